This design comes from an exercise in tuning for small area and a short achievable clock period on the open sky130 flow, not from production work. RTL that was checked went through simulation tests only; none was proved equivalent to the original. The runs stand in the order in which they began. Some may have run side by side, so a run need not build on the results above it, and the first need not be the original design. Some runs may be left out. An edit can pass the tests and still lose a function that they never use. For runs 2 to 6, 10 to 12, 14, 15, 17, 18, 32, 38 and 40, only the layout was checked, not whether the RTL still works. Power figures rest on the tool's default switching activity, not on a simulated workload.

## flow/run.sh

```bash
#!/bin/bash
# synth_recipe.tcl (not shown) runs the flow's synth.tcl, then flattens the netlist and writes it again
# the make line also repeats each setting of config.mk as NAME=value (left out here)
make -C /OpenROAD-flow-scripts/flow DESIGN_CONFIG=/design/flow/config.mk WORK_HOME=/design/flow/orfs CLKGATE_MAP_FILE= SYNTH_SCRIPT=/design/flow/synth_recipe.tcl finish
```

## flow/config.mk

```make
export PLATFORM = sky130hd
export DESIGN_NAME = datapath
export DESIGN_NICKNAME = datapath
export VERILOG_FILES = /design/flow/design.v
export SDC_FILE = /design/flow/constraint.sdc
export NUM_CORES = 4
export LEC_CHECK = 0
export CAP_MARGIN = 20
export CORE_MARGIN = 2
export CORE_UTILIZATION = 40
export SLEW_MARGIN = 20
```

## flow/constraint.sdc

```tcl
create_clock -name core_clock -period 5.5 [get_ports {clk}]
set_input_delay 1.1000 -clock core_clock [delete_from_list [all_inputs] [get_ports {clk}]]
set_output_delay 1.1000 -clock core_clock [all_outputs]
set_load 0.01 [all_outputs]
```

## flow/design.v

```verilog
module ALU(Ain,Bin,ALUop,out,Z);
input [15:0] Ain, Bin;
input [1:0] ALUop;
output [15:0] out;
output Z;
assign out = (ALUop == 2'b00) ? (Ain + Bin) : (ALUop == 2'b01) ? (Ain - Bin) : (ALUop == 2'b10) ? (Ain & Bin) : (~Bin) ;
assign Z =  (out == 16'b0000000000000000) ?  1'b1 : 1'b0;
endmodule
module regfile(data_in,writenum,write,readnum,clk,data_out);
input [15:0] data_in;
input [2:0] writenum, readnum;
input write, clk;
output [15:0] data_out;
reg [15:0] R[7:0];  
reg [15:0] data_out;
always_ff @ (posedge clk)
begin 
if (write)  
    R[writenum] <= data_in;   
end  
assign data_out = R[readnum];  
endmodule
module shifter(in,shift,sout);
input [15:0] in;
input [1:0] shift;
output [15:0] sout;
reg [15:0] sout;
always_comb 
begin 
    if (shift == 2'b00)
        sout = in;
    else if (shift == 2'b01)
        sout = in << 1;
    else if (shift == 2'b10)
        sout = in >> 1;
    else if (shift == 2'b11)
    begin
      sout = in >> 1;
      sout[15] = in[15];
    end 
    else 
    sout = 16'bxxxxxxxxxxxxxxxx;
end 
endmodule
module datapath (clk, writenum, readnum, write, datapath_in, vsel, loada, loadb, loadc, shift, asel, bsel, ALUop, loads, Z_out, datapath_out);
input write, clk, loada, loadb, loadc, asel, bsel, loads, vsel;
input [1:0] ALUop, shift;
input [2:0] writenum, readnum;
input [15:0] datapath_in;
output Z_out;
output [15:0] datapath_out;
wire [15:0] data_in;
reg[15:0] aloaded, in;
wire [15:0] Bin, Ain;
reg Z_out;
reg [15:0] datapath_out;
wire [15:0] data_out, sout, out;
wire Z;
assign data_in = vsel ? datapath_in : datapath_out;  
regfile REGFILE(data_in, writenum, write, readnum, clk, data_out);  
always_ff @(posedge clk)  
begin
if (loada == 1) 
begin
 aloaded <= data_out ;
end
end 
always_ff @(posedge clk)  
begin
if (loadb == 1) 
begin
 in <= data_out ;
end
end 
shifter SHIFTER(in,shift,sout);
assign Bin = bsel ? ({11'b0, datapath_in[4:0]}) : sout ;  
assign Ain = asel ? (16'b0000000000000000) : aloaded ;
ALU alu(Ain,Bin,ALUop,out,Z);  
always_ff @(posedge clk)  
begin
if (loads == 1) 
begin
 Z_out <= Z ;
end
end 
always_ff @(posedge clk)  
begin
if (loadc == 1) 
begin
 datapath_out <= out ;
end
end 
endmodule 
```

==> reports/results.tsv, run 1 <==
metric	value	unit
status	finished clean	
wirelength	22300	um
clockBufferDepth	2	
cts_hold_buf	0	
hold_path.class	register to register	
first_pass_iters	5	
synth_area_per_cell	13.8	sq um
path_class	input port to register	
path_cells	clkdlybuf4s50_1, inv_1, buf_4, mux2i_1, ha_1, a21o_1, buf_4, o211ai_1, o22ai_2, o41ai_4, o31ai_2, mux2_4, a211o_1, or4_1, or4_4, nor4_2	
drtAntennaViolNets	0	
vias	6095	
tritoncts	built	
p_per_area	310	mW/mm^2
die_h	156	um
tns	0	ps
synth.largest_area_cell	edfxtp_1	
cp.required	5750	ps
grt_use_met2	32.0	%
synth_area	0.00919	sq mm
synth_edf_count	177	
seq_area	0.00532	sq mm
relSlewSlack	32.5	%
die_w	156	um
fp.dieArea	0.0242	sq mm
cts_sinks	177	
multi_input_area	0.00368	sq mm
drt_iter0_markers	518	
fillCellCount	1965	
cp_common_cell	buf_4	
setup_viol	0	
seq_area_frac_synth	57.8	%
top_usage_layer	met2	
gp_congestion	0.895	
skew	7.99	ps
hold_violations	0	
arrival	5490	ps
cp_max_fo	3	
max_stage_delay	550	ps
coreArea	0.0226	sq mm
async_reset_ff_share	0	%
avgViaCountPerCell	5.63	
antennaDiodeCount	0	
max-cap-violations	0	
drc	0	
wl_per_cell	20.6	um
post_dp_cell_area	0.0106	sq mm
fmaxAchievable	0.191	GHz
tightest_slew	1010	ps
num_rows	55	
min_period	5240	ps
design_area	0.0112	sq mm
syn_inst	664	
netlist.area_leader.share	57.8	%
synthTopCellsByArea	edfxtp_1 (58%), mux4_2 (8.6%), mux2_2 (4.5%)	
maxSlewViolCount	0	
critPathTopFamily	compound AO/OA/AOI/OAI gates	
start_util	40.7	%
final_common_cell	edfxtp_1	
numCtsBuffers	17	
portBuffers	51	
vdd_drop_max	0.000255	V
critPathBufInv	4	
grt_usage	19.0	%
nNetsFinal	851	
critPathSlowestCell	or4_1	
cp-end-kind	register	
yosysUniqueCellTypes	68	
startpoint_type	input port	
post-route-period-util	95.3	%
ys_warn_count	4	
cts-root-buf	clkbuf_16	
clk_latency	420	ps
grt_pass1_vias	6242	
layout_common_cells	edfxtp_1 (177), buf_4 (84), nor2_1 (50), clkdlybuf4s50_1 (48), mux2_2 (37)	
use_met3	2.47	%
ys.flop_type	edfxtp_1	
h-tree-depth	4	
ios	52	
layout-drive-gt1-share	26.2	%
antenna_found_initial	0	
synth_seq_cells	177	
hpwl	15800	um
syn2layout_area_growth	22.1	%
rsz0062_at_grt	no	
power	3.47	mW
p_leak	4.08	nW
grt_pass1_wl	34800	um
grt_util_met1	25.3	%
path_clk_slew	70	ps
grt_max_degree	38	
grt_overflow_total	0	
-- timing repair --
action	in CTS	in global routing
resized for setup	0	10
setup endpoints to repair	0	1
buffers inserted	0	1
-- kinds of logic (layout without fill, tap and decap cells) --
kind of cell | Yosys count | count (layout) | share of synthesized area, %
compound gates | 122 | 122 | 9.57
mux | 92 | 92 | 15.3
xor+xnor | 9 | 9 | 0.858
fa+ha+maj | 32 | 32 | 4.49
flops | 177 | 177 | 57.8
simple gates | 170 | 170 | 9.22
buf+inv | 62 | 196 | 2.70
-- through the flow --
stage                     hold WS [ps]  utilization (%)  setup slack, ps  instances
after floorplan                    706                -              223        664
after global placement             681             46.7             -275       1050
after detailed placement           703             46.7             -347       1050
after CTS                          719             49.4             69.1       1082
after global routing               759             49.7              140       1083
final                              712             49.7              260       1083
-- layout make-up --
type	count	area share [%]
sequential	177	47.4
multi-input combinational	425	32.8
timing repair buffer	136	10.3
clock buffer	18	3.82
tap	285	3.18
clock inverter	14	1.59
inverter	28	0.937
-- synth_stat cells, types with 10 or more instances --
cell and count:
nor2_1 50, nor2b_1 21, edfxtp_1 177, mux4_2 35, o21ai_0 23, a21oi_1 30
mux2i_1 19, mux2_2 37, clkbuf_1 21, nor3_1 14, inv_1 27, ha_1 29
nand3_1 15, nand2b_1 10, nand2_1 33
-- state kept, by name, summed over array words and instances, names as in the netlist --
| register | cells |
|---|---|
| REGFILE.R | 128 |
| aloaded | 16 |
| datapath_out | 16 |
| in | 16 |
| Z_out | 1 |
-- where the power goes --
group          internal, mW  switching [mW]
Sequential             1.58          0.0269
Combinational         0.307           0.344
Clock                 0.723           0.497
Total                  2.61           0.868
-- path summary, 6_finish.rpt --
check / startpoint / end / slack [ps] / cells past startpoint
worst max-delay path: bsel / Z_out / 260 / 16
worst min-delay path: datapath_out[3] / REGFILE.R[7][3] / 710 / 1
worst max register to register: in[0] / Z_out / 830 / 16
worst min register to register: datapath_out[3] / REGFILE.R[7][3] / 710 / 1
-- routing by layer --
metal / vias to the layer above / wire [um]
li1: 2832 / -
met1: 3057 / 9760
met2: 164 / 11200
met3: 42 / 830
met4: 0 / 539
met5: - / 0
==> run 2: changes to the inputs <==
==> flow/design.v (replaced) <==
module ALU(Ain, Bin, ALUop, out, Z);
  input [15:0] Ain, Bin;
  input [1:0] ALUop;
  output [15:0] out;
  output Z;
  wire        cin = ALUop[0];
  wire [15:0] bx  = Bin ^ {16{ALUop[0]}};
  wire [15:0] g   = Ain & bx;
  wire [15:0] p   = Ain ^ bx;
  wire [15:0] t   = Ain | bx;
  wire [15:0] gl [0:4];
  wire [15:0] pl [0:4];
  assign gl[0] = {g[15:1], g[0] | (p[0] & cin)};
  assign pl[0] = p;
  genvar k, i;
  generate
    for (k = 0; k < 4; k = k + 1) begin : lvl
      for (i = 0; i < 16; i = i + 1) begin : bit_
        if ((i >> k) & 1) begin : comb
          localparam integer J = ((i >> k) << k) - 1;
          assign gl[k+1][i] = gl[k][i] | (pl[k][i] & gl[k][J]);
          assign pl[k+1][i] = pl[k][i] & pl[k][J];
        end else begin : pass
          assign gl[k+1][i] = gl[k][i];
          assign pl[k+1][i] = pl[k][i];
        end
      end
    end
  endgenerate
  wire [15:0] c   = {gl[4][14:0], cin};
  wire [15:0] sum = p ^ c;
  assign out = ALUop[1] ? (ALUop[0] ? bx : g) : sum;
  wire zas  = &(p ~^ {t[14:0], cin});
  wire zand = ~|g;
  wire znot = ~|bx;
  assign Z = ALUop[1] ? (ALUop[0] ? znot : zand) : zas;
endmodule
module regfile(data_in, writenum, write, readnum, clk, data_out);
  input [15:0] data_in;
  input [2:0] writenum, readnum;
  input write, clk;
  output [15:0] data_out;
  reg [15:0] R [7:0];
  always_ff @(posedge clk)
    if (write)
      R[writenum] <= data_in;
  assign data_out = R[readnum];
endmodule
module shifter(in, shift, sout);
  input [15:0] in;
  input [1:0] shift;
  output [15:0] sout;
  assign sout = (shift == 2'b00) ? in :
                (shift == 2'b01) ? {in[14:0], 1'b0} :
                (shift == 2'b10) ? {1'b0, in[15:1]} :
                                   {in[15], in[15:1]};
endmodule
module datapath (clk, writenum, readnum, write, datapath_in, vsel, loada, loadb, loadc, shift, asel, bsel, ALUop, loads, Z_out, datapath_out);
  input write, clk, loada, loadb, loadc, asel, bsel, loads, vsel;
  input [1:0] ALUop, shift;
  input [2:0] writenum, readnum;
  input [15:0] datapath_in;
  output reg Z_out;
  output reg [15:0] datapath_out;
  reg  [15:0] aloaded, in;
  wire [15:0] data_in, data_out, sout, Ain, Bin, out;
  wire Z;
  assign data_in = vsel ? datapath_in : datapath_out;
  regfile REGFILE(data_in, writenum, write, readnum, clk, data_out);
  always_ff @(posedge clk) if (loada) aloaded <= data_out;
  always_ff @(posedge clk) if (loadb) in <= data_out;
  shifter SHIFTER(in, shift, sout);
  assign Bin = bsel ? {11'b0, datapath_in[4:0]} : sout;
  assign Ain = asel ? 16'b0 : aloaded;
  ALU alu(Ain, Bin, ALUop, out, Z);
  always_ff @(posedge clk) if (loads) Z_out <= Z;
  always_ff @(posedge clk) if (loadc) datapath_out <= out;
endmodule
==> run 2 against run 1 <==
Fmax up 15%. Area after synthesis decreased by 1.9%. Register-to-register slack improved by 1200 ps. Die area down 1.9%. Cell area is 7.4% lower. Clock power shrank 6%. Combinational power down 14%. Sequential share of layout area increased by 3.8 points. Clock skew increased by 8.3 ps. Non-clock buffer count is 69 lower.
==> reports/results.tsv, run 2 <==
metric	value	unit
vdd_drop_max	0.000198	V
reg2reg_from	in[2]	
min_period	4560	ps
drtAntennaViolNets	0	
portBuffers	51	
hold_depth	1	
largest_reg_flops	128	
synth.largest_area_cell	edfxtp_1	
hold_violations	0	
synth_compound_area_share	6.59	%
final_core_util	47.3	%
synth-xor-area-share	3.68	%
cts_resized	0	
fp.dieArea	0.0237	sq mm
critPathTopFamily	compound AO/OA/AOI/OAI gates	
largest-register	REGFILE.R	
muxShareOfSynthArea	15.0	%
netlist.area_leader.share	59.0	%
cp_common_cell	a21oi_1	
relSlewSlack	32.5	%
wl_per_cell	21.3	um
max_stage_delay	640	ps
critPathBufInv	3	
wirelength	20400	um
start_util	41.0	%
ios	52	
clk_latency	430	ps
gp_congestion	0.890	
tritoncts	built	
grt_pass1_vias	5445	
clockBufferDepth	2	
synth_area	0.00901	sq mm
avgViaCountPerCell	5.58	
first_pass_iters	5	
hold_path.class	register to register	
final_common_cell	edfxtp_1	
worstHoldStart	datapath_out[1]	
tightest_slew	1010	ps
synth_most_common_cell	edfxtp_1	
drc	0	
layout_common_cells	edfxtp_1 (177), clkdlybuf4s50_1 (48), mux2_2 (38), nand2_1 (35), inv_1 (33)	
setup_viol	0	
post-route-period-util	82.9	%
h-tree-depth	4	
die_h	154	um
rr_worst_depth	11	
grt_max_degree	35	
grt_pass1_wl	31700	um
tns	0	ps
rsz0062_at_grt	no	
die_w	154	um
fmaxAchievable	0.219	GHz
syn2layout_area_growth	15.2	%
antennaDiodeCount	0	
ys.flop_type	edfxtp_1	
drt_iter0_markers	403	
reg2reg_setup_slack	2050	ps
cp-end-kind	register	
synth_area_per_cell	14.6	sq um
path_depth	13	
cp_max_fo	16	
maxSlewViolCount	0	
cts_hold_buf	0	
fin_cells	960	
critPathSlowestCell	clkdlybuf4s50_1	
max-cap-violations	0	
place_inst	928	
vias	5355	
antenna_found_initial	0	
path_clk_slew	70	ps
nNetsFinal	736	
synth_edf_count	177	
synth-simple-area-share	7.39	%
cp.required	5770	ps
p_per_area	320	mW/mm^2
cts_sinks	177	
coreArea	0.0220	sq mm
num_rows	54	
startpoint_type	input port	
layout-drive-gt1-share	20.1	%
status	finished clean	
yosys.area_share.adder	4.97	%
synthTopCellsByArea	edfxtp_1 (59%), mux4_2 (8.0%), mux2_2 (4.7%)	
synth_common_cells	edfxtp_1 (177), mux2_2 (38), nand2_1 (35)	
post_cts_buffers	0	
ys_warn_count	3	
path_cells	clkdlybuf4s50_1, buf_4, inv_2, a211oi_1, a21oi_1, xnor2_1, ha_1, a21oi_1, a21oi_1, a211oi_2, and2_1, fa_1, o21ai_0	
rr_endpoint	datapath_out[8]	
arrival	4830	ps
syn_inst	617	
worst_hold_path.endpoint	REGFILE.R[0][1]	
seq_area_frac_synth	59.0	%
skew	16.2	ps
numCtsBuffers	17	
grt_usage	18.0	%
cts-root-buf	clkbuf_16	
synth_seq_cells	177	
synth_top_family_by_area	multiplexers	
path_class	input port to register	
grt_overflow_total	0	
power	3.32	mW
p_leak	3.65	nW
async_reset_ff_share	0	%
yosysUniqueCellTypes	57	
hpwl	14300	um
run 2: through the flow:
| step | cell area (sq um) | worst slack, ps | hold WS (ps) |
|---|---|---|---|
| after floorplan | 9010 | 1330 | 706 |
| after global placement | 9820 | 631 | 701 |
| after detailed placement | 9820 | 561 | 733 |
| after CTS | 10400 | 979 | 759 |
| after global routing | 10400 | 741 | 798 |
| final | 10400 | 941 | 743 |
run 2: cell families (layout without fill, tap and decap cells):
family	count (synthesis)	in the layout
flip-flops	177	177
AND/OR/NAND/NOR	130	130
multiplexers	88	88
AO/OA/AOI/OAI	81	81
buffers and inverters	70	133
XOR/XNOR	37	37
adder cells (fa/ha/maj)	34	34
run 2: area by class of cell:
| class | count | area (sq um) |
|---|---|---|
| fill | 1881 | 11600 |
| sequential | 177 | 5320 |
| multi-input combinational | 370 | 3410 |
| timing repair buffer | 67 | 616 |
| clock buffer | 17 | 425 |
| tap | 280 | 350 |
| clock inverter | 15 | 146 |
| inverter | 34 | 128 |
run 2: worst reg2reg max path, cell delays in order, from the launching register on:
cell and delay [ps]:
edfxtp_1 490, mux2i_1 130, a211oi_1 310, a21oi_1 150
xnor2_1 200, ha_1 420, a21oi_1 220, a21oi_1 110
a211oi_2 350, and2_1 320, fa_1 430, o21ai_0 170
run 2: worst max path at each step:
| stage | slack, ps | end | startpoint |
|---|---|---|---|
| 2_1_floorplan | 1330 | datapath_out[9] | shift[0] |
| 3_3_place_gp | 630 | datapath_out[14] | shift[0] |
| 3_5_place_dp | 560 | datapath_out[9] | shift[1] |
| 4_1_cts | 980 | datapath_out[9] | shift[1] |
| 5_1_grt | 740 | datapath_out[8] | shift[1] |
| 6_report | 940 | datapath_out[8] | shift[1] |
run 2: power breakdown:
group / internal [mW] / leakage (nW) / switching (mW)
combinational: 0.243 / 1.73 / 0.318
clock: 0.600 / 0.274 / 0.551
sequential: 1.58 / 1.64 / 0.0314
run 2: layer usage:
metal	global-route usage, %	part of all wire (%)	up-vias
li1	-	-	2440
met1	23.4	43	2747
met2	30.3	51	139
met3	3.30	3.6	29
met4	6.19	2.2	0
met5	0	0	-
==> run 3: changes to the inputs <==
--- a/flow/config.mk
+++ b/flow/config.mk
@@ -7,5 +7,6 @@
 export LEC_CHECK = 0
 export CAP_MARGIN = 20
 export CORE_MARGIN = 2
-export CORE_UTILIZATION = 40
+export CORE_UTILIZATION = 60
+export SETUP_SLACK_MARGIN = 2.0
 export SLEW_MARGIN = 20
==> run 3 against run 2 <==
Critical path depth is 1 lower. Global-route usage is 8.0 points higher. Count of clock-buffer cells in the layout is 1 higher. Die area down 33%. Total power increased by 2.6%. Still clean. Combinational power increased by 13%. Register-to-register slack improved by 430 ps. Setup slack improved by 1200 ps. Cell count fell by 8.2%.
==> reports/results.tsv, run 3 <==
metric	value	unit
grt_overflow_total	0	
cp_max_fo	7	
clockBufferDepth	2	
path_cells	buf_8, buf_12, mux2_1, nand2_1, a21oi_4, xor2_1, ha_2, a21o_1, a221oi_4, nor2_1, o311a_1, a211oi_1	
grt_usage	26.0	%
die_w	127	um
critPathSlowestCell	ha_2	
critPathTopFamily	compound AO/OA/AOI/OAI gates	
ys.flop_type	edfxtp_1	
synth_edf_count	177	
syn_inst	617	
ios	52	
cts-root-buf	clkbuf_16	
path_class	input port to register	
yosysUniqueCellTypes	57	
status	finished clean	
hold_path.class	register to register	
clk_latency	440	ps
numCtsBuffers	17	
synth_area	0.00901	sq mm
vdd_drop_max	0.000299	V
drc	0	
fin_ws	2110	ps
tightest_slew	976	ps
grt_pass1_wl	30900	um
relSlewSlack	34.8	%
cp.required	5770	ps
antennaDiodeCount	0	
num_rows	44	
p_per_area	317	mW/mm^2
async_reset_ff_share	0	%
die_h	127	um
fillCellCount	909	
switching_power	0.935	mW
vias	5454	
arrival	3660	ps
netSwitchingFraction	27.4	%
cts_sinks	177	
p_seq_share	47.2	%
skew	13.1	ps
path_clk_slew	70	ps
holdWs	763	ps
startpoint_type	input port	
h-tree-depth	4	
setup_viol	0	
wirelength	19800	um
min_period	3390	ps
synth_seq_cells	177	
layout_common_cells	edfxtp_1 (177), clkdlybuf4s50_1 (43), mux2_2 (37), nand2_1 (34), mux4_2 (32)	
final_common_cell	edfxtp_1	
hold_violations	0	
largest-register	REGFILE.R	
combPwrFrac	18.6	%
pwr-share-clk	34.1	%
first_pass_iters	5	
start_util	61.8	%
largest_reg_flops	128	
seq_area_frac_synth	59.0	%
ys_warn_count	3	
critPathBufInv	2	
synthTopCellsByArea	edfxtp_1 (59%), mux4_2 (8.0%), mux2_2 (4.7%)	
cp-end-kind	register	
maxSlewViolCount	0	
grt_max_degree	36	
syn2layout_area_growth	19.4	%
grt_pass1_vias	5632	
antenna_found_initial	0	
layout-drive-gt1-share	28.1	%
portBuffers	51	
avgViaCountPerCell	6.19	
wl_per_cell	22.5	um
max_stage_delay	360	ps
rsz0062_at_grt	no	
fp.dieArea	0.0160	sq mm
max-cap-violations	0	
fmaxAchievable	0.295	GHz
post_dp_cell_area	0.00974	sq mm
synth_most_common_cell	edfxtp_1	
nNetsFinal	753	
synth_common_cells	edfxtp_1 (177), mux2_2 (38), nand2_1 (35)	
design_area	0.0108	sq mm
p_leak	3.79	nW
synth.largest_area_cell	edfxtp_1	
drt_iter0_markers	482	
netlist.area_leader.share	59.0	%
tns	0	ps
gp_congestion	0.875	
place_ws	781	ps
synth_area_per_cell	14.6	sq um
coreArea	0.0146	sq mm
tritoncts	built	
hpwl	13600	um
p_int	2.48	mW
drtAntennaViolNets	0	
post-route-period-util	61.6	%
## run 3: power by group through the flow
stage	Clock (mW)	Combinational, mW	Sequential, mW
finish	1.16	0.635	1.61
global placement	0	0.551	1.64
CTS	1.17	0.611	1.61
floorplan	0	0.387	1.63
global route	1.23	0.687	1.62
detailed placement	0	0.561	1.64
## run 3: area by class of cell
type	count	area, sq um	share of cell area [%]
Sequential cell	177	5320	49.4
Tap cell	184	230	2.14
Timing Repair Buffer	84	795	7.38
Clock buffer	18	429	3.99
Inverter	34	133	1.23
Clock inverter	14	151	1.41
Multi-Input combinational cell	370	3710	34.4
## run 3: path summary, 6_finish.rpt
kind,start,endpoint,slack (ps),cells after the start
setup / recovery,shift[0],datapath_out[14],2110,12
hold / removal,datapath_out[11],REGFILE.R[2][11],760,1
setup reg to reg,in[2],datapath_out[9],2480,14
hold reg to reg,datapath_out[11],REGFILE.R[2][11],760,1
## run 3: layer usage
layer | routed length (um) | global-route usage, % | vias up
met5 | 0 | 0 | -
met2 | 10100 | 44.0 | 206
met1 | 8050 | 33.5 | 2733
met4 | 691 | 9.83 | 0
met3 | 1000 | 5.06 | 49
li1 | - | - | 2466
## run 3: logic make-up after synthesis
kind of cell,count (synthesis),share of synthesized area (%)
AOI/OAI and AO/OA,81,6.59
xor gates and xnor gates,37,3.68
adders and majority gates,34,4.97
buffers and inverters,70,3.35
DFF,177,59.0
muxes,88,15.0
and+or+nand+nor,130,7.39
## run 3: what timing repair did
item	CTS	global route
hold buffers	0	0
hold endpoints to repair	0	0
pin swaps	15	10
buffers inserted	10	5
gates cloned	2	1
resized for setup	55	27
setup endpoints to repair	15	10
## run 3: stage by stage
stage	std cells	util (%)	total power, mW
global route	881	73.7	3.53
floorplan	617	-	2.02
CTS	875	72.8	3.40
detailed placement	831	66.7	2.20
finish	881	73.7	3.41
global placement	831	66.7	2.19
==> run 4: changes to the inputs <==
--- a/flow/config.mk
+++ b/flow/config.mk
@@ -8,5 +8,5 @@
 export CAP_MARGIN = 20
 export CORE_MARGIN = 2
 export CORE_UTILIZATION = 60
-export SETUP_SLACK_MARGIN = 2.0
+export SETUP_SLACK_MARGIN = 3.0
 export SLEW_MARGIN = 20
==> run 4 against run 3 <==
Still clean. Global-route usage is 1.9 points higher. Clock skew shrank 0.73 ps. Sequential power hardly changed. First-iteration DRC count shrank 2.9%. Critical path depth stayed put. Combinational power increased by 22%. Cell area increased by 7.2%. Routed wire length increased by 10%. Register-to-register slack about the same. Non-clock buffer count grew 37. Highest routed layer unchanged.
==> reports/results.tsv, run 4 <==
metric	value	unit
status	finished clean	
vdd_drop_max	0.000310	V
numCtsBuffers	17	
startpoint_type	input port	
combPwrFrac	21.3	%
fp.dieArea	0.0160	sq mm
antenna_found_initial	0	
post-route-period-util	61.1	%
netlist.area_leader.share	59.0	%
coreArea	0.0146	sq mm
relSlewSlack	35.4	%
vias	5696	
synth_area	0.00901	sq mm
ys.flop_type	edfxtp_1	
antennaDiodeCount	0	
start_util	61.8	%
layout_common_cells	edfxtp_1 (177), buf_4 (55), mux2_2 (37), inv_1 (32), mux4_2 (32)	
hpwl	13700	um
tritoncts	built	
gp_congestion	0.883	
die_w	127	um
fin_cells	918	
multi_input_area	0.00409	sq mm
nNetsFinal	790	
synth_edf_count	177	
cp-end-kind	register	
wl_per_cell	23.9	um
avgViaCountPerCell	6.20	
min_period	3360	ps
seq_area_frac_synth	59.0	%
cts-root-buf	clkbuf_16	
rsz0062_at_grt	yes	
cp_max_fo	8	
max_stage_delay	430	ps
setup_viol	0	
synth_area_per_cell	14.6	sq um
synth_common_cells	edfxtp_1 (177), mux2_2 (38), nand2_1 (35)	
clk_latency	440	ps
hold_path.class	register to register	
h-tree-depth	4	
maxSlewViolCount	0	
ios	52	
fmaxAchievable	0.297	GHz
switching_power	0.984	mW
tightest_slew	967	ps
first_pass_iters	5	
async_reset_ff_share	0	%
power	3.62	mW
p_seq_share	44.6	%
largest-register	REGFILE.R	
seq_area	0.00532	sq mm
final_common_cell	edfxtp_1	
cts_hold_buf	0	
routed.top_layer	met4	
drt_iter0_markers	468	
skew	12.4	ps
tns	0	ps
syn2layout_area_growth	28.0	%
grt_overflow_total	0	
clockBufferDepth	2	
critPathSlowestCell	fa_2	
ys_warn_count	3	
hold_violations	0	
path_class	input port to register	
drtAntennaViolNets	0	
largest_reg_flops	128	
pwr-share-clk	34.1	%
syn_inst	617	
num_rows	44	
yosysUniqueCellTypes	57	
synth.largest_area_cell	edfxtp_1	
p_leak	4.14	nW
wl_met2	11800	um
grt_pass1_vias	5854	
synthTopCellsByArea	edfxtp_1 (59%), mux4_2 (8.0%), mux2_2 (4.7%)	
synth_seq_cells	177	
grt_usage	27.8	%
max-cap-violations	0	
p_per_area	314	mW/mm^2
netSwitchingFraction	27.2	%
p_int	2.63	mW
path_clk_slew	70	ps
wirelength	21900	um
synth_most_common_cell	edfxtp_1	
layout-drive-gt1-share	37.9	%
met1_length	8520	um
critPathBufInv	2	
path_cells	buf_12, buf_8, nor2b_4, a211oi_4, xor2_2, ha_4, a21o_1, a21o_1, a211oi_4, and2_4, fa_2, o21ai_1	
die_h	127	um
cp.required	5780	ps
reg2reg_setup_slack	2480	ps
drc	0	
place_inst	831	
portBuffers	51	
critPathTopFamily	compound AO/OA/AOI/OAI gates	
arrival	3650	ps
grt_max_degree	33	
wl_met3	856	um
grt_pass1_wl	32900	um
fillCellCount	799	
cts_sinks	177	
[run 4: path summary, 6_finish.rpt]
path | from | endpoint | depth (start not counted)
setup / recovery | shift[1] | datapath_out[8] | 12
hold / removal | datapath_out[1] | REGFILE.R[0][1] | 1
setup reg to reg | in[2] | datapath_out[8] | 12
hold reg to reg | datapath_out[1] | REGFILE.R[0][1] | 1
[run 4: cells by family (layout without fill, tap and decap cells)]
logic type               after synthesis  count (layout)  share of synthesized area (%)
AO/OA/AOI/OAI                         81              81                           6.59
buffers and inverters                 70             187                           3.35
adder cells (fa/ha/maj)               34              34                           4.97
flip-flops                           177             177                           59.0
XOR/XNOR                              37              37                           3.68
AND/OR/NAND/NOR                      130             130                           7.39
multiplexers                          88              88                           15.0
[run 4: metrics by stage]
step / utilization (%) / cell area, sq um / hold WS, ps / setup WS, ps
floorplan: - / 9190 / 706 / 1640
detailed placement: 67.0 / 9780 / 730 / 642
global placement: 67.0 / 9780 / 705 / 783
global route: 79.1 / 11500 / 805 / 2120
finish: 79.1 / 11500 / 752 / 2140
CTS: 76.1 / 11100 / 758 / 2230
[run 4: timing repair]
item | in CTS | in global routing
cloned | 1 | 0
pin swaps | 40 | 44
gates resized for setup | 118 | 57
endpoints found under the setup margin | 54 | 21
setup buffers | 36 | 18
[run 4: layer usage]
layer  track usage [%]  vias up
met2              49.3      184
met1              34.9     2915
li1                  -     2544
met4              9.05        0
met5                 0        -
met3              5.02       53
[run 4: power by group through the flow]
stage                     Clock [mW]  Combinational (mW)  Sequential [mW]
final                           1.23               0.772             1.61
after global routing            1.29               0.823             1.62
after CTS                       1.24               0.685             1.61
after detailed placement           0               0.568             1.64
after global placement             0               0.559             1.64
after floorplan                    0               0.400             1.63
[run 4: area by class of cell]
cell class / instances / share of cell area, %
Clock inverter: 14 / 1.54
Timing Repair Buffer: 121 / 10.1
Clock buffer: 18 / 3.72
Multi-Input combinational cell: 370 / 35.5
Tap cell: 184 / 2.00
Sequential cell: 177 / 46.1
Inverter: 34 / 1.15
[run 4: worst reg2reg max path, delay by kind of cell, from the launching register on]
kind | cells | cell delay [ps]
multiplexers | 2 | 490
adder cells (fa/ha/maj) | 2 | 800
AO/OA/AOI/OAI | 2 | 120
AND/OR/NAND/NOR | 4 | 590
XOR/XNOR | 1 | 190
buffers and inverters | 1 | 60
flip-flops | 1 | 510
==> run 5: changes to the inputs <==
--- a/flow/config.mk
+++ b/flow/config.mk
@@ -8,5 +8,5 @@
 export CAP_MARGIN = 20
 export CORE_MARGIN = 2
 export CORE_UTILIZATION = 60
-export SETUP_SLACK_MARGIN = 3.0
+export SETUP_SLACK_MARGIN = 2.5
 export SLEW_MARGIN = 20
==> run 5 against run 4 <==
Critical path type unchanged. Clock skew up 3.4 ps. Still clean. Combinational power down 2%. Hold slack worse by 0.62 ps. Area after synthesis unchanged. Via count up 0.33%. Cell area down 1.3%. Flip-flop and latch count unchanged. Clock power up 4%. Sequential power about the same. Cell count down 0.33%.
==> reports/results.tsv, run 5 <==
metric	value	unit
final_core_util	78.0	%
synth_seq_cells	177	
synthTopCellsByArea	edfxtp_1 (59%), mux4_2 (8.0%), mux2_2 (4.7%)	
grt_max_degree	43	
cp_max_fo	5	
post-route-period-util	61.0	%
arrival	3530	ps
synth.largest_area_cell	edfxtp_1	
max-cap-violations	0	
seq_area_frac_synth	59.0	%
cp.required	5680	ps
layout-drive-gt1-share	35.8	%
maxSlewViolCount	0	
layout_common_cells	edfxtp_1 (177), buf_4 (55), clkdlybuf4s50_1 (41), mux2_2 (36), mux4_2 (32)	
drt_iter0_markers	503	
synth_common_cells	edfxtp_1 (177), mux2_2 (38), nand2_1 (35)	
antenna_found_initial	0	
hpwl	13700	um
grt_usage	28.2	%
nNetsFinal	787	
place_inst	831	
grt_pass1_vias	6014	
fmaxAchievable	0.298	GHz
largest_reg_flops	128	
start_util	61.8	%
rsz0062_at_grt	yes	
async_reset_ff_share	0	%
tightest_slew	979	ps
p_leak	4.08	nW
wl_per_cell	23.3	um
relSlewSlack	34.5	%
cts-root-buf	clkbuf_16	
netlist.area_leader.share	59.0	%
clk_latency	430	ps
critPathBufInv	1	
hold_path.class	register to register	
grt_overflow_total	0	
tns	0	ps
path_cells	buf_12, mux2i_4, mux2i_4, nand2_2, ha_4, ha_4, nand3_1, a21oi_2, a211oi_4, and2_4, fa_2, o21ai_2	
wirelength	21300	um
path_class	input port to register	
die_h	127	um
num_rows	44	
skew	15.8	ps
grt_pass1_wl	33400	um
drtAntennaViolNets	0	
syn_inst	617	
routed.top_layer	met4	
critPathSlowestCell	fa_2	
cp-end-kind	register	
syn2layout_area_growth	26.3	%
clockBufferDepth	2	
hold_violations	0	
synth_edf_count	177	
ys.flop_type	edfxtp_1	
synth_most_common_cell	edfxtp_1	
ios	52	
fin_ws	2140	ps
fin_cells	915	
numCtsBuffers	17	
gp_congestion	0.926	
setup_viol	0	
vdd_drop_max	0.000346	V
place_ws	692	ps
critPathTopFamily	adder cells	
synth_area	0.00901	sq mm
coreArea	0.0146	sq mm
largest-register	REGFILE.R	
max_stage_delay	570	ps
cts_hold_buf	0	
wl_met3	1150	um
met1_length	8510	um
portBuffers	51	
yosysUniqueCellTypes	57	
h-tree-depth	4	
tritoncts	built	
fp.dieArea	0.0160	sq mm
vias	5715	
p_per_area	321	mW/mm^2
first_pass_iters	5	
synth_area_per_cell	14.6	sq um
antennaDiodeCount	0	
drc	0	
status	finished clean	
path_clk_slew	70	ps
startpoint_type	input port	
wl_met2	10900	um
min_period	3360	ps
cts_sinks	177	
final_common_cell	edfxtp_1	
die_w	127	um
ys_warn_count	3	
avgViaCountPerCell	6.25	
run 5: cell counts after synthesis:
No cell type changed its count.
run 5: where the power goes:
| part | switching [mW] | internal [mW] |
|---|---|---|
| Clock | 0.580 | 0.703 |
| Combinational | 0.390 | 0.368 |
| Sequential | 0.0330 | 1.58 |
run 5: logic make-up (layout without fill, tap and decap cells):
logic type      count (synthesis)  count (layout)  share of synthesized area, %
flops                         177             177                          59.0
simple gates                  130             130                          7.39
mux                            88              88                          15.0
compound gates                 81              81                          6.59
buf+inv                        70             184                          3.35
xor+xnor                       37              37                          3.68
fa+ha+maj                      34              34                          4.97
run 5: worst paths after layout:
check	start	endpoint	slack, ps	cells past startpoint
worst max-delay path	shift[0]	datapath_out[8]	2140	12
worst min-delay path	datapath_out[6]	REGFILE.R[0][6]	750	1
worst max register to register	in[2]	datapath_out[8]	2420	12
worst min register to register	datapath_out[6]	REGFILE.R[0][6]	750	1
run 5: routing by layer:
metal / vias up / global-route usage, %
li1: 2546 / -
met1: 2883 / 36.1
met2: 224 / 48.1
met3: 62 / 4.56
met4: 0 / 12.0
met5: - / 0
run 5: per-stage QoR:
step                total power, mW  instance area, sq um  hold slack, ps
global placement               2.19                  9780             729
floorplan                      2.03                  9160             706
finish                         3.65                 11400             752
global route                   3.79                 11400             792
CTS                            3.63                 11200             761
detailed placement             2.21                  9780             749
run 5: repair_timing:
item	4_1_cts	5_1_grt
setup buffers	44	7
setup endpoints to repair	17	14
gates cloned	1	0
resized for setup	126	14
endpoints found under the hold margin	0	0
pin swaps	62	15
run 5: worst reg2reg max path: cells and delay by family, from the launching register on:
kind	cells	cell delay [ps]
AO/OA/AOI/OAI	2	140
XOR/XNOR	1	150
adder cells (fa/ha/maj)	2	860
buffers and inverters	1	70
flip-flops	1	510
multiplexers	2	490
AND/OR/NAND/NOR	4	610
run 5: layout make-up:
class,instances,area [sq um]
clock buffer,17,425
tap,184,230
timing repair buffer,118,1120
multi-input combinational,370,3950
clock inverter,15,211
sequential,177,5320
fill,826,3200
inverter,34,135
==> run 6: changes to the inputs <==
==> flow/design.v (replaced) <==
module ALU(Aq, Bq, imm, shift, asel, bsel, ALUop, Cq, loadc, Sq, loads, Cnext, Snext);
  input  [15:0] Aq, Bq, Cq;
  input  [4:0]  imm;
  input  [1:0]  shift, ALUop;
  input         asel, bsel, loadc, Sq, loads;
  output [15:0] Cnext;
  output        Snext;
  wire [15:0] sh  = (shift == 2'b00) ? Bq :
                    (shift == 2'b01) ? {Bq[14:0], 1'b0} :
                    (shift == 2'b10) ? {1'b0, Bq[15:1]} :
                                       {Bq[15], Bq[15:1]};
  wire [15:0] Bin = bsel ? {11'b0, imm} : sh;
  wire [15:0] Ain = asel ? 16'b0 : Aq;
  wire        cin = ALUop[0];
  wire [15:0] bx  = Bin ^ {16{ALUop[0]}};
  wire [15:0] g0  = Ain & bx;
  wire [15:0] t   = Ain | bx;
  wire [15:0] p   = Ain ^ bx;
  wire [15:0] g   = {g0[15:1], g0[0] | (t[0] & cin)};
  wire [15:0] x   = ALUop[0] ? bx : g0;
  wire [15:0] y0  = loadc ? (ALUop[1] ? x : p) : Cq;
  wire [15:0] y1  = loadc ? (ALUop[1] ? x : ~p) : Cq;
  wire [15:0] c;
  wire g1_1;
  wire g1_3;
  wire t1_3;
  wire g1_5;
  wire t1_5;
  wire g1_7;
  wire t1_7;
  wire g1_9;
  wire t1_9;
  wire g1_11;
  wire t1_11;
  wire g1_13;
  wire t1_13;
  wire g1_1_i;
  wire g2_2;
  wire g2_3;
  wire g1_5_i;
  wire t1_5_i;
  wire g2_6;
  wire t2_6;
  wire g2_7;
  wire t2_7;
  wire g1_9_i;
  wire t1_9_i;
  wire g2_10;
  wire t2_10;
  wire g2_11;
  wire t2_11;
  wire g1_13_i;
  wire t1_13_i;
  wire g2_14;
  wire t2_14;
  wire g3_4;
  wire g2_3_i;
  wire g3_5;
  wire g3_6;
  wire g3_7;
  wire g3_12;
  wire t3_12;
  wire g2_11_i;
  wire t2_11_i;
  wire g3_13;
  wire t3_13;
  wire g3_14;
  wire t3_14;
  wire g3_7_i;
  wire g4_8;
  wire g4_9;
  wire g4_10;
  wire g4_11;
  wire g4_12;
  wire g4_13;
  wire g4_14;
  g_aoi u1 (.gh(g[1]), .th(t[1]), .gl(g[0]), .go(g1_1));
  pg_aoi u2 (.gh(g[3]), .th(t[3]), .gl(g[2]), .tl(t[2]), .go(g1_3), .to(t1_3));
  pg_aoi u3 (.gh(g[5]), .th(t[5]), .gl(g[4]), .tl(t[4]), .go(g1_5), .to(t1_5));
  pg_aoi u4 (.gh(g[7]), .th(t[7]), .gl(g[6]), .tl(t[6]), .go(g1_7), .to(t1_7));
  pg_aoi u5 (.gh(g[9]), .th(t[9]), .gl(g[8]), .tl(t[8]), .go(g1_9), .to(t1_9));
  pg_aoi u6 (.gh(g[11]), .th(t[11]), .gl(g[10]), .tl(t[10]), .go(g1_11), .to(t1_11));
  pg_aoi u7 (.gh(g[13]), .th(t[13]), .gl(g[12]), .tl(t[12]), .go(g1_13), .to(t1_13));
  pfx_inv u8 (.a(g1_1), .y(g1_1_i));
  g_aoi u9 (.gh(g[2]), .th(t[2]), .gl(g1_1_i), .go(g2_2));
  g_oai u10 (.gh(g1_3), .th(t1_3), .gl(g1_1), .go(g2_3));
  pfx_inv u11 (.a(g1_5), .y(g1_5_i));
  pfx_inv u12 (.a(t1_5), .y(t1_5_i));
  pg_aoi u13 (.gh(g[6]), .th(t[6]), .gl(g1_5_i), .tl(t1_5_i), .go(g2_6), .to(t2_6));
  pg_oai u14 (.gh(g1_7), .th(t1_7), .gl(g1_5), .tl(t1_5), .go(g2_7), .to(t2_7));
  pfx_inv u15 (.a(g1_9), .y(g1_9_i));
  pfx_inv u16 (.a(t1_9), .y(t1_9_i));
  pg_aoi u17 (.gh(g[10]), .th(t[10]), .gl(g1_9_i), .tl(t1_9_i), .go(g2_10), .to(t2_10));
  pg_oai u18 (.gh(g1_11), .th(t1_11), .gl(g1_9), .tl(t1_9), .go(g2_11), .to(t2_11));
  pfx_inv u19 (.a(g1_13), .y(g1_13_i));
  pfx_inv u20 (.a(t1_13), .y(t1_13_i));
  pg_aoi u21 (.gh(g[14]), .th(t[14]), .gl(g1_13_i), .tl(t1_13_i), .go(g2_14), .to(t2_14));
  g_aoi u22 (.gh(g[4]), .th(t[4]), .gl(g2_3), .go(g3_4));
  pfx_inv u23 (.a(g2_3), .y(g2_3_i));
  g_oai u24 (.gh(g1_5), .th(t1_5), .gl(g2_3_i), .go(g3_5));
  g_oai u25 (.gh(g2_6), .th(t2_6), .gl(g2_3_i), .go(g3_6));
  g_aoi u26 (.gh(g2_7), .th(t2_7), .gl(g2_3), .go(g3_7));
  pg_aoi u27 (.gh(g[12]), .th(t[12]), .gl(g2_11), .tl(t2_11), .go(g3_12), .to(t3_12));
  pfx_inv u28 (.a(g2_11), .y(g2_11_i));
  pfx_inv u29 (.a(t2_11), .y(t2_11_i));
  pg_oai u30 (.gh(g1_13), .th(t1_13), .gl(g2_11_i), .tl(t2_11_i), .go(g3_13), .to(t3_13));
  pg_oai u31 (.gh(g2_14), .th(t2_14), .gl(g2_11_i), .tl(t2_11_i), .go(g3_14), .to(t3_14));
  pfx_inv u32 (.a(g3_7), .y(g3_7_i));
  g_aoi u33 (.gh(g[8]), .th(t[8]), .gl(g3_7_i), .go(g4_8));
  g_oai u34 (.gh(g1_9), .th(t1_9), .gl(g3_7), .go(g4_9));
  g_oai u35 (.gh(g2_10), .th(t2_10), .gl(g3_7), .go(g4_10));
  g_aoi u36 (.gh(g2_11), .th(t2_11), .gl(g3_7_i), .go(g4_11));
  g_oai u37 (.gh(g3_12), .th(t3_12), .gl(g3_7), .go(g4_12));
  g_aoi u38 (.gh(g3_13), .th(t3_13), .gl(g3_7_i), .go(g4_13));
  g_aoi u39 (.gh(g3_14), .th(t3_14), .gl(g3_7_i), .go(g4_14));
  assign c = {~g4_14, ~g4_13, g4_12, ~g4_11, g4_10, g4_9, ~g4_8, ~g3_7, g3_6, g3_5, ~g3_4, g2_3, ~g2_2, ~g1_1, g[0], cin};
  genvar i;
  generate
    for (i = 0; i < 16; i = i + 1) begin : sel
      csel u (.c(c[i]), .y0(y0[i]), .y1(y1[i]), .o(Cnext[i]));
    end
  endgenerate
  wire [15:0] zb = ALUop[1] ? ~x : (p ~^ {t[14:0], cin});
  assign Snext = loads ? &zb : Sq;
endmodule
module csel(c, y0, y1, o);
  input c, y0, y1;
  output o;
  assign o = c ? y1 : y0;
endmodule
module pg_aoi(gh, th, gl, tl, go, to);
  input gh, th, gl, tl;
  output go, to;
  assign go = ~(gh | (th & gl));
  assign to = ~(th & tl);
endmodule
module g_aoi(gh, th, gl, go);
  input gh, th, gl;
  output go;
  assign go = ~(gh | (th & gl));
endmodule
module pg_oai(gh, th, gl, tl, go, to);
  input gh, th, gl, tl;
  output go, to;
  assign go = ~(gh & (th | gl));
  assign to = ~(th | tl);
endmodule
module g_oai(gh, th, gl, go);
  input gh, th, gl;
  output go;
  assign go = ~(gh & (th | gl));
endmodule
module pfx_inv(a, y);
  input a;
  output y;
  assign y = ~a;
endmodule
module regfile(data_in, writenum, write, readnum, clk, data_out);
  input [15:0] data_in;
  input [2:0] writenum, readnum;
  input write, clk;
  output [15:0] data_out;
  reg  [15:0] R [7:0];
  wire [15:0] Rn [7:0];
  genvar k, b;
  generate
    for (k = 0; k < 8; k = k + 1) begin : r
      wire we = write & (writenum == k);
      for (b = 0; b < 16; b = b + 1) begin : bit_
        hold_ao h (.e(we), .en(~we), .d(data_in[b]), .q(R[k][b]), .o(Rn[k][b]));
      end
      always_ff @(posedge clk) R[k] <= Rn[k];
    end
  endgenerate
  assign data_out = R[readnum];
endmodule
module hold_ao(e, en, d, q, o);
  input e, en, d, q;
  output o;
  assign o = (e & d) | (en & q);
endmodule
module datapath (clk, writenum, readnum, write, datapath_in, vsel, loada, loadb, loadc, shift, asel, bsel, ALUop, loads, Z_out, datapath_out);
  input write, clk, loada, loadb, loadc, asel, bsel, loads, vsel;
  input [1:0] ALUop, shift;
  input [2:0] writenum, readnum;
  input [15:0] datapath_in;
  output reg Z_out;
  output reg [15:0] datapath_out;
  reg  [15:0] aloaded, in;
  wire [15:0] data_in, data_out, an, bn, cn;
  wire sn;
  assign data_in = vsel ? datapath_in : datapath_out;
  regfile REGFILE(data_in, writenum, write, readnum, clk, data_out);
  genvar b;
  generate
    for (b = 0; b < 16; b = b + 1) begin : ab
      hold_ao ha (.e(loada), .en(~loada), .d(data_out[b]), .q(aloaded[b]), .o(an[b]));
      hold_ao hb (.e(loadb), .en(~loadb), .d(data_out[b]), .q(in[b]), .o(bn[b]));
    end
  endgenerate
  always_ff @(posedge clk) aloaded <= an;
  always_ff @(posedge clk) in <= bn;
  ALU alu(aloaded, in, datapath_in[4:0], shift, asel, bsel, ALUop,
          datapath_out, loadc, Z_out, loads, cn, sn);
  always_ff @(posedge clk) Z_out <= sn;
  always_ff @(posedge clk) datapath_out <= cn;
endmodule
--- a/flow/config.mk
+++ b/flow/config.mk
@@ -10,3 +10,5 @@
 export CORE_UTILIZATION = 60
 export SETUP_SLACK_MARGIN = 2.5
 export SLEW_MARGIN = 20
+export SYNTH_HIERARCHICAL = 1
+export SYNTH_MINIMUM_KEEP_SIZE = 0
==> run 6 against run 5 <==
Total power rose by 22%. Count of clock-buffer cells in the layout rose by 2. Sequential power rose by 16%. Register-to-register slack improved by 430 ps. Clock skew fell by 5.4 ps. Clock power fell by 4%. Routed wire length rose by 28%. Fmax rose by 7.3%. Cell area fell by 3.5%. Via count rose by 40%. Combinational power rose by 81%. Die area rose by 2.1%.
==> reports/results.tsv, run 6 <==
metric	value	unit
syn_inst	947	
power	4.45	mW
seq_area_frac_synth	38.5	%
synth_area	0.00921	sq mm
synth_top_family_by_area	compound AO/OA/AOI/OAI gates	
post-route-period-util	56.9	%
vdd_drop_max	0.000251	V
ios	52	
num_rows	45	
die_h	128	um
coreArea	0.0151	sq mm
maxSlewViolCount	0	
synth.largest_area_cell	dfxtp_1	
layout-drive-gt1-share	20.9	%
fin_cells	1217	
gp_congestion	0.881	
drc	0	
fp.dieArea	0.0164	sq mm
hold_violations	0	
first_pass_iters	5	
path_class	input port to register	
tightest_slew	1100	ps
synth_compound_area_share	28.5	%
async_reset_ff_share	0	%
yosys.area_share.adder	2.45	%
numCtsBuffers	17	
portBuffers	51	
min_period	3130	ps
critPathSlowestCell	nand2_1	
syn2layout_area_growth	19.4	%
fmaxAchievable	0.320	GHz
drtAntennaViolNets	0	
final_common_cell	dfxtp_1	
hold_depth	1	
skew	10.4	ps
grt_usage	33.3	%
grt_overflow_total	0	
cts_hold_buf	0	
startpoint_type	input port	
ys.flop_type	dfxtp_1	
grt_pass1_wl	42200	um
cts_sinks	177	
path_clk_slew	70	ps
max_stage_delay	620	ps
drt_iter0_markers	694	
antenna_found_initial	0	
tritoncts	built	
netlist.area_leader.share	38.5	%
relSlewSlack	26.2	%
nNetsFinal	1070	
synthTopCellsByArea	dfxtp_1 (38%), a22o_1 (15%), mux2i_1 (6.2%)	
hold_path.class	register to register	
rsz0062_at_grt	yes	
p_per_area	405	mW/mm^2
clk_latency	440	ps
critPathBufInv	2	
rr_worst_depth	9	
synth_most_common_cell	dfxtp_1	
tns	0	ps
avgViaCountPerCell	6.56	
grt_max_degree	34	
largest_reg_flops	128	
grt_pass1_vias	7824	
fillCellCount	1053	
cp.required	5830	ps
cts-root-buf	clkbuf_16	
synth_seq_cells	177	
cp-end-kind	register	
cp_max_fo	17	
p_leak	4.87	nW
status	finished clean	
layout_common_cells	dfxtp_1 (177), a22o_1 (160), nor2_1 (77), mux2i_1 (56), nand2_1 (41)	
synth_edf_count	0	
clockBufferDepth	2	
largest-register	REGFILE.R	
vias	7987	
muxShareOfSynthArea	12.0	%
critPathTopFamily	buffers and inverters	
antennaDiodeCount	0	
yosysUniqueCellTypes	67	
path_cells	clkdlybuf4s50_1, nor2b_1, nand2_1, clkinvlp_4, a22o_1	
setup_viol	0	
synth_area_per_cell	9.72	sq um
arrival	3460	ps
ys_warn_count	9	
die_w	128	um
start_util	61.0	%
wl_per_cell	22.5	um
place_inst	1157	
max-cap-violations	0	
path_depth	5	
synth-xor-area-share	2.28	%
synth_common_cells	dfxtp_1 (177), a22o_1 (160), nor2_1 (77)	
synth-simple-area-share	11.3	%
h-tree-depth	4	
wirelength	27400	um
hpwl	17900	um
-- run 6: metrics by stage --
step	cell area, sq um	setup WS, ps	hold WS (ps)	utilization (%)
after floorplan	9290	1980	431	-
after global placement	9850	1070	447	65.3
after detailed placement	9850	974	451	65.3
after CTS	10700	2190	467	70.9
after global routing	11000	2230	482	72.8
final	11000	2370	470	72.8
-- run 6: final timing paths --
check,slack [ps],from,end
setup reg to reg,2850,in[11],Z_out
hold / removal,470,REGFILE.R[2][9],REGFILE.R[2][9]
setup / recovery,2370,write,REGFILE.R[0][9]
hold reg to reg,470,REGFILE.R[2][9],REGFILE.R[2][9]
-- run 6: timing repair --
item                       in CTS  in global routing
setup endpoints to repair     105                 60
cloned                          1                  0
setup buffers                  18                 10
pin swaps                      15                 19
gates resized for setup        58                 43
-- run 6: area by class of cell --
cell class / instances / area (sq um) / area share, %
Multi-Input combinational cell: 679 / 5560 / 50.6
Sequential cell: 177 / 3540 / 32.2
Timing Repair Buffer: 92 / 850 / 7.73
Clock buffer: 19 / 433 / 3.94
Tap cell: 188 / 235 / 2.14
Inverter: 49 / 220 / 2.00
Clock inverter: 12 / 148 / 1.34
Timing Repair inverter: 1 / 5.00 / 0.0455
-- run 6: where the power goes --
part           leakage [nW]  internal (mW)  switching (mW)
clock                 0.283          0.680           0.546
sequential             1.48           1.62           0.232
combinational          3.10          0.702           0.666
total                  4.87           3.01            1.44
-- run 6: worst reg2reg max path, cell delays in order (launching register included) --
cell,delay [ps]
dfxtp_1,420
mux2i_1,150
a211oi_4,360
xnor2_1,120
ha_1,220
or4_1,520
nor2_1,100
a41oi_1,60
o32a_1,370
o32ai_2,240
-- run 6: per-layer routing --
metal | wire length, um | global-route usage (%) | up-vias
met4 | 882 | 13.4 | 0
met3 | 1780 | 6.09 | 83
met1 | 11800 | 43.3 | 3887
li1 | - | - | 3664
met2 | 13000 | 54.8 | 353
met5 | 0 | 0 | -
-- run 6: cells by family (layout without fill, tap and decap cells) --
logic type | Yosys count | after routing
fa+ha+maj | 18 | 18
xor+xnor | 24 | 24
flops | 177 | 177
compound gates | 328 | 328
simple gates | 214 | 214
mux | 95 | 95
buf+inv | 91 | 173
-- run 6: Yosys stat by module (local to each module, per instance) --
| module | copies in the design | flip-flops and latches |
|---|---|---|
| hold_ao | 160 | 0 |
| datapath | 1 | 49 |
| g_aoi | 8 | 0 |
| ALU | 1 | 0 |
| pfx_inv | 11 | 0 |
| g_oai | 6 | 0 |
| pg_aoi | 10 | 0 |
| pg_oai | 4 | 0 |
| regfile | 1 | 128 |
| csel | 16 | 0 |
==> run 7: changes to the inputs <==
--- a/flow/design.v
+++ b/flow/design.v
@@ -1,10 +1,10 @@
-module ALU(Aq, Bq, imm, shift, asel, bsel, ALUop, Cq, loadc, Sq, loads, Cnext, Snext);
-  input  [15:0] Aq, Bq, Cq;
+module ALU(Aq, Bq, imm, shift, asel, bsel, ALUop, out, Z);
+  input  [15:0] Aq, Bq;
   input  [4:0]  imm;
   input  [1:0]  shift, ALUop;
-  input         asel, bsel, loadc, Sq, loads;
-  output [15:0] Cnext;
-  output        Snext;
+  input         asel, bsel;
+  output [15:0] out;
+  output        Z;
   wire [15:0] sh  = (shift == 2'b00) ? Bq :
                     (shift == 2'b01) ? {Bq[14:0], 1'b0} :
                     (shift == 2'b10) ? {1'b0, Bq[15:1]} :
@@ -18,8 +18,8 @@
   wire [15:0] p   = Ain ^ bx;
   wire [15:0] g   = {g0[15:1], g0[0] | (t[0] & cin)};
   wire [15:0] x   = ALUop[0] ? bx : g0;
-  wire [15:0] y0  = loadc ? (ALUop[1] ? x : p) : Cq;
-  wire [15:0] y1  = loadc ? (ALUop[1] ? x : ~p) : Cq;
+  wire [15:0] y0  = ALUop[1] ? x : p;
+  wire [15:0] y1  = ALUop[1] ? x : ~p;
   wire [15:0] c;
   wire g1_1;
   wire g1_3;
@@ -114,19 +114,9 @@
   g_aoi u38 (.gh(g3_13), .th(t3_13), .gl(g3_7_i), .go(g4_13));
   g_aoi u39 (.gh(g3_14), .th(t3_14), .gl(g3_7_i), .go(g4_14));
   assign c = {~g4_14, ~g4_13, g4_12, ~g4_11, g4_10, g4_9, ~g4_8, ~g3_7, g3_6, g3_5, ~g3_4, g2_3, ~g2_2, ~g1_1, g[0], cin};
-  genvar i;
-  generate
-    for (i = 0; i < 16; i = i + 1) begin : sel
-      csel u (.c(c[i]), .y0(y0[i]), .y1(y1[i]), .o(Cnext[i]));
-    end
-  endgenerate
+  assign out = (c & y1) | (~c & y0);
   wire [15:0] zb = ALUop[1] ? ~x : (p ~^ {t[14:0], cin});
-  assign Snext = loads ? &zb : Sq;
-endmodule
-module csel(c, y0, y1, o);
-  input c, y0, y1;
-  output o;
-  assign o = c ? y1 : y0;
+  assign Z = &zb;
 endmodule
 module pg_aoi(gh, th, gl, tl, go, to);
   input gh, th, gl, tl;
@@ -160,24 +150,11 @@
   input [2:0] writenum, readnum;
   input write, clk;
   output [15:0] data_out;
-  reg  [15:0] R [7:0];
-  wire [15:0] Rn [7:0];
-  genvar k, b;
-  generate
-    for (k = 0; k < 8; k = k + 1) begin : r
-      wire we = write & (writenum == k);
-      for (b = 0; b < 16; b = b + 1) begin : bit_
-        hold_ao h (.e(we), .en(~we), .d(data_in[b]), .q(R[k][b]), .o(Rn[k][b]));
-      end
-      always_ff @(posedge clk) R[k] <= Rn[k];
-    end
-  endgenerate
+  reg [15:0] R [7:0];
+  always_ff @(posedge clk)
+    if (write)
+      R[writenum] <= data_in;
   assign data_out = R[readnum];
-endmodule
-module hold_ao(e, en, d, q, o);
-  input e, en, d, q;
-  output o;
-  assign o = (e & d) | (en & q);
 endmodule
 module datapath (clk, writenum, readnum, write, datapath_in, vsel, loada, loadb, loadc, shift, asel, bsel, ALUop, loads, Z_out, datapath_out);
   input write, clk, loada, loadb, loadc, asel, bsel, loads, vsel;
@@ -187,21 +164,13 @@
   output reg Z_out;
   output reg [15:0] datapath_out;
   reg  [15:0] aloaded, in;
-  wire [15:0] data_in, data_out, an, bn, cn;
-  wire sn;
+  wire [15:0] data_in, data_out, out;
+  wire Z;
   assign data_in = vsel ? datapath_in : datapath_out;
   regfile REGFILE(data_in, writenum, write, readnum, clk, data_out);
-  genvar b;
-  generate
-    for (b = 0; b < 16; b = b + 1) begin : ab
-      hold_ao ha (.e(loada), .en(~loada), .d(data_out[b]), .q(aloaded[b]), .o(an[b]));
-      hold_ao hb (.e(loadb), .en(~loadb), .d(data_out[b]), .q(in[b]), .o(bn[b]));
-    end
-  endgenerate
-  always_ff @(posedge clk) aloaded <= an;
-  always_ff @(posedge clk) in <= bn;
-  ALU alu(aloaded, in, datapath_in[4:0], shift, asel, bsel, ALUop,
-          datapath_out, loadc, Z_out, loads, cn, sn);
-  always_ff @(posedge clk) Z_out <= sn;
-  always_ff @(posedge clk) datapath_out <= cn;
+  always_ff @(posedge clk) if (loada) aloaded <= data_out;
+  always_ff @(posedge clk) if (loadb) in <= data_out;
+  ALU alu(aloaded, in, datapath_in[4:0], shift, asel, bsel, ALUop, out, Z);
+  always_ff @(posedge clk) if (loads) Z_out <= Z;
+  always_ff @(posedge clk) if (loadc) datapath_out <= out;
 endmodule
==> run 7 against run 6 <==
Still clean on timing, DRC and antenna. Via count shrank 34%. Critical path depth grew 6. First-iteration DRC count shrank 29%. Flip-flop and latch count is the same. Non-clock buffer count grew 5. Critical path type unchanged. Count of clock-buffer cells in the layout shrank 1. Sequential power shrank 13%. Highest routed layer unchanged. Largest cell class is now registers.
==> reports/results.tsv, run 7 <==
metric	value	unit
synth_top_family_by_area	multiplexers	
syn2layout_area_growth	21.4	%
yosysUniqueCellTypes	54	
p_seq_share	46.6	%
tightest_slew	1080	ps
synth-simple-area-share	6.99	%
cts_sinks	177	
synth.largest_area_cell	edfxtp_1	
muxShareOfSynthArea	16.0	%
hold_depth	1	
post-route-period-util	57.5	%
coreArea	0.0145	sq mm
drt_iter0_markers	491	
async_reset_ff_share	0	%
grt_usage	26.1	%
switching_power	0.955	mW
grt_pass1_vias	5408	
reg2reg_setup_slack	2770	ps
vias	5283	
antenna_found_initial	0	
die_h	126	um
p_per_area	319	mW/mm^2
fin_cells	859	
post_dp_cell_area	0.00960	sq mm
clockBufferDepth	2	
cp-end-kind	register	
design_area	0.0108	sq mm
portBuffers	51	
netlist.area_leader.share	59.5	%
pwr-share-clk	34.1	%
met1_length	8310	um
multi_input_area	0.00366	sq mm
synth_seq_cells	177	
maxSlewViolCount	0	
drc	0	
synth_area	0.00893	sq mm
wl_met2	10100	um
p_int	2.51	mW
rr_worst_depth	9	
relSlewSlack	28.1	%
largest_reg_flops	128	
grt_max_degree	46	
final_core_util	74.6	%
wl_per_cell	23.1	um
wirelength	19800	um
ios	52	
max-cap-violations	0	
layout-drive-gt1-share	33.3	%
cp_max_fo	8	
cp.required	5750	ps
setup_viol	0	
final_common_cell	edfxtp_1	
die_w	126	um
cts_hold_buf	0	
antennaDiodeCount	0	
skew	7.55	ps
path_clk_slew	70	ps
start_util	61.5	%
num_rows	44	
yosys.area_share.adder	2.52	%
place_inst	794	
synth_area_per_cell	15.6	sq um
avgViaCountPerCell	6.15	
seq_area	0.00532	sq mm
status	finished clean	
seq_area_frac_synth	59.5	%
holdWs	723	ps
synthTopCellsByArea	edfxtp_1 (59%), mux4_1 (8.2%), mux2_2 (3.2%)	
synth_compound_area_share	7.34	%
synth-xor-area-share	4.02	%
clk_latency	430	ps
vdd_drop_max	0.000494	V
tns	0	ps
cts-root-buf	clkbuf_16	
synth_most_common_cell	edfxtp_1	
synth_common_cells	edfxtp_1 (177), nand2_1 (29), mux4_1 (28)	
layout_common_cells	edfxtp_1 (177), clkdlybuf4s50_1 (41), buf_4 (39), mux4_1 (28), nand2_1 (26)	
nNetsFinal	715	
combPwrFrac	19.3	%
p_leak	3.86	nW
netSwitchingFraction	27.6	%
largest-register	REGFILE.R	
hold_path.class	register to register	
tritoncts	built	
wl_met3	817	um
gp_congestion	0.935	
numCtsBuffers	17	
ys.flop_type	edfxtp_1	
drtAntennaViolNets	0	
hold_violations	0	
ys_warn_count	8	
min_period	3160	ps
syn_inst	573	
fp.dieArea	0.0159	sq mm
hpwl	12800	um
h-tree-depth	4	
first_pass_iters	5	
arrival	3410	ps
fillCellCount	889	
startpoint_type	input port	
synth_edf_count	177	
grt_overflow_total	0	
grt_pass1_wl	30600	um
path_class	input port to register	
fmaxAchievable	0.316	GHz
rsz0062_at_grt	yes	
routed.top_layer	met4	
run 7: path summary, 6_finish.rpt:
check	start	end
setup / recovery	shift[0]	Z_out
hold / removal	datapath_out[5]	REGFILE.R[3][5]
setup reg to reg	in[8]	Z_out
hold reg to reg	datapath_out[5]	REGFILE.R[3][5]
run 7: what timing repair did:
item,4_1_cts,5_1_grt
pin swaps,32,17
setup buffers,25,6
resized for setup,88,21
gates cloned,2,0
endpoints found under the setup margin,17,13
run 7: kinds of logic after synthesis:
family,after synthesis
AOI/OAI and AO/OA,88
xor gates and xnor gates,41
adders and majority gates,18
buffers and inverters,49
DFF,177
muxes,84
and+or+nand+nor,116
run 7: cell type report:
| cell class | count | share of cell area [%] |
|---|---|---|
| Sequential cell | 177 | 49.0 |
| Inverter | 22 | 0.831 |
| Clock buffer | 18 | 3.96 |
| Tap cell | 184 | 2.12 |
| Multi-Input combinational cell | 347 | 33.8 |
| Clock inverter | 14 | 1.52 |
| Timing Repair Buffer | 97 | 8.79 |
run 7: power by group through the flow:
stage                     Combinational [mW]  Sequential (mW)  Clock, mW
after detailed placement               0.559             1.64          0
after global placement                 0.547             1.64          0
final                                  0.667             1.61       1.18
after CTS                              0.640             1.61       1.20
after global routing                   0.712             1.62       1.26
after floorplan                        0.389             1.63          0
run 7: worst max-delay path, stage by stage:
cell and delay [ps]:
buf_16 130, buf_8 130, mux2i_2 150, a211oi_2 270, xor2_1 140, ha_2 240
nor3_2 150, a31oi_2 90, or4b_4 560, or3_4 400, o41ai_2 50
run 7: Yosys stat by module, one instance, submodules excluded:
| module | flops+latches | times used |
|---|---|---|
| ALU | 0 | 1 |
| g_oai | 0 | 6 |
| pfx_inv | 0 | 11 |
| datapath | 49 | 1 |
| pg_oai | 0 | 4 |
| regfile | 128 | 1 |
| g_aoi | 0 | 8 |
| pg_aoi | 0 | 10 |
run 7: metrics by stage:
stage               power, mW  setup WS, ps
CTS                      3.45          2380
global placement         2.19           883
detailed placement       2.20           823
floorplan                2.02          2090
finish                   3.46          2340
global route             3.59          2260
run 7: layer usage:
metal,up-vias,global-route usage [%]
met5,-,0
met4,0,9.44
met3,46,4.72
met2,163,43.8
met1,2677,34.5
li1,2397,-
==> run 8: changes to the inputs <==
==> flow/design.v (replaced) <==
module ALU(Aq, Bq, imm, shift, asel, bsel, ALUop, out, Z);
  input  [15:0] Aq, Bq;
  input  [4:0]  imm;
  input  [1:0]  shift, ALUop;
  input         asel, bsel;
  output [15:0] out;
  output        Z;
  wire [15:0] sh  = (shift == 2'b00) ? Bq :
                    (shift == 2'b01) ? {Bq[14:0], 1'b0} :
                    (shift == 2'b10) ? {1'b0, Bq[15:1]} :
                                       {Bq[15], Bq[15:1]};
  wire [15:0] Bin = bsel ? {11'b0, imm} : sh;
  wire [15:0] Ain = asel ? 16'b0 : Aq;
  wire        sub = ALUop[0];
  wire [15:0] ai  = Ain ^ {16{sub}};
  wire [15:0] g   = ai & Bin & {16{~ALUop[1]}};
  wire [15:0] t   = ai | Bin;
  wire [15:0] sr  = Ain ^ Bin;
  wire [15:0] x   = ALUop[0] ? ~Bin : (Ain & Bin);
  wire [15:0] y   = ALUop[1] ? x : sr;
  wire [15:0] zas = sub ? ~sr : (sr ~^ {t[14:0], 1'b0});
  wire [15:0] zb  = ALUop[1] ? ~x : zas;
  wire g1_1;
  wire g1_3;
  wire t1_3;
  wire g1_5;
  wire t1_5;
  wire g1_7;
  wire t1_7;
  wire g1_9;
  wire t1_9;
  wire g1_11;
  wire t1_11;
  wire g1_13;
  wire t1_13;
  wire g1_1_n;
  wire g2_2;
  wire g2_3;
  wire g1_5_n;
  wire t1_5_n;
  wire g2_6;
  wire t2_6;
  wire g2_7;
  wire t2_7;
  wire g1_9_n;
  wire t1_9_n;
  wire g2_10;
  wire t2_10;
  wire g2_11;
  wire t2_11;
  wire g1_13_n;
  wire t1_13_n;
  wire g2_14;
  wire t2_14;
  wire g3_4;
  wire g2_3_n;
  wire g3_5;
  wire g3_6;
  wire g3_7;
  wire g3_12;
  wire t3_12;
  wire g2_11_n;
  wire t2_11_n;
  wire g3_13;
  wire t3_13;
  wire g3_14;
  wire t3_14;
  wire g3_7_n;
  wire g4_8;
  wire g4_9;
  wire g4_10;
  wire g4_11;
  wire g4_12;
  wire g4_13;
  wire g4_14;
  g_aoi u1 (.gh(g[1]), .th(t[1]), .gl(g[0]), .go(g1_1));
  pg_aoi u2 (.gh(g[3]), .th(t[3]), .gl(g[2]), .tl(t[2]), .go(g1_3), .to(t1_3));
  pg_aoi u3 (.gh(g[5]), .th(t[5]), .gl(g[4]), .tl(t[4]), .go(g1_5), .to(t1_5));
  pg_aoi u4 (.gh(g[7]), .th(t[7]), .gl(g[6]), .tl(t[6]), .go(g1_7), .to(t1_7));
  pg_aoi u5 (.gh(g[9]), .th(t[9]), .gl(g[8]), .tl(t[8]), .go(g1_9), .to(t1_9));
  pg_aoi u6 (.gh(g[11]), .th(t[11]), .gl(g[10]), .tl(t[10]), .go(g1_11), .to(t1_11));
  pg_aoi u7 (.gh(g[13]), .th(t[13]), .gl(g[12]), .tl(t[12]), .go(g1_13), .to(t1_13));
  pfx_inv u8 (.a(g1_1), .y(g1_1_n));
  g_aoi u9 (.gh(g[2]), .th(t[2]), .gl(g1_1_n), .go(g2_2));
  g_oai u10 (.gh(g1_3), .th(t1_3), .gl(g1_1), .go(g2_3));
  pfx_inv u11 (.a(g1_5), .y(g1_5_n));
  pfx_inv u12 (.a(t1_5), .y(t1_5_n));
  pg_aoi u13 (.gh(g[6]), .th(t[6]), .gl(g1_5_n), .tl(t1_5_n), .go(g2_6), .to(t2_6));
  pg_oai u14 (.gh(g1_7), .th(t1_7), .gl(g1_5), .tl(t1_5), .go(g2_7), .to(t2_7));
  pfx_inv u15 (.a(g1_9), .y(g1_9_n));
  pfx_inv u16 (.a(t1_9), .y(t1_9_n));
  pg_aoi u17 (.gh(g[10]), .th(t[10]), .gl(g1_9_n), .tl(t1_9_n), .go(g2_10), .to(t2_10));
  pg_oai u18 (.gh(g1_11), .th(t1_11), .gl(g1_9), .tl(t1_9), .go(g2_11), .to(t2_11));
  pfx_inv u19 (.a(g1_13), .y(g1_13_n));
  pfx_inv u20 (.a(t1_13), .y(t1_13_n));
  pg_aoi u21 (.gh(g[14]), .th(t[14]), .gl(g1_13_n), .tl(t1_13_n), .go(g2_14), .to(t2_14));
  g_aoi u22 (.gh(g[4]), .th(t[4]), .gl(g2_3), .go(g3_4));
  pfx_inv u23 (.a(g2_3), .y(g2_3_n));
  g_oai u24 (.gh(g1_5), .th(t1_5), .gl(g2_3_n), .go(g3_5));
  g_oai u25 (.gh(g2_6), .th(t2_6), .gl(g2_3_n), .go(g3_6));
  g_aoi u26 (.gh(g2_7), .th(t2_7), .gl(g2_3), .go(g3_7));
  pg_aoi u27 (.gh(g[12]), .th(t[12]), .gl(g2_11), .tl(t2_11), .go(g3_12), .to(t3_12));
  pfx_inv u28 (.a(g2_11), .y(g2_11_n));
  pfx_inv u29 (.a(t2_11), .y(t2_11_n));
  pg_oai u30 (.gh(g1_13), .th(t1_13), .gl(g2_11_n), .tl(t2_11_n), .go(g3_13), .to(t3_13));
  pg_oai u31 (.gh(g2_14), .th(t2_14), .gl(g2_11_n), .tl(t2_11_n), .go(g3_14), .to(t3_14));
  pfx_inv u32 (.a(g3_7), .y(g3_7_n));
  g_aoi u33 (.gh(g[8]), .th(t[8]), .gl(g3_7_n), .go(g4_8));
  g_oai u34 (.gh(g1_9), .th(t1_9), .gl(g3_7), .go(g4_9));
  g_oai u35 (.gh(g2_10), .th(t2_10), .gl(g3_7), .go(g4_10));
  g_aoi u36 (.gh(g2_11), .th(t2_11), .gl(g3_7_n), .go(g4_11));
  g_oai u37 (.gh(g3_12), .th(t3_12), .gl(g3_7), .go(g4_12));
  g_aoi u38 (.gh(g3_13), .th(t3_13), .gl(g3_7_n), .go(g4_13));
  g_aoi u39 (.gh(g3_14), .th(t3_14), .gl(g3_7_n), .go(g4_14));
  assign out[0] = y[0];
  cxor cx1 (.c(g[0]), .y(y[1]), .o(out[1]));
  cxnor cx2 (.c(g1_1), .y(y[2]), .o(out[2]));
  cxnor cx3 (.c(g2_2), .y(y[3]), .o(out[3]));
  cxor cx4 (.c(g2_3), .y(y[4]), .o(out[4]));
  cxnor cx5 (.c(g3_4), .y(y[5]), .o(out[5]));
  cxor cx6 (.c(g3_5), .y(y[6]), .o(out[6]));
  cxor cx7 (.c(g3_6), .y(y[7]), .o(out[7]));
  cxnor cx8 (.c(g3_7), .y(y[8]), .o(out[8]));
  cxnor cx9 (.c(g4_8), .y(y[9]), .o(out[9]));
  cxor cx10 (.c(g4_9), .y(y[10]), .o(out[10]));
  cxor cx11 (.c(g4_10), .y(y[11]), .o(out[11]));
  cxnor cx12 (.c(g4_11), .y(y[12]), .o(out[12]));
  cxor cx13 (.c(g4_12), .y(y[13]), .o(out[13]));
  cxnor cx14 (.c(g4_13), .y(y[14]), .o(out[14]));
  cxnor cx15 (.c(g4_14), .y(y[15]), .o(out[15]));
  wire [7:0] zn1;
  wire [3:0] z2;
  wire [1:0] zn3;
  z_nand zt1_0 (.a(zb[0]), .b(zb[1]), .y(zn1[0]));
  z_nand zt1_1 (.a(zb[2]), .b(zb[3]), .y(zn1[1]));
  z_nand zt1_2 (.a(zb[4]), .b(zb[5]), .y(zn1[2]));
  z_nand zt1_3 (.a(zb[6]), .b(zb[7]), .y(zn1[3]));
  z_nand zt1_4 (.a(zb[8]), .b(zb[9]), .y(zn1[4]));
  z_nand zt1_5 (.a(zb[10]), .b(zb[11]), .y(zn1[5]));
  z_nand zt1_6 (.a(zb[12]), .b(zb[13]), .y(zn1[6]));
  z_nand zt1_7 (.a(zb[14]), .b(zb[15]), .y(zn1[7]));
  z_nor zt2_0 (.a(zn1[0]), .b(zn1[1]), .y(z2[0]));
  z_nor zt2_1 (.a(zn1[2]), .b(zn1[3]), .y(z2[1]));
  z_nor zt2_2 (.a(zn1[4]), .b(zn1[5]), .y(z2[2]));
  z_nor zt2_3 (.a(zn1[6]), .b(zn1[7]), .y(z2[3]));
  z_nand zt3_0 (.a(z2[0]), .b(z2[1]), .y(zn3[0]));
  z_nand zt3_1 (.a(z2[2]), .b(z2[3]), .y(zn3[1]));
  z_nor zt4 (.a(zn3[0]), .b(zn3[1]), .y(Z));
endmodule
module pg_aoi(gh, th, gl, tl, go, to);
  input gh, th, gl, tl;
  output go, to;
  assign go = ~(gh | (th & gl));
  assign to = ~(th & tl);
endmodule
module g_aoi(gh, th, gl, go);
  input gh, th, gl;
  output go;
  assign go = ~(gh | (th & gl));
endmodule
module pg_oai(gh, th, gl, tl, go, to);
  input gh, th, gl, tl;
  output go, to;
  assign go = ~(gh & (th | gl));
  assign to = ~(th | tl);
endmodule
module g_oai(gh, th, gl, go);
  input gh, th, gl;
  output go;
  assign go = ~(gh & (th | gl));
endmodule
module pfx_inv(a, y);
  input a;
  output y;
  assign y = ~a;
endmodule
module cxor(c, y, o);
  input c, y;
  output o;
  assign o = c ^ y;
endmodule
module cxnor(c, y, o);
  input c, y;
  output o;
  assign o = ~(c ^ y);
endmodule
module z_nand(a, b, y);
  input a, b;
  output y;
  assign y = ~(a & b);
endmodule
module z_nor(a, b, y);
  input a, b;
  output y;
  assign y = ~(a | b);
endmodule
module regfile(data_in, writenum, write, readnum, clk, data_out);
  input [15:0] data_in;
  input [2:0] writenum, readnum;
  input write, clk;
  output [15:0] data_out;
  reg [15:0] R [7:0];
  always_ff @(posedge clk)
    if (write)
      R[writenum] <= data_in;
  assign data_out = R[readnum];
endmodule
module datapath (clk, writenum, readnum, write, datapath_in, vsel, loada, loadb, loadc, shift, asel, bsel, ALUop, loads, Z_out, datapath_out);
  input write, clk, loada, loadb, loadc, asel, bsel, loads, vsel;
  input [1:0] ALUop, shift;
  input [2:0] writenum, readnum;
  input [15:0] datapath_in;
  output reg Z_out;
  output reg [15:0] datapath_out;
  reg  [15:0] aloaded, in;
  wire [15:0] data_in, data_out, out;
  wire Z;
  assign data_in = vsel ? datapath_in : datapath_out;
  regfile REGFILE(data_in, writenum, write, readnum, clk, data_out);
  always_ff @(posedge clk) if (loada) aloaded <= data_out;
  always_ff @(posedge clk) if (loadb) in <= data_out;
  ALU alu(aloaded, in, datapath_in[4:0], shift, asel, bsel, ALUop, out, Z);
  always_ff @(posedge clk) if (loads) Z_out <= Z;
  always_ff @(posedge clk) if (loadc) datapath_out <= out;
endmodule
==> run 8 against run 7 <==
Clock skew increased by 2.4 ps. Routed wire length is 3.7% higher. Total power is 1.1% lower.
==> reports/results.tsv, run 8 <==
metric	value	unit
antennaDiodeCount	0	
max-cap-violations	0	
synth_most_common_cell	edfxtp_1	
vias	5779	
power	3.42	mW
grt_overflow_total	0	
tns	0	ps
gp_congestion	0.877	
status	finished clean	
synthTopCellsByArea	edfxtp_1 (57%), mux4_1 (7.8%), mux2_2 (5.2%)	
synth_area_per_cell	14.3	sq um
worst_hold_path.endpoint	REGFILE.R[2][10]	
min_period	2930	ps
reg2reg_setup_slack	3020	ps
synth_common_cells	edfxtp_1 (177), nand2_1 (44), mux2_2 (43)	
first_pass_iters	5	
ys_warn_count	8	
hpwl	13500	um
wl_per_cell	21.6	um
fmaxAchievable	0.341	GHz
num_rows	45	
tritoncts	built	
cp.required	5790	ps
synth.largest_area_cell	edfxtp_1	
cp_max_fo	3	
p_leak	4.00	nW
cts_sinks	177	
vdd_drop_max	0.000235	V
start_util	61.5	%
rr_worst_depth	11	
fin_cells	953	
fp.dieArea	0.0167	sq mm
final_common_cell	edfxtp_1	
antenna_found_initial	0	
skew	9.91	ps
max_stage_delay	480	ps
synth_seq_cells	177	
tightest_slew	1080	ps
grt_pass1_wl	31400	um
drt_iter0_markers	446	
cp-end-kind	register	
holdWs	678	ps
clk_latency	430	ps
path_cells	clkdlybuf4s50_1, nor2b_1, a211o_1, inv_2, ha_4, nor2b_1, a22oi_1, o21ai_1, nor3_1, nand2_1, nor2_1, nand2_1, nor2_1	
clockBufferDepth	2	
worstHoldStart	datapath_out[10]	
coreArea	0.0153	sq mm
async_reset_ff_share	0	%
ys.flop_type	edfxtp_1	
hold_violations	0	
syn2layout_area_growth	17.8	%
critPathTopFamily	simple AND/OR/NAND/NOR gates	
drc	0	
die_w	129	um
wirelength	20600	um
startpoint_type	input port	
place_inst	899	
critPathBufInv	2	
largest-register	REGFILE.R	
synth_area	0.00938	sq mm
largest_reg_flops	128	
seq_area_frac_synth	56.6	%
layout-drive-gt1-share	27.2	%
layout_common_cells	edfxtp_1 (177), clkdlybuf4s50_1 (44), nand2_1 (43), mux2_2 (41), nor2_1 (35)	
reg2reg_from	in[11]	
syn_inst	657	
avgViaCountPerCell	6.06	
cts-root-buf	clkbuf_16	
numCtsBuffers	17	
relSlewSlack	27.5	%
setup_viol	0	
rr_endpoint	Z_out	
maxSlewViolCount	0	
path_depth	13	
final_core_util	72.5	%
path_class	input port to register	
portBuffers	51	
drtAntennaViolNets	0	
post-route-period-util	53.3	%
grt_max_degree	37	
die_h	129	um
path_clk_slew	70	ps
arrival	3220	ps
critPathSlowestCell	clkdlybuf4s50_1	
yosysUniqueCellTypes	55	
netlist.area_leader.share	56.6	%
h-tree-depth	4	
ios	52	
grt_pass1_vias	5618	
nNetsFinal	780	
grt_usage	25.8	%
rsz0062_at_grt	yes	
p_per_area	309	mW/mm^2
hold_depth	1	
hold_path.class	register to register	
synth_edf_count	177	
[run 8: cell types whose count changed in the layout (fill, tap and decap cells not counted), moves of 9 or more]
cell | previous run | this run
nand2_1 | 26 | 43
nor2_1 | 13 | 35
nor3_1 | 4 | 16
ha_2 | 9 | 0
mux2_2 | 25 | 41
ha_4 | 0 | 9
inv_1 | 17 | 29
nand2b_1 | 6 | 15
[run 8: repair_timing]
item	4_1_cts	5_1_grt
gates resized for setup	44	25
buffers inserted	11	10
setup endpoints to repair	17	11
pin swaps	7	15
hold buffers	0	0
cloned	1	0
[run 8: layout make-up]
class / instances / area (sq um)
Fill cell: 986 / 4200
Tap cell: 211 / 264
Timing Repair Buffer: 85 / 792
Multi-Input combinational cell: 414 / 3960
Clock buffer: 17 / 425
Sequential cell: 177 / 5320
Inverter: 34 / 131
Clock inverter: 15 / 169
[run 8: power by group]
| part | internal, mW | leakage, nW | total [mW] | switching [mW] |
|---|---|---|---|---|
| combinational | 0.286 | 2.06 | 0.623 | 0.338 |
| clock | 0.609 | 0.286 | 1.17 | 0.558 |
| sequential | 1.60 | 1.65 | 1.63 | 0.0358 |
| total | 2.49 | 4.00 | 3.42 | 0.931 |
[run 8: worst max path at each step]
stage	startpoint	endpoint	slack [ps]
2_1_floorplan	shift[0]	Z_out	2270
4_1_cts	shift[0]	Z_out	2510
3_3_place_gp	shift[0]	Z_out	1020
3_5_place_dp	shift[0]	Z_out	1010
5_1_grt	datapath_in[4]	Z_out	2450
6_report	datapath_in[4]	Z_out	2570
[run 8: through the flow]
stage	setup slack (ps)	area [sq um]
2_1_floorplan	2270	9430
3_3_place_gp	1020	10000
3_5_place_dp	1010	10000
4_1_cts	2510	10900
5_1_grt	2450	11100
6_report	2570	11100
[run 8: layer usage]
metal  global-route usage, %  vias up  wire length, um
met5                       0        -                0
met4                    8.63        0              325
met3                    4.46       24              697
met2                    42.0      148            10400
met1                    36.0     2931             9170
li1                        -     2676                -
[run 8: Yosys stat by module, one instance, submodules excluded, a selection]
module / flip-flops and latches / cell area (sq um)
regfile: 128 / 4970
ALU: 0 / 2190
datapath: 49 / 1720
pg_oai: 0 / 12.5
cxor: 0 / 8.76
g_oai: 0 / 5.00
pfx_inv: 0 / 3.75
z_nor: 0 / 3.75
[run 8: kinds of logic after synthesis]
logic type	synth area share [%]
AOI/OAI and AO/OA	8.27
xor gates and xnor gates	2.80
adders and majority gates	2.13
buffers and inverters	4.08
DFF	56.6
muxes	17.3
and+or+nand+nor	8.79
==> run 9: changes to the inputs <==
--- a/flow/config.mk
+++ b/flow/config.mk
@@ -7,8 +7,10 @@
 export LEC_CHECK = 0
 export CAP_MARGIN = 20
 export CORE_MARGIN = 2
-export CORE_UTILIZATION = 60
-export SETUP_SLACK_MARGIN = 2.5
+export CORE_UTILIZATION = 70
+export CTS_BUF_LIST = sky130_fd_sc_hd__clkbuf_4 sky130_fd_sc_hd__clkbuf_8
+export CTS_CLUSTER_SIZE = 30
+export SETUP_SLACK_MARGIN = 2.8
 export SLEW_MARGIN = 20
 export SYNTH_HIERARCHICAL = 1
 export SYNTH_MINIMUM_KEEP_SIZE = 0
==> run 9 against run 8 <==
Largest cell class unchanged. First-iteration DRC count rose by 100%. Non-clock buffer count is 27 higher. Critical path depth increased by 1. Still clean. Clock power down 22%. Global-route usage rose by 7.2 points. Routed wire length grew 12%. Area after synthesis unchanged. Die area shrank 14%. Highest routed layer unchanged.
==> reports/results.tsv, run 9 <==
metric	value	unit
status	finished clean	
startpoint_type	input port	
netlist.area_leader.share	56.6	%
layout-drive-gt1-share	34.1	%
wl_per_cell	24.4	um
synth_most_common_cell	edfxtp_1	
fp.dieArea	0.0143	sq mm
cts_sinks	177	
nNetsFinal	807	
grt_max_degree	37	
grt_pass1_wl	34700	um
num_rows	42	
largest_reg_flops	128	
cp_max_fo	7	
ios	52	
fmaxAchievable	0.348	GHz
avgViaCountPerCell	6.62	
p_int	2.34	mW
cp-end-kind	register	
synth_seq_cells	177	
switching_power	0.913	mW
hold_violations	0	
ys.flop_type	edfxtp_1	
arrival	3190	ps
place_inst	864	
vdd_drop_max	0.000284	V
grt_pass1_vias	6286	
max_stage_delay	320	ps
portBuffers	51	
post-route-period-util	52.3	%
numCtsBuffers	17	
drtAntennaViolNets	0	
coreArea	0.0132	sq mm
largest-register	REGFILE.R	
die_w	120	um
hpwl	13900	um
cp.required	5820	ps
path_class	input port to register	
drt_iter0_markers	898	
clockBufferDepth	2	
p_per_area	287	mW/mm^2
synth_edf_count	177	
p_seq_share	50.1	%
async_reset_ff_share	0	%
p_leak	4.19	nW
rsz0062_at_grt	yes	
first_pass_iters	5	
netSwitchingFraction	28.0	%
skew	25.6	ps
tns	0	ps
antennaDiodeCount	0	
grt_usage	33.0	%
hold_path.class	register to register	
drc	0	
grt_overflow_total	0	
setup_viol	0	
relSlewSlack	25.7	%
path_clk_slew	110	ps
synth_common_cells	edfxtp_1 (177), nand2_1 (44), mux2_2 (43)	
pwr-share-clk	28.1	%
combPwrFrac	21.7	%
h-tree-depth	4	
seq_area_frac_synth	56.6	%
cts_hold_buf	0	
critPathSlowestCell	a211o_1	
fin_cells	944	
path_cells	buf_4, buf_12, nor3b_2, a211o_1, inv_2, ha_4, nor2b_2, a22oi_1, o21ai_1, nor3_1, nand2_1, nor2_1, nand2_1, nor2_1	
synth_area_per_cell	14.3	sq um
min_period	2880	ps
gp_congestion	0.876	
wirelength	23000	um
clk_latency	460	ps
tritoncts	built	
tightest_slew	1110	ps
syn_inst	657	
maxSlewViolCount	0	
yosysUniqueCellTypes	55	
die_h	120	um
synth.largest_area_cell	edfxtp_1	
antenna_found_initial	0	
ys_warn_count	8	
vias	6251	
start_util	71.1	%
final_common_cell	edfxtp_1	
synth_area	0.00938	sq mm
layout_common_cells	edfxtp_1 (177), buf_4 (47), mux2_2 (39), clkdlybuf4s50_1 (39), nand2_1 (38)	
syn2layout_area_growth	20.9	%
cts-root-buf	clkbuf_8	
synthTopCellsByArea	edfxtp_1 (57%), mux4_1 (7.8%), mux2_2 (5.2%)	
max-cap-violations	0	
-- run 9: cell types whose count changed in the layout (fill, tap and decap cells not counted), sizes merged --
cell           before  now
bufinv              0    2
dlymetal6s2s        0    2
dlygate4sd2         0    3
inv                39   40
clkinv              8    5
clkdlybuf4s50      44   39
buf                39   66
clkinvlp            2    1
-- run 9: what timing repair did --
action,4_1_cts,5_1_grt
pin swaps,30,33
setup buffers,31,15
endpoints found under the hold margin,0,0
cloned,2,1
setup endpoints to repair,34,21
gates resized for setup,85,47
-- run 9: logic make-up (layout without fill, tap and decap cells) --
kind of cell	Yosys count	in the layout	share of synthesized area, %
AND/OR/NAND/NOR	167	167	8.79
adder cells (fa/ha/maj)	16	16	2.13
AO/OA/AOI/OAI	102	102	8.27
XOR/XNOR	30	30	2.80
multiplexers	99	99	17.3
buffers and inverters	66	177	4.08
flip-flops	177	177	56.6
-- run 9: worst max-delay path, delay by kind of cell --
kind            cells  cell delay [ps]
compound gates      3              570
fa+ha+maj           1              210
buf+inv             3              390
simple gates        7              910
-- run 9: power groups by stage --
stage          Combinational, mW  Clock [mW]  Sequential (mW)
2_1_floorplan              0.392           0             1.65
3_3_place_gp               0.550           0             1.65
3_5_place_dp               0.569           0             1.66
4_1_cts                    0.640       0.922             1.63
5_1_grt                    0.753       0.973             1.64
6_report                   0.707       0.916             1.63
-- run 9: final timing paths --
path	from	to	slack, ps	cells past startpoint
max	shift[1]	Z_out	2620	14
min	datapath_out[7]	REGFILE.R[2][7]	730	1
max reg2reg	in[2]	datapath_out[15]	3020	12
min reg2reg	datapath_out[7]	REGFILE.R[2][7]	730	1
-- run 9: through the flow --
step                      total power [mW]  hold WS, ps  utilization [%]  instance area, sq um  setup WS [ps]
after global routing                  3.36          740             86.0                 11300           2590
after global placement                2.20          661             76.3                 10100           1150
after floorplan                       2.04          678                -                  9540           2270
final                                 3.26          726             86.0                 11300           2620
after CTS                             3.19          711             83.3                 11000           2670
after detailed placement              2.23          675             76.3                 10100           1010
-- run 9: routing by layer --
| metal | vias to the layer above | global-route usage [%] | part of all wire, % |
|---|---|---|---|
| met2 | 370 | 54.2 | 50 |
| li1 | 2730 | - | - |
| met3 | 84 | 5.42 | 7.4 |
| met4 | 0 | 13.5 | 4.0 |
| met1 | 3067 | 44.6 | 39 |
| met5 | - | 0 | 0 |
-- run 9: layout make-up --
type                       count  area (sq um)
sequential                   177          5320
multi-input combinational    414          4170
fill                         599          1850
timing repair buffer         112          1100
clock buffer                  17           234
tap                          176           220
clock inverter                14           171
inverter                      34           136
-- run 9: modules after synthesis, one instance, submodules excluded, excerpt --
| module | copies in the design | cells inside |
|---|---|---|
| g_aoi | 8 | 1 |
| datapath | 1 | 67 |
| cxor | 7 | 1 |
| pg_aoi | 10 | 2 |
| z_nand | 10 | 1 |
| z_nor | 5 | 1 |
| pg_oai | 4 | 2 |
| ALU | 1 | 309 |
==> run 10: changes to the inputs <==
--- a/flow/design.v
+++ b/flow/design.v
@@ -1,25 +1,28 @@
-module ALU(Aq, Bq, imm, shift, asel, bsel, ALUop, out, Z);
-  input  [15:0] Aq, Bq;
+module ALU(Aq, Bq, Cq, Sq, imm, shift, asel, bsel, ALUop, loadc, loads, Cn, Sn);
+  input  [15:0] Aq, Bq, Cq;
   input  [4:0]  imm;
   input  [1:0]  shift, ALUop;
-  input         asel, bsel;
-  output [15:0] out;
-  output        Z;
-  wire [15:0] sh  = (shift == 2'b00) ? Bq :
-                    (shift == 2'b01) ? {Bq[14:0], 1'b0} :
-                    (shift == 2'b10) ? {1'b0, Bq[15:1]} :
-                                       {Bq[15], Bq[15:1]};
-  wire [15:0] Bin = bsel ? {11'b0, imm} : sh;
-  wire [15:0] Ain = asel ? 16'b0 : Aq;
-  wire        sub = ALUop[0];
-  wire [15:0] ai  = Ain ^ {16{sub}};
-  wire [15:0] g   = ai & Bin & {16{~ALUop[1]}};
-  wire [15:0] t   = ai | Bin;
-  wire [15:0] sr  = Ain ^ Bin;
-  wire [15:0] x   = ALUop[0] ? ~Bin : (Ain & Bin);
-  wire [15:0] y   = ALUop[1] ? x : sr;
-  wire [15:0] zas = sub ? ~sr : (sr ~^ {t[14:0], 1'b0});
-  wire [15:0] zb  = ALUop[1] ? ~x : zas;
+  input         Sq, asel, bsel, loadc, loads;
+  output [15:0] Cn;
+  output        Sn;
+  wire s0  = ~bsel & (shift == 2'b00);
+  wire sl  = ~bsel & (shift == 2'b01);
+  wire sr  = ~bsel & shift[1];
+  wire s15 = ~bsel & (shift[1] == shift[0]);
+  wire kill = ALUop[1] | ~loadc;
+  wire [15:0] g, t, yc, zb;
+  wire [16:0] bx = {1'b0, Bq, 1'b0};
+  wire [15:0] im = {11'b0, imm};
+  genvar i;
+  generate
+    for (i = 0; i < 16; i = i + 1) begin : b
+      opbit u (.s0(i == 15 ? s15 : s0), .sl(sl), .sr(i == 15 ? 1'b0 : sr), .si(bsel),
+               .b0(bx[i+1]), .bl(bx[i]), .br(bx[i+2]), .imm(im[i]),
+               .a(Aq[i]), .asel(asel), .op(ALUop), .kill(kill), .loadc(loadc), .cq(Cq[i]),
+               .tprev(i == 0 ? 1'b0 : t[i == 0 ? 0 : i-1]),
+               .g(g[i]), .t(t[i]), .yc(yc[i]), .zb(zb[i]));
+    end
+  endgenerate
   wire g1_1;
   wire g1_3;
   wire t1_3;
@@ -112,22 +115,22 @@
   g_oai u37 (.gh(g3_12), .th(t3_12), .gl(g3_7), .go(g4_12));
   g_aoi u38 (.gh(g3_13), .th(t3_13), .gl(g3_7_n), .go(g4_13));
   g_aoi u39 (.gh(g3_14), .th(t3_14), .gl(g3_7_n), .go(g4_14));
-  assign out[0] = y[0];
-  cxor cx1 (.c(g[0]), .y(y[1]), .o(out[1]));
-  cxnor cx2 (.c(g1_1), .y(y[2]), .o(out[2]));
-  cxnor cx3 (.c(g2_2), .y(y[3]), .o(out[3]));
-  cxor cx4 (.c(g2_3), .y(y[4]), .o(out[4]));
-  cxnor cx5 (.c(g3_4), .y(y[5]), .o(out[5]));
-  cxor cx6 (.c(g3_5), .y(y[6]), .o(out[6]));
-  cxor cx7 (.c(g3_6), .y(y[7]), .o(out[7]));
-  cxnor cx8 (.c(g3_7), .y(y[8]), .o(out[8]));
-  cxnor cx9 (.c(g4_8), .y(y[9]), .o(out[9]));
-  cxor cx10 (.c(g4_9), .y(y[10]), .o(out[10]));
-  cxor cx11 (.c(g4_10), .y(y[11]), .o(out[11]));
-  cxnor cx12 (.c(g4_11), .y(y[12]), .o(out[12]));
-  cxor cx13 (.c(g4_12), .y(y[13]), .o(out[13]));
-  cxnor cx14 (.c(g4_13), .y(y[14]), .o(out[14]));
-  cxnor cx15 (.c(g4_14), .y(y[15]), .o(out[15]));
+  assign Cn[0] = yc[0];
+  cxor cx1 (.c(g[0]), .y(yc[1]), .o(Cn[1]));
+  cxnor cx2 (.c(g1_1), .y(yc[2]), .o(Cn[2]));
+  cxnor cx3 (.c(g2_2), .y(yc[3]), .o(Cn[3]));
+  cxor cx4 (.c(g2_3), .y(yc[4]), .o(Cn[4]));
+  cxnor cx5 (.c(g3_4), .y(yc[5]), .o(Cn[5]));
+  cxor cx6 (.c(g3_5), .y(yc[6]), .o(Cn[6]));
+  cxor cx7 (.c(g3_6), .y(yc[7]), .o(Cn[7]));
+  cxnor cx8 (.c(g3_7), .y(yc[8]), .o(Cn[8]));
+  cxnor cx9 (.c(g4_8), .y(yc[9]), .o(Cn[9]));
+  cxor cx10 (.c(g4_9), .y(yc[10]), .o(Cn[10]));
+  cxor cx11 (.c(g4_10), .y(yc[11]), .o(Cn[11]));
+  cxnor cx12 (.c(g4_11), .y(yc[12]), .o(Cn[12]));
+  cxor cx13 (.c(g4_12), .y(yc[13]), .o(Cn[13]));
+  cxnor cx14 (.c(g4_13), .y(yc[14]), .o(Cn[14]));
+  cxnor cx15 (.c(g4_14), .y(yc[15]), .o(Cn[15]));
   wire [7:0] zn1;
   wire [3:0] z2;
   wire [1:0] zn3;
@@ -145,7 +148,7 @@
   z_nor zt2_3 (.a(zn1[6]), .b(zn1[7]), .y(z2[3]));
   z_nand zt3_0 (.a(z2[0]), .b(z2[1]), .y(zn3[0]));
   z_nand zt3_1 (.a(z2[2]), .b(z2[3]), .y(zn3[1]));
-  z_nor zt4 (.a(zn3[0]), .b(zn3[1]), .y(Z));
+  z_fin zt4 (.a(zn3[0]), .b(zn3[1]), .ld(loads), .s(Sq), .y(Sn));
 endmodule
 module pg_aoi(gh, th, gl, tl, go, to);
   input gh, th, gl, tl;
@@ -173,6 +176,26 @@
   input a;
   output y;
   assign y = ~a;
+endmodule
+module opbit(s0, sl, sr, si, b0, bl, br, imm, a, asel, op, kill, loadc, cq, tprev, g, t, yc, zb);
+  input s0, sl, sr, si, b0, bl, br, imm, a, asel, kill, loadc, cq, tprev;
+  input [1:0] op;
+  output g, t, yc, zb;
+  wire bin = (s0 & b0) | (sl & bl) | (sr & br) | (si & imm);
+  wire ain = a & ~asel;
+  wire ai  = ain ^ op[0];
+  assign g = ai & bin & ~kill;
+  assign t = ai | bin;
+  wire s   = ain ^ bin;
+  wire x   = op[0] ? ~bin : (ain & bin);
+  wire y   = op[1] ? x : s;
+  assign yc = loadc ? y : cq;
+  assign zb = op[1] ? ~x : ~(s ^ (tprev & ~op[0]));
+endmodule
+module z_fin(a, b, ld, s, y);
+  input a, b, ld, s;
+  output y;
+  assign y = ld ? ~(a | b) : s;
 endmodule
 module cxor(c, y, o);
   input c, y;
@@ -213,13 +236,14 @@
   output reg Z_out;
   output reg [15:0] datapath_out;
   reg  [15:0] aloaded, in;
-  wire [15:0] data_in, data_out, out;
-  wire Z;
+  wire [15:0] data_in, data_out, cn;
+  wire sn;
   assign data_in = vsel ? datapath_in : datapath_out;
   regfile REGFILE(data_in, writenum, write, readnum, clk, data_out);
   always_ff @(posedge clk) if (loada) aloaded <= data_out;
   always_ff @(posedge clk) if (loadb) in <= data_out;
-  ALU alu(aloaded, in, datapath_in[4:0], shift, asel, bsel, ALUop, out, Z);
-  always_ff @(posedge clk) if (loads) Z_out <= Z;
-  always_ff @(posedge clk) if (loadc) datapath_out <= out;
-endmodule
+  ALU alu(aloaded, in, datapath_out, Z_out, datapath_in[4:0], shift, asel, bsel, ALUop,
+          loadc, loads, cn, sn);
+  always_ff @(posedge clk) Z_out <= sn;
+  always_ff @(posedge clk) datapath_out <= cn;
+endmodule
==> flow/flow/run.sh (new file) <==
#!/bin/bash
# The standard layout (standard.sh), with every input and output port
# buffered by a buf_4 cell instead of the buffer the resizer picks by default.
set -euo pipefail
bash standard.sh 'BUFFER_PORTS_ARGS=-buffer_cell sky130_fd_sc_hd__buf_4' finish > make.log 2>&1
==> flow/standard.sh (new file) <==
#!/bin/bash
# synth_recipe.tcl (not shown) runs the flow's synth.tcl, then flattens the netlist and writes it again
# the make line also repeats each setting of config.mk as NAME=value (left out here)
make -C /OpenROAD-flow-scripts/flow DESIGN_CONFIG=/design/flow/config.mk WORK_HOME=/design/flow/orfs CLKGATE_MAP_FILE= SYNTH_SCRIPT=/design/flow/synth_recipe.tcl "${@:-finish}"
--- a/flow/config.mk
+++ b/flow/config.mk
@@ -7,9 +7,7 @@
 export LEC_CHECK = 0
 export CAP_MARGIN = 20
 export CORE_MARGIN = 2
-export CORE_UTILIZATION = 70
-export CTS_BUF_LIST = sky130_fd_sc_hd__clkbuf_4 sky130_fd_sc_hd__clkbuf_8
-export CTS_CLUSTER_SIZE = 30
+export CORE_UTILIZATION = 60
 export SETUP_SLACK_MARGIN = 2.8
 export SLEW_MARGIN = 20
 export SYNTH_HIERARCHICAL = 1
removed: flow/run.sh
==> run 10 against run 9 <==
Cell area down 0.62%. Largest power group unchanged. Highest routed layer unchanged. Setup slack worse by 250 ps. Fmax is 8.1% lower. Clock skew is 13 ps lower. Hold slack worse by 220 ps. Largest cell class unchanged.
==> reports/results.tsv, run 10 <==
metric	value	unit
cp-endpoint	Z_out	
p_leak	4.15	nW
portBuffers	51	
coreArea	0.0152	sq mm
grt_usage	25.5	%
clockBufferDepth	2	
wirelength	20700	um
cp-end-kind	register	
grt_pass1_vias	5674	
ios	52	
fmaxAchievable	0.319	GHz
crit_start	shift[0]	
cp_max_fo	7	
holdWs	507	ps
synth_area_per_cell	14.5	sq um
largest_reg_flops	128	
die_w	129	um
layout_common_cells	edfxtp_1 (160), buf_4 (87), nor2b_1 (46), nand2_1 (31)	
h-tree-depth	4	
largest-register	REGFILE.R	
startpoint_type	input port	
grt_overflow_total	0	
status	finished clean	
hold_violations	0	
final_common_cell	edfxtp_1	
path_clk_slew	70	ps
tns	0	ps
die_h	129	um
avgViaCountPerCell	6.18	
syn2layout_area_growth	20.4	%
num_rows	45	
layout-drive-gt1-share	34.7	%
rr_endpoint	Z_out	
hold_depth	1	
clk_latency	430	ps
multi_input_area	0.00439	sq mm
rsz0062_at_grt	yes	
min_period	3130	ps
hpwl	13400	um
use_met3	3.87	%
seq_area	0.00514	sq mm
reg2reg_from	in[14]	
arrival	3510	ps
vdd_drop_max	0.000268	V
fillCellCount	1004	
synth_area	0.00936	sq mm
rr_worst_depth	12	
tightest_slew	851	ps
path_class	input port to register	
drt_iter0_markers	481	
max-cap-violations	0	
skew	12.4	ps
grt_max_degree	80	
relSlewSlack	43.3	%
grt_use_met2	42.2	%
ys_warn_count	9	
cts_sinks	177	
wl_per_cell	21.4	um
top_usage_layer	met2	
start_util	61.6	%
grt_util_met1	34.5	%
hold_path.class	register to register	
final_core_util	74.1	%
gp_congestion	0.836	
first_pass_iters	5	
syn_inst	645	
cp.required	5880	ps
fp.dieArea	0.0166	sq mm
cts_hold_buf	0	
nNetsFinal	818	
reg2reg_setup_slack	2990	ps
antenna_found_initial	0	
maxSlewViolCount	0	
tritoncts	built	
p_per_area	318	mW/mm^2
drc	0	
setup_viol	0	
drtAntennaViolNets	0	
cts-root-buf	clkbuf_16	
numCtsBuffers	17	
post-route-period-util	56.9	%
antennaDiodeCount	0	
vias	5969	
grt_pass1_wl	31200	um
==> run 10: cell types whose count changed in the layout (fill, tap and decap cells not counted), moves of 17 or more <==
cell / delta
buf_4: +40
nor2b_1: +34
clkdlybuf4s50_1: -39
edfxtp_1: -17
dfxtp_1: +17
mux2_2: -17
clkbuf_8: -17
==> run 10: timing repair <==
item / in CTS / in global routing
pin swaps: 26 / 38
endpoints found under the setup margin: 17 / 16
setup buffers: 17 / 21
resized for setup: 20 / 43
cloned: 2 / 0
==> run 10: stage by stage <==
stage | cells | power [mW] | setup slack [ps] | instance area [sq um]
2_1_floorplan | 659 | 2.12 | 2320 | 9530
3_5_place_dp | 894 | 2.37 | 1500 | 10100
5_1_grt | 966 | 3.72 | 2200 | 11300
4_1_cts | 945 | 3.54 | 2400 | 10900
6_report | 966 | 3.58 | 2370 | 11300
3_3_place_gp | 894 | 2.35 | 1560 | 10100
==> run 10: worst min-delay path by stage <==
stage,start,to,slack (ps)
after floorplan,Z_out,Z_out,530
after global placement,Z_out,Z_out,490
after detailed placement,Z_out,Z_out,500
after CTS,Z_out,Z_out,520
after global routing,Z_out,Z_out,540
final,Z_out,Z_out,510
==> run 10: routing by layer <==
layer	share of wire [%]	up-vias
li1	-	2785
met1	43	3000
met2	51	154
met3	3.7	30
met4	2.2	0
met5	0	-
==> run 10: layout make-up <==
type	instances	share of cell area [%]
flip-flops and latches	177	45.6
multi-input cells	443	39.0
repair buffers	97	7.13
clock buffers	18	3.81
well taps	188	2.09
clock inverters	14	1.20
inverters	29	1.14
==> run 10: power breakdown <==
part	total, mW	internal, mW	switching [mW]
sequential	1.69	1.61	0.0817
clock	1.14	0.601	0.540
combinational	0.749	0.355	0.394
==> run 10: worst max-delay path, cell delays in order <==
cell and delay, ps:
buf_8 90, inv_6 30, ha_4 150, nor2b_2 190
a22o_1 270, a221oi_4 280, nand2_1 170, nor2b_1 170
nor2b_1 170, a311oi_1 310, nand2_1 130, nor2_1 140
nand2_1 70, nor2_2 100, mux2_4 140
==> run 11: changes to the inputs <==
--- a/flow/config.mk
+++ b/flow/config.mk
@@ -8,7 +8,7 @@
 export CAP_MARGIN = 20
 export CORE_MARGIN = 2
 export CORE_UTILIZATION = 60
-export SETUP_SLACK_MARGIN = 2.8
+export SETUP_SLACK_MARGIN = 3.1
 export SLEW_MARGIN = 20
 export SYNTH_HIERARCHICAL = 1
 export SYNTH_MINIMUM_KEEP_SIZE = 0
==> run 11 against run 10 <==
Area after synthesis unchanged. Core utilization is 1.8 points higher. Routed wire length increased by 2.7%. Critical endpoint unchanged. Highest routed layer unchanged.
==> reports/results.tsv, run 11 <==
metric	value	unit
die_w	129	um
largest_reg_flops	128	
p_leak	4.19	nW
tritoncts	built	
cts_sinks	177	
critPathTopFamily	simple AND/OR/NAND/NOR gates	
cp-endpoint	Z_out	
ys_warn_count	9	
vdd_drop_max	0.000292	V
largest-register	REGFILE.R	
clk_latency	430	ps
rsz0062_at_grt	yes	
max-cap-violations	0	
grt_pass1_vias	6156	
coreArea	0.0152	sq mm
grt_pass1_wl	33000	um
cp_max_fo	8	
skew	13.2	ps
cp-end-kind	register	
tightest_slew	953	ps
path_depth	16	
critPathBufInv	3	
wl_per_cell	21.9	um
place_inst	893	
fillCellCount	912	
syn2layout_area_growth	23.3	%
fmaxAchievable	0.327	GHz
path_cells	buf_12, inv_12, ha_4, nor2b_4, a22o_1, a221oi_4, inv_2, ha_4, or2_4, nor2b_2, a311oi_2, nand2_1, nor2_2, nand2_1, nor2_1, mux2_4	
numCtsBuffers	17	
path_class	input port to register	
antenna_found_initial	0	
portBuffers	51	
layout_common_cells	edfxtp_1 (160), buf_4 (82), nor2b_1 (45), nand2_1 (32), nor2_1 (29)	
path_clk_slew	80	ps
start_util	61.6	%
cts-root-buf	clkbuf_16	
min_period	3060	ps
post-route-period-util	55.6	%
hold_violations	0	
synth_area_per_cell	14.5	sq um
syn_inst	645	
max_stage_delay	340	ps
rr_worst_depth	12	
setup_viol	0	
crit_start	shift[1]	
synth_area	0.00936	sq mm
tns	0	ps
nNetsFinal	824	
reg2reg_from	in[10]	
clockBufferDepth	2	
layout-drive-gt1-share	39.9	%
avgViaCountPerCell	6.26	
cp.required	5820	ps
num_rows	45	
vias	6083	
drtAntennaViolNets	0	
fin_ws	2440	ps
hpwl	13700	um
antennaDiodeCount	0	
fin_cells	972	
fp.dieArea	0.0166	sq mm
place_ws	1640	ps
reg2reg_setup_slack	3020	ps
startpoint_type	input port	
final_common_cell	edfxtp_1	
drc	0	
critPathSlowestCell	a221oi_4	
gp_congestion	0.900	
maxSlewViolCount	0	
status	finished clean	
rr_endpoint	Z_out	
relSlewSlack	36.3	%
grt_usage	26.7	%
grt_overflow_total	0	
seq_area	0.00514	sq mm
grt_max_degree	80	
hold_path.class	register to register	
wirelength	21300	um
ios	52	
p_per_area	323	mW/mm^2
worstHoldStart	Z_out	
h-tree-depth	4	
drt_iter0_markers	394	
arrival	3380	ps
multi_input_area	0.00452	sq mm
first_pass_iters	4	
die_h	129	um
run 11: routing by layer:
metal  vias up  global-route usage [%]  routed length, um
li1       2769                       -                  -
met2       174                    45.6              10700
met4         0                    8.38                567
met1      3097                    35.3               9210
met3        43                    4.41                815
met5         -                       0                  0
run 11: final cells by class:
| cell class | instances | share of cell area [%] |
|---|---|---|
| flip-flops and latches | 177 | 44.6 |
| well taps | 188 | 2.04 |
| inverters | 29 | 1.14 |
| clock buffers | 17 | 3.69 |
| clock inverters | 15 | 1.65 |
| multi-input cells | 443 | 39.2 |
| repair buffers | 103 | 7.72 |
run 11: worst min path at each step:
stage            end  slack [ps]  cells past startpoint
3_3_place_gp   Z_out         470                      1
5_1_grt        Z_out         530                      1
3_5_place_dp   Z_out         490                      1
2_1_floorplan  Z_out         530                      1
6_report       Z_out         500                      1
4_1_cts        Z_out         510                      1
run 11: repair_timing:
item | 4_1_cts | 5_1_grt
hold buffers | 0 | 0
buffers inserted | 30 | 15
setup endpoints to repair | 21 | 17
resized for setup | 53 | 51
pin swaps | 45 | 43
gates cloned | 2 | 0
run 11: through the flow:
step / power, mW / instance area (sq um) / hold slack, ps / util (%)
global route: 3.86 / 11500 / 533 / 75.9
detailed placement: 2.38 / 10000 / 488 / 66.0
finish: 3.72 / 11500 / 502 / 75.9
floorplan: 2.13 / 9470 / 533 / -
global placement: 2.36 / 10000 / 474 / 66.0
CTS: 3.67 / 11200 / 506 / 73.7
run 11: report_power, final:
| part | internal, mW | switching (mW) | total [mW] |
|---|---|---|---|
| Sequential | 1.61 | 0.0780 | 1.69 |
| Clock | 0.658 | 0.571 | 1.23 |
| Combinational | 0.385 | 0.421 | 0.806 |
| Total | 2.65 | 1.07 | 3.72 |
==> run 12: changes to the inputs <==
--- a/flow/design.v
+++ b/flow/design.v
@@ -9,20 +9,45 @@
   wire sl  = ~bsel & (shift == 2'b01);
   wire sr  = ~bsel & shift[1];
   wire s15 = ~bsel & (shift[1] == shift[0]);
+  wire ka  = ~asel & ~ALUop[0];
+  wire kn  = ~asel & ALUop[0];
+  wire k1  = asel & ALUop[0];
   wire kill = ALUop[1] | ~loadc;
-  wire [15:0] g, t, yc, zb;
-  wire [16:0] bx = {1'b0, Bq, 1'b0};
-  wire [15:0] im = {11'b0, imm};
+  wire kz  = ~ALUop[1] & ~ALUop[0];
+  wire [15:0] An  = ~Aq;
+  wire [15:0] Ain = Aq & {16{~asel}};
+  wire [16:0] bx  = {1'b0, Bq, 1'b0};
+  wire [15:0] Bin, nai, g, t, q, zb;
   genvar i;
   generate
     for (i = 0; i < 16; i = i + 1) begin : b
-      opbit u (.s0(i == 15 ? s15 : s0), .sl(sl), .sr(i == 15 ? 1'b0 : sr), .si(bsel),
-               .b0(bx[i+1]), .bl(bx[i]), .br(bx[i+2]), .imm(im[i]),
-               .a(Aq[i]), .asel(asel), .op(ALUop), .kill(kill), .loadc(loadc), .cq(Cq[i]),
-               .tprev(i == 0 ? 1'b0 : t[i == 0 ? 0 : i-1]),
-               .g(g[i]), .t(t[i]), .yc(yc[i]), .zb(zb[i]));
+      gm_a221oi ua (.a1(ka), .a2(Aq[i]), .b1(kn), .b2(An[i]), .c1(k1), .y(nai[i]));
+      if (i < 5) begin : lo
+        wire u, v;
+        gm_a22oi uu (.a1(s0), .a2(bx[i+1]), .b1(sl), .b2(bx[i]), .y(u));
+        gm_a22oi uv (.a1(sr), .a2(bx[i+2]), .b1(bsel), .b2(imm[i]), .y(v));
+        gm_nand2 ub (.a(u), .b(v), .y(Bin[i]));
+        gm_a211oi ug (.a1(u), .a2(v), .b1(nai[i]), .c1(kill), .y(g[i]));
+        gm_nand3 ut (.a(u), .b(v), .c(nai[i]), .y(t[i]));
+      end else begin : hi
+        wire nb;
+        gm_a222oi un (.a1(i == 15 ? s15 : s0), .a2(bx[i+1]), .b1(sl), .b2(bx[i]),
+                      .c1(i == 15 ? 1'b0 : sr), .c2(bx[i+2]), .y(nb));
+        gm_inv ub (.a(nb), .y(Bin[i]));
+        gm_nor3 ug (.a(nb), .b(nai[i]), .c(kill), .y(g[i]));
+        gm_nand2 ut (.a(nb), .b(nai[i]), .y(t[i]));
+      end
+      zq uq (.ain(Ain[i]), .bin(Bin[i]), .op(ALUop), .q(q[i]));
+      if (i == 0) begin : z0
+        assign zb[0] = q[0];
+      end else begin : zi
+        zx uz (.q(q[i]), .tp(t[i-1]), .k(kz), .y(zb[i]));
+      end
     end
   endgenerate
+  wire [15:0] x   = ALUop[0] ? ~Bin : (Ain & Bin);
+  wire [15:0] y   = ALUop[1] ? x : (Ain ^ Bin);
+  wire [15:0] yc  = loadc ? y : Cq;
   wire g1_1;
   wire g1_3;
   wire t1_3;
@@ -177,25 +202,62 @@
   output y;
   assign y = ~a;
 endmodule
-module opbit(s0, sl, sr, si, b0, bl, br, imm, a, asel, op, kill, loadc, cq, tprev, g, t, yc, zb);
-  input s0, sl, sr, si, b0, bl, br, imm, a, asel, kill, loadc, cq, tprev;
+module zq(ain, bin, op, q);
+  input ain, bin;
   input [1:0] op;
-  output g, t, yc, zb;
-  wire bin = (s0 & b0) | (sl & bl) | (sr & br) | (si & imm);
-  wire ain = a & ~asel;
-  wire ai  = ain ^ op[0];
-  assign g = ai & bin & ~kill;
-  assign t = ai | bin;
-  wire s   = ain ^ bin;
-  wire x   = op[0] ? ~bin : (ain & bin);
-  wire y   = op[1] ? x : s;
-  assign yc = loadc ? y : cq;
-  assign zb = op[1] ? ~x : ~(s ^ (tprev & ~op[0]));
+  output q;
+  wire x = op[0] ? ~bin : (ain & bin);
+  assign q = op[1] ? ~x : ~(ain ^ bin);
+endmodule
+module zx(q, tp, k, y);
+  input q, tp, k;
+  output y;
+  assign y = q ^ (tp & k);
 endmodule
 module z_fin(a, b, ld, s, y);
   input a, b, ld, s;
   output y;
   assign y = ld ? ~(a | b) : s;
+endmodule
+module gm_a221oi(a1, a2, b1, b2, c1, y);
+  input a1, a2, b1, b2, c1;
+  output y;
+  assign y = ~((a1 & a2) | (b1 & b2) | c1);
+endmodule
+module gm_a22oi(a1, a2, b1, b2, y);
+  input a1, a2, b1, b2;
+  output y;
+  assign y = ~((a1 & a2) | (b1 & b2));
+endmodule
+module gm_a222oi(a1, a2, b1, b2, c1, c2, y);
+  input a1, a2, b1, b2, c1, c2;
+  output y;
+  assign y = ~((a1 & a2) | (b1 & b2) | (c1 & c2));
+endmodule
+module gm_a211oi(a1, a2, b1, c1, y);
+  input a1, a2, b1, c1;
+  output y;
+  assign y = ~((a1 & a2) | b1 | c1);
+endmodule
+module gm_nand2(a, b, y);
+  input a, b;
+  output y;
+  assign y = ~(a & b);
+endmodule
+module gm_nand3(a, b, c, y);
+  input a, b, c;
+  output y;
+  assign y = ~(a & b & c);
+endmodule
+module gm_nor3(a, b, c, y);
+  input a, b, c;
+  output y;
+  assign y = ~(a | b | c);
+endmodule
+module gm_inv(a, y);
+  input a;
+  output y;
+  assign y = ~a;
 endmodule
 module cxor(c, y, o);
   input c, y;
--- a/flow/config.mk
+++ b/flow/config.mk
@@ -8,7 +8,7 @@
 export CAP_MARGIN = 20
 export CORE_MARGIN = 2
 export CORE_UTILIZATION = 60
-export SETUP_SLACK_MARGIN = 3.1
+export SETUP_SLACK_MARGIN = 2.9
 export SLEW_MARGIN = 20
 export SYNTH_HIERARCHICAL = 1
 export SYNTH_MINIMUM_KEEP_SIZE = 0
==> run 12 against run 11 <==
Flip-flop and latch count is the same. Fmax shrank 1.3%. Combinational power shrank 21%. Total power shrank 6.2%. Clock skew shrank 0.82 ps. Cell count grew 4.3%. Global-route usage shrank 0.13 points. Largest power group unchanged. Synthesized cell count grew 5.7%. Setup slack lost 39 ps. Area after synthesis grew 1.6%. Hold slack is essentially flat. Clock power is essentially flat.
==> reports/results.tsv, run 12 <==
metric	value	unit
path_class	input port to register	
gp_congestion	0.892	
cts_sinks	177	
nNetsFinal	854	
synth.largest_area_cell	edfxtp_1	
start_util	60.5	%
tns	0	ps
drtAntennaViolNets	0	
wirelength	21500	um
largest_reg_flops	128	
tightest_slew	1030	ps
path_clk_slew	70	ps
vias	6051	
antenna_found_initial	0	
async_reset_ff_share	0	%
grt_usage	26.5	%
syn2layout_area_growth	18.4	%
pwr-share-clk	34.3	%
wl_per_cell	21.2	um
cp_max_fo	6	
startpoint_type	input port	
synth_seq_cells	177	
synth_area_per_cell	13.9	sq um
die_w	130	um
combPwrFrac	18.3	%
grt_overflow_total	0	
switching_power	0.994	mW
die_h	130	um
seq_area	0.00514	sq mm
hpwl	14400	um
synthTopCellsByArea	edfxtp_1 (51%), mux4_1 (7.7%), ha_1 (4.5%)	
p_int	2.50	mW
p_seq_share	47.4	%
syn_inst	682	
ys.flop_type	edfxtp_1	
status	finished clean	
fillCellCount	1077	
yosysUniqueCellTypes	43	
grt_pass1_vias	5862	
numCtsBuffers	17	
cp-end-kind	register	
largest-register	REGFILE.R	
drt_iter0_markers	494	
hold_violations	0	
multi_input_area	0.00422	sq mm
rsz0062_at_grt	yes	
p_per_area	310	mW/mm^2
power	3.49	mW
seq_area_frac_synth	54.1	%
clockBufferDepth	2	
p_leak	4.34	nW
hold_path.class	register to register	
skew	12.3	ps
final_common_cell	edfxtp_1	
grt_max_degree	69	
synth_most_common_cell	edfxtp_1	
vdd_drop_max	0.000241	V
avgViaCountPerCell	5.97	
max-cap-violations	0	
place_ws	1730	ps
portBuffers	51	
maxSlewViolCount	0	
drc	0	
synth_common_cells	edfxtp_1 (160), nor2_1 (64), nand2_1 (55)	
antennaDiodeCount	0	
fp.dieArea	0.0169	sq mm
tritoncts	built	
num_rows	46	
synth_edf_count	160	
ys_warn_count	9	
fmaxAchievable	0.323	GHz
cp.required	5830	ps
netSwitchingFraction	28.4	%
first_pass_iters	5	
post-route-period-util	56.3	%
grt_pass1_wl	32800	um
synth_area	0.00951	sq mm
setup_viol	0	
coreArea	0.0157	sq mm
ios	52	
layout-drive-gt1-share	34.8	%
netlist.area_leader.share	50.5	%
layout_common_cells	edfxtp_1 (160), buf_4 (94), nor2_1 (58), nand2_1 (47), nand2b_1 (36)	
clk_latency	430	ps
relSlewSlack	30.9	%
h-tree-depth	4	
min_period	3100	ps
fin_ws	2400	ps
arrival	3420	ps
cts-root-buf	clkbuf_16	
==> run 12: timing repair <==
item                                    in CTS  in global routing
hold buffers                                 0                  0
endpoints found under the setup margin      16                 16
buffers inserted                            31                 14
gates resized for setup                     22                 22
gates cloned                                 1                  0
endpoints found under the hold margin        0                  0
pin swaps                                   28                 17
==> run 12: metal layers <==
| layer | vias up | wire length, um | global-route usage, % |
|---|---|---|---|
| met1 | 3012 | 9380 | 36.5 |
| met4 | 0 | 480 | 8.92 |
| met2 | 173 | 10900 | 44.3 |
| met5 | - | 0 | 0 |
| met3 | 38 | 785 | 3.53 |
| li1 | 2828 | - | - |
==> run 12: cells by family (layout without fill, tap and decap cells) <==
| logic type | Yosys count | in the layout | share of synthesized area [%] |
|---|---|---|---|
| multiplexers | 65 | 65 | 13.0 |
| adder cells (fa/ha/maj) | 34 | 34 | 4.47 |
| AND/OR/NAND/NOR | 196 | 197 | 10.4 |
| XOR/XNOR | 30 | 30 | 2.76 |
| other | 1 | 3 | 0.0394 |
| buffers and inverters | 63 | 176 | 3.49 |
| AO/OA/AOI/OAI | 116 | 116 | 11.7 |
| flip-flops | 177 | 177 | 54.1 |
==> run 12: power by group through the flow <==
stage                     logic, mW  clock network [mW]  registers, mW
after detailed placement      0.579                   0           1.68
after floorplan               0.390                   0           1.67
final                         0.639                1.20           1.66
after global routing          0.695                1.26           1.66
after CTS                     0.617                1.22           1.65
after global placement        0.566                   0           1.68
==> run 12: path summary, 6_finish.rpt <==
kind,startpoint,end,slack [ps],depth (start not counted)
setup / recovery,shift[1],Z_out,2400,15
setup reg to reg,in[8],Z_out,3020,11
hold reg to reg,Z_out,Z_out,500,1
hold / removal,Z_out,Z_out,500,1
==> run 12: layout make-up <==
| type | count | share of cell area (%) |
|---|---|---|
| repair buffers | 104 | 7.48 |
| multi-input cells | 445 | 37.5 |
| clock buffers | 17 | 3.78 |
| clock inverters | 15 | 1.61 |
| well taps | 216 | 2.40 |
| inverters | 40 | 1.58 |
| flip-flops and latches | 177 | 45.7 |
==> run 12: per-module statistics from Yosys (local to each module, per instance), excerpt <==
module / copies in the design / cells / flip-flops and latches / area [sq um]
regfile: 1 / 198 / 128 / 4970
datapath: 1 / 67 / 49 / 1550
ALU: 1 / 141 / 0 / 936
zq: 16 / 5 / 0 / 37.5
zx: 15 / 2 / 0 / 12.5
pg_oai: 4 / 2 / 0 / 12.5
gm_a211oi: 5 / 1 / 0 / 12.5
pg_aoi: 10 / 2 / 0 / 12.5
gm_a222oi: 11 / 1 / 0 / 10.0
gm_nor3: 10 / 1 / 0 / 10.0
cxnor: 8 / 1 / 0 / 8.76
cxor: 7 / 1 / 0 / 8.76
g_oai: 6 / 1 / 0 / 5.00
pfx_inv: 11 / 1 / 0 / 3.75
z_nand: 10 / 1 / 0 / 3.75
gm_nand2: 15 / 1 / 0 / 3.75
==> run 12: critical path, stage by stage <==
cell and delay [ps]:
buf_8 90, inv_12 30, ha_4 150, nor2b_4 150, a222oi_1 620, inv_1 170, ha_1 330, nor2_1 40
a31o_1 200, xnor2_1 120, nand2_1 50, nor2_1 40, nand2_1 50, nor2_1 30, mux2_4 240
==> run 12: metrics by stage <==
stage                     instance area, sq um  hold WS [ps]  utilization [%]  instances
after floorplan                           9620           533                -        684
after global placement                   10100           498             64.5        936
after detailed placement                 10100           485             64.5        936
after CTS                                11100           505             70.5       1000
after global routing                     11300           531             71.7       1014
final                                    11300           501             71.7       1014
==> run 13: changes to the inputs <==
==> flow/design.v: back to that of run 8 <==
--- a/flow/config.mk
+++ b/flow/config.mk
@@ -8,7 +8,7 @@
 export CAP_MARGIN = 20
 export CORE_MARGIN = 2
 export CORE_UTILIZATION = 60
-export SETUP_SLACK_MARGIN = 2.9
+export SETUP_SLACK_MARGIN = 2.5
 export SLEW_MARGIN = 20
 export SYNTH_HIERARCHICAL = 1
 export SYNTH_MINIMUM_KEEP_SIZE = 0
==> run 13 against run 12 <==
Sequential share of layout area is 3.5 points higher. Area after synthesis is 1.4% lower. Total power is 0.32% lower. Cell area is 4.1% lower. Still clean on timing, DRC and antenna. Die area is 1.3% lower. Highest routed layer unchanged. Non-clock buffer count is 28 lower. Routed wire length is 6.8% lower. Sequential power hardly changed.
==> reports/results.tsv, run 13 <==
metric	value	unit
hpwl	13300	um
synth_most_common_cell	edfxtp_1	
min_period	2950	ps
die_h	129	um
start_util	61.5	%
synth_seq_cells	177	
num_rows	45	
vdd_drop_max	0.000333	V
layout_common_cells	edfxtp_1 (177), buf_4 (71), nand2_1 (44), mux2_2 (41), nor2_1 (34)	
arrival	3140	ps
nNetsFinal	771	
syn_inst	657	
grt_pass1_wl	30500	um
first_pass_iters	5	
yosys.area_share.adder	2.13	%
antenna_found_initial	0	
netlist.area_leader.share	56.6	%
critPathSlowestCell	mux2_2	
p_leak	4.00	nW
cp-end-kind	register	
synth-simple-area-share	8.79	%
maxSlewViolCount	0	
numCtsBuffers	17	
relSlewSlack	44.4	%
worst_hold_path.endpoint	REGFILE.R[3][6]	
muxShareOfSynthArea	17.3	%
post-route-period-util	53.6	%
clockBufferDepth	2	
vias	5686	
portBuffers	51	
tritoncts	built	
fp.dieArea	0.0167	sq mm
cts-root-buf	clkbuf_16	
largest_reg_flops	128	
syn2layout_area_growth	15.2	%
power	3.48	mW
final_common_cell	edfxtp_1	
grt_usage	25.3	%
grt_overflow_total	0	
layout-drive-gt1-share	30.2	%
status	finished clean	
setup_viol	0	
async_reset_ff_share	0	%
ys.flop_type	edfxtp_1	
hold_depth	1	
rsz0062_at_grt	no	
reg2reg_setup_slack	3010	ps
ios	52	
die_w	129	um
max_stage_delay	370	ps
max-cap-violations	0	
startpoint_type	input port	
synth-xor-area-share	2.80	%
wl_per_cell	21.2	um
path_clk_slew	80	ps
h-tree-depth	4	
hold_violations	0	
p_per_area	322	mW/mm^2
yosysUniqueCellTypes	55	
cp_max_fo	17	
synth_common_cells	edfxtp_1 (177), nand2_1 (44), mux2_2 (43)	
hold_path.class	register to register	
synth.largest_area_cell	edfxtp_1	
skew	15.6	ps
drtAntennaViolNets	0	
avgViaCountPerCell	6.02	
synth_area	0.00938	sq mm
synth_compound_area_share	8.27	%
drc	0	
reg2reg_from	in[10]	
path_class	input port to register	
rr_endpoint	Z_out	
drt_iter0_markers	461	
antennaDiodeCount	0	
cts_sinks	177	
largest-register	REGFILE.R	
grt_pass1_vias	5353	
cp_common_cell	nor2_1	
grt_max_degree	62	
path_cells	buf_12, mux2_2, o211ai_4, inv_1, ha_4, nor2_1, a31o_2, or3_1, nand2_1, nor2_1, nand2_1, nor2_1	
worstHoldStart	datapath_out[6]	
cp.required	5690	ps
tns	0	ps
gp_congestion	0.865	
tightest_slew	831	ps
wirelength	20100	um
seq_area_frac_synth	56.6	%
synth_edf_count	177	
coreArea	0.0153	sq mm
holdWs	710	ps
clk_latency	440	ps
rr_worst_depth	11	
synthTopCellsByArea	edfxtp_1 (57%), mux4_1 (7.8%), mux2_2 (5.2%)	
ys_warn_count	8	
synth_area_per_cell	14.3	sq um
fmaxAchievable	0.339	GHz
synth_top_family_by_area	multiplexers	
[run 13: report_power, final]
part           internal (mW)  switching, mW
clock network          0.700          0.570
logic                  0.256          0.327
registers               1.59         0.0345
[run 13: logic make-up (layout without fill, tap and decap cells)]
| group | Yosys count | after routing |
|---|---|---|
| AOI/OAI and AO/OA | 102 | 102 |
| xor gates and xnor gates | 30 | 30 |
| adders and majority gates | 16 | 16 |
| buffers and inverters | 66 | 142 |
| DFF | 177 | 177 |
| muxes | 99 | 99 |
| and+or+nand+nor | 167 | 167 |
[run 13: how the worst max path moves through the flow]
| stage | from | slack, ps | endpoint | cells after the start |
|---|---|---|---|---|
| after global placement | shift[0] | 1870 | Z_out | 12 |
| after CTS | shift[0] | 2470 | Z_out | 12 |
| after global routing | shift[1] | 2490 | Z_out | 13 |
| final | shift[0] | 2550 | Z_out | 12 |
| after detailed placement | shift[0] | 1840 | Z_out | 12 |
| after floorplan | shift[0] | 2270 | Z_out | 12 |
[run 13: layout make-up]
class	count	area, sq um
Clock buffer	17	425
Clock inverter	15	216
Fill cell	1016	4450
Inverter	34	131
Multi-Input combinational cell	414	3850
Sequential cell	177	5320
Tap cell	211	264
Timing Repair Buffer	76	611
[run 13: metrics by stage]
stage          std cells  utilization (%)  instance area [sq um]  setup slack [ps]
2_1_floorplan        657                -                   9430              2270
3_3_place_gp         895             64.7                   9880              1870
3_5_place_dp         895             64.7                   9880              1840
4_1_cts              929             69.3                  10600              2470
5_1_grt              944             70.8                  10800              2490
6_report             944             70.8                  10800              2550
[run 13: what timing repair did]
action                     CTS  global route
gates resized for setup      7            17
setup buffers                2            15
cloned                       0             0
hold buffers                 0             0
setup endpoints to repair    1             8
pin swaps                    2             8
[run 13: worst max-delay path, delay by kind of cell]
family,cells,cell delay [ps]
compound gates,2,500
fa+ha+maj,1,290
mux,1,370
simple gates,6,620
buf+inv,2,240
[run 13: modules after synthesis (local to each module, per instance), excerpt]
module | cell area [sq um] | cells inside | times used | flip-flops and latches
pfx_inv | 3.75 | 1 | 11 | 0
cxnor | 8.76 | 1 | 8 | 0
datapath | 1720 | 67 | 1 | 49
g_aoi | 8.76 | 1 | 8 | 0
z_nand | 3.75 | 1 | 10 | 0
pg_oai | 12.5 | 2 | 4 | 0
pg_aoi | 12.5 | 2 | 10 | 0
regfile | 4970 | 198 | 1 | 128
[run 13: metal layers]
| layer | part of all wire, % | global-route usage (%) | vias up |
|---|---|---|---|
| li1 | - | - | 2663 |
| met1 | 44 | 35.4 | 2845 |
| met2 | 50 | 41.1 | 149 |
| met3 | 3.8 | 4.79 | 29 |
| met4 | 1.8 | 7.42 | 0 |
| met5 | 0 | 0 | - |
==> run 14: too many edits to list; what changed since run 13 <==
flow/design.v: 225 -> 334 lines; modules unchanged: 10
  ALU: edited, 149 -> 192 lines, shown in part
  zsel: new, 6 lines
  zx: new, 5 lines
  bdec: new, 8 lines
  bdec15: new, 6 lines
  z_fin: new, 5 lines
  gm_buf: new, 5 lines
  gm_nand4: new, 5 lines
  gm_nor2: new, 5 lines
  gm_xnor2: new, 5 lines
  gm_nand2: new, 5 lines
  gm_nand3: new, 5 lines
  gm_inv: new, 5 lines
  datapath: edited, 18 -> 19 lines, not shown
==> module ALU, changes in run 14, first 47 of 202 lines <==
@@ -1,25 +1,68 @@
-module ALU(Aq, Bq, imm, shift, asel, bsel, ALUop, out, Z);
-  input  [15:0] Aq, Bq;
+module ALU(Aq, Bq, Cq, Sq, imm, shift, asel, bsel, ALUop, loadc, loads, Cn, Sn);
+  input  [15:0] Aq, Bq, Cq;
   input  [4:0]  imm;
   input  [1:0]  shift, ALUop;
-  input         asel, bsel;
-  output [15:0] out;
-  output        Z;
-  wire [15:0] sh  = (shift == 2'b00) ? Bq :
-                    (shift == 2'b01) ? {Bq[14:0], 1'b0} :
-                    (shift == 2'b10) ? {1'b0, Bq[15:1]} :
-                                       {Bq[15], Bq[15:1]};
-  wire [15:0] Bin = bsel ? {11'b0, imm} : sh;
-  wire [15:0] Ain = asel ? 16'b0 : Aq;
-  wire        sub = ALUop[0];
-  wire [15:0] ai  = Ain ^ {16{sub}};
-  wire [15:0] g   = ai & Bin & {16{~ALUop[1]}};
-  wire [15:0] t   = ai | Bin;
-  wire [15:0] sr  = Ain ^ Bin;
-  wire [15:0] x   = ALUop[0] ? ~Bin : (Ain & Bin);
-  wire [15:0] y   = ALUop[1] ? x : sr;
-  wire [15:0] zas = sub ? ~sr : (sr ~^ {t[14:0], 1'b0});
-  wire [15:0] zb  = ALUop[1] ? ~x : zas;
+  input         Sq, asel, bsel, loadc, loads;
+  output [15:0] Cn;
+  output        Sn;
+  wire s0, sl, sr, s15;
+  bdec ud (.bsel(bsel), .sh(shift), .s0(s0), .sl(sl), .sr(sr));
+  bdec15 ud15 (.bsel(bsel), .sh(shift), .s15(s15));
+  wire pa, subb;
+  gm_xnor2 upa (.a(asel), .b(ALUop[0]), .y(pa));
+  gm_buf usb (.a(ALUop[0]), .y(subb));
+  wire op0b, op1b, ldcb;
+  gm_buf ub0 (.a(ALUop[0]), .y(op0b));
+  gm_buf ub1 (.a(ALUop[1]), .y(op1b));
+  gm_buf ubc (.a(loadc), .y(ldcb));
+  wire [1:0] opb = {op1b, op0b};
+  wire nokill = ~ALUop[1] & loadc;
+  wire kz  = ~ALUop[1] & ~ALUop[0];
+  wire [15:0] An  = ~Aq;
+  wire [15:0] Ain = Aq & {16{~asel}};
+  wire [16:0] bx  = {1'b0, Bq, 1'b0};
+  wire [15:0] Bin, ai, g, t, xn, nd, q, zb;
+  genvar i;
+  generate
==> module zsel as of run 14 <==
module zsel(xn, nd, bin, op, q);
  input xn, nd, bin;
  input [1:0] op;
  output q;
  assign q = op[1] ? (op[0] ? bin : nd) : xn;
endmodule
==> module zx as of run 14 <==
module zx(q, tn, k, y);
  input q, tn, k;
  output y;
  assign y = q ^ (~tn & k);
endmodule
==> module bdec as of run 14 <==
module bdec(bsel, sh, s0, sl, sr);
  input bsel;
  input [1:0] sh;
  output s0, sl, sr;
  assign s0 = ~bsel & ~sh[1] & ~sh[0];
  assign sl = ~bsel & ~sh[1] & sh[0];
  assign sr = ~bsel & sh[1];
endmodule
==> module bdec15 as of run 14 <==
module bdec15(bsel, sh, s15);
  input bsel;
  input [1:0] sh;
  output s15;
  assign s15 = ~bsel & (sh[1] == sh[0]);
endmodule
==> module z_fin as of run 14 <==
module z_fin(a, b, ldn, q, y);
  input a, b, ldn, q;
  output y;
  assign y = ~((a | b | ldn) & q);
endmodule
==> module gm_buf as of run 14 <==
module gm_buf(a, y);
  input a;
  output y;
  assign y = a;
endmodule
==> module gm_nand4 as of run 14 <==
module gm_nand4(a, b, c, d, y);
  input a, b, c, d;
  output y;
  assign y = ~(a & b & c & d);
endmodule
==> module gm_nor2 as of run 14 <==
module gm_nor2(a, b, y);
  input a, b;
  output y;
  assign y = ~(a | b);
endmodule
==> module gm_xnor2 as of run 14 <==
module gm_xnor2(a, b, y);
  input a, b;
  output y;
  assign y = ~(a ^ b);
endmodule
==> module gm_nand2 as of run 14 <==
module gm_nand2(a, b, y);
  input a, b;
  output y;
  assign y = ~(a & b);
endmodule
==> module gm_nand3 as of run 14 <==
module gm_nand3(a, b, c, y);
  input a, b, c;
  output y;
  assign y = ~(a & b & c);
endmodule
==> module gm_inv as of run 14 <==
module gm_inv(a, y);
  input a;
  output y;
  assign y = ~a;
endmodule
--- a/flow/config.mk
+++ b/flow/config.mk
@@ -8,7 +8,7 @@
 export CAP_MARGIN = 20
 export CORE_MARGIN = 2
 export CORE_UTILIZATION = 60
-export SETUP_SLACK_MARGIN = 2.5
+export SETUP_SLACK_MARGIN = 2.9
 export SLEW_MARGIN = 20
 export SYNTH_HIERARCHICAL = 1
 export SYNTH_MINIMUM_KEEP_SIZE = 0
==> run 14 against run 13 <==
Still clean on timing, DRC and antenna. Synthesized cell count rose by 10%. Count of clock-buffer cells in the layout rose by 1. Hold slack got worse by 230 ps. Via count rose by 4.4%. Total power rose by 3.2%. Critical endpoint is now Z_out. Highest routed layer unchanged.
==> reports/results.tsv, run 14 <==
metric	value	unit
p_leak	4.51	nW
cts_hold_buf	0	
clk_latency	440	ps
path_depth	15	
largest-register	REGFILE.R	
p_int	2.58	mW
cp_common_cell	buf_6	
cp.required	5860	ps
grt_overflow_total	0	
synth_area	0.00939	sq mm
cp_max_fo	5	
layout-drive-gt1-share	35.2	%
numCtsBuffers	17	
path_clk_slew	80	ps
rr_endpoint	datapath_out[10]	
wirelength	21000	um
coreArea	0.0153	sq mm
syn2layout_area_growth	21.1	%
startpoint_type	input port	
nNetsFinal	849	
vias	5937	
p_per_area	316	mW/mm^2
synthTopCellsByArea	edfxtp_1 (51%), mux4_1 (7.8%), nand2_1 (5.2%)	
arrival	3020	ps
seq_area_frac_synth	54.8	%
tritoncts	built	
synth_seq_cells	177	
reg2reg_from	in[2]	
portBuffers	51	
pwr-share-clk	34.0	%
tns	0	ps
ys_warn_count	8	
fp.dieArea	0.0167	sq mm
critPathSlowestCell	nor3b_4	
setup_viol	0	
antennaDiodeCount	0	
syn_inst	723	
critPathBufInv	5	
cp-end-kind	register	
synth.largest_area_cell	edfxtp_1	
cts_sinks	177	
yosysUniqueCellTypes	37	
switching_power	1.01	mW
rr_worst_depth	9	
antenna_found_initial	0	
combPwrFrac	19.8	%
drc	0	
synth_area_per_cell	13.0	sq um
synth_common_cells	edfxtp_1 (160), nand2_1 (131), nor2_1 (68)	
drt_iter0_markers	388	
hold_path.class	register to register	
ios	52	
maxSlewViolCount	0	
grt_pass1_wl	32300	um
path_class	input port to register	
cts-root-buf	clkbuf_16	
post-route-period-util	48.4	%
final_common_cell	edfxtp_1	
grt_max_degree	52	
status	finished clean	
hpwl	13500	um
ys.flop_type	edfxtp_1	
rsz0062_at_grt	yes	
synth_edf_count	160	
first_pass_iters	6	
hold_depth	2	
fillCellCount	945	
start_util	61.5	%
netSwitchingFraction	28.1	%
drtAntennaViolNets	0	
hold_violations	0	
vdd_drop_max	0.000423	V
synth_most_common_cell	edfxtp_1	
max_stage_delay	270	ps
grt_pass1_vias	5824	
async_reset_ff_share	0	%
worst_hold_path.endpoint	Z_out	
max-cap-violations	0	
reg2reg_setup_slack	3420	ps
wl_per_cell	20.2	um
p_seq_share	46.2	%
tightest_slew	1070	ps
critPathTopFamily	simple AND/OR/NAND/NOR gates	
layout_common_cells	edfxtp_1 (160), nand2_1 (128), buf_4 (84), nor2_1 (51), mux2i_1 (32)	
die_h	129	um
relSlewSlack	28.7	%
grt_usage	26.8	%
worstHoldStart	Z_out	
netlist.area_leader.share	51.2	%
place_ws	1790	ps
path_cells	buf_12, nor3b_4, buf_6, clkbuf_16, nand2_4, nand4_1, buf_6, buf_6, mux2i_1, a21oi_2, xnor2_2, nand2_1, nor2_2, nand2_1, o31ai_2	
min_period	2660	ps
clockBufferDepth	2	
h-tree-depth	4	
avgViaCountPerCell	5.72	
num_rows	45	
die_w	129	um
fin_ws	2840	ps
fmaxAchievable	0.376	GHz
gp_congestion	0.870	
skew	15.7	ps
largest_reg_flops	128	
## run 14: cell types whose count changed after synthesis, moves of 19 or more
cell	change
mux2_2	-21
mux2i_1	+21
nand2_1	+87
nand3_1	+22
nor2_1	+32
nor3_1	-19
## run 14: final cells by class
cell class	instances	area, sq um	share of cell area [%]
flip-flops and latches	177	5140	45.3
multi-input cells	493	4400	38.7
repair buffers	97	860	7.56
clock buffers	18	429	3.77
well taps	211	264	2.32
clock inverters	14	163	1.43
inverters	28	105	0.924
## run 14: power groups by stage
stage,clock network (mW),registers [mW],logic (mW)
after floorplan,0,1.67,0.449
after global placement,0,1.68,0.618
after detailed placement,0,1.69,0.633
after CTS,1.24,1.66,0.673
after global routing,1.29,1.67,0.770
final,1.22,1.66,0.710
## run 14: worst max-delay path by stage
stage,start,to
global route,shift[1],Z_out
floorplan,shift[0],datapath_out[12]
CTS,bsel,datapath_out[10]
finish,shift[1],Z_out
global placement,loadc,datapath_out[12]
detailed placement,loadc,datapath_out[14]
## run 14: repair_timing
item,in CTS,in global routing
resized for setup,17,40
pin swaps,12,16
hold endpoints to repair,0,0
endpoints found under the setup margin,15,12
buffers inserted,25,14
gates cloned,1,1
## run 14: logic make-up (layout without fill, tap and decap cells)
family | Yosys count | in the layout | synth area share (%)
AND/OR/NAND/NOR | 286 | 287 | 14.9
flip-flops | 177 | 177 | 54.8
multiplexers | 96 | 96 | 16.4
AO/OA/AOI/OAI | 61 | 61 | 4.79
buffers and inverters | 54 | 157 | 3.37
XOR/XNOR | 48 | 48 | 5.68
other | 1 | 1 | 0.0400
## run 14: Yosys stat by module, one instance, submodules excluded, a selection
module,flip-flops and latches,cells inside,times used
bdec,0,3,1
z_nor,0,1,4
zsel,0,3,16
gm_nor2,0,1,15
cxor,0,1,8
z_fin,0,1,1
pg_aoi,0,2,4
gm_nand2,0,1,114
bdec15,0,2,1
datapath,49,67,1
regfile,128,198,1
gm_xnor2,0,1,17
pfx_inv,0,1,11
gm_buf,0,1,4
g_aoi,0,1,6
g_oai,0,1,8
## run 14: routing by layer
metal | wire length (um) | GRT usage, % | part of all wire (%)
met1 | 9220 | 36.6 | 44
met2 | 10500 | 44.1 | 50
met3 | 916 | 5.45 | 4.4
met4 | 343 | 7.86 | 1.6
met5 | 0 | 0 | 0
## run 14: worst min-delay path, cell delays in order, from the launching register on
cell and delay [ps]:
dfxtp_1 340, nand2_1 60, o31ai_2 50
## run 14: through the flow
step | std cells | power (mW) | hold slack, ps | utilization [%] | cell area, sq um
finish | 1038 | 3.59 | 477 | 74.5 | 11400
global route | 1038 | 3.73 | 520 | 74.5 | 11400
CTS | 1023 | 3.57 | 474 | 72.4 | 11000
detailed placement | 965 | 2.32 | 455 | 66.4 | 10100
global placement | 965 | 2.30 | 450 | 66.4 | 10100
floorplan | 723 | 2.12 | 498 | - | 9630
==> run 15: changes to the inputs <==
--- a/flow/config.mk
+++ b/flow/config.mk
@@ -8,7 +8,7 @@
 export CAP_MARGIN = 20
 export CORE_MARGIN = 2
 export CORE_UTILIZATION = 60
-export SETUP_SLACK_MARGIN = 2.9
+export SETUP_SLACK_MARGIN = 2.5
 export SLEW_MARGIN = 20
 export SYNTH_HIERARCHICAL = 1
 export SYNTH_MINIMUM_KEEP_SIZE = 0
==> run 15 against run 14 <==
Clock power hardly changed. Global-route usage down 1.2 points. Flip-flop and latch count is the same. Cell area down 5.5%. Area after synthesis did not move. Fmax is 8.3% lower. Combinational power shrank 11%. Sequential share of layout area grew 2.6 points. Sequential power about the same. Non-clock buffer count down 28. Core utilization down 4.1 points. Hold slack worse by 6.6 ps. Critical path type unchanged. Critical endpoint unchanged. Largest power group unchanged. Highest routed layer unchanged.
==> reports/results.tsv, run 15 <==
metric	value	unit
post-route-period-util	52.7	%
p_seq_share	47.1	%
cts_hold_buf	0	
wl_per_cell	19.7	um
start_util	61.5	%
ys_warn_count	8	
status	finished clean	
largest_reg_flops	128	
clockBufferDepth	2	
setup_viol	0	
h-tree-depth	4	
switching_power	0.970	mW
cts_sinks	177	
drt_iter0_markers	407	
async_reset_ff_share	0	%
avgViaCountPerCell	5.72	
synth_area_per_cell	13.0	sq um
fmaxAchievable	0.345	GHz
tightest_slew	975	ps
grt_pass1_wl	31100	um
vdd_drop_max	0.000290	V
grt_max_degree	52	
syn2layout_area_growth	14.5	%
yosysUniqueCellTypes	37	
grt_pass1_vias	5823	
place_ws	1640	ps
nNetsFinal	821	
ios	52	
synth.largest_area_cell	edfxtp_1	
skew	9.71	ps
combPwrFrac	18.0	%
synth_most_common_cell	edfxtp_1	
critPathBufInv	3	
antenna_found_initial	0	
netSwitchingFraction	27.6	%
seq_area_frac_synth	54.8	%
synth_edf_count	160	
synthTopCellsByArea	edfxtp_1 (51%), mux4_1 (7.8%), nand2_1 (5.2%)	
startpoint_type	input port	
top_usage_layer	met2	
coreArea	0.0153	sq mm
grt_overflow_total	0	
grt_util_met1	33.0	%
max-cap-violations	0	
synth_seq_cells	177	
drtAntennaViolNets	0	
largest-register	REGFILE.R	
tns	0	ps
path_clk_slew	70	ps
path_class	input port to register	
first_pass_iters	4	
cp_max_fo	11	
critPathTopFamily	simple AND/OR/NAND/NOR gates	
grt_use_met2	44.5	%
relSlewSlack	34.8	%
numCtsBuffers	17	
clk_latency	430	ps
use_met3	4.21	%
rsz0062_at_grt	no	
maxSlewViolCount	0	
portBuffers	51	
gp_congestion	0.838	
layout_common_cells	edfxtp_1 (160), nand2_1 (131), buf_4 (67), nor2_1 (66), mux2i_1 (32)	
netlist.area_leader.share	51.2	%
antennaDiodeCount	0	
synth_area	0.00939	sq mm
drc	0	
p_per_area	327	mW/mm^2
path_cells	buf_4, nor3_4, buf_4, buf_4, nand2_1, nand3_1, xnor2_1, nor2_1, a21oi_2, xnor2_2, nand2_1, nor2_1, nand2_1, o31ai_2	
synth_common_cells	edfxtp_1 (160), nand2_1 (131), nor2_1 (68)	
fin_ws	2600	ps
arrival	3250	ps
hold_path.class	register to register	
p_int	2.54	mW
tritoncts	built	
critPathSlowestCell	a21oi_2	
fp.dieArea	0.0167	sq mm
cts-root-buf	clkbuf_16	
p_leak	4.22	nW
hold_violations	0	
ys.flop_type	edfxtp_1	
num_rows	45	
vias	5781	
die_w	129	um
syn_inst	723	
hpwl	13500	um
cp.required	5850	ps
layout-drive-gt1-share	25.9	%
pwr-share-clk	34.9	%
grt_usage	25.5	%
die_h	129	um
wirelength	19900	um
holdWs	470	ps
cp-end-kind	register	
fillCellCount	1085	
min_period	2900	ps
max_stage_delay	220	ps
final_common_cell	edfxtp_1	
run 15: cell counts after synthesis:
Identical to the previous run, type by type.
run 15: Yosys stat by module, one instance, submodules excluded, a selection:
module | flops+latches | cells inside | times used
cxor | 0 | 1 | 8
pg_aoi | 0 | 2 | 4
z_nand | 0 | 1 | 10
gm_nor2 | 0 | 1 | 15
regfile | 128 | 198 | 1
zsel | 0 | 3 | 16
gm_buf | 0 | 1 | 4
gm_xnor2 | 0 | 1 | 17
pg_oai | 0 | 2 | 10
run 15: metal layers:
metal | part of all wire [%] | routed length (um)
met1 | 42 | 8410
met2 | 52 | 10500
met3 | 3.7 | 731
met4 | 1.6 | 321
met5 | 0 | 0
run 15: layout make-up:
| cell class | count | area [sq um] | share of cell area, % |
|---|---|---|---|
| flip-flops and latches | 177 | 5140 | 47.9 |
| multi-input cells | 493 | 4070 | 37.9 |
| repair buffers | 69 | 543 | 5.05 |
| clock buffers | 17 | 425 | 3.96 |
| well taps | 211 | 264 | 2.46 |
| clock inverters | 15 | 195 | 1.82 |
| inverters | 28 | 105 | 0.978 |
run 15: kinds of logic after synthesis:
| group | share of synthesized area [%] |
|---|---|
| AND/OR/NAND/NOR | 14.9 |
| buffers and inverters | 3.37 |
| flip-flops | 54.8 |
| multiplexers | 16.4 |
| XOR/XNOR | 5.68 |
| AO/OA/AOI/OAI | 4.79 |
| other | 0.0400 |
run 15: worst paths after layout:
kind,from,endpoint,slack [ps],cells past startpoint
worst min register to register,Z_out,Z_out,470,2
worst max-delay path,shift[1],Z_out,2600,14
worst min-delay path,Z_out,Z_out,470,2
worst max register to register,in[3],Z_out,3390,10
run 15: tightest hold or removal path, delay by kind of cell, from the launching register on:
family	cells	cell delay, ps
AO/OA/AOI/OAI	1	50
flip-flops	1	330
AND/OR/NAND/NOR	1	60
run 15: per-stage QoR:
stage          instances  power (mW)  utilization, %  cell area [sq um]
6_report            1010        3.51            70.4              10700
5_1_grt             1010        3.65            70.4              10700
4_1_cts             1005        3.52            69.8              10700
3_5_place_dp         966        2.30            65.2               9940
3_3_place_gp         966        2.28            65.2               9940
2_1_floorplan        723        2.10               -               9430
run 15: repair_timing:
action                                  4_1_cts  5_1_grt
endpoints found under the setup margin       11        8
buffers inserted                              7        4
hold endpoints to repair                      0        0
pin swaps                                     3        4
cloned                                        0        1
gates resized for setup                       3       13
run 15: power by group through the flow:
stage                     sequential, mW  clock [mW]  combinational (mW)
after global routing                1.67        1.29               0.693
after global placement              1.68           0               0.597
final                               1.65        1.22               0.634
after floorplan                     1.67           0               0.427
after detailed placement            1.69           0               0.612
after CTS                           1.66        1.24               0.624
==> run 16: changes to the inputs <==
--- a/flow/design.v
+++ b/flow/design.v
@@ -8,14 +8,8 @@
   wire s0, sl, sr, s15;
   bdec ud (.bsel(bsel), .sh(shift), .s0(s0), .sl(sl), .sr(sr));
   bdec15 ud15 (.bsel(bsel), .sh(shift), .s15(s15));
-  wire pa, subb;
-  gm_xnor2 upa (.a(asel), .b(ALUop[0]), .y(pa));
-  gm_buf usb (.a(ALUop[0]), .y(subb));
-  wire op0b, op1b, ldcb;
-  gm_buf ub0 (.a(ALUop[0]), .y(op0b));
-  gm_buf ub1 (.a(ALUop[1]), .y(op1b));
-  gm_buf ubc (.a(loadc), .y(ldcb));
-  wire [1:0] opb = {op1b, op0b};
+  wire ka, kn, k1;
+  adec ua (.asel(asel), .sub(ALUop[0]), .ka(ka), .kn(kn), .k1(k1));
   wire nokill = ~ALUop[1] & loadc;
   wire kz  = ~ALUop[1] & ~ALUop[0];
   wire [15:0] An  = ~Aq;
@@ -25,10 +19,7 @@
   genvar i;
   generate
     for (i = 0; i < 16; i = i + 1) begin : b
-      wire na0, na1;
-      gm_nand2 ua0 (.a(Aq[i]), .b(pa), .y(na0));
-      gm_nand2 ua1 (.a(An[i]), .b(subb), .y(na1));
-      gm_nand2 ua (.a(na0), .b(na1), .y(ai[i]));
+      gm_a221o ua (.a1(ka), .a2(Aq[i]), .b1(kn), .b2(An[i]), .c1(k1), .x(ai[i]));
       if (i < 5) begin : lo
         wire n0, n1, n2, n3;
         gm_nand2 u0 (.a(s0), .b(bx[i+1]), .y(n0));
@@ -52,7 +43,7 @@
       gm_nor2 ut (.a(Bin[i]), .b(ai[i]), .y(t[i]));
       gm_xnor2 ux (.a(Ain[i]), .b(Bin[i]), .y(xn[i]));
       gm_nand2 un (.a(Ain[i]), .b(Bin[i]), .y(nd[i]));
-      zsel uq (.xn(xn[i]), .nd(nd[i]), .bin(Bin[i]), .op(opb), .q(q[i]));
+      zsel uq (.xn(xn[i]), .nd(nd[i]), .bin(Bin[i]), .op(ALUop), .q(q[i]));
       if (i == 0) begin : z0
         assign zb[0] = q[0];
       end else begin : zi
@@ -60,8 +51,8 @@
       end
     end
   endgenerate
-  wire [15:0] y   = op1b ? (op0b ? ~Bin : ~nd) : ~xn;
-  wire [15:0] yc  = ldcb ? y : Cq;
+  wire [15:0] y   = ALUop[1] ? (ALUop[0] ? ~Bin : ~nd) : ~xn;
+  wire [15:0] yc  = loadc ? y : Cq;
   wire        sq  = ~(~loads & Sq);
   wire g1_1;
   wire g1_3;
@@ -242,15 +233,22 @@
   output s15;
   assign s15 = ~bsel & (sh[1] == sh[0]);
 endmodule
+module adec(asel, sub, ka, kn, k1);
+  input asel, sub;
+  output ka, kn, k1;
+  assign ka = ~asel & ~sub;
+  assign kn = ~asel & sub;
+  assign k1 = asel & sub;
+endmodule
 module z_fin(a, b, ldn, q, y);
   input a, b, ldn, q;
   output y;
   assign y = ~((a | b | ldn) & q);
 endmodule
-module gm_buf(a, y);
-  input a;
-  output y;
-  assign y = a;
+module gm_a221o(a1, a2, b1, b2, c1, x);
+  input a1, a2, b1, b2, c1;
+  output x;
+  assign x = (a1 & a2) | (b1 & b2) | c1;
 endmodule
 module gm_nand4(a, b, c, d, y);
   input a, b, c, d;
@@ -267,6 +265,21 @@
   output y;
   assign y = ~(a ^ b);
 endmodule
+module gm_a22oi(a1, a2, b1, b2, y);
+  input a1, a2, b1, b2;
+  output y;
+  assign y = ~((a1 & a2) | (b1 & b2));
+endmodule
+module gm_a222oi(a1, a2, b1, b2, c1, c2, y);
+  input a1, a2, b1, b2, c1, c2;
+  output y;
+  assign y = ~((a1 & a2) | (b1 & b2) | (c1 & c2));
+endmodule
+module gm_a211oi(a1, a2, b1, c1, y);
+  input a1, a2, b1, c1;
+  output y;
+  assign y = ~((a1 & a2) | b1 | c1);
+endmodule
 module gm_nand2(a, b, y);
   input a, b;
   output y;
@@ -277,6 +290,11 @@
   output y;
   assign y = ~(a & b & c);
 endmodule
+module gm_nor3(a, b, c, y);
+  input a, b, c;
+  output y;
+  assign y = ~(a | b | c);
+endmodule
 module gm_inv(a, y);
   input a;
   output y;
==> run 16 against run 15 <==
Routed wire length is 0.44% lower. Clock skew is 0.53 ps lower. Register-to-register slack worse by 100 ps. Flip-flop and latch count stayed put. Cell count is 5.6% lower. Combinational power is 4.1% lower. Core utilization is 0.61 points lower. Still clean on timing, DRC and antenna. Non-clock buffer count is 5 lower. Die area is 0.35% lower. Sequential power hardly changed. Global-route usage is 0.19 points lower.
==> reports/results.tsv, run 16 <==
metric	value	unit
path_depth	13	
ys.flop_type	edfxtp_1	
syn_inst	691	
ios	52	
drt_iter0_markers	328	
portBuffers	51	
path_class	input port to register	
grt_overflow_total	0	
die_w	129	um
wl_per_cell	20.8	um
muxShareOfSynthArea	16.5	%
critPathSlowestCell	nor3b_4	
synth_edf_count	160	
async_reset_ff_share	0	%
hold_path.class	register to register	
status	finished clean	
wirelength	19800	um
tns	0	ps
max_stage_delay	300	ps
die_h	129	um
design_area	0.0106	sq mm
fp.dieArea	0.0166	sq mm
startpoint_type	input port	
post_dp_cell_area	0.00989	sq mm
grt_pass1_wl	30900	um
h-tree-depth	4	
final_core_util	69.8	%
post-route-period-util	53.0	%
synth_seq_cells	177	
layout_common_cells	edfxtp_1 (160), nand2_1 (86), nor2_1 (65), buf_4 (62), mux2i_1 (32)	
grt_pass1_vias	5664	
drc	0	
hpwl	13300	um
critPathBufInv	2	
rsz0062_at_grt	no	
skew	9.18	ps
crit_start	shift[1]	
start_util	61.5	%
cp.required	5850	ps
num_rows	45	
synth_area	0.00935	sq mm
clk_latency	440	ps
reg2reg_from	in[12]	
yosysUniqueCellTypes	40	
first_pass_iters	5	
maxSlewViolCount	0	
path_cells	buf_4, nor3b_4, buf_12, nand2_1, nand3_1, xnor2_1, nor2_1, a21oi_1, xnor2_2, nand2_1, nor2_1, nand2_1, o31ai_2	
fmaxAchievable	0.343	GHz
antennaDiodeCount	0	
cp-endpoint	Z_out	
rr_endpoint	Z_out	
numCtsBuffers	17	
path_clk_slew	70	ps
yosys.area_share.adder	0	%
synth-xor-area-share	5.61	%
synthTopCellsByArea	edfxtp_1 (51%), mux4_1 (7.9%), dfxtp_1 (3.6%)	
layout-drive-gt1-share	26.1	%
clockBufferDepth	2	
gp_congestion	0.870	
cts_sinks	177	
vdd_drop_max	0.000271	V
largest-register	REGFILE.R	
avgViaCountPerCell	6.02	
synth_area_per_cell	13.5	sq um
nNetsFinal	787	
tightest_slew	1010	ps
rr_worst_depth	10	
tritoncts	built	
synth_top_family_by_area	multiplexers	
final_common_cell	edfxtp_1	
largest_reg_flops	128	
cp_max_fo	14	
cp-end-kind	register	
relSlewSlack	32.6	%
synth_compound_area_share	6.41	%
min_period	2910	ps
grt_usage	25.3	%
vias	5737	
drtAntennaViolNets	0	
cts-root-buf	clkbuf_16	
arrival	3270	ps
max-cap-violations	0	
cp_common_cell	nand2_1	
setup_viol	0	
synth_common_cells	edfxtp_1 (160), nand2_1 (86), nor2_1 (70)	
seq_area_frac_synth	55.0	%
netlist.area_leader.share	51.4	%
synth_most_common_cell	edfxtp_1	
coreArea	0.0152	sq mm
syn2layout_area_growth	13.5	%
synth.largest_area_cell	edfxtp_1	
antenna_found_initial	0	
hold_violations	0	
p_per_area	329	mW/mm^2
reg2reg_setup_slack	3290	ps
p_leak	4.09	nW
ys_warn_count	8	
grt_max_degree	52	
critPathTopFamily	simple AND/OR/NAND/NOR gates	
synth-simple-area-share	13.3	%
[run 16: cell types whose count changed in the layout (fill, tap and decap cells not counted), sizes merged]
cell    change
a221o      +15
and2        +1
and2b       +3
buf         -5
clkinv      -3
inv         +3
nand2      -45
nor2        +2
nor2b       -3
xnor2       -2
[run 16: routing by layer]
layer / vias up / GRT usage [%] / part of all wire [%]
met4: 0 / 7.74 / 1.6
met1: 2868 / 33.0 / 44
met5: - / 0 / 0
met2: 131 / 43.9 / 51
met3: 25 / 4.32 / 3.5
li1: 2713 / - / -
[run 16: cells by family after synthesis]
family	count (synthesis)
AOI/OAI and AO/OA	76
buffers and inverters	50
and+or+nand+nor	244
other	1
xor gates and xnor gates	47
muxes	96
DFF	177
[run 16: per-stage QoR]
step / power (mW) / hold WS, ps / setup WS [ps] / cells
5_1_grt: 3.62 / 506 / 2500 / 953
3_3_place_gp: 2.26 / 458 / 1660 / 915
4_1_cts: 3.50 / 477 / 2550 / 950
3_5_place_dp: 2.27 / 458 / 1500 / 915
6_report: 3.50 / 473 / 2590 / 953
2_1_floorplan: 2.07 / 499 / 2260 / 691
[run 16: report_power, final]
part | switching, mW | leakage [nW] | internal (mW)
logic | 0.327 | 2.16 | 0.281
clock network | 0.580 | 0.302 | 0.657
registers | 0.0597 | 1.63 | 1.59
total | 0.966 | 4.09 | 2.53
[run 16: final cells by class]
| class | count | area, sq um |
|---|---|---|
| Tap cell | 188 | 235 |
| Multi-Input combinational cell | 464 | 4020 |
| Fill cell | 1070 | 4590 |
| Timing Repair Buffer | 64 | 500 |
| Clock buffer | 17 | 425 |
| Inverter | 28 | 105 |
| Clock inverter | 15 | 189 |
| Sequential cell | 177 | 5140 |
[run 16: what timing repair did]
| action | 4_1_cts | 5_1_grt |
|---|---|---|
| gates resized for setup | 8 | 5 |
| buffers inserted | 3 | 3 |
| hold buffers | 0 | 0 |
| pin swaps | 2 | 3 |
| endpoints found under the setup margin | 10 | 9 |
[run 16: tightest hold or removal path, delay by kind of cell (launching register included)]
kind / cells / cell delay [ps]
DFF: 1 / 330
and+or+nand+nor: 1 / 60
AOI/OAI and AO/OA: 1 / 50
[run 16: how the worst min path moves through the flow]
stage | to | start | slack (ps) | depth (start not counted)
2_1_floorplan | Z_out | Z_out | 500 | 2
3_3_place_gp | Z_out | Z_out | 460 | 2
3_5_place_dp | Z_out | Z_out | 460 | 2
4_1_cts | Z_out | Z_out | 480 | 2
5_1_grt | Z_out | Z_out | 510 | 2
6_report | Z_out | Z_out | 470 | 2
[run 16: per-module statistics from Yosys, one instance, submodules excluded, excerpt]
module / area, sq um / times used
g_aoi: 8.76 / 6
gm_xnor2: 8.76 / 16
adec: 20.0 / 1
gm_nand2: 3.75 / 69
pg_oai: 12.5 / 10
pg_aoi: 12.5 / 4
datapath: 1550 / 1
pfx_inv: 3.75 / 11
zx: 30.0 / 15
==> run 17: changes to the inputs <==
--- a/flow/design.v
+++ b/flow/design.v
@@ -325,12 +325,26 @@
   input [2:0] writenum, readnum;
   input write, clk;
   output [15:0] data_out;
-  reg [15:0] R [7:0];
-  always_ff @(posedge clk)
-    if (write)
-      R[writenum] <= data_in;
+  reg  [15:0] R [7:0];
+  wire [15:0] Rn [7:0];
+  genvar k, b;
+  generate
+    for (k = 0; k < 8; k = k + 1) begin : r
+      wire we = write & (writenum == k);
+      wire wn = ~we;
+      for (b = 0; b < 16; b = b + 1) begin : bit_
+        hold_ao h (.e(we), .en(wn), .d(data_in[b]), .q(R[k][b]), .o(Rn[k][b]));
+      end
+      always_ff @(posedge clk) R[k] <= Rn[k];
+    end
+  endgenerate
   assign data_out = R[readnum];
 endmodule
+module hold_ao(e, en, d, q, o);
+  input e, en, d, q;
+  output o;
+  assign o = (e & d) | (en & q);
+endmodule
 module datapath (clk, writenum, readnum, write, datapath_in, vsel, loada, loadb, loadc, shift, asel, bsel, ALUop, loads, Z_out, datapath_out);
   input write, clk, loada, loadb, loadc, asel, bsel, loads, vsel;
   input [1:0] ALUop, shift;
@@ -339,12 +353,20 @@
   output reg Z_out;
   output reg [15:0] datapath_out;
   reg  [15:0] aloaded, in;
-  wire [15:0] data_in, data_out, cn;
+  wire [15:0] data_in, data_out, an, bn, cn;
   wire sn;
   assign data_in = vsel ? datapath_in : datapath_out;
   regfile REGFILE(data_in, writenum, write, readnum, clk, data_out);
-  always_ff @(posedge clk) if (loada) aloaded <= data_out;
-  always_ff @(posedge clk) if (loadb) in <= data_out;
+  wire nla = ~loada, nlb = ~loadb;
+  genvar b;
+  generate
+    for (b = 0; b < 16; b = b + 1) begin : ab
+      hold_ao ha (.e(loada), .en(nla), .d(data_out[b]), .q(aloaded[b]), .o(an[b]));
+      hold_ao hb (.e(loadb), .en(nlb), .d(data_out[b]), .q(in[b]), .o(bn[b]));
+    end
+  endgenerate
+  always_ff @(posedge clk) aloaded <= an;
+  always_ff @(posedge clk) in <= bn;
   ALU alu(aloaded, in, datapath_out, Z_out, datapath_in[4:0], shift, asel, bsel, ALUop,
           loadc, loads, cn, sn);
   always_ff @(posedge clk) Z_out <= sn;
--- a/flow/config.mk
+++ b/flow/config.mk
@@ -7,8 +7,9 @@
 export LEC_CHECK = 0
 export CAP_MARGIN = 20
 export CORE_MARGIN = 2
-export CORE_UTILIZATION = 60
-export SETUP_SLACK_MARGIN = 2.5
+export CORE_UTILIZATION = 65
+export CTS_BUF_LIST = sky130_fd_sc_hd__clkbuf_8 sky130_fd_sc_hd__clkbuf_16
+export SETUP_SLACK_MARGIN = 3.0
 export SLEW_MARGIN = 20
 export SYNTH_HIERARCHICAL = 1
 export SYNTH_MINIMUM_KEEP_SIZE = 0
==> run 17 against run 16 <==
Combinational power grew 110%. Fmax shrank 0.53%. Register-to-register slack is essentially flat. Non-clock buffer count grew 35. Critical path depth grew 1. Cell count grew 29%. Largest power group unchanged. Clock power shrank 6%. Synthesized cell count grew 38%.
==> reports/results.tsv, run 17 <==
metric	value	unit
clockBufferDepth	2	
synth-xor-area-share	5.70	%
synth_seq_cells	177	
cp.required	5810	ps
wl_per_cell	23.3	um
netlist.area_leader.share	38.5	%
post_dp_cell_area	0.00971	sq mm
critPathTopFamily	simple AND/OR/NAND/NOR gates	
relSlewSlack	33.6	%
path_cells	buf_12, nor3b_4, clkbuf_16, nand2_2, nand4_1, buf_6, xnor2_4, nor2_2, a21oi_2, xnor2_2, nand2_1, nor2_1, nand2_1, o31ai_2	
synth_edf_count	0	
first_pass_iters	5	
p_per_area	377	mW/mm^2
gp_congestion	0.990	
cts_hold_buf	0	
syn2layout_area_growth	22.3	%
drtAntennaViolNets	0	
min_period	2930	ps
arrival	3240	ps
hold_path.class	register to register	
antennaDiodeCount	0	
start_util	66.3	%
tightest_slew	994	ps
grt_overflow_total	0	
critPathSlowestCell	o31ai_2	
p_seq_share	43.2	%
layout_common_cells	dfxtp_1 (177), a22o_1 (160), nand2_1 (82), buf_4 (77), mux2i_1 (70)	
fin_cells	1233	
hpwl	17000	um
synthTopCellsByArea	dfxtp_1 (39%), a22o_1 (15%), mux2i_1 (7.9%)	
power	4.24	mW
fmaxAchievable	0.341	GHz
routed.top_layer	met4	
synth_top_family_by_area	compound AO/OA/AOI/OAI gates	
path_class	input port to register	
synth_area	0.00920	sq mm
synth_common_cells	dfxtp_1 (177), a22o_1 (160), nand2_1 (93)	
max-cap-violations	0	
synth_compound_area_share	25.5	%
max_stage_delay	340	ps
startpoint_type	input port	
drc	0	
maxSlewViolCount	0	
async_reset_ff_share	0	%
antenna_found_initial	0	
rsz0062_at_grt	yes	
switching_power	1.38	mW
final_common_cell	dfxtp_1	
vias	8477	
post-route-period-util	53.3	%
ys_warn_count	9	
p_leak	4.97	nW
synth_area_per_cell	9.68	sq um
wl_met3	2610	um
combPwrFrac	29.4	%
synth.largest_area_cell	dfxtp_1	
ys.flop_type	dfxtp_1	
grt_pass1_vias	7769	
largest-register	REGFILE.R	
muxShareOfSynthArea	10.7	%
grt_usage	34.8	%
skew	10.9	ps
netSwitchingFraction	32.5	%
die_h	123	um
wl_met2	13600	um
vdd_drop_max	0.000300	V
grt_max_degree	56	
clk_latency	430	ps
final_core_util	81.1	%
synth_most_common_cell	dfxtp_1	
cts-root-buf	clkbuf_16	
pwr-share-clk	27.3	%
portBuffers	51	
largest_reg_flops	128	
seq_area_frac_synth	38.5	%
h-tree-depth	4	
tritoncts	built	
hold_violations	0	
status	finished clean	
yosysUniqueCellTypes	44	
wirelength	28800	um
cp_max_fo	8	
grt_pass1_wl	40900	um
p_int	2.86	mW
design_area	0.0113	sq mm
numCtsBuffers	17	
setup_viol	0	
critPathBufInv	3	
yosys.area_share.adder	0	%
fp.dieArea	0.0151	sq mm
cts_sinks	177	
path_clk_slew	70	ps
cp_common_cell	nand2_1	
nNetsFinal	1076	
num_rows	43	
synth-simple-area-share	15.5	%
cp-end-kind	register	
ios	52	
avgViaCountPerCell	6.88	
tns	0	ps
layout-drive-gt1-share	28.6	%
die_w	123	um
syn_inst	951	
coreArea	0.0139	sq mm
met1_length	11600	um
place_inst	1152	
drt_iter0_markers	988	
==> run 17: repair_timing <==
| action | 4_1_cts | 5_1_grt |
|---|---|---|
| setup buffers | 29 | 17 |
| pin swaps | 11 | 39 |
| cloned | 1 | 3 |
| setup endpoints to repair | 122 | 86 |
| resized for setup | 39 | 86 |
| endpoints found under the hold margin | 0 | 0 |
==> run 17: cell families (layout without fill, tap and decap cells) <==
family	after synthesis	in the layout
compound gates	286	286
xor+xnor	47	47
buf+inv	68	168
flops	177	177
mux	91	91
other cells	1	1
simple gates	281	283
==> run 17: layout make-up <==
cell class                 count  area [sq um]
tap                          180           225
fill                         850          2630
clock inverter                10          76.3
timing repair buffer          99           905
sequential                   177          3540
multi-input combinational    708          5850
inverter                      38           174
clock buffer                  21           480
==> run 17: per-module statistics from Yosys, one instance, submodules excluded, a selection <==
| module | flops+latches | cells | copies in the design | cell area, sq um |
|---|---|---|---|---|
| cxor | 0 | 1 | 8 | 8.76 |
| z_fin | 0 | 1 | 1 | 12.5 |
| zsel | 0 | 3 | 16 | 18.8 |
| cxnor | 0 | 1 | 7 | 8.76 |
| datapath | 49 | 69 | 1 | 1240 |
| bdec | 0 | 3 | 1 | 21.3 |
| pfx_inv | 0 | 1 | 11 | 3.75 |
| pg_oai | 0 | 2 | 10 | 12.5 |
==> run 17: worst paths after layout <==
| path | start | end | slack [ps] | cells after the start |
|---|---|---|---|---|
| worst max-delay path | shift[1] | Z_out | 2570 | 14 |
| worst min-delay path | REGFILE.R[3][8] | REGFILE.R[3][8] | 470 | 1 |
| worst max register to register | aloaded[12] | Z_out | 3300 | 9 |
| worst min register to register | REGFILE.R[3][8] | REGFILE.R[3][8] | 470 | 1 |
==> run 17: worst register-to-register path: stages, from the launching register on <==
cell and delay (ps):
dfxtp_1 370, inv_1 90, a221o_1 350, nor2_1 360, nand2b_4 220, xnor2_2 100
nand2_1 70, nor2_1 90, nand2_1 110, o31ai_2 320
==> run 17: per-stage QoR <==
step | setup slack [ps] | hold slack (ps)
2_1_floorplan | 2700 | 431
3_3_place_gp | 2100 | 449
3_5_place_dp | 1960 | 453
4_1_cts | 2830 | 473
5_1_grt | 2570 | 481
6_report | 2570 | 473
==> run 17: power groups by stage <==
stage	Clock (mW)	Sequential, mW	Combinational, mW
floorplan	0	1.78	0.800
global placement	0	1.83	1.02
detailed placement	0	1.84	1.06
CTS	1.15	1.82	1.12
global route	1.20	1.86	1.33
finish	1.16	1.83	1.25
==> run 17: per-layer routing <==
metal | GRT usage, % | up-vias
li1 | - | 3718
met1 | 47.2 | 4103
met2 | 56.9 | 568
met3 | 5.67 | 88
met4 | 11.2 | 0
met5 | 0 | -
==> run 18: changes to the inputs <==
--- a/flow/design.v
+++ b/flow/design.v
@@ -8,8 +8,14 @@
   wire s0, sl, sr, s15;
   bdec ud (.bsel(bsel), .sh(shift), .s0(s0), .sl(sl), .sr(sr));
   bdec15 ud15 (.bsel(bsel), .sh(shift), .s15(s15));
-  wire ka, kn, k1;
-  adec ua (.asel(asel), .sub(ALUop[0]), .ka(ka), .kn(kn), .k1(k1));
+  wire pa, subb;
+  gm_xnor2 upa (.a(asel), .b(ALUop[0]), .y(pa));
+  gm_buf usb (.a(ALUop[0]), .y(subb));
+  wire op0b, op1b, ldcb;
+  gm_buf ub0 (.a(ALUop[0]), .y(op0b));
+  gm_buf ub1 (.a(ALUop[1]), .y(op1b));
+  gm_buf ubc (.a(loadc), .y(ldcb));
+  wire [1:0] opb = {op1b, op0b};
   wire nokill = ~ALUop[1] & loadc;
   wire kz  = ~ALUop[1] & ~ALUop[0];
   wire [15:0] An  = ~Aq;
@@ -19,7 +25,10 @@
   genvar i;
   generate
     for (i = 0; i < 16; i = i + 1) begin : b
-      gm_a221o ua (.a1(ka), .a2(Aq[i]), .b1(kn), .b2(An[i]), .c1(k1), .x(ai[i]));
+      wire na0, na1;
+      gm_nand2 ua0 (.a(Aq[i]), .b(pa), .y(na0));
+      gm_nand2 ua1 (.a(An[i]), .b(subb), .y(na1));
+      gm_nand2 ua (.a(na0), .b(na1), .y(ai[i]));
       if (i < 5) begin : lo
         wire n0, n1, n2, n3;
         gm_nand2 u0 (.a(s0), .b(bx[i+1]), .y(n0));
@@ -43,7 +52,7 @@
       gm_nor2 ut (.a(Bin[i]), .b(ai[i]), .y(t[i]));
       gm_xnor2 ux (.a(Ain[i]), .b(Bin[i]), .y(xn[i]));
       gm_nand2 un (.a(Ain[i]), .b(Bin[i]), .y(nd[i]));
-      zsel uq (.xn(xn[i]), .nd(nd[i]), .bin(Bin[i]), .op(ALUop), .q(q[i]));
+      zsel uq (.xn(xn[i]), .nd(nd[i]), .bin(Bin[i]), .op(opb), .q(q[i]));
       if (i == 0) begin : z0
         assign zb[0] = q[0];
       end else begin : zi
@@ -51,8 +60,8 @@
       end
     end
   endgenerate
-  wire [15:0] y   = ALUop[1] ? (ALUop[0] ? ~Bin : ~nd) : ~xn;
-  wire [15:0] yc  = loadc ? y : Cq;
+  wire [15:0] y   = op1b ? (op0b ? ~Bin : ~nd) : ~xn;
+  wire [15:0] yc  = ldcb ? y : Cq;
   wire        sq  = ~(~loads & Sq);
   wire g1_1;
   wire g1_3;
@@ -233,22 +242,15 @@
   output s15;
   assign s15 = ~bsel & (sh[1] == sh[0]);
 endmodule
-module adec(asel, sub, ka, kn, k1);
-  input asel, sub;
-  output ka, kn, k1;
-  assign ka = ~asel & ~sub;
-  assign kn = ~asel & sub;
-  assign k1 = asel & sub;
-endmodule
 module z_fin(a, b, ldn, q, y);
   input a, b, ldn, q;
   output y;
   assign y = ~((a | b | ldn) & q);
 endmodule
-module gm_a221o(a1, a2, b1, b2, c1, x);
-  input a1, a2, b1, b2, c1;
-  output x;
-  assign x = (a1 & a2) | (b1 & b2) | c1;
+module gm_buf(a, y);
+  input a;
+  output y;
+  assign y = a;
 endmodule
 module gm_nand4(a, b, c, d, y);
   input a, b, c, d;
@@ -265,21 +267,6 @@
   output y;
   assign y = ~(a ^ b);
 endmodule
-module gm_a22oi(a1, a2, b1, b2, y);
-  input a1, a2, b1, b2;
-  output y;
-  assign y = ~((a1 & a2) | (b1 & b2));
-endmodule
-module gm_a222oi(a1, a2, b1, b2, c1, c2, y);
-  input a1, a2, b1, b2, c1, c2;
-  output y;
-  assign y = ~((a1 & a2) | (b1 & b2) | (c1 & c2));
-endmodule
-module gm_a211oi(a1, a2, b1, c1, y);
-  input a1, a2, b1, c1;
-  output y;
-  assign y = ~((a1 & a2) | b1 | c1);
-endmodule
 module gm_nand2(a, b, y);
   input a, b;
   output y;
@@ -290,11 +277,6 @@
   output y;
   assign y = ~(a & b & c);
 endmodule
-module gm_nor3(a, b, c, y);
-  input a, b, c;
-  output y;
-  assign y = ~(a | b | c);
-endmodule
 module gm_inv(a, y);
   input a;
   output y;
==> run 18 against run 17 <==
Still clean on timing, DRC and antenna. Register-to-register slack better by 180 ps. Non-clock buffer count is 10 higher. Flip-flop and latch count stayed put. First-iteration DRC count is 2.7% lower. Count of clock-buffer cells in the layout is 4 lower. Clock skew is 1.5 ps higher. Via count is 1.0% lower. Total power is 4.3% higher. Sequential power hardly changed. Cell count is 3.1% higher. Fmax is 6.4% higher. Highest routed layer unchanged.
==> reports/results.tsv, run 18 <==
metric	value	unit
synth_edf_count	0	
arrival	3090	ps
fp.dieArea	0.0152	sq mm
reg2reg_setup_slack	3480	ps
drc	0	
post-route-period-util	50.0	%
relSlewSlack	33.6	%
cp_max_fo	10	
tns	0	ps
seq_area_frac_synth	38.4	%
wl_met2	12800	um
maxSlewViolCount	0	
max-cap-violations	0	
clk_latency	450	ps
fin_ws	2750	ps
hold_depth	1	
synth_common_cells	dfxtp_1 (177), a22o_1 (160), nand2_1 (138)	
ios	52	
rr_worst_depth	11	
clockBufferDepth	2	
avgViaCountPerCell	6.60	
layout_common_cells	dfxtp_1 (177), a22o_1 (160), nand2_1 (126), buf_4 (78), mux2i_1 (71)	
drtAntennaViolNets	0	
crit_start	bsel	
path_class	input port to register	
antenna_found_initial	0	
p_leak	5.17	nW
yosysUniqueCellTypes	41	
first_pass_iters	5	
wl_met3	2730	um
rsz0062_at_grt	yes	
setup_viol	0	
nNetsFinal	1113	
synth.largest_area_cell	dfxtp_1	
synth_area_per_cell	9.39	sq um
grt_pass1_vias	7446	
synth_most_common_cell	dfxtp_1	
met1_length	12100	um
fmaxAchievable	0.363	GHz
wirelength	28500	um
place_ws	1860	ps
wl_per_cell	22.4	um
layout-drive-gt1-share	28.4	%
min_period	2750	ps
hpwl	16000	um
antennaDiodeCount	0	
startpoint_type	input port	
start_util	66.5	%
vias	8392	
routed.top_layer	met4	
rr_endpoint	datapath_out[13]	
drt_iter0_markers	961	
vdd_drop_max	0.000305	V
grt_overflow_total	0	
gp_congestion	0.865	
synth_seq_cells	177	
portBuffers	51	
cp.required	5830	ps
path_clk_slew	60	ps
p_per_area	388	mW/mm^2
die_h	123	um
hold_path.class	register to register	
hold_violations	0	
syn_inst	983	
final_common_cell	dfxtp_1	
status	finished clean	
syn2layout_area_growth	23.4	%
tightest_slew	994	ps
skew	12.4	ps
grt_usage	35.2	%
coreArea	0.0139	sq mm
holdWs	470	ps
cts-root-buf	clkbuf_16	
die_w	123	um
cts_sinks	177	
synth_area	0.00924	sq mm
cp-end-kind	register	
ys.flop_type	dfxtp_1	
cp-endpoint	datapath_out[11]	
ys_warn_count	9	
tritoncts	built	
grt_max_degree	56	
netlist.area_leader.share	38.4	%
fin_cells	1271	
cts_hold_buf	0	
reg2reg_from	in[0]	
async_reset_ff_share	0	%
synthTopCellsByArea	dfxtp_1 (38%), a22o_1 (15%), mux2i_1 (7.9%)	
largest_reg_flops	128	
largest-register	REGFILE.R	
place_inst	1183	
num_rows	43	
h-tree-depth	4	
grt_pass1_wl	40500	um
numCtsBuffers	17	
-- run 18: cell count changes in the layout (fill, tap and decap cells not counted), sizes merged, moves of 4 or more --
cell | before | now
clkinv | 4 | 8
nand2 | 93 | 138
clkinvlp | 9 | 5
buf | 97 | 109
a221o | 16 | 1
and2b | 6 | 2
clkbuf | 23 | 17
-- run 18: worst min path at each step --
stage	from	to	slack (ps)
3_3_place_gp	REGFILE.R[7][14]	REGFILE.R[7][14]	450
2_1_floorplan	aloaded[15]	aloaded[15]	430
4_1_cts	aloaded[15]	aloaded[15]	470
5_1_grt	REGFILE.R[4][14]	REGFILE.R[4][14]	490
3_5_place_dp	REGFILE.R[2][13]	REGFILE.R[2][13]	450
6_report	REGFILE.R[7][14]	REGFILE.R[7][14]	470
-- run 18: Yosys stat by module (local to each module, per instance), a selection --
| module | area [sq um] | cells | flip-flops and latches |
|---|---|---|---|
| ALU | 753 | 112 | 0 |
| cxnor | 8.76 | 1 | 0 |
| gm_nor2 | 3.75 | 1 | 0 |
| hold_ao | 8.76 | 1 | 0 |
| z_fin | 12.5 | 1 | 0 |
| zx | 30.0 | 2 | 0 |
-- run 18: kinds of logic after synthesis --
kind of cell | after synthesis | share of synthesized area [%]
simple gates | 323 | 17.1
other cells | 1 | 0.0406
compound gates | 271 | 23.8
xor+xnor | 48 | 5.77
flops | 177 | 38.4
mux | 91 | 10.6
buf+inv | 72 | 4.35
-- run 18: stage by stage --
step | utilization (%) | power (mW) | area [sq um]
global route | 82.1 | 4.59 | 11400
CTS | 79.2 | 4.26 | 11000
detailed placement | 70.9 | 2.99 | 9840
finish | 82.1 | 4.42 | 11400
global placement | 70.9 | 2.96 | 9840
floorplan | - | 2.68 | 9470
-- run 18: area by class of cell --
class | instances | area [sq um]
timing repair buffer | 109 | 1020
clock inverter | 15 | 159
clock buffer | 17 | 425
sequential | 177 | 3540
inverter | 38 | 154
fill | 829 | 2490
tap | 180 | 225
multi-input combinational | 735 | 5860
-- run 18: layer usage --
layer  vias to the layer above  GRT usage [%]
met5                         -              0
met4                         0           12.0
met3                        94           6.96
met2                       476           52.9
met1                      4047           50.5
li1                       3775              -
-- run 18: power by group --
group	switching [mW]	internal (mW)	total [mW]
registers	0.236	1.62	1.85
clock network	0.548	0.673	1.22
logic	0.666	0.678	1.34
-- run 18: critical path, stage by stage --
cell     delay [ps]
buf_6           130
nor3b_4         250
buf_4           170
nand2_1          60
nand4_1         160
buf_4           180
nor2_4           50
o21ai_4         170
a21oi_4         110
o21ai_4         270
buf_6           150
buf_6            90
a21oi_4          40
xnor2_1         120
-- run 18: repair_timing --
item                                    in CTS  in global routing
endpoints found under the setup margin     121                 64
pin swaps                                   24                 40
cloned                                       2                  0
buffers inserted                            36                 18
resized for setup                           46                 61
==> run 19: changes to the inputs <==
==> flow/design.v: back to that of run 16 <==
==> flow/config.mk (replaced) <==
export PLATFORM = sky130hd
export DESIGN_NAME = datapath
export DESIGN_NICKNAME = datapath
export VERILOG_FILES = /design/flow/design.v
export SDC_FILE = /design/flow/constraint.sdc
export NUM_CORES = 4
export LEC_CHECK = 0
export CAP_MARGIN = 20
export CORE_MARGIN = 2
export CORE_UTILIZATION = 60
export SETUP_SLACK_MARGIN = 2.9
export SLEW_MARGIN = 20
export SYNTH_HIERARCHICAL = 1
export SYNTH_MINIMUM_KEEP_SIZE = 0
==> run 19 against run 18 <==
Routed wire length shrank 28%. Cell count shrank 24%. Cell area down 3.6%. Critical path depth down 4. Critical endpoint is now datapath_out[13].
==> reports/results.tsv, run 19 <==
metric	value	unit
die_w	129	um
vdd_drop_max	0.000276	V
rr_endpoint	Z_out	
num_rows	45	
seq_area_frac_synth	55.0	%
netlist.area_leader.share	51.4	%
grt_pass1_wl	32400	um
tightest_slew	973	ps
grt_pass1_vias	5990	
vias	5874	
cp-end-kind	register	
layout-drive-gt1-share	33.0	%
start_util	61.5	%
p_leak	4.27	nW
rr_worst_depth	10	
coreArea	0.0152	sq mm
clockBufferDepth	2	
arrival	3080	ps
worstHoldStart	Z_out	
min_period	2720	ps
path_class	input port to register	
worst_hold_path.endpoint	Z_out	
tritoncts	built	
synth_area	0.00935	sq mm
cp_max_fo	19	
synth_common_cells	edfxtp_1 (160), nand2_1 (86), nor2_1 (70)	
syn_inst	691	
syn2layout_area_growth	17.5	%
path_cells	buf_6, and2b_4, a221o_1, nor2_1, nor2_1, a21oi_4, o21ai_4, buf_4, a21oi_2, xnor2_1	
synth_edf_count	160	
reg2reg_setup_slack	3460	ps
ys.flop_type	edfxtp_1	
hpwl	13600	um
layout_common_cells	edfxtp_1 (160), nand2_1 (85), buf_4 (76), nor2_1 (56), mux2i_1 (32)	
cp.required	5860	ps
h-tree-depth	4	
critPathBufInv	2	
relSlewSlack	34.9	%
startpoint_type	input port	
cts_hold_buf	0	
hold_violations	0	
p_per_area	319	mW/mm^2
hold_depth	2	
cts_sinks	177	
power	3.50	mW
critPathTopFamily	compound AO/OA/AOI/OAI gates	
antennaDiodeCount	0	
die_h	129	um
drc	0	
synth.largest_area_cell	edfxtp_1	
antenna_found_initial	0	
clk_latency	430	ps
fmaxAchievable	0.367	GHz
skew	9.50	ps
status	finished clean	
post-route-period-util	49.5	%
fp.dieArea	0.0166	sq mm
path_clk_slew	70	ps
drtAntennaViolNets	0	
synth_seq_cells	177	
wirelength	20600	um
drt_iter0_markers	440	
ys_warn_count	8	
grt_usage	26.4	%
tns	0	ps
fillCellCount	990	
grt_overflow_total	0	
gp_congestion	0.826	
portBuffers	51	
yosysUniqueCellTypes	40	
cp_common_cell	nor2_1	
setup_viol	0	
grt_max_degree	52	
largest_reg_flops	128	
synth_area_per_cell	13.5	sq um
synthTopCellsByArea	edfxtp_1 (51%), mux4_1 (7.9%), dfxtp_1 (3.6%)	
nNetsFinal	806	
max-cap-violations	0	
ios	52	
numCtsBuffers	17	
async_reset_ff_share	0	%
max_stage_delay	350	ps
final_common_cell	edfxtp_1	
rsz0062_at_grt	yes	
final_core_util	72.3	%
largest-register	REGFILE.R	
wl_per_cell	21.2	um
hold_path.class	register to register	
first_pass_iters	5	
cts-root-buf	clkbuf_16	
synth_most_common_cell	edfxtp_1	
maxSlewViolCount	0	
critPathSlowestCell	a221o_1	
avgViaCountPerCell	6.04	
reg2reg_from	in[2]	
==> run 19: worst max path at each step <==
stage | start | endpoint | depth (start not counted)
floorplan | shift[1] | Z_out | 11
global placement | ALUop[0] | datapath_out[9] | 10
detailed placement | ALUop[0] | datapath_out[9] | 10
CTS | bsel | Z_out | 12
global route | bsel | Z_out | 14
finish | asel | datapath_out[13] | 10
==> run 19: per-module statistics from Yosys, one instance, submodules excluded, excerpt <==
module | copies in the design | cell area (sq um)
zx | 15 | 30.0
gm_nand3 | 25 | 5.00
bdec15 | 1 | 12.5
gm_nand4 | 5 | 6.26
gm_nand2 | 69 | 3.75
bdec | 1 | 21.3
cxor | 8 | 8.76
g_oai | 8 | 5.00
adec | 1 | 20.0
gm_a221o | 15 | 10.0
pg_aoi | 4 | 12.5
cxnor | 7 | 8.76
ALU | 1 | 757
z_fin | 1 | 12.5
gm_nor2 | 15 | 3.75
==> run 19: routing by layer <==
layer | vias up | share of wire (%) | GRT usage, %
li1 | 2745 | - | -
met1 | 2959 | 43 | 34.2
met2 | 137 | 52 | 45.7
met3 | 33 | 3.1 | 4.03
met4 | 0 | 2.3 | 9.46
met5 | - | 0 | 0
==> run 19: kinds of logic after synthesis <==
family          count (synthesis)  synth area share, %
flops                         177                 55.0
other cells                     1               0.0401
buf+inv                        50                 3.10
simple gates                  244                 13.3
compound gates                 76                 6.41
xor+xnor                       47                 5.61
mux                            96                 16.5
==> run 19: cell type report <==
| type | instances | area [sq um] | area share [%] |
|---|---|---|---|
| Clock inverter | 15 | 170 | 1.55 |
| Tap cell | 188 | 235 | 2.14 |
| Multi-Input combinational cell | 465 | 4230 | 38.5 |
| Clock buffer | 17 | 425 | 3.87 |
| Sequential cell | 177 | 5140 | 46.8 |
| Timing Repair Buffer | 82 | 673 | 6.13 |
| Inverter | 28 | 108 | 0.980 |
==> run 19: repair_timing <==
action / CTS / global route
cloned: 0 / 1
setup buffers: 20 / 5
resized for setup: 38 / 11
endpoints found under the setup margin: 14 / 12
hold endpoints to repair: 0 / 0
pin swaps: 17 / 5
==> run 19: worst min-delay path, cell delays in order (launching register included) <==
cell and delay, ps:
dfxtp_1 340, nand2_1 70, o31ai_2 50
==> run 19: stage by stage <==
step                setup WS [ps]  std cells  hold WS [ps]  instance area [sq um]
detailed placement           1910        914           478                   9950
global route                 2710        972           521                  11000
finish                       2780        972           492                  11000
floorplan                    2680        691           499                   9460
global placement             2030        914           471                   9950
CTS                          2850        966           496                  10900
==> run 19: where the power goes <==
group          internal [mW]  switching [mW]  total [mW]
logic                  0.307           0.348       0.655
registers               1.59          0.0597        1.65
clock network          0.647           0.551        1.20
total                   2.55           0.959        3.50
==> run 20: changes to the inputs <==
--- a/flow/config.mk
+++ b/flow/config.mk
@@ -8,6 +8,7 @@
 export CAP_MARGIN = 20
 export CORE_MARGIN = 2
 export CORE_UTILIZATION = 60
+export CTS_BUF_LIST = sky130_fd_sc_hd__clkbuf_4 sky130_fd_sc_hd__clkbuf_8
 export SETUP_SLACK_MARGIN = 2.9
 export SLEW_MARGIN = 20
 export SYNTH_HIERARCHICAL = 1
==> run 20 against run 19 <==
Synthesized cell count stayed put. Still clean on timing, DRC and antenna. Non-clock buffer count up 8. Routed wire length shrank 0.34%. Cell count grew 0.82%. Core utilization fell by 0.091 points. Sequential share of layout area up 0.058 points. Count of clock-buffer cells in the layout is the same. Critical endpoint is now Z_out.
==> reports/results.tsv, run 20 <==
metric	value	unit
status	finished clean	
synth_most_common_cell	edfxtp_1	
netlist.area_leader.share	51.4	%
synth_seq_cells	177	
rr_worst_depth	11	
ys.flop_type	edfxtp_1	
largest_reg_flops	128	
fin_ws	2820	ps
antenna_found_initial	0	
tightest_slew	990	ps
drc	0	
gp_congestion	0.826	
avgViaCountPerCell	6.02	
post_dp_cell_area	0.00995	sq mm
arrival	3080	ps
fmaxAchievable	0.373	GHz
p_leak	4.25	nW
layout_common_cells	edfxtp_1 (160), buf_4 (80), nand2_1 (79), nor2_1 (53), mux2i_1 (32)	
yosysUniqueCellTypes	40	
cts-root-buf	clkbuf_8	
vias	5902	
hold_path.class	register to register	
drtAntennaViolNets	0	
vdd_drop_max	0.000235	V
grt_usage	25.8	%
portBuffers	51	
drt_iter0_markers	388	
p_per_area	294	mW/mm^2
h-tree-depth	4	
synth_common_cells	edfxtp_1 (160), nand2_1 (86), nor2_1 (70)	
startpoint_type	input port	
numCtsBuffers	17	
setup_viol	0	
clockBufferDepth	2	
hold_violations	0	
hpwl	13600	um
syn2layout_area_growth	17.3	%
place_ws	1910	ps
synth_area_per_cell	13.5	sq um
fp.dieArea	0.0166	sq mm
cp.required	5900	ps
design_area	0.0110	sq mm
tritoncts	built	
grt_pass1_vias	5919	
min_period	2680	ps
tns	0	ps
ys_warn_count	8	
relSlewSlack	33.8	%
nNetsFinal	814	
die_w	129	um
seq_area_frac_synth	55.0	%
synth_area	0.00935	sq mm
cts_sinks	177	
cts_hold_buf	0	
max_stage_delay	320	ps
critPathBufInv	3	
fillCellCount	1018	
path_class	input port to register	
synth.largest_area_cell	edfxtp_1	
wirelength	20500	um
final_common_cell	edfxtp_1	
async_reset_ff_share	0	%
wl_per_cell	20.9	um
path_cells	buf_12, nor3b_4, buf_12, nand2_2, nand4_1, buf_4, xnor2_2, nor2_1, a21oi_2, xnor2_2, nand2_1, nor2_2, nand2_1, o31ai_2	
critPathTopFamily	simple AND/OR/NAND/NOR gates	
critPathSlowestCell	nor3b_4	
cp_max_fo	7	
grt_pass1_wl	31700	um
skew	12.9	ps
power	3.22	mW
grt_overflow_total	0	
hold_depth	2	
path_clk_slew	100	ps
largest-register	REGFILE.R	
antennaDiodeCount	0	
first_pass_iters	5	
post-route-period-util	48.7	%
grt_max_degree	52	
start_util	61.5	%
coreArea	0.0152	sq mm
ios	52	
synthTopCellsByArea	edfxtp_1 (51%), mux4_1 (7.9%), dfxtp_1 (3.6%)	
cp-end-kind	register	
syn_inst	691	
synth_edf_count	160	
path_depth	14	
num_rows	45	
maxSlewViolCount	0	
rsz0062_at_grt	yes	
max-cap-violations	0	
die_h	129	um
layout-drive-gt1-share	35.5	%
clk_latency	470	ps
==> run 20: changes by cell type in the layout (fill, tap and decap cells not counted), sizes merged <==
cell    before  now
buf         82   89
clkbuf      17   18
==> run 20: Yosys stat by module (local to each module, per instance), excerpt <==
module    flip-flops and latches  cells inside  copies in the design  area (sq um)
z_fin                          0             1                     1          12.5
regfile                      128           198                     1          4970
z_nor                          0             1                     4          3.75
zx                             0             2                    15          30.0
pg_oai                         0             2                    10          12.5
g_aoi                          0             1                     6          8.76
zsel                           0             3                    16          18.8
bdec                           0             3                     1          21.3
gm_nor2                        0             1                    15          3.75
gm_a221o                       0             1                    15          10.0
==> run 20: kinds of logic after synthesis <==
logic type / Yosys count / share of synthesized area [%]
and+or+nand+nor: 244 / 13.3
xor gates and xnor gates: 47 / 5.61
DFF: 177 / 55.0
muxes: 96 / 16.5
AOI/OAI and AO/OA: 76 / 6.41
buffers and inverters: 50 / 3.10
other: 1 / 0.0401
==> run 20: timing repair <==
| action | 4_1_cts | 5_1_grt |
|---|---|---|
| setup buffers | 17 | 15 |
| hold endpoints to repair | 0 | 0 |
| gates cloned | 0 | 2 |
| setup endpoints to repair | 14 | 11 |
| pin swaps | 18 | 27 |
| gates resized for setup | 36 | 36 |
==> run 20: area by class of cell <==
class	instances	area [sq um]	share of cell area (%)
sequential	177	5140	46.9
multi-input combinational	465	4310	39.2
tap	188	235	2.14
timing repair buffer	90	774	7.06
inverter	28	108	0.981
clock buffer	17	234	2.13
clock inverter	15	170	1.55
==> run 20: metrics by stage <==
stage          hold slack, ps  cells  utilization (%)
5_1_grt                   525    980             72.2
6_report                  499    980             72.2
2_1_floorplan             499    691                -
3_3_place_gp              471    914             65.4
4_1_cts                   502    963             70.2
3_5_place_dp              478    914             65.4
==> run 20: worst paths after layout <==
| path | end | slack (ps) | start |
|---|---|---|---|
| setup / recovery | Z_out | 2820 | shift[1] |
| hold / removal | Z_out | 500 | Z_out |
| setup reg to reg | Z_out | 3450 | in[5] |
| hold reg to reg | Z_out | 500 | Z_out |
==> run 20: worst reg2reg max path: stages (launching register included) <==
cell and delay [ps]:
edfxtp_1 430, nand2_1 100, nand4_1 210, buf_4 230
xnor2_2 180, nor2_1 80, a21oi_2 180, xnor2_2 120
nand2_1 80, nor2_2 130, nand2_1 90, o31ai_2 170
==> run 20: routing by layer <==
layer	vias to the layer above	track usage, %	share of wire (%)
li1	2752	-	-
met4	0	8.50	2.5
met3	38	4.41	3.5
met2	147	43.9	52
met5	-	0	0
met1	2965	34.1	42
==> run 20: report_power, final <==
| part | switching, mW | internal, mW |
|---|---|---|
| clock network | 0.519 | 0.380 |
| logic | 0.355 | 0.319 |
| registers | 0.0596 | 1.59 |
==> run 21: changes to the inputs <==
--- a/flow/design.v
+++ b/flow/design.v
@@ -5,54 +5,71 @@
   input         Sq, asel, bsel, loadc, loads;
   output [15:0] Cn;
   output        Sn;
-  wire s0, sl, sr, s15;
-  bdec ud (.bsel(bsel), .sh(shift), .s0(s0), .sl(sl), .sr(sr));
+  wire [3:0] s0, sl, sr, pa, subb, nokill, kz;
+  wire s15;
   bdec15 ud15 (.bsel(bsel), .sh(shift), .s15(s15));
-  wire ka, kn, k1;
-  adec ua (.asel(asel), .sub(ALUop[0]), .ka(ka), .kn(kn), .k1(k1));
-  wire nokill = ~ALUop[1] & loadc;
-  wire kz  = ~ALUop[1] & ~ALUop[0];
+  wire op0b, op1b, ldcb;
+  gm_buf ub0 (.a(ALUop[0]), .y(op0b));
+  gm_buf ub1 (.a(ALUop[1]), .y(op1b));
+  gm_buf ubc (.a(loadc), .y(ldcb));
+  wire [1:0] opb = {op1b, op0b};
+  genvar i;
+  generate
+    for (i = 0; i < 4; i = i + 1) begin : dec
+      bdec ud (.bsel(bsel), .sh(shift), .s0(s0[i]), .sl(sl[i]), .sr(sr[i]));
+      gm_xnor2 upa (.a(asel), .b(ALUop[0]), .y(pa[i]));
+      gm_buf usb (.a(ALUop[0]), .y(subb[i]));
+      gm_andn unk (.an(ALUop[1]), .b(loadc), .y(nokill[i]));
+      gm_nor2 ukz (.a(ALUop[1]), .b(ALUop[0]), .y(kz[i]));
+    end
+  endgenerate
   wire [15:0] An  = ~Aq;
   wire [15:0] Ain = Aq & {16{~asel}};
   wire [16:0] bx  = {1'b0, Bq, 1'b0};
-  wire [15:0] Bin, ai, g, t, xn, nd, q, zb;
-  genvar i;
+  wire [15:0] Bin, Bz, ai, g, t, xn, nd, q, zb;
   generate
     for (i = 0; i < 16; i = i + 1) begin : b
-      gm_a221o ua (.a1(ka), .a2(Aq[i]), .b1(kn), .b2(An[i]), .c1(k1), .x(ai[i]));
+      localparam integer D = i / 4;
+      wire na0, na1;
+      gm_nand2 ua0 (.a(Aq[i]), .b(pa[D]), .y(na0));
+      gm_nand2 ua1 (.a(An[i]), .b(subb[D]), .y(na1));
+      gm_nand2 ua (.a(na0), .b(na1), .y(ai[i]));
       if (i < 5) begin : lo
         wire n0, n1, n2, n3;
-        gm_nand2 u0 (.a(s0), .b(bx[i+1]), .y(n0));
-        gm_nand2 u1 (.a(sl), .b(bx[i]), .y(n1));
-        gm_nand2 u2 (.a(sr), .b(bx[i+2]), .y(n2));
+        gm_nand2 u0 (.a(s0[D]), .b(bx[i+1]), .y(n0));
+        gm_nand2 u1 (.a(sl[D]), .b(bx[i]), .y(n1));
+        gm_nand2 u2 (.a(sr[D]), .b(bx[i+2]), .y(n2));
         gm_nand2 u3 (.a(bsel), .b(imm[i]), .y(n3));
         gm_nand4 ub (.a(n0), .b(n1), .c(n2), .d(n3), .y(Bin[i]));
+        gm_nand4 uz (.a(n0), .b(n1), .c(n2), .d(n3), .y(Bz[i]));
       end else if (i < 15) begin : mid
         wire n0, n1, n2;
-        gm_nand2 u0 (.a(s0), .b(bx[i+1]), .y(n0));
-        gm_nand2 u1 (.a(sl), .b(bx[i]), .y(n1));
-        gm_nand2 u2 (.a(sr), .b(bx[i+2]), .y(n2));
+        gm_nand2 u0 (.a(s0[D]), .b(bx[i+1]), .y(n0));
+        gm_nand2 u1 (.a(sl[D]), .b(bx[i]), .y(n1));
+        gm_nand2 u2 (.a(sr[D]), .b(bx[i+2]), .y(n2));
         gm_nand3 ub (.a(n0), .b(n1), .c(n2), .y(Bin[i]));
+        gm_nand3 uz (.a(n0), .b(n1), .c(n2), .y(Bz[i]));
       end else begin : top
         wire n0, n1;
         gm_nand2 u0 (.a(s15), .b(bx[i+1]), .y(n0));
-        gm_nand2 u1 (.a(sl), .b(bx[i]), .y(n1));
+        gm_nand2 u1 (.a(sl[D]), .b(bx[i]), .y(n1));
         gm_nand2 ub (.a(n0), .b(n1), .y(Bin[i]));
+        gm_nand2 uz (.a(n0), .b(n1), .y(Bz[i]));
       end
-      gm_nand3 ug (.a(Bin[i]), .b(ai[i]), .c(nokill), .y(g[i]));
+      gm_nand3 ug (.a(Bin[i]), .b(ai[i]), .c(nokill[D]), .y(g[i]));
       gm_nor2 ut (.a(Bin[i]), .b(ai[i]), .y(t[i]));
-      gm_xnor2 ux (.a(Ain[i]), .b(Bin[i]), .y(xn[i]));
-      gm_nand2 un (.a(Ain[i]), .b(Bin[i]), .y(nd[i]));
-      zsel uq (.xn(xn[i]), .nd(nd[i]), .bin(Bin[i]), .op(ALUop), .q(q[i]));
+      gm_xnor2 ux (.a(Ain[i]), .b(Bz[i]), .y(xn[i]));
+      gm_nand2 un (.a(Ain[i]), .b(Bz[i]), .y(nd[i]));
+      zsel uq (.xn(xn[i]), .nd(nd[i]), .bin(Bz[i]), .op(opb), .q(q[i]));
       if (i == 0) begin : z0
         assign zb[0] = q[0];
       end else begin : zi
-        zx uz (.q(q[i]), .tn(t[i-1]), .k(kz), .y(zb[i]));
+        zx uz (.q(q[i]), .tn(t[i-1]), .k(kz[D]), .y(zb[i]));
       end
     end
   endgenerate
-  wire [15:0] y   = ALUop[1] ? (ALUop[0] ? ~Bin : ~nd) : ~xn;
-  wire [15:0] yc  = loadc ? y : Cq;
+  wire [15:0] y   = op1b ? (op0b ? ~Bz : ~nd) : ~xn;
+  wire [15:0] yc  = ldcb ? y : Cq;
   wire        sq  = ~(~loads & Sq);
   wire g1_1;
   wire g1_3;
@@ -233,22 +250,20 @@
   output s15;
   assign s15 = ~bsel & (sh[1] == sh[0]);
 endmodule
-module adec(asel, sub, ka, kn, k1);
-  input asel, sub;
-  output ka, kn, k1;
-  assign ka = ~asel & ~sub;
-  assign kn = ~asel & sub;
-  assign k1 = asel & sub;
-endmodule
 module z_fin(a, b, ldn, q, y);
   input a, b, ldn, q;
   output y;
   assign y = ~((a | b | ldn) & q);
 endmodule
-module gm_a221o(a1, a2, b1, b2, c1, x);
-  input a1, a2, b1, b2, c1;
-  output x;
-  assign x = (a1 & a2) | (b1 & b2) | c1;
+module gm_andn(an, b, y);
+  input an, b;
+  output y;
+  assign y = ~an & b;
+endmodule
+module gm_buf(a, y);
+  input a;
+  output y;
+  assign y = a;
 endmodule
 module gm_nand4(a, b, c, d, y);
   input a, b, c, d;
@@ -265,21 +280,6 @@
   output y;
   assign y = ~(a ^ b);
 endmodule
-module gm_a22oi(a1, a2, b1, b2, y);
-  input a1, a2, b1, b2;
-  output y;
-  assign y = ~((a1 & a2) | (b1 & b2));
-endmodule
-module gm_a222oi(a1, a2, b1, b2, c1, c2, y);
-  input a1, a2, b1, b2, c1, c2;
-  output y;
-  assign y = ~((a1 & a2) | (b1 & b2) | (c1 & c2));
-endmodule
-module gm_a211oi(a1, a2, b1, c1, y);
-  input a1, a2, b1, c1;
-  output y;
-  assign y = ~((a1 & a2) | b1 | c1);
-endmodule
 module gm_nand2(a, b, y);
   input a, b;
   output y;
@@ -290,11 +290,6 @@
   output y;
   assign y = ~(a & b & c);
 endmodule
-module gm_nor3(a, b, c, y);
-  input a, b, c;
-  output y;
-  assign y = ~(a | b | c);
-endmodule
 module gm_inv(a, y);
   input a;
   output y;
--- a/flow/config.mk
+++ b/flow/config.mk
@@ -9,7 +9,7 @@
 export CORE_MARGIN = 2
 export CORE_UTILIZATION = 60
 export CTS_BUF_LIST = sky130_fd_sc_hd__clkbuf_4 sky130_fd_sc_hd__clkbuf_8
-export SETUP_SLACK_MARGIN = 2.9
+export SETUP_SLACK_MARGIN = 3.2
 export SLEW_MARGIN = 20
 export SYNTH_HIERARCHICAL = 1
 export SYNTH_MINIMUM_KEEP_SIZE = 0
==> run 21 against run 20 <==
Register-to-register slack improved by 30 ps. Global-route usage rose by 0.63 points. Highest routed layer unchanged. Critical endpoint unchanged. Sequential power barely moved. Flip-flop and latch count did not move.
==> reports/results.tsv, run 21 <==
metric	value	unit
status	finished clean	
path_clk_slew	100	ps
yosysUniqueCellTypes	38	
hold_path.class	register to register	
numCtsBuffers	17	
largest-register	REGFILE.R	
coreArea	0.0158	sq mm
avgViaCountPerCell	5.81	
synth_edf_count	160	
clockBufferDepth	2	
portBuffers	51	
place_inst	998	
grt_use_met2	45.2	%
ys.flop_type	edfxtp_1	
top_usage_layer	met2	
synth_area	0.00964	sq mm
startpoint_type	input port	
critPathBufInv	2	
arrival	2970	ps
tns	0	ps
die_w	131	um
antennaDiodeCount	0	
grt_pass1_wl	32700	um
cts-root-buf	clkbuf_8	
clk_latency	450	ps
num_rows	46	
synth_seq_cells	177	
gp_congestion	0.896	
p_leak	4.47	nW
drtAntennaViolNets	0	
ios	52	
syn2layout_area_growth	19.0	%
synthTopCellsByArea	edfxtp_1 (50%), mux4_1 (7.6%), nand2_1 (5.1%)	
synth.largest_area_cell	edfxtp_1	
synth_common_cells	edfxtp_1 (160), nand2_1 (131), nor2_1 (71)	
cp.required	5870	ps
layout-drive-gt1-share	40.0	%
setup_viol	0	
async_reset_ff_share	0	%
layout_common_cells	edfxtp_1 (160), nand2_1 (119), buf_4 (70), nor2_1 (48), mux2i_1 (32)	
nNetsFinal	869	
fillCellCount	1100	
p_per_area	287	mW/mm^2
maxSlewViolCount	0	
use_met3	4.64	%
grt_pass1_vias	6194	
grt_util_met1	33.7	%
seq_area_frac_synth	53.4	%
fin_cells	1063	
synth_area_per_cell	12.7	sq um
hold_violations	0	
die_h	131	um
first_pass_iters	7	
wl_per_cell	20.5	um
max_stage_delay	220	ps
fmaxAchievable	0.386	GHz
tritoncts	built	
largest_reg_flops	128	
cp_max_fo	7	
grt_usage	26.4	%
grt_max_degree	58	
hpwl	14000	um
max-cap-violations	0	
min_period	2590	ps
path_cells	buf_16, buf_12, nor3_4, nand2_1, nand4_1, nand2_1, mux2i_1, a21oi_2, xnor2_2, nand2_1, nor2_2, nand2_1, o31ai_2	
critPathTopFamily	simple AND/OR/NAND/NOR gates	
syn_inst	759	
start_util	61.1	%
h-tree-depth	4	
antenna_found_initial	0	
cp-end-kind	register	
relSlewSlack	29.5	%
drt_iter0_markers	357	
drc	0	
path_class	input port to register	
critPathSlowestCell	nand4_1	
final_common_cell	edfxtp_1	
rsz0062_at_grt	yes	
ys_warn_count	8	
cp_common_cell	nand2_1	
grt_overflow_total	0	
cts_sinks	177	
wirelength	21800	um
post-route-period-util	47.1	%
netlist.area_leader.share	49.8	%
vdd_drop_max	0.000240	V
synth_most_common_cell	edfxtp_1	
skew	11.1	ps
tightest_slew	1060	ps
fp.dieArea	0.0171	sq mm
vias	6178	
run 21: cell count changes after synthesis, moves of 4 or more:
cell	previous run	this run
nand2_1	86	131
a221o_1	16	1
nand3_1	25	35
buf_4	1	8
nand4_1	5	10
nor2b_4	0	4
xnor2_1	23	27
run 21: layout make-up:
class / instances / area (sq um) / share of cell area, %
flip-flops and latches: 177 / 5140 / 44.9
repair buffers: 85 / 828 / 7.22
inverters: 28 / 110 / 0.960
clock inverters: 15 / 168 / 1.46
clock buffers: 17 / 234 / 2.04
well taps: 216 / 270 / 2.36
multi-input cells: 525 / 4720 / 41.1
run 21: logic make-up after synthesis:
family	Yosys count	synth area share, %
XOR/XNOR	51	5.80
other	1	0.0389
AO/OA/AOI/OAI	61	4.66
multiplexers	96	16.0
AND/OR/NAND/NOR	316	16.6
flip-flops	177	53.4
buffers and inverters	57	3.52
run 21: worst register-to-register path, cell delays in order, from the launching register on:
cell	delay, ps
edfxtp_1	440
nand2_1	130
nand4_1	260
buf_4	240
mux2i_1	170
a21oi_2	100
xnor2_2	160
nand2_2	80
nor2_4	130
nand2_1	80
o31ai_2	160
run 21: per-module statistics from Yosys (local to each module, per instance), excerpt:
| module | flops+latches | cell area (sq um) | cells inside | times used |
|---|---|---|---|---|
| gm_nand4 | 0 | 6.26 | 1 | 10 |
| bdec | 0 | 21.3 | 3 | 4 |
| g_aoi | 0 | 8.76 | 1 | 6 |
| regfile | 128 | 4970 | 198 | 1 |
| gm_buf | 0 | 7.51 | 1 | 7 |
| gm_andn | 0 | 13.8 | 1 | 4 |
| gm_nand3 | 0 | 5.00 | 1 | 35 |
| z_fin | 0 | 12.5 | 1 | 1 |
| ALU | 0 | 743 | 110 | 1 |
| gm_xnor2 | 0 | 8.76 | 1 | 20 |
run 21: repair_timing:
item                       CTS  global route
hold buffers                 0             0
buffers inserted            18            12
cloned                       3             0
pin swaps                   30            47
setup endpoints to repair   30            14
resized for setup           46            61
run 21: routing by layer:
layer,up-vias,wire length [um]
met2,151,11100
met3,64,711
met4,0,820
li1,2897,-
met1,3066,9110
met5,-,0
run 21: final timing paths:
kind,slack (ps),cells after the start,end,start
worst min-delay path,480,2,Z_out,Z_out
worst max register to register,3480,10,Z_out,in[3]
worst min register to register,480,2,Z_out,Z_out
worst max-delay path,2910,13,Z_out,shift[1]
run 21: stage by stage:
| stage | area (sq um) | setup slack [ps] | util, % | hold WS (ps) | total power, mW |
|---|---|---|---|---|---|
| 4_1_cts | 11100 | 3000 | 70.3 | 486 | 3.25 |
| 3_3_place_gp | 10200 | 2200 | 64.8 | 450 | 2.32 |
| 2_1_floorplan | 9830 | 2960 | - | 499 | 2.14 |
| 5_1_grt | 11500 | 2830 | 72.7 | 502 | 3.42 |
| 3_5_place_dp | 10200 | 2110 | 64.8 | 462 | 2.34 |
| 6_report | 11500 | 2910 | 72.7 | 483 | 3.29 |
run 21: where the power goes:
group,internal (mW),switching [mW],total (mW)
logic,0.363,0.405,0.768
clock network,0.342,0.522,0.864
registers,1.59,0.0656,1.66
==> run 22: changes to the inputs <==
--- a/flow/config.mk
+++ b/flow/config.mk
@@ -8,8 +8,7 @@
 export CAP_MARGIN = 20
 export CORE_MARGIN = 2
 export CORE_UTILIZATION = 60
-export CTS_BUF_LIST = sky130_fd_sc_hd__clkbuf_4 sky130_fd_sc_hd__clkbuf_8
-export SETUP_SLACK_MARGIN = 3.2
+export SETUP_SLACK_MARGIN = 2.9
 export SLEW_MARGIN = 20
 export SYNTH_HIERARCHICAL = 1
 export SYNTH_MINIMUM_KEEP_SIZE = 0
==> run 22 against run 21 <==
Largest power group unchanged. Clock power is 41% higher. Routed wire length fell by 2.6%. Global-route usage fell by 1.4 points. Still clean. Flip-flop and latch count did not move. Hold slack improved by 18 ps. Die area unchanged. Register-to-register slack is essentially flat.
==> reports/results.tsv, run 22 <==
metric	value	unit
layout-drive-gt1-share	32.8	%
antennaDiodeCount	0	
synth_top_family_by_area	simple AND/OR/NAND/NOR gates	
cts-root-buf	clkbuf_16	
synth.largest_area_cell	edfxtp_1	
min_period	2540	ps
synth_seq_cells	177	
grt_max_degree	58	
holdWs	500	ps
synth_common_cells	edfxtp_1 (160), nand2_1 (131), nor2_1 (71)	
path_clk_slew	70	ps
layout_common_cells	edfxtp_1 (160), nand2_1 (122), buf_4 (69), nor2_1 (58), mux2i_1 (32)	
synth_edf_count	160	
die_h	131	um
async_reset_ff_share	0	%
synth_most_common_cell	edfxtp_1	
antenna_found_initial	0	
p_per_area	315	mW/mm^2
pwr-share-clk	34.0	%
largest-register	REGFILE.R	
drtAntennaViolNets	0	
startpoint_type	input port	
grt_overflow_total	0	
tightest_slew	991	ps
gp_congestion	0.897	
synth-xor-area-share	5.80	%
clk_latency	420	ps
synthTopCellsByArea	edfxtp_1 (50%), mux4_1 (7.6%), nand2_1 (5.1%)	
fin_ws	2960	ps
grt_pass1_vias	5698	
yosys.area_share.adder	0	%
path_class	input port to register	
vdd_drop_max	0.000246	V
cp-end-kind	register	
nNetsFinal	863	
skew	7.61	ps
rsz0062_at_grt	yes	
synth_area	0.00964	sq mm
final_common_cell	edfxtp_1	
p_leak	4.54	nW
setup_viol	0	
h-tree-depth	4	
grt_pass1_wl	31000	um
cts_sinks	177	
fmaxAchievable	0.394	GHz
syn2layout_area_growth	18.6	%
post-route-period-util	46.2	%
maxSlewViolCount	0	
num_rows	46	
tns	0	ps
wirelength	21200	um
first_pass_iters	7	
numCtsBuffers	17	
drt_iter0_markers	414	
seq_area_frac_synth	53.4	%
cp_max_fo	7	
hold_path.class	register to register	
grt_usage	25.0	%
hold_violations	0	
vias	6115	
hpwl	14000	um
netlist.area_leader.share	49.8	%
muxShareOfSynthArea	16.0	%
start_util	61.1	%
die_w	131	um
yosysUniqueCellTypes	38	
synth-simple-area-share	16.6	%
portBuffers	51	
ios	52	
drc	0	
largest_reg_flops	128	
synth_area_per_cell	12.7	sq um
switching_power	0.979	mW
combPwrFrac	19.8	%
place_ws	2040	ps
ys.flop_type	edfxtp_1	
tritoncts	built	
relSlewSlack	33.7	%
wl_per_cell	20.0	um
fp.dieArea	0.0171	sq mm
synth_compound_area_share	4.66	%
avgViaCountPerCell	5.79	
p_seq_share	46.2	%
coreArea	0.0158	sq mm
status	finished clean	
cp.required	5850	ps
p_int	2.62	mW
fillCellCount	1104	
arrival	2890	ps
final_core_util	72.5	%
max-cap-violations	0	
clockBufferDepth	2	
ys_warn_count	8	
netSwitchingFraction	27.2	%
syn_inst	759	
==> run 22: kinds of logic after synthesis <==
kind of cell / Yosys count
simple gates: 316
flops: 177
mux: 96
compound gates: 61
buf+inv: 57
xor+xnor: 51
other cells: 1
==> run 22: critical path, stage by stage <==
cell and delay, ps:
buf_16 120, and2b_2 230, nand2_2 80, nand4_1 280, xnor2_2 260, nor2_1 70, a21oi_2 160, xnor2_2 130
nand2_2 80, nor2_4 150, nand2_2 60, o31ai_2 160
==> run 22: per-layer routing <==
metal	wire, um	track usage [%]	vias up
met5	0	0	-
met4	289	6.76	0
met3	902	4.28	27
met2	10800	42.7	152
met1	9230	33.5	3029
li1	-	-	2907
==> run 22: final cells by class <==
cell class | count | area (sq um) | area share [%]
timing repair buffer | 79 | 738 | 6.46
sequential | 177 | 5140 | 45.0
clock buffer | 18 | 429 | 3.75
clock inverter | 14 | 174 | 1.52
tap | 216 | 270 | 2.36
multi-input combinational | 525 | 4570 | 40.0
inverter | 28 | 105 | 0.919
==> run 22: path summary, 6_finish.rpt <==
kind / slack [ps] / start / cells after the start / end
worst min-delay path: 500 / Z_out / 2 / Z_out
worst max register to register: 3490 / in[3] / 10 / Z_out
worst max-delay path: 2960 / shift[1] / 12 / Z_out
worst min register to register: 500 / Z_out / 2 / Z_out
==> run 22: Yosys stat by module (local to each module, per instance), a selection <==
module / cells / flops+latches / times used
zx: 2 / 0 / 15
bdec15: 2 / 0 / 1
z_nand: 1 / 0 / 10
cxnor: 1 / 0 / 7
pg_oai: 2 / 0 / 10
pg_aoi: 2 / 0 / 4
z_fin: 1 / 0 / 1
gm_xnor2: 1 / 0 / 20
cxor: 1 / 0 / 8
gm_nor2: 1 / 0 / 19
==> run 22: power by group through the flow <==
stage | registers (mW) | clock network [mW] | logic, mW
after detailed placement | 1.69 | 0 | 0.636
after CTS | 1.66 | 1.24 | 0.660
after global placement | 1.69 | 0 | 0.619
after floorplan | 1.67 | 0 | 0.449
after global routing | 1.67 | 1.29 | 0.772
final | 1.66 | 1.22 | 0.711
==> run 22: repair_timing <==
| item | 4_1_cts | 5_1_grt |
|---|---|---|
| setup buffers | 7 | 11 |
| endpoints found under the setup margin | 12 | 9 |
| hold buffers | 0 | 0 |
| gates resized for setup | 22 | 53 |
| cloned | 0 | 4 |
| hold endpoints to repair | 0 | 0 |
| pin swaps | 10 | 30 |
==> run 22: per-stage QoR <==
stage                     std cells  area, sq um  power, mW
after floorplan                 759         9760       2.12
after global placement         1003        10200       2.30
after detailed placement       1003        10200       2.32
after CTS                      1042        11000       3.56
after global routing           1057        11400       3.73
final                          1057        11400       3.60
==> run 23: changes to the inputs <==
==> flow/flow/run.sh (replaced) <==
#!/bin/bash
# The standard layout (standard.sh), with two changes:
# - every input and output port is buffered by a buf_4 cell instead of the
#   buffer the resizer picks by default;
# - mux4_1 joins the platform's don't-use cells, so the resizer keeps the
#   smaller mux4_2 that synthesis chose (mux4_1 is the larger of the two).
set -euo pipefail
bash standard.sh 'BUFFER_PORTS_ARGS=-buffer_cell sky130_fd_sc_hd__buf_4' \
  'DONT_USE_CELLS=sky130_fd_sc_hd__probe_p_8 sky130_fd_sc_hd__probec_p_8 sky130_fd_sc_hd__lpflow_bleeder_1 sky130_fd_sc_hd__lpflow_clkbufkapwr_1 sky130_fd_sc_hd__lpflow_clkbufkapwr_16 sky130_fd_sc_hd__lpflow_clkbufkapwr_2 sky130_fd_sc_hd__lpflow_clkbufkapwr_4 sky130_fd_sc_hd__lpflow_clkbufkapwr_8 sky130_fd_sc_hd__lpflow_clkinvkapwr_1 sky130_fd_sc_hd__lpflow_clkinvkapwr_16 sky130_fd_sc_hd__lpflow_clkinvkapwr_2 sky130_fd_sc_hd__lpflow_clkinvkapwr_4 sky130_fd_sc_hd__lpflow_clkinvkapwr_8 sky130_fd_sc_hd__lpflow_decapkapwr_12 sky130_fd_sc_hd__lpflow_decapkapwr_3 sky130_fd_sc_hd__lpflow_decapkapwr_4 sky130_fd_sc_hd__lpflow_decapkapwr_6 sky130_fd_sc_hd__lpflow_decapkapwr_8 sky130_fd_sc_hd__lpflow_inputiso0n_1 sky130_fd_sc_hd__lpflow_inputiso0p_1 sky130_fd_sc_hd__lpflow_inputiso1n_1 sky130_fd_sc_hd__lpflow_inputiso1p_1 sky130_fd_sc_hd__lpflow_inputisolatch_1 sky130_fd_sc_hd__lpflow_isobufsrc_1 sky130_fd_sc_hd__lpflow_isobufsrc_16 sky130_fd_sc_hd__lpflow_isobufsrc_2 sky130_fd_sc_hd__lpflow_isobufsrc_4 sky130_fd_sc_hd__lpflow_isobufsrc_8 sky130_fd_sc_hd__lpflow_isobufsrckapwr_16 sky130_fd_sc_hd__lpflow_lsbuf_lh_hl_isowell_tap_1 sky130_fd_sc_hd__lpflow_lsbuf_lh_hl_isowell_tap_2 sky130_fd_sc_hd__lpflow_lsbuf_lh_hl_isowell_tap_4 sky130_fd_sc_hd__lpflow_lsbuf_lh_isowell_4 sky130_fd_sc_hd__lpflow_lsbuf_lh_isowell_tap_1 sky130_fd_sc_hd__lpflow_lsbuf_lh_isowell_tap_2 sky130_fd_sc_hd__lpflow_lsbuf_lh_isowell_tap_4 sky130_fd_sc_hd__mux4_1' finish > make.log 2>&1
==> run 23 against run 22 <==
Synthesized cell count is 0.13% higher. Core utilization is 1.7 points lower. Setup slack worse by 93 ps. Fmax is 3.5% lower. Sequential share of layout area is 1.2 points higher. Critical path depth stayed put. Count of clock-buffer cells in the layout is 1 lower.
==> reports/results.tsv, run 23 <==
metric	value	unit
status	finished clean	
drc	0	
min_period	2630	ps
syn_inst	760	
power	3.53	mW
p_per_area	317	mW/mm^2
synth_area	0.00957	sq mm
synthTopCellsByArea	edfxtp_1 (50%), mux4_2 (7.5%), nand2_1 (5.1%)	
place_inst	1005	
rr_endpoint	datapath_out[3]	
async_reset_ff_share	0	%
numCtsBuffers	17	
fin_cells	1055	
cp.required	5810	ps
startpoint_type	input port	
path_clk_slew	80	ps
cts_hold_buf	0	
hold_violations	0	
drt_iter0_markers	472	
synth_common_cells	edfxtp_1 (160), nand2_1 (131), nor2_1 (71)	
reg2reg_setup_slack	3430	ps
grt_pass1_wl	31600	um
yosysUniqueCellTypes	37	
ios	52	
largest-register	REGFILE.R	
worstHoldStart	Z_out	
setup_viol	0	
arrival	2940	ps
wl_per_cell	19.6	um
wirelength	20600	um
vdd_drop_max	0.000237	V
clk_latency	420	ps
post_dp_cell_area	0.0101	sq mm
maxSlewViolCount	0	
ys.flop_type	edfxtp_1	
worst_hold_path.endpoint	Z_out	
synth_seq_cells	177	
hold_depth	2	
synth_area_per_cell	12.6	sq um
grt_usage	25.4	%
layout_common_cells	edfxtp_1 (160), nand2_1 (129), nor2_1 (68), buf_4 (64), mux4_2 (32)	
avgViaCountPerCell	5.76	
netlist.area_leader.share	50.2	%
tns	0	ps
die_w	130	um
design_area	0.0111	sq mm
skew	11.1	ps
nNetsFinal	861	
grt_overflow_total	0	
final_common_cell	edfxtp_1	
holdWs	466	ps
clockBufferDepth	2	
portBuffers	51	
coreArea	0.0157	sq mm
max-cap-violations	0	
cp_max_fo	8	
fp.dieArea	0.0170	sq mm
seq_area_frac_synth	53.8	%
synth_edf_count	160	
antenna_found_initial	0	
hold_path.class	register to register	
post-route-period-util	47.8	%
p_leak	4.34	nW
path_class	input port to register	
largest_reg_flops	128	
rsz0062_at_grt	yes	
relSlewSlack	44.1	%
first_pass_iters	6	
cts-root-buf	clkbuf_16	
cts_sinks	177	
die_h	130	um
tritoncts	built	
gp_congestion	0.855	
start_util	60.9	%
synth.largest_area_cell	edfxtp_1	
cp-end-kind	register	
grt_pass1_vias	5902	
reg2reg_from	in[3]	
vias	6073	
antennaDiodeCount	0	
h-tree-depth	4	
hpwl	13800	um
fmaxAchievable	0.380	GHz
synth_most_common_cell	edfxtp_1	
drtAntennaViolNets	0	
tightest_slew	835	ps
ys_warn_count	8	
rr_worst_depth	10	
grt_max_degree	58	
num_rows	46	
layout-drive-gt1-share	33.0	%
syn2layout_area_growth	16.3	%
-- run 23: how the worst max path moves through the flow --
stage,cells after the start,slack (ps),start,end
finish,12,2870,bsel,datapath_out[3]
CTS,12,2900,bsel,Z_out
floorplan,11,2900,bsel,Z_out
global placement,11,2170,ALUop[0],datapath_out[15]
detailed placement,11,2070,ALUop[0],datapath_out[15]
global route,12,2760,bsel,datapath_out[3]
-- run 23: final cells by class --
cell class,instances,area (sq um)
Clock buffer,17,425
Clock inverter,15,154
Fill cell,1137,4580
Inverter,28,105
Multi-Input combinational cell,525,4330
Sequential cell,177,5140
Tap cell,216,270
Timing Repair Buffer,77,703
-- run 23: timing repair --
item / in CTS / in global routing
endpoints found under the setup margin: 12 / 8
buffers inserted: 10 / 6
pin swaps: 5 / 20
gates cloned: 0 / 2
gates resized for setup: 18 / 31
-- run 23: per-stage QoR --
| step | utilization [%] | setup slack, ps |
|---|---|---|
| after floorplan | - | 2900 |
| after global placement | 64.5 | 2170 |
| after detailed placement | 64.5 | 2070 |
| after CTS | 69.2 | 2900 |
| after global routing | 70.8 | 2760 |
| final | 70.8 | 2870 |
-- run 23: kinds of logic (layout without fill, tap and decap cells) --
kind of cell	after synthesis	after routing	share of synthesized area, %
buf+inv	58	137	3.90
flops	177	177	53.8
xor+xnor	51	51	5.84
simple gates	316	316	16.7
mux	96	96	15.0
compound gates	61	61	4.69
other cells	1	1	0.0392
-- run 23: modules after synthesis, one instance, submodules excluded, excerpt --
module    copies in the design  area [sq um]  cells inside
pg_aoi                       4          12.5             2
bdec                         4          21.3             3
ALU                          1           743           110
pg_oai                      10          12.5             2
bdec15                       1          12.5             2
regfile                      1          4900           199
gm_nand3                    35          5.00             1
cxor                         8          8.76             1
z_fin                        1          12.5             1
pfx_inv                     11          3.75             1
z_nor                        4          3.75             1
z_nand                      10          3.75             1
g_oai                        8          5.00             1
-- run 23: worst max-delay path: stages --
cell     delay (ps)
buf_16          110
and2b_2         250
nand2_2          70
nand4_1         250
xnor2_1         280
buf_4           140
buf_6            80
buf_6            80
buf_6            80
nor3b_2          30
a211o_1         300
xor2_1          160
-- run 23: metal layers --
metal  track usage, %  vias to the layer above  share of wire, %
li1                 -                     2866                 -
met5                0                        -                 0
met2             44.6                      158                52
met1             33.5                     3025                43
met4             6.14                        0               1.3
met3             3.85                       24               4.1
-- run 23: power breakdown --
group	leakage (nW)	switching, mW	internal (mW)
clock network	0.279	0.531	0.640
logic	2.43	0.366	0.331
registers	1.63	0.0678	1.60
==> run 24: changes to the inputs <==
==> flow/flow/run.sh (replaced) <==
#!/bin/bash
# The standard layout (standard.sh), with every input and output port
# buffered by a buf_4 cell instead of the buffer the resizer picks by default.
set -euo pipefail
bash standard.sh 'BUFFER_PORTS_ARGS=-buffer_cell sky130_fd_sc_hd__buf_4' finish > make.log 2>&1
--- a/flow/config.mk
+++ b/flow/config.mk
@@ -8,6 +8,7 @@
 export CAP_MARGIN = 20
 export CORE_MARGIN = 2
 export CORE_UTILIZATION = 60
+export CTS_BUF_LIST = sky130_fd_sc_hd__clkbuf_4 sky130_fd_sc_hd__clkbuf_8
 export SETUP_SLACK_MARGIN = 2.9
 export SLEW_MARGIN = 20
 export SYNTH_HIERARCHICAL = 1
==> run 24 against run 23 <==
Via count rose by 0.35%. Cell count barely moved. Global-route usage fell by 0.57 points. Critical path type unchanged. Sequential power barely moved. Count of clock-buffer cells in the layout rose by 1. Non-clock buffer count fell by 1. Total power fell by 6.9%. Routed wire length rose by 3.0%. Sequential share of layout area fell by 0.29 points. First-iteration DRC count fell by 4.9%. Cell area rose by 0.64%.
==> reports/results.tsv, run 24 <==
metric	value	unit
status	finished clean	
ys.flop_type	edfxtp_1	
hold_path.class	register to register	
yosysUniqueCellTypes	38	
rsz0062_at_grt	yes	
hold_violations	0	
netlist.area_leader.share	49.8	%
drt_iter0_markers	449	
syn_inst	759	
first_pass_iters	5	
synthTopCellsByArea	edfxtp_1 (50%), mux4_1 (7.6%), nand2_1 (5.1%)	
maxSlewViolCount	0	
synth_seq_cells	177	
portBuffers	51	
numCtsBuffers	17	
grt_max_degree	58	
reg2reg_from	in[2]	
rr_endpoint	datapath_out[10]	
tritoncts	built	
die_h	131	um
rr_worst_depth	9	
post_dp_cell_area	0.0102	sq mm
grt_pass1_wl	30700	um
tns	0	ps
wl_per_cell	20.2	um
largest_reg_flops	128	
synth_edf_count	160	
hpwl	14000	um
seq_area_frac_synth	53.4	%
avgViaCountPerCell	5.78	
cts_sinks	177	
clockBufferDepth	2	
ios	52	
cts-root-buf	clkbuf_8	
ys_warn_count	8	
post-route-period-util	46.3	%
vias	6094	
layout_common_cells	edfxtp_1 (160), nand2_1 (122), buf_4 (67), nor2_1 (62), mux2i_1 (32)	
power	3.29	mW
path_class	input port to register	
skew	15.4	ps
path_clk_slew	100	ps
design_area	0.0112	sq mm
final_common_cell	edfxtp_1	
nNetsFinal	860	
wirelength	21300	um
synth.largest_area_cell	edfxtp_1	
drc	0	
fmaxAchievable	0.392	GHz
fp.dieArea	0.0171	sq mm
drtAntennaViolNets	0	
cp_max_fo	57	
grt_pass1_vias	5672	
grt_usage	24.8	%
min_period	2550	ps
tightest_slew	995	ps
reg2reg_setup_slack	3500	ps
start_util	61.1	%
max-cap-violations	0	
grt_overflow_total	0	
relSlewSlack	33.5	%
gp_congestion	0.897	
h-tree-depth	4	
antenna_found_initial	0	
cp-end-kind	register	
cts_hold_buf	0	
p_leak	4.44	nW
layout-drive-gt1-share	32.0	%
synth_area_per_cell	12.7	sq um
cp.required	5890	ps
synth_area	0.00964	sq mm
vdd_drop_max	0.000208	V
async_reset_ff_share	0	%
die_w	131	um
setup_viol	0	
p_per_area	293	mW/mm^2
clk_latency	460	ps
coreArea	0.0158	sq mm
arrival	2930	ps
largest-register	REGFILE.R	
crit_start	ALUop[1]	
syn2layout_area_growth	16.2	%
hold_depth	2	
synth_most_common_cell	edfxtp_1	
antennaDiodeCount	0	
cp-endpoint	datapath_out[10]	
synth_common_cells	edfxtp_1 (160), nand2_1 (131), nor2_1 (71)	
startpoint_type	input port	
num_rows	46	
-- run 24: metal layers --
layer	vias to the layer above	wire length [um]	global-route usage, %
li1	2896	-	-
met5	-	0	0
met3	23	712	3.42
met1	3032	9320	33.5
met2	143	11000	42.5
met4	0	245	7.38
-- run 24: critical path: stages --
cell,delay [ps]
buf_4,580
nor2b_4,110
nand3_1,180
o21ai_4,100
a21oi_4,260
o21ai_4,110
buf_4,150
a21oi_2,190
xnor2_1,130
-- run 24: kinds of logic after synthesis --
logic type             Yosys count  share of synthesized area (%)
other                            1                         0.0389
AND/OR/NAND/NOR                316                           16.6
flip-flops                     177                           53.4
XOR/XNOR                        51                           5.80
multiplexers                    96                           16.0
buffers and inverters           57                           3.52
AO/OA/AOI/OAI                   61                           4.66
-- run 24: area by class of cell --
type	count	area, sq um
flip-flops and latches	177	5140
fillers	1130	4570
multi-input cells	525	4550
repair buffers	76	712
well taps	216	270
clock buffers	18	241
clock inverters	14	174
inverters	28	105
-- run 24: metrics by stage --
stage,std cells,util (%),setup slack (ps),hold WS (ps)
after floorplan,759,-,2900,499
after global placement,1003,64.9,2150,470
after detailed placement,1003,64.9,2040,492
after CTS,1039,68.1,2900,515
after global routing,1054,71.0,2860,552
final,1054,71.0,2950,506
-- run 24: what timing repair did --
| action | CTS | global route |
|---|---|---|
| pin swaps | 7 | 29 |
| buffers inserted | 4 | 11 |
| setup endpoints to repair | 12 | 9 |
| cloned | 0 | 4 |
| endpoints found under the hold margin | 0 | 0 |
| resized for setup | 14 | 55 |
-- run 24: worst min path at each step --
| stage | start | to | slack (ps) |
|---|---|---|---|
| floorplan | Z_out | Z_out | 500 |
| global placement | Z_out | Z_out | 470 |
| detailed placement | Z_out | Z_out | 490 |
| CTS | Z_out | Z_out | 510 |
| global route | Z_out | Z_out | 550 |
| finish | Z_out | Z_out | 510 |
-- run 24: Yosys stat by module (local to each module, per instance), excerpt --
module    flops+latches  times used
pg_aoi                0           4
gm_nand3              0          35
bdec15                0           1
g_oai                 0           8
z_nand                0          10
z_nor                 0           4
gm_buf                0           7
zsel                  0          16
datapath             49           1
gm_xnor2              0          20
z_fin                 0           1
bdec                  0           4
gm_nand4              0          10
pfx_inv               0          11
cxnor                 0           7
-- run 24: report_power, final --
group / internal [mW] / switching (mW) / leakage (nW) / total, mW
clock: 0.427 / 0.494 / 0.208 / 0.921
combinational: 0.331 / 0.373 / 2.60 / 0.704
sequential: 1.59 / 0.0690 / 1.63 / 1.66
==> run 25: changes to the inputs <==
==> flow/flow/run.sh (replaced) <==
#!/bin/bash
# The standard layout (standard.sh), with two changes:
# - every input and output port is buffered by a buf_4 cell instead of the
#   buffer the resizer picks by default;
# - mux4_1 joins the platform's don't-use cells, so the resizer keeps the
#   smaller mux4_2 that synthesis chose (mux4_1 is the larger of the two).
set -euo pipefail
bash standard.sh 'BUFFER_PORTS_ARGS=-buffer_cell sky130_fd_sc_hd__buf_4' \
  'DONT_USE_CELLS=sky130_fd_sc_hd__probe_p_8 sky130_fd_sc_hd__probec_p_8 sky130_fd_sc_hd__lpflow_bleeder_1 sky130_fd_sc_hd__lpflow_clkbufkapwr_1 sky130_fd_sc_hd__lpflow_clkbufkapwr_16 sky130_fd_sc_hd__lpflow_clkbufkapwr_2 sky130_fd_sc_hd__lpflow_clkbufkapwr_4 sky130_fd_sc_hd__lpflow_clkbufkapwr_8 sky130_fd_sc_hd__lpflow_clkinvkapwr_1 sky130_fd_sc_hd__lpflow_clkinvkapwr_16 sky130_fd_sc_hd__lpflow_clkinvkapwr_2 sky130_fd_sc_hd__lpflow_clkinvkapwr_4 sky130_fd_sc_hd__lpflow_clkinvkapwr_8 sky130_fd_sc_hd__lpflow_decapkapwr_12 sky130_fd_sc_hd__lpflow_decapkapwr_3 sky130_fd_sc_hd__lpflow_decapkapwr_4 sky130_fd_sc_hd__lpflow_decapkapwr_6 sky130_fd_sc_hd__lpflow_decapkapwr_8 sky130_fd_sc_hd__lpflow_inputiso0n_1 sky130_fd_sc_hd__lpflow_inputiso0p_1 sky130_fd_sc_hd__lpflow_inputiso1n_1 sky130_fd_sc_hd__lpflow_inputiso1p_1 sky130_fd_sc_hd__lpflow_inputisolatch_1 sky130_fd_sc_hd__lpflow_isobufsrc_1 sky130_fd_sc_hd__lpflow_isobufsrc_16 sky130_fd_sc_hd__lpflow_isobufsrc_2 sky130_fd_sc_hd__lpflow_isobufsrc_4 sky130_fd_sc_hd__lpflow_isobufsrc_8 sky130_fd_sc_hd__lpflow_isobufsrckapwr_16 sky130_fd_sc_hd__lpflow_lsbuf_lh_hl_isowell_tap_1 sky130_fd_sc_hd__lpflow_lsbuf_lh_hl_isowell_tap_2 sky130_fd_sc_hd__lpflow_lsbuf_lh_hl_isowell_tap_4 sky130_fd_sc_hd__lpflow_lsbuf_lh_isowell_4 sky130_fd_sc_hd__lpflow_lsbuf_lh_isowell_tap_1 sky130_fd_sc_hd__lpflow_lsbuf_lh_isowell_tap_2 sky130_fd_sc_hd__lpflow_lsbuf_lh_isowell_tap_4 sky130_fd_sc_hd__mux4_1' finish > make.log 2>&1
==> run 25 against run 24 <==
Core utilization down 1.7 points. Non-clock buffer count decreased by 1. Die area fell by 0.72%. Synthesized cell count is 0.13% higher. Fmax shrank 0.90%. Count of clock-buffer cells in the layout down 1. Hold slack got worse by 34 ps. Flip-flop and latch count did not move. Critical path depth grew 3.
==> reports/results.tsv, run 25 <==
metric	value	unit
maxSlewViolCount	0	
largest-register	REGFILE.R	
tritoncts	built	
drt_iter0_markers	379	
syn_inst	760	
skew	16.9	ps
design_area	0.0109	sq mm
cp_max_fo	7	
place_inst	1005	
hpwl	13800	um
status	finished clean	
tns	0	ps
hold_path.class	register to register	
start_util	60.9	%
synthTopCellsByArea	edfxtp_1 (50%), mux4_2 (7.5%), nand2_1 (5.1%)	
largest_reg_flops	128	
grt_usage	24.5	%
grt_overflow_total	0	
cts_hold_buf	0	
fin_cells	1053	
yosysUniqueCellTypes	37	
post_dp_cell_area	0.0101	sq mm
max-cap-violations	0	
final_common_cell	edfxtp_1	
tightest_slew	838	ps
layout-drive-gt1-share	32.3	%
async_reset_ff_share	0	%
path_class	input port to register	
first_pass_iters	4	
arrival	2930	ps
fp.dieArea	0.0170	sq mm
numCtsBuffers	17	
drc	0	
fmaxAchievable	0.389	GHz
avgViaCountPerCell	5.69	
drtAntennaViolNets	0	
ios	52	
min_period	2570	ps
gp_congestion	0.855	
cts-root-buf	clkbuf_8	
nNetsFinal	859	
h-tree-depth	4	
num_rows	46	
reg2reg_setup_slack	3440	ps
synth_edf_count	160	
fillCellCount	1166	
syn2layout_area_growth	13.9	%
antenna_found_initial	0	
ys_warn_count	8	
seq_area	0.00514	sq mm
rsz0062_at_grt	yes	
p_leak	4.24	nW
crit_start	shift[1]	
rr_worst_depth	10	
coreArea	0.0157	sq mm
die_w	130	um
synth_seq_cells	177	
cts_sinks	177	
synth_most_common_cell	edfxtp_1	
hold_violations	0	
grt_max_degree	58	
ys.flop_type	edfxtp_1	
multi_input_area	0.00430	sq mm
synth.largest_area_cell	edfxtp_1	
relSlewSlack	43.9	%
synth_common_cells	edfxtp_1 (160), nand2_1 (131), nor2_1 (71)	
clk_latency	460	ps
wirelength	20200	um
antennaDiodeCount	0	
rr_endpoint	datapath_out[3]	
cp-end-kind	register	
cp.required	5850	ps
synth_area_per_cell	12.6	sq um
vias	5989	
reg2reg_from	in[4]	
power	3.20	mW
vdd_drop_max	0.000237	V
wl_per_cell	19.2	um
synth_area	0.00957	sq mm
netlist.area_leader.share	50.2	%
startpoint_type	input port	
layout_common_cells	edfxtp_1 (160), nand2_1 (130), nor2_1 (70), buf_4 (66)	
portBuffers	51	
grt_pass1_wl	30500	um
clockBufferDepth	2	
post-route-period-util	46.8	%
p_per_area	294	mW/mm^2
die_h	130	um
seq_area_frac_synth	53.8	%
setup_viol	0	
cp-endpoint	datapath_out[3]	
grt_pass1_vias	5747	
path_clk_slew	110	ps
-- run 25: cell types whose count changed in the layout (fill, tap and decap cells not counted), sizes merged --
cell      change
clkinv        +2
inv           -1
bufinv        -1
clkinvlp      +1
clkbuf        -2
-- run 25: kinds of logic (layout without fill, tap and decap cells) --
group                  count (synthesis)  count (layout)  synth area share (%)
flip-flops                           177             177                  53.8
multiplexers                          96              96                  15.0
AND/OR/NAND/NOR                      316             316                  16.7
other                                  1               1                0.0392
XOR/XNOR                              51              51                  5.84
buffers and inverters                 58             135                  3.90
AO/OA/AOI/OAI                         61              61                  4.69
-- run 25: worst min-delay path by stage --
stage | depth (start not counted) | slack [ps] | to | startpoint
4_1_cts | 2 | 480 | Z_out | Z_out
5_1_grt | 2 | 510 | Z_out | Z_out
2_1_floorplan | 2 | 500 | Z_out | Z_out
3_5_place_dp | 2 | 450 | Z_out | Z_out
6_report | 2 | 470 | Z_out | Z_out
3_3_place_gp | 2 | 450 | Z_out | Z_out
-- run 25: layer usage --
metal / wire [um] / track usage, %
met5: 0 / 0
met4: 281 / 5.82
met3: 812 / 4.22
met2: 10400 / 42.1
met1: 8710 / 33.0
-- run 25: critical path, stage by stage --
cell and delay (ps):
buf_16 130, and2b_2 220, nand2_2 70, nand4_1 240
xnor2_1 280, buf_4 150, buf_6 80, buf_4 80
buf_4 90, nor3b_2 30, a211o_1 300, xor2_1 160
-- run 25: modules after synthesis (local to each module, per instance), a selection --
module	flops+latches	cells inside	area [sq um]
gm_buf	0	1	7.51
gm_nand2	0	1	3.75
gm_nand3	0	1	5.00
zsel	0	3	18.8
gm_andn	0	1	13.8
gm_nor2	0	1	3.75
cxnor	0	1	8.76
-- run 25: where the power goes --
group	leakage, nW	internal (mW)	switching, mW
registers	1.63	1.59	0.0650
logic	2.42	0.324	0.358
clock network	0.192	0.373	0.490
total	4.24	2.29	0.913
-- run 25: metrics by stage --
step	setup WS, ps	util, %	hold WS, ps
floorplan	2900	-	499
global placement	2170	64.5	449
detailed placement	2070	64.5	452
CTS	2900	67.4	477
global route	2870	69.4	512
finish	2930	69.4	472
-- run 25: what timing repair did --
item	in CTS	in global routing
resized for setup	7	31
pin swaps	3	15
setup endpoints to repair	12	6
buffers inserted	6	7
hold endpoints to repair	0	0
gates cloned	0	3
-- run 25: layout make-up --
class,count,share of cell area (%)
Multi-Input combinational cell,525,39.4
Clock inverter,15,1.41
Inverter,28,0.965
Timing Repair Buffer,75,6.34
Clock buffer,17,2.15
Tap cell,216,2.48
Sequential cell,177,47.2
==> run 26: changes to the inputs <==
--- a/flow/design.v
+++ b/flow/design.v
@@ -324,7 +324,22 @@
   always_ff @(posedge clk)
     if (write)
       R[writenum] <= data_in;
-  assign data_out = R[readnum];
+  wire [7:0] rs;
+  genvar k, b;
+  generate
+    for (k = 0; k < 8; k = k + 1) begin : dec
+      assign rs[k] = (readnum == k);
+    end
+    for (b = 0; b < 16; b = b + 1) begin : rd
+      rd8 m (.rs(rs), .r({R[7][b], R[6][b], R[5][b], R[4][b], R[3][b], R[2][b], R[1][b], R[0][b]}),
+             .y(data_out[b]));
+    end
+  endgenerate
+endmodule
+module rd8(rs, r, y);
+  input [7:0] rs, r;
+  output y;
+  assign y = |(rs & r);
 endmodule
 module datapath (clk, writenum, readnum, write, datapath_in, vsel, loada, loadb, loadc, shift, asel, bsel, ALUop, loads, Z_out, datapath_out);
   input write, clk, loada, loadb, loadc, asel, bsel, loads, vsel;
==> flow/flow/run.sh (replaced) <==
#!/bin/bash
# The standard layout (standard.sh), with every input and output port
# buffered by a buf_4 cell instead of the buffer the resizer picks by default.
set -euo pipefail
bash standard.sh 'BUFFER_PORTS_ARGS=-buffer_cell sky130_fd_sc_hd__buf_4' finish > make.log 2>&1
==> run 26 against run 25 <==
Still clean on timing, DRC and antenna. Register-to-register slack got worse by 20 ps. Global-route usage up 2.5 points. Clock skew up 2.3 ps. Cell area shrank 2.3%. Flip-flop and latch count is the same. Clock power rose by 9.4%. Synthesized cell count rose by 3.3%. Sequential power hardly changed. Routed wire length grew 9.3%. Critical endpoint is now Z_out.
==> reports/results.tsv, run 26 <==
metric	value	unit
status	finished clean	
drtAntennaViolNets	0	
grt_pass1_wl	32700	um
antennaDiodeCount	0	
synth.largest_area_cell	edfxtp_1	
min_period	2590	ps
die_w	128	um
drt_iter0_markers	427	
gp_congestion	0.900	
fillCellCount	1090	
synth_seq_cells	177	
vdd_drop_max	0.000210	V
yosysUniqueCellTypes	40	
syn2layout_area_growth	15.1	%
async_reset_ff_share	0	%
hpwl	14400	um
layout-drive-gt1-share	25.9	%
max_stage_delay	270	ps
cp.required	5890	ps
drc	0	
seq_area_frac_synth	55.6	%
antenna_found_initial	0	
cts_sinks	177	
tightest_slew	831	ps
path_cells	buf_16, and2b_2, nand2_2, nand4_1, xnor2_2, nor2_1, a21oi_2, xnor2_2, nand2_1, nor2_2, nand2_1, o31ai_2	
cp-end-kind	register	
coreArea	0.0151	sq mm
cts-root-buf	clkbuf_8	
netSwitchingFraction	29.1	%
place_inst	1009	
p_int	2.32	mW
rsz0062_at_grt	yes	
fin_cells	1059	
ys_warn_count	8	
first_pass_iters	4	
synth_area	0.00925	sq mm
hold_violations	0	
layout_common_cells	edfxtp_1 (160), nand2_1 (127), buf_4 (65), a22oi_1 (64), nor2_1 (64)	
portBuffers	51	
vias	6329	
grt_max_degree	58	
startpoint_type	input port	
grt_pass1_vias	6034	
hold_path.class	register to register	
fmaxAchievable	0.386	GHz
grt_usage	27.0	%
fp.dieArea	0.0164	sq mm
cts_hold_buf	0	
clk_latency	470	ps
synth_most_common_cell	edfxtp_1	
skew	19.2	ps
nNetsFinal	893	
wirelength	22100	um
switching_power	0.952	mW
maxSlewViolCount	0	
p_seq_share	50.8	%
ios	52	
max-cap-violations	0	
grt_overflow_total	0	
syn_inst	785	
post-route-period-util	47.2	%
arrival	2990	ps
start_util	61.1	%
num_rows	45	
wl_per_cell	20.8	um
path_class	input port to register	
cp_max_fo	7	
pwr-share-clk	28.8	%
tritoncts	built	
synthTopCellsByArea	edfxtp_1 (52%), nand2_1 (5.2%), a22oi_1 (5.2%)	
setup_viol	0	
clockBufferDepth	2	
critPathSlowestCell	nand4_1	
combPwrFrac	20.4	%
die_h	128	um
p_leak	4.13	nW
power	3.28	mW
synth_edf_count	160	
h-tree-depth	4	
avgViaCountPerCell	5.98	
synth_area_per_cell	11.8	sq um
relSlewSlack	44.6	%
final_common_cell	edfxtp_1	
largest_reg_flops	128	
holdWs	526	ps
tns	0	ps
p_per_area	308	mW/mm^2
largest-register	REGFILE.R	
synth_common_cells	edfxtp_1 (160), nand2_1 (129), nor2_1 (65)	
ys.flop_type	edfxtp_1	
path_clk_slew	100	ps
netlist.area_leader.share	52.0	%
numCtsBuffers	17	
## run 26: cell type report
| cell class | count | area, sq um | share of cell area (%) |
|---|---|---|---|
| Tap cell | 188 | 235 | 2.21 |
| Sequential cell | 177 | 5140 | 48.3 |
| Clock buffer | 17 | 234 | 2.20 |
| Timing Repair Buffer | 74 | 702 | 6.59 |
| Inverter | 28 | 105 | 0.987 |
| Clock inverter | 15 | 188 | 1.76 |
| Multi-Input combinational cell | 560 | 4040 | 37.9 |
## run 26: cells by family after synthesis
kind of cell | synth area share (%)
AOI/OAI and AO/OA | 10.1
xor gates and xnor gates | 6.05
buffers and inverters | 2.96
DFF | 55.6
muxes | 5.82
other | 0.0406
and+or+nand+nor | 19.4
## run 26: per-module statistics from Yosys, one instance, submodules excluded, a selection
module	flip-flops and latches	cell area, sq um
pg_aoi	0	12.5
z_nor	0	3.75
ALU	0	743
bdec15	0	12.5
pg_oai	0	12.5
gm_nand3	0	5.00
z_nand	0	3.75
## run 26: through the flow
| step | setup slack, ps | area [sq um] | util (%) |
|---|---|---|---|
| floorplan | 2900 | 9350 | - |
| global placement | 2170 | 9870 | 65.2 |
| detailed placement | 2050 | 9870 | 65.2 |
| CTS | 2900 | 10400 | 68.5 |
| global route | 2770 | 10600 | 70.3 |
| finish | 2910 | 10600 | 70.3 |
## run 26: worst max-delay path, delay by kind of cell
| kind | cells | cell delay (ps) |
|---|---|---|
| AO/OA/AOI/OAI | 2 | 410 |
| AND/OR/NAND/NOR | 7 | 950 |
| XOR/XNOR | 2 | 390 |
| buffers and inverters | 1 | 130 |
## run 26: power by group through the flow
| stage | clock (mW) | sequential [mW] | combinational, mW |
|---|---|---|---|
| 2_1_floorplan | 0 | 1.67 | 0.426 |
| 3_3_place_gp | 0 | 1.69 | 0.606 |
| 3_5_place_dp | 0 | 1.69 | 0.623 |
| 4_1_cts | 0.950 | 1.66 | 0.639 |
| 5_1_grt | 1.00 | 1.67 | 0.724 |
| 6_report | 0.944 | 1.66 | 0.668 |
## run 26: final timing paths
path | startpoint | end | slack (ps) | depth (start not counted)
max | shift[1] | Z_out | 2910 | 12
max reg2reg | in[1] | Z_out | 3420 | 10
min reg2reg | Z_out | Z_out | 530 | 2
min | Z_out | Z_out | 530 | 2
## run 26: metal layers
metal / GRT usage [%] / vias up / part of all wire [%]
met3: 3.80 / 39 / 4.3
met5: 0 / - / 0
li1: - / 3036 / -
met4: 10.1 / 0 / 2.3
met1: 35.7 / 3064 / 42
met2: 45.9 / 190 / 51
## run 26: timing repair
item / 4_1_cts / 5_1_grt
pin swaps: 6 / 17
buffers inserted: 7 / 7
gates cloned: 0 / 4
gates resized for setup: 8 / 21
endpoints found under the setup margin: 12 / 8
==> run 27: changes to the inputs <==
--- a/flow/design.v
+++ b/flow/design.v
@@ -5,7 +5,7 @@
   input         Sq, asel, bsel, loadc, loads;
   output [15:0] Cn;
   output        Sn;
-  wire [3:0] s0, sl, sr, pa, subb, nokill, kz;
+  wire [3:0] s0, sl, sr, pa, subb, nokill, kz;   
   wire s15;
   bdec15 ud15 (.bsel(bsel), .sh(shift), .s15(s15));
   wire op0b, op1b, ldcb;
@@ -20,7 +20,7 @@
       gm_xnor2 upa (.a(asel), .b(ALUop[0]), .y(pa[i]));
       gm_buf usb (.a(ALUop[0]), .y(subb[i]));
       gm_andn unk (.an(ALUop[1]), .b(loadc), .y(nokill[i]));
-      gm_nor2 ukz (.a(ALUop[1]), .b(ALUop[0]), .y(kz[i]));
+      gm_or2 ukz (.a(ALUop[1]), .b(ALUop[0]), .y(kz[i]));
     end
   endgenerate
   wire [15:0] An  = ~Aq;
@@ -64,7 +64,7 @@
       if (i == 0) begin : z0
         assign zb[0] = q[0];
       end else begin : zi
-        zx uz (.q(q[i]), .tn(t[i-1]), .k(kz[D]), .y(zb[i]));
+        zx uz (.q(q[i]), .tn(t[i-1]), .kn(kz[D]), .y(zb[i]));
       end
     end
   endgenerate
@@ -231,10 +231,10 @@
   output q;
   assign q = op[1] ? (op[0] ? bin : nd) : xn;
 endmodule
-module zx(q, tn, k, y);
-  input q, tn, k;
+module zx(q, tn, kn, y);
+  input q, tn, kn;
   output y;
-  assign y = q ^ (~tn & k);
+  assign y = q ^ ~(tn | kn);
 endmodule
 module bdec(bsel, sh, s0, sl, sr);
   input bsel;
@@ -270,6 +270,11 @@
   output y;
   assign y = ~(a & b & c & d);
 endmodule
+module gm_or2(a, b, y);
+  input a, b;
+  output y;
+  assign y = a | b;
+endmodule
 module gm_nor2(a, b, y);
   input a, b;
   output y;
==> flow/flow/run.sh (replaced) <==
#!/bin/bash
# The standard layout (standard.sh), with every input and output port
# buffered by a buf_2 cell instead of the buffer the resizer picks by default.
set -euo pipefail
bash standard.sh 'BUFFER_PORTS_ARGS=-buffer_cell sky130_fd_sc_hd__buf_2' finish > make.log 2>&1
==> run 27 against run 26 <==
Still clean on timing, DRC and antenna. Clock power down 6.9%. Setup slack worse by 28 ps. Synthesized cell count unchanged. Clock skew up 12 ps. First-iteration DRC count up 21%. Core utilization up 1.6 points. Critical endpoint unchanged. Largest cell class unchanged.
==> reports/results.tsv, run 27 <==
metric	value	unit
netlist.area_leader.share	53.4	%
nNetsFinal	905	
die_w	126	um
drtAntennaViolNets	0	
wirelength	21700	um
fillCellCount	1044	
synth_most_common_cell	edfxtp_1	
status	finished clean	
ys.flop_type	edfxtp_1	
grt_pass1_wl	33200	um
synth_area	0.00899	sq mm
ios	52	
synth.largest_area_cell	edfxtp_1	
arrival	3000	ps
cp_max_fo	9	
cts_hold_buf	0	
grt_pass1_vias	6129	
relSlewSlack	43.8	%
tns	0	ps
largest_reg_flops	128	
wl_per_cell	20.3	um
seq_area_frac_synth	57.2	%
synth_seq_cells	177	
path_clk_slew	100	ps
tritoncts	built	
crit_start	shift[0]	
fp.dieArea	0.0160	sq mm
setup_viol	0	
reg2reg_setup_slack	3360	ps
layout-drive-gt1-share	26.3	%
first_pass_iters	5	
hold_path.class	register to register	
h-tree-depth	4	
tightest_slew	843	ps
min_period	2620	ps
syn_inst	785	
vias	6417	
antenna_found_initial	0	
startpoint_type	input port	
grt_overflow_total	0	
hpwl	14100	um
async_reset_ff_share	0	%
skew	30.8	ps
drc	0	
hold_violations	0	
final_common_cell	edfxtp_1	
largest-register	REGFILE.R	
holdWs	492	ps
start_util	61.7	%
avgViaCountPerCell	6.01	
reg2reg_from	in[3]	
cp.required	5880	ps
ys_warn_count	8	
cp-end-kind	register	
syn2layout_area_growth	16.6	%
layout_common_cells	edfxtp_1 (160), nand2_1 (121), nor2_1 (67), a22oi_1 (64), buf_2 (44)	
worstHoldStart	Z_out	
synthTopCellsByArea	edfxtp_1 (53%), nand2_1 (5.4%), a22oi_1 (5.3%)	
max-cap-violations	0	
die_h	126	um
clk_latency	470	ps
rsz0062_at_grt	yes	
clockBufferDepth	2	
p_per_area	303	mW/mm^2
maxSlewViolCount	0	
grt_usage	27.4	%
p_leak	4.08	nW
synth_area_per_cell	11.5	sq um
num_rows	44	
drt_iter0_markers	515	
post-route-period-util	47.7	%
synth_edf_count	160	
antennaDiodeCount	0	
path_class	input port to register	
cts-root-buf	clkbuf_8	
gp_congestion	0.909	
synth_common_cells	edfxtp_1 (160), nand2_1 (129), nor2_1 (76)	
grt_max_degree	40	
yosysUniqueCellTypes	39	
coreArea	0.0146	sq mm
fmaxAchievable	0.381	GHz
numCtsBuffers	17	
portBuffers	51	
vdd_drop_max	0.000223	V
cts_sinks	177	
[run 27: changes by cell type after synthesis, sizes merged]
cell,change
nand2b,-15
xnor2,-15
xor2,+15
nor2,+11
or2,+4
[run 27: timing repair]
item                       in CTS  in global routing
setup endpoints to repair      13                 12
setup buffers                  16                 11
resized for setup              19                 67
cloned                          0                  1
pin swaps                       8                 29
[run 27: area by class of cell]
cell class	instances	area (sq um)	area share, %
clock inverter	15	170	1.62
sequential	177	5140	49.1
tap	184	230	2.20
timing repair buffer	86	666	6.35
inverter	28	105	1.00
multi-input combinational	560	3930	37.5
clock buffer	17	234	2.23
[run 27: Yosys stat by module (local to each module, per instance), a selection]
module	flops+latches	cell area (sq um)	cells inside	times used
ALU	0	743	110	1
z_nor	0	3.75	1	4
zx	0	12.5	2	15
pfx_inv	0	3.75	1	11
regfile	128	4000	144	1
datapath	49	1550	67	1
z_fin	0	12.5	1	1
gm_xnor2	0	8.76	1	20
gm_nand4	0	6.26	1	10
z_nand	0	3.75	1	10
[run 27: path summary, 6_finish.rpt]
check / cells after the start / endpoint
worst min register to register: 2 / Z_out
worst min-delay path: 2 / Z_out
worst max-delay path: 12 / Z_out
worst max register to register: 10 / Z_out
[run 27: cell families after synthesis]
family                 synth area share (%)
flip-flops                             57.2
XOR/XNOR                               4.97
AND/OR/NAND/NOR                        18.4
buffers and inverters                  3.05
other                                0.0417
AO/OA/AOI/OAI                          10.3
multiplexers                           5.98
[run 27: metal layers]
metal  part of all wire [%]  global-route usage (%)  vias up
li1                       -                       -     3063
met1                     44                    37.1     3136
met2                     50                    46.5      182
met3                    4.7                    4.01       36
met4                    1.9                    8.21        0
met5                      0                       0        -
[run 27: power by group]
| group | total [mW] | internal (mW) | switching (mW) | leakage [nW] |
|---|---|---|---|---|
| Sequential | 1.66 | 1.60 | 0.0668 | 1.63 |
| Clock | 0.879 | 0.342 | 0.537 | 0.196 |
| Combinational | 0.636 | 0.268 | 0.367 | 2.25 |
| Total | 3.18 | 2.21 | 0.971 | 4.08 |
[run 27: per-stage QoR]
stage          util, %  power, mW  instances  instance area, sq um  setup WS (ps)
6_report          71.9       3.18       1067                 10500           2880
4_1_cts           68.9       3.12       1055                 10100           2900
3_5_place_dp      64.8       2.23       1007                  9450           1950
2_1_floorplan        -       2.05        785                  9050           2900
3_3_place_gp      64.8       2.22       1007                  9450           2060
5_1_grt           71.9       3.30       1067                 10500           2780
[run 27: worst max-delay path: stages]
cell and delay (ps):
buf_6 150, nor3b_4 270, nand2_1 110, nand4_1 200, buf_4 160, mux2i_1 70, a21oi_2 170, xor2_1 190
nand2_1 110, nor2_2 150, nand2_1 90, o31ai_2 220
==> run 28: changes to the inputs <==
--- a/flow/config.mk
+++ b/flow/config.mk
@@ -8,7 +8,7 @@
 export CAP_MARGIN = 20
 export CORE_MARGIN = 2
 export CORE_UTILIZATION = 60
-export CTS_BUF_LIST = sky130_fd_sc_hd__clkbuf_4 sky130_fd_sc_hd__clkbuf_8
+export CTS_BUF_LIST = sky130_fd_sc_hd__clkbuf_8
 export SETUP_SLACK_MARGIN = 2.9
 export SLEW_MARGIN = 20
 export SYNTH_HIERARCHICAL = 1
==> run 28 against run 27 <==
Setup slack did not move. Area after synthesis did not move. Clock skew stayed put. Fmax is the same. Still clean on timing, DRC and antenna. Critical path depth unchanged. Core utilization stayed put.
==> reports/results.tsv, run 28 <==
metric	value	unit
hold_violations	0	
cp.required	5880	ps
clk_latency	470	ps
synthTopCellsByArea	edfxtp_1 (53%), nand2_1 (5.4%), a22oi_1 (5.3%)	
cts_sinks	177	
wl_per_cell	20.3	um
critPathSlowestCell	nor3b_4	
synth.largest_area_cell	edfxtp_1	
wirelength	21700	um
maxSlewViolCount	0	
coreArea	0.0146	sq mm
drtAntennaViolNets	0	
portBuffers	51	
async_reset_ff_share	0	%
startpoint_type	input port	
critPathTopFamily	simple AND/OR/NAND/NOR gates	
synth_most_common_cell	edfxtp_1	
syn_inst	785	
grt_pass1_vias	6129	
fin_cells	1067	
syn2layout_area_growth	16.6	%
ios	52	
path_class	input port to register	
nNetsFinal	905	
relSlewSlack	43.8	%
rsz0062_at_grt	yes	
gp_congestion	0.909	
grt_overflow_total	0	
seq_area	0.00514	sq mm
start_util	61.7	%
numCtsBuffers	17	
die_w	126	um
min_period	2620	ps
skew	30.8	ps
reg2reg_from	in[3]	
final_common_cell	edfxtp_1	
num_rows	44	
drt_iter0_markers	515	
layout-drive-gt1-share	26.3	%
max_stage_delay	270	ps
setup_viol	0	
vias	6417	
cp-end-kind	register	
synth_edf_count	160	
die_h	126	um
hold_path.class	register to register	
reg2reg_setup_slack	3360	ps
largest-register	REGFILE.R	
clockBufferDepth	2	
antennaDiodeCount	0	
grt_max_degree	40	
h-tree-depth	4	
avgViaCountPerCell	6.01	
fillCellCount	1044	
path_clk_slew	100	ps
yosysUniqueCellTypes	39	
ys.flop_type	edfxtp_1	
status	finished clean	
crit_start	shift[0]	
cts-root-buf	clkbuf_8	
ys_warn_count	8	
cts_hold_buf	0	
seq_area_frac_synth	57.2	%
arrival	3000	ps
cp_max_fo	9	
layout_common_cells	edfxtp_1 (160), nand2_1 (121), nor2_1 (67), a22oi_1 (64), buf_2 (44)	
fp.dieArea	0.0160	sq mm
post-route-period-util	47.7	%
grt_pass1_wl	33200	um
tritoncts	built	
rr_endpoint	Z_out	
fmaxAchievable	0.381	GHz
vdd_drop_max	0.000223	V
max-cap-violations	0	
synth_seq_cells	177	
cp_common_cell	nand2_1	
netlist.area_leader.share	53.4	%
post_dp_cell_area	0.00945	sq mm
tightest_slew	843	ps
synth_area_per_cell	11.5	sq um
design_area	0.0105	sq mm
drc	0	
antenna_found_initial	0	
place_inst	1007	
synth_area	0.00899	sq mm
rr_worst_depth	10	
first_pass_iters	5	
path_cells	buf_6, nor3b_4, nand2_1, nand4_1, buf_4, mux2i_1, a21oi_2, xor2_1, nand2_1, nor2_2, nand2_1, o31ai_2	
cp-endpoint	Z_out	
critPathBufInv	2	
largest_reg_flops	128	
p_leak	4.08	nW
grt_usage	27.4	%
p_per_area	303	mW/mm^2
synth_common_cells	edfxtp_1 (160), nand2_1 (129), nor2_1 (76)	
path_depth	12	
multi_input_area	0.00393	sq mm
hpwl	14100	um
tns	0	ps
-- run 28: worst min-delay path by stage --
stage | from | to | depth (start not counted)
global placement | Z_out | Z_out | 2
finish | Z_out | Z_out | 2
global route | Z_out | Z_out | 2
detailed placement | Z_out | Z_out | 2
floorplan | Z_out | Z_out | 2
CTS | Z_out | Z_out | 2
-- run 28: through the flow --
stage	utilization, %	power (mW)	worst slack [ps]	hold slack [ps]
after global routing	71.9	3.30	2780	514
final	71.9	3.18	2880	492
after global placement	64.8	2.22	2060	450
after detailed placement	64.8	2.23	1950	470
after floorplan	-	2.05	2900	499
after CTS	68.9	3.12	2900	493
-- run 28: area by class of cell --
cell class	instances	area share, %
Clock buffer	17	2.23
Multi-Input combinational cell	560	37.5
Clock inverter	15	1.62
Inverter	28	1.00
Tap cell	184	2.20
Timing Repair Buffer	86	6.35
Sequential cell	177	49.1
-- run 28: power breakdown --
part           leakage [nW]  switching (mW)  internal [mW]  total, mW
combinational          2.25           0.367          0.268      0.636
clock                 0.196           0.537          0.342      0.879
sequential             1.63          0.0668           1.60       1.66
total                  4.08           0.971           2.21       3.18
-- run 28: logic make-up after synthesis --
logic type,synth area share [%]
other cells,0.0417
mux,5.98
simple gates,18.4
xor+xnor,4.97
flops,57.2
compound gates,10.3
buf+inv,3.05
-- run 28: metal layers --
| layer | global-route usage [%] | wire [um] |
|---|---|---|
| met3 | 4.01 | 1010 |
| met4 | 8.21 | 406 |
| met1 | 37.1 | 9450 |
| met5 | 0 | 0 |
| met2 | 46.5 | 10800 |
-- run 28: worst min-delay path: stages, from the launching register on --
cell	delay (ps)
dfxtp_1	330
nand2_1	70
o31ai_2	60
-- run 28: Yosys stat by module (local to each module, per instance), excerpt --
module | cells | times used | area [sq um] | flip-flops and latches
rd8 | 5 | 16 | 36.3 | 0
zx | 2 | 15 | 12.5 | 0
gm_or2 | 1 | 4 | 6.26 | 0
g_aoi | 1 | 6 | 8.76 | 0
z_nand | 1 | 10 | 3.75 | 0
pg_aoi | 2 | 4 | 12.5 | 0
bdec | 3 | 4 | 21.3 | 0
gm_xnor2 | 1 | 20 | 8.76 | 0
ALU | 110 | 1 | 743 | 0
regfile | 144 | 1 | 4000 | 128
zsel | 3 | 16 | 18.8 | 0
gm_nand4 | 1 | 10 | 6.26 | 0
-- run 28: timing repair --
action / in CTS / in global routing
resized for setup: 19 / 67
cloned: 0 / 1
setup endpoints to repair: 13 / 12
hold endpoints to repair: 0 / 0
pin swaps: 8 / 29
setup buffers: 16 / 11
==> run 29: changes to the inputs <==
--- a/flow/design.v
+++ b/flow/design.v
@@ -26,7 +26,7 @@
   wire [15:0] An  = ~Aq;
   wire [15:0] Ain = Aq & {16{~asel}};
   wire [16:0] bx  = {1'b0, Bq, 1'b0};
-  wire [15:0] Bin, Bz, ai, g, t, xn, nd, q, zb;
+  wire [15:0] Bin, Bz, By, ai, g, t, xn, nd, wn, rn, zb;
   generate
     for (i = 0; i < 16; i = i + 1) begin : b
       localparam integer D = i / 4;
@@ -42,6 +42,7 @@
         gm_nand2 u3 (.a(bsel), .b(imm[i]), .y(n3));
         gm_nand4 ub (.a(n0), .b(n1), .c(n2), .d(n3), .y(Bin[i]));
         gm_nand4 uz (.a(n0), .b(n1), .c(n2), .d(n3), .y(Bz[i]));
+        gm_nand4 uy (.a(n0), .b(n1), .c(n2), .d(n3), .y(By[i]));
       end else if (i < 15) begin : mid
         wire n0, n1, n2;
         gm_nand2 u0 (.a(s0[D]), .b(bx[i+1]), .y(n0));
@@ -49,26 +50,29 @@
         gm_nand2 u2 (.a(sr[D]), .b(bx[i+2]), .y(n2));
         gm_nand3 ub (.a(n0), .b(n1), .c(n2), .y(Bin[i]));
         gm_nand3 uz (.a(n0), .b(n1), .c(n2), .y(Bz[i]));
+        gm_nand3 uy (.a(n0), .b(n1), .c(n2), .y(By[i]));
       end else begin : top
         wire n0, n1;
         gm_nand2 u0 (.a(s15), .b(bx[i+1]), .y(n0));
         gm_nand2 u1 (.a(sl[D]), .b(bx[i]), .y(n1));
         gm_nand2 ub (.a(n0), .b(n1), .y(Bin[i]));
         gm_nand2 uz (.a(n0), .b(n1), .y(Bz[i]));
+        gm_nand2 uy (.a(n0), .b(n1), .y(By[i]));
       end
       gm_nand3 ug (.a(Bin[i]), .b(ai[i]), .c(nokill[D]), .y(g[i]));
       gm_nor2 ut (.a(Bin[i]), .b(ai[i]), .y(t[i]));
       gm_xnor2 ux (.a(Ain[i]), .b(Bz[i]), .y(xn[i]));
-      gm_nand2 un (.a(Ain[i]), .b(Bz[i]), .y(nd[i]));
-      zsel uq (.xn(xn[i]), .nd(nd[i]), .bin(Bz[i]), .op(opb), .q(q[i]));
+      gm_nand2 un (.a(Ain[i]), .b(By[i]), .y(nd[i]));
       if (i == 0) begin : z0
-        assign zb[0] = q[0];
+        gm_inv uz (.a(xn[0]), .y(wn[0]));
       end else begin : zi
-        zx uz (.q(q[i]), .tn(t[i-1]), .kn(kz[D]), .y(zb[i]));
+        zx uz (.q(xn[i]), .tn(t[i-1]), .kn(kz[D]), .y(wn[i]));
       end
+      gm_mux2i ur (.s(op0b), .a0(nd[i]), .a1(Bz[i]), .y(rn[i]));
+      gm_mux2i uq (.s(op1b), .a0(wn[i]), .a1(rn[i]), .y(zb[i]));
     end
   endgenerate
-  wire [15:0] y   = op1b ? (op0b ? ~Bz : ~nd) : ~xn;
+  wire [15:0] y   = op1b ? (op0b ? ~By : ~nd) : ~xn;
   wire [15:0] yc  = ldcb ? y : Cq;
   wire        sq  = ~(~loads & Sq);
   wire g1_1;
@@ -225,16 +229,15 @@
   output y;
   assign y = ~a;
 endmodule
-module zsel(xn, nd, bin, op, q);
-  input xn, nd, bin;
-  input [1:0] op;
-  output q;
-  assign q = op[1] ? (op[0] ? bin : nd) : xn;
+module gm_mux2i(s, a0, a1, y);
+  input s, a0, a1;
+  output y;
+  assign y = ~(s ? a1 : a0);
 endmodule
 module zx(q, tn, kn, y);
   input q, tn, kn;
   output y;
-  assign y = q ^ ~(tn | kn);
+  assign y = ~(q ^ ~(tn | kn));
 endmodule
 module bdec(bsel, sh, s0, sl, sr);
   input bsel;
--- a/flow/config.mk
+++ b/flow/config.mk
@@ -8,7 +8,7 @@
 export CAP_MARGIN = 20
 export CORE_MARGIN = 2
 export CORE_UTILIZATION = 60
-export CTS_BUF_LIST = sky130_fd_sc_hd__clkbuf_8
+export CTS_BUF_LIST = sky130_fd_sc_hd__clkbuf_4 sky130_fd_sc_hd__clkbuf_8
 export SETUP_SLACK_MARGIN = 2.9
 export SLEW_MARGIN = 20
 export SYNTH_HIERARCHICAL = 1
==> run 29 against run 28 <==
First-iteration DRC count rose by 23%. Largest cell class unchanged. Global-route usage increased by 0.085 points. Still clean on timing, DRC and antenna. Flip-flop and latch count stayed put. Combinational power fell by 4.6%. Clock skew down 18 ps. Area after synthesis grew 1.6%.
==> reports/results.tsv, run 29 <==
metric	value	unit
combPwrFrac	19.5	%
min_period	2490	ps
p_int	2.17	mW
tritoncts	built	
antenna_found_initial	0	
path_clk_slew	100	ps
holdWs	489	ps
vdd_drop_max	0.000244	V
netSwitchingFraction	30.1	%
cp.required	5900	ps
die_h	127	um
setup_viol	0	
cp_max_fo	18	
critPathSlowestCell	and2b_2	
hpwl	14800	um
yosys.area_share.adder	0	%
syn_inst	786	
syn2layout_area_growth	11.9	%
max-cap-violations	0	
cts_sinks	177	
grt_pass1_wl	33400	um
fin_ws	3010	ps
fmaxAchievable	0.401	GHz
cts_hold_buf	0	
p_per_area	304	mW/mm^2
antennaDiodeCount	0	
switching_power	0.938	mW
synthTopCellsByArea	edfxtp_1 (53%), nand2_1 (5.3%), mux2i_1 (5.3%)	
synth_top_family_by_area	simple AND/OR/NAND/NOR gates	
post-route-period-util	45.3	%
status	finished clean	
wl_per_cell	20.8	um
rsz0062_at_grt	no	
layout-drive-gt1-share	23.6	%
num_rows	45	
ios	52	
place_ws	1970	ps
tightest_slew	921	ps
skew	13.1	ps
p_seq_share	53.4	%
ys_warn_count	8	
path_cells	buf_12, and2b_2, nand2_1, nand4_1, nor2_4, nor2_2, a21oi_4, o21ai_4, buf_4, a21oi_2, xnor2_1	
hold_path.class	register to register	
final_core_util	68.1	%
p_leak	3.95	nW
first_pass_iters	5	
ys.flop_type	edfxtp_1	
drc	0	
synth_compound_area_share	9.29	%
arrival	2890	ps
synth-simple-area-share	18.8	%
gp_congestion	0.885	
largest-register	REGFILE.R	
die_w	127	um
synth-xor-area-share	4.89	%
grt_max_degree	38	
tns	0	ps
startpoint_type	input port	
h-tree-depth	4	
cts-root-buf	clkbuf_8	
portBuffers	51	
vias	6526	
synth_area	0.00914	sq mm
synth_edf_count	160	
nNetsFinal	885	
grt_overflow_total	0	
clk_latency	460	ps
avgViaCountPerCell	6.21	
clockBufferDepth	2	
maxSlewViolCount	0	
yosysUniqueCellTypes	39	
layout_common_cells	edfxtp_1 (160), nand2_1 (127), a22oi_1 (64), mux2i_1 (48)	
fin_cells	1051	
relSlewSlack	38.6	%
muxShareOfSynthArea	7.64	%
pwr-share-clk	27.1	%
netlist.area_leader.share	52.6	%
final_common_cell	edfxtp_1	
wirelength	21800	um
drt_iter0_markers	631	
synth_most_common_cell	edfxtp_1	
synth_seq_cells	177	
hold_violations	0	
seq_area_frac_synth	56.3	%
coreArea	0.0150	sq mm
largest_reg_flops	128	
async_reset_ff_share	0	%
place_inst	1013	
synth_area_per_cell	11.6	sq um
cp-end-kind	register	
path_class	input port to register	
start_util	60.8	%
grt_usage	27.5	%
drtAntennaViolNets	0	
synth.largest_area_cell	edfxtp_1	
synth_common_cells	edfxtp_1 (160), nand2_1 (130), a22oi_1 (64)	
max_stage_delay	270	ps
fp.dieArea	0.0162	sq mm
numCtsBuffers	17	
grt_pass1_vias	6288	
==> run 29: changes by cell type after synthesis, sizes merged, moves of 10 or more <==
cell	change
nand3	+10
xnor2	+15
nor2	-16
mux2i	+16
xor2	-15
a21oi	-16
==> run 29: through the flow <==
step                      total power [mW]  cell area (sq um)
after floorplan                       2.07               9180
after global placement                2.24               9590
after detailed placement              2.26               9590
after CTS                             3.09              10100
after global routing                  3.23              10200
final                                 3.11              10200
==> run 29: final timing paths <==
check / slack, ps / start / depth (start not counted) / end
worst max-delay path: 3010 / bsel / 11 / datapath_out[10]
worst min-delay path: 490 / Z_out / 2 / Z_out
worst max register to register: 3610 / in[3] / 9 / datapath_out[10]
worst min register to register: 490 / Z_out / 2 / Z_out
==> run 29: cells by family after synthesis <==
kind of cell,count (synthesis)
xor gates and xnor gates,51
muxes,64
AOI/OAI and AO/OA,109
buffers and inverters,49
other,1
and+or+nand+nor,335
DFF,177
==> run 29: final cells by class <==
| class | count | area, sq um |
|---|---|---|
| sequential | 177 | 5140 |
| fill | 1135 | 4800 |
| multi-input combinational | 560 | 3960 |
| timing repair buffer | 65 | 409 |
| tap | 188 | 235 |
| clock buffer | 17 | 234 |
| clock inverter | 15 | 145 |
| inverter | 29 | 109 |
==> run 29: per-module statistics from Yosys (local to each module, per instance), excerpt <==
module	copies in the design	cell area [sq um]
z_nor	4	3.75
regfile	1	4000
gm_or2	4	6.26
gm_andn	4	13.8
g_oai	8	5.00
g_aoi	6	8.76
gm_nor2	15	3.75
z_nand	10	3.75
pfx_inv	11	3.75
rd8	16	36.3
==> run 29: worst max-delay path: cells and delay by family <==
kind	cells	cell delay, ps
AOI/OAI and AO/OA	3	530
xor gates and xnor gates	1	120
and+or+nand+nor	5	860
buffers and inverters	2	290
==> run 29: routing by layer <==
layer	track usage (%)	share of wire, %	vias up
met2	45.0	48	218
li1	-	-	3045
met5	0	0	-
met4	10.3	3.0	0
met1	38.1	44	3213
met3	3.52	5.0	50
==> run 29: timing repair <==
item	4_1_cts	5_1_grt
cloned	0	0
setup buffers	3	3
pin swaps	3	8
gates resized for setup	22	31
setup endpoints to repair	13	11
==> run 29: power by group through the flow <==
| stage | clock network [mW] | logic (mW) | registers [mW] |
|---|---|---|---|
| floorplan | 0 | 0.393 | 1.67 |
| global placement | 0 | 0.553 | 1.69 |
| detailed placement | 0 | 0.567 | 1.69 |
| CTS | 0.853 | 0.580 | 1.66 |
| global route | 0.897 | 0.659 | 1.67 |
| finish | 0.843 | 0.607 | 1.66 |
==> run 30: changes to the inputs <==
--- a/flow/config.mk
+++ b/flow/config.mk
@@ -9,7 +9,7 @@
 export CORE_MARGIN = 2
 export CORE_UTILIZATION = 60
 export CTS_BUF_LIST = sky130_fd_sc_hd__clkbuf_4 sky130_fd_sc_hd__clkbuf_8
-export SETUP_SLACK_MARGIN = 2.9
+export SETUP_SLACK_MARGIN = 3.15
 export SLEW_MARGIN = 20
 export SYNTH_HIERARCHICAL = 1
 export SYNTH_MINIMUM_KEEP_SIZE = 0
==> run 30 against run 29 <==
Synthesized cell count unchanged. Still clean. Routed wire length increased by 5.3%. Clock skew decreased by 3.7 ps. Non-clock buffer count increased by 20. Cell count increased by 1.9%. Register-to-register slack got worse by 90 ps. Total power increased by 4.0%. Count of clock-buffer cells in the layout unchanged. Setup slack improved by 27 ps.
==> reports/results.tsv, run 30 <==
metric	value	unit
status	finished clean	
cts-root-buf	clkbuf_8	
p_per_area	297	mW/mm^2
max_stage_delay	310	ps
synth_area	0.00914	sq mm
synth.largest_area_cell	edfxtp_1	
tritoncts	built	
synth_edf_count	160	
cp_max_fo	7	
met1_length	9420	um
h-tree-depth	4	
rr_endpoint	Z_out	
async_reset_ff_share	0	%
synth_common_cells	edfxtp_1 (160), nand2_1 (130), a22oi_1 (64)	
startpoint_type	input port	
cp.required	5900	ps
layout_common_cells	edfxtp_1 (160), nand2_1 (108), a22oi_1 (64), mux2i_1 (48), buf_2 (44)	
largest-register	REGFILE.R	
seq_area_frac_synth	56.3	%
final_common_cell	edfxtp_1	
skew	9.41	ps
clockBufferDepth	2	
ys_warn_count	8	
place_inst	1013	
numCtsBuffers	17	
rsz0062_at_grt	yes	
holdWs	530	ps
grt_pass1_vias	6486	
max-cap-violations	0	
cp-endpoint	datapath_out[9]	
critPathTopFamily	simple AND/OR/NAND/NOR gates	
critPathSlowestCell	nor3b_4	
path_cells	buf_16, nor3b_4, nand2_2, nand4_1, nor2_4, buf_4, nor2_4, a21oi_4, o21ai_4, inv_2, o21ai_2, xor2_1	
arrival	2870	ps
largest_reg_flops	128	
vias	6606	
path_clk_slew	100	ps
tns	0	ps
reg2reg_setup_slack	3520	ps
fmaxAchievable	0.406	GHz
tightest_slew	830	ps
yosysUniqueCellTypes	39	
avgViaCountPerCell	6.17	
routed.top_layer	met4	
path_depth	12	
relSlewSlack	44.7	%
hold_path.class	register to register	
layout-drive-gt1-share	31.3	%
gp_congestion	0.911	
drc	0	
grt_usage	29.2	%
syn2layout_area_growth	19.2	%
maxSlewViolCount	0	
clk_latency	470	ps
nNetsFinal	905	
hold_violations	0	
grt_max_degree	34	
wl_met2	11700	um
antenna_found_initial	0	
cp_common_cell	nor2_4	
grt_overflow_total	0	
wl_per_cell	21.5	um
die_w	127	um
portBuffers	51	
ys.flop_type	edfxtp_1	
synth_seq_cells	177	
setup_viol	0	
fp.dieArea	0.0162	sq mm
die_h	127	um
min_period	2460	ps
wl_met3	1270	um
vdd_drop_max	0.000249	V
coreArea	0.0150	sq mm
post-route-period-util	44.8	%
p_leak	4.29	nW
fin_cells	1071	
start_util	60.8	%
cts_sinks	177	
path_class	input port to register	
critPathBufInv	3	
hpwl	15500	um
synth_most_common_cell	edfxtp_1	
netlist.area_leader.share	52.6	%
first_pass_iters	7	
syn_inst	786	
fillCellCount	1052	
ios	52	
antennaDiodeCount	0	
synth_area_per_cell	11.6	sq um
drtAntennaViolNets	0	
cp-end-kind	register	
grt_pass1_wl	35200	um
rr_worst_depth	9	
crit_start	shift[1]	
synthTopCellsByArea	edfxtp_1 (53%), nand2_1 (5.3%), mux2i_1 (5.3%)	
num_rows	45	
drt_iter0_markers	541	
reg2reg_from	in[4]	
wirelength	23000	um
==> run 30: cell counts after synthesis <==
No cell type changed its count.
==> run 30: modules after synthesis, one instance, submodules excluded, a selection <==
module | cells | area [sq um] | copies in the design | flops+latches
ALU | 110 | 743 | 1 | 0
bdec | 3 | 21.3 | 4 | 0
bdec15 | 2 | 12.5 | 1 | 0
cxnor | 1 | 8.76 | 7 | 0
cxor | 1 | 8.76 | 8 | 0
g_oai | 1 | 5.00 | 8 | 0
gm_inv | 1 | 3.75 | 1 | 0
gm_nand2 | 1 | 3.75 | 115 | 0
gm_xnor2 | 1 | 8.76 | 20 | 0
pfx_inv | 1 | 3.75 | 11 | 0
pg_aoi | 2 | 12.5 | 4 | 0
z_nor | 1 | 3.75 | 4 | 0
==> run 30: kinds of logic after synthesis <==
logic type	Yosys count	share of synthesized area [%]
other	1	0.0410
DFF	177	56.3
xor gates and xnor gates	51	4.89
AOI/OAI and AO/OA	109	9.29
and+or+nand+nor	335	18.8
buffers and inverters	49	3.04
muxes	64	7.64
==> run 30: power by group <==
part	switching, mW	internal [mW]
combinational	0.389	0.283
sequential	0.0668	1.60
clock	0.547	0.353
total	1.00	2.23
==> run 30: layer usage <==
metal  global-route usage (%)  vias up
li1                         -     3100
met4                     10.3        0
met3                     4.61       45
met5                        0        -
met2                     50.5      244
met1                     37.5     3217
==> run 30: worst register-to-register path: stages, from the launching register on <==
cell and delay, ps:
edfxtp_1 500, nand2_2 150, nand4_1 190, xnor2_2 200, xnor2_1 130, mux2i_1 160
nand2_1 90, nor2_2 170, nand2_1 100, o31ai_2 230
==> run 30: layout make-up <==
class / count / area, sq um / area share [%]
Inverter: 29 / 109 / 0.999
Clock buffer: 17 / 234 / 2.15
Tap cell: 188 / 235 / 2.16
Multi-Input combinational cell: 560 / 4270 / 39.2
Sequential cell: 177 / 5140 / 47.2
Clock inverter: 15 / 185 / 1.70
Timing Repair Buffer: 85 / 714 / 6.56
==> run 30: worst min path at each step <==
stage | from | endpoint | cells after the start
final | Z_out | Z_out | 2
after global routing | Z_out | Z_out | 2
after CTS | Z_out | Z_out | 2
after global placement | Z_out | Z_out | 2
after floorplan | Z_out | Z_out | 2
after detailed placement | Z_out | Z_out | 2
==> run 30: per-stage QoR <==
step / setup WS, ps / area (sq um) / utilization (%) / total power, mW
3_5_place_dp: 1870 / 9750 / 64.9 / 2.28
2_1_floorplan: 2950 / 9370 / - / 2.09
6_report: 3040 / 10900 / 72.5 / 3.24
3_3_place_gp: 1960 / 9750 / 64.9 / 2.26
4_1_cts: 3120 / 10700 / 71.3 / 3.21
5_1_grt: 2930 / 10900 / 72.5 / 3.35
==> run 30: what timing repair did <==
action | CTS | global route
pin swaps | 29 | 17
setup buffers | 19 | 4
gates resized for setup | 83 | 17
hold buffers | 0 | 0
gates cloned | 1 | 2
endpoints found under the setup margin | 16 | 12
==> run 31: changes to the inputs <==
--- a/flow/design.v
+++ b/flow/design.v
@@ -5,7 +5,7 @@
   input         Sq, asel, bsel, loadc, loads;
   output [15:0] Cn;
   output        Sn;
-  wire [3:0] s0, sl, sr, pa, subb, nokill, kz;   
+  wire [3:0] s0, sl, sr, asb, subb, nokill, kz;   
   wire s15;
   bdec15 ud15 (.bsel(bsel), .sh(shift), .s15(s15));
   wire op0b, op1b, ldcb;
@@ -17,23 +17,20 @@
   generate
     for (i = 0; i < 4; i = i + 1) begin : dec
       bdec ud (.bsel(bsel), .sh(shift), .s0(s0[i]), .sl(sl[i]), .sr(sr[i]));
-      gm_xnor2 upa (.a(asel), .b(ALUop[0]), .y(pa[i]));
+      gm_buf uas (.a(asel), .y(asb[i]));
       gm_buf usb (.a(ALUop[0]), .y(subb[i]));
       gm_andn unk (.an(ALUop[1]), .b(loadc), .y(nokill[i]));
       gm_or2 ukz (.a(ALUop[1]), .b(ALUop[0]), .y(kz[i]));
     end
   endgenerate
   wire [15:0] An  = ~Aq;
-  wire [15:0] Ain = Aq & {16{~asel}};
   wire [16:0] bx  = {1'b0, Bq, 1'b0};
-  wire [15:0] Bin, Bz, By, ai, g, t, xn, nd, wn, rn, zb;
+  wire [15:0] Ain, Bin, Bz, By, ai, g, t, xn, nd, wn, rn, zb;
   generate
     for (i = 0; i < 16; i = i + 1) begin : b
       localparam integer D = i / 4;
-      wire na0, na1;
-      gm_nand2 ua0 (.a(Aq[i]), .b(pa[D]), .y(na0));
-      gm_nand2 ua1 (.a(An[i]), .b(subb[D]), .y(na1));
-      gm_nand2 ua (.a(na0), .b(na1), .y(ai[i]));
+      gm_nor2 uan (.a(An[i]), .b(asb[D]), .y(Ain[i]));
+      gm_xor2 ua (.a(Ain[i]), .b(subb[D]), .y(ai[i]));
       if (i < 5) begin : lo
         wire n0, n1, n2, n3;
         gm_nand2 u0 (.a(s0[D]), .b(bx[i+1]), .y(n0));
@@ -283,6 +280,11 @@
   output y;
   assign y = ~(a | b);
 endmodule
+module gm_xor2(a, b, y);
+  input a, b;
+  output y;
+  assign y = a ^ b;
+endmodule
 module gm_xnor2(a, b, y);
   input a, b;
   output y;
--- a/flow/config.mk
+++ b/flow/config.mk
@@ -9,7 +9,7 @@
 export CORE_MARGIN = 2
 export CORE_UTILIZATION = 60
 export CTS_BUF_LIST = sky130_fd_sc_hd__clkbuf_4 sky130_fd_sc_hd__clkbuf_8
-export SETUP_SLACK_MARGIN = 3.15
+export SETUP_SLACK_MARGIN = 2.9
 export SLEW_MARGIN = 20
 export SYNTH_HIERARCHICAL = 1
 export SYNTH_MINIMUM_KEEP_SIZE = 0
==> run 31 against run 30 <==
Still clean. Fmax fell by 2.7%. Global-route usage fell by 2.3 points. Register-to-register slack barely moved. First-iteration DRC count fell by 16%. Synthesized cell count fell by 3.8%. Clock skew rose by 3.8 ps. Area after synthesis fell by 0.49%. Routed wire length fell by 9.1%. Die area fell by 0.48%. Largest cell class unchanged.
==> reports/results.tsv, run 31 <==
metric	value	unit
status	finished clean	
tritoncts	built	
wl_met3	865	um
async_reset_ff_share	0	%
synth_area_per_cell	12.0	sq um
hold_path.class	register to register	
yosysUniqueCellTypes	39	
cp_max_fo	16	
antenna_found_initial	0	
largest-register	REGFILE.R	
maxSlewViolCount	0	
h-tree-depth	4	
grt_pass1_wl	32400	um
rsz0062_at_grt	yes	
ys_warn_count	8	
avgViaCountPerCell	6.01	
gp_congestion	0.936	
met1_length	8930	um
fillCellCount	1117	
seq_area	0.00514	sq mm
numCtsBuffers	17	
fin_ws	2970	ps
syn2layout_area_growth	12.5	%
synth_area	0.00910	sq mm
place_ws	1910	ps
layout-drive-gt1-share	26.1	%
cts-root-buf	clkbuf_8	
p_per_area	313	mW/mm^2
wl_met2	10600	um
grt_overflow_total	0	
drtAntennaViolNets	0	
startpoint_type	input port	
seq_area_frac_synth	56.6	%
final_common_cell	edfxtp_1	
first_pass_iters	5	
clk_latency	460	ps
synth_seq_cells	177	
post-route-period-util	46.0	%
multi_input_area	0.00391	sq mm
start_util	60.5	%
cp-end-kind	register	
synth_common_cells	edfxtp_1 (160), nand2_1 (85), a22oi_1 (64)	
synth.largest_area_cell	edfxtp_1	
path_class	input port to register	
grt_pass1_vias	5997	
drt_iter0_markers	453	
synth_edf_count	160	
antennaDiodeCount	0	
relSlewSlack	40.8	%
nNetsFinal	852	
path_clk_slew	100	ps
setup_viol	0	
wl_per_cell	20.5	um
min_period	2530	ps
post_dp_cell_area	0.00957	sq mm
syn_inst	756	
fp.dieArea	0.0162	sq mm
routed.top_layer	met4	
num_rows	45	
hold_violations	0	
design_area	0.0102	sq mm
portBuffers	51	
layout_common_cells	edfxtp_1 (160), nand2_1 (84), a22oi_1 (64), mux2i_1 (48), buf_2 (44)	
wirelength	20900	um
p_leak	3.91	nW
final_core_util	68.1	%
vias	6118	
vdd_drop_max	0.000229	V
synthTopCellsByArea	edfxtp_1 (53%), mux2i_1 (5.3%), a22oi_1 (5.3%)	
netlist.area_leader.share	52.8	%
tightest_slew	889	ps
max-cap-violations	0	
drc	0	
skew	13.2	ps
ys.flop_type	edfxtp_1	
grt_usage	26.8	%
cts_sinks	177	
clockBufferDepth	2	
cts_hold_buf	0	
fmaxAchievable	0.395	GHz
coreArea	0.0150	sq mm
arrival	2920	ps
ios	52	
synth_most_common_cell	edfxtp_1	
hpwl	14600	um
power	3.20	mW
largest_reg_flops	128	
tns	0	ps
grt_max_degree	38	
die_w	127	um
die_h	127	um
cp.required	5890	ps
run 31: path summary, 6_finish.rpt:
check / from / slack, ps / cells past startpoint / to
worst max-delay path: asel / 2970 / 11 / Z_out
worst min-delay path: Z_out / 500 / 2 / Z_out
worst max register to register: aloaded[14] / 3510 / 11 / Z_out
worst min register to register: Z_out / 500 / 2 / Z_out
run 31: final cells by class:
| type | instances | share of cell area [%] |
|---|---|---|
| repair buffers | 65 | 4.03 |
| multi-input cells | 526 | 38.2 |
| clock inverters | 14 | 1.74 |
| inverters | 30 | 1.10 |
| clock buffers | 18 | 2.36 |
| flip-flops and latches | 177 | 50.3 |
| well taps | 188 | 2.30 |
run 31: cell families after synthesis:
kind of cell / count (synthesis) / share of synthesized area, %
xor+xnor: 62 / 5.97
compound gates: 109 / 9.34
mux: 64 / 7.68
simple gates: 290 / 17.0
buf+inv: 53 / 3.38
flops: 177 / 56.6
other cells: 1 / 0.0412
run 31: what timing repair did:
action	CTS	global route
gates resized for setup	18	31
setup buffers	2	4
endpoints found under the setup margin	13	9
pin swaps	3	7
run 31: stage by stage:
step / hold WS, ps / std cells
after floorplan: 499 / 756
after global placement: 476 / 980
after detailed placement: 487 / 980
after CTS: 508 / 1014
after global routing: 516 / 1018
final: 497 / 1018
run 31: per-module statistics from Yosys, one instance, submodules excluded, excerpt:
module    cell area, sq um  flip-flops and latches
g_aoi                 8.76                       0
datapath              1550                      49
cxnor                 8.76                       0
gm_or2                6.26                       0
gm_xnor2              8.76                       0
pg_oai                12.5                       0
bdec15                12.5                       0
gm_nand3              5.00                       0
pfx_inv               3.75                       0
run 31: metal layers:
layer | track usage (%) | vias to the layer above
li1 | - | 2939
met2 | 46.0 | 164
met4 | 9.76 | 0
met5 | 0 | -
met1 | 35.2 | 2977
met3 | 3.89 | 38
run 31: power breakdown:
part | total (mW) | internal, mW | switching (mW)
clock | 0.918 | 0.425 | 0.493
combinational | 0.613 | 0.250 | 0.363
sequential | 1.67 | 1.60 | 0.0657
run 31: critical path: stages:
cell	delay, ps
buf_4	210
nor2_1	310
xor2_1	130
nor2_1	270
nor2_2	70
xnor2_1	120
mux2i_1	130
nand2_1	80
nor2_1	180
nand2_1	90
o31ai_2	220
--- run 32: outline of the changes from run 31 ---
flow/design.v: 372 -> 409 lines; modules unchanged: 27
  ALU: edited, 201 -> 238 lines, shown in part
==> module ALU, changes in run 32, first 98 of 207 lines <==
@@ -73,113 +73,150 @@
   wire [15:0] yc  = ldcb ? y : Cq;
   wire        sq  = ~(~loads & Sq);
   wire g1_1;
+  wire g1_2;
+  wire t1_2;
   wire g1_3;
   wire t1_3;
+  wire g1_4;
+  wire t1_4;
   wire g1_5;
   wire t1_5;
+  wire g1_6;
+  wire t1_6;
   wire g1_7;
   wire t1_7;
+  wire g1_8;
+  wire t1_8;
   wire g1_9;
   wire t1_9;
+  wire g1_10;
+  wire t1_10;
   wire g1_11;
   wire t1_11;
+  wire g1_12;
+  wire t1_12;
   wire g1_13;
   wire t1_13;
-  wire g1_1_n;
+  wire g1_14;
+  wire t1_14;
+  wire g_0_n;
   wire g2_2;
   wire g2_3;
-  wire g1_5_n;
-  wire t1_5_n;
+  wire g2_4;
+  wire t2_4;
+  wire g2_5;
+  wire t2_5;
   wire g2_6;
   wire t2_6;
   wire g2_7;
   wire t2_7;
-  wire g1_9_n;
-  wire t1_9_n;
+  wire g2_8;
+  wire t2_8;
+  wire g2_9;
+  wire t2_9;
   wire g2_10;
   wire t2_10;
   wire g2_11;
   wire t2_11;
-  wire g1_13_n;
-  wire t1_13_n;
+  wire g2_12;
+  wire t2_12;
+  wire g2_13;
+  wire t2_13;
   wire g2_14;
   wire t2_14;
   wire g3_4;
-  wire g2_3_n;
+  wire g1_1_n;
   wire g3_5;
   wire g3_6;
   wire g3_7;
+  wire g3_8;
+  wire t3_8;
+  wire g3_9;
+  wire t3_9;
+  wire g3_10;
+  wire t3_10;
+  wire g3_11;
+  wire t3_11;
   wire g3_12;
   wire t3_12;
-  wire g2_11_n;
-  wire t2_11_n;
   wire g3_13;
   wire t3_13;
   wire g3_14;
   wire t3_14;
-  wire g3_7_n;
   wire g4_8;
   wire g4_9;
+  wire g2_2_n;
   wire g4_10;
+  wire g2_3_n;
   wire g4_11;
   wire g4_12;
   wire g4_13;
   wire g4_14;
   g_oai u1 (.gh(g[1]), .th(t[1]), .gl(g[0]), .go(g1_1));
-  pg_oai u2 (.gh(g[3]), .th(t[3]), .gl(g[2]), .tl(t[2]), .go(g1_3), .to(t1_3));
-  pg_oai u3 (.gh(g[5]), .th(t[5]), .gl(g[4]), .tl(t[4]), .go(g1_5), .to(t1_5));
-  pg_oai u4 (.gh(g[7]), .th(t[7]), .gl(g[6]), .tl(t[6]), .go(g1_7), .to(t1_7));
==> run 32 against run 31 <==
Largest power group unchanged. Critical endpoint unchanged. Via count is 6.0% higher. Hold slack improved by 17 ps. Critical path depth stayed put. Non-clock buffer count down 1. Clock power decreased by 5.0%. Sequential power about the same.
==> reports/results.tsv, run 32 <==
metric	value	unit
drc	0	
netlist.area_leader.share	51.7	%
path_class	input port to register	
rr_worst_depth	10	
status	finished clean	
fillCellCount	1115	
multi_input_area	0.00420	sq mm
synth_edf_count	160	
die_h	128	um
synth.largest_area_cell	edfxtp_1	
critPathBufInv	1	
rr_endpoint	Z_out	
drtAntennaViolNets	0	
wl_per_cell	21.6	um
antennaDiodeCount	0	
skew	16.9	ps
fin_cells	1044	
vdd_drop_max	0.000189	V
synth_area	0.00929	sq mm
maxSlewViolCount	0	
synth_area_per_cell	11.9	sq um
syn2layout_area_growth	12.6	%
worst_hold_path.endpoint	Z_out	
num_rows	45	
start_util	61.4	%
routed.top_layer	met4	
wirelength	22600	um
synth_common_cells	edfxtp_1 (160), nand2_1 (92), a22oi_1 (64)	
yosysUniqueCellTypes	39	
cp_max_fo	16	
antenna_found_initial	0	
layout-drive-gt1-share	29.0	%
layout_common_cells	edfxtp_1 (160), nand2_1 (88), a22oi_1 (64), mux2i_1 (48), buf_2 (44)	
cp.required	5900	ps
portBuffers	51	
reg2reg_setup_slack	3540	ps
synthTopCellsByArea	edfxtp_1 (52%), mux2i_1 (5.2%), a22oi_1 (5.2%)	
async_reset_ff_share	0	%
grt_max_degree	38	
ys.flop_type	edfxtp_1	
hold_violations	0	
reg2reg_from	in[12]	
holdWs	514	ps
wl_met3	1060	um
cp-end-kind	register	
hpwl	15600	um
clockBufferDepth	2	
max_stage_delay	300	ps
coreArea	0.0151	sq mm
fp.dieArea	0.0165	sq mm
rsz0062_at_grt	yes	
setup_viol	0	
worstHoldStart	Z_out	
grt_pass1_vias	6379	
clk_latency	470	ps
min_period	2540	ps
tns	0	ps
startpoint_type	input port	
ios	52	
cts_sinks	177	
arrival	2950	ps
fmaxAchievable	0.393	GHz
path_clk_slew	110	ps
drt_iter0_markers	517	
largest_reg_flops	128	
critPathSlowestCell	nor2_2	
first_pass_iters	5	
h-tree-depth	4	
vias	6487	
nNetsFinal	878	
met1_length	9030	um
gp_congestion	0.910	
post-route-period-util	46.2	%
seq_area	0.00514	sq mm
hold_depth	2	
die_w	128	um
largest-register	REGFILE.R	
seq_area_frac_synth	55.4	%
cts-root-buf	clkbuf_8	
place_inst	1007	
numCtsBuffers	17	
p_per_area	306	mW/mm^2
ys_warn_count	8	
path_cells	clkbuf_4, nor2_2, xor2_1, nor2_2, nor2_2, xnor2_1, mux2i_1, nand2_1, nor2_2, nand2_1, o31ai_2	
wl_met2	11700	um
syn_inst	783	
relSlewSlack	41.8	%
synth_seq_cells	177	
grt_usage	28.5	%
critPathTopFamily	simple AND/OR/NAND/NOR gates	
grt_overflow_total	0	
max-cap-violations	0	
tightest_slew	873	ps
cts_hold_buf	0	
hold_path.class	register to register	
tritoncts	built	
final_common_cell	edfxtp_1	
grt_pass1_wl	34700	um
cp_common_cell	nor2_2	
synth_most_common_cell	edfxtp_1	
avgViaCountPerCell	6.21	
p_leak	3.95	nW
run 32: cell count changes after synthesis:
cell,previous run,this run
a21oi_2,10,20
nor2_1,46,56
o21ai_2,10,20
inv_1,30,23
nand2_1,85,92
o21ai_1,8,5
xnor2_1,38,41
xor2_1,24,21
run 32: power breakdown:
part	leakage [nW]	internal [mW]	switching, mW
clock	0.195	0.342	0.530
sequential	1.63	1.60	0.0643
combinational	2.12	0.262	0.400
run 32: repair_timing:
action / 4_1_cts / 5_1_grt
gates resized for setup: 26 / 62
pin swaps: 3 / 8
setup buffers: 1 / 4
setup endpoints to repair: 15 / 11
run 32: worst max path at each step:
stage          cells after the start               end  slack (ps)      from
6_report                          11             Z_out        2960      asel
5_1_grt                           11             Z_out        2850  shift[0]
4_1_cts                           12             Z_out        2870  shift[1]
3_5_place_dp                       9  datapath_out[15]        1900  ALUop[0]
3_3_place_gp                       8   datapath_out[6]        1950  ALUop[0]
2_1_floorplan                     11             Z_out        2920      asel
run 32: cell type report:
class / instances / area share [%]
Clock buffer: 17 / 2.24
Sequential cell: 177 / 49.2
Tap cell: 188 / 2.25
Timing Repair Buffer: 64 / 3.82
Inverter: 23 / 0.825
Clock inverter: 15 / 1.59
Multi-Input combinational cell: 560 / 40.1
run 32: stage by stage:
stage	util, %	worst slack, ps	area, sq um	power [mW]
2_1_floorplan	-	2920	9310	2.10
3_3_place_gp	64.0	1950	9690	2.29
3_5_place_dp	64.0	1900	9690	2.30
4_1_cts	67.2	2870	10200	3.17
5_1_grt	69.1	2850	10500	3.32
6_report	69.1	2960	10500	3.20
run 32: kinds of logic after synthesis:
kind of cell	Yosys count	synth area share [%]
buf+inv	46	3.03
flops	177	55.4
simple gates	307	17.4
other cells	1	0.0403
compound gates	126	10.9
mux	64	7.51
xor+xnor	62	5.84
run 32: per-layer routing:
metal | global-route usage (%) | vias to the layer above
met5 | 0 | -
met2 | 49.4 | 232
met3 | 3.95 | 57
met1 | 35.7 | 3135
li1 | - | 3063
met4 | 12.9 | 0
run 32: Yosys stat by module, one instance, submodules excluded, excerpt:
module	area (sq um)	copies in the design	flip-flops and latches
ALU	681	1	0
bdec15	12.5	1	0
cxor	8.76	5	0
datapath	1550	1	49
g_oai	5.00	5	0
gm_inv	3.75	1	0
gm_nand2	3.75	70	0
gm_nand3	5.00	45	0
gm_xnor2	8.76	16	0
pfx_inv	3.75	4	0
pg_oai	12.5	20	0
rd8	36.3	16	0
regfile	4000	1	128
z_fin	12.5	1	0
z_nand	3.75	10	0
run 32: worst min-delay path: stages, from the launching register on:
cell     delay [ps]
dfxtp_1         350
nand2_1          80
o31ai_2          50
==> run 33: changes to the inputs <==
==> flow/design.v: back to that of run 31 <==
--- a/flow/config.mk
+++ b/flow/config.mk
@@ -7,7 +7,7 @@
 export LEC_CHECK = 0
 export CAP_MARGIN = 20
 export CORE_MARGIN = 2
-export CORE_UTILIZATION = 60
+export CORE_UTILIZATION = 70
 export CTS_BUF_LIST = sky130_fd_sc_hd__clkbuf_4 sky130_fd_sc_hd__clkbuf_8
 export SETUP_SLACK_MARGIN = 2.9
 export SLEW_MARGIN = 20
==> run 33 against run 32 <==
Still clean on timing, DRC and antenna. Sequential power about the same. Fmax about the same. Setup slack about the same. Count of clock-buffer cells in the layout unchanged. Critical path type unchanged. Highest routed layer unchanged.
==> reports/results.tsv, run 33 <==
metric	value	unit
synth_seq_cells	177	
first_pass_iters	5	
grt_pass1_vias	6241	
portBuffers	51	
synthTopCellsByArea	edfxtp_1 (53%), mux2i_1 (5.3%), a22oi_1 (5.3%)	
startpoint_type	input port	
place_ws	1980	ps
drc	0	
hold_violations	0	
final_common_cell	edfxtp_1	
grt_pass1_wl	32800	um
hold_depth	2	
switching_power	0.958	mW
hold_path.class	register to register	
arrival	2930	ps
setup_viol	0	
drtAntennaViolNets	0	
fp.dieArea	0.0139	sq mm
pwr-share-clk	28.6	%
worstHoldStart	Z_out	
vias	6403	
post-route-period-util	46.2	%
cp-end-kind	register	
gp_congestion	0.935	
netlist.area_leader.share	52.8	%
rsz0062_at_grt	yes	
wirelength	21200	um
synth_area_per_cell	12.0	sq um
crit_start	bsel	
ios	52	
clockBufferDepth	2	
p_seq_share	52.2	%
numCtsBuffers	17	
fillCellCount	772	
ys.flop_type	edfxtp_1	
largest_reg_flops	128	
async_reset_ff_share	0	%
syn_inst	756	
tns	0	ps
layout-drive-gt1-share	25.8	%
design_area	0.0102	sq mm
status	finished clean	
cp_max_fo	18	
wl_per_cell	21.2	um
max-cap-violations	0	
place_inst	964	
skew	26.3	ps
rr_worst_depth	10	
hpwl	14100	um
synth_edf_count	160	
grt_overflow_total	0	
nNetsFinal	850	
drt_iter0_markers	580	
reg2reg_setup_slack	3500	ps
cts-root-buf	clkbuf_8	
syn2layout_area_growth	11.8	%
synth.largest_area_cell	edfxtp_1	
reg2reg_from	aloaded[2]	
power	3.19	mW
min_period	2540	ps
clk_latency	480	ps
fin_ws	2960	ps
largest-register	REGFILE.R	
num_rows	41	
antenna_found_initial	0	
path_class	input port to register	
tritoncts	built	
ys_warn_count	8	
cts_sinks	177	
coreArea	0.0127	sq mm
cp.required	5880	ps
combPwrFrac	19.2	%
grt_usage	31.3	%
seq_area_frac_synth	56.6	%
final_core_util	80.2	%
fmaxAchievable	0.393	GHz
synth_area	0.00910	sq mm
synth_most_common_cell	edfxtp_1	
maxSlewViolCount	0	
grt_max_degree	39	
post_dp_cell_area	0.00955	sq mm
die_w	118	um
die_h	118	um
yosysUniqueCellTypes	39	
start_util	71.8	%
layout_common_cells	edfxtp_1 (160), nand2_1 (85), a22oi_1 (64), mux2i_1 (48)	
vdd_drop_max	0.000289	V
holdWs	505	ps
fin_cells	1000	
netSwitchingFraction	30.0	%
antennaDiodeCount	0	
tightest_slew	832	ps
synth_common_cells	edfxtp_1 (160), nand2_1 (85), a22oi_1 (64)	
p_int	2.23	mW
h-tree-depth	4	
avgViaCountPerCell	6.40	
p_per_area	314	mW/mm^2
p_leak	3.89	nW
relSlewSlack	44.5	%
path_clk_slew	100	ps
run 33: what timing repair did:
| action | CTS | global route |
|---|---|---|
| setup buffers | 2 | 2 |
| pin swaps | 1 | 4 |
| endpoints found under the setup margin | 12 | 9 |
| resized for setup | 13 | 32 |
| hold buffers | 0 | 0 |
run 33: logic make-up (layout without fill, tap and decap cells):
| kind of cell | Yosys count | after routing | share of synthesized area [%] |
|---|---|---|---|
| flip-flops | 177 | 177 | 56.6 |
| buffers and inverters | 53 | 125 | 3.38 |
| XOR/XNOR | 62 | 62 | 5.97 |
| AO/OA/AOI/OAI | 109 | 109 | 9.34 |
| AND/OR/NAND/NOR | 290 | 290 | 17.0 |
| multiplexers | 64 | 64 | 7.68 |
| other | 1 | 1 | 0.0412 |
run 33: critical path: stages:
cell,delay [ps]
buf_12,150
and2b_2,260
nand2_1,130
nand4_1,180
nor2_2,220
nor2_2,60
xnor2_1,110
mux2i_1,130
nand2_1,80
nor2_2,180
nand2_1,90
o31ai_2,220
run 33: final timing paths:
| kind | to |
|---|---|
| setup / recovery | Z_out |
| hold / removal | Z_out |
| setup reg to reg | datapath_out[9] |
| hold reg to reg | Z_out |
run 33: layout make-up:
cell class              count  area, sq um  area share [%]
flip-flops and latches    177         5140            50.6
multi-input cells         526         3900            38.3
repair buffers             63          389            3.83
clock buffers              17          234            2.30
well taps                 172          215            2.12
clock inverters            15          173            1.70
inverters                  30          113            1.11
run 33: layer usage:
layer | wire, um | track usage (%) | vias up | part of all wire, %
met1 | 8570 | 41.1 | 3118 | 40
met2 | 10700 | 52.3 | 291 | 50
met5 | 0 | 0 | - | 0
met4 | 512 | 11.8 | 0 | 2.4
met3 | 1470 | 5.91 | 48 | 6.9
li1 | - | - | 2946 | -
run 33: power by group through the flow:
stage                     Sequential, mW  Combinational, mW  Clock (mW)
final                               1.67              0.613       0.911
after global routing                1.67              0.664       0.957
after CTS                           1.66              0.588       0.908
after detailed placement            1.69              0.578           0
after global placement              1.69              0.559           0
after floorplan                     1.68              0.406           0
run 33: Yosys stat by module (local to each module, per instance), excerpt:
module	cells inside	copies in the design
regfile	144	1
gm_andn	1	4
pg_oai	2	10
pg_aoi	2	4
bdec15	2	1
gm_mux2i	1	32
gm_xnor2	1	16
cxor	1	8
gm_buf	1	11
z_nor	1	4
z_nand	1	10
gm_nand2	1	70
gm_inv	1	1
==> run 34: changes to the inputs <==
--- a/flow/config.mk
+++ b/flow/config.mk
@@ -7,7 +7,7 @@
 export LEC_CHECK = 0
 export CAP_MARGIN = 20
 export CORE_MARGIN = 2
-export CORE_UTILIZATION = 70
+export CORE_UTILIZATION = 50
 export CTS_BUF_LIST = sky130_fd_sc_hd__clkbuf_4 sky130_fd_sc_hd__clkbuf_8
 export SETUP_SLACK_MARGIN = 2.9
 export SLEW_MARGIN = 20
==> run 34 against run 33 <==
Critical path depth decreased by 1. Count of clock-buffer cells in the layout grew 1. Cell count up 5.8%. Routed wire length rose by 2.4%. Still clean on timing, DRC and antenna. Die area increased by 39%. Synthesized cell count unchanged. Area after synthesis unchanged. Core utilization shrank 23 points. Sequential share of layout area decreased by 0.62 points. Non-clock buffer count up 1. Via count is 5.0% lower. Flip-flop and latch count unchanged.
==> reports/results.tsv, run 34 <==
metric	value	unit
antennaDiodeCount	0	
largest-register	REGFILE.R	
grt_overflow_total	0	
cp_max_fo	18	
netlist.area_leader.share	52.8	%
path_class	input port to register	
crit_start	bsel	
p_per_area	313	mW/mm^2
num_rows	49	
avgViaCountPerCell	5.75	
tightest_slew	861	ps
wl_per_cell	20.5	um
grt_max_degree	38	
drc	0	
skew	22.1	ps
synth_common_cells	edfxtp_1 (160), nand2_1 (85), a22oi_1 (64)	
fillCellCount	1484	
post-route-period-util	46.1	%
clockBufferDepth	2	
ys_warn_count	8	
rsz0062_at_grt	yes	
final_common_cell	edfxtp_1	
cts_hold_buf	0	
start_util	50.8	%
min_period	2540	ps
coreArea	0.0179	sq mm
nNetsFinal	851	
fp.dieArea	0.0193	sq mm
startpoint_type	input port	
synth_seq_cells	177	
cts-root-buf	clkbuf_8	
syn2layout_area_growth	13.2	%
hold_violations	0	
clk_latency	460	ps
hold_path.class	register to register	
portBuffers	51	
maxSlewViolCount	0	
die_w	139	um
status	finished clean	
arrival	2930	ps
async_reset_ff_share	0	%
antenna_found_initial	0	
setup_viol	0	
h-tree-depth	4	
ys.flop_type	edfxtp_1	
post_dp_cell_area	0.00963	sq mm
seq_area_frac_synth	56.6	%
grt_usage	22.6	%
layout-drive-gt1-share	26.1	%
layout_common_cells	edfxtp_1 (160), nand2_1 (83), a22oi_1 (64), mux2i_1 (48), buf_2 (44)	
relSlewSlack	42.6	%
gp_congestion	0.838	
drt_iter0_markers	335	
cp-end-kind	register	
max-cap-violations	0	
reg2reg_from	aloaded[0]	
synth_area_per_cell	12.0	sq um
cts_sinks	177	
synth.largest_area_cell	edfxtp_1	
design_area	0.0103	sq mm
cp.required	5890	ps
die_h	139	um
wirelength	21700	um
synth_most_common_cell	edfxtp_1	
grt_pass1_vias	5872	
numCtsBuffers	17	
fmaxAchievable	0.394	GHz
p_leak	3.91	nW
vdd_drop_max	0.000171	V
tns	0	ps
vias	6086	
synth_edf_count	160	
largest_reg_flops	128	
synthTopCellsByArea	edfxtp_1 (53%), mux2i_1 (5.3%), a22oi_1 (5.3%)	
tritoncts	built	
grt_pass1_wl	33000	um
hpwl	15000	um
synth_area	0.00910	sq mm
syn_inst	756	
yosysUniqueCellTypes	39	
ios	52	
power	3.23	mW
drtAntennaViolNets	0	
first_pass_iters	5	
path_clk_slew	100	ps
worstHoldStart	Z_out	
-- run 34: cell count changes in the layout (fill, tap and decap cells not counted), moves of 3 or more --
cell	before	now
clkinv_8	3	0
inv_6	2	5
inv_8	4	1
nor2_4	2	5
xnor2_1	34	37
xnor2_2	4	1
-- run 34: worst max-delay path, stage by stage --
cell and delay, ps:
buf_12 150, and2b_2 270, nand2_1 110, nand4_1 160, nor2_2 220, o21ai_4 100, a21oi_4 260, o21ai_4 110
buf_4 150, a21oi_2 150, xnor2_1 120
-- run 34: worst paths after layout --
path,to,depth (start not counted),slack (ps)
setup reg to reg,datapath_out[15],10,3500
hold / removal,Z_out,2,490
setup / recovery,datapath_out[10],11,2960
hold reg to reg,Z_out,2,490
-- run 34: logic make-up after synthesis --
kind of cell | after synthesis | synth area share, %
xor+xnor | 62 | 5.97
flops | 177 | 56.6
buf+inv | 53 | 3.38
compound gates | 109 | 9.34
other cells | 1 | 0.0412
mux | 64 | 7.68
simple gates | 290 | 17.0
-- run 34: power by group --
part	internal (mW)	switching, mW
logic	0.250	0.372
registers	1.60	0.0632
clock network	0.461	0.476
total	2.31	0.911
-- run 34: layout make-up --
type	instances	area [sq um]	share of cell area (%)
Sequential cell	177	5140	50.0
Multi-Input combinational cell	526	3930	38.1
Timing Repair Buffer	64	407	3.95
Tap cell	229	287	2.78
Clock buffer	18	241	2.35
Clock inverter	14	174	1.69
Inverter	30	113	1.09
-- run 34: what timing repair did --
item | 4_1_cts | 5_1_grt
setup endpoints to repair | 14 | 8
pin swaps | 1 | 6
gates cloned | 0 | 0
gates resized for setup | 22 | 33
setup buffers | 1 | 4
-- run 34: per-layer routing --
layer,track usage (%),share of wire (%)
met1,30.8,46
met2,38.1,50
met3,3.42,2.4
met4,6.43,1.0
met5,0,0
-- run 34: Yosys stat by module (local to each module, per instance), a selection --
module	flip-flops and latches	cell area (sq um)
gm_buf	0	7.51
z_nand	0	3.75
regfile	128	4000
gm_nand2	0	3.75
gm_nand3	0	5.00
cxnor	0	8.76
z_fin	0	12.5
gm_xor2	0	8.76
g_aoi	0	8.76
gm_or2	0	6.26
z_nor	0	3.75
bdec	0	21.3
gm_nor2	0	3.75
datapath	49	1550
pfx_inv	0	3.75
-- run 34: metrics by stage --
stage	utilization (%)	setup slack, ps	std cells	hold WS (ps)
final	57.5	2960	1058	487
after global routing	57.5	2880	1058	530
after CTS	56.6	2900	1054	493
after detailed placement	53.8	1870	1021	468
after global placement	53.8	2020	1021	454
after floorplan	-	2900	756	499
==> run 35: changes to the inputs <==
--- a/flow/config.mk
+++ b/flow/config.mk
@@ -7,9 +7,9 @@
 export LEC_CHECK = 0
 export CAP_MARGIN = 20
 export CORE_MARGIN = 2
-export CORE_UTILIZATION = 50
+export CORE_UTILIZATION = 60
 export CTS_BUF_LIST = sky130_fd_sc_hd__clkbuf_4 sky130_fd_sc_hd__clkbuf_8
-export SETUP_SLACK_MARGIN = 2.9
+export SETUP_SLACK_MARGIN = 3.0
 export SLEW_MARGIN = 20
 export SYNTH_HIERARCHICAL = 1
 export SYNTH_MINIMUM_KEEP_SIZE = 0
==> run 35 against run 34 <==
Flip-flop and latch count stayed put. Still clean. Combinational power rose by 5.3%. Setup slack improved by 59 ps. Non-clock buffer count increased by 9. Total power decreased by 1.0%. Hold slack gained 35 ps.
==> reports/results.tsv, run 35 <==
metric	value	unit
vdd_drop_max	0.000219	V
grt_pass1_vias	6184	
setup_viol	0	
grt_overflow_total	0	
cp-end-kind	register	
drc	0	
ys_warn_count	8	
worst_hold_path.endpoint	Z_out	
seq_area_frac_synth	56.6	%
die_w	127	um
synth_area	0.00910	sq mm
cp_max_fo	9	
synth_seq_cells	177	
cts_sinks	177	
netlist.area_leader.share	52.8	%
max_stage_delay	250	ps
status	finished clean	
rr_endpoint	datapath_out[15]	
final_core_util	70.4	%
first_pass_iters	5	
drt_iter0_markers	459	
synth_area_per_cell	12.0	sq um
numCtsBuffers	17	
synth_edf_count	160	
h-tree-depth	4	
hold_violations	0	
reg2reg_from	aloaded[1]	
rsz0062_at_grt	yes	
ys.flop_type	edfxtp_1	
async_reset_ff_share	0	%
rr_worst_depth	10	
antenna_found_initial	0	
largest_reg_flops	128	
max-cap-violations	0	
synthTopCellsByArea	edfxtp_1 (53%), mux2i_1 (5.3%), a22oi_1 (5.3%)	
cts-root-buf	clkbuf_8	
skew	17.9	ps
grt_pass1_wl	33700	um
post-route-period-util	45.1	%
tns	0	ps
antennaDiodeCount	0	
portBuffers	51	
p_per_area	302	mW/mm^2
critPathSlowestCell	nor3_4	
layout_common_cells	edfxtp_1 (160), nand2_1 (77), a22oi_1 (64), mux2i_1 (48), buf_2 (44)	
coreArea	0.0150	sq mm
startpoint_type	input port	
clockBufferDepth	2	
fmaxAchievable	0.403	GHz
hold_depth	2	
die_h	127	um
p_leak	4.03	nW
tritoncts	built	
yosysUniqueCellTypes	39	
ios	52	
syn_inst	756	
gp_congestion	0.948	
largest-register	REGFILE.R	
wl_per_cell	21.3	um
layout-drive-gt1-share	30.7	%
vias	6311	
fillCellCount	1070	
tightest_slew	842	ps
hold_path.class	register to register	
nNetsFinal	860	
clk_latency	470	ps
final_common_cell	edfxtp_1	
cp_common_cell	o21ai_4	
path_class	input port to register	
maxSlewViolCount	0	
synth_common_cells	edfxtp_1 (160), nand2_1 (85), a22oi_1 (64)	
grt_usage	27.8	%
cp.required	5900	ps
syn2layout_area_growth	16.3	%
crit_start	shift[0]	
grt_max_degree	38	
start_util	60.5	%
wirelength	21800	um
drtAntennaViolNets	0	
hpwl	14500	um
relSlewSlack	43.9	%
avgViaCountPerCell	6.15	
synth_most_common_cell	edfxtp_1	
critPathTopFamily	simple AND/OR/NAND/NOR gates	
arrival	2870	ps
reg2reg_setup_slack	3510	ps
critPathBufInv	2	
num_rows	45	
synth.largest_area_cell	edfxtp_1	
path_clk_slew	110	ps
min_period	2480	ps
worstHoldStart	Z_out	
path_cells	buf_12, nor3_4, nand2_1, nand4_1, nand3_2, o21ai_4, a21oi_4, o21ai_4, inv_4, o21ai_4, xor2_1	
fp.dieArea	0.0162	sq mm
## run 35: cell count changes in the layout (fill, tap and decap cells not counted), sizes merged
cell | previous run | this run
inv | 36 | 37
clkinv | 4 | 5
bufinv | 3 | 0
buf | 64 | 71
clkinvlp | 1 | 2
clkbuf | 18 | 20
## run 35: how the worst max path moves through the flow
stage | end | cells after the start
finish | datapath_out[15] | 11
global route | datapath_out[15] | 10
CTS | datapath_out[15] | 11
detailed placement | datapath_out[15] | 9
global placement | datapath_out[9] | 10
floorplan | datapath_out[12] | 10
## run 35: per-layer routing
layer | wire, um | up-vias | track usage (%)
met5 | 0 | - | 0
met4 | 671 | 0 | 9.50
met3 | 1090 | 61 | 4.36
met2 | 10800 | 213 | 45.9
met1 | 9310 | 3071 | 38.0
li1 | - | 2966 | -
## run 35: through the flow
stage / cell area [sq um] / setup slack, ps / instances / hold WS (ps) / total power, mW
2_1_floorplan: 9300 / 2940 / 756 / 499 / 2.10
4_1_cts: 10200 / 2990 / 1016 / 515 / 3.16
5_1_grt: 10600 / 2960 / 1026 / 527 / 3.32
3_3_place_gp: 9670 / 2230 / 980 / 474 / 2.27
3_5_place_dp: 9670 / 2160 / 980 / 499 / 2.29
6_report: 10600 / 3020 / 1026 / 522 / 3.19
## run 35: kinds of logic after synthesis
family | count (synthesis) | synth area share (%)
multiplexers | 64 | 7.68
other | 1 | 0.0412
flip-flops | 177 | 56.6
AND/OR/NAND/NOR | 290 | 17.0
XOR/XNOR | 62 | 5.97
AO/OA/AOI/OAI | 109 | 9.34
buffers and inverters | 53 | 3.38
## run 35: tightest hold or removal path, cell delays in order, from the launching register on
cell     delay [ps]
dfxtp_1         350
nand2_1          80
o31ai_2          60
## run 35: layout make-up
class	instances	area [sq um]	share of cell area, %
Clock buffer	18	241	2.28
Clock inverter	14	145	1.37
Inverter	30	115	1.09
Multi-Input combinational cell	526	4130	39.1
Sequential cell	177	5140	48.6
Tap cell	188	235	2.22
Timing Repair Buffer	73	561	5.30
## run 35: timing repair
action,CTS,global route
gates resized for setup,20,61
pin swaps,3,32
setup endpoints to repair,12,9
setup buffers,4,8
hold buffers,0,0
cloned,0,2
hold endpoints to repair,0,0
## run 35: power by group
part	switching [mW]	internal [mW]
registers	0.0639	1.60
logic	0.384	0.272
clock network	0.527	0.343
## run 35: per-module statistics from Yosys, one instance, submodules excluded, a selection
module / copies in the design / flops+latches / cells / cell area, sq um
bdec: 4 / 0 / 3 / 21.3
regfile: 1 / 128 / 144 / 4000
z_nand: 10 / 0 / 1 / 3.75
gm_or2: 4 / 0 / 1 / 6.26
pfx_inv: 11 / 0 / 1 / 3.75
datapath: 1 / 49 / 67 / 1550
bdec15: 1 / 0 / 2 / 12.5
gm_xnor2: 16 / 0 / 1 / 8.76
gm_andn: 4 / 0 / 1 / 13.8
gm_buf: 11 / 0 / 1 / 7.51
g_aoi: 6 / 0 / 1 / 8.76
cxor: 8 / 0 / 1 / 8.76
gm_nand4: 15 / 0 / 1 / 6.26
pg_oai: 10 / 0 / 2 / 12.5
==> run 36: changes to the inputs <==
--- a/flow/config.mk
+++ b/flow/config.mk
@@ -9,7 +9,7 @@
 export CORE_MARGIN = 2
 export CORE_UTILIZATION = 60
 export CTS_BUF_LIST = sky130_fd_sc_hd__clkbuf_4 sky130_fd_sc_hd__clkbuf_8
-export SETUP_SLACK_MARGIN = 3.0
+export SETUP_SLACK_MARGIN = 2.75
 export SLEW_MARGIN = 20
 export SYNTH_HIERARCHICAL = 1
 export SYNTH_MINIMUM_KEEP_SIZE = 0
==> run 36 against run 35 <==
Area after synthesis unchanged. Total power decreased by 1.4%. First-iteration DRC count decreased by 13%. Core utilization decreased by 3.7 points. Still clean. Largest power group unchanged. Register-to-register slack got worse by 90 ps. Flip-flop and latch count unchanged. Combinational power decreased by 11%. Cell count decreased by 1.4%.
==> reports/results.tsv, run 36 <==
metric	value	unit
wl_met2	10500	um
relSlewSlack	44.4	%
rr_worst_depth	10	
hpwl	14200	um
layout-drive-gt1-share	21.7	%
clockBufferDepth	2	
first_pass_iters	5	
met1_length	8890	um
synth_common_cells	edfxtp_1 (160), nand2_1 (85), a22oi_1 (64)	
post_dp_cell_area	0.00950	sq mm
gp_congestion	0.856	
h-tree-depth	4	
layout_common_cells	edfxtp_1 (160), nand2_1 (85), a22oi_1 (64), mux2i_1 (48), buf_2 (46)	
hold_depth	2	
synth.largest_area_cell	edfxtp_1	
vdd_drop_max	0.000329	V
tritoncts	built	
coreArea	0.0150	sq mm
drtAntennaViolNets	0	
maxSlewViolCount	0	
synth_area	0.00910	sq mm
fp.dieArea	0.0162	sq mm
path_class	input port to register	
antenna_found_initial	0	
final_common_cell	edfxtp_1	
routed.top_layer	met4	
num_rows	45	
cp-end-kind	register	
start_util	60.5	%
ios	52	
p_per_area	314	mW/mm^2
synth_edf_count	160	
drt_iter0_markers	401	
crit_start	bsel	
worstHoldStart	Z_out	
nNetsFinal	846	
grt_overflow_total	0	
cp.required	5900	ps
drc	0	
vias	6104	
yosysUniqueCellTypes	39	
syn2layout_area_growth	10.1	%
wl_met3	998	um
hold_violations	0	
cp_max_fo	18	
path_clk_slew	110	ps
arrival	3060	ps
largest_reg_flops	128	
setup_viol	0	
die_w	127	um
skew	21.5	ps
netlist.area_leader.share	52.8	%
startpoint_type	input port	
hold_path.class	register to register	
synthTopCellsByArea	edfxtp_1 (53%), mux2i_1 (5.3%), a22oi_1 (5.3%)	
numCtsBuffers	17	
reg2reg_from	aloaded[1]	
fillCellCount	1129	
largest-register	REGFILE.R	
design_area	0.0100	sq mm
fmaxAchievable	0.376	GHz
synth_area_per_cell	12.0	sq um
max-cap-violations	0	
grt_usage	26.9	%
grt_max_degree	38	
power	3.15	mW
rsz0062_at_grt	yes	
final_core_util	66.6	%
wl_per_cell	20.5	um
rr_endpoint	datapath_out[14]	
status	finished clean	
clk_latency	470	ps
avgViaCountPerCell	6.03	
wirelength	20700	um
portBuffers	51	
min_period	2660	ps
post-route-period-util	48.4	%
async_reset_ff_share	0	%
grt_pass1_vias	6104	
ys_warn_count	8	
grt_pass1_wl	32400	um
ys.flop_type	edfxtp_1	
p_leak	3.84	nW
seq_area_frac_synth	56.6	%
tns	0	ps
cts-root-buf	clkbuf_8	
reg2reg_setup_slack	3420	ps
synth_seq_cells	177	
cts_sinks	177	
tightest_slew	834	ps
cp-endpoint	Z_out	
synth_most_common_cell	edfxtp_1	
die_h	127	um
syn_inst	756	
cts_hold_buf	0	
antennaDiodeCount	0	
## run 36: cell counts after synthesis
No cell type changed its count.
## run 36: final cells by class
type / count / area (sq um) / share of cell area [%]
timing repair buffer: 59 / 334 / 3.33
multi-input combinational: 526 / 3770 / 37.6
tap: 188 / 235 / 2.35
clock buffer: 17 / 234 / 2.34
sequential: 177 / 5140 / 51.4
clock inverter: 15 / 185 / 1.85
inverter: 30 / 113 / 1.12
## run 36: repair_timing
action                     CTS  global route
buffers inserted             0             1
setup endpoints to repair    9             5
pin swaps                    0             2
resized for setup            8            12
hold endpoints to repair     0             0
## run 36: layer usage
layer,up-vias,GRT usage (%)
li1,2930,-
met1,2962,35.1
met2,185,45.4
met3,27,5.23
met4,0,9.83
met5,-,0
## run 36: modules after synthesis, one instance, submodules excluded, a selection
module,flops+latches,cells
gm_buf,0,1
gm_nand2,0,1
zx,0,2
gm_inv,0,1
cxnor,0,1
gm_xnor2,0,1
gm_mux2i,0,1
gm_andn,0,1
pfx_inv,0,1
pg_oai,0,2
pg_aoi,0,2
gm_nand3,0,1
gm_xor2,0,1
z_fin,0,1
gm_nand4,0,1
## run 36: cell families after synthesis
group	synth area share [%]
and+or+nand+nor	17.0
DFF	56.6
AOI/OAI and AO/OA	9.34
muxes	7.68
xor gates and xnor gates	5.97
buffers and inverters	3.38
other	0.0412
## run 36: report_power, final
part           leakage (nW)  internal, mW  switching [mW]  total [mW]
clock                 0.208         0.348           0.549       0.897
sequential             1.63          1.60          0.0620        1.66
combinational          2.00         0.236           0.350       0.586
total                  3.84          2.19           0.961        3.15
## run 36: how the worst min path moves through the flow
stage	end
2_1_floorplan	Z_out
4_1_cts	Z_out
5_1_grt	Z_out
6_report	Z_out
3_3_place_gp	Z_out
3_5_place_dp	Z_out
## run 36: stage by stage
| stage | instances | hold slack (ps) | setup WS [ps] |
|---|---|---|---|
| finish | 1012 | 472 | 2840 |
| global placement | 979 | 444 | 1960 |
| CTS | 1011 | 475 | 2760 |
| global route | 1012 | 512 | 2700 |
| floorplan | 756 | 499 | 2750 |
| detailed placement | 979 | 449 | 1860 |
## run 36: worst max-delay path: stages
cell     delay [ps]
buf_4           260
and2b_2         290
nand2_1         110
nand4_1         140
nor2_1          250
nor2_2           60
xnor2_1         120
mux2i_1         150
nand2_1          70
nor2_1          200
nand2_1         100
o31ai_2         210
==> run 37: changes to the inputs <==
--- a/flow/design.v
+++ b/flow/design.v
@@ -25,7 +25,7 @@
   endgenerate
   wire [15:0] An  = ~Aq;
   wire [16:0] bx  = {1'b0, Bq, 1'b0};
-  wire [15:0] Ain, Bin, Bz, By, ai, g, t, xn, nd, wn, rn, zb;
+  wire [15:0] Ain, Bin, Bz, ai, g, t, xn, nd, wn, rn, zb;
   generate
     for (i = 0; i < 16; i = i + 1) begin : b
       localparam integer D = i / 4;
@@ -39,7 +39,6 @@
         gm_nand2 u3 (.a(bsel), .b(imm[i]), .y(n3));
         gm_nand4 ub (.a(n0), .b(n1), .c(n2), .d(n3), .y(Bin[i]));
         gm_nand4 uz (.a(n0), .b(n1), .c(n2), .d(n3), .y(Bz[i]));
-        gm_nand4 uy (.a(n0), .b(n1), .c(n2), .d(n3), .y(By[i]));
       end else if (i < 15) begin : mid
         wire n0, n1, n2;
         gm_nand2 u0 (.a(s0[D]), .b(bx[i+1]), .y(n0));
@@ -47,19 +46,17 @@
         gm_nand2 u2 (.a(sr[D]), .b(bx[i+2]), .y(n2));
         gm_nand3 ub (.a(n0), .b(n1), .c(n2), .y(Bin[i]));
         gm_nand3 uz (.a(n0), .b(n1), .c(n2), .y(Bz[i]));
-        gm_nand3 uy (.a(n0), .b(n1), .c(n2), .y(By[i]));
       end else begin : top
         wire n0, n1;
         gm_nand2 u0 (.a(s15), .b(bx[i+1]), .y(n0));
         gm_nand2 u1 (.a(sl[D]), .b(bx[i]), .y(n1));
         gm_nand2 ub (.a(n0), .b(n1), .y(Bin[i]));
         gm_nand2 uz (.a(n0), .b(n1), .y(Bz[i]));
-        gm_nand2 uy (.a(n0), .b(n1), .y(By[i]));
       end
       gm_nand3 ug (.a(Bin[i]), .b(ai[i]), .c(nokill[D]), .y(g[i]));
       gm_nor2 ut (.a(Bin[i]), .b(ai[i]), .y(t[i]));
       gm_xnor2 ux (.a(Ain[i]), .b(Bz[i]), .y(xn[i]));
-      gm_nand2 un (.a(Ain[i]), .b(By[i]), .y(nd[i]));
+      gm_nand2 un (.a(Ain[i]), .b(Bz[i]), .y(nd[i]));
       if (i == 0) begin : z0
         gm_inv uz (.a(xn[0]), .y(wn[0]));
       end else begin : zi
@@ -69,7 +66,7 @@
       gm_mux2i uq (.s(op1b), .a0(wn[i]), .a1(rn[i]), .y(zb[i]));
     end
   endgenerate
-  wire [15:0] y   = op1b ? (op0b ? ~By : ~nd) : ~xn;
+  wire [15:0] y   = op1b ? rn : ~xn;
   wire [15:0] yc  = ldcb ? y : Cq;
   wire        sq  = ~(~loads & Sq);
   wire g1_1;
--- a/flow/config.mk
+++ b/flow/config.mk
@@ -9,7 +9,7 @@
 export CORE_MARGIN = 2
 export CORE_UTILIZATION = 60
 export CTS_BUF_LIST = sky130_fd_sc_hd__clkbuf_4 sky130_fd_sc_hd__clkbuf_8
-export SETUP_SLACK_MARGIN = 2.75
+export SETUP_SLACK_MARGIN = 2.9
 export SLEW_MARGIN = 20
 export SYNTH_HIERARCHICAL = 1
 export SYNTH_MINIMUM_KEEP_SIZE = 0
==> run 37 against run 36 <==
Clock skew shrank 7.8 ps. Synthesized cell count shrank 2.6%. Critical path depth shrank 1. Hold slack gained 28 ps. Fmax grew 4.9%. Non-clock buffer count grew 5. Global-route usage shrank 2.1 points. Die area shrank 3.5%. Total power shrank 2.2%. Flip-flop and latch count is the same. First-iteration DRC count grew 24%. Cell area shrank 1.7%. Critical path type unchanged. Largest cell class unchanged.
==> reports/results.tsv, run 37 <==
metric	value	unit
p_per_area	313	mW/mm^2
layout_common_cells	edfxtp_1 (160), nand2_1 (100), a22oi_1 (64), buf_2 (44), nor2_1 (41)	
cts_hold_buf	0	
tns	0	ps
antenna_found_initial	0	
syn_inst	736	
reg2reg_setup_slack	3540	ps
cts_sinks	177	
cts-root-buf	clkbuf_8	
seq_area_frac_synth	58.7	%
setup_viol	0	
skew	13.7	ps
grt_max_degree	42	
vdd_drop_max	0.000259	V
start_util	60.8	%
grt_pass1_wl	29500	um
max_stage_delay	270	ps
post_dp_cell_area	0.00926	sq mm
grt_overflow_total	0	
tritoncts	built	
ys.flop_type	edfxtp_1	
portBuffers	51	
rr_worst_depth	10	
ios	52	
synthTopCellsByArea	edfxtp_1 (55%), a22oi_1 (5.5%), nand2_1 (4.3%)	
synth.largest_area_cell	edfxtp_1	
antennaDiodeCount	0	
status	finished clean	
cp_common_cell	o21ai_2	
ys_warn_count	8	
wl_per_cell	19.0	um
fp.dieArea	0.0156	sq mm
yosysUniqueCellTypes	36	
p_leak	3.59	nW
fmaxAchievable	0.394	GHz
grt_pass1_vias	5367	
path_clk_slew	110	ps
netlist.area_leader.share	54.8	%
critPathTopFamily	compound AO/OA/AOI/OAI gates	
layout-drive-gt1-share	25.5	%
synth_area	0.00877	sq mm
path_cells	buf_4, and2b_2, nand2_1, nand4_1, nand3_2, o21ai_2, a21oi_4, o21ai_4, inv_2, o21ai_2, xor2_1	
min_period	2540	ps
tightest_slew	832	ps
die_w	125	um
path_depth	11	
hold_depth	2	
cp-end-kind	register	
largest_reg_flops	128	
vias	5788	
clockBufferDepth	2	
relSlewSlack	44.5	%
largest-register	REGFILE.R	
startpoint_type	input port	
drt_iter0_markers	498	
syn2layout_area_growth	12.3	%
maxSlewViolCount	0	
synth_edf_count	160	
hpwl	12900	um
first_pass_iters	5	
synth_area_per_cell	11.9	sq um
cp_max_fo	13	
numCtsBuffers	17	
fillCellCount	1083	
synth_seq_cells	177	
max-cap-violations	0	
arrival	2930	ps
die_h	125	um
avgViaCountPerCell	5.81	
grt_usage	24.8	%
synth_common_cells	edfxtp_1 (160), nand2_1 (100), a22oi_1 (64)	
cp.required	5900	ps
gp_congestion	0.875	
wirelength	18900	um
post-route-period-util	46.1	%
nNetsFinal	834	
h-tree-depth	4	
num_rows	44	
design_area	0.00985	sq mm
critPathSlowestCell	o21ai_2	
hold_path.class	register to register	
clk_latency	460	ps
rsz0062_at_grt	yes	
final_common_cell	edfxtp_1	
path_class	input port to register	
async_reset_ff_share	0	%
hold_violations	0	
drc	0	
coreArea	0.0144	sq mm
synth_most_common_cell	edfxtp_1	
drtAntennaViolNets	0	
critPathBufInv	2	
run 37: kinds of logic after synthesis:
group / synth area share (%)
and+or+nand+nor: 16.7
DFF: 58.7
AOI/OAI and AO/OA: 9.22
xor gates and xnor gates: 6.19
buffers and inverters: 3.10
muxes: 6.13
other: 0.0428
run 37: per-stage QoR:
step | total power, mW | utilization, % | setup slack (ps) | std cells | hold WS [ps]
4_1_cts | 3.07 | 67.0 | 2900 | 989 | 515
3_3_place_gp | 2.18 | 64.2 | 2280 | 957 | 498
3_5_place_dp | 2.20 | 64.2 | 2220 | 957 | 500
6_report | 3.08 | 68.3 | 2960 | 996 | 500
5_1_grt | 3.20 | 68.3 | 2860 | 996 | 552
2_1_floorplan | 2.03 | - | 2900 | 736 | 499
run 37: where the power goes:
| group | switching (mW) | internal (mW) | total, mW |
|---|---|---|---|
| combinational | 0.330 | 0.212 | 0.543 |
| sequential | 0.0577 | 1.59 | 1.65 |
| clock | 0.534 | 0.351 | 0.886 |
run 37: final timing paths:
path              startpoint                to
hold reg to reg        Z_out             Z_out
setup reg to reg  aloaded[0]  datapath_out[12]
hold / removal         Z_out             Z_out
setup / recovery    shift[1]  datapath_out[12]
run 37: layer usage:
layer | vias to the layer above | wire length (um) | track usage, %
li1 | 2828 | - | -
met1 | 2798 | 8610 | 34.9
met2 | 141 | 9270 | 40.2
met3 | 21 | 796 | 3.48
met4 | 0 | 268 | 8.30
met5 | - | 0 | 0
run 37: worst register-to-register path: stages, from the launching register on:
cell and delay (ps):
edfxtp_1 370, inv_1 100, nor2_4 50, xor2_2 200
nand3_2 130, o21ai_2 270, a21oi_4 120, o21ai_4 250
inv_2 110, o21ai_2 130, xor2_1 160
run 37: what timing repair did:
action / 4_1_cts / 5_1_grt
buffers inserted: 0 / 7
hold endpoints to repair: 0 / 0
pin swaps: 0 / 8
gates resized for setup: 4 / 32
endpoints found under the setup margin: 10 / 8
gates cloned: 0 / 0
run 37: cell type report:
class / instances / area, sq um / area share, %
Sequential cell: 177 / 5140 / 52.3
Multi-Input combinational cell: 510 / 3580 / 36.3
Timing Repair Buffer: 64 / 382 / 3.88
Clock buffer: 18 / 241 / 2.45
Tap cell: 184 / 230 / 2.34
Clock inverter: 14 / 163 / 1.65
Inverter: 29 / 109 / 1.11
run 37: modules after synthesis (local to each module, per instance), a selection:
module / cells / flops+latches / area [sq um]
gm_nand3: 1 / 0 / 5.00
bdec15: 2 / 0 / 12.5
pg_oai: 2 / 0 / 12.5
g_aoi: 1 / 0 / 8.76
z_nand: 1 / 0 / 3.75
bdec: 3 / 0 / 21.3
gm_mux2i: 1 / 0 / 10.0
pfx_inv: 1 / 0 / 3.75
gm_nand2: 1 / 0 / 3.75
==> run 38: changes to the inputs <==
--- a/flow/design.v
+++ b/flow/design.v
@@ -5,7 +5,7 @@
   input         Sq, asel, bsel, loadc, loads;
   output [15:0] Cn;
   output        Sn;
-  wire [3:0] s0, sl, sr, asb, subb, nokill, kz;   
+  wire [1:0] s0, sl, sr, asb, subb, nokill, kz;   
   wire s15;
   bdec15 ud15 (.bsel(bsel), .sh(shift), .s15(s15));
   wire op0b, op1b, ldcb;
@@ -15,7 +15,7 @@
   wire [1:0] opb = {op1b, op0b};
   genvar i;
   generate
-    for (i = 0; i < 4; i = i + 1) begin : dec
+    for (i = 0; i < 2; i = i + 1) begin : dec
       bdec ud (.bsel(bsel), .sh(shift), .s0(s0[i]), .sl(sl[i]), .sr(sr[i]));
       gm_buf uas (.a(asel), .y(asb[i]));
       gm_buf usb (.a(ALUop[0]), .y(subb[i]));
@@ -28,7 +28,7 @@
   wire [15:0] Ain, Bin, Bz, ai, g, t, xn, nd, wn, rn, zb;
   generate
     for (i = 0; i < 16; i = i + 1) begin : b
-      localparam integer D = i / 4;
+      localparam integer D = i / 8;
       gm_nor2 uan (.a(An[i]), .b(asb[D]), .y(Ain[i]));
       gm_xor2 ua (.a(Ain[i]), .b(subb[D]), .y(ai[i]));
       if (i < 5) begin : lo
==> run 38 against run 37 <==
Critical endpoint unchanged. Highest routed layer unchanged. Via count grew 0.62%. Largest power group unchanged. Cell count fell by 0.70%. Still clean on timing, DRC and antenna. Total power increased by 1.1%. Core utilization grew 2.0 points.
==> reports/results.tsv, run 38 <==
metric	value	unit
seq_area_frac_synth	59.4	%
muxShareOfSynthArea	6.21	%
synth_edf_count	160	
setup_viol	0	
drtAntennaViolNets	0	
die_w	124	um
max_stage_delay	330	ps
startpoint_type	input port	
tightest_slew	849	ps
antennaDiodeCount	0	
synth.largest_area_cell	edfxtp_1	
crit_start	bsel	
wl_per_cell	19.2	um
hold_violations	0	
vias	5824	
syn_inst	722	
numCtsBuffers	17	
coreArea	0.0140	sq mm
nNetsFinal	831	
clockBufferDepth	2	
start_util	61.9	%
vdd_drop_max	0.000276	V
synth_most_common_cell	edfxtp_1	
worstHoldStart	Z_out	
synth_compound_area_share	9.34	%
drc	0	
synth-xor-area-share	6.27	%
wirelength	19000	um
min_period	2550	ps
tritoncts	built	
layout_common_cells	edfxtp_1 (160), nand2_1 (100), a22oi_1 (64), nor2_1 (46), buf_2 (44)	
final_common_cell	edfxtp_1	
p_per_area	317	mW/mm^2
tns	0	ps
rsz0062_at_grt	yes	
grt_pass1_vias	5464	
reg2reg_setup_slack	3540	ps
yosysUniqueCellTypes	36	
grt_max_degree	53	
p_leak	3.60	nW
arrival	2960	ps
cts_sinks	177	
grt_usage	26.1	%
grt_pass1_wl	29200	um
die_h	124	um
path_cells	buf_6, nor3_4, nand2_1, nand4_1, nand3_2, o21ai_4, a21oi_4, o21ai_4, inv_2, o21ai_2, xor2_1	
ios	52	
path_class	input port to register	
cp-end-kind	register	
num_rows	43	
hold_path.class	register to register	
cp_common_cell	o21ai_4	
fp.dieArea	0.0154	sq mm
post-route-period-util	46.3	%
synth_area_per_cell	12.0	sq um
skew	13.2	ps
synth-simple-area-share	15.9	%
syn2layout_area_growth	13.5	%
yosys.area_share.adder	0	%
portBuffers	51	
gp_congestion	0.914	
relSlewSlack	43.4	%
synthTopCellsByArea	edfxtp_1 (55%), a22oi_1 (5.5%), nand2_1 (4.3%)	
synth_common_cells	edfxtp_1 (160), nand2_1 (100), a22oi_1 (64)	
ys_warn_count	8	
reg2reg_from	aloaded[9]	
antenna_found_initial	0	
grt_overflow_total	0	
cp.required	5910	ps
ys.flop_type	edfxtp_1	
avgViaCountPerCell	5.89	
first_pass_iters	5	
cts-root-buf	clkbuf_8	
clk_latency	470	ps
layout-drive-gt1-share	25.1	%
power	3.11	mW
synth_area	0.00866	sq mm
path_clk_slew	100	ps
synth_top_family_by_area	simple AND/OR/NAND/NOR gates	
synth_seq_cells	177	
hpwl	12800	um
fmaxAchievable	0.392	GHz
h-tree-depth	4	
max-cap-violations	0	
maxSlewViolCount	0	
cp_max_fo	12	
largest_reg_flops	128	
largest-register	REGFILE.R	
netlist.area_leader.share	55.5	%
drt_iter0_markers	580	
async_reset_ff_share	0	%
status	finished clean	
critPathSlowestCell	nor3_4	
## run 38: cell types whose count changed after synthesis
cell	before	now
nor3b_1	7	5
nor3_1	5	3
or2_1	20	18
and2b_2	4	2
nor2b_4	4	2
buf_4	12	8
## run 38: per-layer routing
layer	track usage, %	vias up	wire, um
met4	6.74	0	228
li1	-	2816	-
met3	4.76	18	1190
met1	36.3	2789	8410
met2	42.7	201	9150
met5	0	-	0
## run 38: metrics by stage
| stage | util, % | cell area [sq um] | cells | setup slack (ps) | hold WS, ps |
|---|---|---|---|---|---|
| 2_1_floorplan | - | 8760 | 722 | 2890 | 499 |
| 3_3_place_gp | 65.6 | 9170 | 942 | 2220 | 470 |
| 3_5_place_dp | 65.6 | 9170 | 942 | 2160 | 472 |
| 4_1_cts | 69.1 | 9660 | 978 | 2870 | 494 |
| 5_1_grt | 70.3 | 9830 | 989 | 2850 | 521 |
| 6_report | 70.3 | 9830 | 989 | 2950 | 486 |
## run 38: cell type report
class,instances,area [sq um]
clock buffer,17,234
sequential,177,5140
timing repair buffer,71,434
fill,1021,4160
multi-input combinational,500,3490
tap,180,225
clock inverter,15,191
inverter,29,109
## run 38: where the power goes
part           total (mW)  switching [mW]  internal (mW)
Combinational       0.547           0.332          0.215
Clock               0.914           0.526          0.388
Sequential           1.65          0.0587           1.59
## run 38: final timing paths
check                          end  cells after the start
hold reg to reg              Z_out                      2
setup / recovery  datapath_out[12]                     11
hold / removal               Z_out                      2
setup reg to reg  datapath_out[14]                     10
## run 38: kinds of logic after synthesis
| kind of cell | count (synthesis) |
|---|---|
| simple gates | 280 |
| flops | 177 |
| compound gates | 109 |
| xor+xnor | 62 |
| mux | 48 |
| buf+inv | 45 |
| other cells | 1 |
## run 38: critical path: cells and delay by family
family,cells,cell delay [ps]
buf+inv,2,250
compound gates,4,700
simple gates,4,760
xor+xnor,1,150
## run 38: timing repair
action	4_1_cts	5_1_grt
pin swaps	3	16
setup endpoints to repair	12	11
resized for setup	8	24
hold buffers	0	0
setup buffers	4	11
## run 38: modules after synthesis, one instance, submodules excluded, a selection
module    cells inside  copies in the design
bdec                 3                     2
gm_mux2i             1                    32
gm_xnor2             1                    16
z_nand               1                    10
g_aoi                1                     6
gm_nand4             1                    10
cxor                 1                     8
ALU                 90                     1
pfx_inv              1                    11
gm_buf               1                     7
pg_oai               2                    10
gm_nor2              1                    31
gm_or2               1                     2
cxnor                1                     7
zx                   2                    15
z_fin                1                     1
==> run 39: changes to the inputs <==
--- a/flow/design.v
+++ b/flow/design.v
@@ -5,7 +5,7 @@
   input         Sq, asel, bsel, loadc, loads;
   output [15:0] Cn;
   output        Sn;
-  wire [1:0] s0, sl, sr, asb, subb, nokill, kz;   
+  wire [3:0] s0, sl, sr, asb, subb, nokill, kz;   
   wire s15;
   bdec15 ud15 (.bsel(bsel), .sh(shift), .s15(s15));
   wire op0b, op1b, ldcb;
@@ -15,7 +15,7 @@
   wire [1:0] opb = {op1b, op0b};
   genvar i;
   generate
-    for (i = 0; i < 2; i = i + 1) begin : dec
+    for (i = 0; i < 4; i = i + 1) begin : dec
       bdec ud (.bsel(bsel), .sh(shift), .s0(s0[i]), .sl(sl[i]), .sr(sr[i]));
       gm_buf uas (.a(asel), .y(asb[i]));
       gm_buf usb (.a(ALUop[0]), .y(subb[i]));
@@ -28,7 +28,7 @@
   wire [15:0] Ain, Bin, Bz, ai, g, t, xn, nd, wn, rn, zb;
   generate
     for (i = 0; i < 16; i = i + 1) begin : b
-      localparam integer D = i / 8;
+      localparam integer D = i / 4;
       gm_nor2 uan (.a(An[i]), .b(asb[D]), .y(Ain[i]));
       gm_xor2 ua (.a(Ain[i]), .b(subb[D]), .y(ai[i]));
       if (i < 5) begin : lo
--- a/flow/config.mk
+++ b/flow/config.mk
@@ -9,6 +9,7 @@
 export CORE_MARGIN = 2
 export CORE_UTILIZATION = 60
 export CTS_BUF_LIST = sky130_fd_sc_hd__clkbuf_4 sky130_fd_sc_hd__clkbuf_8
+export CTS_CLUSTER_SIZE = 25
 export SETUP_SLACK_MARGIN = 2.9
 export SLEW_MARGIN = 20
 export SYNTH_HIERARCHICAL = 1
==> run 39 against run 38 <==
Sequential share of layout area shrank 0.080 points. Sequential power is essentially flat. Count of clock-buffer cells in the layout increased by 1. Largest cell class unchanged.
==> reports/results.tsv, run 39 <==
metric	value	unit
cts_sinks	177	
arrival	2930	ps
holdWs	500	ps
skew	13.7	ps
path_class	input port to register	
vias	5788	
first_pass_iters	5	
synth_common_cells	edfxtp_1 (160), nand2_1 (100), a22oi_1 (64)	
min_period	2540	ps
fillCellCount	1083	
grt_pass1_vias	5367	
use_met3	3.48	%
grt_overflow_total	0	
rsz0062_at_grt	yes	
wirelength	18900	um
antennaDiodeCount	0	
die_h	125	um
final_common_cell	edfxtp_1	
relSlewSlack	44.5	%
seq_area_frac_synth	58.7	%
path_clk_slew	110	ps
status	finished clean	
drtAntennaViolNets	0	
synthTopCellsByArea	edfxtp_1 (55%), a22oi_1 (5.5%), nand2_1 (4.3%)	
clk_latency	460	ps
grt_usage	24.8	%
cp.required	5900	ps
cp-end-kind	register	
grt_util_met1	34.9	%
hpwl	12900	um
ys_warn_count	8	
vdd_drop_max	0.000259	V
gp_congestion	0.875	
p_per_area	313	mW/mm^2
antenna_found_initial	0	
synth.largest_area_cell	edfxtp_1	
syn_inst	736	
startpoint_type	input port	
cp_max_fo	13	
synth_edf_count	160	
fmaxAchievable	0.394	GHz
portBuffers	51	
synth_area	0.00877	sq mm
maxSlewViolCount	0	
ys.flop_type	edfxtp_1	
synth_most_common_cell	edfxtp_1	
drc	0	
tns	0	ps
hold_path.class	register to register	
tightest_slew	832	ps
design_area	0.00985	sq mm
layout_common_cells	edfxtp_1 (160), nand2_1 (100), a22oi_1 (64), buf_2 (44), nor2_1 (41)	
setup_viol	0	
ios	52	
grt_max_degree	42	
seq_area	0.00514	sq mm
hold_depth	2	
nNetsFinal	834	
layout-drive-gt1-share	25.5	%
rr_worst_depth	10	
largest_reg_flops	128	
p_leak	3.59	nW
top_usage_layer	met2	
syn2layout_area_growth	12.3	%
synth_seq_cells	177	
avgViaCountPerCell	5.81	
post_dp_cell_area	0.00926	sq mm
num_rows	44	
hold_violations	0	
fp.dieArea	0.0156	sq mm
post-route-period-util	46.1	%
h-tree-depth	4	
tritoncts	built	
multi_input_area	0.00358	sq mm
numCtsBuffers	17	
async_reset_ff_share	0	%
grt_pass1_wl	29500	um
start_util	60.8	%
largest-register	REGFILE.R	
power	3.08	mW
clockBufferDepth	2	
drt_iter0_markers	498	
cts-root-buf	clkbuf_8	
coreArea	0.0144	sq mm
grt_use_met2	40.2	%
die_w	125	um
wl_per_cell	19.0	um
yosysUniqueCellTypes	36	
max-cap-violations	0	
netlist.area_leader.share	54.8	%
synth_area_per_cell	11.9	sq um
-- run 39: changes by cell type in the layout (fill, tap and decap cells not counted), moves of 2 or more --
cell	before	now
nor2_4	6	3
xor2_1	24	22
nor3b_2	3	5
xor2_2	0	2
nor2b_4	2	4
nand3_2	3	1
nand3_1	32	34
inv_8	2	4
or2_1	18	20
and2b_2	1	4
nor2_2	25	33
nor2_1	46	41
buf_4	24	17
-- run 39: report_power, final --
group          switching [mW]  leakage [nW]  total [mW]  internal (mW)
clock                   0.534         0.205       0.886          0.351
combinational           0.330          1.76       0.543          0.212
sequential             0.0577          1.62        1.65           1.59
total                   0.922          3.59        3.08           2.16
-- run 39: final timing paths --
kind,from,endpoint,slack (ps)
setup / recovery,shift[1],datapath_out[12],2960
hold / removal,Z_out,Z_out,500
setup reg to reg,aloaded[0],datapath_out[12],3540
hold reg to reg,Z_out,Z_out,500
-- run 39: critical path, cell delays in order --
cell     delay [ps]
buf_4           230
and2b_2         220
nand2_1          80
nand4_1         140
nand3_2         120
o21ai_2         270
a21oi_4         120
o21ai_4         250
inv_2           110
o21ai_2         130
xor2_1          160
-- run 39: logic make-up (layout without fill, tap and decap cells) --
logic type	count (synthesis)	count (layout)	synth area share (%)
AND/OR/NAND/NOR	290	290	16.7
multiplexers	48	48	6.13
other	1	1	0.0428
buffers and inverters	49	125	3.10
AO/OA/AOI/OAI	109	109	9.22
flip-flops	177	177	58.7
XOR/XNOR	62	62	6.19
-- run 39: what timing repair did --
item                                    4_1_cts  5_1_grt
endpoints found under the setup margin       10        8
hold buffers                                  0        0
gates resized for setup                       4       32
gates cloned                                  0        0
setup buffers                                 0        7
pin swaps                                     0        8
-- run 39: per-stage QoR --
| step | worst slack, ps | utilization [%] | instances |
|---|---|---|---|
| after CTS | 2900 | 67.0 | 989 |
| after global routing | 2860 | 68.3 | 996 |
| after global placement | 2280 | 64.2 | 957 |
| final | 2960 | 68.3 | 996 |
| after detailed placement | 2220 | 64.2 | 957 |
| after floorplan | 2900 | - | 736 |
-- run 39: layout make-up --
class	instances	share of cell area, %
Multi-Input combinational cell	510	36.3
Sequential cell	177	52.3
Timing Repair Buffer	64	3.88
Inverter	29	1.11
Clock inverter	14	1.65
Clock buffer	18	2.45
Tap cell	184	2.34
-- run 39: Yosys stat by module (local to each module, per instance), excerpt --
module / flops+latches / cell area, sq um / cells
regfile: 128 / 4000 / 144
pg_aoi: 0 / 12.5 / 2
gm_xor2: 0 / 8.76 / 1
g_aoi: 0 / 8.76 / 1
z_fin: 0 / 12.5 / 1
pg_oai: 0 / 12.5 / 2
bdec: 0 / 21.3 / 3
rd8: 0 / 36.3 / 5
-- run 39: per-layer routing --
metal	part of all wire, %	vias up
met2	49	141
li1	-	2828
met3	4.2	21
met4	1.4	0
met1	45	2798
met5	0	-
==> run 40: changes to the inputs <==
--- a/flow/design.v
+++ b/flow/design.v
@@ -25,7 +25,7 @@
   endgenerate
   wire [15:0] An  = ~Aq;
   wire [16:0] bx  = {1'b0, Bq, 1'b0};
-  wire [15:0] Ain, Bin, Bz, ai, g, t, xn, nd, wn, rn, zb;
+  wire [15:0] Ain, Bin, ai, g, t, xn, nd, wn, rn, zb;
   generate
     for (i = 0; i < 16; i = i + 1) begin : b
       localparam integer D = i / 4;
@@ -38,31 +38,28 @@
         gm_nand2 u2 (.a(sr[D]), .b(bx[i+2]), .y(n2));
         gm_nand2 u3 (.a(bsel), .b(imm[i]), .y(n3));
         gm_nand4 ub (.a(n0), .b(n1), .c(n2), .d(n3), .y(Bin[i]));
-        gm_nand4 uz (.a(n0), .b(n1), .c(n2), .d(n3), .y(Bz[i]));
       end else if (i < 15) begin : mid
         wire n0, n1, n2;
         gm_nand2 u0 (.a(s0[D]), .b(bx[i+1]), .y(n0));
         gm_nand2 u1 (.a(sl[D]), .b(bx[i]), .y(n1));
         gm_nand2 u2 (.a(sr[D]), .b(bx[i+2]), .y(n2));
         gm_nand3 ub (.a(n0), .b(n1), .c(n2), .y(Bin[i]));
-        gm_nand3 uz (.a(n0), .b(n1), .c(n2), .y(Bz[i]));
       end else begin : top
         wire n0, n1;
         gm_nand2 u0 (.a(s15), .b(bx[i+1]), .y(n0));
         gm_nand2 u1 (.a(sl[D]), .b(bx[i]), .y(n1));
         gm_nand2 ub (.a(n0), .b(n1), .y(Bin[i]));
-        gm_nand2 uz (.a(n0), .b(n1), .y(Bz[i]));
       end
       gm_nand3 ug (.a(Bin[i]), .b(ai[i]), .c(nokill[D]), .y(g[i]));
       gm_nor2 ut (.a(Bin[i]), .b(ai[i]), .y(t[i]));
-      gm_xnor2 ux (.a(Ain[i]), .b(Bz[i]), .y(xn[i]));
-      gm_nand2 un (.a(Ain[i]), .b(Bz[i]), .y(nd[i]));
+      gm_xnor2 ux (.a(Ain[i]), .b(Bin[i]), .y(xn[i]));
+      gm_nand2 un (.a(Ain[i]), .b(Bin[i]), .y(nd[i]));
       if (i == 0) begin : z0
         gm_inv uz (.a(xn[0]), .y(wn[0]));
       end else begin : zi
         zx uz (.q(xn[i]), .tn(t[i-1]), .kn(kz[D]), .y(wn[i]));
       end
-      gm_mux2i ur (.s(op0b), .a0(nd[i]), .a1(Bz[i]), .y(rn[i]));
+      gm_mux2i ur (.s(op0b), .a0(nd[i]), .a1(Bin[i]), .y(rn[i]));
       gm_mux2i uq (.s(op1b), .a0(wn[i]), .a1(rn[i]), .y(zb[i]));
     end
   endgenerate
--- a/flow/config.mk
+++ b/flow/config.mk
@@ -9,7 +9,6 @@
 export CORE_MARGIN = 2
 export CORE_UTILIZATION = 60
 export CTS_BUF_LIST = sky130_fd_sc_hd__clkbuf_4 sky130_fd_sc_hd__clkbuf_8
-export CTS_CLUSTER_SIZE = 25
 export SETUP_SLACK_MARGIN = 2.9
 export SLEW_MARGIN = 20
 export SYNTH_HIERARCHICAL = 1
==> run 40 against run 39 <==
Largest power group unchanged. Register-to-register slack barely moved. Total power rose by 2.6%. Still clean on timing, DRC and antenna. Combinational power up 5.0%. Die area shrank 0.89%. Critical endpoint is now datapath_out[15]. Area after synthesis is 0.93% lower. Non-clock buffer count grew 8. Critical path type unchanged. Hold slack worse by 2.6 ps. Sequential share of layout area down 0.84 points. Core utilization up 3.3 points. Largest cell class unchanged. Count of clock-buffer cells in the layout shrank 1. Flip-flop and latch count did not move.
==> reports/results.tsv, run 40 <==
metric	value	unit
p_per_area	316	mW/mm^2
largest_reg_flops	128	
cts-root-buf	clkbuf_8	
reg2reg_from	aloaded[0]	
tightest_slew	860	ps
setup_viol	0	
fmaxAchievable	0.398	GHz
post-route-period-util	45.7	%
ys_warn_count	8	
final_core_util	71.5	%
largest-register	REGFILE.R	
wirelength	19300	um
synth_seq_cells	177	
nNetsFinal	827	
numCtsBuffers	17	
h-tree-depth	4	
drtAntennaViolNets	0	
cts_hold_buf	0	
p_int	2.21	mW
tns	0	ps
portBuffers	51	
layout_common_cells	edfxtp_1 (160), nand2_1 (100), a22oi_1 (64), buf_2 (44), nor2_1 (35)	
hold_depth	2	
rsz0062_at_grt	no	
synth_edf_count	160	
gp_congestion	0.907	
fin_cells	985	
die_h	124	um
rr_endpoint	datapath_out[15]	
p_seq_share	52.2	%
wl_per_cell	19.6	um
ys.flop_type	edfxtp_1	
coreArea	0.0140	sq mm
vias	5789	
synth_area_per_cell	12.1	sq um
min_period	2510	ps
post_dp_cell_area	0.00917	sq mm
antennaDiodeCount	0	
avgViaCountPerCell	5.88	
vdd_drop_max	0.000267	V
design_area	0.0100	sq mm
grt_max_degree	46	
synth.largest_area_cell	edfxtp_1	
seq_area_frac_synth	59.2	%
synth_common_cells	edfxtp_1 (160), nand2_1 (100), a22oi_1 (64)	
pwr-share-clk	29.8	%
max-cap-violations	0	
drt_iter0_markers	591	
p_leak	3.63	nW
drc	0	
final_common_cell	edfxtp_1	
clockBufferDepth	2	
cp_common_cell	o21ai_4	
reg2reg_setup_slack	3540	ps
netlist.area_leader.share	55.3	%
switching_power	0.943	mW
clk_latency	450	ps
grt_usage	25.2	%
status	finished clean	
syn_inst	721	
arrival	2890	ps
relSlewSlack	42.7	%
place_ws	2100	ps
cp.required	5880	ps
layout-drive-gt1-share	28.8	%
power	3.16	mW
async_reset_ff_share	0	%
die_w	124	um
synth_most_common_cell	edfxtp_1	
path_cells	buf_6, nor3b_4, nand2_1, nand4_1, buf_4, nor2_4, o21ai_4, a21oi_4, o21ai_4, inv_2, o21ai_2, xor2_1	
skew	14.2	ps
tritoncts	built	
combPwrFrac	18.0	%
rr_worst_depth	10	
yosysUniqueCellTypes	36	
fp.dieArea	0.0155	sq mm
path_class	input port to register	
first_pass_iters	5	
worstHoldStart	Z_out	
hold_path.class	register to register	
synthTopCellsByArea	edfxtp_1 (55%), a22oi_1 (5.5%), nand2_1 (4.3%)	
num_rows	43	
hpwl	12800	um
critPathSlowestCell	nor3b_4	
grt_pass1_vias	5655	
ios	52	
cp_max_fo	13	
max_stage_delay	250	ps
synth_area	0.00869	sq mm
syn2layout_area_growth	15.2	%
grt_pass1_wl	30000	um
maxSlewViolCount	0	
worst_hold_path.endpoint	Z_out	
path_clk_slew	110	ps
netSwitchingFraction	29.9	%
start_util	62.1	%
place_inst	938	
holdWs	497	ps
fin_ws	2990	ps
antenna_found_initial	0	
grt_overflow_total	0	
cts_sinks	177	
hold_violations	0	
cp-end-kind	register	
startpoint_type	input port	
-- run 40: power by group through the flow --
| stage | sequential, mW | clock (mW) | combinational (mW) |
|---|---|---|---|
| after floorplan | 1.67 | 0 | 0.357 |
| after global placement | 1.67 | 0 | 0.502 |
| after detailed placement | 1.68 | 0 | 0.518 |
| after CTS | 1.65 | 0.953 | 0.528 |
| after global routing | 1.66 | 1.01 | 0.623 |
| final | 1.65 | 0.940 | 0.570 |
-- run 40: worst max path at each step --
stage,start,endpoint,slack [ps],cells after the start
2_1_floorplan,bsel,datapath_out[12],2880,10
3_3_place_gp,ALUop[0],datapath_out[14],2250,9
3_5_place_dp,ALUop[0],datapath_out[15],2100,9
4_1_cts,asel,datapath_out[15],2880,10
5_1_grt,bsel,Z_out,2870,13
6_report,shift[1],datapath_out[15],2990,12
-- run 40: final cells by class --
class	instances	area, sq um
flip-flops and latches	177	5140
clock inverters	15	208
fillers	998	3980
repair buffers	72	449
clock buffers	17	234
well taps	180	225
inverters	29	109
multi-input cells	495	3640
-- run 40: kinds of logic after synthesis --
kind of cell | synth area share (%)
flops | 59.2
compound gates | 9.30
mux | 6.19
simple gates | 15.9
buf+inv | 3.12
xor+xnor | 6.25
other cells | 0.0432
-- run 40: per-module statistics from Yosys (local to each module, per instance), excerpt --
| module | copies in the design | cells | cell area, sq um | flip-flops and latches |
|---|---|---|---|---|
| gm_nand2 | 69 | 1 | 3.75 | 0 |
| gm_nand4 | 5 | 1 | 6.26 | 0 |
| pg_aoi | 4 | 2 | 12.5 | 0 |
| z_nor | 4 | 1 | 3.75 | 0 |
| pfx_inv | 11 | 1 | 3.75 | 0 |
| gm_nand3 | 25 | 1 | 5.00 | 0 |
| bdec15 | 1 | 2 | 12.5 | 0 |
| datapath | 1 | 67 | 1550 | 49 |
| cxnor | 7 | 1 | 8.76 | 0 |
| gm_mux2i | 32 | 1 | 10.0 | 0 |
| rd8 | 16 | 5 | 36.3 | 0 |
| g_oai | 8 | 1 | 5.00 | 0 |
| pg_oai | 10 | 2 | 12.5 | 0 |
| ALU | 1 | 90 | 440 | 0 |
-- run 40: what timing repair did --
item / CTS / global route
buffers inserted: 2 / 13
gates resized for setup: 13 / 51
pin swaps: 2 / 16
setup endpoints to repair: 12 / 11
-- run 40: critical path: cells and delay by family --
family / cells / cell delay, ps
and+or+nand+nor: 4 / 470
AOI/OAI and AO/OA: 4 / 720
buffers and inverters: 3 / 410
xor gates and xnor gates: 1 / 170
-- run 40: routing by layer --
metal	vias to the layer above	track usage [%]	routed length, um
li1	2784	-	-
met4	0	6.28	275
met1	2815	34.0	8240
met5	-	0	0
met2	170	42.9	9680
met3	20	4.21	1080
==> run 41: changes to the inputs <==
--- a/flow/design.v
+++ b/flow/design.v
@@ -25,7 +25,7 @@
   endgenerate
   wire [15:0] An  = ~Aq;
   wire [16:0] bx  = {1'b0, Bq, 1'b0};
-  wire [15:0] Ain, Bin, ai, g, t, xn, nd, wn, rn, zb;
+  wire [15:0] Ain, Bin, Bz, ai, g, t, xn, nd, wn, rn, zb;
   generate
     for (i = 0; i < 16; i = i + 1) begin : b
       localparam integer D = i / 4;
@@ -38,28 +38,31 @@
         gm_nand2 u2 (.a(sr[D]), .b(bx[i+2]), .y(n2));
         gm_nand2 u3 (.a(bsel), .b(imm[i]), .y(n3));
         gm_nand4 ub (.a(n0), .b(n1), .c(n2), .d(n3), .y(Bin[i]));
+        gm_nand4 uz (.a(n0), .b(n1), .c(n2), .d(n3), .y(Bz[i]));
       end else if (i < 15) begin : mid
         wire n0, n1, n2;
         gm_nand2 u0 (.a(s0[D]), .b(bx[i+1]), .y(n0));
         gm_nand2 u1 (.a(sl[D]), .b(bx[i]), .y(n1));
         gm_nand2 u2 (.a(sr[D]), .b(bx[i+2]), .y(n2));
         gm_nand3 ub (.a(n0), .b(n1), .c(n2), .y(Bin[i]));
+        gm_nand3 uz (.a(n0), .b(n1), .c(n2), .y(Bz[i]));
       end else begin : top
         wire n0, n1;
         gm_nand2 u0 (.a(s15), .b(bx[i+1]), .y(n0));
         gm_nand2 u1 (.a(sl[D]), .b(bx[i]), .y(n1));
         gm_nand2 ub (.a(n0), .b(n1), .y(Bin[i]));
+        gm_nand2 uz (.a(n0), .b(n1), .y(Bz[i]));
       end
       gm_nand3 ug (.a(Bin[i]), .b(ai[i]), .c(nokill[D]), .y(g[i]));
       gm_nor2 ut (.a(Bin[i]), .b(ai[i]), .y(t[i]));
-      gm_xnor2 ux (.a(Ain[i]), .b(Bin[i]), .y(xn[i]));
-      gm_nand2 un (.a(Ain[i]), .b(Bin[i]), .y(nd[i]));
+      gm_xnor2 ux (.a(Ain[i]), .b(Bz[i]), .y(xn[i]));
+      gm_nand2 un (.a(Ain[i]), .b(Bz[i]), .y(nd[i]));
       if (i == 0) begin : z0
         gm_inv uz (.a(xn[0]), .y(wn[0]));
       end else begin : zi
         zx uz (.q(xn[i]), .tn(t[i-1]), .kn(kz[D]), .y(wn[i]));
       end
-      gm_mux2i ur (.s(op0b), .a0(nd[i]), .a1(Bin[i]), .y(rn[i]));
+      gm_mux2i ur (.s(op0b), .a0(nd[i]), .a1(Bz[i]), .y(rn[i]));
       gm_mux2i uq (.s(op1b), .a0(wn[i]), .a1(rn[i]), .y(zb[i]));
     end
   endgenerate
--- a/flow/config.mk
+++ b/flow/config.mk
@@ -7,7 +7,7 @@
 export LEC_CHECK = 0
 export CAP_MARGIN = 20
 export CORE_MARGIN = 2
-export CORE_UTILIZATION = 60
+export CORE_UTILIZATION = 70
 export CTS_BUF_LIST = sky130_fd_sc_hd__clkbuf_4 sky130_fd_sc_hd__clkbuf_8
 export SETUP_SLACK_MARGIN = 2.9
 export SLEW_MARGIN = 20
==> run 41 against run 40 <==
Still clean. Combinational power fell by 4.7%. Critical path depth decreased by 1. Routed wire length fell by 2.3%. Synthesized cell count grew 2.1%. Via count grew 2.7%. Count of clock-buffer cells in the layout unchanged. Global-route usage increased by 4.6 points. Hold slack worse by 9.3 ps. Die area decreased by 13%. Area after synthesis grew 0.94%. Sequential share of layout area increased by 1.2 points. Critical path type unchanged.
==> reports/results.tsv, run 41 <==
metric	value	unit
path_cells	buf_4, and2b_2, nand2_1, nand4_1, nor2_2, o21ai_4, a21oi_4, o21ai_4, buf_4, a21oi_2, xnor2_1	
ys.flop_type	edfxtp_1	
drtAntennaViolNets	0	
status	finished clean	
reg2reg_from	aloaded[12]	
grt_pass1_wl	29500	um
max_stage_delay	250	ps
vias	5947	
largest_reg_flops	128	
syn_inst	736	
final_core_util	80.7	%
synth_common_cells	edfxtp_1 (160), nand2_1 (100), a22oi_1 (64)	
startpoint_type	input port	
synthTopCellsByArea	edfxtp_1 (55%), a22oi_1 (5.5%), nand2_1 (4.3%)	
critPathSlowestCell	and2b_2	
p_per_area	314	mW/mm^2
numCtsBuffers	17	
async_reset_ff_share	0	%
wirelength	18800	um
grt_max_degree	43	
place_inst	941	
p_seq_share	53.8	%
vdd_drop_max	0.000389	V
p_leak	3.56	nW
synth.largest_area_cell	edfxtp_1	
grt_pass1_vias	5816	
hold_path.class	register to register	
rsz0062_at_grt	yes	
pwr-share-clk	28.5	%
combPwrFrac	17.7	%
cts_sinks	177	
holdWs	488	ps
yosysUniqueCellTypes	36	
p_int	2.14	mW
power	3.07	mW
cp_max_fo	13	
clockBufferDepth	2	
synth_most_common_cell	edfxtp_1	
gp_congestion	0.913	
drc	0	
grt_overflow_total	0	
wl_per_cell	19.3	um
netlist.area_leader.share	54.8	%
cts_hold_buf	0	
h-tree-depth	4	
ys_warn_count	8	
synth_edf_count	160	
num_rows	40	
fmaxAchievable	0.402	GHz
tightest_slew	842	ps
rr_worst_depth	10	
layout-drive-gt1-share	24.4	%
netSwitchingFraction	30.0	%
clk_latency	480	ps
skew	12.0	ps
die_w	116	um
portBuffers	51	
avgViaCountPerCell	6.09	
cp-end-kind	register	
drt_iter0_markers	443	
path_class	input port to register	
worstHoldStart	Z_out	
syn2layout_area_growth	11.4	%
setup_viol	0	
largest-register	REGFILE.R	
maxSlewViolCount	0	
path_clk_slew	100	ps
post-route-period-util	45.3	%
hold_violations	0	
relSlewSlack	43.9	%
hpwl	12800	um
coreArea	0.0121	sq mm
synth_seq_cells	177	
ios	52	
arrival	2890	ps
antenna_found_initial	0	
start_util	72.4	%
seq_area_frac_synth	58.7	%
cp.required	5900	ps
grt_usage	29.9	%
tritoncts	built	
fin_cells	976	
min_period	2490	ps
first_pass_iters	7	
max-cap-violations	0	
fp.dieArea	0.0134	sq mm
layout_common_cells	edfxtp_1 (160), nand2_1 (100), a22oi_1 (64), nor2_1 (46), buf_2 (44)	
die_h	116	um
hold_depth	2	
synth_area_per_cell	11.9	sq um
final_common_cell	edfxtp_1	
antennaDiodeCount	0	
switching_power	0.921	mW
nNetsFinal	830	
tns	0	ps
cts-root-buf	clkbuf_8	
crit_start	shift[1]	
synth_area	0.00877	sq mm
==> run 41: cell types whose count changed after synthesis, sizes merged <==
cell and change:
nand3 +10, nand4 +5
==> run 41: cell families after synthesis <==
| kind of cell | synth area share, % |
|---|---|
| and+or+nand+nor | 16.7 |
| DFF | 58.7 |
| AOI/OAI and AO/OA | 9.22 |
| xor gates and xnor gates | 6.19 |
| buffers and inverters | 3.10 |
| muxes | 6.13 |
| other | 0.0428 |
==> run 41: final timing paths <==
| check | end | slack [ps] |
|---|---|---|
| worst max-delay path | datapath_out[11] | 3010 |
| worst min-delay path | Z_out | 490 |
| worst max register to register | datapath_out[15] | 3560 |
| worst min register to register | Z_out | 490 |
==> run 41: metal layers <==
layer | routed length [um] | GRT usage (%)
met3 | 1230 | 5.86
met2 | 9050 | 48.9
met4 | 529 | 11.1
met1 | 8010 | 40.2
met5 | 0 | 0
==> run 41: power groups by stage <==
stage | sequential (mW) | combinational [mW] | clock (mW)
6_report | 1.65 | 0.543 | 0.873
5_1_grt | 1.66 | 0.593 | 0.925
4_1_cts | 1.65 | 0.522 | 0.876
3_5_place_dp | 1.68 | 0.519 | 0
3_3_place_gp | 1.67 | 0.501 | 0
2_1_floorplan | 1.67 | 0.364 | 0
==> run 41: worst max-delay path: cells and delay by family <==
family | cells | cell delay [ps]
AOI/OAI and AO/OA | 4 | 580
and+or+nand+nor | 4 | 710
buffers and inverters | 2 | 350
xor gates and xnor gates | 1 | 130
==> run 41: per-stage QoR <==
| step | instance area, sq um | setup slack, ps |
|---|---|---|
| floorplan | 8860 | 2900 |
| global placement | 9240 | 2290 |
| detailed placement | 9240 | 2190 |
| CTS | 9650 | 2910 |
| global route | 9770 | 2860 |
| finish | 9770 | 3010 |
==> run 41: final cells by class <==
type                       count  area, sq um
sequential                   177         5140
tap                          168          210
clock buffer                  17          234
fill                         726         2340
multi-input combinational    510         3560
clock inverter                15          166
inverter                      29          109
timing repair buffer          60          348
==> run 41: repair_timing <==
action	4_1_cts	5_1_grt
gates resized for setup	4	23
pin swaps	0	3
setup endpoints to repair	10	9
buffers inserted	0	3
==> run 41: per-module statistics from Yosys (local to each module, per instance), excerpt <==
module,flip-flops and latches,cells inside,times used,cell area [sq um]
pg_oai,0,2,10,12.5
bdec15,0,2,1,12.5
z_nor,0,1,4,3.75
gm_xor2,0,1,15,8.76
gm_nand4,0,1,10,6.26
gm_xnor2,0,1,16,8.76
cxor,0,1,8,8.76
regfile,128,144,1,4000
gm_andn,0,1,4,13.8
gm_buf,0,1,11,7.51
rd8,0,5,16,36.3
pfx_inv,0,1,11,3.75
g_aoi,0,1,6,8.76
==> run 42: changes to the inputs <==
--- a/flow/config.mk
+++ b/flow/config.mk
@@ -7,7 +7,7 @@
 export LEC_CHECK = 0
 export CAP_MARGIN = 20
 export CORE_MARGIN = 2
-export CORE_UTILIZATION = 70
+export CORE_UTILIZATION = 78
 export CTS_BUF_LIST = sky130_fd_sc_hd__clkbuf_4 sky130_fd_sc_hd__clkbuf_8
 export SETUP_SLACK_MARGIN = 2.9
 export SLEW_MARGIN = 20
==> run 42 against run 41 <==
Register-to-register slack got worse by 30 ps. Cell area fell by 0.28%. Critical path depth did not move. Cell count fell by 3.1%. Fmax fell by 3.3%. Critical path type unchanged. Largest cell class unchanged. Largest power group unchanged. Highest routed layer unchanged.
==> reports/results.tsv, run 42 <==
metric	value	unit
max_stage_delay	290	ps
syn2layout_area_growth	11.1	%
wirelength	22400	um
tightest_slew	982	ps
largest-register	REGFILE.R	
die_h	110	um
die_w	110	um
rsz0062_at_grt	yes	
max-cap-violations	0	
netlist.area_leader.share	54.8	%
setup_viol	0	
path_class	input port to register	
netSwitchingFraction	29.4	%
layout_common_cells	edfxtp_1 (160), nand2_1 (99), a22oi_1 (64), buf_2 (44), nor2_2 (38)	
antennaDiodeCount	0	
vdd_drop_max	0.000428	V
critPathBufInv	2	
pwr-share-clk	27.5	%
avgViaCountPerCell	6.87	
tritoncts	built	
gp_congestion	0.956	
path_cells	buf_4, nor3b_4, nand2_1, nand3_1, nor2_1, nor2_1, inv_1, nor2_1, nand2_1, o21ai_2, xor2_1	
post-route-period-util	46.8	%
yosysUniqueCellTypes	36	
grt_overflow_total	0	
critPathTopFamily	simple AND/OR/NAND/NOR gates	
clockBufferDepth	2	
synth.largest_area_cell	edfxtp_1	
path_clk_slew	100	ps
final_common_cell	edfxtp_1	
seq_area	0.00514	sq mm
multi_input_area	0.00361	sq mm
grt_max_degree	57	
p_int	2.17	mW
synth_most_common_cell	edfxtp_1	
drc	0	
ios	52	
grt_usage	36.9	%
h-tree-depth	4	
syn_inst	736	
largest_reg_flops	128	
critPathSlowestCell	nor3b_4	
nNetsFinal	829	
fin_ws	2930	ps
place_ws	2260	ps
synthTopCellsByArea	edfxtp_1 (55%), a22oi_1 (5.5%), nand2_1 (4.3%)	
cp_max_fo	9	
combPwrFrac	18.6	%
fmaxAchievable	0.388	GHz
post_dp_cell_area	0.00919	sq mm
synth_area_per_cell	11.9	sq um
p_seq_share	53.9	%
portBuffers	51	
maxSlewViolCount	0	
design_area	0.00974	sq mm
cp_common_cell	nor2_1	
synth_common_cells	edfxtp_1 (160), nand2_1 (100), a22oi_1 (64)	
seq_area_frac_synth	58.7	%
cp.required	5900	ps
relSlewSlack	34.2	%
vias	6497	
num_rows	38	
ys_warn_count	8	
antenna_found_initial	0	
min_period	2570	ps
fillCellCount	431	
power	3.08	mW
synth_edf_count	160	
reg2reg_setup_slack	3530	ps
grt_pass1_wl	32200	um
cts-root-buf	clkbuf_8	
clk_latency	470	ps
hold_violations	0	
cp-end-kind	register	
grt_pass1_vias	6199	
skew	14.3	ps
numCtsBuffers	17	
drt_iter0_markers	941	
arrival	2980	ps
cts_sinks	177	
switching_power	0.905	mW
async_reset_ff_share	0	%
drtAntennaViolNets	0	
final_core_util	89.5	%
status	finished clean	
fp.dieArea	0.0121	sq mm
hpwl	13500	um
synth_seq_cells	177	
ys.flop_type	edfxtp_1	
p_per_area	316	mW/mm^2
wl_per_cell	23.7	um
startpoint_type	input port	
first_pass_iters	6	
synth_area	0.00877	sq mm
coreArea	0.0109	sq mm
tns	0	ps
layout-drive-gt1-share	25.8	%
start_util	80.6	%
hold_path.class	register to register	
p_leak	3.56	nW
## run 42: cell types whose count changed in the layout (fill, tap and decap cells not counted), moves of 2 or more
cell and change:
nor2_4 +2, clkinv_8 -4, inv_8 -3, clkinv_4 -2, nor2_1 -11, nor2_2 +9
clkinv_2 +5
## run 42: worst register-to-register path: stages (launching register included)
cell and delay (ps):
edfxtp_1 360, inv_1 60, nor2_2 210, xor2_1 290, nor2_2 110, nor2_1 240
nand2_1 170, inv_1 100, nand2_1 80, o21ai_2 160, xor2_1 150
## run 42: layer usage
layer / vias to the layer above / global-route usage (%) / wire (um)
met5: - / 0 / 0
met1: 3056 / 47.6 / 7940
met3: 97 / 7.76 / 2550
li1: 2823 / - / -
met2: 521 / 61.5 / 11100
met4: 0 / 15.2 / 813
## run 42: what timing repair did
action                     in CTS  in global routing
setup endpoints to repair      11                 12
pin swaps                       0                  5
setup buffers                   0                  3
gates resized for setup         6                 40
gates cloned                    0                  0
hold buffers                    0                  0
## run 42: through the flow
step	hold slack, ps	std cells
after global placement	481	912
after global routing	530	946
after detailed placement	485	912
final	493	946
after CTS	499	943
after floorplan	499	736
## run 42: cells by family (layout without fill, tap and decap cells)
group                     after synthesis  count (layout)  share of synthesized area (%)
other                                   1               1                         0.0428
and+or+nand+nor                       290             290                           16.7
buffers and inverters                  49             119                           3.10
DFF                                   177             177                           58.7
muxes                                  48              48                           6.13
xor gates and xnor gates               62              62                           6.19
AOI/OAI and AO/OA                     109             109                           9.22
## run 42: final cells by class
| type | count | area share [%] |
|---|---|---|
| clock buffers | 19 | 2.56 |
| repair buffers | 59 | 3.53 |
| multi-input cells | 510 | 37.1 |
| clock inverters | 12 | 1.09 |
| inverters | 29 | 1.12 |
| flip-flops and latches | 177 | 52.8 |
| well taps | 140 | 1.80 |
## run 42: modules after synthesis, one instance, submodules excluded, a selection
module / cell area (sq um) / flops+latches / cells
regfile: 4000 / 128 / 144
ALU: 440 / 0 / 90
bdec: 21.3 / 0 / 3
bdec15: 12.5 / 0 / 2
pg_aoi: 12.5 / 0 / 2
z_fin: 12.5 / 0 / 1
gm_mux2i: 10.0 / 0 / 1
cxnor: 8.76 / 0 / 1
gm_xor2: 8.76 / 0 / 1
gm_xnor2: 8.76 / 0 / 1
g_oai: 5.00 / 0 / 1
gm_nor2: 3.75 / 0 / 1
## run 42: path summary, 6_finish.rpt
check,startpoint,to,depth (start not counted)
max reg2reg,aloaded[9],datapath_out[15],10
max,shift[0],datapath_out[15],11
min,Z_out,Z_out,2
min reg2reg,Z_out,Z_out,2
## run 42: power groups by stage
| stage | logic [mW] | clock network (mW) | registers [mW] |
|---|---|---|---|
| final | 0.572 | 0.847 | 1.66 |
| after global routing | 0.613 | 0.874 | 1.67 |
| after CTS | 0.531 | 0.825 | 1.65 |
| after detailed placement | 0.523 | 0 | 1.68 |
| after global placement | 0.495 | 0 | 1.68 |
| after floorplan | 0.364 | 0 | 1.67 |
==> run 43: changes to the inputs <==
--- a/flow/config.mk
+++ b/flow/config.mk
@@ -7,8 +7,9 @@
 export LEC_CHECK = 0
 export CAP_MARGIN = 20
 export CORE_MARGIN = 2
-export CORE_UTILIZATION = 78
+export CORE_UTILIZATION = 70
 export CTS_BUF_LIST = sky130_fd_sc_hd__clkbuf_4 sky130_fd_sc_hd__clkbuf_8
+export PLACE_DENSITY = 0.8
 export SETUP_SLACK_MARGIN = 2.9
 export SLEW_MARGIN = 20
 export SYNTH_HIERARCHICAL = 1
==> run 43 against run 42 <==
Critical path type unchanged. Fmax increased by 3.4%. Die area increased by 11%. Sequential power about the same. Highest routed layer unchanged. First-iteration DRC count decreased by 53%. Non-clock buffer count increased by 1. Core utilization decreased by 8.8 points. Clock power increased by 3.1%. Hold slack got worse by 5.1 ps. Count of clock-buffer cells in the layout decreased by 2. Cell count increased by 3.2%. Flip-flop and latch count unchanged. Routed wire length decreased by 16%.
==> reports/results.tsv, run 43 <==
metric	value	unit
status	finished clean	
drt_iter0_markers	443	
grt_usage	29.9	%
synth_seq_cells	177	
synthTopCellsByArea	edfxtp_1 (55%), a22oi_1 (5.5%), nand2_1 (4.3%)	
synth_most_common_cell	edfxtp_1	
portBuffers	51	
grt_overflow_total	0	
tightest_slew	842	ps
syn_inst	736	
first_pass_iters	7	
tns	0	ps
post_dp_cell_area	0.00924	sq mm
post-route-period-util	45.3	%
critPathTopFamily	simple AND/OR/NAND/NOR gates	
cp.required	5900	ps
hold_violations	0	
gp_congestion	0.913	
cp-endpoint	datapath_out[11]	
yosysUniqueCellTypes	36	
cp-end-kind	register	
die_h	116	um
h-tree-depth	4	
fp.dieArea	0.0134	sq mm
design_area	0.00977	sq mm
path_class	input port to register	
fmaxAchievable	0.402	GHz
cts_sinks	177	
largest-register	REGFILE.R	
cts-root-buf	clkbuf_8	
path_clk_slew	100	ps
synth_edf_count	160	
p_leak	3.56	nW
tritoncts	built	
rsz0062_at_grt	yes	
arrival	2890	ps
layout_common_cells	edfxtp_1 (160), nand2_1 (100), a22oi_1 (64), nor2_1 (46), buf_2 (44)	
min_period	2490	ps
ios	52	
final_core_util	80.7	%
reg2reg_setup_slack	3560	ps
reg2reg_from	aloaded[12]	
ys.flop_type	edfxtp_1	
synth.largest_area_cell	edfxtp_1	
path_cells	buf_4, and2b_2, nand2_1, nand4_1, nor2_2, o21ai_4, a21oi_4, o21ai_4, buf_4, a21oi_2, xnor2_1	
clk_latency	480	ps
skew	12.0	ps
coreArea	0.0121	sq mm
nNetsFinal	830	
max_stage_delay	250	ps
critPathBufInv	2	
rr_worst_depth	10	
antenna_found_initial	0	
antennaDiodeCount	0	
path_depth	11	
avgViaCountPerCell	6.09	
netlist.area_leader.share	54.8	%
clockBufferDepth	2	
wirelength	18800	um
hpwl	12800	um
numCtsBuffers	17	
wl_per_cell	19.3	um
grt_pass1_wl	29500	um
power	3.07	mW
p_per_area	314	mW/mm^2
drtAntennaViolNets	0	
relSlewSlack	43.9	%
syn2layout_area_growth	11.4	%
synth_common_cells	edfxtp_1 (160), nand2_1 (100), a22oi_1 (64)	
layout-drive-gt1-share	24.4	%
synth_area	0.00877	sq mm
start_util	72.4	%
rr_endpoint	datapath_out[15]	
critPathSlowestCell	and2b_2	
drc	0	
startpoint_type	input port	
crit_start	shift[1]	
seq_area	0.00514	sq mm
synth_area_per_cell	11.9	sq um
die_w	116	um
ys_warn_count	8	
grt_pass1_vias	5816	
maxSlewViolCount	0	
largest_reg_flops	128	
vdd_drop_max	0.000389	V
setup_viol	0	
multi_input_area	0.00356	sq mm
max-cap-violations	0	
cp_max_fo	13	
async_reset_ff_share	0	%
num_rows	40	
fillCellCount	726	
grt_max_degree	43	
seq_area_frac_synth	58.7	%
vias	5947	
hold_path.class	register to register	
final_common_cell	edfxtp_1	
cts_hold_buf	0	
[run 43: through the flow]
step / hold WS (ps) / setup WS, ps / cells
4_1_cts: 498 / 2910 / 973
2_1_floorplan: 499 / 2900 / 736
5_1_grt: 513 / 2860 / 976
3_3_place_gp: 468 / 2290 / 941
6_report: 488 / 3010 / 976
3_5_place_dp: 477 / 2190 / 941
[run 43: worst min-delay path, delay by kind of cell, from the launching register on]
kind             cells  cell delay [ps]
AND/OR/NAND/NOR      1               70
AO/OA/AOI/OAI        1               50
flip-flops           1              330
[run 43: metal layers]
layer  global-route usage [%]  vias up  routed length (um)
met5                        0        -                   0
met2                     48.9      260                9050
met4                     11.1        0                 529
met1                     40.2     2811                8010
li1                         -     2827                   -
met3                     5.86       49                1230
[run 43: area by class of cell]
cell class | instances | area share [%]
Timing Repair Buffer | 60 | 3.56
Clock buffer | 17 | 2.39
Sequential cell | 177 | 52.7
Inverter | 29 | 1.11
Tap cell | 168 | 2.15
Clock inverter | 15 | 1.70
Multi-Input combinational cell | 510 | 36.4
[run 43: worst min-delay path by stage]
stage               slack, ps  startpoint  depth (start not counted)    end
finish                    490       Z_out                          2  Z_out
global route              510       Z_out                          2  Z_out
CTS                       500       Z_out                          2  Z_out
detailed placement        480       Z_out                          2  Z_out
global placement          470       Z_out                          2  Z_out
floorplan                 500       Z_out                          2  Z_out
[run 43: power breakdown]
part | switching [mW] | leakage (nW) | internal (mW)
Clock | 0.532 | 0.194 | 0.341
Combinational | 0.333 | 1.74 | 0.210
Sequential | 0.0561 | 1.62 | 1.59
[run 43: cells by family after synthesis]
| group | count (synthesis) | synth area share [%] |
|---|---|---|
| xor+xnor | 62 | 6.19 |
| simple gates | 290 | 16.7 |
| flops | 177 | 58.7 |
| mux | 48 | 6.13 |
| other cells | 1 | 0.0428 |
| compound gates | 109 | 9.22 |
| buf+inv | 49 | 3.10 |
[run 43: what timing repair did]
action / in CTS / in global routing
pin swaps: 0 / 3
resized for setup: 4 / 23
setup endpoints to repair: 10 / 9
setup buffers: 0 / 3
[run 43: Yosys stat by module, one instance, submodules excluded, excerpt]
module    cells  flip-flops and latches  times used
datapath     67                      49           1
ALU          90                       0           1
zx            2                       0          15
cxor          1                       0           8
g_aoi         1                       0           6
gm_nand2      1                       0          69
z_nor         1                       0           4
==> run 44: changes to the inputs <==
--- a/flow/config.mk
+++ b/flow/config.mk
@@ -9,7 +9,7 @@
 export CORE_MARGIN = 2
 export CORE_UTILIZATION = 70
 export CTS_BUF_LIST = sky130_fd_sc_hd__clkbuf_4 sky130_fd_sc_hd__clkbuf_8
-export PLACE_DENSITY = 0.8
+export PLACE_DENSITY = 0.9
 export SETUP_SLACK_MARGIN = 2.9
 export SLEW_MARGIN = 20
 export SYNTH_HIERARCHICAL = 1
==> run 44 against run 43 <==
Fmax fell by 2.4%. Clock skew rose by 7.8 ps. Cell area rose by 0.49%. Cell count rose by 0.10%. Die area did not move. Non-clock buffer count rose by 1. Synthesized cell count did not move. Sequential share of layout area fell by 0.26 points. Global-route usage rose by 0.13 points. Critical path depth did not move. Largest cell class unchanged. Highest routed layer unchanged.
==> reports/results.tsv, run 44 <==
metric	value	unit
synth_edf_count	160	
start_util	72.4	%
synth.largest_area_cell	edfxtp_1	
status	finished clean	
p_per_area	317	mW/mm^2
path_cells	buf_4, and2b_2, nand2_1, nand4_1, nor2_2, o21ai_4, a21oi_4, o21ai_4, buf_4, a21oi_2, xnor2_1	
cts-root-buf	clkbuf_8	
post-route-period-util	46.4	%
synthTopCellsByArea	edfxtp_1 (55%), a22oi_1 (5.5%), nand2_1 (4.3%)	
synth_seq_cells	177	
numCtsBuffers	17	
startpoint_type	input port	
avgViaCountPerCell	6.14	
first_pass_iters	5	
grt_usage	30.0	%
crit_start	shift[1]	
critPathSlowestCell	and2b_2	
syn_inst	736	
reg2reg_from	aloaded[2]	
ys.flop_type	edfxtp_1	
ios	52	
min_period	2550	ps
fillCellCount	669	
synth_area	0.00877	sq mm
nNetsFinal	831	
gp_congestion	0.900	
worst_hold_path.endpoint	Z_out	
p_seq_share	53.1	%
grt_util_met1	38.8	%
place_inst	940	
netlist.area_leader.share	54.8	%
netSwitchingFraction	30.5	%
worstHoldStart	Z_out	
cts_sinks	177	
ys_warn_count	8	
largest_reg_flops	128	
tightest_slew	807	ps
fin_cells	977	
drtAntennaViolNets	0	
syn2layout_area_growth	11.9	%
num_rows	40	
hold_path.class	register to register	
path_class	input port to register	
skew	19.8	ps
antennaDiodeCount	0	
coreArea	0.0121	sq mm
relSlewSlack	46.2	%
clk_latency	470	ps
combPwrFrac	17.6	%
seq_area_frac_synth	58.7	%
clockBufferDepth	2	
h-tree-depth	4	
antenna_found_initial	0	
vdd_drop_max	0.000264	V
portBuffers	51	
rr_endpoint	datapath_out[15]	
max_stage_delay	260	ps
cp-end-kind	register	
hold_violations	0	
drt_iter0_markers	743	
synth_area_per_cell	11.9	sq um
grt_pass1_vias	5823	
final_common_cell	edfxtp_1	
drc	0	
fp.dieArea	0.0134	sq mm
cp_max_fo	13	
arrival	2950	ps
grt_overflow_total	0	
maxSlewViolCount	0	
grt_max_degree	57	
pwr-share-clk	29.4	%
switching_power	0.947	mW
fmaxAchievable	0.392	GHz
hpwl	12700	um
wirelength	19300	um
synth_common_cells	edfxtp_1 (160), nand2_1 (100), a22oi_1 (64)	
largest-register	REGFILE.R	
async_reset_ff_share	0	%
wl_per_cell	19.7	um
layout-drive-gt1-share	24.5	%
p_int	2.16	mW
synth_most_common_cell	edfxtp_1	
p_leak	3.58	nW
hold_depth	2	
reg2reg_setup_slack	3510	ps
cp.required	5900	ps
yosysUniqueCellTypes	36	
grt_pass1_wl	29400	um
grt_use_met2	50.4	%
rr_worst_depth	10	
top_usage_layer	met2	
setup_viol	0	
die_h	116	um
max-cap-violations	0	
vias	5995	
path_clk_slew	100	ps
tns	0	ps
layout_common_cells	edfxtp_1 (160), nand2_1 (100), a22oi_1 (64), nor2_1 (47), buf_2 (44)	
rsz0062_at_grt	no	
use_met3	6.54	%
tritoncts	built	
die_w	116	um
## run 44: through the flow
stage               hold WS [ps]  power (mW)  setup WS [ps]  area, sq um  utilization [%]
floorplan                    499        2.03           2900         8860                -
global placement             482        2.17           2340         9230             76.2
detailed placement           482        2.20           2190         9230             76.2
CTS                          502        3.10           2900         9690             80.0
global route                 541        3.23           2880         9820             81.1
finish                       501        3.11           2950         9820             81.1
## run 44: modules after synthesis, one instance, submodules excluded, a selection
module / cells / flip-flops and latches / area, sq um / copies in the design
ALU: 90 / 0 / 440 / 1
datapath: 67 / 49 / 1550 / 1
g_aoi: 1 / 0 / 8.76 / 6
gm_buf: 1 / 0 / 7.51 / 11
gm_mux2i: 1 / 0 / 10.0 / 32
gm_or2: 1 / 0 / 6.26 / 4
gm_xnor2: 1 / 0 / 8.76 / 16
gm_xor2: 1 / 0 / 8.76 / 15
z_nand: 1 / 0 / 3.75 / 10
z_nor: 1 / 0 / 3.75 / 4
## run 44: logic make-up (layout without fill, tap and decap cells)
family          after synthesis  after routing  synth area share, %
simple gates                290            290                 16.7
mux                          48             48                 6.13
flops                       177            177                 58.7
xor+xnor                     62             62                 6.19
buf+inv                      49            122                 3.10
compound gates              109            109                 9.22
other cells                   1              1               0.0428
## run 44: cell type report
type | count | area [sq um] | share of cell area, %
multi-input combinational | 510 | 3560 | 36.2
timing repair buffer | 61 | 359 | 3.66
sequential | 177 | 5140 | 52.4
clock inverter | 15 | 204 | 2.08
clock buffer | 17 | 234 | 2.38
inverter | 29 | 109 | 1.11
tap | 168 | 210 | 2.14
## run 44: how the worst max path moves through the flow
stage | end | cells after the start
after floorplan | datapath_out[12] | 10
after global placement | datapath_out[14] | 9
after detailed placement | datapath_out[15] | 9
after CTS | datapath_out[15] | 11
after global routing | Z_out | 11
final | datapath_out[13] | 11
## run 44: worst max-delay path, delay by kind of cell
| kind | cells | cell delay [ps] |
|---|---|---|
| buffers and inverters | 2 | 340 |
| AOI/OAI and AO/OA | 4 | 600 |
| xor gates and xnor gates | 1 | 130 |
| and+or+nand+nor | 4 | 760 |
## run 44: routing by layer
| layer | wire length, um | vias to the layer above |
|---|---|---|
| li1 | - | 2828 |
| met2 | 9710 | 278 |
| met3 | 1640 | 29 |
| met5 | 0 | - |
| met1 | 7580 | 2860 |
| met4 | 371 | 0 |
## run 44: timing repair
action / in CTS / in global routing
hold buffers: 0 / 0
hold endpoints to repair: 0 / 0
endpoints found under the setup margin: 12 / 10
resized for setup: 7 / 20
pin swaps: 0 / 8
setup buffers: 0 / 5
## run 44: power by group through the flow
stage	sequential (mW)	combinational [mW]	clock (mW)
2_1_floorplan	1.67	0.364	0
4_1_cts	1.65	0.526	0.920
5_1_grt	1.66	0.595	0.977
3_5_place_dp	1.68	0.519	0
6_report	1.65	0.546	0.913
3_3_place_gp	1.67	0.496	0
==> run 45: changes to the inputs <==
--- a/flow/config.mk
+++ b/flow/config.mk
@@ -9,8 +9,7 @@
 export CORE_MARGIN = 2
 export CORE_UTILIZATION = 70
 export CTS_BUF_LIST = sky130_fd_sc_hd__clkbuf_4 sky130_fd_sc_hd__clkbuf_8
-export PLACE_DENSITY = 0.9
-export SETUP_SLACK_MARGIN = 2.9
+export SETUP_SLACK_MARGIN = 2.95
 export SLEW_MARGIN = 20
 export SYNTH_HIERARCHICAL = 1
 export SYNTH_MINIMUM_KEEP_SIZE = 0
==> run 45 against run 44 <==
Largest power group unchanged. Still clean on timing, DRC and antenna. Via count is 0.13% higher. Routed wire length decreased by 1.5%. Global-route usage down 0.60 points.
==> reports/results.tsv, run 45 <==
metric	value	unit
gp_congestion	0.944	
tritoncts	built	
cp_max_fo	13	
synth_seq_cells	177	
drtAntennaViolNets	0	
startpoint_type	input port	
synthTopCellsByArea	edfxtp_1 (55%), a22oi_1 (5.5%), nand2_1 (4.3%)	
hold_violations	0	
async_reset_ff_share	0	%
skew	8.12	ps
maxSlewViolCount	0	
cts_sinks	177	
avgViaCountPerCell	6.14	
hold_depth	2	
seq_area_frac_synth	58.7	%
max-cap-violations	0	
layout_common_cells	edfxtp_1 (160), nand2_1 (99), a22oi_1 (64), buf_2 (44), nor2_1 (39)	
worst_hold_path.endpoint	Z_out	
nNetsFinal	832	
die_w	116	um
holdWs	503	ps
reg2reg_from	aloaded[0]	
antennaDiodeCount	0	
grt_overflow_total	0	
synth.largest_area_cell	edfxtp_1	
wirelength	19000	um
path_clk_slew	100	ps
p_per_area	318	mW/mm^2
rr_endpoint	datapath_out[15]	
cts_hold_buf	0	
rsz0062_at_grt	no	
layout-drive-gt1-share	25.7	%
grt_pass1_vias	5552	
cts-root-buf	clkbuf_8	
power	3.14	mW
worstHoldStart	Z_out	
netlist.area_leader.share	54.8	%
path_class	input port to register	
grt_pass1_wl	28900	um
clockBufferDepth	2	
synth_area	0.00877	sq mm
coreArea	0.0121	sq mm
ys_warn_count	8	
final_core_util	81.4	%
ios	52	
relSlewSlack	42.9	%
grt_usage	29.4	%
yosysUniqueCellTypes	36	
wl_per_cell	19.4	um
rr_worst_depth	10	
numCtsBuffers	17	
h-tree-depth	4	
first_pass_iters	5	
multi_input_area	0.00361	sq mm
tns	0	ps
cp-end-kind	register	
antenna_found_initial	0	
syn_inst	736	
post-route-period-util	45.7	%
fmaxAchievable	0.398	GHz
status	finished clean	
cp.required	5900	ps
synth_common_cells	edfxtp_1 (160), nand2_1 (100), a22oi_1 (64)	
synth_most_common_cell	edfxtp_1	
die_h	116	um
fillCellCount	709	
seq_area	0.00514	sq mm
min_period	2520	ps
hold_path.class	register to register	
synth_area_per_cell	11.9	sq um
start_util	72.4	%
grt_max_degree	41	
clk_latency	470	ps
largest_reg_flops	128	
reg2reg_setup_slack	3570	ps
setup_viol	0	
tightest_slew	857	ps
vias	6003	
arrival	2920	ps
portBuffers	51	
largest-register	REGFILE.R	
synth_edf_count	160	
fp.dieArea	0.0134	sq mm
drt_iter0_markers	596	
ys.flop_type	edfxtp_1	
vdd_drop_max	0.000296	V
syn2layout_area_growth	12.5	%
p_leak	3.60	nW
final_common_cell	edfxtp_1	
hpwl	12900	um
drc	0	
num_rows	40	
[run 45: cell counts after synthesis]
No cell type changed its count.
[run 45: power breakdown]
part	switching [mW]	internal, mW	total (mW)
Sequential	0.0596	1.59	1.65
Clock	0.513	0.425	0.938
Combinational	0.335	0.214	0.549
[run 45: per-layer routing]
| layer | track usage, % | share of wire (%) | wire, um | vias up |
|---|---|---|---|---|
| met3 | 6.59 | 8.0 | 1530 | 41 |
| met4 | 10.6 | 2.2 | 413 | 0 |
| met5 | 0 | 0 | 0 | - |
| met2 | 48.3 | 49 | 9380 | 270 |
| li1 | - | - | - | 2835 |
| met1 | 39.0 | 40 | 7670 | 2857 |
[run 45: Yosys stat by module (local to each module, per instance), a selection]
module,flip-flops and latches,cells,times used,cell area (sq um)
g_aoi,0,1,6,8.76
g_oai,0,1,8,5.00
ALU,0,90,1,440
gm_nand2,0,1,69,3.75
z_fin,0,1,1,12.5
gm_nand3,0,1,35,5.00
gm_nand4,0,1,10,6.26
cxor,0,1,8,8.76
gm_xor2,0,1,15,8.76
rd8,0,5,16,36.3
gm_mux2i,0,1,32,10.0
regfile,128,144,1,4000
[run 45: final cells by class]
cell class | count | area share (%)
sequential | 177 | 52.2
multi-input combinational | 510 | 36.6
timing repair buffer | 62 | 3.79
clock buffer | 17 | 2.37
tap | 168 | 2.13
clock inverter | 15 | 1.88
inverter | 29 | 1.10
[run 45: per-stage QoR]
stage / area [sq um] / cells / setup slack, ps
4_1_cts: 9720 / 973 / 2950
5_1_grt: 9860 / 978 / 2900
2_1_floorplan: 8910 / 736 / 2940
3_5_place_dp: 9280 / 941 / 2180
6_report: 9860 / 978 / 2980
3_3_place_gp: 9280 / 941 / 2290
[run 45: how the worst max path moves through the flow]
stage                         from  cells after the start               end
after floorplan               asel                     10  datapath_out[12]
after global placement    ALUop[0]                      9  datapath_out[14]
after detailed placement  ALUop[0]                      9  datapath_out[15]
after CTS                     bsel                     11  datapath_out[12]
after global routing          bsel                     11             Z_out
final                     shift[1]                     11             Z_out
[run 45: cell families after synthesis]
family,share of synthesized area [%]
other cells,0.0428
flops,58.7
mux,6.13
compound gates,9.22
buf+inv,3.10
xor+xnor,6.19
simple gates,16.7
[run 45: repair_timing]
action	CTS	global route
buffers inserted	0	5
gates resized for setup	7	24
setup endpoints to repair	11	11
pin swaps	0	4
[run 45: worst max-delay path: stages]
cell,delay [ps]
buf_4,190
and2b_2,250
nand2_1,100
nand4_1,200
xnor2_1,280
xnor2_1,100
mux2i_1,160
nand2_1,90
nor2_2,150
nand2_2,100
o31ai_2,200
==> run 46: changes to the inputs <==
--- a/flow/config.mk
+++ b/flow/config.mk
@@ -9,7 +9,7 @@
 export CORE_MARGIN = 2
 export CORE_UTILIZATION = 70
 export CTS_BUF_LIST = sky130_fd_sc_hd__clkbuf_4 sky130_fd_sc_hd__clkbuf_8
-export SETUP_SLACK_MARGIN = 2.95
+export SETUP_SLACK_MARGIN = 2.85
 export SLEW_MARGIN = 20
 export SYNTH_HIERARCHICAL = 1
 export SYNTH_MINIMUM_KEEP_SIZE = 0
==> run 46 against run 45 <==
Critical endpoint is now datapath_out[11]. Core utilization down 0.83 points. Flip-flop and latch count unchanged. Hold slack worse by 4.6 ps. Sequential share of layout area up 0.53 points. Count of clock-buffer cells in the layout up 4.
==> reports/results.tsv, run 46 <==
metric	value	unit
clk_latency	460	ps
reg2reg_setup_slack	3510	ps
cts_sinks	177	
p_leak	3.59	nW
hold_path.class	register to register	
fillCellCount	726	
coreArea	0.0121	sq mm
cp-end-kind	register	
die_w	116	um
antenna_found_initial	0	
vdd_drop_max	0.000364	V
drtAntennaViolNets	0	
synth_seq_cells	177	
grt_use_met2	49.9	%
grt_max_degree	44	
hpwl	12900	um
portBuffers	51	
ys.flop_type	edfxtp_1	
ios	52	
grt_pass1_wl	29000	um
grt_pass1_vias	5733	
seq_area_frac_synth	58.7	%
syn2layout_area_growth	11.3	%
drt_iter0_markers	536	
use_met3	5.91	%
rr_worst_depth	10	
cts-root-buf	clkbuf_8	
crit_start	asel	
tritoncts	built	
start_util	72.4	%
skew	19.5	ps
cp_max_fo	16	
reg2reg_from	aloaded[3]	
max-cap-violations	0	
path_clk_slew	100	ps
startpoint_type	input port	
h-tree-depth	4	
largest-register	REGFILE.R	
syn_inst	736	
p_per_area	319	mW/mm^2
synth_area_per_cell	11.9	sq um
maxSlewViolCount	0	
setup_viol	0	
numCtsBuffers	17	
first_pass_iters	5	
design_area	0.00976	sq mm
clockBufferDepth	2	
post-route-period-util	46.6	%
status	finished clean	
top_usage_layer	met2	
tightest_slew	845	ps
async_reset_ff_share	0	%
vias	5917	
avgViaCountPerCell	6.05	
relSlewSlack	43.6	%
grt_overflow_total	0	
cp-endpoint	datapath_out[11]	
synth_area	0.00877	sq mm
synthTopCellsByArea	edfxtp_1 (55%), a22oi_1 (5.5%), nand2_1 (4.3%)	
final_common_cell	edfxtp_1	
num_rows	40	
arrival	2960	ps
wirelength	18700	um
yosysUniqueCellTypes	36	
ys_warn_count	8	
nNetsFinal	832	
cp.required	5890	ps
cts_hold_buf	0	
rsz0062_at_grt	yes	
die_h	116	um
post_dp_cell_area	0.00921	sq mm
netlist.area_leader.share	54.8	%
rr_endpoint	datapath_out[11]	
drc	0	
synth_most_common_cell	edfxtp_1	
synth_edf_count	160	
grt_usage	29.5	%
hold_violations	0	
layout_common_cells	edfxtp_1 (160), nand2_1 (100), a22oi_1 (64), nor2_1 (51), buf_2 (45)	
tns	0	ps
synth.largest_area_cell	edfxtp_1	
wl_per_cell	19.2	um
layout-drive-gt1-share	23.5	%
gp_congestion	0.900	
largest_reg_flops	128	
fmaxAchievable	0.390	GHz
min_period	2560	ps
synth_common_cells	edfxtp_1 (160), nand2_1 (100), a22oi_1 (64)	
path_class	input port to register	
antennaDiodeCount	0	
grt_util_met1	38.7	%
fp.dieArea	0.0134	sq mm
==> run 46: cell counts after synthesis <==
No cell type changed its count.
==> run 46: worst max-delay path, cell delays in order <==
cell,delay [ps]
clkbuf_4,230
nor2_1,350
xor2_1,150
nor2_2,200
nor2_1,80
a21oi_2,280
o21ai_4,130
buf_12,140
a21oi_2,130
xnor2_1,140
==> run 46: Yosys stat by module, one instance, submodules excluded, excerpt <==
module	cells	area, sq um	times used	flip-flops and latches
gm_mux2i	1	10.0	32	0
bdec15	2	12.5	1	0
bdec	3	21.3	4	0
ALU	90	440	1	0
cxnor	1	8.76	7	0
gm_nand3	1	5.00	35	0
gm_nand4	1	6.26	10	0
pg_aoi	2	12.5	4	0
g_oai	1	5.00	8	0
regfile	144	4000	1	128
datapath	67	1550	1	49
gm_nor2	1	3.75	31	0
gm_nand2	1	3.75	69	0
gm_andn	1	13.8	4	0
==> run 46: stage by stage <==
stage	worst slack (ps)	hold WS [ps]	std cells	util [%]	power (mW)
after floorplan	2880	499	736	-	2.03
after global placement	2300	488	941	76.0	2.17
after detailed placement	2200	493	941	76.0	2.20
after CTS	2880	507	973	79.5	3.09
after global routing	2800	530	978	80.6	3.22
final	2940	498	978	80.6	3.12
==> run 46: layout make-up <==
| cell class | instances | area [sq um] | area share [%] |
|---|---|---|---|
| clock buffer | 21 | 264 | 2.70 |
| clock inverter | 11 | 150 | 1.54 |
| inverter | 29 | 109 | 1.11 |
| multi-input combinational | 510 | 3510 | 36.0 |
| sequential | 177 | 5140 | 52.7 |
| tap | 168 | 210 | 2.15 |
| timing repair buffer | 62 | 373 | 3.82 |
==> run 46: how the worst min path moves through the flow <==
stage | end | cells after the start | slack [ps] | startpoint
final | Z_out | 2 | 500 | Z_out
after global routing | Z_out | 2 | 530 | Z_out
after CTS | Z_out | 2 | 510 | Z_out
after detailed placement | Z_out | 2 | 490 | Z_out
after global placement | Z_out | 2 | 490 | Z_out
after floorplan | Z_out | 2 | 500 | Z_out
==> run 46: per-layer routing <==
| metal | up-vias | wire (um) |
|---|---|---|
| met5 | - | 0 |
| met4 | 0 | 332 |
| met3 | 32 | 1160 |
| met2 | 222 | 9520 |
| met1 | 2833 | 7720 |
| li1 | 2830 | - |
==> run 46: where the power goes <==
part | switching [mW] | internal, mW
clock | 0.486 | 0.440
sequential | 0.0610 | 1.59
combinational | 0.326 | 0.210
total | 0.873 | 2.24
==> run 46: what timing repair did <==
| item | 4_1_cts | 5_1_grt |
|---|---|---|
| pin swaps | 0 | 6 |
| setup endpoints to repair | 8 | 7 |
| resized for setup | 3 | 19 |
| cloned | 0 | 0 |
| setup buffers | 0 | 5 |
==> run 46: kinds of logic (layout without fill, tap and decap cells) <==
family / Yosys count / after routing / share of synthesized area [%]
DFF: 177 / 177 / 58.7
and+or+nand+nor: 290 / 290 / 16.7
muxes: 48 / 48 / 6.13
xor gates and xnor gates: 62 / 62 / 6.19
buffers and inverters: 49 / 123 / 3.10
other: 1 / 1 / 0.0428
AOI/OAI and AO/OA: 109 / 109 / 9.22

-- port drivers added, routing unchanged --
The results above use ideal ports. As a check the final layouts listed here were re-extracted and re-timed, cells and wires unchanged. Step 1 sets driving cells, clkbuf_16 on the clock port and buf_2 on the other inputs (assumed; they add their load-dependent delay and slew). Step 2 also shifts input and output timing later by t, the mid clock arrival at the registers, as if the neighbouring blocks saw the same clock. Three values: ideal ports, drivers, drivers and shift; two values: the first two.
run | shift t [ns] | setup WS [ns] | hold WS [ns] | worst setup path after step 2
run 1 | 0.451 | 0.260 / 0.264 / -0.187 | 0.712 / 0.712 / 0.712 | input to register
run 2 | 0.468 | 0.941 / 0.957 / 0.490 | 0.743 / 0.743 / 0.743 | input to register
run 3 | 0.475 | 2.110 / 2.093 / 1.619 | 0.763 / 0.763 / 0.763 | input to register
run 4 | 0.473 | 2.137 / 2.071 / 1.599 | 0.752 / 0.752 / 0.752 | input to register
run 5 | 0.473 | 2.144 / 2.043 / 1.570 | 0.752 / 0.752 / 0.752 | input to register
run 6 | 0.476 | 2.371 / 2.393 / 1.916 | 0.470 / 0.470 / 0.470 | input to register
run 7 | 0.471 | 2.335 / 2.318 / 1.847 | 0.723 / 0.723 / 0.723 | input to register
run 8 | 0.466 | 2.566 / 2.539 / 2.073 | 0.678 / 0.678 / 0.678 | input to register
run 9 | 0.482 | 2.623 / 2.559 / 2.077 | 0.726 / 0.726 / 0.726 | input to register
run 10 | 0.466 | 2.368 / 2.349 / 1.883 | 0.507 / 0.507 / 0.507 | input to register
run 11 | 0.466 | 2.443 / 2.420 / 1.955 | 0.502 / 0.502 / 0.502 | input to register
run 12 | 0.470 | 2.404 / 2.394 / 1.924 | 0.501 / 0.501 / 0.501 | input to register
run 13 | 0.471 | 2.552 / 2.518 / 2.047 | 0.710 / 0.710 / 0.710 | input to register
run 14 | 0.476 | 2.839 / 2.837 / 2.361 | 0.477 / 0.477 / 0.477 | input to register
run 15 | 0.469 | 2.599 / 2.620 / 2.151 | 0.470 / 0.470 / 0.470 | input to register
run 16 | 0.477 | 2.586 / 2.609 / 2.132 | 0.473 / 0.473 / 0.473 | input to register
run 17 | 0.468 | 2.571 / 2.566 / 2.099 | 0.473 / 0.473 / 0.473 | input to register
run 18 | 0.488 | 2.748 / 2.746 / 2.258 | 0.470 / 0.470 / 0.470 | input to register
run 19 | 0.466 | 2.778 / 2.781 / 2.315 | 0.492 / 0.492 / 0.492 | input to register
run 20 | 0.506 | 2.821 / 2.813 / 2.308 | 0.499 / 0.499 / 0.499 | input to register
run 21 | 0.483 | 2.907 / 2.821 / 2.337 | 0.483 / 0.483 / 0.483 | input to register
run 22 | 0.466 | 2.961 / 2.835 / 2.369 | 0.500 / 0.500 / 0.500 | input to register
run 23 | 0.459 | 2.868 / 2.768 / 2.309 | 0.466 / 0.466 / 0.466 | input to register
run 24 | 0.493 | 2.952 / 2.810 / 2.317 | 0.506 / 0.506 / 0.506 | input to register
run 25 | 0.483 | 2.929 / 2.784 / 2.301 | 0.472 / 0.472 / 0.472 | input to register
run 26 | 0.496 | 2.907 / 2.749 / 2.253 | 0.526 / 0.526 / 0.526 | input to register
run 27 | 0.498 | 2.878 / 2.803 / 2.305 | 0.492 / 0.492 / 0.492 | input to register
run 28 | 0.498 | 2.878 / 2.803 / 2.305 | 0.492 / 0.492 / 0.492 | input to register
run 29 | 0.494 | 3.008 / 2.982 / 2.487 | 0.489 / 0.489 / 0.489 | input to register
run 30 | 0.503 | 3.035 / 2.912 / 2.409 | 0.530 / 0.530 / 0.530 | input to register
run 31 | 0.489 | 2.968 / 2.958 / 2.469 | 0.497 / 0.497 / 0.497 | input to register
run 32 | 0.504 | 2.957 / 2.964 / 2.460 | 0.514 / 0.514 / 0.514 | input to register
run 33 | 0.505 | 2.957 / 2.935 / 2.430 | 0.505 / 0.505 / 0.505 | input to register
run 34 | 0.492 | 2.963 / 2.937 / 2.445 | 0.486 / 0.486 / 0.486 | input to register
run 35 | 0.502 | 3.021 / 2.915 / 2.413 | 0.522 / 0.522 / 0.522 | input to register
run 36 | 0.502 | 2.840 / 2.850 / 2.347 | 0.472 / 0.472 / 0.472 | input to register
run 37 | 0.493 | 2.964 / 2.975 / 2.482 | 0.500 / 0.500 / 0.500 | input to register
run 38 | 0.508 | 2.951 / 2.956 / 2.448 | 0.486 / 0.486 / 0.486 | input to register
run 39 | 0.493 | 2.964 / 2.975 / 2.482 | 0.500 / 0.500 / 0.500 | input to register
run 40 | 0.484 | 2.989 / 2.993 / 2.508 | 0.497 / 0.497 / 0.497 | input to register
run 41 | 0.505 | 3.010 / 3.003 / 2.498 | 0.488 / 0.488 / 0.488 | input to register
run 42 | 0.495 | 2.925 / 2.913 / 2.417 | 0.493 / 0.493 / 0.493 | input to register
run 43 | 0.505 | 3.010 / 3.003 / 2.498 | 0.488 / 0.488 / 0.488 | input to register
run 44 | 0.497 | 2.948 / 2.941 / 2.444 | 0.501 / 0.501 / 0.501 | input to register
run 45 | 0.504 | 2.985 / 2.980 / 2.475 | 0.503 / 0.503 / 0.503 | input to register
run 46 | 0.490 | 2.937 / 2.946 / 2.456 | 0.498 / 0.498 / 0.498 | input to register
Met with ideal ports but missed after step 2: setup timing in run 1. The setup slack of run 26, which loses most, moves by -0.158 ns with the drivers and by -0.654 ns with both steps.
